This design comes from an exercise in tuning for small area and a short achievable clock period on the open sky130 flow, not from production work.
At most, simulation tests tie the RTL to the original design; equivalence was not proved.
Order is by start time. A run may have started before the one above it ended, and the first run may already hold edits.
Some runs may be left out. An edit can pass the tests and still lose a function that they never use.
Function not checked in runs 3 to 12, 15 to 19 and 22 to 26: the RTL went through the layout flow alone.
Power and IR drop assume default switching activity.

## config.mk

```make
export PLATFORM = sky130hd
export DESIGN_NAME = arbiter_rr
export DESIGN_NICKNAME = arbiter_rr
export VERILOG_FILES = /design/flow/design.v
export SDC_FILE = /design/flow/constraint.sdc
export NUM_CORES = 4
export LEC_CHECK = 0
export CAP_MARGIN = 20
export CORE_MARGIN = 2
export CORE_UTILIZATION = 40
export SETUP_SLACK_MARGIN = 0.3
export SLEW_MARGIN = 20
```

## constraint.sdc

```tcl
create_clock -name core_clock -period 6.5 [get_ports {clk}]
set_input_delay 1.3000 -clock core_clock [delete_from_list [all_inputs] [get_ports {clk}]]
set_output_delay 1.3000 -clock core_clock [all_outputs]
set_load 0.01 [all_outputs]
```

## design.v

```verilog
module arbiter_rr #(
    parameter WIDTH = 64
)(
    input               clk,
    input               rst,
    input   [WIDTH-1:0] req,
    output  [WIDTH-1:0] grant
);
    reg     [WIDTH-1:0] onehot;
    always @(posedge clk or negedge rst) begin
        if(!rst)
            onehot <= {{(WIDTH-1){1'b0}},1'b1};
        else 
            if(|req)
                onehot <= {grant[WIDTH-2:0],grant[WIDTH-1]};
    end
    wire [2*WIDTH-1:0]  double_req = {req,req};
    wire [2*WIDTH-1:0]  double_grant = double_req & ~(double_req - onehot);
    assign grant = double_grant[WIDTH-1:0] | double_grant[2*WIDTH-1:WIDTH];
endmodule
```

## run.sh

```bash
#!/bin/bash
# synth_recipe.tcl (not shown) runs the flow's synth.tcl, then flattens the netlist and writes it again
# the make line also repeats each setting of config.mk as NAME=value (left out here)
make -C /OpenROAD-flow-scripts/flow DESIGN_CONFIG=/design/flow/config.mk WORK_HOME=/design/flow/orfs CLKGATE_MAP_FILE= SYNTH_SCRIPT=/design/flow/synth_recipe.tcl finish
```

==> impl_metrics.toml, run 1 <==
[clock_network]
clkSinkCount = 64
cts-buffers-inserted = 9
clock_latency_ns = 0.36
cts_root_buf = "clkbuf_16"
htreeDepth = 3
clk_pin_slew_ns = 0.06
holdBufCountCts = 0
clockBufferDepth = 2
cts_tree = "built"

[setup_path]
crit_required_ns = 5.20
worst-setup-path-type = "primary input to primary output"
ff2ff_path_depth = 13
worstPathMaxFanout = 7
start_kind = "primary input"
cp-end-kind = "primary output"
arrival_ns = 4.93

[detailed_routing]
vias_per_cell = 6.162
drtAntennaViolNets = 0
routed_wl_mm = 42.50
wire_per_inst_um = 23.46
route.detailed.drc = 0
dr.pass1.iters = 5
drtIter0Drc = 1049
vias = 11170

[place]
placed_area_sq_um = 11550
io_buffers = 129
gp_congestion = 1.028
placedCellCount = 1773
hpwl_mm = 34.95

[worst_hold_path]
hold_path.class = "register to register"
hold_path_depth = 1

[sta]
hold_viol = 0
rsz0062_at_grt = "yes"
setup_viol = 0
final_max_slew_viol_count = 0
tightest_slew_ns = 0.9124
max_freq_mhz = 160.6
skew_ns = 0.009818
relSlewSlack_pct = 38.40
period_needed_ns = 6.226
min_period_over_period_pct = 95.78

[synthesis]
syn_inst = 1232
syn_avg_cell_area_sq_um = 7.096
ys_ff_latch = 64
ys.warnings.count = 1
syn_area_sq_um = 8742
synth_edf_count = 0
synth_flop_cell = "dfrtp_1"
synth_fp_nets = 1362
synth_cell_types = 79
synth_seq_area_share_pct = 18.33
async_flop_share_pct = 100.0

[power]
irDropWorstVdd_v = 0.0002035
combPwrFrac_pct = 77.5
p_int_uw = 2692
netSwitchingFraction_pct = 49.30
seqPwrFrac_pct = 12.5
fin_total_pwr_uw = 5309
clkPwrFrac_pct = 10.0
p_sw_uw = 2617
powerDensity_nw_per_um2 = 421.7
p_leak_uw = 0.005582

[grt]
grt_antenna_before_repair = 1
grt_max_degree = 65
grt_pass1_wl_mm = 63.76
grtUsageTotal_pct = 35.69
grt_pass1_vias = 10830
grt.overflow.total = 0

[die]
fp-row-count = 54
die_h_um = 151.8
die_w_um = 151.8
fp.coreArea_sq_um = 21620
die-area_sq_um = 23050
num_io_pins = 130
start_util_pct = 40.43

[final_layout]
nets = 1656
fillCellCount = 2155
largest_reg_flops = 64
top_regs = "onehot (64)"
syn_to_final_growth_pct = 44.00
drive_gt1_share_pct = 21.42
regMostFlops = "onehot"
design_area_sq_um = 12590
instances_no_fill = 1812

[status]
status = "complete, no violations"

[run]
drv_cap = 0
-- area by class of cell --
type	count	area (sq um)	share of cell area, %
Antenna cell	1	2.502	0.01988
Clock buffer	12	246.5	1.958
Clock inverter	4	53.80	0.4274
Inverter	98	367.9	2.922
Multi-Input combinational cell	1024	7132	56.65
Sequential cell	64	1603	12.73
Tap cell	280	350.3	2.783
Timing Repair Buffer	329	2833	22.50
-- worst max-delay path, stage by stage --
cell and delay (ns):
clkdlybuf4s50_1 0.42, buf_4 0.17, or4_1 0.61, or3_4 0.39
nor2_2 0.18, nand3_1 0.16, or2_1 0.30, nor4_4 0.23
a211oi_1 0.15, a221oi_2 0.29, buf_4 0.18, clkdlybuf4s50_1 0.53
-- power by group through the flow --
stage	clock (uW)	sequential (uW)	combinational, uW
2_1_floorplan	0	641	2200
3_3_place_gp	0	662	3780
3_5_place_dp	0	669	3780
4_1_cts	538	662	3900
5_1_grt	547	681	4410
6_report	533	662	4110
-- logic make-up after synthesis --
| kind of cell | share of synthesized area, % |
|---|---|
| and+or+nand+nor | 28.88 |
| AOI/OAI and AO/OA | 32.45 |
| buffers and inverters | 6.269 |
| adders and majority gates | 9.246 |
| DFF | 18.33 |
| xor gates and xnor gates | 4.709 |
| muxes | 0.1145 |
-- cells in the final DEF, fill, tap and decap left out, types with 44 or more instances in the layout --
| master | synthesis | layout |
|---|---|---|
| clkdlybuf4s50_1 | 0 | 94 |
| dfrtp_1 | 63 | 63 |
| nor2_1 | 84 | 80 |
| a21o_1 | 70 | 70 |
| buf_4 | 0 | 195 |
| inv_1 | 98 | 98 |
| nand2_1 | 117 | 115 |
| nor3_1 | 49 | 45 |
| ha_1 | 63 | 44 |
| a21oi_1 | 120 | 110 |
| o21ai_0 | 68 | 49 |
-- routing by layer --
layer | up-vias | GRT usage (%) | part of all wire (%)
met5 | - | 0 | 0
met3 | 111 | 5.990 | 8.2
met2 | 496 | 57.06 | 45
met4 | 0 | 16.69 | 4.5
met1 | 5378 | 47.12 | 42
li1 | 5181 | - | -
-- synth_stat cells, drive strengths merged (4+ instances only) --
master | count | area [sq um]
xor2 | 16 | 140.1
a311oi | 4 | 41.29
o311a | 4 | 40.04
o211ai | 11 | 82.58
nor4 | 26 | 168.9
clkbuf | 45 | 168.9
a22o | 11 | 96.34
o31a | 4 | 35.03
nor3 | 51 | 265.3
inv | 98 | 367.9
nand3b | 8 | 60.06
a31oi | 16 | 100.1
ha | 63 | 788.3
nor2b | 5 | 31.28
and3 | 17 | 106.4
a21boi | 9 | 67.57
nand3 | 36 | 180.2
o21a | 25 | 188.9
a21oi | 120 | 600.6
nand4 | 43 | 269.0
or4 | 14 | 108.9
or2 | 11 | 68.82
a211oi | 13 | 112.6
o21ai | 85 | 425.4
nand2 | 117 | 439.2
nand2b | 14 | 87.58
or3 | 19 | 123.9
a221oi | 7 | 67.56
a21o | 70 | 525.5
xnor2 | 31 | 271.5
and2 | 13 | 81.33
o21bai | 14 | 105.1
nor3b | 5 | 42.54
o31ai | 6 | 45.04
or4b | 5 | 50.05
dfrtp | 63 | 1577
nor2 | 84 | 315.3
-- final timing paths --
path | from | end | slack [ns]
worst min register to register | onehot[6]$_DFFE_PN0P_ | onehot[6]$_DFFE_PN0P_ | 0.48
max in group asynchronous | rst | onehot[19]$_DFFE_PN0P_ | 4.75
worst max-delay path | req[6] | grant[59] | 0.27
worst max register to register | onehot[26]$_DFFE_PN0P_ | onehot[0]$_DFFE_PN1P_ | 3.11
worst min-delay path | onehot[6]$_DFFE_PN0P_ | onehot[6]$_DFFE_PN0P_ | 0.48
min in group asynchronous | rst | onehot[50]$_DFFE_PN0P_ | 1.15
-- metrics by stage --
| step | setup WS, ns | hold WS [ns] | utilization (%) | TNS [ns] |
|---|---|---|---|---|
| 5_1_grt | 0.1961 | 0.4861 | 58.21 | 0 |
| 3_3_place_gp | -0.2041 | 0.4610 | 53.44 | -1.043 |
| 6_report | 0.2744 | 0.4756 | 58.22 | 0 |
| 3_5_place_dp | -0.2095 | 0.4654 | 53.44 | -1.221 |
| 4_1_cts | 0.1520 | 0.4793 | 56.45 | 0 |
| 2_1_floorplan | 1.184 | 0.4493 | - | 0 |
-- timing repair --
item	CTS	global route
pin swaps	18	18
setup buffers	15	7
gates resized for setup	78	88
endpoints found under the setup margin	48	58
==> run 2: changes to the inputs <==
==> design.v (replaced) <==
module arbiter_rr #(
    parameter WIDTH = 64
)(
    input               clk,
    input               rst,
    input   [WIDTH-1:0] req,
    output  [WIDTH-1:0] grant
);
    reg  [5:0]  ptr;
    wire [63:0] mask = {64{1'b1}} << ptr;    
    wire [63:0] mreq = req & mask;
    reg [63:0] lm, lu;      
    reg [7:0]  am, au;      
    reg [7:0]  gm, gu;      
    integer g, l;
    always @* begin
        for (g = 0; g < 8; g = g + 1) begin
            lm[8*g] = 1'b0; lu[8*g] = 1'b0;
            for (l = 1; l < 8; l = l + 1) begin
                lm[8*g+l] = lm[8*g+l-1] | mreq[8*g+l-1];
                lu[8*g+l] = lu[8*g+l-1] | req[8*g+l-1];
            end
            am[g] = lm[8*g+7] | mreq[8*g+7];
            au[g] = lu[8*g+7] | req[8*g+7];
        end
        gm[0] = 1'b0; gu[0] = 1'b0;
        for (g = 1; g < 8; g = g + 1) begin
            gm[g] = gm[g-1] | am[g-1];
            gu[g] = gu[g-1] | au[g-1];
        end
    end
    wire any_m = gm[7] | am[7];
    genvar i;
    generate for (i = 0; i < 64; i = i + 1) begin : b
        assign grant[i] = mreq[i] & ~(gm[i/8] | lm[i]) | req[i] & ~(any_m | gu[i/8] | lu[i]);
    end endgenerate
    reg [5:0] nxt;
    integer k;
    always @* begin
        nxt = 6'd0;
        for (k = 0; k < 64; k = k + 1)
            if (grant[k]) nxt = nxt | (k + 1);
    end
    always @(posedge clk or negedge rst) begin
        if (!rst)
            ptr <= 6'd0;
        else if (|req)
            ptr <= nxt;
    end
endmodule
==> impl_metrics.toml, run 2 <==
[status]
status = "complete, no violations"

[grt]
grt_max_degree = 20
busiest_layer = "met2"
globalRouteMet1Util_pct = 52.22
grt_antenna_before_repair = 0
met2_usage_pct = 65.64
grtUsageTotal_pct = 40.68
use_met3_pct = 7.866
grt_pass1_wl_mm = 32.26
grt_pass1_vias = 5602
grt.overflow.total = 0

[detailed_routing]
wire_per_inst_um = 25.12
dr.pass1.iters = 9
route.detailed.drc = 0
routed_wl_mm = 21.88
drtAntennaViolNets = 0
vias = 6174
vias_per_cell = 7.088
drtIter0Drc = 876

[final_layout]
drive_gt1_share_pct = 13.48
largest_reg_flops = 6
nets = 810
layout_common_cells = "clkdlybuf4s50_1 (129), nor2_1 (60), nand2_1 (52)"
antenna_cells = 0
fillCellCount = 912
regMostFlops = "ptr"
syn_to_final_growth_pct = 43.92
final_common_cell = "clkdlybuf4s50_1"
instances_no_fill = 871
top_regs = "ptr (6)"

[sta]
relSlewSlack_pct = 34.70
hold_viol = 0
period_needed_ns = 6.144
skew_ns = 0.01037
min_period_over_period_pct = 94.52
final_max_slew_viol_count = 0
tightest_slew_ns = 0.9548
rsz0062_at_grt = "yes"
max_freq_mhz = 162.8
setup_viol = 0
setup-tns-final_ns = 0

[setup_path]
worstPathMaxFanout = 14
crit_required_ns = 5.20
worst-setup-path-type = "primary input to primary output"
arrival_ns = 4.84
cp_common_cell = "clkdlybuf4s50_1"
slowest_delay_ns = 0.58
worst_path_max_delay_cell = "or4_4"
crit_path_cell_trace = "clkdlybuf4s50_1 -> nand2b_1 -> o221a_2 -> or4_4 -> o31ai_4 -> buf_4 -> nand3_4 -> nor4_1 -> o21a_1 -> clkdlybuf4s50_1"
timing.critical_path.buf_inv = 3
start_kind = "primary input"
cp_top_family = "buffers and inverters"
cp-end-kind = "primary output"

[place]
gp_congestion = 1.011
io_buffers = 129
hpwl_mm = 17.50
placedCellCount = 868

[clock_network]
clockBufferDepth = 2
clock_latency_ns = 0.24
clkSinkCount = 6
holdBufCountCts = 0
ctsResizeCount = 0
htreeDepth = 1
cts_root_buf = "clkbuf_8"
clk_pin_slew_ns = 0.04
postCtsSetupBuffers = 0
cts_tree = "built"
cts-buffers-inserted = 3

[die]
die_h_um = 102.1
fp-row-count = 35
fp.coreArea_sq_um = 9284
die-area_sq_um = 10420
die_w_um = 102.1
start_util_pct = 41.46
num_io_pins = 130

[power]
irDropWorstVdd_v = 0.00009715
p_leak_uw = 0.002076
powerDensity_nw_per_um2 = 189.0

[run]
drv_cap = 0

[synthesis]
syn_avg_cell_area_sq_um = 6.436
synth_fp_nets = 664
synth_edf_count = 0
synthTopCellsByCount = "nor2_1 (60), nand2_1 (52), nand3_1 (34)"
synth_top_area_share_pct = 5.852
synth_seq_area_share_pct = 3.901
ys.warnings.count = 1
synth_most_common_cell = "nor2_1"
ys_ff_latch = 6
async_flop_share_pct = 100.0
synth_flop_cell = "dfrtp_1"
synth.area.top_cells = "nor2_1 (5.9%), nand2_1 (5.1%), nor4_1 (4.6%)"
syn_inst = 598
syn_area_sq_um = 3849
yosys.area.top_type = "nor2_1"
synth_cell_types = 83

[worst_hold_path]
hold_path.class = "register to register"
run 2: routing by layer:
layer / part of all wire, % / vias up
li1: - / 2669
met1: 36 / 2832
met2: 44 / 543
met3: 13 / 130
met4: 6.4 / 0
met5: 0 / -
run 2: worst paths after layout:
| path | start | end | slack [ns] | cells past startpoint |
|---|---|---|---|---|
| min in group asynchronous | rst | ptr[2]$_DFFE_PN0P_ | 1.30 | 1 |
| setup / recovery | req[7] | grant[34] | 0.36 | 10 |
| hold reg to reg | ptr[5]$_DFFE_PN0P_ | ptr[5]$_DFFE_PN0P_ | 0.81 | 1 |
| hold / removal | ptr[5]$_DFFE_PN0P_ | ptr[5]$_DFFE_PN0P_ | 0.81 | 1 |
| setup reg to reg | ptr[0]$_DFFE_PN0P_ | ptr[4]$_DFFE_PN0P_ | 1.44 | 12 |
| max in group asynchronous | rst | ptr[1]$_DFFE_PN0P_ | 4.97 | 1 |
run 2: area by class of cell:
cell class | instances | area, sq um | area share [%]
Inverter | 25 | 93.84 | 1.694
Tap cell | 129 | 161.4 | 2.914
Multi-Input combinational cell | 534 | 3463 | 62.53
Clock buffer | 3 | 41.29 | 0.7454
Sequential cell | 6 | 150.1 | 2.711
Timing Repair Buffer | 174 | 1629 | 29.41
run 2: where the power goes:
| part | switching [uW] | leakage (uW) | internal [uW] |
|---|---|---|---|
| registers | 63.1 | 0.0000776 | 52.0 |
| clock network | 19.7 | 0.0000216 | 40.1 |
| logic | 560 | 0.00198 | 312 |
| total | 642 | 0.00208 | 404 |
run 2: logic make-up after synthesis:
| group | synth area share, % |
|---|---|
| buffers and inverters | 7.152 |
| and+or+nand+nor | 53.48 |
| AOI/OAI and AO/OA | 35.47 |
| DFF | 3.901 |
run 2: stage by stage:
step	hold WS, ns	worst slack (ns)	total power (uW)	util (%)	cell area (sq um)
4_1_cts	0.7628	0.3434	983.3	59.23	5499
3_5_place_dp	0.7513	0.3496	922.1	58.79	5458
3_3_place_gp	0.7625	0.3755	918.7	58.79	5458
2_1_floorplan	0.8326	1.510	574.6	-	3849
5_1_grt	0.7929	0.2939	1076	59.66	5539
6_report	0.8058	0.3562	1047	59.66	5539
==> run 3: changes to the inputs <==
==> design.v (replaced) <==
module arb_a21o (input a1, a2, b1, output y);
    assign y = a1 & a2 | b1;
endmodule
module arb_a221oi (input a1, a2, b1, b2, c1, output y);
    assign y = ~(a1 & a2 | b1 & b2 | c1);
endmodule
module arb_a222oi (input a1, a2, b1, b2, c1, c2, output y);
    assign y = ~(a1 & a2 | b1 & b2 | c1 & c2);
endmodule
module arb_a22oi (input a1, a2, b1, b2, output y);
    assign y = ~(a1 & a2 | b1 & b2);
endmodule
module arb_a31oi (input a1, a2, a3, b1, output y);
    assign y = ~(a1 & a2 & a3 | b1);
endmodule
module arb_a32o (input a1, a2, a3, b1, b2, output y);
    assign y = a1 & a2 & a3 | b1 & b2;
endmodule
module arb_and2 (input a, b, output y);
    assign y = a & b;
endmodule
module arb_and3 (input a, b, c, output y);
    assign y = a & b & c;
endmodule
module arb_inv (input a, output y);
    assign y = ~a;
endmodule
module arb_nand2 (input a, b, output y);
    assign y = ~(a & b);
endmodule
module arb_nand4 (input a, b, c, d, output y);
    assign y = ~(a & b & c & d);
endmodule
module arb_nor2 (input a, b, output y);
    assign y = ~(a | b);
endmodule
module arb_nor2b (input a, bn, output y);
    assign y = ~a & bn;
endmodule
module arb_nor3 (input a, b, c, output y);
    assign y = ~(a | b | c);
endmodule
module arb_nor3b (input a, b, cn, output y);
    assign y = ~a & ~b & cn;
endmodule
module arb_nor4 (input a, b, c, d, output y);
    assign y = ~(a | b | c | d);
endmodule
module arb_nor4b (input a, b, c, dn, output y);
    assign y = ~a & ~b & ~c & dn;
endmodule
module arb_o21a (input a1, a2, b1, output y);
    assign y = (a1 | a2) & b1;
endmodule
module arb_or2 (input a, b, output y);
    assign y = a | b;
endmodule
module arb_or3 (input a, b, c, output y);
    assign y = a | b | c;
endmodule
module arb_or4 (input a, b, c, d, output y);
    assign y = a | b | c | d;
endmodule
module arbiter_rr #(
    parameter WIDTH = 64
)(
    input               clk,
    input               rst,
    input   [WIDTH-1:0] req,
    output  [WIDTH-1:0] grant
);
    reg  [5:0] k;
    wire [5:0] kn;
    wire a0;
    wire a1;
    wire a2;
    wire a3;
    wire a4;
    wire a5;
    wire a6;
    wire a7;
    wire ag1;
    wire ag2;
    wire ag3;
    wire ag4;
    wire ag5;
    wire ag6;
    wire ag7;
    wire anyg;
    wire cw1;
    wire cw1_a;
    wire cw1_b;
    wire cw2;
    wire cw2_a;
    wire cw2_b;
    wire cw3;
    wire cw3_a;
    wire cw3_b;
    wire cw4;
    wire cw4_a;
    wire cw4_b;
    wire cw5;
    wire cw5_a;
    wire cw5_b;
    wire cw6;
    wire cw6_a;
    wire cw6_b;
    wire cw7;
    wire cw7_a;
    wire cw7_b;
    wire eq0;
    wire eq1;
    wire eq2;
    wire eq3;
    wire eq4;
    wire eq5;
    wire eq6;
    wire eq7;
    wire g14;
    wire g57;
    wire h14;
    wire hap;
    wire le1;
    wire le2;
    wire le3;
    wire le5;
    wire le6;
    wire le7;
    wire na03;
    wire na47;
    wire nar;
    wire nkr0;
    wire nkr1;
    wire nkr2;
    wire nrw1;
    wire nrw2;
    wire nrw3;
    wire nrw4;
    wire nrw5;
    wire nrw6;
    wire nrw7;
    wire ntl1;
    wire ntl2;
    wire ntl3;
    wire ntl5;
    wire ntl6;
    wire ntl7;
    wire nz0;
    wire nz1;
    wire nz2;
    wire nz3;
    wire nz4;
    wire nz5;
    wire nz6;
    wire nz7;
    wire pa2;
    wire pa3;
    wire pa4;
    wire pa5;
    wire pa6;
    wire pa7;
    wire pg2;
    wire pg3;
    wire pg4;
    wire pg5;
    wire pg6;
    wire pg7;
    wire px1_1;
    wire px1_2;
    wire px1_3;
    wire px2_1;
    wire px2_2;
    wire px2_3;
    wire px3_1;
    wire px3_2;
    wire px3_3;
    wire px4_1;
    wire px4_2;
    wire px4_3;
    wire px5_1;
    wire px5_2;
    wire px5_3;
    wire px6_1;
    wire px6_2;
    wire px6_3;
    wire px7_1;
    wire px7_2;
    wire px7_3;
    wire r0_n47;
    wire r0_nl1;
    wire r0_nl2;
    wire r0_nl3;
    wire r0_nl4;
    wire r0_nl5;
    wire r0_nl6;
    wire r0_nl7;
    wire r0_o4;
    wire r1_n47;
    wire r1_nl1;
    wire r1_nl2;
    wire r1_nl3;
    wire r1_nl4;
    wire r1_nl5;
    wire r1_nl6;
    wire r1_nl7;
    wire r1_o4;
    wire r2_n47;
    wire r2_nl1;
    wire r2_nl2;
    wire r2_nl3;
    wire r2_nl4;
    wire r2_nl5;
    wire r2_nl6;
    wire r2_nl7;
    wire r2_o4;
    wire r3_n47;
    wire r3_nl1;
    wire r3_nl2;
    wire r3_nl3;
    wire r3_nl4;
    wire r3_nl5;
    wire r3_nl6;
    wire r3_nl7;
    wire r3_o4;
    wire r4_n47;
    wire r4_nl1;
    wire r4_nl2;
    wire r4_nl3;
    wire r4_nl4;
    wire r4_nl5;
    wire r4_nl6;
    wire r4_nl7;
    wire r4_o4;
    wire r5_n47;
    wire r5_nl1;
    wire r5_nl2;
    wire r5_nl3;
    wire r5_nl4;
    wire r5_nl5;
    wire r5_nl6;
    wire r5_nl7;
    wire r5_o4;
    wire r6_n47;
    wire r6_nl1;
    wire r6_nl2;
    wire r6_nl3;
    wire r6_nl4;
    wire r6_nl5;
    wire r6_nl6;
    wire r6_nl7;
    wire r6_o4;
    wire r7_n47;
    wire r7_nl1;
    wire r7_nl2;
    wire r7_nl3;
    wire r7_nl4;
    wire r7_nl5;
    wire r7_nl6;
    wire r7_nl7;
    wire r7_o4;
    wire rh1;
    wire rh2;
    wire rh3;
    wire rh4;
    wire rh5;
    wire rh6;
    wire rh7;
    wire sp2;
    wire sp3;
    wire sp4;
    wire sp5;
    wire sp6;
    wire sp7;
    wire wc0;
    wire wc1;
    wire wc2;
    wire wr0;
    wire wr1;
    wire wr2;
    arb_inv u1 (.a(k[3]), .y(nkr0));
    arb_inv u2 (.a(k[4]), .y(nkr1));
    arb_inv u3 (.a(k[5]), .y(nkr2));
    arb_nor3 u4 (.a(k[5]), .b(k[4]), .c(k[3]), .y(eq0));
    arb_nor3 u5 (.a(k[5]), .b(k[4]), .c(nkr0), .y(eq1));
    arb_nor3 u6 (.a(k[5]), .b(nkr1), .c(k[3]), .y(eq2));
    arb_nor3 u7 (.a(k[5]), .b(nkr1), .c(nkr0), .y(eq3));
    arb_nor3 u8 (.a(nkr2), .b(k[4]), .c(k[3]), .y(eq4));
    arb_nor3 u9 (.a(nkr2), .b(k[4]), .c(nkr0), .y(eq5));
    arb_nor3 u10 (.a(nkr2), .b(nkr1), .c(k[3]), .y(eq6));
    arb_nor3 u11 (.a(nkr2), .b(nkr1), .c(nkr0), .y(eq7));
    arb_or3 u12 (.a(k[5]), .b(k[4]), .c(k[3]), .y(le1));
    arb_or2 u13 (.a(k[5]), .b(k[4]), .y(le2));
    arb_a21o u14 (.a1(k[4]), .a2(k[3]), .b1(k[5]), .y(le3));
    arb_o21a u15 (.a1(k[4]), .a2(k[3]), .b1(k[5]), .y(le5));
    arb_and2 u16 (.a(k[5]), .b(k[4]), .y(le6));
    arb_and3 u17 (.a(k[5]), .b(k[4]), .c(k[3]), .y(le7));
    arb_or3 u18 (.a(k[2]), .b(k[1]), .c(k[0]), .y(ntl1));
    arb_or2 u19 (.a(k[2]), .b(k[1]), .y(ntl2));
    arb_a21o u20 (.a1(k[1]), .a2(k[0]), .b1(k[2]), .y(ntl3));
    arb_o21a u21 (.a1(k[1]), .a2(k[0]), .b1(k[2]), .y(ntl5));
    arb_and2 u22 (.a(k[2]), .b(k[1]), .y(ntl6));
    arb_and3 u23 (.a(k[2]), .b(k[1]), .c(k[0]), .y(ntl7));
    arb_inv u24 (.a(req[0]), .y(r0_nl1));
    arb_nor2 u25 (.a(req[0]), .b(req[1]), .y(r0_nl2));
    arb_nor3 u26 (.a(req[0]), .b(req[1]), .c(req[2]), .y(r0_nl3));
    arb_nor4 u27 (.a(req[0]), .b(req[1]), .c(req[2]), .d(req[3]), .y(r0_nl4));
    arb_inv u28 (.a(r0_nl4), .y(r0_o4));
    arb_nor2 u29 (.a(r0_o4), .b(req[4]), .y(r0_nl5));
    arb_nor3 u30 (.a(r0_o4), .b(req[4]), .c(req[5]), .y(r0_nl6));
    arb_nor4 u31 (.a(r0_o4), .b(req[4]), .c(req[5]), .d(req[6]), .y(r0_nl7));
    arb_nor4 u32 (.a(req[4]), .b(req[5]), .c(req[6]), .d(req[7]), .y(r0_n47));
    arb_nand2 u33 (.a(r0_nl4), .b(r0_n47), .y(a0));
    arb_inv u34 (.a(req[8]), .y(r1_nl1));
    arb_nor2 u35 (.a(req[8]), .b(req[9]), .y(r1_nl2));
    arb_nor3 u36 (.a(req[8]), .b(req[9]), .c(req[10]), .y(r1_nl3));
    arb_nor4 u37 (.a(req[8]), .b(req[9]), .c(req[10]), .d(req[11]), .y(r1_nl4));
    arb_inv u38 (.a(r1_nl4), .y(r1_o4));
    arb_nor2 u39 (.a(r1_o4), .b(req[12]), .y(r1_nl5));
    arb_nor3 u40 (.a(r1_o4), .b(req[12]), .c(req[13]), .y(r1_nl6));
    arb_nor4 u41 (.a(r1_o4), .b(req[12]), .c(req[13]), .d(req[14]), .y(r1_nl7));
    arb_nor4 u42 (.a(req[12]), .b(req[13]), .c(req[14]), .d(req[15]), .y(r1_n47));
    arb_nand2 u43 (.a(r1_nl4), .b(r1_n47), .y(a1));
    arb_inv u44 (.a(req[16]), .y(r2_nl1));
    arb_nor2 u45 (.a(req[16]), .b(req[17]), .y(r2_nl2));
    arb_nor3 u46 (.a(req[16]), .b(req[17]), .c(req[18]), .y(r2_nl3));
    arb_nor4 u47 (.a(req[16]), .b(req[17]), .c(req[18]), .d(req[19]), .y(r2_nl4));
    arb_inv u48 (.a(r2_nl4), .y(r2_o4));
    arb_nor2 u49 (.a(r2_o4), .b(req[20]), .y(r2_nl5));
    arb_nor3 u50 (.a(r2_o4), .b(req[20]), .c(req[21]), .y(r2_nl6));
    arb_nor4 u51 (.a(r2_o4), .b(req[20]), .c(req[21]), .d(req[22]), .y(r2_nl7));
    arb_nor4 u52 (.a(req[20]), .b(req[21]), .c(req[22]), .d(req[23]), .y(r2_n47));
    arb_nand2 u53 (.a(r2_nl4), .b(r2_n47), .y(a2));
    arb_inv u54 (.a(req[24]), .y(r3_nl1));
    arb_nor2 u55 (.a(req[24]), .b(req[25]), .y(r3_nl2));
    arb_nor3 u56 (.a(req[24]), .b(req[25]), .c(req[26]), .y(r3_nl3));
    arb_nor4 u57 (.a(req[24]), .b(req[25]), .c(req[26]), .d(req[27]), .y(r3_nl4));
    arb_inv u58 (.a(r3_nl4), .y(r3_o4));
    arb_nor2 u59 (.a(r3_o4), .b(req[28]), .y(r3_nl5));
    arb_nor3 u60 (.a(r3_o4), .b(req[28]), .c(req[29]), .y(r3_nl6));
    arb_nor4 u61 (.a(r3_o4), .b(req[28]), .c(req[29]), .d(req[30]), .y(r3_nl7));
    arb_nor4 u62 (.a(req[28]), .b(req[29]), .c(req[30]), .d(req[31]), .y(r3_n47));
    arb_nand2 u63 (.a(r3_nl4), .b(r3_n47), .y(a3));
    arb_inv u64 (.a(req[32]), .y(r4_nl1));
    arb_nor2 u65 (.a(req[32]), .b(req[33]), .y(r4_nl2));
    arb_nor3 u66 (.a(req[32]), .b(req[33]), .c(req[34]), .y(r4_nl3));
    arb_nor4 u67 (.a(req[32]), .b(req[33]), .c(req[34]), .d(req[35]), .y(r4_nl4));
    arb_inv u68 (.a(r4_nl4), .y(r4_o4));
    arb_nor2 u69 (.a(r4_o4), .b(req[36]), .y(r4_nl5));
    arb_nor3 u70 (.a(r4_o4), .b(req[36]), .c(req[37]), .y(r4_nl6));
    arb_nor4 u71 (.a(r4_o4), .b(req[36]), .c(req[37]), .d(req[38]), .y(r4_nl7));
    arb_nor4 u72 (.a(req[36]), .b(req[37]), .c(req[38]), .d(req[39]), .y(r4_n47));
    arb_nand2 u73 (.a(r4_nl4), .b(r4_n47), .y(a4));
    arb_inv u74 (.a(req[40]), .y(r5_nl1));
    arb_nor2 u75 (.a(req[40]), .b(req[41]), .y(r5_nl2));
    arb_nor3 u76 (.a(req[40]), .b(req[41]), .c(req[42]), .y(r5_nl3));
    arb_nor4 u77 (.a(req[40]), .b(req[41]), .c(req[42]), .d(req[43]), .y(r5_nl4));
    arb_inv u78 (.a(r5_nl4), .y(r5_o4));
    arb_nor2 u79 (.a(r5_o4), .b(req[44]), .y(r5_nl5));
    arb_nor3 u80 (.a(r5_o4), .b(req[44]), .c(req[45]), .y(r5_nl6));
    arb_nor4 u81 (.a(r5_o4), .b(req[44]), .c(req[45]), .d(req[46]), .y(r5_nl7));
    arb_nor4 u82 (.a(req[44]), .b(req[45]), .c(req[46]), .d(req[47]), .y(r5_n47));
    arb_nand2 u83 (.a(r5_nl4), .b(r5_n47), .y(a5));
    arb_inv u84 (.a(req[48]), .y(r6_nl1));
    arb_nor2 u85 (.a(req[48]), .b(req[49]), .y(r6_nl2));
    arb_nor3 u86 (.a(req[48]), .b(req[49]), .c(req[50]), .y(r6_nl3));
    arb_nor4 u87 (.a(req[48]), .b(req[49]), .c(req[50]), .d(req[51]), .y(r6_nl4));
    arb_inv u88 (.a(r6_nl4), .y(r6_o4));
    arb_nor2 u89 (.a(r6_o4), .b(req[52]), .y(r6_nl5));
    arb_nor3 u90 (.a(r6_o4), .b(req[52]), .c(req[53]), .y(r6_nl6));
    arb_nor4 u91 (.a(r6_o4), .b(req[52]), .c(req[53]), .d(req[54]), .y(r6_nl7));
    arb_nor4 u92 (.a(req[52]), .b(req[53]), .c(req[54]), .d(req[55]), .y(r6_n47));
    arb_nand2 u93 (.a(r6_nl4), .b(r6_n47), .y(a6));
    arb_inv u94 (.a(req[56]), .y(r7_nl1));
    arb_nor2 u95 (.a(req[56]), .b(req[57]), .y(r7_nl2));
    arb_nor3 u96 (.a(req[56]), .b(req[57]), .c(req[58]), .y(r7_nl3));
    arb_nor4 u97 (.a(req[56]), .b(req[57]), .c(req[58]), .d(req[59]), .y(r7_nl4));
    arb_inv u98 (.a(r7_nl4), .y(r7_o4));
    arb_nor2 u99 (.a(r7_o4), .b(req[60]), .y(r7_nl5));
    arb_nor3 u100 (.a(r7_o4), .b(req[60]), .c(req[61]), .y(r7_nl6));
    arb_nor4 u101 (.a(r7_o4), .b(req[60]), .c(req[61]), .d(req[62]), .y(r7_nl7));
    arb_nor4 u102 (.a(req[60]), .b(req[61]), .c(req[62]), .d(req[63]), .y(r7_n47));
    arb_nand2 u103 (.a(r7_nl4), .b(r7_n47), .y(a7));
    arb_a222oi u104 (.a1(eq0), .a2(req[1]), .b1(eq1), .b2(req[9]), .c1(eq2), .c2(req[17]), .y(px1_1));
    arb_a222oi u105 (.a1(eq3), .a2(req[25]), .b1(eq4), .b2(req[33]), .c1(eq5), .c2(req[41]), .y(px1_2));
    arb_a22oi u106 (.a1(eq6), .a2(req[49]), .b1(eq7), .b2(req[57]), .y(px1_3));
    arb_a31oi u107 (.a1(px1_1), .a2(px1_2), .a3(px1_3), .b1(ntl1), .y(rh1));
    arb_a222oi u108 (.a1(eq0), .a2(req[2]), .b1(eq1), .b2(req[10]), .c1(eq2), .c2(req[18]), .y(px2_1));
    arb_a222oi u109 (.a1(eq3), .a2(req[26]), .b1(eq4), .b2(req[34]), .c1(eq5), .c2(req[42]), .y(px2_2));
    arb_a22oi u110 (.a1(eq6), .a2(req[50]), .b1(eq7), .b2(req[58]), .y(px2_3));
    arb_a31oi u111 (.a1(px2_1), .a2(px2_2), .a3(px2_3), .b1(ntl2), .y(rh2));
    arb_a222oi u112 (.a1(eq0), .a2(req[3]), .b1(eq1), .b2(req[11]), .c1(eq2), .c2(req[19]), .y(px3_1));
    arb_a222oi u113 (.a1(eq3), .a2(req[27]), .b1(eq4), .b2(req[35]), .c1(eq5), .c2(req[43]), .y(px3_2));
    arb_a22oi u114 (.a1(eq6), .a2(req[51]), .b1(eq7), .b2(req[59]), .y(px3_3));
    arb_a31oi u115 (.a1(px3_1), .a2(px3_2), .a3(px3_3), .b1(ntl3), .y(rh3));
    arb_a222oi u116 (.a1(eq0), .a2(req[4]), .b1(eq1), .b2(req[12]), .c1(eq2), .c2(req[20]), .y(px4_1));
    arb_a222oi u117 (.a1(eq3), .a2(req[28]), .b1(eq4), .b2(req[36]), .c1(eq5), .c2(req[44]), .y(px4_2));
    arb_a22oi u118 (.a1(eq6), .a2(req[52]), .b1(eq7), .b2(req[60]), .y(px4_3));
    arb_a31oi u119 (.a1(px4_1), .a2(px4_2), .a3(px4_3), .b1(k[2]), .y(rh4));
    arb_a222oi u120 (.a1(eq0), .a2(req[5]), .b1(eq1), .b2(req[13]), .c1(eq2), .c2(req[21]), .y(px5_1));
    arb_a222oi u121 (.a1(eq3), .a2(req[29]), .b1(eq4), .b2(req[37]), .c1(eq5), .c2(req[45]), .y(px5_2));
    arb_a22oi u122 (.a1(eq6), .a2(req[53]), .b1(eq7), .b2(req[61]), .y(px5_3));
    arb_a31oi u123 (.a1(px5_1), .a2(px5_2), .a3(px5_3), .b1(ntl5), .y(rh5));
    arb_a222oi u124 (.a1(eq0), .a2(req[6]), .b1(eq1), .b2(req[14]), .c1(eq2), .c2(req[22]), .y(px6_1));
    arb_a222oi u125 (.a1(eq3), .a2(req[30]), .b1(eq4), .b2(req[38]), .c1(eq5), .c2(req[46]), .y(px6_2));
    arb_a22oi u126 (.a1(eq6), .a2(req[54]), .b1(eq7), .b2(req[62]), .y(px6_3));
    arb_a31oi u127 (.a1(px6_1), .a2(px6_2), .a3(px6_3), .b1(ntl6), .y(rh6));
    arb_a222oi u128 (.a1(eq0), .a2(req[7]), .b1(eq1), .b2(req[15]), .c1(eq2), .c2(req[23]), .y(px7_1));
    arb_a222oi u129 (.a1(eq3), .a2(req[31]), .b1(eq4), .b2(req[39]), .c1(eq5), .c2(req[47]), .y(px7_2));
    arb_a22oi u130 (.a1(eq6), .a2(req[55]), .b1(eq7), .b2(req[63]), .y(px7_3));
    arb_a31oi u131 (.a1(px7_1), .a2(px7_2), .a3(px7_3), .b1(ntl7), .y(rh7));
    arb_nor2b u132 (.a(rh1), .bn(rh2), .y(sp2));
    arb_nor3b u133 (.a(rh1), .b(rh2), .cn(rh3), .y(sp3));
    arb_nor4b u134 (.a(rh1), .b(rh2), .c(rh3), .dn(rh4), .y(sp4));
    arb_or4 u135 (.a(rh1), .b(rh2), .c(rh3), .d(rh4), .y(h14));
    arb_nor2b u136 (.a(h14), .bn(rh5), .y(sp5));
    arb_nor3b u137 (.a(h14), .b(rh5), .cn(rh6), .y(sp6));
    arb_nor4b u138 (.a(h14), .b(rh5), .c(rh6), .dn(rh7), .y(sp7));
    arb_or4 u139 (.a(h14), .b(rh5), .c(rh6), .d(rh7), .y(hap));
    arb_nor2b u140 (.a(le1), .bn(a1), .y(ag1));
    arb_nor2b u141 (.a(le2), .bn(a2), .y(ag2));
    arb_nor2b u142 (.a(le3), .bn(a3), .y(ag3));
    arb_nor2b u143 (.a(k[5]), .bn(a4), .y(ag4));
    arb_nor2b u144 (.a(le5), .bn(a5), .y(ag5));
    arb_nor2b u145 (.a(le6), .bn(a6), .y(ag6));
    arb_nor2b u146 (.a(le7), .bn(a7), .y(ag7));
    arb_or2 u147 (.a(hap), .b(ag1), .y(pg2));
    arb_or3 u148 (.a(hap), .b(ag1), .c(ag2), .y(pg3));
    arb_or4 u149 (.a(hap), .b(ag1), .c(ag2), .d(ag3), .y(pg4));
    arb_or4 u150 (.a(ag1), .b(ag2), .c(ag3), .d(ag4), .y(g14));
    arb_or2 u151 (.a(hap), .b(g14), .y(pg5));
    arb_or3 u152 (.a(hap), .b(g14), .c(ag5), .y(pg6));
    arb_or4 u153 (.a(hap), .b(g14), .c(ag5), .d(ag6), .y(pg7));
    arb_or3 u154 (.a(ag5), .b(ag6), .c(ag7), .y(g57));
    arb_or2 u155 (.a(g14), .b(g57), .y(anyg));
    arb_or2 u156 (.a(a0), .b(a1), .y(pa2));
    arb_or3 u157 (.a(a0), .b(a1), .c(a2), .y(pa3));
    arb_or4 u158 (.a(a0), .b(a1), .c(a2), .d(a3), .y(pa4));
    arb_or2 u159 (.a(pa4), .b(a4), .y(pa5));
    arb_or3 u160 (.a(pa4), .b(a4), .c(a5), .y(pa6));
    arb_or4 u161 (.a(pa4), .b(a4), .c(a5), .d(a6), .y(pa7));
    arb_nor2 u162 (.a(hap), .b(anyg), .y(nz0));
    arb_a221oi u163 (.a1(le1), .a2(anyg), .b1(le1), .b2(a0), .c1(hap), .y(nz1));
    arb_a221oi u164 (.a1(le2), .a2(anyg), .b1(le2), .b2(pa2), .c1(pg2), .y(nz2));
    arb_a221oi u165 (.a1(le3), .a2(anyg), .b1(le3), .b2(pa3), .c1(pg3), .y(nz3));
    arb_a221oi u166 (.a1(k[5]), .a2(anyg), .b1(k[5]), .b2(pa4), .c1(pg4), .y(nz4));
    arb_a221oi u167 (.a1(le5), .a2(anyg), .b1(le5), .b2(pa5), .c1(pg5), .y(nz5));
    arb_a221oi u168 (.a1(le6), .a2(anyg), .b1(le6), .b2(pa6), .c1(pg6), .y(nz6));
    arb_a221oi u169 (.a1(le7), .a2(anyg), .b1(le7), .b2(pa7), .c1(pg7), .y(nz7));
    arb_and2 u170 (.a(req[0]), .b(nz0), .y(grant[0]));
    arb_a32o u171 (.a1(req[1]), .a2(r0_nl1), .a3(nz0), .b1(eq0), .b2(rh1), .y(grant[1]));
    arb_a32o u172 (.a1(req[2]), .a2(r0_nl2), .a3(nz0), .b1(eq0), .b2(sp2), .y(grant[2]));
    arb_a32o u173 (.a1(req[3]), .a2(r0_nl3), .a3(nz0), .b1(eq0), .b2(sp3), .y(grant[3]));
    arb_a32o u174 (.a1(req[4]), .a2(r0_nl4), .a3(nz0), .b1(eq0), .b2(sp4), .y(grant[4]));
    arb_a32o u175 (.a1(req[5]), .a2(r0_nl5), .a3(nz0), .b1(eq0), .b2(sp5), .y(grant[5]));
    arb_a32o u176 (.a1(req[6]), .a2(r0_nl6), .a3(nz0), .b1(eq0), .b2(sp6), .y(grant[6]));
    arb_a32o u177 (.a1(req[7]), .a2(r0_nl7), .a3(nz0), .b1(eq0), .b2(sp7), .y(grant[7]));
    arb_and2 u178 (.a(req[8]), .b(nz1), .y(grant[8]));
    arb_a32o u179 (.a1(req[9]), .a2(r1_nl1), .a3(nz1), .b1(eq1), .b2(rh1), .y(grant[9]));
    arb_a32o u180 (.a1(req[10]), .a2(r1_nl2), .a3(nz1), .b1(eq1), .b2(sp2), .y(grant[10]));
    arb_a32o u181 (.a1(req[11]), .a2(r1_nl3), .a3(nz1), .b1(eq1), .b2(sp3), .y(grant[11]));
    arb_a32o u182 (.a1(req[12]), .a2(r1_nl4), .a3(nz1), .b1(eq1), .b2(sp4), .y(grant[12]));
    arb_a32o u183 (.a1(req[13]), .a2(r1_nl5), .a3(nz1), .b1(eq1), .b2(sp5), .y(grant[13]));
    arb_a32o u184 (.a1(req[14]), .a2(r1_nl6), .a3(nz1), .b1(eq1), .b2(sp6), .y(grant[14]));
    arb_a32o u185 (.a1(req[15]), .a2(r1_nl7), .a3(nz1), .b1(eq1), .b2(sp7), .y(grant[15]));
    arb_and2 u186 (.a(req[16]), .b(nz2), .y(grant[16]));
    arb_a32o u187 (.a1(req[17]), .a2(r2_nl1), .a3(nz2), .b1(eq2), .b2(rh1), .y(grant[17]));
    arb_a32o u188 (.a1(req[18]), .a2(r2_nl2), .a3(nz2), .b1(eq2), .b2(sp2), .y(grant[18]));
    arb_a32o u189 (.a1(req[19]), .a2(r2_nl3), .a3(nz2), .b1(eq2), .b2(sp3), .y(grant[19]));
    arb_a32o u190 (.a1(req[20]), .a2(r2_nl4), .a3(nz2), .b1(eq2), .b2(sp4), .y(grant[20]));
    arb_a32o u191 (.a1(req[21]), .a2(r2_nl5), .a3(nz2), .b1(eq2), .b2(sp5), .y(grant[21]));
    arb_a32o u192 (.a1(req[22]), .a2(r2_nl6), .a3(nz2), .b1(eq2), .b2(sp6), .y(grant[22]));
    arb_a32o u193 (.a1(req[23]), .a2(r2_nl7), .a3(nz2), .b1(eq2), .b2(sp7), .y(grant[23]));
    arb_and2 u194 (.a(req[24]), .b(nz3), .y(grant[24]));
    arb_a32o u195 (.a1(req[25]), .a2(r3_nl1), .a3(nz3), .b1(eq3), .b2(rh1), .y(grant[25]));
    arb_a32o u196 (.a1(req[26]), .a2(r3_nl2), .a3(nz3), .b1(eq3), .b2(sp2), .y(grant[26]));
    arb_a32o u197 (.a1(req[27]), .a2(r3_nl3), .a3(nz3), .b1(eq3), .b2(sp3), .y(grant[27]));
    arb_a32o u198 (.a1(req[28]), .a2(r3_nl4), .a3(nz3), .b1(eq3), .b2(sp4), .y(grant[28]));
    arb_a32o u199 (.a1(req[29]), .a2(r3_nl5), .a3(nz3), .b1(eq3), .b2(sp5), .y(grant[29]));
    arb_a32o u200 (.a1(req[30]), .a2(r3_nl6), .a3(nz3), .b1(eq3), .b2(sp6), .y(grant[30]));
    arb_a32o u201 (.a1(req[31]), .a2(r3_nl7), .a3(nz3), .b1(eq3), .b2(sp7), .y(grant[31]));
    arb_and2 u202 (.a(req[32]), .b(nz4), .y(grant[32]));
    arb_a32o u203 (.a1(req[33]), .a2(r4_nl1), .a3(nz4), .b1(eq4), .b2(rh1), .y(grant[33]));
    arb_a32o u204 (.a1(req[34]), .a2(r4_nl2), .a3(nz4), .b1(eq4), .b2(sp2), .y(grant[34]));
    arb_a32o u205 (.a1(req[35]), .a2(r4_nl3), .a3(nz4), .b1(eq4), .b2(sp3), .y(grant[35]));
    arb_a32o u206 (.a1(req[36]), .a2(r4_nl4), .a3(nz4), .b1(eq4), .b2(sp4), .y(grant[36]));
    arb_a32o u207 (.a1(req[37]), .a2(r4_nl5), .a3(nz4), .b1(eq4), .b2(sp5), .y(grant[37]));
    arb_a32o u208 (.a1(req[38]), .a2(r4_nl6), .a3(nz4), .b1(eq4), .b2(sp6), .y(grant[38]));
    arb_a32o u209 (.a1(req[39]), .a2(r4_nl7), .a3(nz4), .b1(eq4), .b2(sp7), .y(grant[39]));
    arb_and2 u210 (.a(req[40]), .b(nz5), .y(grant[40]));
    arb_a32o u211 (.a1(req[41]), .a2(r5_nl1), .a3(nz5), .b1(eq5), .b2(rh1), .y(grant[41]));
    arb_a32o u212 (.a1(req[42]), .a2(r5_nl2), .a3(nz5), .b1(eq5), .b2(sp2), .y(grant[42]));
    arb_a32o u213 (.a1(req[43]), .a2(r5_nl3), .a3(nz5), .b1(eq5), .b2(sp3), .y(grant[43]));
    arb_a32o u214 (.a1(req[44]), .a2(r5_nl4), .a3(nz5), .b1(eq5), .b2(sp4), .y(grant[44]));
    arb_a32o u215 (.a1(req[45]), .a2(r5_nl5), .a3(nz5), .b1(eq5), .b2(sp5), .y(grant[45]));
    arb_a32o u216 (.a1(req[46]), .a2(r5_nl6), .a3(nz5), .b1(eq5), .b2(sp6), .y(grant[46]));
    arb_a32o u217 (.a1(req[47]), .a2(r5_nl7), .a3(nz5), .b1(eq5), .b2(sp7), .y(grant[47]));
    arb_and2 u218 (.a(req[48]), .b(nz6), .y(grant[48]));
    arb_a32o u219 (.a1(req[49]), .a2(r6_nl1), .a3(nz6), .b1(eq6), .b2(rh1), .y(grant[49]));
    arb_a32o u220 (.a1(req[50]), .a2(r6_nl2), .a3(nz6), .b1(eq6), .b2(sp2), .y(grant[50]));
    arb_a32o u221 (.a1(req[51]), .a2(r6_nl3), .a3(nz6), .b1(eq6), .b2(sp3), .y(grant[51]));
    arb_a32o u222 (.a1(req[52]), .a2(r6_nl4), .a3(nz6), .b1(eq6), .b2(sp4), .y(grant[52]));
    arb_a32o u223 (.a1(req[53]), .a2(r6_nl5), .a3(nz6), .b1(eq6), .b2(sp5), .y(grant[53]));
    arb_a32o u224 (.a1(req[54]), .a2(r6_nl6), .a3(nz6), .b1(eq6), .b2(sp6), .y(grant[54]));
    arb_a32o u225 (.a1(req[55]), .a2(r6_nl7), .a3(nz6), .b1(eq6), .b2(sp7), .y(grant[55]));
    arb_and2 u226 (.a(req[56]), .b(nz7), .y(grant[56]));
    arb_a32o u227 (.a1(req[57]), .a2(r7_nl1), .a3(nz7), .b1(eq7), .b2(rh1), .y(grant[57]));
    arb_a32o u228 (.a1(req[58]), .a2(r7_nl2), .a3(nz7), .b1(eq7), .b2(sp2), .y(grant[58]));
    arb_a32o u229 (.a1(req[59]), .a2(r7_nl3), .a3(nz7), .b1(eq7), .b2(sp3), .y(grant[59]));
    arb_a32o u230 (.a1(req[60]), .a2(r7_nl4), .a3(nz7), .b1(eq7), .b2(sp4), .y(grant[60]));
    arb_a32o u231 (.a1(req[61]), .a2(r7_nl5), .a3(nz7), .b1(eq7), .b2(sp5), .y(grant[61]));
    arb_a32o u232 (.a1(req[62]), .a2(r7_nl6), .a3(nz7), .b1(eq7), .b2(sp6), .y(grant[62]));
    arb_a32o u233 (.a1(req[63]), .a2(r7_nl7), .a3(nz7), .b1(eq7), .b2(sp7), .y(grant[63]));
    arb_a22oi u234 (.a1(a1), .a2(nz1), .b1(eq1), .b2(hap), .y(nrw1));
    arb_a22oi u235 (.a1(a2), .a2(nz2), .b1(eq2), .b2(hap), .y(nrw2));
    arb_a22oi u236 (.a1(a3), .a2(nz3), .b1(eq3), .b2(hap), .y(nrw3));
    arb_a22oi u237 (.a1(a4), .a2(nz4), .b1(eq4), .b2(hap), .y(nrw4));
    arb_a22oi u238 (.a1(a5), .a2(nz5), .b1(eq5), .b2(hap), .y(nrw5));
    arb_a22oi u239 (.a1(a6), .a2(nz6), .b1(eq6), .b2(hap), .y(nrw6));
    arb_a22oi u240 (.a1(a7), .a2(nz7), .b1(eq7), .b2(hap), .y(nrw7));
    arb_nand4 u241 (.a(nrw1), .b(nrw3), .c(nrw5), .d(nrw7), .y(wr0));
    arb_nand4 u242 (.a(nrw2), .b(nrw3), .c(nrw6), .d(nrw7), .y(wr1));
    arb_nand4 u243 (.a(nrw4), .b(nrw5), .c(nrw6), .d(nrw7), .y(wr2));
    arb_nor4 u244 (.a(grant[1]), .b(grant[9]), .c(grant[17]), .d(grant[25]), .y(cw1_a));
    arb_nor4 u245 (.a(grant[33]), .b(grant[41]), .c(grant[49]), .d(grant[57]), .y(cw1_b));
    arb_nand2 u246 (.a(cw1_a), .b(cw1_b), .y(cw1));
    arb_nor4 u247 (.a(grant[2]), .b(grant[10]), .c(grant[18]), .d(grant[26]), .y(cw2_a));
    arb_nor4 u248 (.a(grant[34]), .b(grant[42]), .c(grant[50]), .d(grant[58]), .y(cw2_b));
    arb_nand2 u249 (.a(cw2_a), .b(cw2_b), .y(cw2));
    arb_nor4 u250 (.a(grant[3]), .b(grant[11]), .c(grant[19]), .d(grant[27]), .y(cw3_a));
    arb_nor4 u251 (.a(grant[35]), .b(grant[43]), .c(grant[51]), .d(grant[59]), .y(cw3_b));
    arb_nand2 u252 (.a(cw3_a), .b(cw3_b), .y(cw3));
    arb_nor4 u253 (.a(grant[4]), .b(grant[12]), .c(grant[20]), .d(grant[28]), .y(cw4_a));
    arb_nor4 u254 (.a(grant[36]), .b(grant[44]), .c(grant[52]), .d(grant[60]), .y(cw4_b));
    arb_nand2 u255 (.a(cw4_a), .b(cw4_b), .y(cw4));
    arb_nor4 u256 (.a(grant[5]), .b(grant[13]), .c(grant[21]), .d(grant[29]), .y(cw5_a));
    arb_nor4 u257 (.a(grant[37]), .b(grant[45]), .c(grant[53]), .d(grant[61]), .y(cw5_b));
    arb_nand2 u258 (.a(cw5_a), .b(cw5_b), .y(cw5));
    arb_nor4 u259 (.a(grant[6]), .b(grant[14]), .c(grant[22]), .d(grant[30]), .y(cw6_a));
    arb_nor4 u260 (.a(grant[38]), .b(grant[46]), .c(grant[54]), .d(grant[62]), .y(cw6_b));
    arb_nand2 u261 (.a(cw6_a), .b(cw6_b), .y(cw6));
    arb_nor4 u262 (.a(grant[7]), .b(grant[15]), .c(grant[23]), .d(grant[31]), .y(cw7_a));
    arb_nor4 u263 (.a(grant[39]), .b(grant[47]), .c(grant[55]), .d(grant[63]), .y(cw7_b));
    arb_nand2 u264 (.a(cw7_a), .b(cw7_b), .y(cw7));
    arb_or4 u265 (.a(cw1), .b(cw3), .c(cw5), .d(cw7), .y(wc0));
    arb_or4 u266 (.a(cw2), .b(cw3), .c(cw6), .d(cw7), .y(wc1));
    arb_or4 u267 (.a(cw4), .b(cw5), .c(cw6), .d(cw7), .y(wc2));
    arb_nor4 u268 (.a(a0), .b(a1), .c(a2), .d(a3), .y(na03));
    arb_nor4 u269 (.a(a4), .b(a5), .c(a6), .d(a7), .y(na47));
    arb_and2 u270 (.a(na03), .b(na47), .y(nar));
    arb_a21o u271 (.a1(nar), .a2(k[0]), .b1(wc0), .y(kn[0]));
    arb_a21o u272 (.a1(nar), .a2(k[3]), .b1(wr0), .y(kn[3]));
    arb_a21o u273 (.a1(nar), .a2(k[1]), .b1(wc1), .y(kn[1]));
    arb_a21o u274 (.a1(nar), .a2(k[4]), .b1(wr1), .y(kn[4]));
    arb_a21o u275 (.a1(nar), .a2(k[2]), .b1(wc2), .y(kn[2]));
    arb_a21o u276 (.a1(nar), .a2(k[5]), .b1(wr2), .y(kn[5]));
    always @(posedge clk or negedge rst) begin
        if (!rst)
            k <= 6'd63;
        else
            k <= kn;
    end
endmodule
--- a/config.mk
+++ b/config.mk
@@ -11,2 +11,4 @@
 export SETUP_SLACK_MARGIN = 0.3
 export SLEW_MARGIN = 20
+export SYNTH_HIERARCHICAL = 1
+export SYNTH_MINIMUM_KEEP_SIZE = 0
==> impl_metrics.toml, run 3 <==
[status]
status = "complete, no violations"

[sta]
hold_viol = 0
relSlewSlack_pct = 32.73
fin_ws_ns = 0.2384
skew_ns = 0.002925
final_max_slew_viol_count = 0
rsz0062_at_grt = "yes"
max_freq_mhz = 159.7
period_needed_ns = 6.262
setup_viol = 0
tightest_slew_ns = 1.004
min_period_over_period_pct = 96.33

[detailed_routing]
vias_per_cell = 6.678
drtAntennaViolNets = 0
vias = 3967
dr.pass1.iters = 8
route.detailed.drc = 0
routed_wl_mm = 13.30
drtIter0Drc = 437
wire_per_inst_um = 22.39

[synthesis]
ys_ff_latch = 6
syn_inst = 282
ys.warnings.count = 7
yosys.area.top_type = "a32o_1"
syn_avg_cell_area_sq_um = 9.331
synth_most_common_cell = "a32o_1"
synth_seq_area_share_pct = 5.991
synthTopCellsByCount = "a32o_1 (56), nor4_2 (40), nor3_2 (24)"
synth_top_area_share_pct = 21.30
syn_area_sq_um = 2631
synth.area.top_cells = "a32o_1 (21%), nor4_2 (19%), nor3_2 (9.1%)"
synth_cell_types = 22
synth_edf_count = 0
synth_flop_cell = "dfstp_2"
synth_fp_nets = 348
async_flop_share_pct = 100.0

[final_layout]
regMostFlops = "k"
multiInputGateArea_sq_um = 2449
syn_to_final_growth_pct = 86.21
largest_reg_flops = 6
final_common_cell = "buf_4"
drive_gt1_share_pct = 44.68
top_regs = "k (6)"
layout_common_cells = "buf_4 (99), clkdlybuf4s50_1 (62), a32o_1 (50)"
fillCellCount = 465
antenna_cells = 0
nets = 585
post-route-util_pct = 77.16
instances_no_fill = 594
seqCellArea_sq_um = 157.7

[setup_path]
arrival_ns = 4.96
crit_path_cell_trace = "clkdlybuf4s50_1 -> a222oi_1 -> a31oi_1 -> or4_4 -> or4_4 -> buf_6 -> or3_4 -> a221oi_4 -> buf_4 -> buf_4 -> buf_4 -> buf_4 -> a32o_2 -> clkbuf_2"
ff2ff_path_depth = 20
cp_common_cell = "buf_4"
worst_path_max_delay_cell = "or4_4"
cp-end-kind = "primary output"
crit_required_ns = 5.20
start_kind = "primary input"
worst-setup-path-type = "primary input to primary output"
timing.critical_path.buf_inv = 7
r2r_setup_slack_ns = 1.43
r2r-start = "k[5]$_DFF_PN1_"
rr_endpoint = "k[1]$_DFF_PN1_"
slowest_delay_ns = 0.54
cp_top_family = "simple AND/OR/NAND/NOR gates"
worstPathMaxFanout = 5

[die]
fp-row-count = 29
num_io_pins = 130
die-area_sq_um = 7243
die_h_um = 85.11
start_util_pct = 41.44
die_w_um = 85.11
fp.coreArea_sq_um = 6350

[power]
irDropWorstVdd_v = 0.0001978
p_leak_uw = 0.002394
powerDensity_nw_per_um2 = 234.1
fin_total_pwr_uw = 1147

[clock_network]
clock_latency_ns = 0.22
clockBufferDepth = 2
cts_tree = "built"
holdBufCountCts = 0
clk_pin_slew_ns = 0.03
htreeDepth = 1
cts-buffers-inserted = 3
cts_root_buf = "clkbuf_8"
clkSinkCount = 6

[grt]
grt_antenna_before_repair = 0
grt.overflow.total = 0
grt_pass1_vias = 3899
grt_max_degree = 16
grtUsageTotal_pct = 33.97
grt_pass1_wl_mm = 19.67

[worst_hold_path]
hold_path.class = "register to register"
hold_path_depth = 1
hp-start = "k[0]$_DFF_PN1_"
hold_path_end = "k[0]$_DFF_PN1_"

[place]
hpwl_mm = 10.13
placedCellCount = 556
io_buffers = 129
post-place-ws_ns = -0.06052
gp_congestion = 0.9359

[run]
drv_cap = 0
==> run 3: changes by cell type after synthesis, sizes merged, moves of 10 or more <==
cell    delta
o21a      -10
a222oi    +14
clkbuf    -10
nand3     -36
a32o      +51
a22oi     +12
o21ai     -34
nor2      -47
o31ai     -11
a21oi     -20
buf       -23
nand4     -14
nand2     -39
==> run 3: routing by layer <==
metal,vias up,GRT usage [%],share of wire (%)
li1,1755,-,-
met1,1869,40.24,36
met2,292,62.50,50
met3,51,3.502,9.5
met4,0,12.84,4.2
met5,-,0,0
==> run 3: logic make-up after synthesis <==
family | after synthesis | synth area share (%)
AOI/OAI and AO/OA | 108 | 41.80
and+or+nand+nor | 149 | 49.50
DFF | 6 | 5.991
buffers and inverters | 19 | 2.710
==> run 3: repair_timing <==
item	CTS	global route
setup endpoints to repair	55	57
pin swaps	2	17
setup buffers	15	16
cloned	2	2
gates resized for setup	37	76
endpoints found under the hold margin	0	0
==> run 3: per-module statistics from Yosys (local to each module, per instance), excerpt <==
module	cells inside	area, sq um	flops+latches
arb_a32o	1	10.01	0
arb_nor2	1	3.754	0
arb_nand2	1	3.754	0
arb_a221oi	1	15.01	0
arb_or4	1	7.507	0
arb_nand4	1	6.256	0
==> run 3: how the worst max path moves through the flow <==
stage / start / to / cells past startpoint
finish: req[9] / grant[51] / 14
detailed placement: req[1] / grant[37] / 10
global route: req[9] / grant[51] / 14
global placement: req[2] / grant[37] / 10
CTS: req[1] / grant[39] / 10
floorplan: req[1] / grant[57] / 7
==> run 3: area by class of cell <==
class / count / area share, %
timing repair buffer: 232 / 42.54
sequential: 6 / 3.218
clock buffer: 3 / 0.8427
inverter: 19 / 1.456
tap: 77 / 1.966
multi-input combinational: 257 / 49.97
==> run 3: stage by stage <==
step | TNS (ns) | hold WS [ns] | cell area, sq um
2_1_floorplan | 0 | 0.5101 | 2631
3_3_place_gp | 0 | 0.5297 | 4529
3_5_place_dp | -0.6583 | 0.5311 | 4529
4_1_cts | 0 | 0.5369 | 4671
5_1_grt | 0 | 0.5471 | 4900
6_report | 0 | 0.5356 | 4900
==> run 3: worst reg2reg max path, delay by kind of cell (launching register included) <==
family | cells | cell delay [ns]
flip-flops | 1 | 0.75
buffers and inverters | 8 | 1.30
AO/OA/AOI/OAI | 5 | 0.91
AND/OR/NAND/NOR | 7 | 2.05
==> run 3: where the power goes <==
part	switching (uW)	internal (uW)
logic	517	462
registers	40.8	71.9
clock network	15.9	39.8
==> run 4: changes to the inputs <==
==> flow/run.sh (new file) <==
#!/bin/bash
# The standard layout, with two changes: the port buffers are the smallest
# buffer (buf_1) instead of the default, and after floorplan every logic
# cell is set to its smallest drive strength (flow/downsize.tcl).
set -euo pipefail
here=$(pwd)
export BUFFER_PORTS_ARGS="-buffer_cell sky130_fd_sc_hd__buf_1"
export POST_FLOORPLAN_TCL="$here/flow/downsize.tcl"
bash standard.sh > "$here/flow_standard.log" 2>&1
==> flow/downsize.tcl (new file) <==
# Hook run after floorplan: set every logic cell to its smallest drive
# strength. Synthesis maps each gate on its own and picks stronger cells
# than the loads need; the later repair steps upsize what timing needs.
set db [ord::get_db]
set n 0
foreach inst [[ord::get_db_block] getInsts] {
  set name [[$inst getMaster] getName]
  if {[regexp {^(sky130_fd_sc_hd__[a-z0-9]+)_([0-9]+)$} $name -> base size] && $size > 1} {
    set small [$db findMaster ${base}_1]
    if {$small ne "NULL"} {
      $inst swapMaster $small
      incr n
    }
  }
}
puts "downsize: $n cells set to drive strength 1"
==> standard.sh (new file) <==
#!/bin/bash
# synth_recipe.tcl (not shown) runs the flow's synth.tcl, then flattens the netlist and writes it again
# the make line also repeats each setting of config.mk as NAME=value (left out here)
make -C /OpenROAD-flow-scripts/flow DESIGN_CONFIG=/design/flow/config.mk WORK_HOME=/design/flow/orfs CLKGATE_MAP_FILE= SYNTH_SCRIPT=/design/flow/synth_recipe.tcl "${@:-finish}"
removed: run.sh
==> impl_metrics.toml, run 4 <==
[status]
status = "complete, no violations"

[detailed_routing]
dr_wl_met3_mm = 1.208
vias = 3543
drtIter0Drc = 448
route.detailed.drc = 0
drtAntennaViolNets = 0
highest_layer = "met4"
wl_met1_mm = 4.366
wl_met2_mm = 4.501
wire_per_inst_um = 19.94
dr.pass1.iters = 7
routed_wl_mm = 10.23
vias_per_cell = 6.906

[synthesis]
synth_top_area_share_pct = 21.30
syn_inst = 282
yosys.area.top_type = "a32o_1"
synth_edf_count = 0
synth_cell_types = 22
synth_seq_area_share_pct = 5.991
synth_most_common_cell = "a32o_1"
ys.warnings.count = 7
syn_area_sq_um = 2631
ys_ff_latch = 6
async_flop_share_pct = 100.0
synth.area.top_cells = "a32o_1 (21%), nor4_2 (19%), nor3_2 (9.1%)"
synth_flop_cell = "dfstp_2"
synthTopCellsByCount = "a32o_1 (56), nor4_2 (40), nor3_2 (24)"
synth_fp_nets = 348
syn_avg_cell_area_sq_um = 9.331

[setup_path]
cp-end-kind = "primary output"
start_kind = "primary input"
worst-setup-path-type = "primary input to primary output"
worst_path_max_delay_cell = "or4_4"
arrival_ns = 4.65
r2r_setup_slack_ns = 1.70
slowest_delay_ns = 0.65
critPathLaunch = "req[2]"
crit_required_ns = 5.20
crit_path_cell_trace = "buf_1 -> a222oi_1 -> a31oi_1 -> or4_1 -> or4_4 -> or4_1 -> a221oi_1 -> buf_4 -> a32o_1 -> buf_1"
worstPathMaxFanout = 15
r2r-start = "k[4]$_DFF_PN1_"

[clock_network]
cts_root_buf = "clkbuf_8"
clockBufferDepth = 2
clock_latency_ns = 0.22
cts_tree = "built"
holdBufCountCts = 0
clkSinkCount = 6
postCtsSetupBuffers = 0
cts-buffers-inserted = 3
ctsResizeCount = 0
clk_pin_slew_ns = 0.03
htreeDepth = 1

[final_layout]
layout_common_cells = "buf_1 (129), a32o_1 (56), nor4_1 (40)"
nets = 504
regMostFlops = "k"
largest_reg_flops = 6
syn_to_final_growth_pct = 8.226
antenna_cells = 0
top_regs = "k (6)"
final_common_cell = "buf_1"
drive_gt1_share_pct = 5.963
design_area_sq_um = 2848

[die]
num_io_pins = 130
fp.coreArea_sq_um = 6350
start_util_pct = 41.44
die-area_sq_um = 7243
die_h_um = 85.11
fp-row-count = 29
die_w_um = 85.11

[sta]
tightest_slew_ns = 1.090
skew_ns = 0.0002480
final_max_slew_viol_count = 0
hold_viol = 0
relSlewSlack_pct = 27.16
setup_viol = 0
max_freq_mhz = 168.1
rsz0062_at_grt = "no"
min_period_over_period_pct = 91.52
period_needed_ns = 5.949
setup-tns-final_ns = 0

[worst_hold_path]
hp-start = "k[0]$_DFF_PN1_"
hold_path.class = "register to register"

[grt]
grt_pass1_vias = 2914
grt_antenna_before_repair = 0
grtUsageTotal_pct = 25.63
grt_pass1_wl_mm = 15.19
grt_max_degree = 16
grt.overflow.total = 0

[run]
drv_cap = 0

[place]
placed_area_sq_um = 2803
hpwl_mm = 8.138
gp_congestion = 0.9931
io_buffers = 129

[power]
p_leak_uw = 0.0008988
irDropWorstVdd_v = 0.0001308
powerDensity_nw_per_um2 = 300.7
==> run 4: cell counts after synthesis <==
No cell type changed its count.
==> run 4: layout make-up <==
| cell class | instances | area [sq um] |
|---|---|---|
| Multi-Input combinational cell | 257 | 1832 |
| Timing Repair Buffer | 151 | 649.4 |
| Tap cell | 77 | 96.34 |
| Clock buffer | 3 | 41.29 |
| Inverter | 19 | 71.32 |
| Sequential cell | 6 | 157.7 |
| Fill cell | 674 | 3502 |
==> run 4: final timing paths <==
check                                 end  cells past startpoint
min                        k[0]$_DFF_PN1_                      1
max reg2reg                k[2]$_DFF_PN1_                     14
min in group asynchronous  k[4]$_DFF_PN1_                      1
min reg2reg                k[0]$_DFF_PN1_                      1
max in group asynchronous  k[3]$_DFF_PN1_                      1
max                             grant[35]                     10
==> run 4: cell families (layout without fill, tap and decap cells) <==
| logic type | after synthesis | after routing | synth area share [%] |
|---|---|---|---|
| compound gates | 108 | 108 | 41.80 |
| buf+inv | 19 | 173 | 2.710 |
| flops | 6 | 6 | 5.991 |
| simple gates | 149 | 149 | 49.50 |
==> run 4: modules after synthesis (local to each module, per instance), a selection <==
module | times used | area (sq um) | flops+latches
arb_a32o | 56 | 10.01 | 0
arb_nor2 | 17 | 3.754 | 0
arb_a21o | 8 | 7.507 | 0
arb_nor4b | 2 | 15.01 | 0
arb_a221oi | 7 | 15.01 | 0
arb_nor3 | 24 | 10.01 | 0
arb_or3 | 7 | 6.256 | 0
arb_nand4 | 3 | 6.256 | 0
arb_nand2 | 15 | 3.754 | 0
arbiter_rr | 1 | 157.7 | 6
arb_nor3b | 2 | 12.51 | 0
arb_a222oi | 14 | 10.01 | 0
arb_inv | 19 | 3.754 | 0
arb_nor4 | 40 | 12.51 | 0
arb_or4 | 10 | 7.507 | 0
arb_a22oi | 14 | 12.51 | 0
==> run 4: through the flow <==
| stage | std cells | power, uW | hold WS (ns) | worst slack (ns) | utilization [%] |
|---|---|---|---|---|---|
| detailed placement | 510 | 767.9 | 0.5920 | 0.4205 | 44.14 |
| global route | 513 | 905.2 | 0.6084 | 0.3890 | 44.85 |
| floorplan | 282 | 607.7 | 0.5101 | 0.4734 | - |
| CTS | 513 | 824.8 | 0.5968 | 0.4061 | 44.79 |
| global placement | 510 | 762.0 | 0.5825 | 0.4994 | 44.14 |
| finish | 513 | 856.3 | 0.5990 | 0.5515 | 44.85 |
==> run 4: routing by layer <==
metal / global-route usage, % / vias up
li1: - / 1594
met1: 38.17 / 1650
met2: 39.63 / 281
met3: 3.405 / 18
met4: 4.618 / 0
met5: 0 / -
==> run 4: critical path, delay by kind of cell <==
family          cells  cell delay, ns
simple gates        3            1.81
compound gates      4            1.01
buf+inv             3            0.51
==> run 4: power by group <==
part           internal [uW]  total, uW  leakage, uW  switching [uW]
logic                    265        703     0.000816             438
registers               66.5       99.7    0.0000615            33.2
clock network           39.6       53.2    0.0000216            13.7
total                    371        856     0.000899             485
==> run 5: changes to the inputs <==
==> design.v (replaced) <==
module arb_a21o (input a1, a2, b1, output y);
    assign y = a1 & a2 | b1;
endmodule
module arb_a21oi (input a1, a2, b1, output y);
    assign y = ~(a1 & a2 | b1);
endmodule
module arb_a22oi (input a1, a2, b1, b2, output y);
    assign y = ~(a1 & a2 | b1 & b2);
endmodule
module arb_a32o (input a1, a2, a3, b1, b2, output y);
    assign y = a1 & a2 & a3 | b1 & b2;
endmodule
module arb_a41oi (input a1, a2, a3, a4, b1, output y);
    assign y = ~(a1 & a2 & a3 & a4 | b1);
endmodule
module arb_and2 (input a, b, output y);
    assign y = a & b;
endmodule
module arb_and3 (input a, b, c, output y);
    assign y = a & b & c;
endmodule
module arb_and3b (input an, b, c, output y);
    assign y = ~an & b & c;
endmodule
module arb_and4 (input a, b, c, d, output y);
    assign y = a & b & c & d;
endmodule
module arb_and4b (input an, b, c, d, output y);
    assign y = ~an & b & c & d;
endmodule
module arb_inv (input a, output y);
    assign y = ~a;
endmodule
module arb_nand2 (input a, b, output y);
    assign y = ~(a & b);
endmodule
module arb_nand2b (input an, b, output y);
    assign y = ~(~an & b);
endmodule
module arb_nand3 (input a, b, c, output y);
    assign y = ~(a & b & c);
endmodule
module arb_nand4 (input a, b, c, d, output y);
    assign y = ~(a & b & c & d);
endmodule
module arb_nand4b (input an, b, c, d, output y);
    assign y = ~(~an & b & c & d);
endmodule
module arb_nor2 (input a, b, output y);
    assign y = ~(a | b);
endmodule
module arb_nor2b (input a, bn, output y);
    assign y = ~a & bn;
endmodule
module arb_nor3 (input a, b, c, output y);
    assign y = ~(a | b | c);
endmodule
module arb_nor4 (input a, b, c, d, output y);
    assign y = ~(a | b | c | d);
endmodule
module arb_o21a (input a1, a2, b1, output y);
    assign y = (a1 | a2) & b1;
endmodule
module arb_o21ai (input a1, a2, b1, output y);
    assign y = ~((a1 | a2) & b1);
endmodule
module arb_or2 (input a, b, output y);
    assign y = a | b;
endmodule
module arb_or3 (input a, b, c, output y);
    assign y = a | b | c;
endmodule
module arbiter_rr #(
    parameter WIDTH = 64
)(
    input               clk,
    input               rst,
    input   [WIDTH-1:0] req,
    output  [WIDTH-1:0] grant
);
    reg  [5:0] k;
    wire [5:0] kn;
    wire a0;
    wire a1;
    wire a2;
    wire a3;
    wire a4;
    wire a5;
    wire a6;
    wire a7;
    wire cw1_a;
    wire cw1_b;
    wire cw2_a;
    wire cw2_b;
    wire cw3_a;
    wire cw3_b;
    wire cw4_a;
    wire cw4_b;
    wire cw5_a;
    wire cw5_b;
    wire cw6_a;
    wire cw6_b;
    wire cw7_a;
    wire cw7_b;
    wire eq0;
    wire eq1;
    wire eq2;
    wire eq3;
    wire eq4;
    wire eq5;
    wire eq6;
    wire eq7;
    wire gt2;
    wire gt3;
    wire gt5;
    wire gt6;
    wire gt7;
    wire hap;
    wire kk2;
    wire kk3;
    wire kk4;
    wire kk5;
    wire kk6;
    wire kk7;
    wire m12;
    wire m34;
    wire m56;
    wire na03;
    wire na47;
    wire nag1;
    wire nag2;
    wire nag3;
    wire nag4;
    wire nag5;
    wire nag6;
    wire nag7;
    wire nanyg;
    wire nanyg_n;
    wire nar;
    wire nkr0;
    wire nkr1;
    wire nkr2;
    wire npa1;
    wire npa2;
    wire npa3;
    wire npa4;
    wire npa5;
    wire npa6;
    wire npa7;
    wire npg3;
    wire npg4;
    wire npg5;
    wire npg6;
    wire npg7;
    wire nrw1;
    wire nrw2;
    wire nrw3;
    wire nrw4;
    wire nrw5;
    wire nrw6;
    wire nrw7;
    wire ntl1;
    wire ntl2;
    wire ntl3;
    wire ntl5;
    wire ntl6;
    wire ntl7;
    wire nu1;
    wire nu2;
    wire nu3;
    wire nu4;
    wire nu5;
    wire nu6;
    wire nu7;
    wire nz0;
    wire nz1;
    wire nz2;
    wire nz3;
    wire nz4;
    wire nz5;
    wire nz6;
    wire nz7;
    wire pa4;
    wire px1_0;
    wire px1_1;
    wire px1_2;
    wire px1_3;
    wire px2_0;
    wire px2_1;
    wire px2_2;
    wire px2_3;
    wire px3_0;
    wire px3_1;
    wire px3_2;
    wire px3_3;
    wire px4_0;
    wire px4_1;
    wire px4_2;
    wire px4_3;
    wire px5_0;
    wire px5_1;
    wire px5_2;
    wire px5_3;
    wire px6_0;
    wire px6_1;
    wire px6_2;
    wire px6_3;
    wire px7_0;
    wire px7_1;
    wire px7_2;
    wire px7_3;
    wire r0_n23;
    wire r0_n45;
    wire r0_n67;
    wire r0_nl1;
    wire r0_nl2;
    wire r0_nl3;
    wire r0_nl4;
    wire r0_nl5;
    wire r0_nl6;
    wire r0_nl7;
    wire r0_o4;
    wire r1_n23;
    wire r1_n45;
    wire r1_n67;
    wire r1_nl1;
    wire r1_nl2;
    wire r1_nl3;
    wire r1_nl4;
    wire r1_nl5;
    wire r1_nl6;
    wire r1_nl7;
    wire r1_o4;
    wire r2_n23;
    wire r2_n45;
    wire r2_n67;
    wire r2_nl1;
    wire r2_nl2;
    wire r2_nl3;
    wire r2_nl4;
    wire r2_nl5;
    wire r2_nl6;
    wire r2_nl7;
    wire r2_o4;
    wire r3_n23;
    wire r3_n45;
    wire r3_n67;
    wire r3_nl1;
    wire r3_nl2;
    wire r3_nl3;
    wire r3_nl4;
    wire r3_nl5;
    wire r3_nl6;
    wire r3_nl7;
    wire r3_o4;
    wire r4_n23;
    wire r4_n45;
    wire r4_n67;
    wire r4_nl1;
    wire r4_nl2;
    wire r4_nl3;
    wire r4_nl4;
    wire r4_nl5;
    wire r4_nl6;
    wire r4_nl7;
    wire r4_o4;
    wire r5_n23;
    wire r5_n45;
    wire r5_n67;
    wire r5_nl1;
    wire r5_nl2;
    wire r5_nl3;
    wire r5_nl4;
    wire r5_nl5;
    wire r5_nl6;
    wire r5_nl7;
    wire r5_o4;
    wire r6_n23;
    wire r6_n45;
    wire r6_n67;
    wire r6_nl1;
    wire r6_nl2;
    wire r6_nl3;
    wire r6_nl4;
    wire r6_nl5;
    wire r6_nl6;
    wire r6_nl7;
    wire r6_o4;
    wire r7_n23;
    wire r7_n45;
    wire r7_n67;
    wire r7_nl1;
    wire r7_nl2;
    wire r7_nl3;
    wire r7_nl4;
    wire r7_nl5;
    wire r7_nl6;
    wire r7_nl7;
    wire r7_o4;
    wire rh1;
    wire rh2;
    wire rh3;
    wire rh4;
    wire rh5;
    wire rh6;
    wire rh7;
    wire s12;
    wire s123;
    wire s1234;
    wire s34;
    wire s45;
    wire s456;
    wire s567;
    wire sp2;
    wire sp3;
    wire sp4;
    wire sp5;
    wire sp6;
    wire sp7;
    wire t23;
    wire wc0;
    wire wc0_a;
    wire wc0_b;
    wire wc1;
    wire wc1_a;
    wire wc1_b;
    wire wc2;
    wire wc2_a;
    wire wc2_b;
    wire wr0;
    wire wr1;
    wire wr2;
    arb_inv u1 (.a(k[3]), .y(nkr0));
    arb_inv u2 (.a(k[4]), .y(nkr1));
    arb_inv u3 (.a(k[5]), .y(nkr2));
    arb_nor3 u4 (.a(k[5]), .b(k[4]), .c(k[3]), .y(eq0));
    arb_nor3 u5 (.a(k[5]), .b(k[4]), .c(nkr0), .y(eq1));
    arb_nor3 u6 (.a(k[5]), .b(nkr1), .c(k[3]), .y(eq2));
    arb_nor3 u7 (.a(k[5]), .b(nkr1), .c(nkr0), .y(eq3));
    arb_nor3 u8 (.a(nkr2), .b(k[4]), .c(k[3]), .y(eq4));
    arb_nor3 u9 (.a(nkr2), .b(k[4]), .c(nkr0), .y(eq5));
    arb_nor3 u10 (.a(nkr2), .b(nkr1), .c(k[3]), .y(eq6));
    arb_nor3 u11 (.a(nkr2), .b(nkr1), .c(nkr0), .y(eq7));
    arb_nor2 u12 (.a(k[5]), .b(k[4]), .y(gt2));
    arb_a21oi u13 (.a1(k[4]), .a2(k[3]), .b1(k[5]), .y(gt3));
    arb_o21ai u14 (.a1(k[4]), .a2(k[3]), .b1(k[5]), .y(gt5));
    arb_nand2 u15 (.a(k[5]), .b(k[4]), .y(gt6));
    arb_nand3 u16 (.a(k[5]), .b(k[4]), .c(k[3]), .y(gt7));
    arb_or3 u17 (.a(k[2]), .b(k[1]), .c(k[0]), .y(ntl1));
    arb_or2 u18 (.a(k[2]), .b(k[1]), .y(ntl2));
    arb_a21o u19 (.a1(k[1]), .a2(k[0]), .b1(k[2]), .y(ntl3));
    arb_o21a u20 (.a1(k[1]), .a2(k[0]), .b1(k[2]), .y(ntl5));
    arb_and2 u21 (.a(k[2]), .b(k[1]), .y(ntl6));
    arb_and3 u22 (.a(k[2]), .b(k[1]), .c(k[0]), .y(ntl7));
    arb_inv u23 (.a(req[0]), .y(r0_nl1));
    arb_nor2 u24 (.a(req[0]), .b(req[1]), .y(r0_nl2));
    arb_nor3 u25 (.a(req[0]), .b(req[1]), .c(req[2]), .y(r0_nl3));
    arb_nor2 u26 (.a(req[2]), .b(req[3]), .y(r0_n23));
    arb_nand2 u27 (.a(r0_nl2), .b(r0_n23), .y(r0_o4));
    arb_inv u28 (.a(r0_o4), .y(r0_nl4));
    arb_nor2 u29 (.a(r0_o4), .b(req[4]), .y(r0_nl5));
    arb_nor3 u30 (.a(r0_o4), .b(req[4]), .c(req[5]), .y(r0_nl6));
    arb_nor4 u31 (.a(r0_o4), .b(req[4]), .c(req[5]), .d(req[6]), .y(r0_nl7));
    arb_nor2 u32 (.a(req[4]), .b(req[5]), .y(r0_n45));
    arb_nor2 u33 (.a(req[6]), .b(req[7]), .y(r0_n67));
    arb_nand4 u34 (.a(r0_nl2), .b(r0_n23), .c(r0_n45), .d(r0_n67), .y(a0));
    arb_inv u35 (.a(req[8]), .y(r1_nl1));
    arb_nor2 u36 (.a(req[8]), .b(req[9]), .y(r1_nl2));
    arb_nor3 u37 (.a(req[8]), .b(req[9]), .c(req[10]), .y(r1_nl3));
    arb_nor2 u38 (.a(req[10]), .b(req[11]), .y(r1_n23));
    arb_nand2 u39 (.a(r1_nl2), .b(r1_n23), .y(r1_o4));
    arb_inv u40 (.a(r1_o4), .y(r1_nl4));
    arb_nor2 u41 (.a(r1_o4), .b(req[12]), .y(r1_nl5));
    arb_nor3 u42 (.a(r1_o4), .b(req[12]), .c(req[13]), .y(r1_nl6));
    arb_nor4 u43 (.a(r1_o4), .b(req[12]), .c(req[13]), .d(req[14]), .y(r1_nl7));
    arb_nor2 u44 (.a(req[12]), .b(req[13]), .y(r1_n45));
    arb_nor2 u45 (.a(req[14]), .b(req[15]), .y(r1_n67));
    arb_nand4 u46 (.a(r1_nl2), .b(r1_n23), .c(r1_n45), .d(r1_n67), .y(a1));
    arb_inv u47 (.a(req[16]), .y(r2_nl1));
    arb_nor2 u48 (.a(req[16]), .b(req[17]), .y(r2_nl2));
    arb_nor3 u49 (.a(req[16]), .b(req[17]), .c(req[18]), .y(r2_nl3));
    arb_nor2 u50 (.a(req[18]), .b(req[19]), .y(r2_n23));
    arb_nand2 u51 (.a(r2_nl2), .b(r2_n23), .y(r2_o4));
    arb_inv u52 (.a(r2_o4), .y(r2_nl4));
    arb_nor2 u53 (.a(r2_o4), .b(req[20]), .y(r2_nl5));
    arb_nor3 u54 (.a(r2_o4), .b(req[20]), .c(req[21]), .y(r2_nl6));
    arb_nor4 u55 (.a(r2_o4), .b(req[20]), .c(req[21]), .d(req[22]), .y(r2_nl7));
    arb_nor2 u56 (.a(req[20]), .b(req[21]), .y(r2_n45));
    arb_nor2 u57 (.a(req[22]), .b(req[23]), .y(r2_n67));
    arb_nand4 u58 (.a(r2_nl2), .b(r2_n23), .c(r2_n45), .d(r2_n67), .y(a2));
    arb_inv u59 (.a(req[24]), .y(r3_nl1));
    arb_nor2 u60 (.a(req[24]), .b(req[25]), .y(r3_nl2));
    arb_nor3 u61 (.a(req[24]), .b(req[25]), .c(req[26]), .y(r3_nl3));
    arb_nor2 u62 (.a(req[26]), .b(req[27]), .y(r3_n23));
    arb_nand2 u63 (.a(r3_nl2), .b(r3_n23), .y(r3_o4));
    arb_inv u64 (.a(r3_o4), .y(r3_nl4));
    arb_nor2 u65 (.a(r3_o4), .b(req[28]), .y(r3_nl5));
    arb_nor3 u66 (.a(r3_o4), .b(req[28]), .c(req[29]), .y(r3_nl6));
    arb_nor4 u67 (.a(r3_o4), .b(req[28]), .c(req[29]), .d(req[30]), .y(r3_nl7));
    arb_nor2 u68 (.a(req[28]), .b(req[29]), .y(r3_n45));
    arb_nor2 u69 (.a(req[30]), .b(req[31]), .y(r3_n67));
    arb_nand4 u70 (.a(r3_nl2), .b(r3_n23), .c(r3_n45), .d(r3_n67), .y(a3));
    arb_inv u71 (.a(req[32]), .y(r4_nl1));
    arb_nor2 u72 (.a(req[32]), .b(req[33]), .y(r4_nl2));
    arb_nor3 u73 (.a(req[32]), .b(req[33]), .c(req[34]), .y(r4_nl3));
    arb_nor2 u74 (.a(req[34]), .b(req[35]), .y(r4_n23));
    arb_nand2 u75 (.a(r4_nl2), .b(r4_n23), .y(r4_o4));
    arb_inv u76 (.a(r4_o4), .y(r4_nl4));
    arb_nor2 u77 (.a(r4_o4), .b(req[36]), .y(r4_nl5));
    arb_nor3 u78 (.a(r4_o4), .b(req[36]), .c(req[37]), .y(r4_nl6));
    arb_nor4 u79 (.a(r4_o4), .b(req[36]), .c(req[37]), .d(req[38]), .y(r4_nl7));
    arb_nor2 u80 (.a(req[36]), .b(req[37]), .y(r4_n45));
    arb_nor2 u81 (.a(req[38]), .b(req[39]), .y(r4_n67));
    arb_nand4 u82 (.a(r4_nl2), .b(r4_n23), .c(r4_n45), .d(r4_n67), .y(a4));
    arb_inv u83 (.a(req[40]), .y(r5_nl1));
    arb_nor2 u84 (.a(req[40]), .b(req[41]), .y(r5_nl2));
    arb_nor3 u85 (.a(req[40]), .b(req[41]), .c(req[42]), .y(r5_nl3));
    arb_nor2 u86 (.a(req[42]), .b(req[43]), .y(r5_n23));
    arb_nand2 u87 (.a(r5_nl2), .b(r5_n23), .y(r5_o4));
    arb_inv u88 (.a(r5_o4), .y(r5_nl4));
    arb_nor2 u89 (.a(r5_o4), .b(req[44]), .y(r5_nl5));
    arb_nor3 u90 (.a(r5_o4), .b(req[44]), .c(req[45]), .y(r5_nl6));
    arb_nor4 u91 (.a(r5_o4), .b(req[44]), .c(req[45]), .d(req[46]), .y(r5_nl7));
    arb_nor2 u92 (.a(req[44]), .b(req[45]), .y(r5_n45));
    arb_nor2 u93 (.a(req[46]), .b(req[47]), .y(r5_n67));
    arb_nand4 u94 (.a(r5_nl2), .b(r5_n23), .c(r5_n45), .d(r5_n67), .y(a5));
    arb_inv u95 (.a(req[48]), .y(r6_nl1));
    arb_nor2 u96 (.a(req[48]), .b(req[49]), .y(r6_nl2));
    arb_nor3 u97 (.a(req[48]), .b(req[49]), .c(req[50]), .y(r6_nl3));
    arb_nor2 u98 (.a(req[50]), .b(req[51]), .y(r6_n23));
    arb_nand2 u99 (.a(r6_nl2), .b(r6_n23), .y(r6_o4));
    arb_inv u100 (.a(r6_o4), .y(r6_nl4));
    arb_nor2 u101 (.a(r6_o4), .b(req[52]), .y(r6_nl5));
    arb_nor3 u102 (.a(r6_o4), .b(req[52]), .c(req[53]), .y(r6_nl6));
    arb_nor4 u103 (.a(r6_o4), .b(req[52]), .c(req[53]), .d(req[54]), .y(r6_nl7));
    arb_nor2 u104 (.a(req[52]), .b(req[53]), .y(r6_n45));
    arb_nor2 u105 (.a(req[54]), .b(req[55]), .y(r6_n67));
    arb_nand4 u106 (.a(r6_nl2), .b(r6_n23), .c(r6_n45), .d(r6_n67), .y(a6));
    arb_inv u107 (.a(req[56]), .y(r7_nl1));
    arb_nor2 u108 (.a(req[56]), .b(req[57]), .y(r7_nl2));
    arb_nor3 u109 (.a(req[56]), .b(req[57]), .c(req[58]), .y(r7_nl3));
    arb_nor2 u110 (.a(req[58]), .b(req[59]), .y(r7_n23));
    arb_nand2 u111 (.a(r7_nl2), .b(r7_n23), .y(r7_o4));
    arb_inv u112 (.a(r7_o4), .y(r7_nl4));
    arb_nor2 u113 (.a(r7_o4), .b(req[60]), .y(r7_nl5));
    arb_nor3 u114 (.a(r7_o4), .b(req[60]), .c(req[61]), .y(r7_nl6));
    arb_nor4 u115 (.a(r7_o4), .b(req[60]), .c(req[61]), .d(req[62]), .y(r7_nl7));
    arb_nor2 u116 (.a(req[60]), .b(req[61]), .y(r7_n45));
    arb_nor2 u117 (.a(req[62]), .b(req[63]), .y(r7_n67));
    arb_nand4 u118 (.a(r7_nl2), .b(r7_n23), .c(r7_n45), .d(r7_n67), .y(a7));
    arb_a22oi u119 (.a1(eq0), .a2(req[1]), .b1(eq1), .b2(req[9]), .y(px1_0));
    arb_a22oi u120 (.a1(eq2), .a2(req[17]), .b1(eq3), .b2(req[25]), .y(px1_1));
    arb_a22oi u121 (.a1(eq4), .a2(req[33]), .b1(eq5), .b2(req[41]), .y(px1_2));
    arb_a22oi u122 (.a1(eq6), .a2(req[49]), .b1(eq7), .b2(req[57]), .y(px1_3));
    arb_a41oi u123 (.a1(px1_0), .a2(px1_1), .a3(px1_2), .a4(px1_3), .b1(ntl1), .y(rh1));
    arb_a22oi u124 (.a1(eq0), .a2(req[2]), .b1(eq1), .b2(req[10]), .y(px2_0));
    arb_a22oi u125 (.a1(eq2), .a2(req[18]), .b1(eq3), .b2(req[26]), .y(px2_1));
    arb_a22oi u126 (.a1(eq4), .a2(req[34]), .b1(eq5), .b2(req[42]), .y(px2_2));
    arb_a22oi u127 (.a1(eq6), .a2(req[50]), .b1(eq7), .b2(req[58]), .y(px2_3));
    arb_a41oi u128 (.a1(px2_0), .a2(px2_1), .a3(px2_2), .a4(px2_3), .b1(ntl2), .y(rh2));
    arb_a22oi u129 (.a1(eq0), .a2(req[3]), .b1(eq1), .b2(req[11]), .y(px3_0));
    arb_a22oi u130 (.a1(eq2), .a2(req[19]), .b1(eq3), .b2(req[27]), .y(px3_1));
    arb_a22oi u131 (.a1(eq4), .a2(req[35]), .b1(eq5), .b2(req[43]), .y(px3_2));
    arb_a22oi u132 (.a1(eq6), .a2(req[51]), .b1(eq7), .b2(req[59]), .y(px3_3));
    arb_a41oi u133 (.a1(px3_0), .a2(px3_1), .a3(px3_2), .a4(px3_3), .b1(ntl3), .y(rh3));
    arb_a22oi u134 (.a1(eq0), .a2(req[4]), .b1(eq1), .b2(req[12]), .y(px4_0));
    arb_a22oi u135 (.a1(eq2), .a2(req[20]), .b1(eq3), .b2(req[28]), .y(px4_1));
    arb_a22oi u136 (.a1(eq4), .a2(req[36]), .b1(eq5), .b2(req[44]), .y(px4_2));
    arb_a22oi u137 (.a1(eq6), .a2(req[52]), .b1(eq7), .b2(req[60]), .y(px4_3));
    arb_a41oi u138 (.a1(px4_0), .a2(px4_1), .a3(px4_2), .a4(px4_3), .b1(k[2]), .y(rh4));
    arb_a22oi u139 (.a1(eq0), .a2(req[5]), .b1(eq1), .b2(req[13]), .y(px5_0));
    arb_a22oi u140 (.a1(eq2), .a2(req[21]), .b1(eq3), .b2(req[29]), .y(px5_1));
    arb_a22oi u141 (.a1(eq4), .a2(req[37]), .b1(eq5), .b2(req[45]), .y(px5_2));
    arb_a22oi u142 (.a1(eq6), .a2(req[53]), .b1(eq7), .b2(req[61]), .y(px5_3));
    arb_a41oi u143 (.a1(px5_0), .a2(px5_1), .a3(px5_2), .a4(px5_3), .b1(ntl5), .y(rh5));
    arb_a22oi u144 (.a1(eq0), .a2(req[6]), .b1(eq1), .b2(req[14]), .y(px6_0));
    arb_a22oi u145 (.a1(eq2), .a2(req[22]), .b1(eq3), .b2(req[30]), .y(px6_1));
    arb_a22oi u146 (.a1(eq4), .a2(req[38]), .b1(eq5), .b2(req[46]), .y(px6_2));
    arb_a22oi u147 (.a1(eq6), .a2(req[54]), .b1(eq7), .b2(req[62]), .y(px6_3));
    arb_a41oi u148 (.a1(px6_0), .a2(px6_1), .a3(px6_2), .a4(px6_3), .b1(ntl6), .y(rh6));
    arb_a22oi u149 (.a1(eq0), .a2(req[7]), .b1(eq1), .b2(req[15]), .y(px7_0));
    arb_a22oi u150 (.a1(eq2), .a2(req[23]), .b1(eq3), .b2(req[31]), .y(px7_1));
    arb_a22oi u151 (.a1(eq4), .a2(req[39]), .b1(eq5), .b2(req[47]), .y(px7_2));
    arb_a22oi u152 (.a1(eq6), .a2(req[55]), .b1(eq7), .b2(req[63]), .y(px7_3));
    arb_a41oi u153 (.a1(px7_0), .a2(px7_1), .a3(px7_2), .a4(px7_3), .b1(ntl7), .y(rh7));
    arb_nor2 u154 (.a(rh1), .b(rh2), .y(m12));
    arb_nor2 u155 (.a(rh3), .b(rh4), .y(m34));
    arb_nor2 u156 (.a(rh5), .b(rh6), .y(m56));
    arb_nor2b u157 (.a(rh1), .bn(rh2), .y(sp2));
    arb_and2 u158 (.a(rh3), .b(m12), .y(sp3));
    arb_and3b u159 (.an(rh3), .b(rh4), .c(m12), .y(sp4));
    arb_and3 u160 (.a(rh5), .b(m12), .c(m34), .y(sp5));
    arb_and4b u161 (.an(rh5), .b(rh6), .c(m12), .d(m34), .y(sp6));
    arb_and4 u162 (.a(rh7), .b(m12), .c(m34), .d(m56), .y(sp7));
    arb_nand4b u163 (.an(rh7), .b(m12), .c(m34), .d(m56), .y(hap));
    arb_nand2 u164 (.a(a1), .b(eq0), .y(nag1));
    arb_nand2 u165 (.a(a2), .b(gt2), .y(nag2));
    arb_nand2 u166 (.a(a3), .b(gt3), .y(nag3));
    arb_nand2 u167 (.a(a4), .b(nkr2), .y(nag4));
    arb_nand2 u168 (.a(a5), .b(gt5), .y(nag5));
    arb_nand2 u169 (.a(a6), .b(gt6), .y(nag6));
    arb_nand2 u170 (.a(a7), .b(gt7), .y(nag7));
    arb_nand2 u171 (.a(nag1), .b(nag2), .y(s12));
    arb_nand3 u172 (.a(nag1), .b(nag2), .c(nag3), .y(s123));
    arb_nand2 u173 (.a(nag3), .b(nag4), .y(s34));
    arb_nand2 u174 (.a(nag4), .b(nag5), .y(s45));
    arb_nand3 u175 (.a(nag4), .b(nag5), .c(nag6), .y(s456));
    arb_nand4 u176 (.a(nag1), .b(nag2), .c(nag3), .d(nag4), .y(s1234));
    arb_nand3 u177 (.a(nag5), .b(nag6), .c(nag7), .y(s567));
    arb_inv u178 (.a(s12), .y(npg3));
    arb_inv u179 (.a(s123), .y(npg4));
    arb_nor2 u180 (.a(s12), .b(s34), .y(npg5));
    arb_nor2 u181 (.a(s123), .b(s45), .y(npg6));
    arb_nor2 u182 (.a(s123), .b(s456), .y(npg7));
    arb_nor2 u183 (.a(s1234), .b(s567), .y(nanyg));
    arb_inv u184 (.a(a0), .y(npa1));
    arb_nor2 u185 (.a(a0), .b(a1), .y(npa2));
    arb_nor3 u186 (.a(a0), .b(a1), .c(a2), .y(npa3));
    arb_nor2 u187 (.a(a2), .b(a3), .y(t23));
    arb_nand2 u188 (.a(npa2), .b(t23), .y(pa4));
    arb_inv u189 (.a(pa4), .y(npa4));
    arb_nor2 u190 (.a(pa4), .b(a4), .y(npa5));
    arb_nor3 u191 (.a(pa4), .b(a4), .c(a5), .y(npa6));
    arb_nor4 u192 (.a(pa4), .b(a4), .c(a5), .d(a6), .y(npa7));
    arb_nor2 u193 (.a(hap), .b(nanyg_n), .y(nz0));
    arb_inv u194 (.a(nanyg), .y(nanyg_n));
    arb_a21oi u195 (.a1(nanyg), .a2(npa1), .b1(eq0), .y(nu1));
    arb_nor2 u196 (.a(hap), .b(nu1), .y(nz1));
    arb_a21oi u197 (.a1(nanyg), .a2(npa2), .b1(gt2), .y(nu2));
    arb_nand2b u198 (.an(nu2), .b(nag1), .y(kk2));
    arb_nor2 u199 (.a(hap), .b(kk2), .y(nz2));
    arb_a21oi u200 (.a1(nanyg), .a2(npa3), .b1(gt3), .y(nu3));
    arb_nand2b u201 (.an(nu3), .b(npg3), .y(kk3));
    arb_nor2 u202 (.a(hap), .b(kk3), .y(nz3));
    arb_a21oi u203 (.a1(nanyg), .a2(npa4), .b1(nkr2), .y(nu4));
    arb_nand2b u204 (.an(nu4), .b(npg4), .y(kk4));
    arb_nor2 u205 (.a(hap), .b(kk4), .y(nz4));
    arb_a21oi u206 (.a1(nanyg), .a2(npa5), .b1(gt5), .y(nu5));
    arb_nand2b u207 (.an(nu5), .b(npg5), .y(kk5));
    arb_nor2 u208 (.a(hap), .b(kk5), .y(nz5));
    arb_a21oi u209 (.a1(nanyg), .a2(npa6), .b1(gt6), .y(nu6));
    arb_nand2b u210 (.an(nu6), .b(npg6), .y(kk6));
    arb_nor2 u211 (.a(hap), .b(kk6), .y(nz6));
    arb_a21oi u212 (.a1(nanyg), .a2(npa7), .b1(gt7), .y(nu7));
    arb_nand2b u213 (.an(nu7), .b(npg7), .y(kk7));
    arb_nor2 u214 (.a(hap), .b(kk7), .y(nz7));
    arb_and2 u215 (.a(req[0]), .b(nz0), .y(grant[0]));
    arb_a32o u216 (.a1(req[1]), .a2(r0_nl1), .a3(nz0), .b1(eq0), .b2(rh1), .y(grant[1]));
    arb_a32o u217 (.a1(req[2]), .a2(r0_nl2), .a3(nz0), .b1(eq0), .b2(sp2), .y(grant[2]));
    arb_a32o u218 (.a1(req[3]), .a2(r0_nl3), .a3(nz0), .b1(eq0), .b2(sp3), .y(grant[3]));
    arb_a32o u219 (.a1(req[4]), .a2(r0_nl4), .a3(nz0), .b1(eq0), .b2(sp4), .y(grant[4]));
    arb_a32o u220 (.a1(req[5]), .a2(r0_nl5), .a3(nz0), .b1(eq0), .b2(sp5), .y(grant[5]));
    arb_a32o u221 (.a1(req[6]), .a2(r0_nl6), .a3(nz0), .b1(eq0), .b2(sp6), .y(grant[6]));
    arb_a32o u222 (.a1(req[7]), .a2(r0_nl7), .a3(nz0), .b1(eq0), .b2(sp7), .y(grant[7]));
    arb_and2 u223 (.a(req[8]), .b(nz1), .y(grant[8]));
    arb_a32o u224 (.a1(req[9]), .a2(r1_nl1), .a3(nz1), .b1(eq1), .b2(rh1), .y(grant[9]));
    arb_a32o u225 (.a1(req[10]), .a2(r1_nl2), .a3(nz1), .b1(eq1), .b2(sp2), .y(grant[10]));
    arb_a32o u226 (.a1(req[11]), .a2(r1_nl3), .a3(nz1), .b1(eq1), .b2(sp3), .y(grant[11]));
    arb_a32o u227 (.a1(req[12]), .a2(r1_nl4), .a3(nz1), .b1(eq1), .b2(sp4), .y(grant[12]));
    arb_a32o u228 (.a1(req[13]), .a2(r1_nl5), .a3(nz1), .b1(eq1), .b2(sp5), .y(grant[13]));
    arb_a32o u229 (.a1(req[14]), .a2(r1_nl6), .a3(nz1), .b1(eq1), .b2(sp6), .y(grant[14]));
    arb_a32o u230 (.a1(req[15]), .a2(r1_nl7), .a3(nz1), .b1(eq1), .b2(sp7), .y(grant[15]));
    arb_and2 u231 (.a(req[16]), .b(nz2), .y(grant[16]));
    arb_a32o u232 (.a1(req[17]), .a2(r2_nl1), .a3(nz2), .b1(eq2), .b2(rh1), .y(grant[17]));
    arb_a32o u233 (.a1(req[18]), .a2(r2_nl2), .a3(nz2), .b1(eq2), .b2(sp2), .y(grant[18]));
    arb_a32o u234 (.a1(req[19]), .a2(r2_nl3), .a3(nz2), .b1(eq2), .b2(sp3), .y(grant[19]));
    arb_a32o u235 (.a1(req[20]), .a2(r2_nl4), .a3(nz2), .b1(eq2), .b2(sp4), .y(grant[20]));
    arb_a32o u236 (.a1(req[21]), .a2(r2_nl5), .a3(nz2), .b1(eq2), .b2(sp5), .y(grant[21]));
    arb_a32o u237 (.a1(req[22]), .a2(r2_nl6), .a3(nz2), .b1(eq2), .b2(sp6), .y(grant[22]));
    arb_a32o u238 (.a1(req[23]), .a2(r2_nl7), .a3(nz2), .b1(eq2), .b2(sp7), .y(grant[23]));
    arb_and2 u239 (.a(req[24]), .b(nz3), .y(grant[24]));
    arb_a32o u240 (.a1(req[25]), .a2(r3_nl1), .a3(nz3), .b1(eq3), .b2(rh1), .y(grant[25]));
    arb_a32o u241 (.a1(req[26]), .a2(r3_nl2), .a3(nz3), .b1(eq3), .b2(sp2), .y(grant[26]));
    arb_a32o u242 (.a1(req[27]), .a2(r3_nl3), .a3(nz3), .b1(eq3), .b2(sp3), .y(grant[27]));
    arb_a32o u243 (.a1(req[28]), .a2(r3_nl4), .a3(nz3), .b1(eq3), .b2(sp4), .y(grant[28]));
    arb_a32o u244 (.a1(req[29]), .a2(r3_nl5), .a3(nz3), .b1(eq3), .b2(sp5), .y(grant[29]));
    arb_a32o u245 (.a1(req[30]), .a2(r3_nl6), .a3(nz3), .b1(eq3), .b2(sp6), .y(grant[30]));
    arb_a32o u246 (.a1(req[31]), .a2(r3_nl7), .a3(nz3), .b1(eq3), .b2(sp7), .y(grant[31]));
    arb_and2 u247 (.a(req[32]), .b(nz4), .y(grant[32]));
    arb_a32o u248 (.a1(req[33]), .a2(r4_nl1), .a3(nz4), .b1(eq4), .b2(rh1), .y(grant[33]));
    arb_a32o u249 (.a1(req[34]), .a2(r4_nl2), .a3(nz4), .b1(eq4), .b2(sp2), .y(grant[34]));
    arb_a32o u250 (.a1(req[35]), .a2(r4_nl3), .a3(nz4), .b1(eq4), .b2(sp3), .y(grant[35]));
    arb_a32o u251 (.a1(req[36]), .a2(r4_nl4), .a3(nz4), .b1(eq4), .b2(sp4), .y(grant[36]));
    arb_a32o u252 (.a1(req[37]), .a2(r4_nl5), .a3(nz4), .b1(eq4), .b2(sp5), .y(grant[37]));
    arb_a32o u253 (.a1(req[38]), .a2(r4_nl6), .a3(nz4), .b1(eq4), .b2(sp6), .y(grant[38]));
    arb_a32o u254 (.a1(req[39]), .a2(r4_nl7), .a3(nz4), .b1(eq4), .b2(sp7), .y(grant[39]));
    arb_and2 u255 (.a(req[40]), .b(nz5), .y(grant[40]));
    arb_a32o u256 (.a1(req[41]), .a2(r5_nl1), .a3(nz5), .b1(eq5), .b2(rh1), .y(grant[41]));
    arb_a32o u257 (.a1(req[42]), .a2(r5_nl2), .a3(nz5), .b1(eq5), .b2(sp2), .y(grant[42]));
    arb_a32o u258 (.a1(req[43]), .a2(r5_nl3), .a3(nz5), .b1(eq5), .b2(sp3), .y(grant[43]));
    arb_a32o u259 (.a1(req[44]), .a2(r5_nl4), .a3(nz5), .b1(eq5), .b2(sp4), .y(grant[44]));
    arb_a32o u260 (.a1(req[45]), .a2(r5_nl5), .a3(nz5), .b1(eq5), .b2(sp5), .y(grant[45]));
    arb_a32o u261 (.a1(req[46]), .a2(r5_nl6), .a3(nz5), .b1(eq5), .b2(sp6), .y(grant[46]));
    arb_a32o u262 (.a1(req[47]), .a2(r5_nl7), .a3(nz5), .b1(eq5), .b2(sp7), .y(grant[47]));
    arb_and2 u263 (.a(req[48]), .b(nz6), .y(grant[48]));
    arb_a32o u264 (.a1(req[49]), .a2(r6_nl1), .a3(nz6), .b1(eq6), .b2(rh1), .y(grant[49]));
    arb_a32o u265 (.a1(req[50]), .a2(r6_nl2), .a3(nz6), .b1(eq6), .b2(sp2), .y(grant[50]));
    arb_a32o u266 (.a1(req[51]), .a2(r6_nl3), .a3(nz6), .b1(eq6), .b2(sp3), .y(grant[51]));
    arb_a32o u267 (.a1(req[52]), .a2(r6_nl4), .a3(nz6), .b1(eq6), .b2(sp4), .y(grant[52]));
    arb_a32o u268 (.a1(req[53]), .a2(r6_nl5), .a3(nz6), .b1(eq6), .b2(sp5), .y(grant[53]));
    arb_a32o u269 (.a1(req[54]), .a2(r6_nl6), .a3(nz6), .b1(eq6), .b2(sp6), .y(grant[54]));
    arb_a32o u270 (.a1(req[55]), .a2(r6_nl7), .a3(nz6), .b1(eq6), .b2(sp7), .y(grant[55]));
    arb_and2 u271 (.a(req[56]), .b(nz7), .y(grant[56]));
    arb_a32o u272 (.a1(req[57]), .a2(r7_nl1), .a3(nz7), .b1(eq7), .b2(rh1), .y(grant[57]));
    arb_a32o u273 (.a1(req[58]), .a2(r7_nl2), .a3(nz7), .b1(eq7), .b2(sp2), .y(grant[58]));
    arb_a32o u274 (.a1(req[59]), .a2(r7_nl3), .a3(nz7), .b1(eq7), .b2(sp3), .y(grant[59]));
    arb_a32o u275 (.a1(req[60]), .a2(r7_nl4), .a3(nz7), .b1(eq7), .b2(sp4), .y(grant[60]));
    arb_a32o u276 (.a1(req[61]), .a2(r7_nl5), .a3(nz7), .b1(eq7), .b2(sp5), .y(grant[61]));
    arb_a32o u277 (.a1(req[62]), .a2(r7_nl6), .a3(nz7), .b1(eq7), .b2(sp6), .y(grant[62]));
    arb_a32o u278 (.a1(req[63]), .a2(r7_nl7), .a3(nz7), .b1(eq7), .b2(sp7), .y(grant[63]));
    arb_a22oi u279 (.a1(a1), .a2(nz1), .b1(eq1), .b2(hap), .y(nrw1));
    arb_a22oi u280 (.a1(a2), .a2(nz2), .b1(eq2), .b2(hap), .y(nrw2));
    arb_a22oi u281 (.a1(a3), .a2(nz3), .b1(eq3), .b2(hap), .y(nrw3));
    arb_a22oi u282 (.a1(a4), .a2(nz4), .b1(eq4), .b2(hap), .y(nrw4));
    arb_a22oi u283 (.a1(a5), .a2(nz5), .b1(eq5), .b2(hap), .y(nrw5));
    arb_a22oi u284 (.a1(a6), .a2(nz6), .b1(eq6), .b2(hap), .y(nrw6));
    arb_a22oi u285 (.a1(a7), .a2(nz7), .b1(eq7), .b2(hap), .y(nrw7));
    arb_nand4 u286 (.a(nrw1), .b(nrw3), .c(nrw5), .d(nrw7), .y(wr0));
    arb_nand4 u287 (.a(nrw2), .b(nrw3), .c(nrw6), .d(nrw7), .y(wr1));
    arb_nand4 u288 (.a(nrw4), .b(nrw5), .c(nrw6), .d(nrw7), .y(wr2));
    arb_nor4 u289 (.a(grant[1]), .b(grant[9]), .c(grant[17]), .d(grant[25]), .y(cw1_a));
    arb_nor4 u290 (.a(grant[33]), .b(grant[41]), .c(grant[49]), .d(grant[57]), .y(cw1_b));
    arb_nor4 u291 (.a(grant[2]), .b(grant[10]), .c(grant[18]), .d(grant[26]), .y(cw2_a));
    arb_nor4 u292 (.a(grant[34]), .b(grant[42]), .c(grant[50]), .d(grant[58]), .y(cw2_b));
    arb_nor4 u293 (.a(grant[3]), .b(grant[11]), .c(grant[19]), .d(grant[27]), .y(cw3_a));
    arb_nor4 u294 (.a(grant[35]), .b(grant[43]), .c(grant[51]), .d(grant[59]), .y(cw3_b));
    arb_nor4 u295 (.a(grant[4]), .b(grant[12]), .c(grant[20]), .d(grant[28]), .y(cw4_a));
    arb_nor4 u296 (.a(grant[36]), .b(grant[44]), .c(grant[52]), .d(grant[60]), .y(cw4_b));
    arb_nor4 u297 (.a(grant[5]), .b(grant[13]), .c(grant[21]), .d(grant[29]), .y(cw5_a));
    arb_nor4 u298 (.a(grant[37]), .b(grant[45]), .c(grant[53]), .d(grant[61]), .y(cw5_b));
    arb_nor4 u299 (.a(grant[6]), .b(grant[14]), .c(grant[22]), .d(grant[30]), .y(cw6_a));
    arb_nor4 u300 (.a(grant[38]), .b(grant[46]), .c(grant[54]), .d(grant[62]), .y(cw6_b));
    arb_nor4 u301 (.a(grant[7]), .b(grant[15]), .c(grant[23]), .d(grant[31]), .y(cw7_a));
    arb_nor4 u302 (.a(grant[39]), .b(grant[47]), .c(grant[55]), .d(grant[63]), .y(cw7_b));
    arb_nand4 u303 (.a(cw1_a), .b(cw1_b), .c(cw3_a), .d(cw3_b), .y(wc0_a));
    arb_nand4 u304 (.a(cw5_a), .b(cw5_b), .c(cw7_a), .d(cw7_b), .y(wc0_b));
    arb_or2 u305 (.a(wc0_a), .b(wc0_b), .y(wc0));
    arb_nand4 u306 (.a(cw2_a), .b(cw2_b), .c(cw3_a), .d(cw3_b), .y(wc1_a));
    arb_nand4 u307 (.a(cw6_a), .b(cw6_b), .c(cw7_a), .d(cw7_b), .y(wc1_b));
    arb_or2 u308 (.a(wc1_a), .b(wc1_b), .y(wc1));
    arb_nand4 u309 (.a(cw4_a), .b(cw4_b), .c(cw5_a), .d(cw5_b), .y(wc2_a));
    arb_nand4 u310 (.a(cw6_a), .b(cw6_b), .c(cw7_a), .d(cw7_b), .y(wc2_b));
    arb_or2 u311 (.a(wc2_a), .b(wc2_b), .y(wc2));
    arb_nor4 u312 (.a(a0), .b(a1), .c(a2), .d(a3), .y(na03));
    arb_nor4 u313 (.a(a4), .b(a5), .c(a6), .d(a7), .y(na47));
    arb_and2 u314 (.a(na03), .b(na47), .y(nar));
    arb_a21o u315 (.a1(nar), .a2(k[0]), .b1(wc0), .y(kn[0]));
    arb_a21o u316 (.a1(nar), .a2(k[3]), .b1(wr0), .y(kn[3]));
    arb_a21o u317 (.a1(nar), .a2(k[1]), .b1(wc1), .y(kn[1]));
    arb_a21o u318 (.a1(nar), .a2(k[4]), .b1(wr1), .y(kn[4]));
    arb_a21o u319 (.a1(nar), .a2(k[2]), .b1(wc2), .y(kn[2]));
    arb_a21o u320 (.a1(nar), .a2(k[5]), .b1(wr2), .y(kn[5]));
    always @(posedge clk or negedge rst) begin
        if (!rst)
            k <= 6'd63;
        else
            k <= kn;
    end
endmodule
==> impl_metrics.toml, run 5 <==
[status]
status = "complete, no violations"

[final_layout]
largest_reg_flops = 6
regMostFlops = "k"
final_common_cell = "buf_1"
antenna_cells = 0
drive_gt1_share_pct = 2.570
nets = 535
layout_common_cells = "buf_1 (129), nor2_1 (59), a32o_1 (56)"
top_regs = "k (6)"
syn_to_final_growth_pct = 5.102
post-route-util_pct = 44.15

[die]
fp.coreArea_sq_um = 6422
die_h_um = 86.12
start_util_pct = 42.00
num_io_pins = 130
die_w_um = 86.12
fp-row-count = 29
die-area_sq_um = 7417

[power]
p_sw_uw = 532.8
seqPwrFrac_pct = 11.7
p_int_uw = 367.6
irDropWorstVdd_v = 0.0001151
combPwrFrac_pct = 82.3
clkPwrFrac_pct = 6.0
netSwitchingFraction_pct = 59.17
p_leak_uw = 0.001001
powerDensity_nw_per_um2 = 317.6

[grt]
grtUsageTotal_pct = 27.90
grt_max_degree = 17
grt_antenna_before_repair = 0
busiest_layer = "met2"
met2_usage_pct = 46.23
grt_pass1_vias = 3346
use_met3_pct = 6.064
grt.overflow.total = 0
globalRouteMet1Util_pct = 36.89
grt_pass1_wl_mm = 16.70

[setup_path]
cp_top_family = "simple AND/OR/NAND/NOR gates"
worst-setup-path-type = "primary input to primary output"
start_kind = "primary input"
arrival_ns = 4.17
crit_required_ns = 5.20
cp_common_cell = "nor2_1"
worstPathMaxFanout = 9
slowest_delay_ns = 0.61
crit_path_cell_trace = "buf_1 -> nor2_1 -> nand4_1 -> nand2_1 -> nand4_1 -> nor2_1 -> a21oi_1 -> nand2b_1 -> nor2_1 -> a32o_1 -> buf_1"
timing.critical_path.buf_inv = 2
worst_path_max_delay_cell = "nor2_1"
cp-end-kind = "primary output"

[clock_network]
clockBufferDepth = 2
clk_pin_slew_ns = 0.03
htreeDepth = 1
cts_root_buf = "clkbuf_8"
clkSinkCount = 6
cts_tree = "built"
clock_latency_ns = 0.22
cts-buffers-inserted = 3
ctsResizeCount = 0
postCtsSetupBuffers = 0
holdBufCountCts = 0

[synthesis]
synth_fp_nets = 392
synthTopCellsByCount = "nor2_1 (59), a32o_1 (56), a22oi_2 (35)"
syn_inst = 326
synth_top_area_share_pct = 20.78
synth_most_common_cell = "nor2_1"
yosys.area.top_type = "a32o_1"
ys_ff_latch = 6
synth_seq_area_share_pct = 5.844
synth_cell_types = 25
synth_flop_cell = "dfstp_2"
async_flop_share_pct = 100.0
synth.area.top_cells = "a32o_1 (21%), a22oi_2 (16%), nor4_2 (12%)"
ys.warnings.count = 7
synth_edf_count = 0
syn_area_sq_um = 2698
syn_avg_cell_area_sq_um = 8.275

[detailed_routing]
routed_wl_mm = 11.06
vias = 3681
drtIter0Drc = 320
dr.pass1.iters = 7
wire_per_inst_um = 20.33
vias_per_cell = 6.767
drtAntennaViolNets = 0
route.detailed.drc = 0

[sta]
max_freq_mhz = 182.9
final_max_slew_viol_count = 0
tightest_slew_ns = 0.8127
min_period_over_period_pct = 84.10
rsz0062_at_grt = "no"
setup_viol = 0
hold_viol = 0
setup-tns-final_ns = 0
relSlewSlack_pct = 45.32
period_needed_ns = 5.466
skew_ns = 0.003363

[place]
io_buffers = 129
hpwl_mm = 8.752
gp_congestion = 0.9271

[worst_hold_path]
hold_path.class = "register to register"

[run]
drv_cap = 0
## run 5: cell count changes after synthesis, moves of 10 or more
cell      change
a222oi_1     -14
or4_1        -10
a22oi_2      +21
nand4_1      +15
nor4_2       -15
nor2_1       +42
## run 5: worst paths after layout
path	from	end	slack [ns]	cells past startpoint
worst max-delay path	req[33]	grant[39]	1.03	11
worst min-delay path	k[0]$_DFF_PN1_	k[0]$_DFF_PN1_	0.61	1
worst max register to register	k[5]$_DFF_PN1_	k[0]$_DFF_PN1_	1.96	13
worst min register to register	k[0]$_DFF_PN1_	k[0]$_DFF_PN1_	0.61	1
max in group asynchronous	rst	k[0]$_DFF_PN1_	5.29	1
min in group asynchronous	rst	k[4]$_DFF_PN1_	1.19	1
## run 5: power groups by stage
stage | clock network [uW] | registers [uW] | logic (uW)
2_1_floorplan | 0 | 105 | 575
3_3_place_gp | 0 | 104 | 709
3_5_place_dp | 0 | 105 | 711
4_1_cts | 55.6 | 104 | 713
5_1_grt | 60.0 | 110 | 788
6_report | 53.9 | 105 | 741
## run 5: layout make-up
cell class / instances / area [sq um]
clock buffers: 3 / 41.29
fillers: 729 / 3587
inverters: 24 / 90.09
multi-input cells: 296 / 1898
flip-flops and latches: 6 / 157.7
well taps: 77 / 96.34
repair buffers: 138 / 551.8
## run 5: Yosys stat by module (local to each module, per instance), excerpt
| module | area [sq um] | times used |
|---|---|---|
| arb_a22oi | 12.51 | 35 |
| arb_o21ai | 5.005 | 1 |
| arb_nand4 | 6.256 | 18 |
| arb_nor3 | 10.01 | 26 |
| arb_nor2b | 13.76 | 1 |
| arb_and3b | 8.758 | 1 |
| arb_nand3 | 5.005 | 4 |
| arb_a21o | 7.507 | 7 |
| arb_nand4b | 8.758 | 1 |
| arb_and2 | 6.256 | 11 |
| arbiter_rr | 157.7 | 1 |
| arb_a32o | 10.01 | 56 |
| arb_and4b | 10.01 | 1 |
| arb_inv | 3.754 | 24 |
## run 5: per-stage QoR
step	std cells	cell area, sq um	worst slack (ns)	total power, uW	hold slack (ns)
floorplan	326	2698	1.765	679.6	0.5101
CTS	544	2835	1.198	873.5	0.6086
global placement	541	2794	1.203	813.7	0.5864
finish	544	2835	1.034	900.4	0.6072
detailed placement	541	2794	1.212	815.2	0.6023
global route	544	2835	0.8146	958.0	0.6281
## run 5: metal layers
metal	up-vias	part of all wire, %	wire [um]
met1	1724	41	4518
met5	-	0	0
met3	20	13	1467
li1	1647	-	-
met4	0	1.2	133
met2	290	45	4940
## run 5: kinds of logic (layout without fill, tap and decap cells)
kind of cell	Yosys count	in the layout	synth area share, %
buf+inv	24	165	3.340
simple gates	181	181	44.57
flops	6	6	5.844
compound gates	115	115	46.24
==> run 6: changes to the inputs <==
--- a/config.mk
+++ b/config.mk
@@ -9,5 +9,5 @@
 export CORE_MARGIN = 2
 export CORE_UTILIZATION = 40
-export SETUP_SLACK_MARGIN = 0.3
+export SETUP_SLACK_MARGIN = 2.0
 export SLEW_MARGIN = 20
 export SYNTH_HIERARCHICAL = 1
==> impl_metrics.toml, run 6 <==
[status]
status = "complete, no violations"

[setup_path]
crit_required_ns = 5.20
ff2ff_path_depth = 15
r2r-start = "k[5]$_DFF_PN1_"
slowest_delay_ns = 0.25
r2r_setup_slack_ns = 2.42
arrival_ns = 3.27
worst_path_max_delay_cell = "nor2_4"
crit_path_cell_trace = "clkbuf_4 -> nor2_4 -> nand4_1 -> nand2_1 -> nand4_1 -> nor2_4 -> a21oi_1 -> nand2b_4 -> nor2_4 -> a32o_2 -> clkbuf_2"
start_kind = "primary input"
cp-end-kind = "primary output"
timing.critical_path.buf_inv = 2
rr_endpoint = "k[0]$_DFF_PN1_"
worst-setup-path-type = "primary input to primary output"
cp_common_cell = "nor2_4"
cp_top_family = "simple AND/OR/NAND/NOR gates"
worstPathMaxFanout = 7

[final_layout]
layout_common_cells = "buf_1 (57), buf_4 (52), a32o_2 (42)"
regMostFlops = "k"
syn_to_final_growth_pct = 39.66
largest_reg_flops = 6
top_regs = "k (6)"
drive_gt1_share_pct = 43.02
nets = 584
final_common_cell = "buf_1"
design_area_sq_um = 3767
antenna_cells = 0

[die]
die_h_um = 86.12
start_util_pct = 42.00
die-area_sq_um = 7417
num_io_pins = 130
fp-row-count = 29
fp.coreArea_sq_um = 6422
die_w_um = 86.12

[synthesis]
synth_fp_nets = 392
synth_most_common_cell = "nor2_1"
synth_xor_area_share_pct = 0
synth_top_family_by_area = "compound AO/OA/AOI/OAI gates"
syn_avg_cell_area_sq_um = 8.275
muxShareOfSynthArea_pct = 0
synthSimpleGateAreaFrac_pct = 44.57
synth_cell_types = 25
synthTopCellsByCount = "nor2_1 (59), a32o_1 (56), a22oi_2 (35)"
ys_ff_latch = 6
synth_flop_cell = "dfstp_2"
synth-compound-area-share_pct = 46.24
synthAdderAreaFrac_pct = 0
synth_top_area_share_pct = 20.78
yosys.area.top_type = "a32o_1"
async_flop_share_pct = 100.0
syn_inst = 326
synth_edf_count = 0
ys.warnings.count = 7
syn_area_sq_um = 2698
synth_seq_area_share_pct = 5.844
synth.area.top_cells = "a32o_1 (21%), a22oi_2 (16%), nor4_2 (12%)"

[sta]
final_max_slew_viol_count = 0
rsz0062_at_grt = "yes"
hold_viol = 0
skew_ns = 0.001278
tightest_slew_ns = 0.8245
max_freq_mhz = 218.9
setup_viol = 0
setup-tns-final_ns = 0
period_needed_ns = 4.568
min_period_over_period_pct = 70.27
relSlewSlack_pct = 44.92

[clock_network]
htreeDepth = 1
clock_latency_ns = 0.22
clkSinkCount = 6
cts-buffers-inserted = 3
clk_pin_slew_ns = 0.03
cts_tree = "built"
cts_root_buf = "clkbuf_8"
holdBufCountCts = 0
clockBufferDepth = 2

[run]
drv_cap = 0

[place]
placed_area_sq_um = 2794
io_buffers = 129
gp_congestion = 0.9761
hpwl_mm = 8.734

[detailed_routing]
vias_per_cell = 6.752
dr.pass1.iters = 5
vias = 4004
wire_per_inst_um = 21.60
route.detailed.drc = 0
routed_wl_mm = 12.81
drtIter0Drc = 414
drtAntennaViolNets = 0

[power]
p_leak_uw = 0.001775
powerDensity_nw_per_um2 = 305.8
irDropWorstVdd_v = 0.0001968

[grt]
grtUsageTotal_pct = 28.70
grt_pass1_vias = 3303
grt_max_degree = 17
grt_pass1_wl_mm = 17.21
grt_antenna_before_repair = 0
grt.overflow.total = 0

[worst_hold_path]
hp-start = "k[5]$_DFF_PN1_"
hold_path_depth = 1
hold_path_end = "k[5]$_DFF_PN1_"
hold_path.class = "register to register"
[run 6: cell counts after synthesis]
Identical to the previous run, type by type.
[run 6: how the worst max path moves through the flow]
| stage | startpoint | to | cells after the start |
|---|---|---|---|
| finish | req[28] | grant[27] | 11 |
| CTS | req[9] | grant[60] | 11 |
| detailed placement | req[33] | grant[23] | 11 |
| global route | req[17] | grant[18] | 7 |
| floorplan | req[33] | grant[17] | 6 |
| global placement | req[33] | grant[39] | 11 |
[run 6: power breakdown]
part	switching [uW]	leakage [uW]	total (uW)	internal (uW)
logic	610	0.00169	991	382
registers	37.1	0.0000612	107	69.7
clock network	14.2	0.0000216	53.9	39.6
total	661	0.00177	1150	491
[run 6: cells by family (layout without fill, tap and decap cells)]
logic type,after synthesis,in the layout
compound gates,115,115
simple gates,181,188
flops,6,6
buf+inv,24,207
[run 6: metrics by stage]
step                      cells  utilization, %  setup slack [ns]  hold WS (ns)  power [uW]
after global routing        593           58.66             1.860        0.6087        1202
after detailed placement    541           43.50             1.190        0.5989       817.0
final                       593           58.66             1.932        0.5832        1152
after CTS                   558           46.95             1.901        0.6034       930.1
after global placement      541           43.50             1.187        0.5912       811.6
after floorplan             326               -             1.894        0.5101       698.6
[run 6: worst register-to-register path, delay by kind of cell (launching register included)]
family	cells	cell delay, ns
and+or+nand+nor	7	1.61
AOI/OAI and AO/OA	4	0.96
buffers and inverters	4	0.83
DFF	1	0.62
[run 6: layer usage]
metal  GRT usage [%]  up-vias  part of all wire, %
li1                -     1753                    -
met1           39.87     1848                   39
met2           47.22      352                   46
met3           4.524       51                   13
met4           5.051        0                  2.6
met5               0        -                    0
[run 6: timing repair]
action | CTS | global route
setup endpoints to repair | 64 | 64
cloned | 2 | 5
buffers inserted | 12 | 30
pin swaps | 14 | 67
gates resized for setup | 23 | 240
[run 6: layout make-up]
type                            instances  area, sq um
Inverter                               24        90.09
Timing Repair Buffer                  180         1104
Sequential cell                         6        157.7
Clock buffer                            3        41.29
Fill cell                             632         2655
Multi-Input combinational cell        303         2278
Tap cell                               77        96.34
[run 6: Yosys stat by module (local to each module, per instance), excerpt]
module      area, sq um  times used
arb_o21a          7.507           1
arb_a41oi         16.27           7
arb_and4b         10.01           1
arb_nor2b         13.76           1
arb_or3           6.256           1
arb_and3          6.256           2
arb_nand2b        6.256           6
arb_o21ai         5.005           1
arb_a22oi         12.51          35
arb_nor3          10.01          26
==> run 7: changes to the inputs <==
==> flow/run.sh (replaced) <==
#!/bin/bash
# The standard layout, with three changes: the port buffers are the
# smallest buffer (buf_1) instead of the default; after floorplan every
# logic cell is set to its smallest drive strength (flow/downsize.tcl);
# after placement the cells on the critical paths are sized up again
# (flow/size.tcl).
set -euo pipefail
here=$(pwd)
export BUFFER_PORTS_ARGS="-buffer_cell sky130_fd_sc_hd__buf_1"
export POST_FLOORPLAN_TCL="$here/flow/downsize.tcl"
export POST_RESIZE_TCL="$here/flow/size.tcl"
bash standard.sh > "$here/flow_standard.log" 2>&1
==> flow/downsize.tcl (replaced) <==
# Hook run after floorplan: set every logic cell to its smallest drive
# strength where that is smaller. Synthesis maps each gate on its own and
# picks stronger cells than the loads need; flow/size.tcl then upsizes
# the cells that timing needs, once the cells are placed.
set db [ord::get_db]
set n 0
foreach inst [[ord::get_db_block] getInsts] {
  set master [$inst getMaster]
  set name [$master getName]
  if {[regexp {^(sky130_fd_sc_hd__[a-z0-9]+)_([0-9]+)$} $name -> base size] && $size > 1} {
    set small [$db findMaster ${base}_1]
    if {$small ne "NULL"
        && [$small getWidth] * [$small getHeight] < [$master getWidth] * [$master getHeight]} {
      $inst swapMaster $small
      incr n
    }
  }
}
puts "downsize: $n cells set to drive strength 1"
==> flow/size.tcl (new file) <==
# Hook run after placement and its design repair: size cells up (no new
# buffers) on the paths that limit the clock period.
log_cmd repair_timing -setup -setup_margin 1.5 -sequence "sizeup,swap" -skip_last_gasp -verbose
--- a/config.mk
+++ b/config.mk
@@ -9,5 +9,5 @@
 export CORE_MARGIN = 2
 export CORE_UTILIZATION = 40
-export SETUP_SLACK_MARGIN = 2.0
+export SETUP_SLACK_MARGIN = 0.3
 export SLEW_MARGIN = 20
 export SYNTH_HIERARCHICAL = 1
==> impl_metrics.toml, run 7 <==
[sta]
rsz0062_at_grt = "no"
period_needed_ns = 5.297
final_max_slew_viol_count = 0
tightest_slew_ns = 0.8597
skew_ns = 0.002221
relSlewSlack_pct = 42.38
min_period_over_period_pct = 81.49
max_freq_mhz = 188.8
fin_ws_ns = 1.203
hold_viol = 0
setup_viol = 0
setup-tns-final_ns = 0

[final_layout]
layout_common_cells = "buf_1 (129), a32o_1 (56), nor2_1 (50)"
regMostFlops = "k"
antenna_cells = 0
syn_to_final_growth_pct = 6.957
post-route-util_pct = 44.93
final_common_cell = "buf_1"
drive_gt1_share_pct = 6.638
top_regs = "k (6)"
design_area_sq_um = 2885
largest_reg_flops = 6
nets = 535

[setup_path]
worstPathMaxFanout = 15
crit_required_ns = 5.20
cp-end-kind = "primary output"
start_kind = "primary input"
arrival_ns = 4.00
worst-setup-path-type = "primary input to primary output"

[grt]
grt_antenna_before_repair = 0
met2_usage_pct = 43.20
grt_max_degree = 17
use_met3_pct = 4.812
busiest_layer = "met2"
grt_pass1_wl_mm = 16.22
grtUsageTotal_pct = 27.30
globalRouteMet1Util_pct = 38.62
grt.overflow.total = 0
grt_pass1_vias = 3104

[synthesis]
syn_inst = 326
syn_area_sq_um = 2698
ys.warnings.count = 7
synth_most_common_cell = "nor2_1"
synth.area.top_cells = "a32o_1 (21%), a22oi_2 (16%), nor4_2 (12%)"
synth_cell_types = 25
async_flop_share_pct = 100.0
ys_ff_latch = 6
synth_top_area_share_pct = 20.78
synth_edf_count = 0
syn_avg_cell_area_sq_um = 8.275
synth_seq_area_share_pct = 5.844
synth_flop_cell = "dfstp_2"
synthTopCellsByCount = "nor2_1 (59), a32o_1 (56), a22oi_2 (35)"
synth_fp_nets = 392
yosys.area.top_type = "a32o_1"

[die]
die-area_sq_um = 7417
fp-row-count = 29
start_util_pct = 42.00
num_io_pins = 130
die_h_um = 86.12
fp.coreArea_sq_um = 6422
die_w_um = 86.12

[place]
post-place-ws_ns = 1.356
gp_congestion = 0.9637
io_buffers = 129
hpwl_mm = 8.663
placed_area_sq_um = 2844

[clock_network]
clockBufferDepth = 2
ctsResizeCount = 0
cts_tree = "built"
clk_pin_slew_ns = 0.03
holdBufCountCts = 0
clkSinkCount = 6
clock_latency_ns = 0.22
cts_root_buf = "clkbuf_8"
postCtsSetupBuffers = 0
htreeDepth = 1
cts-buffers-inserted = 3

[power]
p_leak_uw = 0.001003
irDropWorstVdd_v = 0.0001598
powerDensity_nw_per_um2 = 320.2
fin_total_pwr_uw = 924.0

[detailed_routing]
vias_per_cell = 6.678
route.detailed.drc = 0
drtIter0Drc = 313
vias = 3633
drtAntennaViolNets = 0
wire_per_inst_um = 19.90
dr.pass1.iters = 5
routed_wl_mm = 10.83

[run]
drv_cap = 0

[worst_hold_path]
hold_path.class = "register to register"

[status]
status = "complete, no violations"
[run 7: cell counts after synthesis]
Identical to the previous run, type by type.
[run 7: critical path, stage by stage]
cell and delay (ns):
buf_1 0.12, a22oi_1 0.29, a41oi_1 0.20, nor2_2 0.23, nand4b_1 0.71, nor2_2 0.66
a32o_1 0.31, buf_1 0.17
[run 7: final timing paths]
path	startpoint	endpoint	slack [ns]	depth (start not counted)
min reg2reg	k[0]$_DFF_PN1_	k[0]$_DFF_PN1_	0.56	1
min in group asynchronous	rst	k[1]$_DFF_PN1_	1.22	1
max	req[50]	grant[60]	1.20	8
max in group asynchronous	rst	k[5]$_DFF_PN1_	5.26	1
max reg2reg	k[5]$_DFF_PN1_	k[0]$_DFF_PN1_	1.97	13
min	k[0]$_DFF_PN1_	k[0]$_DFF_PN1_	0.56	1
[run 7: cell type report]
class / instances / area, sq um
clock buffers: 3 / 41.29
fillers: 705 / 3537
inverters: 24 / 90.09
multi-input cells: 296 / 1948
flip-flops and latches: 6 / 157.7
well taps: 77 / 96.34
repair buffers: 138 / 551.8
[run 7: routing by layer]
layer / part of all wire (%) / wire (um)
met5: 0 / 0
met4: 1.1 / 120
met3: 13 / 1357
met2: 44 / 4761
met1: 42 / 4586
[run 7: Yosys stat by module, one instance, submodules excluded, a selection]
module,area [sq um],cells inside
arb_nand2b,6.256,1
arb_and4,8.758,1
arb_nand3,5.005,1
arb_nand2,3.754,1
arb_and4b,10.01,1
arb_nand4,6.256,1
arb_o21a,7.507,1
arb_and2,6.256,1
arbiter_rr,157.7,6
arb_a22oi,12.51,1
arb_a21oi,8.758,1
arb_nand4b,8.758,1
[run 7: cells by family (layout without fill, tap and decap cells)]
logic type | after synthesis | count (layout) | synth area share [%]
flops | 6 | 6 | 5.844
simple gates | 181 | 181 | 44.57
buf+inv | 24 | 165 | 3.340
compound gates | 115 | 115 | 46.24
[run 7: per-stage QoR]
stage | instances | hold WS (ns)
after floorplan | 326 | 0.5101
after global placement | 541 | 0.5552
after detailed placement | 541 | 0.5526
after CTS | 544 | 0.5568
after global routing | 544 | 0.5683
final | 544 | 0.5597
[run 7: power breakdown]
part           switching [uW]  leakage (uW)  total [uW]  internal (uW)
Combinational             491      0.000919         757            266
Clock                    14.3     0.0000216        53.9           39.6
Sequential               39.1     0.0000627         113           73.8
Total                     545       0.00100         924            380
==> run 8: changes to the inputs <==
==> flow/size.tcl (replaced) <==
# Hook run after placement and its design repair: size cells up (no new
# buffers) on the paths that limit the clock period.
log_cmd repair_timing -setup -setup_margin 2.5 -sequence "sizeup,swap" -skip_last_gasp -verbose
==> impl_metrics.toml, run 8 <==
[final_layout]
largest_reg_flops = 6
multiInputGateArea_sq_um = 1996
fillCellCount = 701
final_common_cell = "buf_1"
syn_to_final_growth_pct = 10.67
regMostFlops = "k"
top_regs = "k (6)"
layout_common_cells = "buf_1 (120), a32o_1 (52), nor2_1 (49)"
antenna_cells = 0
nets = 535
post-route-util_pct = 46.48
seqCellArea_sq_um = 157.7
instances_no_fill = 544
drive_gt1_share_pct = 11.35

[clock_network]
clock_latency_ns = 0.22
htreeDepth = 1
ctsResizeCount = 0
cts_tree = "built"
cts-buffers-inserted = 3
postCtsSetupBuffers = 0
clkSinkCount = 6
clockBufferDepth = 2
holdBufCountCts = 0
clk_pin_slew_ns = 0.03
cts_root_buf = "clkbuf_8"

[die]
fp-row-count = 29
fp.coreArea_sq_um = 6422
die_h_um = 86.12
start_util_pct = 42.00
num_io_pins = 130
die-area_sq_um = 7417
die_w_um = 86.12

[place]
post-place-ws_ns = 1.387
io_buffers = 129
gp_congestion = 0.9637
placedCellCount = 541
hpwl_mm = 8.707

[synthesis]
synth_fp_nets = 392
ys_ff_latch = 6
ys.warnings.count = 7
async_flop_share_pct = 100.0
synthTopCellsByCount = "nor2_1 (59), a32o_1 (56), a22oi_2 (35)"
synth_most_common_cell = "nor2_1"
synth_edf_count = 0
synth_top_area_share_pct = 20.78
syn_area_sq_um = 2698
synth_flop_cell = "dfstp_2"
syn_avg_cell_area_sq_um = 8.275
synth_seq_area_share_pct = 5.844
yosys.area.top_type = "a32o_1"
syn_inst = 326
synth_cell_types = 25
synth.area.top_cells = "a32o_1 (21%), a22oi_2 (16%), nor4_2 (12%)"

[sta]
tightest_slew_ns = 0.8958
setup-tns-final_ns = 0
relSlewSlack_pct = 39.96
skew_ns = 0.001208
hold_viol = 0
min_period_over_period_pct = 80.37
fin_ws_ns = 1.276
period_needed_ns = 5.224
final_max_slew_viol_count = 0
max_freq_mhz = 191.4
setup_viol = 0
rsz0062_at_grt = "no"

[detailed_routing]
drtAntennaViolNets = 0
route.detailed.drc = 0
vias_per_cell = 6.765
dr.pass1.iters = 6
vias = 3680
routed_wl_mm = 10.81
drtIter0Drc = 415
wire_per_inst_um = 19.87

[setup_path]
worst_path_max_delay_cell = "nand4b_1"
cp-end-kind = "primary output"
cp_top_family = "simple AND/OR/NAND/NOR gates"
crit_path_cell_trace = "buf_1 -> a22oi_1 -> a41oi_1 -> nor2_2 -> nand4b_1 -> nor2_2 -> a32o_1 -> buf_1"
worst-setup-path-type = "primary input to primary output"
crit_required_ns = 5.20
start_kind = "primary input"
slowest_delay_ns = 0.72
timing.critical_path.buf_inv = 2
worstPathMaxFanout = 15
arrival_ns = 3.92

[worst_hold_path]
hold_path.class = "register to register"

[grt]
grt_max_degree = 17
grtUsageTotal_pct = 27.39
grt_pass1_vias = 3164
grt_pass1_wl_mm = 16.46
grt.overflow.total = 0
grt_antenna_before_repair = 0

[run]
drv_cap = 0

[status]
status = "complete, no violations"

[power]
p_leak_uw = 0.001075
irDropWorstVdd_v = 0.0001664
powerDensity_nw_per_um2 = 318.1
-- run 8: cell counts after synthesis --
Identical to the previous run, type by type.
-- run 8: where the power goes --
group	leakage [uW]	switching, uW	internal, uW	total [uW]
combinational	0.000990	500	282	783
clock	0.0000216	14.1	39.6	53.7
sequential	0.0000627	39.5	73.8	113
total	0.00107	554	396	950
-- run 8: area by class of cell --
type	count	share of cell area [%]
tap	77	3.227
timing repair buffer	138	20.24
clock buffer	3	1.383
multi-input combinational	296	66.85
sequential	6	5.281
inverter	24	3.018
-- run 8: metrics by stage --
step                hold slack, ns  power (uW)  area, sq um
CTS                         0.5596       928.1         2985
finish                      0.5632       949.6         2985
global route                0.5679        1012         2985
floorplan                   0.5101       679.6         2698
global placement            0.5552       819.1         2794
detailed placement          0.5547       870.5         2944
-- run 8: final timing paths --
kind	from	to	slack (ns)	depth (start not counted)
max in group asynchronous	rst	k[5]$_DFF_PN1_	5.28	1
min reg2reg	k[1]$_DFF_PN1_	k[1]$_DFF_PN1_	0.56	1
min in group asynchronous	rst	k[1]$_DFF_PN1_	1.19	1
max	req[52]	grant[60]	1.28	8
max reg2reg	k[5]$_DFF_PN1_	k[0]$_DFF_PN1_	2.01	13
min	k[1]$_DFF_PN1_	k[1]$_DFF_PN1_	0.56	1
-- run 8: cell families (layout without fill, tap and decap cells) --
logic type | after synthesis | in the layout | share of synthesized area [%]
flops | 6 | 6 | 5.844
compound gates | 115 | 115 | 46.24
simple gates | 181 | 181 | 44.57
buf+inv | 24 | 165 | 3.340
-- run 8: per-layer routing --
| layer | global-route usage [%] | wire (um) | vias up | share of wire [%] |
|---|---|---|---|---|
| li1 | - | - | 1659 | - |
| met1 | 40.02 | 4531 | 1690 | 42 |
| met2 | 43.41 | 4802 | 306 | 44 |
| met3 | 2.695 | 1289 | 25 | 12 |
| met4 | 5.628 | 184 | 0 | 1.7 |
| met5 | 0 | 0 | - | 0 |
-- run 8: per-module statistics from Yosys (local to each module, per instance), excerpt --
module,cells,flops+latches
arb_a32o,1,0
arb_nor2,1,0
arb_nand3,1,0
arb_nand2b,1,0
arb_and4,1,0
arb_a41oi,1,0
arb_nand2,1,0
arb_nor2b,1,0
arb_or2,1,0
arb_and2,1,0
arb_o21a,1,0
## Run 9: large edit since run 8, in outline
design.v: 659 -> 645 lines; modules unchanged: 22
  arb_a222oi: new, 3 lines
  arb_a31oi: new, 3 lines
  arbiter_rr: edited, 587 -> 573 lines, shown in part
  removed: arb_a41oi, arb_nand2b
==> module arb_a222oi as of run 9 <==
module arb_a222oi (input a1, a2, b1, b2, c1, c2, output y);
    assign y = ~(a1 & a2 | b1 & b2 | c1 & c2);
endmodule
==> module arb_a31oi as of run 9 <==
module arb_a31oi (input a1, a2, a3, b1, output y);
    assign y = ~(a1 & a2 & a3 | b1);
endmodule
==> module arbiter_rr, changes in run 9, first 85 of 627 lines <==
@@ -45,10 +45,10 @@
     wire gt7;
     wire hap;
-    wire kk2;
-    wire kk3;
-    wire kk4;
-    wire kk5;
-    wire kk6;
-    wire kk7;
+    wire le1;
+    wire le2;
+    wire le3;
+    wire le5;
+    wire le6;
+    wire le7;
     wire m12;
     wire m34;
@@ -64,6 +64,13 @@
     wire nag7;
     wire nanyg;
-    wire nanyg_n;
     wire nar;
+    wire nhap;
+    wire nk1;
+    wire nk2;
+    wire nk3;
+    wire nk4;
+    wire nk5;
+    wire nk6;
+    wire nk7;
     wire nkr0;
     wire nkr1;
@@ -94,11 +101,4 @@
     wire ntl6;
     wire ntl7;
-    wire nu1;
-    wire nu2;
-    wire nu3;
-    wire nu4;
-    wire nu5;
-    wire nu6;
-    wire nu7;
     wire nz0;
     wire nz1;
@@ -113,29 +113,22 @@
     wire px1_1;
     wire px1_2;
-    wire px1_3;
     wire px2_0;
     wire px2_1;
     wire px2_2;
-    wire px2_3;
     wire px3_0;
     wire px3_1;
     wire px3_2;
-    wire px3_3;
     wire px4_0;
     wire px4_1;
     wire px4_2;
-    wire px4_3;
     wire px5_0;
     wire px5_1;
     wire px5_2;
-    wire px5_3;
     wire px6_0;
     wire px6_1;
     wire px6_2;
-    wire px6_3;
     wire px7_0;
     wire px7_1;
     wire px7_2;
-    wire px7_3;
     wire r0_n23;
     wire r0_n45;
@@ -275,151 +268,151 @@
     arb_nand2 u15 (.a(k[5]), .b(k[4]), .y(gt6));
     arb_nand3 u16 (.a(k[5]), .b(k[4]), .c(k[3]), .y(gt7));
-    arb_or3 u17 (.a(k[2]), .b(k[1]), .c(k[0]), .y(ntl1));
-    arb_or2 u18 (.a(k[2]), .b(k[1]), .y(ntl2));
-    arb_a21o u19 (.a1(k[1]), .a2(k[0]), .b1(k[2]), .y(ntl3));
-    arb_o21a u20 (.a1(k[1]), .a2(k[0]), .b1(k[2]), .y(ntl5));
-    arb_and2 u21 (.a(k[2]), .b(k[1]), .y(ntl6));
-    arb_and3 u22 (.a(k[2]), .b(k[1]), .c(k[0]), .y(ntl7));
-    arb_inv u23 (.a(req[0]), .y(r0_nl1));
-    arb_nor2 u24 (.a(req[0]), .b(req[1]), .y(r0_nl2));
==> flow/size.tcl (replaced) <==
# Hook run after placement and its design repair: give the drivers of the
# high-fanout nets on the request-to-grant paths a stronger cell.
set db [ord::get_db]
set block [ord::get_db_block]
proc size_driver {net_name size} {
  set net [$::block findNet $net_name]
  if {$net eq "NULL"} { puts "size: no net $net_name"; return }
  foreach iterm [$net getITerms] {
    if {[$iterm isOutputSignal]} {
      set inst [$iterm getInst]
      set name [[$inst getMaster] getName]
      regexp {^(sky130_fd_sc_hd__[a-z0-9]+)_[0-9]+$} $name -> base
      set big [$::db findMaster ${base}_$size]
      if {$big ne "NULL"} {
        $inst swapMaster $big
        puts "size: $net_name driver [$inst getName] $name -> ${base}_$size"
      }
    }
  }
}
foreach g {0 1 2 3 4 5 6 7} { size_driver nz$g 4 }
size_driver nhap 4
size_driver nanyg 4
--- a/config.mk
+++ b/config.mk
@@ -11,4 +11,2 @@
 export SETUP_SLACK_MARGIN = 0.3
 export SLEW_MARGIN = 20
-export SYNTH_HIERARCHICAL = 1
-export SYNTH_MINIMUM_KEEP_SIZE = 0
==> impl_metrics.toml, run 9 <==
[synthesis]
synth_most_common_cell = "buf_4"
syn_inst = 477
yosys.area.top_type = "buf_4"
synthTopCellsByCount = "buf_4 (70), o21ai_0 (42), nor2_1 (40)"
synth_cell_types = 77
synth.area.top_cells = "buf_4 (16%), o21ai_0 (6.4%), nand3_1 (4.9%)"
synth_seq_area_share_pct = 4.811
synth_fp_nets = 543
syn_area_sq_um = 3277
synth_edf_count = 0
ys.warnings.count = 1
synth_top_area_share_pct = 16.04
synth_flop_cell = "dfstp_2"
syn_avg_cell_area_sq_um = 6.870
ys_ff_latch = 6
async_flop_share_pct = 100.0

[die]
die_h_um = 94.51
fp-row-count = 33
num_io_pins = 130
die_w_um = 94.51
start_util_pct = 40.49

[place]
io_buffers = 129
gp_congestion = 0.9893

[status]
status = "stopped before the end"
haltStage = "placement repair"
firstError = "Error: resize.tcl, 39 can't read \"::block\": no such variable"
[run 9: stage by stage]
step              worst slack (ns)  std cells
floorplan                    1.727        477
global placement            0.7206        642
[run 9: power groups by stage]
stage	Clock, uW	Sequential [uW]	Combinational, uW
global placement	0	203	1020
floorplan	0	92.5	875
[run 9: worst min path at each step]
stage	to	slack, ns	cells after the start
3_3_place_gp	k[5]$_DFF_PN1_	0.98	2
2_1_floorplan	k[1]$_DFF_PN1_	0.80	3
[run 9: kinds of logic after synthesis]
family          synth area share, %
compound gates                26.84
buf+inv                       19.66
flops                         4.811
mux                           5.651
simple gates                  43.03
==> run 10: changes to the inputs <==
--- a/flow/size.tcl
+++ b/flow/size.tcl
@@ -22,2 +22,3 @@
 size_driver nhap 4
 size_driver nanyg 4
+foreach g {0 1 2 3 4 5 6 7} { size_driver a$g 2 }
--- a/config.mk
+++ b/config.mk
@@ -9,4 +9,7 @@
 export CORE_MARGIN = 2
 export CORE_UTILIZATION = 40
+export CTS_BUF_LIST = sky130_fd_sc_hd__clkbuf_2
 export SETUP_SLACK_MARGIN = 0.3
 export SLEW_MARGIN = 20
+export SYNTH_HIERARCHICAL = 1
+export SYNTH_MINIMUM_KEEP_SIZE = 0
==> impl_metrics.toml, run 10 <==
[die]
fp-row-count = 28
die_h_um = 83.59
die_w_um = 83.59
start_util_pct = 42.05
num_io_pins = 130

[synthesis]
yosys.area.top_type = "a32o_1"
synth_flop_cell = "dfstp_2"
ys_ff_latch = 6
ys.warnings.count = 7
synth_seq_area_share_pct = 6.222
syn_area_sq_um = 2534
synthAdderAreaFrac_pct = 0
synth_top_family_by_area = "simple AND/OR/NAND/NOR gates"
synth.area.top_cells = "a32o_1 (24%), nor4_2 (12%), nor3_2 (10%)"
synthSimpleGateAreaFrac_pct = 47.90
synth_cell_types = 25
synthTopCellsByCount = "a32o_1 (62), nor2_1 (51), nor3_2 (26)"
synth_fp_nets = 384
synth_edf_count = 0
synth_top_area_share_pct = 24.49
muxShareOfSynthArea_pct = 0
synth_xor_area_share_pct = 0
async_flop_share_pct = 100.0
synth-compound-area-share_pct = 42.47
syn_avg_cell_area_sq_um = 7.968
syn_inst = 318
synth_most_common_cell = "a32o_1"

[status]
haltStage = "placement repair"
firstError = "Error: resize.tcl, 39 can't read \"::block\": no such variable"
status = "stopped before the end"

[place]
gp_congestion = 0.9668
io_buffers = 129
[run 10: power groups by stage]
| stage | clock network [uW] | registers [uW] | logic (uW) |
|---|---|---|---|
| after floorplan | 0 | 110 | 525 |
| after global placement | 0 | 119 | 711 |
[run 10: kinds of logic after synthesis]
kind of cell	count (synthesis)
buffers and inverters	23
AO/OA/AOI/OAI	110
AND/OR/NAND/NOR	179
flip-flops	6
[run 10: worst min-delay path by stage]
stage | from | end | slack, ns | depth (start not counted)
after global placement | k[0]$_DFF_PN1_ | k[0]$_DFF_PN1_ | 0.54 | 1
after floorplan | k[0]$_DFF_PN1_ | k[0]$_DFF_PN1_ | 0.51 | 1
[run 10: per-module statistics from Yosys (local to each module, per instance), a selection]
module	flops+latches	cells inside	times used	area, sq um
arb_a21o	0	1	9	7.507
arb_a21oi	0	1	1	8.758
arb_a222oi	0	1	14	10.01
arb_a22oi	0	1	14	12.51
arb_a31oi	0	1	7	6.256
arb_and4	0	1	1	8.758
arb_and4b	0	1	2	10.01
arb_nand2	0	1	20	3.754
arb_nand4b	0	1	1	8.758
arb_nor2b	0	1	1	13.76
arb_nor3	0	1	26	10.01
arb_nor4	0	1	25	12.51
arb_or3	0	1	1	6.256
[run 10: stage by stage]
step                    total power (uW)  setup slack, ns
after global placement             830.4            1.500
after floorplan                    634.9            1.820
==> run 11: changes to the inputs <==
--- a/flow/size.tcl
+++ b/flow/size.tcl
@@ -1,6 +1,6 @@
 # Hook run after placement and its design repair: give the drivers of the
 # high-fanout nets on the request-to-grant paths a stronger cell.
-set db [ord::get_db]
-set block [ord::get_db_block]
+set ::db [ord::get_db]
+set ::block [ord::get_db_block]
 proc size_driver {net_name size} {
   set net [$::block findNet $net_name]
@@ -22,3 +22,2 @@
 size_driver nhap 4
 size_driver nanyg 4
-foreach g {0 1 2 3 4 5 6 7} { size_driver a$g 2 }
--- a/config.mk
+++ b/config.mk
@@ -9,7 +9,4 @@
 export CORE_MARGIN = 2
 export CORE_UTILIZATION = 40
-export CTS_BUF_LIST = sky130_fd_sc_hd__clkbuf_2
 export SETUP_SLACK_MARGIN = 0.3
 export SLEW_MARGIN = 20
-export SYNTH_HIERARCHICAL = 1
-export SYNTH_MINIMUM_KEEP_SIZE = 0
==> impl_metrics.toml, run 11 <==
[sta]
setup-tns-final_ns = 0
hold_viol = 0
setup_viol = 0
final_max_slew_viol_count = 0
skew_ns = 0.003348
max_freq_mhz = 168.1
period_needed_ns = 5.949
tightest_slew_ns = 0.9882
min_period_over_period_pct = 91.53
relSlewSlack_pct = 33.52
rsz0062_at_grt = "no"

[synthesis]
synth_edf_count = 0
synth_flop_cell = "dfstp_2"
synth_fp_nets = 543
syn_avg_cell_area_sq_um = 6.870
yosys.area.top_type = "buf_4"
syn_area_sq_um = 3277
synthTopCellsByCount = "buf_4 (70), o21ai_0 (42), nor2_1 (40)"
synth_top_area_share_pct = 16.04
synth_seq_area_share_pct = 4.811
synth_most_common_cell = "buf_4"
syn_inst = 477
async_flop_share_pct = 100.0
ys_ff_latch = 6
synth_cell_types = 77
ys.warnings.count = 1
synth.area.top_cells = "buf_4 (16%), o21ai_0 (6.4%), nand3_1 (4.9%)"

[clock_network]
htreeDepth = 1
clock_latency_ns = 0.22
holdBufCountCts = 0
ctsResizeCount = 0
cts_tree = "built"
clockBufferDepth = 2
clkSinkCount = 6
clk_pin_slew_ns = 0.04
postCtsSetupBuffers = 0
cts-buffers-inserted = 3
cts_root_buf = "clkbuf_8"

[grt]
grt_antenna_before_repair = 0
grt.overflow.total = 0
grtUsageTotal_pct = 34.31
grt_max_degree = 41
grt_pass1_wl_mm = 23.06
grt_pass1_vias = 3997

[detailed_routing]
vias_per_cell = 6.561
wire_per_inst_um = 24.42
dr.pass1.iters = 5
drtIter0Drc = 407
drtAntennaViolNets = 0
routed_wl_mm = 15.75
route.detailed.drc = 0
vias = 4232

[setup_path]
ff2ff_path_depth = 12
worst_path_max_delay_cell = "nor4_1"
start_kind = "primary input"
arrival_ns = 4.65
slowest_delay_ns = 0.86
timing.critical_path.buf_inv = 4
cp-end-kind = "primary output"
crit_required_ns = 5.20
worstSetupPathDepth = 11
worstPathMaxFanout = 7
worst-setup-path-type = "primary input to primary output"
cp_top_family = "simple AND/OR/NAND/NOR gates"
crit_path_cell_trace = "buf_1 -> nor4_1 -> nand3b_1 -> a2111oi_1 -> buf_4 -> nand2_1 -> o41a_1 -> nor4b_1 -> buf_4 -> a32o_1 -> buf_1"

[power]
combPwrFrac_pct = 79.9
netSwitchingFraction_pct = 64.10
seqPwrFrac_pct = 15.8
powerDensity_nw_per_um2 = 398.0
p_sw_uw = 840.1
irDropWorstVdd_v = 0.0001711
p_int_uw = 470.5
clkPwrFrac_pct = 4.3
p_leak_uw = 0.001024

[die]
fp.coreArea_sq_um = 8093
die_h_um = 94.51
die-area_sq_um = 8932
start_util_pct = 40.49
num_io_pins = 130
die_w_um = 94.51
fp-row-count = 33

[status]
status = "complete, no violations"

[final_layout]
final_common_cell = "buf_1"
instances_no_fill = 645
top_regs = "k (6)"
syn_to_final_growth_pct = 0.4964
layout_common_cells = "buf_1 (129), o21ai_0 (42), nor2_1 (40)"
regMostFlops = "k"
largest_reg_flops = 6
design_area_sq_um = 3293
fillCellCount = 963
antenna_cells = 0
nets = 608
drive_gt1_share_pct = 7.593

[place]
io_buffers = 129
placed_area_sq_um = 3252
placedCellCount = 642
hpwl_mm = 12.68
gp_congestion = 0.9893

[worst_hold_path]
hold_path.class = "register to register"
hold_path_depth = 2

[run]
drv_cap = 0
==> run 11: cell count changes after synthesis, sizes merged, moves of 14 or more <==
cell / before / now
nand3b: 0 / 20
a21oi: 1 / 17
buf: 0 / 79
a32o: 62 / 8
nand2: 20 / 34
inv: 23 / 7
o21ai: 1 / 46
nand3: 4 / 32
mux2i: 0 / 14
==> run 11: cell families (layout without fill, tap and decap cells) <==
family	count (synthesis)	after routing	share of synthesized area, %
and+or+nand+nor	233	233	43.03
AOI/OAI and AO/OA	125	125	26.84
buffers and inverters	95	158	19.66
muxes	18	18	5.651
DFF	6	6	4.811
==> run 11: area by class of cell <==
cell class / instances / area (sq um) / area share, %
clock buffers: 3 / 41.29 / 1.254
flip-flops and latches: 6 / 157.7 / 4.787
well taps: 105 / 131.4 / 3.989
inverters: 8 / 30.03 / 0.9119
repair buffers: 147 / 619.3 / 18.81
multi-input cells: 376 / 2313 / 70.25
==> run 11: path summary, 6_finish.rpt <==
kind	to	startpoint	slack (ns)
max in group asynchronous	k[0]$_DFF_PN1_	rst	5.25
worst max register to register	k[2]$_DFF_PN1_	k[5]$_DFF_PN1_	1.99
worst min-delay path	k[5]$_DFF_PN1_	k[5]$_DFF_PN1_	0.99
worst min register to register	k[5]$_DFF_PN1_	k[5]$_DFF_PN1_	0.99
worst max-delay path	grant[28]	req[32]	0.55
min in group asynchronous	k[5]$_DFF_PN1_	rst	1.22
==> run 11: power by group through the flow <==
stage / combinational, uW / sequential, uW / clock, uW
floorplan: 875 / 92.5 / 0
global route: 1110 / 212 / 62.4
global placement: 1020 / 203 / 0
finish: 1050 / 208 / 56.4
detailed placement: 1010 / 200 / 0
CTS: 1010 / 200 / 58.7
==> run 11: stage by stage <==
stage | hold WS (ns) | util [%] | power (uW) | setup slack, ns
finish | 0.9864 | 40.69 | 1311 | 0.5508
detailed placement | 0.9486 | 40.18 | 1208 | 0.6366
CTS | 0.9642 | 40.69 | 1269 | 0.6310
global route | 1.038 | 40.69 | 1381 | 0.3681
floorplan | 0.7967 | - | 967.2 | 1.727
global placement | 0.9759 | 40.18 | 1225 | 0.7206
==> run 11: tightest hold or removal path: cells and delay by family (launching register included) <==
kind / cells / cell delay (ns)
flops: 1 / 0.65
compound gates: 1 / 0.20
simple gates: 1 / 0.11
==> run 11: metal layers <==
layer  track usage (%)  wire length, um
met1             46.24             6452
met2             54.23             6905
met3             7.183             1861
met4             11.84              532
met5                 0                0
==> run 12: changes to the inputs <==
--- a/flow/size.tcl
+++ b/flow/size.tcl
@@ -22,2 +22,3 @@
 size_driver nhap 4
 size_driver nanyg 4
+foreach g {0 1 2 3 4 5 6 7} { size_driver a$g 2 }
--- a/config.mk
+++ b/config.mk
@@ -9,4 +9,7 @@
 export CORE_MARGIN = 2
 export CORE_UTILIZATION = 40
+export CTS_BUF_LIST = sky130_fd_sc_hd__clkbuf_2
 export SETUP_SLACK_MARGIN = 0.3
 export SLEW_MARGIN = 20
+export SYNTH_HIERARCHICAL = 1
+export SYNTH_MINIMUM_KEEP_SIZE = 0
==> impl_metrics.toml, run 12 <==
[grt]
grt.overflow.total = 0
grt_antenna_before_repair = 0
busiest_layer = "met2"
grtUsageTotal_pct = 28.11
use_met3_pct = 4.352
grt_pass1_wl_mm = 16.44
globalRouteMet1Util_pct = 39.51
met2_usage_pct = 45.24
grt_max_degree = 18
grt_pass1_vias = 3273

[sta]
relSlewSlack_pct = 47.50
min_period_over_period_pct = 74.63
skew_ns = 0.001272
tightest_slew_ns = 0.7803
setup-tns-final_ns = 0
max_freq_mhz = 206.1
period_needed_ns = 4.851
setup_viol = 0
final_max_slew_viol_count = 0
hold_viol = 0
rsz0062_at_grt = "no"

[synthesis]
synth.area.top_cells = "a32o_1 (24%), nor4_2 (12%), nor3_2 (10%)"
ys.warnings.count = 7
yosys.area.top_type = "a32o_1"
synth_flop_cell = "dfstp_2"
syn_avg_cell_area_sq_um = 7.968
async_flop_share_pct = 100.0
synth_fp_nets = 384
ys_ff_latch = 6
syn_area_sq_um = 2534
synth_edf_count = 0
syn_inst = 318
synth_most_common_cell = "a32o_1"
synthTopCellsByCount = "a32o_1 (62), nor2_1 (51), nor3_2 (26)"
synth_seq_area_share_pct = 6.222
synth_top_area_share_pct = 24.49
synth_cell_types = 25

[final_layout]
drive_gt1_share_pct = 7.843
regMostFlops = "k"
top_regs = "k (6)"
layout_common_cells = "buf_1 (129), a32o_1 (62), nor2_1 (50)"
largest_reg_flops = 6
syn_to_final_growth_pct = 14.77
nets = 527
antenna_cells = 0
final_common_cell = "buf_1"

[power]
p_leak_uw = 0.001107
fin_total_pwr_uw = 903.8
irDropWorstVdd_v = 0.0001708
powerDensity_nw_per_um2 = 310.8

[clock_network]
htreeDepth = 1
ctsResizeCount = 0
cts-buffers-inserted = 3
cts_root_buf = "clkbuf_2"
clock_latency_ns = 0.21
postCtsSetupBuffers = 0
cts_tree = "built"
clkSinkCount = 6
clockBufferDepth = 2
holdBufCountCts = 0
clk_pin_slew_ns = 0.05

[die]
fp-row-count = 28
num_io_pins = 130
start_util_pct = 42.05
die-area_sq_um = 6986
fp.coreArea_sq_um = 6026
die_h_um = 83.59
die_w_um = 83.59

[detailed_routing]
routed_wl_mm = 10.45
vias = 3630
dr.pass1.iters = 6
vias_per_cell = 6.798
wire_per_inst_um = 19.57
route.detailed.drc = 0
drtIter0Drc = 459
drtAntennaViolNets = 0

[run]
drv_cap = 0

[setup_path]
arrival_ns = 3.55
worst-setup-path-type = "primary input to primary output"
start_kind = "primary input"
cp-end-kind = "primary output"
crit_required_ns = 5.20
worstPathMaxFanout = 9

[place]
hpwl_mm = 8.528
io_buffers = 129
gp_congestion = 0.9668

[worst_hold_path]
hold_path.class = "register to register"

[status]
status = "complete, no violations"
-- run 12: changes by cell type after synthesis, moves of 14 or more --
cell | previous run | this run
buf_4 | 70 | 0
a32o_1 | 7 | 62
o21ai_0 | 42 | 0
nand3_1 | 32 | 4
nor3_2 | 2 | 26
nand3b_1 | 19 | 0
nor4_2 | 6 | 25
inv_1 | 7 | 23
a21oi_1 | 15 | 0
a22oi_2 | 0 | 14
mux2i_1 | 14 | 0
-- run 12: kinds of logic (layout without fill, tap and decap cells) --
family	after synthesis	after routing	share of synthesized area (%)
compound gates	110	110	42.47
simple gates	179	179	47.90
buf+inv	23	164	3.407
flops	6	6	6.222
-- run 12: path summary, 6_finish.rpt --
kind | cells after the start | from | to | slack [ns]
worst max-delay path | 8 | req[2] | grant[47] | 1.65
worst min-delay path | 1 | k[0]$_DFF_PN1_ | k[0]$_DFF_PN1_ | 0.54
worst max register to register | 13 | k[5]$_DFF_PN1_ | k[0]$_DFF_PN1_ | 2.47
worst min register to register | 1 | k[0]$_DFF_PN1_ | k[0]$_DFF_PN1_ | 0.54
max in group asynchronous | 1 | rst | k[3]$_DFF_PN1_ | 5.27
min in group asynchronous | 1 | rst | k[0]$_DFF_PN1_ | 1.21
-- run 12: metal layers --
layer  wire length [um]  up-vias
met3               1238       21
li1                   -     1655
met2               4512      273
met1               4491     1681
met5                  0        -
met4                206        0
-- run 12: power breakdown --
part	internal (uW)	switching [uW]	total, uW
clock	12.5	12.2	24.7
combinational	281	478	759
sequential	73.7	46.2	120
total	367	537	904
-- run 12: layout make-up --
cell class	count	area, sq um
clock buffer	3	15.01
fill	672	3118
sequential	6	157.7
timing repair buffer	138	551.8
tap	75	93.84
multi-input combinational	289	2003
inverter	23	86.33
-- run 12: stage by stage --
step,hold WS (ns),instance area [sq um],utilization [%],setup slack [ns],instances
2_1_floorplan,0.5101,2534,-,1.820,318
3_5_place_dp,0.5349,2893,48.01,1.773,531
4_1_cts,0.5433,2908,48.26,1.758,534
6_report,0.5407,2908,48.26,1.649,534
3_3_place_gp,0.5390,2811,46.66,1.500,531
5_1_grt,0.5541,2908,48.26,1.598,534
-- run 12: modules after synthesis, one instance, submodules excluded, excerpt --
module / flip-flops and latches / cell area, sq um / cells / times used
arb_nor2b: 0 / 13.76 / 1 / 1
arb_a22oi: 0 / 12.51 / 1 / 14
arb_and4b: 0 / 10.01 / 1 / 2
arb_nand4b: 0 / 8.758 / 1 / 1
arb_and3b: 0 / 8.758 / 1 / 1
arb_a21oi: 0 / 8.758 / 1 / 1
arb_o21a: 0 / 7.507 / 1 / 2
arb_and2: 0 / 6.256 / 1 / 20
arb_a31oi: 0 / 6.256 / 1 / 7
arb_or3: 0 / 6.256 / 1 / 1
arb_or2: 0 / 6.256 / 1 / 5
arb_and3: 0 / 6.256 / 1 / 3
arb_nand3: 0 / 5.005 / 1 / 4
arb_o21ai: 0 / 5.005 / 1 / 1
arb_nand2: 0 / 3.754 / 1 / 20
-- run 12: worst max-delay path, stage by stage --
cell      delay, ns
buf_1          0.11
a222oi_1       0.58
a31oi_1        0.19
nor2_1         0.35
and4b_4        0.37
and2_4         0.24
a32o_1         0.24
buf_1          0.17
## Run 13: large edit since run 12, in outline
design.v: 645 -> 662 lines; modules unchanged: 22
  arb_a41oi: new, 3 lines
  arbiter_rr: edited, 573 -> 593 lines, shown in part
  removed: arb_a222oi, arb_a31oi
==> module arb_a41oi as of run 13 <==
module arb_a41oi (input a1, a2, a3, a4, b1, output y);
    assign y = ~(a1 & a2 & a3 & a4 | b1);
endmodule
==> module arbiter_rr, changes in run 13, first 51 of 431 lines <==
@@ -44,4 +44,7 @@
     wire gt6;
     wire gt7;
+    wire h12;
+    wire h34;
+    wire h56;
     wire hap;
     wire le1;
@@ -113,22 +116,29 @@
     wire px1_1;
     wire px1_2;
+    wire px1_3;
     wire px2_0;
     wire px2_1;
     wire px2_2;
+    wire px2_3;
     wire px3_0;
     wire px3_1;
     wire px3_2;
+    wire px3_3;
     wire px4_0;
     wire px4_1;
     wire px4_2;
+    wire px4_3;
     wire px5_0;
     wire px5_1;
     wire px5_2;
+    wire px5_3;
     wire px6_0;
     wire px6_1;
     wire px6_2;
+    wire px6_3;
     wire px7_0;
     wire px7_1;
     wire px7_2;
+    wire px7_3;
     wire r0_n23;
     wire r0_n45;
@@ -376,193 +386,203 @@
     arb_nor2 u123 (.a(req[62]), .b(req[63]), .y(r7_n67));
     arb_nand4 u124 (.a(r7_nl2), .b(r7_n23), .c(r7_n45), .d(r7_n67), .y(a7));
-    arb_a222oi u125 (.a1(eq0), .a2(req[1]), .b1(eq1), .b2(req[9]), .c1(eq2), .c2(req[17]), .y(px1_0));
-    arb_a222oi u126 (.a1(eq3), .a2(req[25]), .b1(eq4), .b2(req[33]), .c1(eq5), .c2(req[41]), .y(px1_1));
-    arb_a22oi u127 (.a1(eq6), .a2(req[49]), .b1(eq7), .b2(req[57]), .y(px1_2));
-    arb_a31oi u128 (.a1(px1_0), .a2(px1_1), .a3(px1_2), .b1(ntl1), .y(rh1));
-    arb_a222oi u129 (.a1(eq0), .a2(req[2]), .b1(eq1), .b2(req[10]), .c1(eq2), .c2(req[18]), .y(px2_0));
-    arb_a222oi u130 (.a1(eq3), .a2(req[26]), .b1(eq4), .b2(req[34]), .c1(eq5), .c2(req[42]), .y(px2_1));
-    arb_a22oi u131 (.a1(eq6), .a2(req[50]), .b1(eq7), .b2(req[58]), .y(px2_2));
-    arb_a31oi u132 (.a1(px2_0), .a2(px2_1), .a3(px2_2), .b1(ntl2), .y(rh2));
-    arb_a222oi u133 (.a1(eq0), .a2(req[3]), .b1(eq1), .b2(req[11]), .c1(eq2), .c2(req[19]), .y(px3_0));
-    arb_a222oi u134 (.a1(eq3), .a2(req[27]), .b1(eq4), .b2(req[35]), .c1(eq5), .c2(req[43]), .y(px3_1));
--- a/flow/size.tcl
+++ b/flow/size.tcl
@@ -19,6 +19,11 @@
   }
 }
-foreach g {0 1 2 3 4 5 6 7} { size_driver nz$g 4 }
+foreach g {0 1 2 3 4 5 6 7} {
+  size_driver nz$g 4
+  size_driver a$g 2
+}
 size_driver nhap 4
 size_driver nanyg 4
-foreach g {0 1 2 3 4 5 6 7} { size_driver a$g 2 }
+size_driver rh1 2
+foreach n {h12 h34 h56} { size_driver $n 2 }
+log_cmd repair_timing -setup -setup_margin 2.5 -sequence "sizeup,swap" -skip_last_gasp -verbose
==> impl_metrics.toml, run 13 <==
[status]
status = "complete, no violations"

[synthesis]
async_flop_share_pct = 100.0
synth_edf_count = 0
synth_most_common_cell = "a32o_1"
synthTopCellsByCount = "a32o_1 (62), nor2_1 (54), a22oi_2 (35)"
synth_fp_nets = 394
synth_seq_area_share_pct = 5.759
syn_area_sq_um = 2738
synth.area.top_cells = "a32o_1 (23%), a22oi_2 (16%), nor4_2 (11%)"
syn_inst = 328
ys_ff_latch = 6
yosys.area.top_type = "a32o_1"
synth_cell_types = 24
ys.warnings.count = 7
syn_avg_cell_area_sq_um = 8.346
synth_top_area_share_pct = 22.67
synth_flop_cell = "dfstp_2"

[setup_path]
r2r_setup_slack_ns = 2.43
crit_path_cell_trace = "clkbuf_2 -> nor2_4 -> nand4_4 -> nand2_2 -> nand4_1 -> nor2_4 -> a32o_1 -> and2_4 -> a32o_1 -> clkbuf_2"
worstSetupPathDepth = 10
cp_top_family = "simple AND/OR/NAND/NOR gates"
r2r-start = "k[5]$_DFF_PN1_"
arrival_ns = 3.07
crit_required_ns = 5.20
slowest_delay_ns = 0.26
rr_endpoint = "k[0]$_DFF_PN1_"
worstPathMaxFanout = 9
ff2ff_path_depth = 12
cp-end-kind = "primary output"
worst_path_max_delay_cell = "nor2_4"
worst-setup-path-type = "primary input to primary output"
start_kind = "primary input"
timing.critical_path.buf_inv = 2

[sta]
setup-tns-final_ns = 0
hold_viol = 0
final_max_slew_viol_count = 0
setup_viol = 0
period_needed_ns = 4.374
fin_ws_ns = 2.126
tightest_slew_ns = 0.6858
rsz0062_at_grt = "no"
min_period_over_period_pct = 67.29
skew_ns = 0.0004284
relSlewSlack_pct = 53.86
max_freq_mhz = 228.6

[worst_hold_path]
hold_path.class = "register to register"
hold_path_end = "k[0]$_DFF_PN1_"
hold_path_depth = 1
hp-start = "k[0]$_DFF_PN1_"

[detailed_routing]
wire_per_inst_um = 21.60
vias_per_cell = 6.852
dr.pass1.iters = 6
drtIter0Drc = 310
drtAntennaViolNets = 0
vias = 3762
route.detailed.drc = 0
routed_wl_mm = 11.86

[clock_network]
postCtsSetupBuffers = 0
clock_latency_ns = 0.22
cts-buffers-inserted = 3
ctsResizeCount = 0
cts_tree = "built"
htreeDepth = 1
holdBufCountCts = 0
clk_pin_slew_ns = 0.06
cts_root_buf = "clkbuf_2"
clockBufferDepth = 2
clkSinkCount = 6

[final_layout]
final_common_cell = "buf_6"
nets = 537
layout_common_cells = "buf_6 (42), a32o_2 (38), buf_1 (37)"
top_regs = "k (6)"
largest_reg_flops = 6
drive_gt1_share_pct = 50.32
regMostFlops = "k"
instances_no_fill = 549
syn_to_final_growth_pct = 39.94
antenna_cells = 0

[die]
num_io_pins = 130
fp-row-count = 30
die-area_sq_um = 7522
fp.coreArea_sq_um = 6719
die_h_um = 86.73
die_w_um = 86.73
start_util_pct = 40.74

[grt]
grt_pass1_vias = 3559
grt_pass1_wl_mm = 18.34
grtUsageTotal_pct = 30.23
grt.overflow.total = 0
grt_antenna_before_repair = 0
grt_max_degree = 18

[place]
post-place-ws_ns = 2.210
placedCellCount = 546
io_buffers = 129
gp_congestion = 0.9528
hpwl_mm = 9.533

[power]
p_leak_uw = 0.001773
powerDensity_nw_per_um2 = 274.4
p_sw_uw = 608.2
combPwrFrac_pct = 86.0
irDropWorstVdd_v = 0.0001220
netSwitchingFraction_pct = 57.84
p_int_uw = 443.2
clkPwrFrac_pct = 2.5
seqPwrFrac_pct = 11.5

[run]
drv_cap = 0
run 13: cell count changes after synthesis:
| cell | previous run | this run |
|---|---|---|
| a31oi_1 | 7 | 0 |
| nor2_1 | 51 | 54 |
| a222oi_1 | 14 | 0 |
| a22oi_2 | 14 | 35 |
| a41oi_2 | 0 | 7 |
run 13: logic make-up after synthesis:
group | share of synthesized area, %
AO/OA/AOI/OAI | 46.34
buffers and inverters | 3.153
flip-flops | 5.759
AND/OR/NAND/NOR | 44.74
run 13: per-stage QoR:
step	power [uW]	hold slack, ns	util [%]	area (sq um)
global route	1108	0.5528	57.02	3831
finish	1051	0.5463	57.02	3831
global placement	843.7	0.5412	42.63	2864
detailed placement	991.6	0.5407	56.80	3816
CTS	1023	0.5487	57.02	3831
floorplan	696.4	0.5101	-	2738
run 13: layer usage:
metal	part of all wire [%]	vias to the layer above	track usage (%)
li1	-	1684	-
met1	41	1777	40.35
met2	46	285	51.75
met3	11	16	4.381
met4	1.8	0	6.108
met5	0	-	0
run 13: how the worst max path moves through the flow:
stage                   startpoint        end  slack [ns]
floorplan           k[5]$_DFF_PN1_  grant[10]        2.10
global placement           req[33]  grant[55]        1.53
detailed placement         req[16]  grant[59]        2.21
CTS                 k[5]$_DFF_PN1_  grant[55]        2.16
global route        k[5]$_DFF_PN1_   grant[3]        1.92
finish                     req[16]  grant[59]        2.13
run 13: worst reg2reg max path, stage by stage (launching register included):
cell and delay [ns]:
dfstp_2 0.70, inv_1 0.21, nor3_1 0.24, buf_4 0.26, a22oi_1 0.14, a41oi_1 0.33, and4b_4 0.30, and2_4 0.22
a32o_1 0.29, nor4_1 0.62, nand4_1 0.25, or2_1 0.29, a21o_1 0.16
run 13: final cells by class:
cell class | instances | area, sq um
Timing Repair Buffer | 138 | 949.7
Fill cell | 624 | 2888
Multi-Input combinational cell | 299 | 2522
Sequential cell | 6 | 157.7
Inverter | 23 | 86.33
Clock buffer | 3 | 15.01
Tap cell | 80 | 100.1
run 13: power groups by stage:
stage	combinational, uW	sequential (uW)	clock [uW]
floorplan	586	110	0
global placement	726	118	0
detailed placement	872	120	0
CTS	876	119	27.1
global route	954	124	29.9
finish	905	121	26.1
run 13: Yosys stat by module, one instance, submodules excluded, a selection:
module	copies in the design	area [sq um]	flops+latches
arb_nand4b	1	8.758	0
arb_a41oi	7	16.27	0
arb_a21o	9	7.507	0
arb_nand3	4	5.005	0
arb_and4b	2	10.01	0
arb_a22oi	35	12.51	0
arb_and3	3	6.256	0
arb_a32o	62	10.01	0
arb_or2	5	6.256	0
==> run 14: changes to the inputs <==
--- a/flow/size.tcl
+++ b/flow/size.tcl
@@ -27,3 +27,2 @@
 size_driver rh1 2
 foreach n {h12 h34 h56} { size_driver $n 2 }
-log_cmd repair_timing -setup -setup_margin 2.5 -sequence "sizeup,swap" -skip_last_gasp -verbose
==> impl_metrics.toml, run 14 <==
[detailed_routing]
routed_wl_mm = 11.06
vias_per_cell = 6.778
dr.pass1.iters = 7
drtIter0Drc = 339
wire_per_inst_um = 20.14
vias = 3721
route.detailed.drc = 0
drtAntennaViolNets = 0

[grt]
grt_antenna_before_repair = 0
grt_max_degree = 18
grt_pass1_vias = 3334
grtUsageTotal_pct = 28.63
grt.overflow.total = 0
grt_pass1_wl_mm = 17.26

[setup_path]
worst-setup-path-type = "primary input to primary output"
ff2ff_path_depth = 14
start_kind = "primary input"
worst_path_max_delay_cell = "nor4_1"
worstPathMaxFanout = 9
r2r_setup_slack_ns = 2.41
slowest_delay_ns = 0.34
crit_required_ns = 5.20
crit_path_cell_trace = "buf_1 -> nor2_1 -> nand4_2 -> nor2_1 -> nand2_1 -> nor4_1 -> a32o_1 -> and2_4 -> a32o_1 -> buf_1"
cp-end-kind = "primary output"
arrival_ns = 3.37

[run]
drv_cap = 0

[synthesis]
syn_avg_cell_area_sq_um = 8.346
synth_flop_cell = "dfstp_2"
synth_seq_area_share_pct = 5.759
synth.area.top_cells = "a32o_1 (23%), a22oi_2 (16%), nor4_2 (11%)"
synth_edf_count = 0
yosys.area.top_type = "a32o_1"
syn_area_sq_um = 2738
syn_inst = 328
synth_fp_nets = 394
synth_top_area_share_pct = 22.67
synth_cell_types = 24
ys.warnings.count = 7
ys_ff_latch = 6
async_flop_share_pct = 100.0
synthTopCellsByCount = "a32o_1 (62), nor2_1 (54), a22oi_2 (35)"
synth_most_common_cell = "a32o_1"

[place]
io_buffers = 129
placed_area_sq_um = 2960
gp_congestion = 0.9528
hpwl_mm = 8.970

[final_layout]
antenna_cells = 0
layout_common_cells = "buf_1 (129), a32o_1 (62), nor2_1 (50)"
nets = 537
final_common_cell = "buf_1"
top_regs = "k (6)"
drive_gt1_share_pct = 8.529
fillCellCount = 741
design_area_sq_um = 2975
syn_to_final_growth_pct = 8.684
regMostFlops = "k"
largest_reg_flops = 6

[die]
die_w_um = 86.73
start_util_pct = 40.74
fp.coreArea_sq_um = 6719
fp-row-count = 30
die_h_um = 86.73
die-area_sq_um = 7522
num_io_pins = 130

[sta]
relSlewSlack_pct = 49.25
final_max_slew_viol_count = 0
period_needed_ns = 4.670
setup_viol = 0
max_freq_mhz = 214.2
setup-tns-final_ns = 0
min_period_over_period_pct = 71.84
hold_viol = 0
rsz0062_at_grt = "no"
tightest_slew_ns = 0.7597
skew_ns = 0.001423

[clock_network]
htreeDepth = 1
ctsResizeCount = 0
clock_latency_ns = 0.21
clk_pin_slew_ns = 0.06
postCtsSetupBuffers = 0
cts_root_buf = "clkbuf_2"
cts_tree = "built"
clkSinkCount = 6
clockBufferDepth = 2
cts-buffers-inserted = 3
holdBufCountCts = 0

[power]
powerDensity_nw_per_um2 = 314.4
p_leak_uw = 0.001111
irDropWorstVdd_v = 0.0001028

[worst_hold_path]
hold_path.class = "register to register"
hold_path_depth = 1

[status]
status = "complete, no violations"
[run 14: per-module statistics from Yosys (local to each module, per instance), a selection]
| module | times used | flops+latches | area [sq um] |
|---|---|---|---|
| arb_a21oi | 1 | 0 | 8.758 |
| arb_a22oi | 35 | 0 | 12.51 |
| arb_and3 | 3 | 0 | 6.256 |
| arb_and3b | 1 | 0 | 8.758 |
| arb_and4 | 1 | 0 | 8.758 |
| arb_and4b | 2 | 0 | 10.01 |
| arb_nand4 | 18 | 0 | 6.256 |
| arb_nor2b | 1 | 0 | 13.76 |
[run 14: through the flow]
stage | power, uW | utilization, % | std cells | hold WS [ns] | setup slack, ns
4_1_cts | 912.7 | 44.28 | 549 | 0.5437 | 1.862
3_5_place_dp | 883.2 | 44.06 | 546 | 0.5350 | 1.873
2_1_floorplan | 696.4 | - | 328 | 0.5101 | 2.101
3_3_place_gp | 843.7 | 42.63 | 546 | 0.5412 | 1.532
5_1_grt | 999.8 | 44.28 | 549 | 0.5534 | 1.702
6_report | 935.4 | 44.28 | 549 | 0.5401 | 1.830
[run 14: path summary, 6_finish.rpt]
check | startpoint | to
min | k[0]$_DFF_PN1_ | k[0]$_DFF_PN1_
min reg2reg | k[0]$_DFF_PN1_ | k[0]$_DFF_PN1_
max reg2reg | k[5]$_DFF_PN1_ | k[1]$_DFF_PN1_
max in group asynchronous | rst | k[3]$_DFF_PN1_
max | req[1] | grant[63]
min in group asynchronous | rst | k[2]$_DFF_PN1_
[run 14: final cells by class]
class                   instances  area (sq um)  share of cell area (%)
repair buffers                138         551.8                   18.55
inverters                      23         86.33                   2.902
clock buffers                   3         15.01                  0.5046
well taps                      80         100.1                   3.364
flip-flops and latches          6         157.7                   5.299
multi-input cells             299          2064                   69.39
[run 14: logic make-up (layout without fill, tap and decap cells)]
group / count (synthesis) / after routing / synth area share [%]
DFF: 6 / 6 / 5.759
AOI/OAI and AO/OA: 117 / 117 / 46.34
buffers and inverters: 23 / 164 / 3.153
and+or+nand+nor: 182 / 182 / 44.74
[run 14: worst max-delay path: cells and delay by family]
family	cells	cell delay, ns
simple gates	6	1.33
buf+inv	2	0.29
compound gates	2	0.45
[run 14: power by group]
group,switching (uW),internal [uW]
Combinational,504,288
Clock,12.4,12.5
Sequential,45.3,73.7
Total,561,374
[run 14: per-layer routing]
layer / track usage (%) / part of all wire [%] / vias up / wire length [um]
met2: 46.43 / 44 / 263 / 4902
met3: 4.286 / 10 / 29 / 1138
met4: 6.818 / 2.5 / 0 / 274
met1: 39.83 / 43 / 1754 / 4744
met5: 0 / 0 / - / 0
li1: - / - / 1675 / -
## Run 15: large edit since run 14, in outline
design.v: 662 -> 665 lines; modules unchanged: 21
  arb_nand2b: new, 3 lines
  arbiter_rr: edited, 593 -> 599 lines, shown in part
  removed: arb_or2, arb_or3
==> module arb_nand2b as of run 15 <==
module arb_nand2b (input an, b, output y);
    assign y = ~(~an & b);
endmodule
==> module arbiter_rr, changes in run 15, first 83 of 729 lines <==
@@ -7,6 +7,6 @@
     output  [WIDTH-1:0] grant
 );
-    reg  [5:0] k;
-    wire [5:0] kn;
+    reg  [5:0] nk;
+    wire [5:0] nkn;
     wire a0;
     wire a1;
@@ -17,4 +17,5 @@
     wire a6;
     wire a7;
+    wire anyr;
     wire cw1_a;
     wire cw1_b;
@@ -48,4 +49,8 @@
     wire h56;
     wire hap;
+    wire kc2;
+    wire kr0;
+    wire kr1;
+    wire kr2;
     wire le1;
     wire le2;
@@ -67,5 +72,4 @@
     wire nag7;
     wire nanyg;
-    wire nar;
     wire nhap;
     wire nk1;
@@ -76,7 +80,4 @@
     wire nk6;
     wire nk7;
-    wire nkr0;
-    wire nkr1;
-    wire nkr2;
     wire npa1;
     wire npa2;
@@ -104,4 +105,10 @@
     wire ntl6;
     wire ntl7;
+    wire nwc0;
+    wire nwc1;
+    wire nwc2;
+    wire nwr0;
+    wire nwr1;
+    wire nwr2;
     wire nz0;
     wire nz1;
@@ -113,4 +120,5 @@
     wire nz7;
     wire pa4;
+    wire pa46;
     wire px1_0;
     wire px1_1;
@@ -250,344 +258,342 @@
     wire sp7;
     wire t23;
-    wire wc0;
+    wire t45;
     wire wc0_a;
     wire wc0_b;
-    wire wc1;
     wire wc1_a;
     wire wc1_b;
-    wire wc2;
     wire wc2_a;
     wire wc2_b;
-    wire wr0;
-    wire wr1;
-    wire wr2;
-    arb_inv u1 (.a(k[3]), .y(nkr0));
-    arb_inv u2 (.a(k[4]), .y(nkr1));
-    arb_inv u3 (.a(k[5]), .y(nkr2));
-    arb_nor3 u4 (.a(k[5]), .b(k[4]), .c(k[3]), .y(eq0));
-    arb_nor3 u5 (.a(k[5]), .b(k[4]), .c(nkr0), .y(eq1));
-    arb_nor3 u6 (.a(k[5]), .b(nkr1), .c(k[3]), .y(eq2));
-    arb_nor3 u7 (.a(k[5]), .b(nkr1), .c(nkr0), .y(eq3));
-    arb_nor3 u8 (.a(nkr2), .b(k[4]), .c(k[3]), .y(eq4));
-    arb_nor3 u9 (.a(nkr2), .b(k[4]), .c(nkr0), .y(eq5));
-    arb_nor3 u10 (.a(nkr2), .b(nkr1), .c(k[3]), .y(eq6));
-    arb_nor3 u11 (.a(nkr2), .b(nkr1), .c(nkr0), .y(eq7));
-    arb_nor2 u12 (.a(k[5]), .b(k[4]), .y(gt2));
==> impl_metrics.toml, run 15 <==
[synthesis]
synth_edf_count = 0
syn_avg_cell_area_sq_um = 8.248
synth_flop_cell = "dfrtp_1"
yosys.area.top_type = "a32o_1"
ys_ff_latch = 6
syn_inst = 331
ys.warnings.count = 7
syn_area_sq_um = 2730
synthTopCellsByCount = "a32o_1 (62), nor2_1 (61), a22oi_2 (35)"
synth_fp_nets = 397
synth.area.top_cells = "a32o_1 (23%), a22oi_2 (16%), nor4_2 (11%)"
async_flop_share_pct = 100.0
synth_most_common_cell = "a32o_1"
synth_top_area_share_pct = 22.73
synth_seq_area_share_pct = 5.500
synth_cell_types = 23

[sta]
tightest_slew_ns = 0.7964
hold_viol = 0
hold_ws_ns = 0.6543
setup_viol = 0
period_needed_ns = 4.765
setup-tns-final_ns = 0
relSlewSlack_pct = 46.42
min_period_over_period_pct = 73.31
rsz0062_at_grt = "no"
fin_ws_ns = 1.735
final_max_slew_viol_count = 0
skew_ns = 0.0002582
max_freq_mhz = 209.8

[setup_path]
crit_required_ns = 5.20
worst-setup-path-type = "primary input to primary output"
r2r_setup_slack_ns = 2.29
slowest_delay_ns = 0.49
cp-end-kind = "primary output"
cp_top_family = "compound AO/OA/AOI/OAI gates"
worstPathMaxFanout = 11
timing.critical_path.buf_inv = 2
cp_common_cell = "buf_1"
crit_path_cell_trace = "buf_1 -> a22oi_1 -> a41oi_2 -> nor2_1 -> and4b_1 -> a32o_1 -> buf_1"
start_kind = "primary input"
arrival_ns = 3.47
worst_path_max_delay_cell = "and4b_1"

[power]
p_int_uw = 347.9
seqPwrFrac_pct = 11.1
combPwrFrac_pct = 86.0
netSwitchingFraction_pct = 62.43
p_leak_uw = 0.001047
clkPwrFrac_pct = 2.8
irDropWorstVdd_v = 0.0001728
p_sw_uw = 578.2
powerDensity_nw_per_um2 = 314.3

[worst_hold_path]
hold_path.class = "register to register"

[die]
fp-row-count = 30
die_h_um = 86.62
fp.coreArea_sq_um = 6681
die-area_sq_um = 7502
start_util_pct = 40.86
num_io_pins = 130
die_w_um = 86.62

[detailed_routing]
drtAntennaViolNets = 0
route.detailed.drc = 0
wire_per_inst_um = 20.27
drtIter0Drc = 357
vias = 3728
dr.pass1.iters = 6
vias_per_cell = 6.766
routed_wl_mm = 11.17

[grt]
grtUsageTotal_pct = 28.53
grt.overflow.total = 0
grt_pass1_wl_mm = 17.26
grt_antenna_before_repair = 0
grt_max_degree = 17
grt_pass1_vias = 3340

[final_layout]
antenna_cells = 0
seqCellArea_sq_um = 150.1
top_regs = "nk (6)"
drive_gt1_share_pct = 7.006
syn_to_final_growth_pct = 7.929
instances_no_fill = 551
final_common_cell = "buf_1"
post-route-util_pct = 44.10
layout_common_cells = "buf_1 (129), a32o_1 (62), nor2_1 (57)"
largest_reg_flops = 6
nets = 539
regMostFlops = "nk"
fillCellCount = 751
multiInputGateArea_sq_um = 2047

[clock_network]
cts_tree = "built"
clock_latency_ns = 0.22
clk_pin_slew_ns = 0.06
htreeDepth = 1
cts-buffers-inserted = 3
postCtsSetupBuffers = 0
clkSinkCount = 6
cts_root_buf = "clkbuf_2"
holdBufCountCts = 0
clockBufferDepth = 2
ctsResizeCount = 0

[place]
post-place-ws_ns = 1.854
placedCellCount = 548
io_buffers = 129
gp_congestion = 0.9470
hpwl_mm = 9.025

[status]
status = "complete, no violations"

[run]
drv_cap = 0
[run 15: logic make-up after synthesis]
logic type,synth area share [%]
AOI/OAI and AO/OA,46.38
and+or+nand+nor,44.82
buffers and inverters,3.300
DFF,5.499
[run 15: per-stage QoR]
step | area (sq um) | total power, uW
floorplan | 2730 | 693.8
global placement | 2835 | 833.5
detailed placement | 2932 | 873.5
CTS | 2947 | 903.8
global route | 2947 | 995.3
finish | 2947 | 926.1
[run 15: power groups by stage]
stage	registers, uW	logic, uW	clock network (uW)
final	103	797	26.1
after global routing	109	856	30.9
after CTS	102	774	28.6
after detailed placement	103	771	0
after global placement	101	733	0
after floorplan	98.6	595	0
[run 15: worst paths after layout]
check	endpoint	depth (start not counted)	from
worst max register to register	nk[1]$_DFF_PN0_	12	nk[5]$_DFF_PN0_
min in group asynchronous	nk[0]$_DFF_PN0_	1	rst
worst max-delay path	grant[6]	7	req[1]
worst min-delay path	nk[0]$_DFF_PN0_	1	nk[0]$_DFF_PN0_
worst min register to register	nk[0]$_DFF_PN0_	1	nk[0]$_DFF_PN0_
max in group asynchronous	nk[3]$_DFF_PN0_	1	rst
[run 15: area by class of cell]
| type | count | area share, % |
|---|---|---|
| multi-input cells | 301 | 69.47 |
| repair buffers | 137 | 18.47 |
| well taps | 80 | 3.397 |
| flip-flops and latches | 6 | 5.096 |
| clock buffers | 3 | 0.5096 |
| inverters | 24 | 3.057 |
[run 15: layer usage]
layer	vias to the layer above	track usage [%]	wire length [um]
li1	1684	-	-
met1	1736	40.69	4661
met2	292	46.78	5068
met3	16	3.619	1314
met4	0	4.261	123
met5	-	0	0
[run 15: modules after synthesis (local to each module, per instance), excerpt]
module,flip-flops and latches,copies in the design
arb_nand3,0,5
arb_o21a,0,6
arb_and2,0,17
arb_nor3,0,27
arb_a22oi,0,35
arb_a32o,0,62
arb_nand4b,0,1
arb_nand4,0,15
arb_and4,0,4
arb_inv,0,24
arb_and3b,0,1
==> run 16: changes to the inputs <==
--- a/config.mk
+++ b/config.mk
@@ -8,5 +8,5 @@
 export CAP_MARGIN = 20
 export CORE_MARGIN = 2
-export CORE_UTILIZATION = 40
+export CORE_UTILIZATION = 70
 export CTS_BUF_LIST = sky130_fd_sc_hd__clkbuf_2
 export SETUP_SLACK_MARGIN = 0.3
==> impl_metrics.toml, run 16 <==
[synthesis]
ys_ff_latch = 6
synth_seq_area_share_pct = 5.500
synth_top_area_share_pct = 22.73
yosys.area.top_type = "a32o_1"
synth_cell_types = 23
synth_flop_cell = "dfrtp_1"
syn_avg_cell_area_sq_um = 8.248
async_flop_share_pct = 100.0
synth_fp_nets = 397
syn_inst = 331
synth_edf_count = 0
ys.warnings.count = 7
synthTopCellsByCount = "a32o_1 (62), nor2_1 (61), a22oi_2 (35)"
synth.area.top_cells = "a32o_1 (23%), a22oi_2 (16%), nor4_2 (11%)"
synth_most_common_cell = "a32o_1"
syn_area_sq_um = 2730

[setup_path]
arrival_ns = 3.43
start_kind = "primary input"
critPathLaunch = "req[17]"
crit_required_ns = 5.20
cp_common_cell = "buf_1"
ff2ff_path_depth = 12
r2r-start = "nk[5]$_DFF_PN0_"
worst-setup-path-type = "primary input to primary output"
crit_path_cell_trace = "buf_1 -> a22oi_1 -> a41oi_2 -> nor2_1 -> and4_1 -> a32o_1 -> buf_1"
cp-end-kind = "primary output"
worstPathMaxFanout = 11
crit_path_end = "grant[47]"
rr_endpoint = "nk[0]$_DFF_PN0_"
slowest_delay_ns = 0.49
r2r_setup_slack_ns = 2.32
worst_path_max_delay_cell = "and4_1"

[detailed_routing]
drtAntennaViolNets = 0
dr.pass1.iters = 8
routed_wl_mm = 9.985
dr_wl_met3_mm = 1.698
vias_per_cell = 7.478
highest_layer = "met4"
drtIter0Drc = 845
vias = 3881
route.detailed.drc = 0
wl_met2_mm = 4.318
wire_per_inst_um = 19.24
wl_met1_mm = 3.614

[clock_network]
cts_root_buf = "clkbuf_2"
cts_tree = "built"
clockBufferDepth = 2
clkSinkCount = 6
cts-buffers-inserted = 3
htreeDepth = 1
ctsResizeCount = 0
holdBufCountCts = 0
clk_pin_slew_ns = 0.05
clock_latency_ns = 0.23
postCtsSetupBuffers = 0

[sta]
setup-tns-final_ns = 0
hold_viol = 0
max_freq_mhz = 211.6
final_max_slew_viol_count = 0
relSlewSlack_pct = 51.13
min_period_over_period_pct = 72.72
skew_ns = 0.005756
tightest_slew_ns = 0.7263
setup_viol = 0
period_needed_ns = 4.727
rsz0062_at_grt = "no"

[final_layout]
top_regs = "nk (6)"
drive_gt1_share_pct = 7.006
antenna_cells = 0
syn_to_final_growth_pct = 6.462
fillCellCount = 310
regMostFlops = "nk"
final_common_cell = "buf_1"
nets = 539
layout_common_cells = "buf_1 (129), a32o_1 (62), nor2_1 (57)"
largest_reg_flops = 6

[power]
p_leak_uw = 0.001047
powerDensity_nw_per_um2 = 317.0
irDropWorstVdd_v = 0.0002641
fin_total_pwr_uw = 921.3

[die]
die-area_sq_um = 4416
fp-row-count = 22
start_util_pct = 73.47
die_h_um = 66.45
die_w_um = 66.45
fp.coreArea_sq_um = 3716
num_io_pins = 130

[grt]
grt_pass1_vias = 3045
grtUsageTotal_pct = 42.12
grt_antenna_before_repair = 0
grt.overflow.total = 0
grt_max_degree = 17
grt_pass1_wl_mm = 14.61

[status]
status = "complete, no violations"

[place]
io_buffers = 129
hpwl_mm = 7.761
gp_congestion = 1.034

[run]
drv_cap = 0

[worst_hold_path]
hold_path.class = "register to register"
## run 16: cell counts after synthesis
Identical to the previous run, type by type.
## run 16: per-module statistics from Yosys, one instance, submodules excluded, a selection
module | flops+latches | cells | times used
arb_inv | 0 | 1 | 24
arb_nor2 | 0 | 1 | 61
arb_nor3 | 0 | 1 | 27
arb_and3b | 0 | 1 | 1
arb_nor2b | 0 | 1 | 2
arb_nand4 | 0 | 1 | 15
arb_o21ai | 0 | 1 | 3
arb_a21oi | 0 | 1 | 3
arb_nand2 | 0 | 1 | 23
arb_nor4 | 0 | 1 | 24
arb_a22oi | 0 | 1 | 35
arb_and4b | 0 | 1 | 2
arb_nand4b | 0 | 1 | 1
arb_and2 | 0 | 1 | 17
## run 16: area by class of cell
| type | instances | area (sq um) | share of cell area [%] |
|---|---|---|---|
| well taps | 48 | 60.06 | 2.066 |
| clock buffers | 3 | 15.01 | 0.5166 |
| multi-input cells | 301 | 2047 | 70.43 |
| inverters | 24 | 90.09 | 3.099 |
| repair buffers | 137 | 544.3 | 18.73 |
| flip-flops and latches | 6 | 150.1 | 5.166 |
## run 16: kinds of logic after synthesis
kind of cell           synth area share, %
AND/OR/NAND/NOR                      44.82
flip-flops                           5.499
AO/OA/AOI/OAI                        46.38
buffers and inverters                3.300
## run 16: through the flow
stage	hold WS, ns	cell area [sq um]	util (%)	setup WS (ns)	cells
6_report	0.6163	2907	78.22	1.773	519
5_1_grt	0.6415	2907	78.22	1.686	519
4_1_cts	0.6173	2907	78.22	1.910	519
3_5_place_dp	0.6047	2892	77.81	1.921	516
3_3_place_gp	0.6009	2795	75.22	1.667	516
2_1_floorplan	0.5634	2730	-	2.117	331
## run 16: report_power, final
group	switching (uW)	internal, uW
logic	517	277
clock network	13.8	12.5
registers	42.3	58.4
## run 16: critical path: cells and delay by family
family,cells,cell delay (ns)
compound gates,3,0.98
simple gates,2,0.86
buf+inv,2,0.29
## run 16: layer usage
layer  track usage, %  up-vias
li1                 -     1689
met1            55.13     1695
met2            69.13      429
met3            8.953       68
met4            12.50        0
met5                0        -
## run 16: worst min path at each step
stage,start,end,slack [ns],depth (start not counted)
after floorplan,nk[0]$_DFF_PN0_,nk[0]$_DFF_PN0_,0.56,1
after global placement,nk[0]$_DFF_PN0_,nk[0]$_DFF_PN0_,0.60,1
after detailed placement,nk[0]$_DFF_PN0_,nk[0]$_DFF_PN0_,0.60,1
after CTS,nk[0]$_DFF_PN0_,nk[0]$_DFF_PN0_,0.62,1
after global routing,nk[0]$_DFF_PN0_,nk[0]$_DFF_PN0_,0.64,1
final,nk[0]$_DFF_PN0_,nk[0]$_DFF_PN0_,0.62,1
==> run 17: too many edits to list; what changed since run 16 <==
design.v: 665 -> 684 lines; modules unchanged: 22
  arb_and2b: new, 3 lines
  arbiter_rr: edited, 599 -> 615 lines, shown in part
==> module arb_and2b as of run 17 <==
module arb_and2b (input an, b, output y);
    assign y = ~an & b;
endmodule
==> module arbiter_rr, changes in run 17, first 41 of 668 lines <==
@@ -40,4 +40,12 @@
     wire eq6;
     wire eq7;
+    wire eqm0;
+    wire eqm1;
+    wire eqm2;
+    wire eqm3;
+    wire eqm4;
+    wire eqm5;
+    wire eqm6;
+    wire eqm7;
     wire gt2;
     wire gt3;
@@ -270,325 +278,333 @@
     arb_inv u4 (.a(nk[2]), .y(kc2));
     arb_nor3 u5 (.a(kr2), .b(kr1), .c(kr0), .y(eq0));
-    arb_nor3 u6 (.a(kr2), .b(kr1), .c(nk[3]), .y(eq1));
-    arb_nor3 u7 (.a(kr2), .b(nk[4]), .c(kr0), .y(eq2));
-    arb_nor3 u8 (.a(kr2), .b(nk[4]), .c(nk[3]), .y(eq3));
-    arb_nor3 u9 (.a(nk[5]), .b(kr1), .c(kr0), .y(eq4));
-    arb_nor3 u10 (.a(nk[5]), .b(kr1), .c(nk[3]), .y(eq5));
-    arb_nor3 u11 (.a(nk[5]), .b(nk[4]), .c(kr0), .y(eq6));
-    arb_nor3 u12 (.a(nk[5]), .b(nk[4]), .c(nk[3]), .y(eq7));
-    arb_nor2 u13 (.a(kr2), .b(kr1), .y(gt2));
-    arb_a21oi u14 (.a1(kr1), .a2(kr0), .b1(kr2), .y(gt3));
-    arb_o21ai u15 (.a1(kr1), .a2(kr0), .b1(kr2), .y(gt5));
-    arb_nand2 u16 (.a(kr2), .b(kr1), .y(gt6));
-    arb_nand3 u17 (.a(kr2), .b(kr1), .c(kr0), .y(gt7));
-    arb_nand3 u18 (.a(nk[5]), .b(nk[4]), .c(nk[3]), .y(le1));
-    arb_nand2 u19 (.a(nk[5]), .b(nk[4]), .y(le2));
-    arb_o21ai u20 (.a1(nk[4]), .a2(nk[3]), .b1(nk[5]), .y(le3));
-    arb_a21oi u21 (.a1(nk[4]), .a2(nk[3]), .b1(nk[5]), .y(le5));
-    arb_nor2 u22 (.a(nk[5]), .b(nk[4]), .y(le6));
-    arb_nor3 u23 (.a(nk[5]), .b(nk[4]), .c(nk[3]), .y(le7));
-    arb_nand3 u24 (.a(nk[2]), .b(nk[1]), .c(nk[0]), .y(ntl1));
-    arb_nand2 u25 (.a(nk[2]), .b(nk[1]), .y(ntl2));
-    arb_o21ai u26 (.a1(nk[1]), .a2(nk[0]), .b1(nk[2]), .y(ntl3));
-    arb_a21oi u27 (.a1(nk[1]), .a2(nk[0]), .b1(nk[2]), .y(ntl5));
-    arb_nor2 u28 (.a(nk[2]), .b(nk[1]), .y(ntl6));
-    arb_nor3 u29 (.a(nk[2]), .b(nk[1]), .c(nk[0]), .y(ntl7));
-    arb_inv u30 (.a(req[0]), .y(r0_nl1));
--- a/flow/size.tcl
+++ b/flow/size.tcl
@@ -27,2 +27,4 @@
 size_driver rh1 2
 foreach n {h12 h34 h56} { size_driver $n 2 }
+foreach n {sp2 sp3 sp4 sp5 sp6 sp7} { size_driver $n 4 }
+foreach n {m12 m34 m56} { size_driver $n 2 }
--- a/config.mk
+++ b/config.mk
@@ -8,5 +8,5 @@
 export CAP_MARGIN = 20
 export CORE_MARGIN = 2
-export CORE_UTILIZATION = 70
+export CORE_UTILIZATION = 40
 export CTS_BUF_LIST = sky130_fd_sc_hd__clkbuf_2
 export SETUP_SLACK_MARGIN = 0.3
==> impl_metrics.toml, run 17 <==
[final_layout]
regMostFlops = "nk"
layout_common_cells = "buf_1 (129), a32o_1 (62), nor2_1 (54)"
syn_to_final_growth_pct = 6.545
final_common_cell = "buf_1"
largest_reg_flops = 6
drive_gt1_share_pct = 7.611
fillCellCount = 768
top_regs = "nk (6)"
antenna_cells = 0
nets = 541

[detailed_routing]
vias_per_cell = 6.779
highest_layer = "met4"
dr_wl_met3_mm = 1.382
vias = 3857
drtIter0Drc = 331
wire_per_inst_um = 19.82
routed_wl_mm = 11.28
route.detailed.drc = 0
wl_met1_mm = 4.601
drtAntennaViolNets = 0
wl_met2_mm = 5.055
dr.pass1.iters = 7

[die]
start_util_pct = 41.36
die_h_um = 87.82
fp-row-count = 30
die-area_sq_um = 7712
die_w_um = 87.82
num_io_pins = 130
fp.coreArea_sq_um = 6794

[power]
p_leak_uw = 0.001023
powerDensity_nw_per_um2 = 325.2
fin_total_pwr_uw = 973.8
irDropWorstVdd_v = 0.0002468

[sta]
min_period_over_period_pct = 76.71
setup_viol = 0
tightest_slew_ns = 1.119
setup-tns-final_ns = 0
period_needed_ns = 4.986
max_freq_mhz = 200.5
hold_viol = 0
final_max_slew_viol_count = 0
rsz0062_at_grt = "no"
relSlewSlack_pct = 24.81
skew_ns = 0.003411

[clock_network]
clkSinkCount = 6
cts_tree = "built"
clock_latency_ns = 0.21
holdBufCountCts = 0
clk_pin_slew_ns = 0.05
postCtsSetupBuffers = 0
htreeDepth = 1
cts-buffers-inserted = 3
cts_root_buf = "clkbuf_2"
ctsResizeCount = 0
clockBufferDepth = 2

[run]
drv_cap = 0

[setup_path]
worst-setup-path-type = "register to primary output"
r2r-start = "nk[5]$_DFF_PN0_"
worstPathMaxFanout = 17
start_kind = "register"
cp-end-kind = "primary output"
arrival_ns = 3.69
critPathLaunch = "nk[5]$_DFF_PN0_"
crit_required_ns = 5.20

[synthesis]
synthTopCellsByCount = "a32o_1 (62), nor2_1 (61), a22oi_2 (35), nor3_2 (35)"
synth.area.top_cells = "a32o_1 (22%), a22oi_2 (16%), nor3_2 (12%)"
ys.warnings.count = 7
syn_area_sq_um = 2810
syn_avg_cell_area_sq_um = 8.290
syn_inst = 339
async_flop_share_pct = 100.0
synth_flop_cell = "dfrtp_1"
ys_ff_latch = 6
yosys.area.top_type = "a32o_1"
synth_most_common_cell = "a32o_1"
synth_seq_area_share_pct = 5.343
synth_top_area_share_pct = 22.08
synth_edf_count = 0
synth_cell_types = 23
synth_fp_nets = 405

[grt]
grt_pass1_wl_mm = 16.75
grtUsageTotal_pct = 27.34
grt.overflow.total = 0
grt_pass1_vias = 3235
grt_max_degree = 18
grt_antenna_before_repair = 0

[worst_hold_path]
hp-start = "nk[0]$_DFF_PN0_"
hold_path.class = "register to register"

[place]
hpwl_mm = 9.310
gp_congestion = 0.9994
io_buffers = 129

[status]
status = "complete, no violations"
[run 17: Yosys stat by module, one instance, submodules excluded, a selection]
module      cells inside  flip-flops and latches  area (sq um)  copies in the design
arbiter_rr             6                       6         150.1                     1
arb_a41oi              1                       0         16.27                     7
arb_nor2b              1                       0         13.76                     1
arb_and2b              1                       0         13.76                     1
arb_a22oi              1                       0         12.51                    35
arb_nor3               1                       0         10.01                    35
arb_and4b              1                       0         10.01                     2
arb_and3b              1                       0         8.758                     1
arb_nand4b             1                       0         8.758                     1
arb_o21a               1                       0         7.507                     6
arb_and3               1                       0         6.256                     1
arb_o21ai              1                       0         5.005                     3
arb_nor2               1                       0         3.754                    61
[run 17: final cells by class]
type,count,area (sq um),share of cell area [%]
Tap cell,96,120.1,4.012
Sequential cell,6,150.1,5.015
Multi-Input combinational cell,309,2120,70.79
Timing Repair Buffer,131,499.2,16.67
Clock buffer,3,15.01,0.5015
Inverter,24,90.09,3.009
[run 17: routing by layer]
layer / global-route usage [%] / vias up
li1: - / 1704
met1: 38.74 / 1791
met2: 43.73 / 334
met4: 6.154 / 0
met5: 0 / -
met3: 4.053 / 28
[run 17: worst max-delay path: stages (launching register included)]
cell and delay (ns):
dfrtp_1 0.64, inv_1 0.31, nor3_1 0.75, a22oi_1 0.22, a41oi_2 0.61, nor2_2 0.04, and4b_4 0.26, and2_4 0.21
a32o_1 0.30, buf_1 0.14
[run 17: cells by family (layout without fill, tap and decap cells)]
kind of cell,Yosys count,count (layout),synth area share (%)
flip-flops,6,6,5.343
AND/OR/NAND/NOR,192,192,46.39
buffers and inverters,24,158,3.206
AO/OA/AOI/OAI,117,117,45.06
[run 17: path summary, 6_finish.rpt]
path / cells after the start / endpoint / slack (ns)
hold reg to reg: 1 / nk[0]$_DFF_PN0_ / 0.64
max in group asynchronous: 1 / nk[4]$_DFF_PN0_ / 5.32
min in group asynchronous: 1 / nk[1]$_DFF_PN0_ / 0.95
setup / recovery: 9 / grant[15] / 1.51
hold / removal: 1 / nk[0]$_DFF_PN0_ / 0.64
setup reg to reg: 12 / nk[1]$_DFF_PN0_ / 1.75
[run 17: through the flow]
step	setup slack, ns	instances	utilization [%]	hold WS [ns]	instance area (sq um)
finish	1.514	569	44.07	0.6382	2994
global route	1.218	569	44.07	0.6704	2994
CTS	1.589	569	44.07	0.6359	2994
detailed placement	1.854	566	43.85	0.6225	2979
global placement	1.431	566	41.95	0.6416	2850
floorplan	2.147	339	-	0.5634	2810
[run 17: power breakdown]
| part | switching [uW] | internal [uW] | total (uW) | leakage [uW] |
|---|---|---|---|---|
| sequential | 51.8 | 58.2 | 110 | 0.0000635 |
| clock | 11.5 | 12.5 | 24.0 | 0.0000125 |
| combinational | 548 | 292 | 840 | 0.000947 |
| total | 611 | 362 | 974 | 0.00102 |
==> run 18: too many edits to list; what changed since run 17 <==
design.v: 684 -> 692 lines; modules unchanged: 23
  arbiter_rr: edited, 615 -> 623 lines, shown in part
==> module arbiter_rr, changes in run 18, first 38 of 678 lines <==
@@ -100,4 +100,8 @@
     wire npg6;
     wire npg7;
+    wire nq0;
+    wire nq1;
+    wire nq2;
+    wire nq3;
     wire nrw1;
     wire nrw2;
@@ -277,334 +281,338 @@
     arb_inv u3 (.a(nk[5]), .y(kr2));
     arb_inv u4 (.a(nk[2]), .y(kc2));
-    arb_nor3 u5 (.a(kr2), .b(kr1), .c(kr0), .y(eq0));
-    arb_nor3 u6 (.a(kr2), .b(kr1), .c(kr0), .y(eqm0));
-    arb_nor3 u7 (.a(kr2), .b(kr1), .c(nk[3]), .y(eq1));
-    arb_nor3 u8 (.a(kr2), .b(kr1), .c(nk[3]), .y(eqm1));
-    arb_nor3 u9 (.a(kr2), .b(nk[4]), .c(kr0), .y(eq2));
-    arb_nor3 u10 (.a(kr2), .b(nk[4]), .c(kr0), .y(eqm2));
-    arb_nor3 u11 (.a(kr2), .b(nk[4]), .c(nk[3]), .y(eq3));
-    arb_nor3 u12 (.a(kr2), .b(nk[4]), .c(nk[3]), .y(eqm3));
-    arb_nor3 u13 (.a(nk[5]), .b(kr1), .c(kr0), .y(eq4));
-    arb_nor3 u14 (.a(nk[5]), .b(kr1), .c(kr0), .y(eqm4));
-    arb_nor3 u15 (.a(nk[5]), .b(kr1), .c(nk[3]), .y(eq5));
-    arb_nor3 u16 (.a(nk[5]), .b(kr1), .c(nk[3]), .y(eqm5));
-    arb_nor3 u17 (.a(nk[5]), .b(nk[4]), .c(kr0), .y(eq6));
-    arb_nor3 u18 (.a(nk[5]), .b(nk[4]), .c(kr0), .y(eqm6));
-    arb_nor3 u19 (.a(nk[5]), .b(nk[4]), .c(nk[3]), .y(eq7));
-    arb_nor3 u20 (.a(nk[5]), .b(nk[4]), .c(nk[3]), .y(eqm7));
-    arb_nor2 u21 (.a(kr2), .b(kr1), .y(gt2));
-    arb_a21oi u22 (.a1(kr1), .a2(kr0), .b1(kr2), .y(gt3));
-    arb_o21ai u23 (.a1(kr1), .a2(kr0), .b1(kr2), .y(gt5));
-    arb_nand2 u24 (.a(kr2), .b(kr1), .y(gt6));
-    arb_nand3 u25 (.a(kr2), .b(kr1), .c(kr0), .y(gt7));
-    arb_nand3 u26 (.a(nk[5]), .b(nk[4]), .c(nk[3]), .y(le1));
-    arb_nand2 u27 (.a(nk[5]), .b(nk[4]), .y(le2));
-    arb_o21ai u28 (.a1(nk[4]), .a2(nk[3]), .b1(nk[5]), .y(le3));
-    arb_a21oi u29 (.a1(nk[4]), .a2(nk[3]), .b1(nk[5]), .y(le5));
-    arb_nor2 u30 (.a(nk[5]), .b(nk[4]), .y(le6));
--- a/flow/size.tcl
+++ b/flow/size.tcl
@@ -29,2 +29,3 @@
 foreach n {sp2 sp3 sp4 sp5 sp6 sp7} { size_driver $n 4 }
 foreach n {m12 m34 m56} { size_driver $n 2 }
+foreach g {0 1 2 3 4 5 6 7} { size_driver eqm$g 2 }
==> impl_metrics.toml, run 18 <==
[final_layout]
regMostFlops = "nk"
antenna_cells = 0
largest_reg_flops = 6
syn_to_final_growth_pct = 9.137
design_area_sq_um = 2974
instances_no_fill = 555
fillCellCount = 735
final_common_cell = "buf_1"
top_regs = "nk (6)"
drive_gt1_share_pct = 8.842
layout_common_cells = "buf_1 (129), nor2_1 (62), a32o_1 (62)"
post-route-util_pct = 44.51
nets = 543

[synthesis]
synthTopCellsByCount = "nor2_1 (77), a32o_1 (62), a22oi_2 (35)"
synth_cell_types = 23
synth-compound-area-share_pct = 46.46
syn_area_sq_um = 2725
synth_edf_count = 0
synthSimpleGateAreaFrac_pct = 44.72
synthAdderAreaFrac_pct = 0
synth_fp_nets = 409
synth_top_family_by_area = "compound AO/OA/AOI/OAI gates"
synth.area.top_cells = "a32o_1 (23%), a22oi_2 (16%), nor4_2 (11%)"
synth_top_area_share_pct = 22.77
ys_ff_latch = 6
ys.warnings.count = 7
syn_inst = 343
syn_avg_cell_area_sq_um = 7.945
synth_xor_area_share_pct = 0
synth_seq_area_share_pct = 5.510
muxShareOfSynthArea_pct = 0
yosys.area.top_type = "a32o_1"
async_flop_share_pct = 100.0
synth_flop_cell = "dfrtp_1"
synth_most_common_cell = "nor2_1"

[clock_network]
cts_tree = "built"
postCtsSetupBuffers = 0
cts_root_buf = "clkbuf_2"
cts-buffers-inserted = 3
clkSinkCount = 6
clock_latency_ns = 0.22
holdBufCountCts = 0
clockBufferDepth = 2
htreeDepth = 1
clk_pin_slew_ns = 0.06
ctsResizeCount = 0

[place]
io_buffers = 129
gp_congestion = 1.031
placedCellCount = 552
hpwl_mm = 9.250
placed_area_sq_um = 2959

[grt]
grt_antenna_before_repair = 0
grt_pass1_wl_mm = 17.11
grtUsageTotal_pct = 28.22
grt_max_degree = 18
grt.overflow.total = 0
grt_pass1_vias = 3228

[sta]
skew_ns = 0.003021
max_freq_mhz = 207.6
setup_viol = 0
tightest_slew_ns = 0.7728
period_needed_ns = 4.818
hold_viol = 0
min_period_over_period_pct = 74.12
setup-tns-final_ns = 0
relSlewSlack_pct = 48.48
hold_ws_ns = 0.6278
final_max_slew_viol_count = 0
rsz0062_at_grt = "no"

[setup_path]
worstPathMaxFanout = 17
cp-end-kind = "primary output"
cp_common_cell = "nor2_2"
worst_path_max_delay_cell = "dfrtp_1"
crit_path_cell_trace = "inv_1 -> nor2_2 -> a22oi_1 -> a41oi_2 -> nor2_2 -> and4b_4 -> and2_4 -> a32o_1 -> buf_1"
cp_top_family = "compound AO/OA/AOI/OAI gates"
slowest_delay_ns = 0.72
timing.critical_path.buf_inv = 2
worst-setup-path-type = "register to primary output"
start_kind = "register"
crit_required_ns = 5.20
arrival_ns = 3.52

[power]
irDropWorstVdd_v = 0.0001404
p_leak_uw = 0.001039
powerDensity_nw_per_um2 = 384.9

[die]
fp-row-count = 30
die_h_um = 86.54
num_io_pins = 130
die_w_um = 86.54
start_util_pct = 40.79
die-area_sq_um = 7489
fp.coreArea_sq_um = 6681

[run]
drv_cap = 0

[detailed_routing]
drtIter0Drc = 383
drtAntennaViolNets = 0
vias = 3761
wire_per_inst_um = 20.34
dr.pass1.iters = 5
route.detailed.drc = 0
routed_wl_mm = 11.29
vias_per_cell = 6.777

[worst_hold_path]
hold_path.class = "register to register"

[status]
status = "complete, no violations"
[run 18: cell count changes after synthesis, sizes merged]
cell	before	now
nor2	61	77
nor3	35	19
nand2	23	27
[run 18: metal layers]
metal  GRT usage (%)  wire length (um)  up-vias
met5               0                 0        -
met3           4.190              1394       30
met2           45.80              5008      315
met4           5.966               227        0
li1                -                 -     1686
met1           39.63              4656     1730
[run 18: kinds of logic (layout without fill, tap and decap cells)]
group,after synthesis,after routing
AOI/OAI and AO/OA,117,117
buffers and inverters,24,156
DFF,6,6
and+or+nand+nor,196,196
[run 18: area by class of cell]
type	count	area, sq um	area share (%)
Sequential cell	6	150.1	5.048
Tap cell	80	100.1	3.366
Clock buffer	3	15.01	0.5048
Inverter	24	90.09	3.029
Timing Repair Buffer	129	484.2	16.28
Multi-Input combinational cell	313	2135	71.77
[run 18: path summary, 6_finish.rpt]
check,depth (start not counted),slack (ns),from,endpoint
hold reg to reg,1,0.63,nk[0]$_DFF_PN0_,nk[0]$_DFF_PN0_
hold / removal,1,0.63,nk[0]$_DFF_PN0_,nk[0]$_DFF_PN0_
max in group asynchronous,1,5.31,rst,nk[5]$_DFF_PN0_
setup reg to reg,12,2.10,nk[5]$_DFF_PN0_,nk[2]$_DFF_PN0_
min in group asynchronous,1,0.94,rst,nk[3]$_DFF_PN0_
setup / recovery,9,1.68,nk[5]$_DFF_PN0_,grant[34]
[run 18: per-stage QoR]
stage	setup WS [ns]	power (uW)
floorplan	2.234	812.4
global placement	1.475	970.0
detailed placement	1.871	1074
CTS	1.771	1105
global route	1.521	1211
finish	1.682	1145
[run 18: Yosys stat by module (local to each module, per instance), a selection]
module	flops+latches	cells inside	copies in the design
arb_a21o	0	1	1
arb_a22oi	0	1	35
arb_a32o	0	1	62
arb_and2	0	1	17
arb_and2b	0	1	1
arb_and3	0	1	1
arb_and4b	0	1	2
arb_inv	0	1	24
arb_nand2b	0	1	1
arb_nor2b	0	1	1
arb_nor3	0	1	19
arb_nor4	0	1	24
arb_o21a	0	1	6
arb_o21ai	0	1	3
arbiter_rr	6	6	1
[run 18: worst reg2reg max path: stages (launching register included)]
cell and delay (ns):
dfrtp_1 0.72, inv_1 0.39, nor2_2 0.37, a22oi_1 0.17, a41oi_2 0.67, nor2_2 0.06, and4b_4 0.28, and2_4 0.21
a32o_1 0.30, nor4_1 0.58, nand4_1 0.16, nor2_1 0.27, o21a_1 0.17
[run 18: where the power goes]
group	leakage, uW	switching [uW]	internal [uW]	total (uW)
logic	0.000963	658	351	1010
clock network	0.0000125	13.5	12.5	26.0
registers	0.0000637	49.1	61.0	110
total	0.00104	720	425	1140
==> run 19: changes to the inputs <==
--- a/config.mk
+++ b/config.mk
@@ -8,5 +8,5 @@
 export CAP_MARGIN = 20
 export CORE_MARGIN = 2
-export CORE_UTILIZATION = 40
+export CORE_UTILIZATION = 55
 export CTS_BUF_LIST = sky130_fd_sc_hd__clkbuf_2
 export SETUP_SLACK_MARGIN = 0.3
==> impl_metrics.toml, run 19 <==
[status]
status = "complete, no violations"

[clock_network]
clk_pin_slew_ns = 0.05
htreeDepth = 1
postCtsSetupBuffers = 0
cts_root_buf = "clkbuf_2"
clkSinkCount = 6
cts_tree = "built"
ctsResizeCount = 0
holdBufCountCts = 0
cts-buffers-inserted = 3
clockBufferDepth = 2
clock_latency_ns = 0.22

[grt]
met2_usage_pct = 63.52
busiest_layer = "met2"
grt_antenna_before_repair = 0
globalRouteMet1Util_pct = 51.30
grt_max_degree = 18
grtUsageTotal_pct = 37.73
grt_pass1_wl_mm = 16.35
grt_pass1_vias = 3228
use_met3_pct = 3.659
grt.overflow.total = 0

[run]
drv_cap = 0

[die]
start_util_pct = 57.32
num_io_pins = 130
die_w_um = 74.39
fp-row-count = 25
die_h_um = 74.39
die-area_sq_um = 5534
fp.coreArea_sq_um = 4755

[sta]
hold_viol = 0
setup_viol = 0
relSlewSlack_pct = 55.10
final_max_slew_viol_count = 0
tightest_slew_ns = 0.6710
skew_ns = 0.01266
max_freq_mhz = 216.3
min_period_over_period_pct = 71.13
period_needed_ns = 4.623
setup-tns-final_ns = 0
rsz0062_at_grt = "no"

[synthesis]
yosys.area.top_type = "a32o_1"
synth_fp_nets = 409
synthSimpleGateAreaFrac_pct = 44.72
synth_top_area_share_pct = 22.77
ys.warnings.count = 7
muxShareOfSynthArea_pct = 0
syn_avg_cell_area_sq_um = 7.945
synth_top_family_by_area = "compound AO/OA/AOI/OAI gates"
synth_cell_types = 23
synth_xor_area_share_pct = 0
synth.area.top_cells = "a32o_1 (23%), a22oi_2 (16%), nor4_2 (11%)"
synthTopCellsByCount = "nor2_1 (77), a32o_1 (62), a22oi_2 (35)"
synth_seq_area_share_pct = 5.510
async_flop_share_pct = 100.0
synth_most_common_cell = "nor2_1"
syn_inst = 343
ys_ff_latch = 6
synthAdderAreaFrac_pct = 0
synth-compound-area-share_pct = 46.46
syn_area_sq_um = 2725
synth_edf_count = 0
synth_flop_cell = "dfrtp_1"

[setup_path]
worstPathMaxFanout = 17
cp_common_cell = "a32o_1"
worst_path_max_delay_cell = "dfrtp_1"
slowest_delay_ns = 0.72
worst-setup-path-type = "register to primary output"
crit_path_cell_trace = "inv_1 -> nor2_1 -> nand2_1 -> nand4_1 -> nor2_4 -> a32o_1 -> and2_4 -> a32o_1 -> buf_1"
cp-end-kind = "primary output"
start_kind = "register"
arrival_ns = 3.32
crit_required_ns = 5.20

[detailed_routing]
route.detailed.drc = 0
vias_per_cell = 7.006
dr.pass1.iters = 5
vias = 3804
routed_wl_mm = 10.72
drtAntennaViolNets = 0
drtIter0Drc = 490
wire_per_inst_um = 19.74

[final_layout]
regMostFlops = "nk"
syn_to_final_growth_pct = 8.815
layout_common_cells = "buf_1 (129), nor2_1 (62), a32o_1 (62)"
top_regs = "nk (6)"
seqCellArea_sq_um = 150.1
largest_reg_flops = 6
fillCellCount = 476
post-route-util_pct = 62.37
multiInputGateArea_sq_um = 2135
final_common_cell = "buf_1"
antenna_cells = 0
nets = 544
drive_gt1_share_pct = 9.034

[place]
io_buffers = 129
hpwl_mm = 8.754
gp_congestion = 1.039

[power]
p_leak_uw = 0.001044
irDropWorstVdd_v = 0.0003521
powerDensity_nw_per_um2 = 387.7

[worst_hold_path]
hold_path.class = "register to register"
[run 19: cell type report]
class / instances / share of cell area, %
Multi-Input combinational cell: 313 / 71.98
Tap cell: 67 / 2.827
Sequential cell: 6 / 5.063
Clock buffer: 3 / 0.5063
Inverter: 24 / 3.038
Timing Repair Buffer: 130 / 16.58
[run 19: Yosys stat by module, one instance, submodules excluded, a selection]
module,flip-flops and latches,cells
arb_a22oi,0,1
arb_a32o,0,1
arb_a41oi,0,1
arb_and2b,0,1
arb_and3,0,1
arb_and4,0,1
arb_and4b,0,1
arb_nor2,0,1
[run 19: routing by layer]
layer | vias to the layer above | wire (um)
met5 | - | 0
met4 | 0 | 313
met3 | 30 | 1397
met2 | 358 | 4818
met1 | 1720 | 4191
li1 | 1696 | -
[run 19: kinds of logic (layout without fill, tap and decap cells)]
kind of cell           after synthesis  in the layout
AND/OR/NAND/NOR                    196            196
flip-flops                           6              6
buffers and inverters               24            157
AO/OA/AOI/OAI                      117            117
[run 19: path summary, 6_finish.rpt]
check | startpoint | endpoint | slack, ns | cells after the start
min | nk[0]$_DFF_PN0_ | nk[0]$_DFF_PN0_ | 0.64 | 1
min reg2reg | nk[0]$_DFF_PN0_ | nk[0]$_DFF_PN0_ | 0.64 | 1
max in group asynchronous | rst | nk[1]$_DFF_PN0_ | 5.28 | 1
min in group asynchronous | rst | nk[3]$_DFF_PN0_ | 0.95 | 1
max | nk[5]$_DFF_PN0_ | grant[23] | 1.88 | 9
max reg2reg | nk[5]$_DFF_PN0_ | nk[2]$_DFF_PN0_ | 2.29 | 12
[run 19: critical path: cells and delay by family, from the launching register on]
| family | cells | cell delay [ns] |
|---|---|---|
| buffers and inverters | 2 | 0.54 |
| AND/OR/NAND/NOR | 5 | 1.32 |
| AO/OA/AOI/OAI | 2 | 0.52 |
| flip-flops | 1 | 0.72 |
[run 19: through the flow]
step	worst slack, ns	area [sq um]	hold slack [ns]	std cells	power [uW]
after floorplan	2.234	2725	0.5634	343	812.4
after global placement	1.590	2801	0.6117	540	983.0
after detailed placement	1.962	2950	0.6145	540	1081
after CTS	1.959	2965	0.6280	543	1111
after global routing	1.670	2965	0.6861	543	1224
final	1.877	2965	0.6388	543	1150
[run 19: power breakdown]
group | leakage [uW] | internal [uW] | total, uW | switching [uW]
registers | 0.0000637 | 60.8 | 112 | 51.6
logic | 0.000968 | 355 | 1010 | 657
clock network | 0.0000125 | 12.5 | 25.5 | 13.0
==> run 20: changes to the inputs <==
--- a/design.v
+++ b/design.v
@@ -332,4 +332,5 @@
     wire s456;
     wire s567;
+    wire sp1;
     wire sp2;
     wire sp3;
@@ -518,170 +519,171 @@
     arb_a22oi u171 (.a1(eqm6), .a2(req[55]), .b1(eqm7), .b2(req[63]), .y(px7_3));
     arb_a41oi u172 (.a1(px7_0), .a2(px7_1), .a3(px7_2), .a4(px7_3), .b1(ntl7), .y(rh7));
-    arb_nor2 u173 (.a(rh1), .b(rh2), .y(m12));
-    arb_nor2 u174 (.a(rh3), .b(rh4), .y(m34));
-    arb_nor2 u175 (.a(rh5), .b(rh6), .y(m56));
-    arb_and2b u176 (.an(rh1), .b(rh2), .y(sp2));
-    arb_and2 u177 (.a(rh3), .b(m12), .y(sp3));
-    arb_and3b u178 (.an(rh3), .b(rh4), .c(m12), .y(sp4));
-    arb_and3 u179 (.a(rh5), .b(m12), .c(m34), .y(sp5));
-    arb_and4b u180 (.an(rh5), .b(rh6), .c(m12), .d(m34), .y(sp6));
-    arb_and4 u181 (.a(rh7), .b(m12), .c(m34), .d(m56), .y(sp7));
-    arb_nand4b u182 (.an(rh7), .b(m12), .c(m34), .d(m56), .y(hap));
-    arb_nor2 u183 (.a(rh1), .b(rh2), .y(h12));
-    arb_nor2 u184 (.a(rh3), .b(rh4), .y(h34));
-    arb_nor2 u185 (.a(rh5), .b(rh6), .y(h56));
-    arb_and4b u186 (.an(rh7), .b(h12), .c(h34), .d(h56), .y(nhap));
-    arb_nand2 u187 (.a(a1), .b(eq0), .y(nag1));
-    arb_nand2 u188 (.a(a2), .b(gt2), .y(nag2));
-    arb_nand2 u189 (.a(a3), .b(gt3), .y(nag3));
-    arb_nand2 u190 (.a(a4), .b(nk[5]), .y(nag4));
-    arb_nand2 u191 (.a(a5), .b(gt5), .y(nag5));
-    arb_nand2 u192 (.a(a6), .b(gt6), .y(nag6));
-    arb_nand2 u193 (.a(a7), .b(gt7), .y(nag7));
-    arb_nand2 u194 (.a(nag1), .b(nag2), .y(s12));
-    arb_nand3 u195 (.a(nag1), .b(nag2), .c(nag3), .y(s123));
-    arb_nand2 u196 (.a(nag3), .b(nag4), .y(s34));
-    arb_nand2 u197 (.a(nag4), .b(nag5), .y(s45));
-    arb_nand3 u198 (.a(nag4), .b(nag5), .c(nag6), .y(s456));
-    arb_nand4 u199 (.a(nag1), .b(nag2), .c(nag3), .d(nag4), .y(s1234));
-    arb_nand3 u200 (.a(nag5), .b(nag6), .c(nag7), .y(s567));
-    arb_inv u201 (.a(s12), .y(npg3));
-    arb_inv u202 (.a(s123), .y(npg4));
-    arb_nor2 u203 (.a(s12), .b(s34), .y(npg5));
-    arb_nor2 u204 (.a(s123), .b(s45), .y(npg6));
-    arb_nor2 u205 (.a(s123), .b(s456), .y(npg7));
-    arb_nor2 u206 (.a(s1234), .b(s567), .y(nanyg));
-    arb_inv u207 (.a(a0), .y(npa1));
-    arb_nor2 u208 (.a(a0), .b(a1), .y(npa2));
-    arb_nor3 u209 (.a(a0), .b(a1), .c(a2), .y(npa3));
-    arb_nor2 u210 (.a(a2), .b(a3), .y(t23));
-    arb_nand2 u211 (.a(npa2), .b(t23), .y(pa4));
-    arb_inv u212 (.a(pa4), .y(npa4));
-    arb_nor2 u213 (.a(pa4), .b(a4), .y(npa5));
-    arb_nor2 u214 (.a(a4), .b(a5), .y(t45));
-    arb_nor2b u215 (.a(pa4), .bn(t45), .y(npa6));
-    arb_nand2b u216 (.an(a6), .b(t45), .y(pa46));
-    arb_nor2 u217 (.a(pa4), .b(pa46), .y(npa7));
-    arb_a21o u218 (.a1(nanyg), .a2(npa1), .b1(eq0), .y(nk1));
-    arb_a32o u219 (.a1(le2), .a2(nanyg), .a3(npa2), .b1(gt2), .b2(nag1), .y(nk2));
-    arb_a32o u220 (.a1(le3), .a2(nanyg), .a3(npa3), .b1(gt3), .b2(npg3), .y(nk3));
-    arb_a32o u221 (.a1(kr2), .a2(nanyg), .a3(npa4), .b1(nk[5]), .b2(npg4), .y(nk4));
-    arb_a32o u222 (.a1(le5), .a2(nanyg), .a3(npa5), .b1(gt5), .b2(npg5), .y(nk5));
-    arb_a32o u223 (.a1(le6), .a2(nanyg), .a3(npa6), .b1(gt6), .b2(npg6), .y(nk6));
-    arb_a32o u224 (.a1(le7), .a2(nanyg), .a3(npa7), .b1(gt7), .b2(npg7), .y(nk7));
-    arb_and2 u225 (.a(nhap), .b(nanyg), .y(nz0));
-    arb_and2 u226 (.a(nhap), .b(nk1), .y(nz1));
-    arb_and2 u227 (.a(nhap), .b(nk2), .y(nz2));
-    arb_and2 u228 (.a(nhap), .b(nk3), .y(nz3));
-    arb_and2 u229 (.a(nhap), .b(nk4), .y(nz4));
-    arb_and2 u230 (.a(nhap), .b(nk5), .y(nz5));
-    arb_and2 u231 (.a(nhap), .b(nk6), .y(nz6));
-    arb_and2 u232 (.a(nhap), .b(nk7), .y(nz7));
-    arb_and2 u233 (.a(req[0]), .b(nz0), .y(grant[0]));
-    arb_a32o u234 (.a1(req[1]), .a2(r0_nl1), .a3(nz0), .b1(eq0), .b2(rh1), .y(grant[1]));
-    arb_a32o u235 (.a1(req[2]), .a2(r0_nl2), .a3(nz0), .b1(eq0), .b2(sp2), .y(grant[2]));
-    arb_a32o u236 (.a1(req[3]), .a2(r0_nl3), .a3(nz0), .b1(eq0), .b2(sp3), .y(grant[3]));
-    arb_a32o u237 (.a1(req[4]), .a2(r0_nl4), .a3(nz0), .b1(eq0), .b2(sp4), .y(grant[4]));
-    arb_a32o u238 (.a1(req[5]), .a2(r0_nl5), .a3(nz0), .b1(eq0), .b2(sp5), .y(grant[5]));
-    arb_a32o u239 (.a1(req[6]), .a2(r0_nl6), .a3(nz0), .b1(eq0), .b2(sp6), .y(grant[6]));
-    arb_a32o u240 (.a1(req[7]), .a2(r0_nl7), .a3(nz0), .b1(eq0), .b2(sp7), .y(grant[7]));
-    arb_and2 u241 (.a(req[8]), .b(nz1), .y(grant[8]));
-    arb_a32o u242 (.a1(req[9]), .a2(r1_nl1), .a3(nz1), .b1(eq1), .b2(rh1), .y(grant[9]));
-    arb_a32o u243 (.a1(req[10]), .a2(r1_nl2), .a3(nz1), .b1(eq1), .b2(sp2), .y(grant[10]));
-    arb_a32o u244 (.a1(req[11]), .a2(r1_nl3), .a3(nz1), .b1(eq1), .b2(sp3), .y(grant[11]));
-    arb_a32o u245 (.a1(req[12]), .a2(r1_nl4), .a3(nz1), .b1(eq1), .b2(sp4), .y(grant[12]));
-    arb_a32o u246 (.a1(req[13]), .a2(r1_nl5), .a3(nz1), .b1(eq1), .b2(sp5), .y(grant[13]));
-    arb_a32o u247 (.a1(req[14]), .a2(r1_nl6), .a3(nz1), .b1(eq1), .b2(sp6), .y(grant[14]));
-    arb_a32o u248 (.a1(req[15]), .a2(r1_nl7), .a3(nz1), .b1(eq1), .b2(sp7), .y(grant[15]));
-    arb_and2 u249 (.a(req[16]), .b(nz2), .y(grant[16]));
-    arb_a32o u250 (.a1(req[17]), .a2(r2_nl1), .a3(nz2), .b1(eq2), .b2(rh1), .y(grant[17]));
-    arb_a32o u251 (.a1(req[18]), .a2(r2_nl2), .a3(nz2), .b1(eq2), .b2(sp2), .y(grant[18]));
-    arb_a32o u252 (.a1(req[19]), .a2(r2_nl3), .a3(nz2), .b1(eq2), .b2(sp3), .y(grant[19]));
-    arb_a32o u253 (.a1(req[20]), .a2(r2_nl4), .a3(nz2), .b1(eq2), .b2(sp4), .y(grant[20]));
-    arb_a32o u254 (.a1(req[21]), .a2(r2_nl5), .a3(nz2), .b1(eq2), .b2(sp5), .y(grant[21]));
-    arb_a32o u255 (.a1(req[22]), .a2(r2_nl6), .a3(nz2), .b1(eq2), .b2(sp6), .y(grant[22]));
-    arb_a32o u256 (.a1(req[23]), .a2(r2_nl7), .a3(nz2), .b1(eq2), .b2(sp7), .y(grant[23]));
-    arb_and2 u257 (.a(req[24]), .b(nz3), .y(grant[24]));
-    arb_a32o u258 (.a1(req[25]), .a2(r3_nl1), .a3(nz3), .b1(eq3), .b2(rh1), .y(grant[25]));
-    arb_a32o u259 (.a1(req[26]), .a2(r3_nl2), .a3(nz3), .b1(eq3), .b2(sp2), .y(grant[26]));
-    arb_a32o u260 (.a1(req[27]), .a2(r3_nl3), .a3(nz3), .b1(eq3), .b2(sp3), .y(grant[27]));
-    arb_a32o u261 (.a1(req[28]), .a2(r3_nl4), .a3(nz3), .b1(eq3), .b2(sp4), .y(grant[28]));
-    arb_a32o u262 (.a1(req[29]), .a2(r3_nl5), .a3(nz3), .b1(eq3), .b2(sp5), .y(grant[29]));
-    arb_a32o u263 (.a1(req[30]), .a2(r3_nl6), .a3(nz3), .b1(eq3), .b2(sp6), .y(grant[30]));
-    arb_a32o u264 (.a1(req[31]), .a2(r3_nl7), .a3(nz3), .b1(eq3), .b2(sp7), .y(grant[31]));
-    arb_and2 u265 (.a(req[32]), .b(nz4), .y(grant[32]));
-    arb_a32o u266 (.a1(req[33]), .a2(r4_nl1), .a3(nz4), .b1(eq4), .b2(rh1), .y(grant[33]));
-    arb_a32o u267 (.a1(req[34]), .a2(r4_nl2), .a3(nz4), .b1(eq4), .b2(sp2), .y(grant[34]));
-    arb_a32o u268 (.a1(req[35]), .a2(r4_nl3), .a3(nz4), .b1(eq4), .b2(sp3), .y(grant[35]));
-    arb_a32o u269 (.a1(req[36]), .a2(r4_nl4), .a3(nz4), .b1(eq4), .b2(sp4), .y(grant[36]));
-    arb_a32o u270 (.a1(req[37]), .a2(r4_nl5), .a3(nz4), .b1(eq4), .b2(sp5), .y(grant[37]));
-    arb_a32o u271 (.a1(req[38]), .a2(r4_nl6), .a3(nz4), .b1(eq4), .b2(sp6), .y(grant[38]));
-    arb_a32o u272 (.a1(req[39]), .a2(r4_nl7), .a3(nz4), .b1(eq4), .b2(sp7), .y(grant[39]));
-    arb_and2 u273 (.a(req[40]), .b(nz5), .y(grant[40]));
-    arb_a32o u274 (.a1(req[41]), .a2(r5_nl1), .a3(nz5), .b1(eq5), .b2(rh1), .y(grant[41]));
-    arb_a32o u275 (.a1(req[42]), .a2(r5_nl2), .a3(nz5), .b1(eq5), .b2(sp2), .y(grant[42]));
-    arb_a32o u276 (.a1(req[43]), .a2(r5_nl3), .a3(nz5), .b1(eq5), .b2(sp3), .y(grant[43]));
-    arb_a32o u277 (.a1(req[44]), .a2(r5_nl4), .a3(nz5), .b1(eq5), .b2(sp4), .y(grant[44]));
-    arb_a32o u278 (.a1(req[45]), .a2(r5_nl5), .a3(nz5), .b1(eq5), .b2(sp5), .y(grant[45]));
-    arb_a32o u279 (.a1(req[46]), .a2(r5_nl6), .a3(nz5), .b1(eq5), .b2(sp6), .y(grant[46]));
-    arb_a32o u280 (.a1(req[47]), .a2(r5_nl7), .a3(nz5), .b1(eq5), .b2(sp7), .y(grant[47]));
-    arb_and2 u281 (.a(req[48]), .b(nz6), .y(grant[48]));
-    arb_a32o u282 (.a1(req[49]), .a2(r6_nl1), .a3(nz6), .b1(eq6), .b2(rh1), .y(grant[49]));
-    arb_a32o u283 (.a1(req[50]), .a2(r6_nl2), .a3(nz6), .b1(eq6), .b2(sp2), .y(grant[50]));
-    arb_a32o u284 (.a1(req[51]), .a2(r6_nl3), .a3(nz6), .b1(eq6), .b2(sp3), .y(grant[51]));
-    arb_a32o u285 (.a1(req[52]), .a2(r6_nl4), .a3(nz6), .b1(eq6), .b2(sp4), .y(grant[52]));
-    arb_a32o u286 (.a1(req[53]), .a2(r6_nl5), .a3(nz6), .b1(eq6), .b2(sp5), .y(grant[53]));
-    arb_a32o u287 (.a1(req[54]), .a2(r6_nl6), .a3(nz6), .b1(eq6), .b2(sp6), .y(grant[54]));
-    arb_a32o u288 (.a1(req[55]), .a2(r6_nl7), .a3(nz6), .b1(eq6), .b2(sp7), .y(grant[55]));
-    arb_and2 u289 (.a(req[56]), .b(nz7), .y(grant[56]));
-    arb_a32o u290 (.a1(req[57]), .a2(r7_nl1), .a3(nz7), .b1(eq7), .b2(rh1), .y(grant[57]));
-    arb_a32o u291 (.a1(req[58]), .a2(r7_nl2), .a3(nz7), .b1(eq7), .b2(sp2), .y(grant[58]));
-    arb_a32o u292 (.a1(req[59]), .a2(r7_nl3), .a3(nz7), .b1(eq7), .b2(sp3), .y(grant[59]));
-    arb_a32o u293 (.a1(req[60]), .a2(r7_nl4), .a3(nz7), .b1(eq7), .b2(sp4), .y(grant[60]));
-    arb_a32o u294 (.a1(req[61]), .a2(r7_nl5), .a3(nz7), .b1(eq7), .b2(sp5), .y(grant[61]));
-    arb_a32o u295 (.a1(req[62]), .a2(r7_nl6), .a3(nz7), .b1(eq7), .b2(sp6), .y(grant[62]));
-    arb_a32o u296 (.a1(req[63]), .a2(r7_nl7), .a3(nz7), .b1(eq7), .b2(sp7), .y(grant[63]));
-    arb_a22oi u297 (.a1(a1), .a2(nz1), .b1(eq1), .b2(hap), .y(nrw1));
-    arb_a22oi u298 (.a1(a2), .a2(nz2), .b1(eq2), .b2(hap), .y(nrw2));
-    arb_a22oi u299 (.a1(a3), .a2(nz3), .b1(eq3), .b2(hap), .y(nrw3));
-    arb_a22oi u300 (.a1(a4), .a2(nz4), .b1(eq4), .b2(hap), .y(nrw4));
-    arb_a22oi u301 (.a1(a5), .a2(nz5), .b1(eq5), .b2(hap), .y(nrw5));
-    arb_a22oi u302 (.a1(a6), .a2(nz6), .b1(eq6), .b2(hap), .y(nrw6));
-    arb_a22oi u303 (.a1(a7), .a2(nz7), .b1(eq7), .b2(hap), .y(nrw7));
-    arb_and4 u304 (.a(nrw1), .b(nrw3), .c(nrw5), .d(nrw7), .y(nwr0));
-    arb_and4 u305 (.a(nrw2), .b(nrw3), .c(nrw6), .d(nrw7), .y(nwr1));
-    arb_and4 u306 (.a(nrw4), .b(nrw5), .c(nrw6), .d(nrw7), .y(nwr2));
-    arb_nor4 u307 (.a(grant[1]), .b(grant[9]), .c(grant[17]), .d(grant[25]), .y(cw1_a));
-    arb_nor4 u308 (.a(grant[33]), .b(grant[41]), .c(grant[49]), .d(grant[57]), .y(cw1_b));
-    arb_nor4 u309 (.a(grant[2]), .b(grant[10]), .c(grant[18]), .d(grant[26]), .y(cw2_a));
-    arb_nor4 u310 (.a(grant[34]), .b(grant[42]), .c(grant[50]), .d(grant[58]), .y(cw2_b));
-    arb_nor4 u311 (.a(grant[3]), .b(grant[11]), .c(grant[19]), .d(grant[27]), .y(cw3_a));
-    arb_nor4 u312 (.a(grant[35]), .b(grant[43]), .c(grant[51]), .d(grant[59]), .y(cw3_b));
-    arb_nor4 u313 (.a(grant[4]), .b(grant[12]), .c(grant[20]), .d(grant[28]), .y(cw4_a));
-    arb_nor4 u314 (.a(grant[36]), .b(grant[44]), .c(grant[52]), .d(grant[60]), .y(cw4_b));
-    arb_nor4 u315 (.a(grant[5]), .b(grant[13]), .c(grant[21]), .d(grant[29]), .y(cw5_a));
-    arb_nor4 u316 (.a(grant[37]), .b(grant[45]), .c(grant[53]), .d(grant[61]), .y(cw5_b));
-    arb_nor4 u317 (.a(grant[6]), .b(grant[14]), .c(grant[22]), .d(grant[30]), .y(cw6_a));
-    arb_nor4 u318 (.a(grant[38]), .b(grant[46]), .c(grant[54]), .d(grant[62]), .y(cw6_b));
-    arb_nor4 u319 (.a(grant[7]), .b(grant[15]), .c(grant[23]), .d(grant[31]), .y(cw7_a));
-    arb_nor4 u320 (.a(grant[39]), .b(grant[47]), .c(grant[55]), .d(grant[63]), .y(cw7_b));
-    arb_nand4 u321 (.a(cw1_a), .b(cw1_b), .c(cw3_a), .d(cw3_b), .y(wc0_a));
-    arb_nand4 u322 (.a(cw5_a), .b(cw5_b), .c(cw7_a), .d(cw7_b), .y(wc0_b));
-    arb_nor2 u323 (.a(wc0_a), .b(wc0_b), .y(nwc0));
-    arb_nand4 u324 (.a(cw2_a), .b(cw2_b), .c(cw3_a), .d(cw3_b), .y(wc1_a));
-    arb_nand4 u325 (.a(cw6_a), .b(cw6_b), .c(cw7_a), .d(cw7_b), .y(wc1_b));
-    arb_nor2 u326 (.a(wc1_a), .b(wc1_b), .y(nwc1));
-    arb_nand4 u327 (.a(cw4_a), .b(cw4_b), .c(cw5_a), .d(cw5_b), .y(wc2_a));
-    arb_nand4 u328 (.a(cw6_a), .b(cw6_b), .c(cw7_a), .d(cw7_b), .y(wc2_b));
-    arb_nor2 u329 (.a(wc2_a), .b(wc2_b), .y(nwc2));
-    arb_nor4 u330 (.a(a0), .b(a1), .c(a2), .d(a3), .y(na03));
-    arb_nor4 u331 (.a(a4), .b(a5), .c(a6), .d(a7), .y(na47));
-    arb_nand2 u332 (.a(na03), .b(na47), .y(anyr));
-    arb_o21a u333 (.a1(anyr), .a2(nk[0]), .b1(nwc0), .y(nkn[0]));
-    arb_o21a u334 (.a1(anyr), .a2(nk[3]), .b1(nwr0), .y(nkn[3]));
-    arb_o21a u335 (.a1(anyr), .a2(nk[1]), .b1(nwc1), .y(nkn[1]));
-    arb_o21a u336 (.a1(anyr), .a2(nk[4]), .b1(nwr1), .y(nkn[4]));
-    arb_o21a u337 (.a1(anyr), .a2(nk[2]), .b1(nwc2), .y(nkn[2]));
-    arb_o21a u338 (.a1(anyr), .a2(nk[5]), .b1(nwr2), .y(nkn[5]));
+    arb_a41oi u173 (.a1(px1_0), .a2(px1_1), .a3(px1_2), .a4(px1_3), .b1(ntl1), .y(sp1));
+    arb_nor2 u174 (.a(rh1), .b(rh2), .y(m12));
+    arb_nor2 u175 (.a(rh3), .b(rh4), .y(m34));
+    arb_nor2 u176 (.a(rh5), .b(rh6), .y(m56));
+    arb_and2b u177 (.an(rh1), .b(rh2), .y(sp2));
+    arb_and2 u178 (.a(rh3), .b(m12), .y(sp3));
+    arb_and3b u179 (.an(rh3), .b(rh4), .c(m12), .y(sp4));
+    arb_and3 u180 (.a(rh5), .b(m12), .c(m34), .y(sp5));
+    arb_and4b u181 (.an(rh5), .b(rh6), .c(m12), .d(m34), .y(sp6));
+    arb_and4 u182 (.a(rh7), .b(m12), .c(m34), .d(m56), .y(sp7));
+    arb_nand4b u183 (.an(rh7), .b(m12), .c(m34), .d(m56), .y(hap));
+    arb_nor2 u184 (.a(rh1), .b(rh2), .y(h12));
+    arb_nor2 u185 (.a(rh3), .b(rh4), .y(h34));
+    arb_nor2 u186 (.a(rh5), .b(rh6), .y(h56));
+    arb_and4b u187 (.an(rh7), .b(h12), .c(h34), .d(h56), .y(nhap));
+    arb_nand2 u188 (.a(a1), .b(eq0), .y(nag1));
+    arb_nand2 u189 (.a(a2), .b(gt2), .y(nag2));
+    arb_nand2 u190 (.a(a3), .b(gt3), .y(nag3));
+    arb_nand2 u191 (.a(a4), .b(nk[5]), .y(nag4));
+    arb_nand2 u192 (.a(a5), .b(gt5), .y(nag5));
+    arb_nand2 u193 (.a(a6), .b(gt6), .y(nag6));
+    arb_nand2 u194 (.a(a7), .b(gt7), .y(nag7));
+    arb_nand2 u195 (.a(nag1), .b(nag2), .y(s12));
+    arb_nand3 u196 (.a(nag1), .b(nag2), .c(nag3), .y(s123));
+    arb_nand2 u197 (.a(nag3), .b(nag4), .y(s34));
+    arb_nand2 u198 (.a(nag4), .b(nag5), .y(s45));
+    arb_nand3 u199 (.a(nag4), .b(nag5), .c(nag6), .y(s456));
+    arb_nand4 u200 (.a(nag1), .b(nag2), .c(nag3), .d(nag4), .y(s1234));
+    arb_nand3 u201 (.a(nag5), .b(nag6), .c(nag7), .y(s567));
+    arb_inv u202 (.a(s12), .y(npg3));
+    arb_inv u203 (.a(s123), .y(npg4));
+    arb_nor2 u204 (.a(s12), .b(s34), .y(npg5));
+    arb_nor2 u205 (.a(s123), .b(s45), .y(npg6));
+    arb_nor2 u206 (.a(s123), .b(s456), .y(npg7));
+    arb_nor2 u207 (.a(s1234), .b(s567), .y(nanyg));
+    arb_inv u208 (.a(a0), .y(npa1));
+    arb_nor2 u209 (.a(a0), .b(a1), .y(npa2));
+    arb_nor3 u210 (.a(a0), .b(a1), .c(a2), .y(npa3));
+    arb_nor2 u211 (.a(a2), .b(a3), .y(t23));
+    arb_nand2 u212 (.a(npa2), .b(t23), .y(pa4));
+    arb_inv u213 (.a(pa4), .y(npa4));
+    arb_nor2 u214 (.a(pa4), .b(a4), .y(npa5));
+    arb_nor2 u215 (.a(a4), .b(a5), .y(t45));
+    arb_nor2b u216 (.a(pa4), .bn(t45), .y(npa6));
+    arb_nand2b u217 (.an(a6), .b(t45), .y(pa46));
+    arb_nor2 u218 (.a(pa4), .b(pa46), .y(npa7));
+    arb_a21o u219 (.a1(nanyg), .a2(npa1), .b1(eq0), .y(nk1));
+    arb_a32o u220 (.a1(le2), .a2(nanyg), .a3(npa2), .b1(gt2), .b2(nag1), .y(nk2));
+    arb_a32o u221 (.a1(le3), .a2(nanyg), .a3(npa3), .b1(gt3), .b2(npg3), .y(nk3));
+    arb_a32o u222 (.a1(kr2), .a2(nanyg), .a3(npa4), .b1(nk[5]), .b2(npg4), .y(nk4));
+    arb_a32o u223 (.a1(le5), .a2(nanyg), .a3(npa5), .b1(gt5), .b2(npg5), .y(nk5));
+    arb_a32o u224 (.a1(le6), .a2(nanyg), .a3(npa6), .b1(gt6), .b2(npg6), .y(nk6));
+    arb_a32o u225 (.a1(le7), .a2(nanyg), .a3(npa7), .b1(gt7), .b2(npg7), .y(nk7));
+    arb_and2 u226 (.a(nhap), .b(nanyg), .y(nz0));
+    arb_and2 u227 (.a(nhap), .b(nk1), .y(nz1));
+    arb_and2 u228 (.a(nhap), .b(nk2), .y(nz2));
+    arb_and2 u229 (.a(nhap), .b(nk3), .y(nz3));
+    arb_and2 u230 (.a(nhap), .b(nk4), .y(nz4));
+    arb_and2 u231 (.a(nhap), .b(nk5), .y(nz5));
+    arb_and2 u232 (.a(nhap), .b(nk6), .y(nz6));
+    arb_and2 u233 (.a(nhap), .b(nk7), .y(nz7));
+    arb_and2 u234 (.a(req[0]), .b(nz0), .y(grant[0]));
+    arb_a32o u235 (.a1(req[1]), .a2(r0_nl1), .a3(nz0), .b1(eq0), .b2(sp1), .y(grant[1]));
+    arb_a32o u236 (.a1(req[2]), .a2(r0_nl2), .a3(nz0), .b1(eq0), .b2(sp2), .y(grant[2]));
+    arb_a32o u237 (.a1(req[3]), .a2(r0_nl3), .a3(nz0), .b1(eq0), .b2(sp3), .y(grant[3]));
+    arb_a32o u238 (.a1(req[4]), .a2(r0_nl4), .a3(nz0), .b1(eq0), .b2(sp4), .y(grant[4]));
+    arb_a32o u239 (.a1(req[5]), .a2(r0_nl5), .a3(nz0), .b1(eq0), .b2(sp5), .y(grant[5]));
+    arb_a32o u240 (.a1(req[6]), .a2(r0_nl6), .a3(nz0), .b1(eq0), .b2(sp6), .y(grant[6]));
+    arb_a32o u241 (.a1(req[7]), .a2(r0_nl7), .a3(nz0), .b1(eq0), .b2(sp7), .y(grant[7]));
+    arb_and2 u242 (.a(req[8]), .b(nz1), .y(grant[8]));
+    arb_a32o u243 (.a1(req[9]), .a2(r1_nl1), .a3(nz1), .b1(eq1), .b2(sp1), .y(grant[9]));
+    arb_a32o u244 (.a1(req[10]), .a2(r1_nl2), .a3(nz1), .b1(eq1), .b2(sp2), .y(grant[10]));
+    arb_a32o u245 (.a1(req[11]), .a2(r1_nl3), .a3(nz1), .b1(eq1), .b2(sp3), .y(grant[11]));
+    arb_a32o u246 (.a1(req[12]), .a2(r1_nl4), .a3(nz1), .b1(eq1), .b2(sp4), .y(grant[12]));
+    arb_a32o u247 (.a1(req[13]), .a2(r1_nl5), .a3(nz1), .b1(eq1), .b2(sp5), .y(grant[13]));
+    arb_a32o u248 (.a1(req[14]), .a2(r1_nl6), .a3(nz1), .b1(eq1), .b2(sp6), .y(grant[14]));
+    arb_a32o u249 (.a1(req[15]), .a2(r1_nl7), .a3(nz1), .b1(eq1), .b2(sp7), .y(grant[15]));
+    arb_and2 u250 (.a(req[16]), .b(nz2), .y(grant[16]));
+    arb_a32o u251 (.a1(req[17]), .a2(r2_nl1), .a3(nz2), .b1(eq2), .b2(sp1), .y(grant[17]));
+    arb_a32o u252 (.a1(req[18]), .a2(r2_nl2), .a3(nz2), .b1(eq2), .b2(sp2), .y(grant[18]));
+    arb_a32o u253 (.a1(req[19]), .a2(r2_nl3), .a3(nz2), .b1(eq2), .b2(sp3), .y(grant[19]));
+    arb_a32o u254 (.a1(req[20]), .a2(r2_nl4), .a3(nz2), .b1(eq2), .b2(sp4), .y(grant[20]));
+    arb_a32o u255 (.a1(req[21]), .a2(r2_nl5), .a3(nz2), .b1(eq2), .b2(sp5), .y(grant[21]));
+    arb_a32o u256 (.a1(req[22]), .a2(r2_nl6), .a3(nz2), .b1(eq2), .b2(sp6), .y(grant[22]));
+    arb_a32o u257 (.a1(req[23]), .a2(r2_nl7), .a3(nz2), .b1(eq2), .b2(sp7), .y(grant[23]));
+    arb_and2 u258 (.a(req[24]), .b(nz3), .y(grant[24]));
+    arb_a32o u259 (.a1(req[25]), .a2(r3_nl1), .a3(nz3), .b1(eq3), .b2(sp1), .y(grant[25]));
+    arb_a32o u260 (.a1(req[26]), .a2(r3_nl2), .a3(nz3), .b1(eq3), .b2(sp2), .y(grant[26]));
+    arb_a32o u261 (.a1(req[27]), .a2(r3_nl3), .a3(nz3), .b1(eq3), .b2(sp3), .y(grant[27]));
+    arb_a32o u262 (.a1(req[28]), .a2(r3_nl4), .a3(nz3), .b1(eq3), .b2(sp4), .y(grant[28]));
+    arb_a32o u263 (.a1(req[29]), .a2(r3_nl5), .a3(nz3), .b1(eq3), .b2(sp5), .y(grant[29]));
+    arb_a32o u264 (.a1(req[30]), .a2(r3_nl6), .a3(nz3), .b1(eq3), .b2(sp6), .y(grant[30]));
+    arb_a32o u265 (.a1(req[31]), .a2(r3_nl7), .a3(nz3), .b1(eq3), .b2(sp7), .y(grant[31]));
+    arb_and2 u266 (.a(req[32]), .b(nz4), .y(grant[32]));
+    arb_a32o u267 (.a1(req[33]), .a2(r4_nl1), .a3(nz4), .b1(eq4), .b2(sp1), .y(grant[33]));
+    arb_a32o u268 (.a1(req[34]), .a2(r4_nl2), .a3(nz4), .b1(eq4), .b2(sp2), .y(grant[34]));
+    arb_a32o u269 (.a1(req[35]), .a2(r4_nl3), .a3(nz4), .b1(eq4), .b2(sp3), .y(grant[35]));
+    arb_a32o u270 (.a1(req[36]), .a2(r4_nl4), .a3(nz4), .b1(eq4), .b2(sp4), .y(grant[36]));
+    arb_a32o u271 (.a1(req[37]), .a2(r4_nl5), .a3(nz4), .b1(eq4), .b2(sp5), .y(grant[37]));
+    arb_a32o u272 (.a1(req[38]), .a2(r4_nl6), .a3(nz4), .b1(eq4), .b2(sp6), .y(grant[38]));
+    arb_a32o u273 (.a1(req[39]), .a2(r4_nl7), .a3(nz4), .b1(eq4), .b2(sp7), .y(grant[39]));
+    arb_and2 u274 (.a(req[40]), .b(nz5), .y(grant[40]));
+    arb_a32o u275 (.a1(req[41]), .a2(r5_nl1), .a3(nz5), .b1(eq5), .b2(sp1), .y(grant[41]));
+    arb_a32o u276 (.a1(req[42]), .a2(r5_nl2), .a3(nz5), .b1(eq5), .b2(sp2), .y(grant[42]));
+    arb_a32o u277 (.a1(req[43]), .a2(r5_nl3), .a3(nz5), .b1(eq5), .b2(sp3), .y(grant[43]));
+    arb_a32o u278 (.a1(req[44]), .a2(r5_nl4), .a3(nz5), .b1(eq5), .b2(sp4), .y(grant[44]));
+    arb_a32o u279 (.a1(req[45]), .a2(r5_nl5), .a3(nz5), .b1(eq5), .b2(sp5), .y(grant[45]));
+    arb_a32o u280 (.a1(req[46]), .a2(r5_nl6), .a3(nz5), .b1(eq5), .b2(sp6), .y(grant[46]));
+    arb_a32o u281 (.a1(req[47]), .a2(r5_nl7), .a3(nz5), .b1(eq5), .b2(sp7), .y(grant[47]));
+    arb_and2 u282 (.a(req[48]), .b(nz6), .y(grant[48]));
+    arb_a32o u283 (.a1(req[49]), .a2(r6_nl1), .a3(nz6), .b1(eq6), .b2(sp1), .y(grant[49]));
+    arb_a32o u284 (.a1(req[50]), .a2(r6_nl2), .a3(nz6), .b1(eq6), .b2(sp2), .y(grant[50]));
+    arb_a32o u285 (.a1(req[51]), .a2(r6_nl3), .a3(nz6), .b1(eq6), .b2(sp3), .y(grant[51]));
+    arb_a32o u286 (.a1(req[52]), .a2(r6_nl4), .a3(nz6), .b1(eq6), .b2(sp4), .y(grant[52]));
+    arb_a32o u287 (.a1(req[53]), .a2(r6_nl5), .a3(nz6), .b1(eq6), .b2(sp5), .y(grant[53]));
+    arb_a32o u288 (.a1(req[54]), .a2(r6_nl6), .a3(nz6), .b1(eq6), .b2(sp6), .y(grant[54]));
+    arb_a32o u289 (.a1(req[55]), .a2(r6_nl7), .a3(nz6), .b1(eq6), .b2(sp7), .y(grant[55]));
+    arb_and2 u290 (.a(req[56]), .b(nz7), .y(grant[56]));
+    arb_a32o u291 (.a1(req[57]), .a2(r7_nl1), .a3(nz7), .b1(eq7), .b2(sp1), .y(grant[57]));
+    arb_a32o u292 (.a1(req[58]), .a2(r7_nl2), .a3(nz7), .b1(eq7), .b2(sp2), .y(grant[58]));
+    arb_a32o u293 (.a1(req[59]), .a2(r7_nl3), .a3(nz7), .b1(eq7), .b2(sp3), .y(grant[59]));
+    arb_a32o u294 (.a1(req[60]), .a2(r7_nl4), .a3(nz7), .b1(eq7), .b2(sp4), .y(grant[60]));
+    arb_a32o u295 (.a1(req[61]), .a2(r7_nl5), .a3(nz7), .b1(eq7), .b2(sp5), .y(grant[61]));
+    arb_a32o u296 (.a1(req[62]), .a2(r7_nl6), .a3(nz7), .b1(eq7), .b2(sp6), .y(grant[62]));
+    arb_a32o u297 (.a1(req[63]), .a2(r7_nl7), .a3(nz7), .b1(eq7), .b2(sp7), .y(grant[63]));
+    arb_a22oi u298 (.a1(a1), .a2(nz1), .b1(eq1), .b2(hap), .y(nrw1));
+    arb_a22oi u299 (.a1(a2), .a2(nz2), .b1(eq2), .b2(hap), .y(nrw2));
+    arb_a22oi u300 (.a1(a3), .a2(nz3), .b1(eq3), .b2(hap), .y(nrw3));
+    arb_a22oi u301 (.a1(a4), .a2(nz4), .b1(eq4), .b2(hap), .y(nrw4));
+    arb_a22oi u302 (.a1(a5), .a2(nz5), .b1(eq5), .b2(hap), .y(nrw5));
+    arb_a22oi u303 (.a1(a6), .a2(nz6), .b1(eq6), .b2(hap), .y(nrw6));
+    arb_a22oi u304 (.a1(a7), .a2(nz7), .b1(eq7), .b2(hap), .y(nrw7));
+    arb_and4 u305 (.a(nrw1), .b(nrw3), .c(nrw5), .d(nrw7), .y(nwr0));
+    arb_and4 u306 (.a(nrw2), .b(nrw3), .c(nrw6), .d(nrw7), .y(nwr1));
+    arb_and4 u307 (.a(nrw4), .b(nrw5), .c(nrw6), .d(nrw7), .y(nwr2));
+    arb_nor4 u308 (.a(grant[1]), .b(grant[9]), .c(grant[17]), .d(grant[25]), .y(cw1_a));
+    arb_nor4 u309 (.a(grant[33]), .b(grant[41]), .c(grant[49]), .d(grant[57]), .y(cw1_b));
+    arb_nor4 u310 (.a(grant[2]), .b(grant[10]), .c(grant[18]), .d(grant[26]), .y(cw2_a));
+    arb_nor4 u311 (.a(grant[34]), .b(grant[42]), .c(grant[50]), .d(grant[58]), .y(cw2_b));
+    arb_nor4 u312 (.a(grant[3]), .b(grant[11]), .c(grant[19]), .d(grant[27]), .y(cw3_a));
+    arb_nor4 u313 (.a(grant[35]), .b(grant[43]), .c(grant[51]), .d(grant[59]), .y(cw3_b));
+    arb_nor4 u314 (.a(grant[4]), .b(grant[12]), .c(grant[20]), .d(grant[28]), .y(cw4_a));
+    arb_nor4 u315 (.a(grant[36]), .b(grant[44]), .c(grant[52]), .d(grant[60]), .y(cw4_b));
+    arb_nor4 u316 (.a(grant[5]), .b(grant[13]), .c(grant[21]), .d(grant[29]), .y(cw5_a));
+    arb_nor4 u317 (.a(grant[37]), .b(grant[45]), .c(grant[53]), .d(grant[61]), .y(cw5_b));
+    arb_nor4 u318 (.a(grant[6]), .b(grant[14]), .c(grant[22]), .d(grant[30]), .y(cw6_a));
+    arb_nor4 u319 (.a(grant[38]), .b(grant[46]), .c(grant[54]), .d(grant[62]), .y(cw6_b));
+    arb_nor4 u320 (.a(grant[7]), .b(grant[15]), .c(grant[23]), .d(grant[31]), .y(cw7_a));
+    arb_nor4 u321 (.a(grant[39]), .b(grant[47]), .c(grant[55]), .d(grant[63]), .y(cw7_b));
+    arb_nand4 u322 (.a(cw1_a), .b(cw1_b), .c(cw3_a), .d(cw3_b), .y(wc0_a));
+    arb_nand4 u323 (.a(cw5_a), .b(cw5_b), .c(cw7_a), .d(cw7_b), .y(wc0_b));
+    arb_nor2 u324 (.a(wc0_a), .b(wc0_b), .y(nwc0));
+    arb_nand4 u325 (.a(cw2_a), .b(cw2_b), .c(cw3_a), .d(cw3_b), .y(wc1_a));
+    arb_nand4 u326 (.a(cw6_a), .b(cw6_b), .c(cw7_a), .d(cw7_b), .y(wc1_b));
+    arb_nor2 u327 (.a(wc1_a), .b(wc1_b), .y(nwc1));
+    arb_nand4 u328 (.a(cw4_a), .b(cw4_b), .c(cw5_a), .d(cw5_b), .y(wc2_a));
+    arb_nand4 u329 (.a(cw6_a), .b(cw6_b), .c(cw7_a), .d(cw7_b), .y(wc2_b));
+    arb_nor2 u330 (.a(wc2_a), .b(wc2_b), .y(nwc2));
+    arb_nor4 u331 (.a(a0), .b(a1), .c(a2), .d(a3), .y(na03));
+    arb_nor4 u332 (.a(a4), .b(a5), .c(a6), .d(a7), .y(na47));
+    arb_nand2 u333 (.a(na03), .b(na47), .y(anyr));
+    arb_o21a u334 (.a1(anyr), .a2(nk[0]), .b1(nwc0), .y(nkn[0]));
+    arb_o21a u335 (.a1(anyr), .a2(nk[3]), .b1(nwr0), .y(nkn[3]));
+    arb_o21a u336 (.a1(anyr), .a2(nk[1]), .b1(nwc1), .y(nkn[1]));
+    arb_o21a u337 (.a1(anyr), .a2(nk[4]), .b1(nwr1), .y(nkn[4]));
+    arb_o21a u338 (.a1(anyr), .a2(nk[2]), .b1(nwc2), .y(nkn[2]));
+    arb_o21a u339 (.a1(anyr), .a2(nk[5]), .b1(nwr2), .y(nkn[5]));
     always @(posedge clk or negedge rst) begin
         if (!rst)
--- a/flow/size.tcl
+++ b/flow/size.tcl
@@ -25,7 +25,17 @@
 size_driver nhap 4
 size_driver nanyg 4
-size_driver rh1 2
+size_driver sp1 2
 foreach n {h12 h34 h56} { size_driver $n 2 }
 foreach n {sp2 sp3 sp4 sp5 sp6 sp7} { size_driver $n 4 }
 foreach n {m12 m34 m56} { size_driver $n 2 }
 foreach g {0 1 2 3 4 5 6 7} { size_driver eqm$g 2 }
+foreach n {kr0 kr1 kr2} { size_driver $n 4 }
+# the flip-flops of the pointer row bits drive the row decode
+foreach inst [$::block getInsts] {
+  if {[regexp {^nk\\?\[[345]\\?\]\$_DFF} [$inst getName]]} {
+    set name [[$inst getMaster] getName]
+    regexp {^(sky130_fd_sc_hd__[a-z0-9]+)_[0-9]+$} $name -> base
+    $inst swapMaster [$::db findMaster ${base}_4]
+    puts "size: [$inst getName] $name -> ${base}_4"
+  }
+}
--- a/config.mk
+++ b/config.mk
@@ -8,5 +8,5 @@
 export CAP_MARGIN = 20
 export CORE_MARGIN = 2
-export CORE_UTILIZATION = 55
+export CORE_UTILIZATION = 40
 export CTS_BUF_LIST = sky130_fd_sc_hd__clkbuf_2
 export SETUP_SLACK_MARGIN = 0.3
==> impl_metrics.toml, run 20 <==
[status]
status = "complete, no violations"

[sta]
final_max_slew_viol_count = 0
rsz0062_at_grt = "no"
tightest_slew_ns = 0.7022
max_freq_mhz = 216.1
hold_ws_ns = 0.6200
relSlewSlack_pct = 53.01
setup-tns-final_ns = 0
min_period_over_period_pct = 71.19
hold_viol = 0
setup_viol = 0
skew_ns = 0.008198
period_needed_ns = 4.627

[final_layout]
regMostFlops = "nk"
fillCellCount = 743
final_common_cell = "buf_1"
layout_common_cells = "buf_1 (129), nor2_1 (62), a32o_1 (62)"
syn_to_final_growth_pct = 9.676
nets = 544
antenna_cells = 0
largest_reg_flops = 6
post-route-util_pct = 44.75
drive_gt1_share_pct = 10.27
top_regs = "nk (6)"

[synthesis]
synth_flop_cell = "dfrtp_1"
synth_seq_area_share_pct = 5.477
syn_inst = 344
ys.warnings.count = 7
yosys.area.top_type = "a32o_1"
ys_ff_latch = 6
synth_top_area_share_pct = 22.64
synthTopCellsByCount = "nor2_1 (77), a32o_1 (62), a22oi_2 (35)"
syn_avg_cell_area_sq_um = 7.969
async_flop_share_pct = 100.0
synth_cell_types = 23
synth_edf_count = 0
synth_most_common_cell = "nor2_1"
synth.area.top_cells = "a32o_1 (23%), a22oi_2 (16%), nor4_2 (11%)"
syn_area_sq_um = 2741
synth_fp_nets = 410

[die]
fp-row-count = 30
fp.coreArea_sq_um = 6719
die_w_um = 86.79
die_h_um = 86.79
die-area_sq_um = 7532
start_util_pct = 40.80
num_io_pins = 130

[detailed_routing]
drtIter0Drc = 315
route.detailed.drc = 0
drtAntennaViolNets = 0
dr.pass1.iters = 6
vias_per_cell = 6.860
wire_per_inst_um = 20.78
vias = 3821
routed_wl_mm = 11.58

[clock_network]
cts_tree = "built"
ctsResizeCount = 0
cts_root_buf = "clkbuf_2"
cts-buffers-inserted = 3
clk_pin_slew_ns = 0.06
clockBufferDepth = 2
clock_latency_ns = 0.23
clkSinkCount = 6
holdBufCountCts = 0
htreeDepth = 1
postCtsSetupBuffers = 0

[grt]
grt.overflow.total = 0
grt_antenna_before_repair = 0
grt_pass1_wl_mm = 17.36
grt_pass1_vias = 3296
grtUsageTotal_pct = 28.84
grt_max_degree = 18

[power]
irDropWorstVdd_v = 0.0001333
powerDensity_nw_per_um2 = 386.9
p_leak_uw = 0.001037

[setup_path]
crit_required_ns = 5.20
worstPathMaxFanout = 9
arrival_ns = 3.33
start_kind = "primary input"
worst-setup-path-type = "primary input to primary output"
cp-end-kind = "primary output"

[run]
drv_cap = 0

[place]
gp_congestion = 0.9985
io_buffers = 129
hpwl_mm = 9.393

[worst_hold_path]
hold_path.class = "register to register"
-- run 20: changes by cell type after synthesis --
| cell | previous run | this run |
|---|---|---|
| a41oi_2 | 7 | 8 |
-- run 20: final timing paths --
path / start / endpoint / slack (ns) / cells past startpoint
worst max-delay path: req[33] / grant[46] / 1.87 / 10
worst min-delay path: nk[0]$_DFF_PN0_ / nk[0]$_DFF_PN0_ / 0.62 / 1
worst max register to register: nk[3]$_DFF_PN0_ / nk[2]$_DFF_PN0_ / 2.57 / 13
worst min register to register: nk[0]$_DFF_PN0_ / nk[0]$_DFF_PN0_ / 0.62 / 1
max in group asynchronous: rst / nk[5]$_DFF_PN0_ / 5.28 / 1
min in group asynchronous: rst / nk[2]$_DFF_PN0_ / 0.93 / 1
-- run 20: cell type report --
type,count,area (sq um),area share [%]
flip-flops and latches,6,161.4,5.368
multi-input cells,314,2143,71.29
clock buffers,4,20.02,0.6658
inverters,24,97.59,3.246
well taps,80,100.1,3.329
repair buffers,129,484.2,16.10
-- run 20: cells by family (layout without fill, tap and decap cells) --
group                  count (synthesis)  after routing  synth area share (%)
DFF                                    6              6                 5.477
and+or+nand+nor                      196            196                 44.45
AOI/OAI and AO/OA                    118            118                 46.78
buffers and inverters                 24            157                 3.286
-- run 20: critical path: stages --
cell and delay (ns):
buf_1 0.14, nor2_1 0.26, nand4_2 0.23, nand2_1 0.19, nand4_1 0.16, nor2_4 0.22
a32o_1 0.20, and2_4 0.22, a32o_1 0.23, buf_1 0.17
-- run 20: report_power, final --
part | leakage, uW | switching (uW) | internal [uW]
Combinational | 0.000957 | 656 | 355
Sequential | 0.0000629 | 53.5 | 67.2
Clock | 0.0000166 | 15.2 | 16.3
Total | 0.00104 | 725 | 439
-- run 20: per-stage QoR --
| stage | cells | instance area [sq um] | worst slack [ns] | power, uW |
|---|---|---|---|---|
| finish | 557 | 3007 | 1.873 | 1163 |
| global route | 557 | 3007 | 1.779 | 1227 |
| CTS | 557 | 3007 | 1.968 | 1136 |
| floorplan | 344 | 2741 | 2.234 | 818.3 |
| global placement | 553 | 2819 | 1.519 | 987.5 |
| detailed placement | 553 | 2987 | 1.981 | 1099 |
-- run 20: routing by layer --
layer | track usage (%) | up-vias | routed length [um]
met5 | 0 | - | 0
met3 | 5.429 | 33 | 1551
met2 | 45.52 | 322 | 4990
met1 | 40.27 | 1769 | 4695
met4 | 7.102 | 0 | 339
li1 | - | 1697 | -
-- run 20: modules after synthesis (local to each module, per instance), a selection --
module | flip-flops and latches | times used | cell area [sq um]
arb_nand3 | 0 | 5 | 5.005
arb_a21o | 0 | 1 | 7.507
arb_a22oi | 0 | 35 | 12.51
arb_a32o | 0 | 62 | 10.01
arb_nand2b | 0 | 1 | 6.256
arb_a41oi | 0 | 8 | 16.27
arb_o21ai | 0 | 3 | 5.005
arb_nand4b | 0 | 1 | 8.758
arb_a21oi | 0 | 3 | 8.758
arb_and4b | 0 | 2 | 10.01
arb_and2 | 0 | 17 | 6.256
arb_and4 | 0 | 4 | 8.758
==> run 21: changes to the inputs <==
--- a/config.mk
+++ b/config.mk
@@ -8,5 +8,5 @@
 export CAP_MARGIN = 20
 export CORE_MARGIN = 2
-export CORE_UTILIZATION = 40
+export CORE_UTILIZATION = 60
 export CTS_BUF_LIST = sky130_fd_sc_hd__clkbuf_2
 export SETUP_SLACK_MARGIN = 0.3
==> impl_metrics.toml, run 21 <==
[run]
drv_cap = 0

[setup_path]
arrival_ns = 3.34
cp-end-kind = "primary output"
r2r_setup_slack_ns = 2.56
worst-setup-path-type = "primary input to primary output"
r2r-start = "nk[3]$_DFF_PN0_"
start_kind = "primary input"
crit_required_ns = 5.20
rr_endpoint = "nk[2]$_DFF_PN0_"
worstPathMaxFanout = 9
ff2ff_path_depth = 13

[place]
gp_congestion = 1.056
hpwl_mm = 8.802
placed_area_sq_um = 2952
placedCellCount = 525
io_buffers = 129

[clock_network]
ctsResizeCount = 0
clock_latency_ns = 0.27
htreeDepth = 1
cts-buffers-inserted = 3
holdBufCountCts = 0
cts_root_buf = "clkbuf_2"
clkSinkCount = 6
postCtsSetupBuffers = 0
clockBufferDepth = 2
clk_pin_slew_ns = 0.05
cts_tree = "built"

[worst_hold_path]
hold_path_end = "nk[0]$_DFF_PN0_"
hold_path.class = "register to register"
hold_path_depth = 1
hp-start = "nk[0]$_DFF_PN0_"

[detailed_routing]
route.detailed.drc = 0
vias_per_cell = 7.418
drtIter0Drc = 604
wire_per_inst_um = 20.88
dr.pass1.iters = 6
drtAntennaViolNets = 0
routed_wl_mm = 11.05
vias = 3924

[final_layout]
design_area_sq_um = 2972
drive_gt1_share_pct = 10.27
regMostFlops = "nk"
layout_common_cells = "buf_1 (129), nor2_1 (62), a32o_1 (62)"
largest_reg_flops = 6
nets = 544
top_regs = "nk (6)"
final_common_cell = "buf_1"
antenna_cells = 0
syn_to_final_growth_pct = 8.398
instances_no_fill = 529

[power]
p_leak_uw = 0.001037
irDropWorstVdd_v = 0.0003369
powerDensity_nw_per_um2 = 398.6

[sta]
setup-tns-final_ns = 0
hold_viol = 0
final_max_slew_viol_count = 0
max_freq_mhz = 215.6
tightest_slew_ns = 0.7306
relSlewSlack_pct = 50.84
hold_ws_ns = 0.6456
setup_viol = 0
skew_ns = 0.03076
rsz0062_at_grt = "no"
min_period_over_period_pct = 71.37
period_needed_ns = 4.639

[synthesis]
synth.area.top_cells = "a32o_1 (23%), a22oi_2 (16%), nor4_2 (11%)"
synth_most_common_cell = "nor2_1"
async_flop_share_pct = 100.0
synthTopCellsByCount = "nor2_1 (77), a32o_1 (62), a22oi_2 (35)"
synth_top_area_share_pct = 22.64
syn_inst = 344
ys_ff_latch = 6
syn_avg_cell_area_sq_um = 7.969
synth_fp_nets = 410
synth_flop_cell = "dfrtp_1"
ys.warnings.count = 7
syn_area_sq_um = 2741
synth_seq_area_share_pct = 5.477
synth_edf_count = 0
yosys.area.top_type = "a32o_1"
synth_cell_types = 23

[die]
die_w_um = 71.60
die_h_um = 71.60
die-area_sq_um = 5126
fp.coreArea_sq_um = 4384
fp-row-count = 24
start_util_pct = 62.53
num_io_pins = 130

[grt]
grt_pass1_vias = 3463
grt_pass1_wl_mm = 16.84
grtUsageTotal_pct = 41.31
grt.overflow.total = 0
grt_max_degree = 18
grt_antenna_before_repair = 0

[status]
status = "complete, no violations"
[run 21: cell counts after synthesis]
No cell type changed its count.
[run 21: metal layers]
metal | vias to the layer above | track usage, % | routed length [um]
li1 | 1698 | - | -
met4 | 0 | 20.96 | 567
met3 | 64 | 8.158 | 1618
met5 | - | 0 | 0
met2 | 385 | 66.46 | 4821
met1 | 1777 | 52.41 | 4041
[run 21: power by group]
group / internal [uW] / leakage (uW) / switching, uW
sequential: 67.1 / 0.0000629 / 55.4
combinational: 356 / 0.000957 / 672
clock: 16.2 / 0.0000166 / 18.2
[run 21: worst max-delay path by stage]
stage / endpoint / slack [ns] / depth (start not counted) / startpoint
detailed placement: grant[51] / 1.95 / 10 / req[33]
floorplan: grant[33] / 2.23 / 8 / req[9]
global route: grant[51] / 1.76 / 10 / req[33]
finish: grant[42] / 1.86 / 10 / req[33]
global placement: grant[23] / 1.46 / 10 / req[33]
CTS: grant[51] / 1.94 / 10 / req[33]
[run 21: through the flow]
stage               worst slack (ns)  total power, uW  utilization, %
detailed placement             1.952             1097           67.32
floorplan                      2.234            818.3               -
global route                   1.755             1248           67.78
finish                         1.861             1185           67.78
global placement               1.457            980.5           63.50
CTS                            1.941             1134           67.78
[run 21: logic make-up after synthesis]
kind of cell / Yosys count / synth area share, %
compound gates: 118 / 46.78
flops: 6 / 5.477
simple gates: 196 / 44.45
buf+inv: 24 / 3.286
[run 21: final cells by class]
class | instances | area [sq um]
clock buffer | 4 | 20.02
fill | 435 | 1413
inverter | 24 | 97.59
multi-input combinational | 314 | 2143
sequential | 6 | 161.4
tap | 52 | 65.06
timing repair buffer | 129 | 484.2
[run 21: per-module statistics from Yosys, one instance, submodules excluded, excerpt]
module	cells inside	area (sq um)
arb_a32o	1	10.01
arb_nand4	1	6.256
arb_and3	1	6.256
arb_nor4	1	12.51
arb_nand3	1	5.005
arb_a21o	1	7.507
arb_nand2	1	3.754
[run 21: critical path, cell delays in order]
cell and delay (ns):
buf_1 0.13, nor2_1 0.25, nand4_2 0.24, nand2_1 0.21, nand4_1 0.17, nor2_4 0.22, a32o_1 0.21, and2_4 0.21
a32o_1 0.24, buf_1 0.17
==> run 22: changes to the inputs <==
--- a/design.v
+++ b/design.v
@@ -1,5 +1,2 @@
-module arb_a21o (input a1, a2, b1, output y);
-    assign y = a1 & a2 | b1;
-endmodule
 module arb_a21oi (input a1, a2, b1, output y);
     assign y = ~(a1 & a2 | b1);
@@ -8,4 +5,7 @@
     assign y = ~(a1 & a2 | b1 & b2);
 endmodule
+module arb_a31o (input a1, a2, a3, b1, output y);
+    assign y = a1 & a2 & a3 | b1;
+endmodule
 module arb_a32o (input a1, a2, a3, b1, b2, output y);
     assign y = a1 & a2 & a3 | b1 & b2;
@@ -122,8 +122,16 @@
     wire gt6;
     wire gt7;
+    wire gth1;
+    wire gth2;
+    wire gth3;
+    wire gth4;
+    wire gth5;
+    wire gth6;
+    wire gth7;
     wire h12;
     wire h34;
     wire h56;
     wire hap;
+    wire haph;
     wire kc2;
     wire kr0;
@@ -149,12 +157,6 @@
     wire nag7;
     wire nanyg;
+    wire nanygh;
     wire nhap;
-    wire nk1;
-    wire nk2;
-    wire nk3;
-    wire nk4;
-    wire nk5;
-    wire nk6;
-    wire nk7;
     wire npa1;
     wire npa2;
@@ -565,125 +567,127 @@
     arb_nand2b u217 (.an(a6), .b(t45), .y(pa46));
     arb_nor2 u218 (.a(pa4), .b(pa46), .y(npa7));
-    arb_a21o u219 (.a1(nanyg), .a2(npa1), .b1(eq0), .y(nk1));
-    arb_a32o u220 (.a1(le2), .a2(nanyg), .a3(npa2), .b1(gt2), .b2(nag1), .y(nk2));
-    arb_a32o u221 (.a1(le3), .a2(nanyg), .a3(npa3), .b1(gt3), .b2(npg3), .y(nk3));
-    arb_a32o u222 (.a1(kr2), .a2(nanyg), .a3(npa4), .b1(nk[5]), .b2(npg4), .y(nk4));
-    arb_a32o u223 (.a1(le5), .a2(nanyg), .a3(npa5), .b1(gt5), .b2(npg5), .y(nk5));
-    arb_a32o u224 (.a1(le6), .a2(nanyg), .a3(npa6), .b1(gt6), .b2(npg6), .y(nk6));
-    arb_a32o u225 (.a1(le7), .a2(nanyg), .a3(npa7), .b1(gt7), .b2(npg7), .y(nk7));
-    arb_and2 u226 (.a(nhap), .b(nanyg), .y(nz0));
-    arb_and2 u227 (.a(nhap), .b(nk1), .y(nz1));
-    arb_and2 u228 (.a(nhap), .b(nk2), .y(nz2));
-    arb_and2 u229 (.a(nhap), .b(nk3), .y(nz3));
-    arb_and2 u230 (.a(nhap), .b(nk4), .y(nz4));
-    arb_and2 u231 (.a(nhap), .b(nk5), .y(nz5));
-    arb_and2 u232 (.a(nhap), .b(nk6), .y(nz6));
-    arb_and2 u233 (.a(nhap), .b(nk7), .y(nz7));
-    arb_and2 u234 (.a(req[0]), .b(nz0), .y(grant[0]));
-    arb_a32o u235 (.a1(req[1]), .a2(r0_nl1), .a3(nz0), .b1(eq0), .b2(sp1), .y(grant[1]));
-    arb_a32o u236 (.a1(req[2]), .a2(r0_nl2), .a3(nz0), .b1(eq0), .b2(sp2), .y(grant[2]));
-    arb_a32o u237 (.a1(req[3]), .a2(r0_nl3), .a3(nz0), .b1(eq0), .b2(sp3), .y(grant[3]));
-    arb_a32o u238 (.a1(req[4]), .a2(r0_nl4), .a3(nz0), .b1(eq0), .b2(sp4), .y(grant[4]));
-    arb_a32o u239 (.a1(req[5]), .a2(r0_nl5), .a3(nz0), .b1(eq0), .b2(sp5), .y(grant[5]));
-    arb_a32o u240 (.a1(req[6]), .a2(r0_nl6), .a3(nz0), .b1(eq0), .b2(sp6), .y(grant[6]));
-    arb_a32o u241 (.a1(req[7]), .a2(r0_nl7), .a3(nz0), .b1(eq0), .b2(sp7), .y(grant[7]));
-    arb_and2 u242 (.a(req[8]), .b(nz1), .y(grant[8]));
-    arb_a32o u243 (.a1(req[9]), .a2(r1_nl1), .a3(nz1), .b1(eq1), .b2(sp1), .y(grant[9]));
-    arb_a32o u244 (.a1(req[10]), .a2(r1_nl2), .a3(nz1), .b1(eq1), .b2(sp2), .y(grant[10]));
-    arb_a32o u245 (.a1(req[11]), .a2(r1_nl3), .a3(nz1), .b1(eq1), .b2(sp3), .y(grant[11]));
-    arb_a32o u246 (.a1(req[12]), .a2(r1_nl4), .a3(nz1), .b1(eq1), .b2(sp4), .y(grant[12]));
-    arb_a32o u247 (.a1(req[13]), .a2(r1_nl5), .a3(nz1), .b1(eq1), .b2(sp5), .y(grant[13]));
-    arb_a32o u248 (.a1(req[14]), .a2(r1_nl6), .a3(nz1), .b1(eq1), .b2(sp6), .y(grant[14]));
-    arb_a32o u249 (.a1(req[15]), .a2(r1_nl7), .a3(nz1), .b1(eq1), .b2(sp7), .y(grant[15]));
-    arb_and2 u250 (.a(req[16]), .b(nz2), .y(grant[16]));
-    arb_a32o u251 (.a1(req[17]), .a2(r2_nl1), .a3(nz2), .b1(eq2), .b2(sp1), .y(grant[17]));
-    arb_a32o u252 (.a1(req[18]), .a2(r2_nl2), .a3(nz2), .b1(eq2), .b2(sp2), .y(grant[18]));
-    arb_a32o u253 (.a1(req[19]), .a2(r2_nl3), .a3(nz2), .b1(eq2), .b2(sp3), .y(grant[19]));
-    arb_a32o u254 (.a1(req[20]), .a2(r2_nl4), .a3(nz2), .b1(eq2), .b2(sp4), .y(grant[20]));
-    arb_a32o u255 (.a1(req[21]), .a2(r2_nl5), .a3(nz2), .b1(eq2), .b2(sp5), .y(grant[21]));
-    arb_a32o u256 (.a1(req[22]), .a2(r2_nl6), .a3(nz2), .b1(eq2), .b2(sp6), .y(grant[22]));
-    arb_a32o u257 (.a1(req[23]), .a2(r2_nl7), .a3(nz2), .b1(eq2), .b2(sp7), .y(grant[23]));
-    arb_and2 u258 (.a(req[24]), .b(nz3), .y(grant[24]));
-    arb_a32o u259 (.a1(req[25]), .a2(r3_nl1), .a3(nz3), .b1(eq3), .b2(sp1), .y(grant[25]));
-    arb_a32o u260 (.a1(req[26]), .a2(r3_nl2), .a3(nz3), .b1(eq3), .b2(sp2), .y(grant[26]));
-    arb_a32o u261 (.a1(req[27]), .a2(r3_nl3), .a3(nz3), .b1(eq3), .b2(sp3), .y(grant[27]));
-    arb_a32o u262 (.a1(req[28]), .a2(r3_nl4), .a3(nz3), .b1(eq3), .b2(sp4), .y(grant[28]));
-    arb_a32o u263 (.a1(req[29]), .a2(r3_nl5), .a3(nz3), .b1(eq3), .b2(sp5), .y(grant[29]));
-    arb_a32o u264 (.a1(req[30]), .a2(r3_nl6), .a3(nz3), .b1(eq3), .b2(sp6), .y(grant[30]));
-    arb_a32o u265 (.a1(req[31]), .a2(r3_nl7), .a3(nz3), .b1(eq3), .b2(sp7), .y(grant[31]));
-    arb_and2 u266 (.a(req[32]), .b(nz4), .y(grant[32]));
-    arb_a32o u267 (.a1(req[33]), .a2(r4_nl1), .a3(nz4), .b1(eq4), .b2(sp1), .y(grant[33]));
-    arb_a32o u268 (.a1(req[34]), .a2(r4_nl2), .a3(nz4), .b1(eq4), .b2(sp2), .y(grant[34]));
-    arb_a32o u269 (.a1(req[35]), .a2(r4_nl3), .a3(nz4), .b1(eq4), .b2(sp3), .y(grant[35]));
-    arb_a32o u270 (.a1(req[36]), .a2(r4_nl4), .a3(nz4), .b1(eq4), .b2(sp4), .y(grant[36]));
-    arb_a32o u271 (.a1(req[37]), .a2(r4_nl5), .a3(nz4), .b1(eq4), .b2(sp5), .y(grant[37]));
-    arb_a32o u272 (.a1(req[38]), .a2(r4_nl6), .a3(nz4), .b1(eq4), .b2(sp6), .y(grant[38]));
-    arb_a32o u273 (.a1(req[39]), .a2(r4_nl7), .a3(nz4), .b1(eq4), .b2(sp7), .y(grant[39]));
-    arb_and2 u274 (.a(req[40]), .b(nz5), .y(grant[40]));
-    arb_a32o u275 (.a1(req[41]), .a2(r5_nl1), .a3(nz5), .b1(eq5), .b2(sp1), .y(grant[41]));
-    arb_a32o u276 (.a1(req[42]), .a2(r5_nl2), .a3(nz5), .b1(eq5), .b2(sp2), .y(grant[42]));
-    arb_a32o u277 (.a1(req[43]), .a2(r5_nl3), .a3(nz5), .b1(eq5), .b2(sp3), .y(grant[43]));
-    arb_a32o u278 (.a1(req[44]), .a2(r5_nl4), .a3(nz5), .b1(eq5), .b2(sp4), .y(grant[44]));
-    arb_a32o u279 (.a1(req[45]), .a2(r5_nl5), .a3(nz5), .b1(eq5), .b2(sp5), .y(grant[45]));
-    arb_a32o u280 (.a1(req[46]), .a2(r5_nl6), .a3(nz5), .b1(eq5), .b2(sp6), .y(grant[46]));
-    arb_a32o u281 (.a1(req[47]), .a2(r5_nl7), .a3(nz5), .b1(eq5), .b2(sp7), .y(grant[47]));
-    arb_and2 u282 (.a(req[48]), .b(nz6), .y(grant[48]));
-    arb_a32o u283 (.a1(req[49]), .a2(r6_nl1), .a3(nz6), .b1(eq6), .b2(sp1), .y(grant[49]));
-    arb_a32o u284 (.a1(req[50]), .a2(r6_nl2), .a3(nz6), .b1(eq6), .b2(sp2), .y(grant[50]));
-    arb_a32o u285 (.a1(req[51]), .a2(r6_nl3), .a3(nz6), .b1(eq6), .b2(sp3), .y(grant[51]));
-    arb_a32o u286 (.a1(req[52]), .a2(r6_nl4), .a3(nz6), .b1(eq6), .b2(sp4), .y(grant[52]));
-    arb_a32o u287 (.a1(req[53]), .a2(r6_nl5), .a3(nz6), .b1(eq6), .b2(sp5), .y(grant[53]));
-    arb_a32o u288 (.a1(req[54]), .a2(r6_nl6), .a3(nz6), .b1(eq6), .b2(sp6), .y(grant[54]));
-    arb_a32o u289 (.a1(req[55]), .a2(r6_nl7), .a3(nz6), .b1(eq6), .b2(sp7), .y(grant[55]));
-    arb_and2 u290 (.a(req[56]), .b(nz7), .y(grant[56]));
-    arb_a32o u291 (.a1(req[57]), .a2(r7_nl1), .a3(nz7), .b1(eq7), .b2(sp1), .y(grant[57]));
-    arb_a32o u292 (.a1(req[58]), .a2(r7_nl2), .a3(nz7), .b1(eq7), .b2(sp2), .y(grant[58]));
-    arb_a32o u293 (.a1(req[59]), .a2(r7_nl3), .a3(nz7), .b1(eq7), .b2(sp3), .y(grant[59]));
-    arb_a32o u294 (.a1(req[60]), .a2(r7_nl4), .a3(nz7), .b1(eq7), .b2(sp4), .y(grant[60]));
-    arb_a32o u295 (.a1(req[61]), .a2(r7_nl5), .a3(nz7), .b1(eq7), .b2(sp5), .y(grant[61]));
-    arb_a32o u296 (.a1(req[62]), .a2(r7_nl6), .a3(nz7), .b1(eq7), .b2(sp6), .y(grant[62]));
-    arb_a32o u297 (.a1(req[63]), .a2(r7_nl7), .a3(nz7), .b1(eq7), .b2(sp7), .y(grant[63]));
-    arb_a22oi u298 (.a1(a1), .a2(nz1), .b1(eq1), .b2(hap), .y(nrw1));
-    arb_a22oi u299 (.a1(a2), .a2(nz2), .b1(eq2), .b2(hap), .y(nrw2));
-    arb_a22oi u300 (.a1(a3), .a2(nz3), .b1(eq3), .b2(hap), .y(nrw3));
-    arb_a22oi u301 (.a1(a4), .a2(nz4), .b1(eq4), .b2(hap), .y(nrw4));
-    arb_a22oi u302 (.a1(a5), .a2(nz5), .b1(eq5), .b2(hap), .y(nrw5));
-    arb_a22oi u303 (.a1(a6), .a2(nz6), .b1(eq6), .b2(hap), .y(nrw6));
-    arb_a22oi u304 (.a1(a7), .a2(nz7), .b1(eq7), .b2(hap), .y(nrw7));
-    arb_and4 u305 (.a(nrw1), .b(nrw3), .c(nrw5), .d(nrw7), .y(nwr0));
-    arb_and4 u306 (.a(nrw2), .b(nrw3), .c(nrw6), .d(nrw7), .y(nwr1));
-    arb_and4 u307 (.a(nrw4), .b(nrw5), .c(nrw6), .d(nrw7), .y(nwr2));
-    arb_nor4 u308 (.a(grant[1]), .b(grant[9]), .c(grant[17]), .d(grant[25]), .y(cw1_a));
-    arb_nor4 u309 (.a(grant[33]), .b(grant[41]), .c(grant[49]), .d(grant[57]), .y(cw1_b));
-    arb_nor4 u310 (.a(grant[2]), .b(grant[10]), .c(grant[18]), .d(grant[26]), .y(cw2_a));
-    arb_nor4 u311 (.a(grant[34]), .b(grant[42]), .c(grant[50]), .d(grant[58]), .y(cw2_b));
-    arb_nor4 u312 (.a(grant[3]), .b(grant[11]), .c(grant[19]), .d(grant[27]), .y(cw3_a));
-    arb_nor4 u313 (.a(grant[35]), .b(grant[43]), .c(grant[51]), .d(grant[59]), .y(cw3_b));
-    arb_nor4 u314 (.a(grant[4]), .b(grant[12]), .c(grant[20]), .d(grant[28]), .y(cw4_a));
-    arb_nor4 u315 (.a(grant[36]), .b(grant[44]), .c(grant[52]), .d(grant[60]), .y(cw4_b));
-    arb_nor4 u316 (.a(grant[5]), .b(grant[13]), .c(grant[21]), .d(grant[29]), .y(cw5_a));
-    arb_nor4 u317 (.a(grant[37]), .b(grant[45]), .c(grant[53]), .d(grant[61]), .y(cw5_b));
-    arb_nor4 u318 (.a(grant[6]), .b(grant[14]), .c(grant[22]), .d(grant[30]), .y(cw6_a));
-    arb_nor4 u319 (.a(grant[38]), .b(grant[46]), .c(grant[54]), .d(grant[62]), .y(cw6_b));
-    arb_nor4 u320 (.a(grant[7]), .b(grant[15]), .c(grant[23]), .d(grant[31]), .y(cw7_a));
-    arb_nor4 u321 (.a(grant[39]), .b(grant[47]), .c(grant[55]), .d(grant[63]), .y(cw7_b));
-    arb_nand4 u322 (.a(cw1_a), .b(cw1_b), .c(cw3_a), .d(cw3_b), .y(wc0_a));
-    arb_nand4 u323 (.a(cw5_a), .b(cw5_b), .c(cw7_a), .d(cw7_b), .y(wc0_b));
-    arb_nor2 u324 (.a(wc0_a), .b(wc0_b), .y(nwc0));
-    arb_nand4 u325 (.a(cw2_a), .b(cw2_b), .c(cw3_a), .d(cw3_b), .y(wc1_a));
-    arb_nand4 u326 (.a(cw6_a), .b(cw6_b), .c(cw7_a), .d(cw7_b), .y(wc1_b));
-    arb_nor2 u327 (.a(wc1_a), .b(wc1_b), .y(nwc1));
-    arb_nand4 u328 (.a(cw4_a), .b(cw4_b), .c(cw5_a), .d(cw5_b), .y(wc2_a));
-    arb_nand4 u329 (.a(cw6_a), .b(cw6_b), .c(cw7_a), .d(cw7_b), .y(wc2_b));
-    arb_nor2 u330 (.a(wc2_a), .b(wc2_b), .y(nwc2));
-    arb_nor4 u331 (.a(a0), .b(a1), .c(a2), .d(a3), .y(na03));
-    arb_nor4 u332 (.a(a4), .b(a5), .c(a6), .d(a7), .y(na47));
-    arb_nand2 u333 (.a(na03), .b(na47), .y(anyr));
-    arb_o21a u334 (.a1(anyr), .a2(nk[0]), .b1(nwc0), .y(nkn[0]));
-    arb_o21a u335 (.a1(anyr), .a2(nk[3]), .b1(nwr0), .y(nkn[3]));
-    arb_o21a u336 (.a1(anyr), .a2(nk[1]), .b1(nwc1), .y(nkn[1]));
-    arb_o21a u337 (.a1(anyr), .a2(nk[4]), .b1(nwr1), .y(nkn[4]));
-    arb_o21a u338 (.a1(anyr), .a2(nk[2]), .b1(nwc2), .y(nkn[2]));
-    arb_o21a u339 (.a1(anyr), .a2(nk[5]), .b1(nwr2), .y(nkn[5]));
+    arb_nand4b u219 (.an(rh7), .b(h12), .c(h34), .d(h56), .y(haph));
+    arb_nor3 u220 (.a(s1234), .b(s567), .c(haph), .y(nanygh));
+    arb_and2 u221 (.a(eq0), .b(nhap), .y(gth1));
+    arb_and2 u222 (.a(gt2), .b(nhap), .y(gth2));
+    arb_and2 u223 (.a(gt3), .b(nhap), .y(gth3));
+    arb_and2 u224 (.a(nk[5]), .b(nhap), .y(gth4));
+    arb_and2 u225 (.a(gt5), .b(nhap), .y(gth5));
+    arb_and2 u226 (.a(gt6), .b(nhap), .y(gth6));
+    arb_and2 u227 (.a(gt7), .b(nhap), .y(gth7));
+    arb_and2 u228 (.a(nhap), .b(nanyg), .y(nz0));
+    arb_a31o u229 (.a1(le1), .a2(nanygh), .a3(npa1), .b1(gth1), .y(nz1));
+    arb_a32o u230 (.a1(le2), .a2(nanygh), .a3(npa2), .b1(gth2), .b2(nag1), .y(nz2));
+    arb_a32o u231 (.a1(le3), .a2(nanygh), .a3(npa3), .b1(gth3), .b2(npg3), .y(nz3));
+    arb_a32o u232 (.a1(kr2), .a2(nanygh), .a3(npa4), .b1(gth4), .b2(npg4), .y(nz4));
+    arb_a32o u233 (.a1(le5), .a2(nanygh), .a3(npa5), .b1(gth5), .b2(npg5), .y(nz5));
+    arb_a32o u234 (.a1(le6), .a2(nanygh), .a3(npa6), .b1(gth6), .b2(npg6), .y(nz6));
+    arb_a32o u235 (.a1(le7), .a2(nanygh), .a3(npa7), .b1(gth7), .b2(npg7), .y(nz7));
+    arb_and2 u236 (.a(req[0]), .b(nz0), .y(grant[0]));
+    arb_a32o u237 (.a1(req[1]), .a2(r0_nl1), .a3(nz0), .b1(eq0), .b2(sp1), .y(grant[1]));
+    arb_a32o u238 (.a1(req[2]), .a2(r0_nl2), .a3(nz0), .b1(eq0), .b2(sp2), .y(grant[2]));
+    arb_a32o u239 (.a1(req[3]), .a2(r0_nl3), .a3(nz0), .b1(eq0), .b2(sp3), .y(grant[3]));
+    arb_a32o u240 (.a1(req[4]), .a2(r0_nl4), .a3(nz0), .b1(eq0), .b2(sp4), .y(grant[4]));
+    arb_a32o u241 (.a1(req[5]), .a2(r0_nl5), .a3(nz0), .b1(eq0), .b2(sp5), .y(grant[5]));
+    arb_a32o u242 (.a1(req[6]), .a2(r0_nl6), .a3(nz0), .b1(eq0), .b2(sp6), .y(grant[6]));
+    arb_a32o u243 (.a1(req[7]), .a2(r0_nl7), .a3(nz0), .b1(eq0), .b2(sp7), .y(grant[7]));
+    arb_and2 u244 (.a(req[8]), .b(nz1), .y(grant[8]));
+    arb_a32o u245 (.a1(req[9]), .a2(r1_nl1), .a3(nz1), .b1(eq1), .b2(sp1), .y(grant[9]));
+    arb_a32o u246 (.a1(req[10]), .a2(r1_nl2), .a3(nz1), .b1(eq1), .b2(sp2), .y(grant[10]));
+    arb_a32o u247 (.a1(req[11]), .a2(r1_nl3), .a3(nz1), .b1(eq1), .b2(sp3), .y(grant[11]));
+    arb_a32o u248 (.a1(req[12]), .a2(r1_nl4), .a3(nz1), .b1(eq1), .b2(sp4), .y(grant[12]));
+    arb_a32o u249 (.a1(req[13]), .a2(r1_nl5), .a3(nz1), .b1(eq1), .b2(sp5), .y(grant[13]));
+    arb_a32o u250 (.a1(req[14]), .a2(r1_nl6), .a3(nz1), .b1(eq1), .b2(sp6), .y(grant[14]));
+    arb_a32o u251 (.a1(req[15]), .a2(r1_nl7), .a3(nz1), .b1(eq1), .b2(sp7), .y(grant[15]));
+    arb_and2 u252 (.a(req[16]), .b(nz2), .y(grant[16]));
+    arb_a32o u253 (.a1(req[17]), .a2(r2_nl1), .a3(nz2), .b1(eq2), .b2(sp1), .y(grant[17]));
+    arb_a32o u254 (.a1(req[18]), .a2(r2_nl2), .a3(nz2), .b1(eq2), .b2(sp2), .y(grant[18]));
+    arb_a32o u255 (.a1(req[19]), .a2(r2_nl3), .a3(nz2), .b1(eq2), .b2(sp3), .y(grant[19]));
+    arb_a32o u256 (.a1(req[20]), .a2(r2_nl4), .a3(nz2), .b1(eq2), .b2(sp4), .y(grant[20]));
+    arb_a32o u257 (.a1(req[21]), .a2(r2_nl5), .a3(nz2), .b1(eq2), .b2(sp5), .y(grant[21]));
+    arb_a32o u258 (.a1(req[22]), .a2(r2_nl6), .a3(nz2), .b1(eq2), .b2(sp6), .y(grant[22]));
+    arb_a32o u259 (.a1(req[23]), .a2(r2_nl7), .a3(nz2), .b1(eq2), .b2(sp7), .y(grant[23]));
+    arb_and2 u260 (.a(req[24]), .b(nz3), .y(grant[24]));
+    arb_a32o u261 (.a1(req[25]), .a2(r3_nl1), .a3(nz3), .b1(eq3), .b2(sp1), .y(grant[25]));
+    arb_a32o u262 (.a1(req[26]), .a2(r3_nl2), .a3(nz3), .b1(eq3), .b2(sp2), .y(grant[26]));
+    arb_a32o u263 (.a1(req[27]), .a2(r3_nl3), .a3(nz3), .b1(eq3), .b2(sp3), .y(grant[27]));
+    arb_a32o u264 (.a1(req[28]), .a2(r3_nl4), .a3(nz3), .b1(eq3), .b2(sp4), .y(grant[28]));
+    arb_a32o u265 (.a1(req[29]), .a2(r3_nl5), .a3(nz3), .b1(eq3), .b2(sp5), .y(grant[29]));
+    arb_a32o u266 (.a1(req[30]), .a2(r3_nl6), .a3(nz3), .b1(eq3), .b2(sp6), .y(grant[30]));
+    arb_a32o u267 (.a1(req[31]), .a2(r3_nl7), .a3(nz3), .b1(eq3), .b2(sp7), .y(grant[31]));
+    arb_and2 u268 (.a(req[32]), .b(nz4), .y(grant[32]));
+    arb_a32o u269 (.a1(req[33]), .a2(r4_nl1), .a3(nz4), .b1(eq4), .b2(sp1), .y(grant[33]));
+    arb_a32o u270 (.a1(req[34]), .a2(r4_nl2), .a3(nz4), .b1(eq4), .b2(sp2), .y(grant[34]));
+    arb_a32o u271 (.a1(req[35]), .a2(r4_nl3), .a3(nz4), .b1(eq4), .b2(sp3), .y(grant[35]));
+    arb_a32o u272 (.a1(req[36]), .a2(r4_nl4), .a3(nz4), .b1(eq4), .b2(sp4), .y(grant[36]));
+    arb_a32o u273 (.a1(req[37]), .a2(r4_nl5), .a3(nz4), .b1(eq4), .b2(sp5), .y(grant[37]));
+    arb_a32o u274 (.a1(req[38]), .a2(r4_nl6), .a3(nz4), .b1(eq4), .b2(sp6), .y(grant[38]));
+    arb_a32o u275 (.a1(req[39]), .a2(r4_nl7), .a3(nz4), .b1(eq4), .b2(sp7), .y(grant[39]));
+    arb_and2 u276 (.a(req[40]), .b(nz5), .y(grant[40]));
+    arb_a32o u277 (.a1(req[41]), .a2(r5_nl1), .a3(nz5), .b1(eq5), .b2(sp1), .y(grant[41]));
+    arb_a32o u278 (.a1(req[42]), .a2(r5_nl2), .a3(nz5), .b1(eq5), .b2(sp2), .y(grant[42]));
+    arb_a32o u279 (.a1(req[43]), .a2(r5_nl3), .a3(nz5), .b1(eq5), .b2(sp3), .y(grant[43]));
+    arb_a32o u280 (.a1(req[44]), .a2(r5_nl4), .a3(nz5), .b1(eq5), .b2(sp4), .y(grant[44]));
+    arb_a32o u281 (.a1(req[45]), .a2(r5_nl5), .a3(nz5), .b1(eq5), .b2(sp5), .y(grant[45]));
+    arb_a32o u282 (.a1(req[46]), .a2(r5_nl6), .a3(nz5), .b1(eq5), .b2(sp6), .y(grant[46]));
+    arb_a32o u283 (.a1(req[47]), .a2(r5_nl7), .a3(nz5), .b1(eq5), .b2(sp7), .y(grant[47]));
+    arb_and2 u284 (.a(req[48]), .b(nz6), .y(grant[48]));
+    arb_a32o u285 (.a1(req[49]), .a2(r6_nl1), .a3(nz6), .b1(eq6), .b2(sp1), .y(grant[49]));
+    arb_a32o u286 (.a1(req[50]), .a2(r6_nl2), .a3(nz6), .b1(eq6), .b2(sp2), .y(grant[50]));
+    arb_a32o u287 (.a1(req[51]), .a2(r6_nl3), .a3(nz6), .b1(eq6), .b2(sp3), .y(grant[51]));
+    arb_a32o u288 (.a1(req[52]), .a2(r6_nl4), .a3(nz6), .b1(eq6), .b2(sp4), .y(grant[52]));
+    arb_a32o u289 (.a1(req[53]), .a2(r6_nl5), .a3(nz6), .b1(eq6), .b2(sp5), .y(grant[53]));
+    arb_a32o u290 (.a1(req[54]), .a2(r6_nl6), .a3(nz6), .b1(eq6), .b2(sp6), .y(grant[54]));
+    arb_a32o u291 (.a1(req[55]), .a2(r6_nl7), .a3(nz6), .b1(eq6), .b2(sp7), .y(grant[55]));
+    arb_and2 u292 (.a(req[56]), .b(nz7), .y(grant[56]));
+    arb_a32o u293 (.a1(req[57]), .a2(r7_nl1), .a3(nz7), .b1(eq7), .b2(sp1), .y(grant[57]));
+    arb_a32o u294 (.a1(req[58]), .a2(r7_nl2), .a3(nz7), .b1(eq7), .b2(sp2), .y(grant[58]));
+    arb_a32o u295 (.a1(req[59]), .a2(r7_nl3), .a3(nz7), .b1(eq7), .b2(sp3), .y(grant[59]));
+    arb_a32o u296 (.a1(req[60]), .a2(r7_nl4), .a3(nz7), .b1(eq7), .b2(sp4), .y(grant[60]));
+    arb_a32o u297 (.a1(req[61]), .a2(r7_nl5), .a3(nz7), .b1(eq7), .b2(sp5), .y(grant[61]));
+    arb_a32o u298 (.a1(req[62]), .a2(r7_nl6), .a3(nz7), .b1(eq7), .b2(sp6), .y(grant[62]));
+    arb_a32o u299 (.a1(req[63]), .a2(r7_nl7), .a3(nz7), .b1(eq7), .b2(sp7), .y(grant[63]));
+    arb_a22oi u300 (.a1(a1), .a2(nz1), .b1(eq1), .b2(hap), .y(nrw1));
+    arb_a22oi u301 (.a1(a2), .a2(nz2), .b1(eq2), .b2(hap), .y(nrw2));
+    arb_a22oi u302 (.a1(a3), .a2(nz3), .b1(eq3), .b2(hap), .y(nrw3));
+    arb_a22oi u303 (.a1(a4), .a2(nz4), .b1(eq4), .b2(hap), .y(nrw4));
+    arb_a22oi u304 (.a1(a5), .a2(nz5), .b1(eq5), .b2(hap), .y(nrw5));
+    arb_a22oi u305 (.a1(a6), .a2(nz6), .b1(eq6), .b2(hap), .y(nrw6));
+    arb_a22oi u306 (.a1(a7), .a2(nz7), .b1(eq7), .b2(hap), .y(nrw7));
+    arb_and4 u307 (.a(nrw1), .b(nrw3), .c(nrw5), .d(nrw7), .y(nwr0));
+    arb_and4 u308 (.a(nrw2), .b(nrw3), .c(nrw6), .d(nrw7), .y(nwr1));
+    arb_and4 u309 (.a(nrw4), .b(nrw5), .c(nrw6), .d(nrw7), .y(nwr2));
+    arb_nor4 u310 (.a(grant[1]), .b(grant[9]), .c(grant[17]), .d(grant[25]), .y(cw1_a));
+    arb_nor4 u311 (.a(grant[33]), .b(grant[41]), .c(grant[49]), .d(grant[57]), .y(cw1_b));
+    arb_nor4 u312 (.a(grant[2]), .b(grant[10]), .c(grant[18]), .d(grant[26]), .y(cw2_a));
+    arb_nor4 u313 (.a(grant[34]), .b(grant[42]), .c(grant[50]), .d(grant[58]), .y(cw2_b));
+    arb_nor4 u314 (.a(grant[3]), .b(grant[11]), .c(grant[19]), .d(grant[27]), .y(cw3_a));
+    arb_nor4 u315 (.a(grant[35]), .b(grant[43]), .c(grant[51]), .d(grant[59]), .y(cw3_b));
+    arb_nor4 u316 (.a(grant[4]), .b(grant[12]), .c(grant[20]), .d(grant[28]), .y(cw4_a));
+    arb_nor4 u317 (.a(grant[36]), .b(grant[44]), .c(grant[52]), .d(grant[60]), .y(cw4_b));
+    arb_nor4 u318 (.a(grant[5]), .b(grant[13]), .c(grant[21]), .d(grant[29]), .y(cw5_a));
+    arb_nor4 u319 (.a(grant[37]), .b(grant[45]), .c(grant[53]), .d(grant[61]), .y(cw5_b));
+    arb_nor4 u320 (.a(grant[6]), .b(grant[14]), .c(grant[22]), .d(grant[30]), .y(cw6_a));
+    arb_nor4 u321 (.a(grant[38]), .b(grant[46]), .c(grant[54]), .d(grant[62]), .y(cw6_b));
+    arb_nor4 u322 (.a(grant[7]), .b(grant[15]), .c(grant[23]), .d(grant[31]), .y(cw7_a));
+    arb_nor4 u323 (.a(grant[39]), .b(grant[47]), .c(grant[55]), .d(grant[63]), .y(cw7_b));
+    arb_nand4 u324 (.a(cw1_a), .b(cw1_b), .c(cw3_a), .d(cw3_b), .y(wc0_a));
+    arb_nand4 u325 (.a(cw5_a), .b(cw5_b), .c(cw7_a), .d(cw7_b), .y(wc0_b));
+    arb_nor2 u326 (.a(wc0_a), .b(wc0_b), .y(nwc0));
+    arb_nand4 u327 (.a(cw2_a), .b(cw2_b), .c(cw3_a), .d(cw3_b), .y(wc1_a));
+    arb_nand4 u328 (.a(cw6_a), .b(cw6_b), .c(cw7_a), .d(cw7_b), .y(wc1_b));
+    arb_nor2 u329 (.a(wc1_a), .b(wc1_b), .y(nwc1));
+    arb_nand4 u330 (.a(cw4_a), .b(cw4_b), .c(cw5_a), .d(cw5_b), .y(wc2_a));
+    arb_nand4 u331 (.a(cw6_a), .b(cw6_b), .c(cw7_a), .d(cw7_b), .y(wc2_b));
+    arb_nor2 u332 (.a(wc2_a), .b(wc2_b), .y(nwc2));
+    arb_nor4 u333 (.a(a0), .b(a1), .c(a2), .d(a3), .y(na03));
+    arb_nor4 u334 (.a(a4), .b(a5), .c(a6), .d(a7), .y(na47));
+    arb_nand2 u335 (.a(na03), .b(na47), .y(anyr));
+    arb_o21a u336 (.a1(anyr), .a2(nk[0]), .b1(nwc0), .y(nkn[0]));
+    arb_o21a u337 (.a1(anyr), .a2(nk[3]), .b1(nwr0), .y(nkn[3]));
+    arb_o21a u338 (.a1(anyr), .a2(nk[1]), .b1(nwc1), .y(nkn[1]));
+    arb_o21a u339 (.a1(anyr), .a2(nk[4]), .b1(nwr1), .y(nkn[4]));
+    arb_o21a u340 (.a1(anyr), .a2(nk[2]), .b1(nwc2), .y(nkn[2]));
+    arb_o21a u341 (.a1(anyr), .a2(nk[5]), .b1(nwr2), .y(nkn[5]));
     always @(posedge clk or negedge rst) begin
         if (!rst)
--- a/flow/size.tcl
+++ b/flow/size.tcl
@@ -19,10 +19,9 @@
   }
 }
-foreach g {0 1 2 3 4 5 6 7} {
-  size_driver nz$g 4
-  size_driver a$g 2
-}
+size_driver nz0 4
+foreach g {1 2 3 4 5 6 7} { size_driver nz$g 2 }
+foreach g {0 1 2 3 4 5 6 7} { size_driver a$g 2 }
 size_driver nhap 4
-size_driver nanyg 4
+size_driver nanygh 2
 size_driver sp1 2
 foreach n {h12 h34 h56} { size_driver $n 2 }
--- a/config.mk
+++ b/config.mk
@@ -8,5 +8,5 @@
 export CAP_MARGIN = 20
 export CORE_MARGIN = 2
-export CORE_UTILIZATION = 60
+export CORE_UTILIZATION = 40
 export CTS_BUF_LIST = sky130_fd_sc_hd__clkbuf_2
 export SETUP_SLACK_MARGIN = 0.3
==> impl_metrics.toml, run 22 <==
[detailed_routing]
drtAntennaViolNets = 0
vias = 3802
wire_per_inst_um = 19.72
routed_wl_mm = 11.04
vias_per_cell = 6.789
drtIter0Drc = 434
route.detailed.drc = 0
dr.pass1.iters = 5

[power]
combPwrFrac_pct = 86.8
p_leak_uw = 0.001065
netSwitchingFraction_pct = 61.96
powerDensity_nw_per_um2 = 390.5
clkPwrFrac_pct = 2.5
p_int_uw = 447.8
p_sw_uw = 729.2
irDropWorstVdd_v = 0.0003733
fin_total_pwr_uw = 1177
seqPwrFrac_pct = 10.7

[setup_path]
slowest_delay_ns = 0.44
r2r-start = "nk[4]$_DFF_PN0_"
cp_top_family = "compound AO/OA/AOI/OAI gates"
timing.critical_path.buf_inv = 2
crit_path_cell_trace = "buf_1 -> a22oi_1 -> a41oi_1 -> nor2_2 -> nand4b_1 -> nor3_2 -> a32o_2 -> a32o_1 -> buf_1"
r2r_setup_slack_ns = 2.39
rr_endpoint = "nk[0]$_DFF_PN0_"
start_kind = "primary input"
crit_required_ns = 5.20
cp-end-kind = "primary output"
ff2ff_path_depth = 14
worst-setup-path-type = "primary input to primary output"
arrival_ns = 3.70
worst_path_max_delay_cell = "a32o_2"
cp_common_cell = "buf_1"
worstPathMaxFanout = 9

[grt]
grtUsageTotal_pct = 27.13
grt_max_degree = 19
grt.overflow.total = 0
busiest_layer = "met2"
grt_antenna_before_repair = 0
use_met3_pct = 1.706
globalRouteMet1Util_pct = 35.95
met2_usage_pct = 43.86
grt_pass1_wl_mm = 16.44
grt_pass1_vias = 3470

[die]
die_h_um = 87.16
die_w_um = 87.16
num_io_pins = 130
fp.coreArea_sq_um = 6756
start_util_pct = 40.94
die-area_sq_um = 7597
fp-row-count = 30

[synthesis]
synth_top_family_by_area = "compound AO/OA/AOI/OAI gates"
synth_edf_count = 0
muxShareOfSynthArea_pct = 0
syn_inst = 347
synth_cell_types = 23
synthAdderAreaFrac_pct = 0
syn_area_sq_um = 2766
synth_fp_nets = 413
synthSimpleGateAreaFrac_pct = 44.91
syn_avg_cell_area_sq_um = 7.972
async_flop_share_pct = 100.0
ys.warnings.count = 7
synth_most_common_cell = "nor2_1"
synth-compound-area-share_pct = 46.40
synthTopCellsByCount = "nor2_1 (77), a32o_1 (62), a22oi_2 (35)"
synth_seq_area_share_pct = 5.427
synth_top_area_share_pct = 22.43
yosys.area.top_type = "a32o_1"
synth_xor_area_share_pct = 0
ys_ff_latch = 6
synth_flop_cell = "dfrtp_1"
synth.area.top_cells = "a32o_1 (22%), a22oi_2 (16%), nor4_2 (11%)"

[clock_network]
clockBufferDepth = 2
clkSinkCount = 6
cts_tree = "built"
holdBufCountCts = 0
postCtsSetupBuffers = 0
htreeDepth = 1
cts-buffers-inserted = 3
ctsResizeCount = 0
clock_latency_ns = 0.22
cts_root_buf = "clkbuf_2"
clk_pin_slew_ns = 0.06

[final_layout]
instances_no_fill = 560
antenna_cells = 0
layout_common_cells = "buf_1 (129), nor2_1 (63), a32o_1 (56)"
post-route-util_pct = 44.61
drive_gt1_share_pct = 10.21
regMostFlops = "nk"
top_regs = "nk (6)"
final_common_cell = "buf_1"
syn_to_final_growth_pct = 8.955
nets = 547
largest_reg_flops = 6

[sta]
min_period_over_period_pct = 76.88
setup_viol = 0
max_freq_mhz = 200.1
period_needed_ns = 4.997
rsz0062_at_grt = "no"
final_max_slew_viol_count = 0
hold_ws_ns = 0.6377
tightest_slew_ns = 0.7405
skew_ns = 0.009777
hold_viol = 0
setup-tns-final_ns = 0
relSlewSlack_pct = 50.45

[worst_hold_path]
hold_path_depth = 1
hp-start = "nk[0]$_DFF_PN0_"
hold_path_end = "nk[0]$_DFF_PN0_"
hold_path.class = "register to register"

[run]
drv_cap = 0

[status]
status = "complete, no violations"

[place]
gp_congestion = 0.9268
io_buffers = 129
hpwl_mm = 8.971
placedCellCount = 556
[run 22: changes by cell type in the layout (fill, tap and decap cells not counted), sizes merged]
cell    previous run  this run
nor3              19        20
a31o               0         1
a21o               1         0
nand4b             1         2
nand3              5         6
[run 22: power groups by stage]
stage / Combinational, uW / Sequential, uW / Clock (uW)
3_3_place_gp: 894 / 110 / 0
5_1_grt: 1090 / 129 / 33.1
6_report: 1020 / 126 / 30.0
2_1_floorplan: 746 / 99.9 / 0
3_5_place_dp: 983 / 123 / 0
4_1_cts: 986 / 123 / 31.6
[run 22: how the worst max path moves through the flow]
stage,start,endpoint,slack (ns),cells past startpoint
6_report,req[33],grant[53],1.50,9
5_1_grt,req[49],grant[22],1.43,9
4_1_cts,req[33],grant[22],1.61,9
3_5_place_dp,req[33],grant[22],1.63,9
3_3_place_gp,req[25],grant[22],1.43,9
2_1_floorplan,req[9],grant[17],2.24,7
[run 22: per-module statistics from Yosys (local to each module, per instance), excerpt]
module	cells	cell area (sq um)	flops+latches	copies in the design
arb_and4	1	8.758	0	4
arb_nor4	1	12.51	0	24
arb_nand2	1	3.754	0	27
arbiter_rr	6	150.1	6	1
arb_and3b	1	8.758	0	1
arb_a32o	1	10.01	0	62
arb_a41oi	1	16.27	0	8
arb_a31o	1	8.758	0	1
arb_nand4	1	6.256	0	15
arb_nor2	1	3.754	0	77
arb_o21ai	1	5.005	0	3
[run 22: cell type report]
cell class / instances / area (sq um)
multi-input combinational: 317 / 2151
timing repair buffer: 129 / 484.2
inverter: 24 / 97.59
clock buffer: 4 / 20.02
tap: 80 / 100.1
sequential: 6 / 161.4
fill: 742 / 3742
[run 22: cells by family (layout without fill, tap and decap cells)]
| kind of cell | after synthesis | in the layout |
|---|---|---|
| simple gates | 199 | 199 |
| flops | 6 | 6 |
| compound gates | 118 | 118 |
| buf+inv | 24 | 157 |
[run 22: routing by layer]
metal | vias to the layer above | routed length, um
met5 | - | 0
li1 | 1709 | -
met1 | 1756 | 4259
met3 | 51 | 1126
met4 | 0 | 564
met2 | 286 | 5092
[run 22: per-stage QoR]
stage | setup slack, ns | area, sq um
global route | 1.431 | 3014
global placement | 1.430 | 2839
detailed placement | 1.629 | 2994
CTS | 1.608 | 3014
floorplan | 2.243 | 2766
finish | 1.503 | 3014
==> run 23: changes to the inputs <==
--- a/config.mk
+++ b/config.mk
@@ -8,5 +8,5 @@
 export CAP_MARGIN = 20
 export CORE_MARGIN = 2
-export CORE_UTILIZATION = 40
+export CORE_UTILIZATION = 50
 export CTS_BUF_LIST = sky130_fd_sc_hd__clkbuf_2
 export SETUP_SLACK_MARGIN = 0.3
==> impl_metrics.toml, run 23 <==
[synthesis]
async_flop_share_pct = 100.0
synthAdderAreaFrac_pct = 0
synth.area.top_cells = "a32o_1 (22%), a22oi_2 (16%), nor4_2 (11%)"
synth_xor_area_share_pct = 0
synth_flop_cell = "dfrtp_1"
synth_cell_types = 23
synthSimpleGateAreaFrac_pct = 44.91
synth_most_common_cell = "nor2_1"
synth_seq_area_share_pct = 5.427
ys.warnings.count = 7
syn_area_sq_um = 2766
yosys.area.top_type = "a32o_1"
synth_edf_count = 0
synth_top_family_by_area = "compound AO/OA/AOI/OAI gates"
ys_ff_latch = 6
synth_top_area_share_pct = 22.43
synth_fp_nets = 413
synth-compound-area-share_pct = 46.40
syn_avg_cell_area_sq_um = 7.972
syn_inst = 347
synthTopCellsByCount = "nor2_1 (77), a32o_1 (62), a22oi_2 (35)"
muxShareOfSynthArea_pct = 0

[grt]
grt_pass1_wl_mm = 16.95
grt_pass1_vias = 3478
grt_max_degree = 19
grt_antenna_before_repair = 1
grtUsageTotal_pct = 33.87
grt.overflow.total = 0

[setup_path]
cp-end-kind = "primary output"
worst-setup-path-type = "primary input to primary output"
r2r_setup_slack_ns = 2.34
ff2ff_path_depth = 14
critPathLaunch = "req[49]"
worstPathMaxFanout = 9
r2r-start = "nk[4]$_DFF_PN0_"
crit_required_ns = 5.20
arrival_ns = 3.68
start_kind = "primary input"
rr_endpoint = "nk[2]$_DFF_PN0_"

[power]
seqPwrFrac_pct = 10.5
clkPwrFrac_pct = 2.5
p_leak_uw = 0.001065
p_sw_uw = 731.7
netSwitchingFraction_pct = 62.00
irDropWorstVdd_v = 0.0003390
powerDensity_nw_per_um2 = 392.9
combPwrFrac_pct = 87.0
p_int_uw = 448.5

[final_layout]
top_regs = "nk (6)"
nets = 547
syn_to_final_growth_pct = 8.593
seqCellArea_sq_um = 161.4
antenna_cells = 0
instances_no_fill = 552
layout_common_cells = "buf_1 (129), nor2_1 (63), a32o_1 (56)"
largest_reg_flops = 6
drive_gt1_share_pct = 10.21
fillCellCount = 610
multiInputGateArea_sq_um = 2151
final_common_cell = "buf_1"
regMostFlops = "nk"

[run]
drv_cap = 0

[detailed_routing]
dr.pass1.iters = 5
routed_wl_mm = 10.89
drtAntennaViolNets = 0
vias = 3773
drtIter0Drc = 365
wire_per_inst_um = 19.73
vias_per_cell = 6.835
route.detailed.drc = 0

[place]
placedCellCount = 548
hpwl_mm = 9.027
io_buffers = 129
gp_congestion = 1.068

[clock_network]
ctsResizeCount = 0
htreeDepth = 1
clk_pin_slew_ns = 0.05
cts_root_buf = "clkbuf_2"
clkSinkCount = 6
cts-buffers-inserted = 3
postCtsSetupBuffers = 0
holdBufCountCts = 0
clock_latency_ns = 0.22
clockBufferDepth = 2
cts_tree = "built"

[sta]
hold_viol = 0
tightest_slew_ns = 0.8010
relSlewSlack_pct = 46.11
max_freq_mhz = 201.0
skew_ns = 0.01176
rsz0062_at_grt = "no"
min_period_over_period_pct = 76.55
setup_viol = 0
final_max_slew_viol_count = 0
period_needed_ns = 4.975
setup-tns-final_ns = 0

[die]
fp-row-count = 27
die-area_sq_um = 6143
die_w_um = 78.38
die_h_um = 78.38
start_util_pct = 50.86
fp.coreArea_sq_um = 5439
num_io_pins = 130

[worst_hold_path]
hold_path_depth = 1
hold_path_end = "nk[0]$_DFF_PN0_"
hold_path.class = "register to register"
hp-start = "nk[0]$_DFF_PN0_"

[status]
status = "complete, no violations"
==> run 23: how the worst max path moves through the flow <==
stage                           end  slack (ns)
after global routing      grant[39]        1.36
after CTS                 grant[59]        1.58
after detailed placement  grant[59]        1.60
after global placement    grant[39]        1.32
after floorplan           grant[17]        2.24
final                     grant[59]        1.52
==> run 23: area by class of cell <==
| type | count | share of cell area [%] |
|---|---|---|
| sequential | 6 | 5.373 |
| tap | 72 | 2.999 |
| inverter | 24 | 3.249 |
| timing repair buffer | 129 | 16.12 |
| clock buffer | 4 | 0.6664 |
| multi-input combinational | 317 | 71.60 |
==> run 23: stage by stage <==
stage	setup WS [ns]	cell area (sq um)	power (uW)	hold WS [ns]	utilization [%]
final	1.525	3004	1180	0.6478	55.23
after global routing	1.361	3004	1261	0.6603	55.23
after CTS	1.581	3004	1142	0.6476	55.23
after detailed placement	1.596	2984	1109	0.6354	54.87
after global placement	1.325	2829	1011	0.6274	52.01
after floorplan	2.243	2766	845.8	0.5634	-
==> run 23: cells by family after synthesis <==
| family | Yosys count |
|---|---|
| simple gates | 199 |
| compound gates | 118 |
| buf+inv | 24 |
| flops | 6 |
==> run 23: power groups by stage <==
| stage | sequential [uW] | clock (uW) | combinational (uW) |
|---|---|---|---|
| 2_1_floorplan | 99.9 | 0 | 746 |
| 5_1_grt | 128 | 33.5 | 1100 |
| 6_report | 124 | 29.1 | 1030 |
| 3_3_place_gp | 110 | 0 | 901 |
| 3_5_place_dp | 123 | 0 | 985 |
| 4_1_cts | 123 | 30.2 | 989 |
==> run 23: worst max-delay path: stages <==
cell	delay (ns)
buf_1	0.12
a22oi_1	0.32
a41oi_1	0.31
nor2_2	0.20
nand4b_1	0.16
nor3_2	0.41
a32o_2	0.41
a32o_1	0.26
buf_1	0.17
==> run 23: per-module statistics from Yosys, one instance, submodules excluded, a selection <==
module	area, sq um	flops+latches	cells inside
arb_a21oi	8.758	0	1
arb_a31o	8.758	0	1
arb_a32o	10.01	0	1
arb_and3	6.256	0	1
arb_and3b	8.758	0	1
arb_and4	8.758	0	1
arb_inv	3.754	0	1
arb_nand2b	6.256	0	1
arb_nand3	5.005	0	1
arb_nand4	6.256	0	1
arb_nand4b	8.758	0	1
arb_nor2	3.754	0	1
arb_nor2b	13.76	0	1
arb_nor3	10.01	0	1
arb_o21ai	5.005	0	1
arbiter_rr	150.1	6	6
==> run 23: metal layers <==
layer / vias up / wire length [um] / GRT usage, %
met3: 29 / 1146 / 4.253
met1: 1745 / 4569 / 45.18
met2: 280 / 4914 / 56.81
li1: 1719 / - / -
met5: - / 0 / 0
met4: 0 / 259 / 10.53
==> run 24: changes to the inputs <==
--- a/design.v
+++ b/design.v
@@ -2,10 +2,10 @@
     assign y = ~(a1 & a2 | b1);
 endmodule
+module arb_a221oi (input a1, a2, b1, b2, c1, output y);
+    assign y = ~(a1 & a2 | b1 & b2 | c1);
+endmodule
 module arb_a22oi (input a1, a2, b1, b2, output y);
     assign y = ~(a1 & a2 | b1 & b2);
 endmodule
-module arb_a31o (input a1, a2, a3, b1, output y);
-    assign y = a1 & a2 & a3 | b1;
-endmodule
 module arb_a32o (input a1, a2, a3, b1, b2, output y);
     assign y = a1 & a2 & a3 | b1 & b2;
@@ -44,4 +44,7 @@
     assign y = ~(a & b & c);
 endmodule
+module arb_nand3b (input an, b, c, output y);
+    assign y = ~(~an & b & c);
+endmodule
 module arb_nand4 (input a, b, c, d, output y);
     assign y = ~(a & b & c & d);
@@ -53,7 +56,4 @@
     assign y = ~(a | b);
 endmodule
-module arb_nor2b (input a, bn, output y);
-    assign y = ~a & bn;
-endmodule
 module arb_nor3 (input a, b, c, output y);
     assign y = ~(a | b | c);
@@ -68,4 +68,7 @@
     assign y = ~((a1 | a2) & b1);
 endmodule
+module arb_or2 (input a, b, output y);
+    assign y = a | b;
+endmodule
 module arbiter_rr #(
     parameter WIDTH = 64
@@ -86,4 +89,5 @@
     wire a6;
     wire a7;
+    wire anyg;
     wire anyr;
     wire cw1_a;
@@ -122,16 +126,8 @@
     wire gt6;
     wire gt7;
-    wire gth1;
-    wire gth2;
-    wire gth3;
-    wire gth4;
-    wire gth5;
-    wire gth6;
-    wire gth7;
     wire h12;
     wire h34;
     wire h56;
     wire hap;
-    wire haph;
     wire kc2;
     wire kr0;
@@ -152,23 +148,15 @@
     wire nag2;
     wire nag3;
-    wire nag4;
     wire nag5;
-    wire nag6;
     wire nag7;
     wire nanyg;
-    wire nanygh;
     wire nhap;
-    wire npa1;
-    wire npa2;
-    wire npa3;
-    wire npa4;
-    wire npa5;
-    wire npa6;
-    wire npa7;
-    wire npg3;
-    wire npg4;
-    wire npg5;
-    wire npg6;
-    wire npg7;
+    wire nk1;
+    wire nk2;
+    wire nk3;
+    wire nk4;
+    wire nk5;
+    wire nk6;
+    wire nk7;
     wire nq0;
     wire nq1;
@@ -202,6 +190,16 @@
     wire nz6;
     wire nz7;
+    wire pa2;
+    wire pa3;
     wire pa4;
-    wire pa46;
+    wire pa5;
+    wire pa6;
+    wire pa7;
+    wire pg2;
+    wire pg3;
+    wire pg4;
+    wire pg5;
+    wire pg6;
+    wire pg7;
     wire px1_0;
     wire px1_1;
@@ -327,11 +325,4 @@
     wire rh6;
     wire rh7;
-    wire s12;
-    wire s123;
-    wire s1234;
-    wire s34;
-    wire s45;
-    wire s456;
-    wire s567;
     wire sp1;
     wire sp2;
@@ -341,6 +332,10 @@
     wire sp6;
     wire sp7;
+    wire t01;
     wire t23;
     wire t45;
+    wire w12;
+    wire w34;
+    wire w56;
     wire wc0_a;
     wire wc0_b;
@@ -539,155 +534,147 @@
     arb_nand2 u189 (.a(a2), .b(gt2), .y(nag2));
     arb_nand2 u190 (.a(a3), .b(gt3), .y(nag3));
-    arb_nand2 u191 (.a(a4), .b(nk[5]), .y(nag4));
-    arb_nand2 u192 (.a(a5), .b(gt5), .y(nag5));
-    arb_nand2 u193 (.a(a6), .b(gt6), .y(nag6));
-    arb_nand2 u194 (.a(a7), .b(gt7), .y(nag7));
-    arb_nand2 u195 (.a(nag1), .b(nag2), .y(s12));
-    arb_nand3 u196 (.a(nag1), .b(nag2), .c(nag3), .y(s123));
-    arb_nand2 u197 (.a(nag3), .b(nag4), .y(s34));
-    arb_nand2 u198 (.a(nag4), .b(nag5), .y(s45));
-    arb_nand3 u199 (.a(nag4), .b(nag5), .c(nag6), .y(s456));
-    arb_nand4 u200 (.a(nag1), .b(nag2), .c(nag3), .d(nag4), .y(s1234));
-    arb_nand3 u201 (.a(nag5), .b(nag6), .c(nag7), .y(s567));
-    arb_inv u202 (.a(s12), .y(npg3));
-    arb_inv u203 (.a(s123), .y(npg4));
-    arb_nor2 u204 (.a(s12), .b(s34), .y(npg5));
-    arb_nor2 u205 (.a(s123), .b(s45), .y(npg6));
-    arb_nor2 u206 (.a(s123), .b(s456), .y(npg7));
-    arb_nor2 u207 (.a(s1234), .b(s567), .y(nanyg));
-    arb_inv u208 (.a(a0), .y(npa1));
-    arb_nor2 u209 (.a(a0), .b(a1), .y(npa2));
-    arb_nor3 u210 (.a(a0), .b(a1), .c(a2), .y(npa3));
-    arb_nor2 u211 (.a(a2), .b(a3), .y(t23));
-    arb_nand2 u212 (.a(npa2), .b(t23), .y(pa4));
-    arb_inv u213 (.a(pa4), .y(npa4));
-    arb_nor2 u214 (.a(pa4), .b(a4), .y(npa5));
-    arb_nor2 u215 (.a(a4), .b(a5), .y(t45));
-    arb_nor2b u216 (.a(pa4), .bn(t45), .y(npa6));
-    arb_nand2b u217 (.an(a6), .b(t45), .y(pa46));
-    arb_nor2 u218 (.a(pa4), .b(pa46), .y(npa7));
-    arb_nand4b u219 (.an(rh7), .b(h12), .c(h34), .d(h56), .y(haph));
-    arb_nor3 u220 (.a(s1234), .b(s567), .c(haph), .y(nanygh));
-    arb_and2 u221 (.a(eq0), .b(nhap), .y(gth1));
-    arb_and2 u222 (.a(gt2), .b(nhap), .y(gth2));
-    arb_and2 u223 (.a(gt3), .b(nhap), .y(gth3));
-    arb_and2 u224 (.a(nk[5]), .b(nhap), .y(gth4));
-    arb_and2 u225 (.a(gt5), .b(nhap), .y(gth5));
-    arb_and2 u226 (.a(gt6), .b(nhap), .y(gth6));
-    arb_and2 u227 (.a(gt7), .b(nhap), .y(gth7));
-    arb_and2 u228 (.a(nhap), .b(nanyg), .y(nz0));
-    arb_a31o u229 (.a1(le1), .a2(nanygh), .a3(npa1), .b1(gth1), .y(nz1));
-    arb_a32o u230 (.a1(le2), .a2(nanygh), .a3(npa2), .b1(gth2), .b2(nag1), .y(nz2));
-    arb_a32o u231 (.a1(le3), .a2(nanygh), .a3(npa3), .b1(gth3), .b2(npg3), .y(nz3));
-    arb_a32o u232 (.a1(kr2), .a2(nanygh), .a3(npa4), .b1(gth4), .b2(npg4), .y(nz4));
-    arb_a32o u233 (.a1(le5), .a2(nanygh), .a3(npa5), .b1(gth5), .b2(npg5), .y(nz5));
-    arb_a32o u234 (.a1(le6), .a2(nanygh), .a3(npa6), .b1(gth6), .b2(npg6), .y(nz6));
-    arb_a32o u235 (.a1(le7), .a2(nanygh), .a3(npa7), .b1(gth7), .b2(npg7), .y(nz7));
-    arb_and2 u236 (.a(req[0]), .b(nz0), .y(grant[0]));
-    arb_a32o u237 (.a1(req[1]), .a2(r0_nl1), .a3(nz0), .b1(eq0), .b2(sp1), .y(grant[1]));
-    arb_a32o u238 (.a1(req[2]), .a2(r0_nl2), .a3(nz0), .b1(eq0), .b2(sp2), .y(grant[2]));
-    arb_a32o u239 (.a1(req[3]), .a2(r0_nl3), .a3(nz0), .b1(eq0), .b2(sp3), .y(grant[3]));
-    arb_a32o u240 (.a1(req[4]), .a2(r0_nl4), .a3(nz0), .b1(eq0), .b2(sp4), .y(grant[4]));
-    arb_a32o u241 (.a1(req[5]), .a2(r0_nl5), .a3(nz0), .b1(eq0), .b2(sp5), .y(grant[5]));
-    arb_a32o u242 (.a1(req[6]), .a2(r0_nl6), .a3(nz0), .b1(eq0), .b2(sp6), .y(grant[6]));
-    arb_a32o u243 (.a1(req[7]), .a2(r0_nl7), .a3(nz0), .b1(eq0), .b2(sp7), .y(grant[7]));
-    arb_and2 u244 (.a(req[8]), .b(nz1), .y(grant[8]));
-    arb_a32o u245 (.a1(req[9]), .a2(r1_nl1), .a3(nz1), .b1(eq1), .b2(sp1), .y(grant[9]));
-    arb_a32o u246 (.a1(req[10]), .a2(r1_nl2), .a3(nz1), .b1(eq1), .b2(sp2), .y(grant[10]));
-    arb_a32o u247 (.a1(req[11]), .a2(r1_nl3), .a3(nz1), .b1(eq1), .b2(sp3), .y(grant[11]));
-    arb_a32o u248 (.a1(req[12]), .a2(r1_nl4), .a3(nz1), .b1(eq1), .b2(sp4), .y(grant[12]));
-    arb_a32o u249 (.a1(req[13]), .a2(r1_nl5), .a3(nz1), .b1(eq1), .b2(sp5), .y(grant[13]));
-    arb_a32o u250 (.a1(req[14]), .a2(r1_nl6), .a3(nz1), .b1(eq1), .b2(sp6), .y(grant[14]));
-    arb_a32o u251 (.a1(req[15]), .a2(r1_nl7), .a3(nz1), .b1(eq1), .b2(sp7), .y(grant[15]));
-    arb_and2 u252 (.a(req[16]), .b(nz2), .y(grant[16]));
-    arb_a32o u253 (.a1(req[17]), .a2(r2_nl1), .a3(nz2), .b1(eq2), .b2(sp1), .y(grant[17]));
-    arb_a32o u254 (.a1(req[18]), .a2(r2_nl2), .a3(nz2), .b1(eq2), .b2(sp2), .y(grant[18]));
-    arb_a32o u255 (.a1(req[19]), .a2(r2_nl3), .a3(nz2), .b1(eq2), .b2(sp3), .y(grant[19]));
-    arb_a32o u256 (.a1(req[20]), .a2(r2_nl4), .a3(nz2), .b1(eq2), .b2(sp4), .y(grant[20]));
-    arb_a32o u257 (.a1(req[21]), .a2(r2_nl5), .a3(nz2), .b1(eq2), .b2(sp5), .y(grant[21]));
-    arb_a32o u258 (.a1(req[22]), .a2(r2_nl6), .a3(nz2), .b1(eq2), .b2(sp6), .y(grant[22]));
-    arb_a32o u259 (.a1(req[23]), .a2(r2_nl7), .a3(nz2), .b1(eq2), .b2(sp7), .y(grant[23]));
-    arb_and2 u260 (.a(req[24]), .b(nz3), .y(grant[24]));
-    arb_a32o u261 (.a1(req[25]), .a2(r3_nl1), .a3(nz3), .b1(eq3), .b2(sp1), .y(grant[25]));
-    arb_a32o u262 (.a1(req[26]), .a2(r3_nl2), .a3(nz3), .b1(eq3), .b2(sp2), .y(grant[26]));
-    arb_a32o u263 (.a1(req[27]), .a2(r3_nl3), .a3(nz3), .b1(eq3), .b2(sp3), .y(grant[27]));
-    arb_a32o u264 (.a1(req[28]), .a2(r3_nl4), .a3(nz3), .b1(eq3), .b2(sp4), .y(grant[28]));
-    arb_a32o u265 (.a1(req[29]), .a2(r3_nl5), .a3(nz3), .b1(eq3), .b2(sp5), .y(grant[29]));
-    arb_a32o u266 (.a1(req[30]), .a2(r3_nl6), .a3(nz3), .b1(eq3), .b2(sp6), .y(grant[30]));
-    arb_a32o u267 (.a1(req[31]), .a2(r3_nl7), .a3(nz3), .b1(eq3), .b2(sp7), .y(grant[31]));
-    arb_and2 u268 (.a(req[32]), .b(nz4), .y(grant[32]));
-    arb_a32o u269 (.a1(req[33]), .a2(r4_nl1), .a3(nz4), .b1(eq4), .b2(sp1), .y(grant[33]));
-    arb_a32o u270 (.a1(req[34]), .a2(r4_nl2), .a3(nz4), .b1(eq4), .b2(sp2), .y(grant[34]));
-    arb_a32o u271 (.a1(req[35]), .a2(r4_nl3), .a3(nz4), .b1(eq4), .b2(sp3), .y(grant[35]));
-    arb_a32o u272 (.a1(req[36]), .a2(r4_nl4), .a3(nz4), .b1(eq4), .b2(sp4), .y(grant[36]));
-    arb_a32o u273 (.a1(req[37]), .a2(r4_nl5), .a3(nz4), .b1(eq4), .b2(sp5), .y(grant[37]));
-    arb_a32o u274 (.a1(req[38]), .a2(r4_nl6), .a3(nz4), .b1(eq4), .b2(sp6), .y(grant[38]));
-    arb_a32o u275 (.a1(req[39]), .a2(r4_nl7), .a3(nz4), .b1(eq4), .b2(sp7), .y(grant[39]));
-    arb_and2 u276 (.a(req[40]), .b(nz5), .y(grant[40]));
-    arb_a32o u277 (.a1(req[41]), .a2(r5_nl1), .a3(nz5), .b1(eq5), .b2(sp1), .y(grant[41]));
-    arb_a32o u278 (.a1(req[42]), .a2(r5_nl2), .a3(nz5), .b1(eq5), .b2(sp2), .y(grant[42]));
-    arb_a32o u279 (.a1(req[43]), .a2(r5_nl3), .a3(nz5), .b1(eq5), .b2(sp3), .y(grant[43]));
-    arb_a32o u280 (.a1(req[44]), .a2(r5_nl4), .a3(nz5), .b1(eq5), .b2(sp4), .y(grant[44]));
-    arb_a32o u281 (.a1(req[45]), .a2(r5_nl5), .a3(nz5), .b1(eq5), .b2(sp5), .y(grant[45]));
-    arb_a32o u282 (.a1(req[46]), .a2(r5_nl6), .a3(nz5), .b1(eq5), .b2(sp6), .y(grant[46]));
-    arb_a32o u283 (.a1(req[47]), .a2(r5_nl7), .a3(nz5), .b1(eq5), .b2(sp7), .y(grant[47]));
-    arb_and2 u284 (.a(req[48]), .b(nz6), .y(grant[48]));
-    arb_a32o u285 (.a1(req[49]), .a2(r6_nl1), .a3(nz6), .b1(eq6), .b2(sp1), .y(grant[49]));
-    arb_a32o u286 (.a1(req[50]), .a2(r6_nl2), .a3(nz6), .b1(eq6), .b2(sp2), .y(grant[50]));
-    arb_a32o u287 (.a1(req[51]), .a2(r6_nl3), .a3(nz6), .b1(eq6), .b2(sp3), .y(grant[51]));
-    arb_a32o u288 (.a1(req[52]), .a2(r6_nl4), .a3(nz6), .b1(eq6), .b2(sp4), .y(grant[52]));
-    arb_a32o u289 (.a1(req[53]), .a2(r6_nl5), .a3(nz6), .b1(eq6), .b2(sp5), .y(grant[53]));
-    arb_a32o u290 (.a1(req[54]), .a2(r6_nl6), .a3(nz6), .b1(eq6), .b2(sp6), .y(grant[54]));
-    arb_a32o u291 (.a1(req[55]), .a2(r6_nl7), .a3(nz6), .b1(eq6), .b2(sp7), .y(grant[55]));
-    arb_and2 u292 (.a(req[56]), .b(nz7), .y(grant[56]));
-    arb_a32o u293 (.a1(req[57]), .a2(r7_nl1), .a3(nz7), .b1(eq7), .b2(sp1), .y(grant[57]));
-    arb_a32o u294 (.a1(req[58]), .a2(r7_nl2), .a3(nz7), .b1(eq7), .b2(sp2), .y(grant[58]));
-    arb_a32o u295 (.a1(req[59]), .a2(r7_nl3), .a3(nz7), .b1(eq7), .b2(sp3), .y(grant[59]));
-    arb_a32o u296 (.a1(req[60]), .a2(r7_nl4), .a3(nz7), .b1(eq7), .b2(sp4), .y(grant[60]));
-    arb_a32o u297 (.a1(req[61]), .a2(r7_nl5), .a3(nz7), .b1(eq7), .b2(sp5), .y(grant[61]));
-    arb_a32o u298 (.a1(req[62]), .a2(r7_nl6), .a3(nz7), .b1(eq7), .b2(sp6), .y(grant[62]));
-    arb_a32o u299 (.a1(req[63]), .a2(r7_nl7), .a3(nz7), .b1(eq7), .b2(sp7), .y(grant[63]));
-    arb_a22oi u300 (.a1(a1), .a2(nz1), .b1(eq1), .b2(hap), .y(nrw1));
-    arb_a22oi u301 (.a1(a2), .a2(nz2), .b1(eq2), .b2(hap), .y(nrw2));
-    arb_a22oi u302 (.a1(a3), .a2(nz3), .b1(eq3), .b2(hap), .y(nrw3));
-    arb_a22oi u303 (.a1(a4), .a2(nz4), .b1(eq4), .b2(hap), .y(nrw4));
-    arb_a22oi u304 (.a1(a5), .a2(nz5), .b1(eq5), .b2(hap), .y(nrw5));
-    arb_a22oi u305 (.a1(a6), .a2(nz6), .b1(eq6), .b2(hap), .y(nrw6));
-    arb_a22oi u306 (.a1(a7), .a2(nz7), .b1(eq7), .b2(hap), .y(nrw7));
-    arb_and4 u307 (.a(nrw1), .b(nrw3), .c(nrw5), .d(nrw7), .y(nwr0));
-    arb_and4 u308 (.a(nrw2), .b(nrw3), .c(nrw6), .d(nrw7), .y(nwr1));
-    arb_and4 u309 (.a(nrw4), .b(nrw5), .c(nrw6), .d(nrw7), .y(nwr2));
-    arb_nor4 u310 (.a(grant[1]), .b(grant[9]), .c(grant[17]), .d(grant[25]), .y(cw1_a));
-    arb_nor4 u311 (.a(grant[33]), .b(grant[41]), .c(grant[49]), .d(grant[57]), .y(cw1_b));
-    arb_nor4 u312 (.a(grant[2]), .b(grant[10]), .c(grant[18]), .d(grant[26]), .y(cw2_a));
-    arb_nor4 u313 (.a(grant[34]), .b(grant[42]), .c(grant[50]), .d(grant[58]), .y(cw2_b));
-    arb_nor4 u314 (.a(grant[3]), .b(grant[11]), .c(grant[19]), .d(grant[27]), .y(cw3_a));
-    arb_nor4 u315 (.a(grant[35]), .b(grant[43]), .c(grant[51]), .d(grant[59]), .y(cw3_b));
-    arb_nor4 u316 (.a(grant[4]), .b(grant[12]), .c(grant[20]), .d(grant[28]), .y(cw4_a));
-    arb_nor4 u317 (.a(grant[36]), .b(grant[44]), .c(grant[52]), .d(grant[60]), .y(cw4_b));
-    arb_nor4 u318 (.a(grant[5]), .b(grant[13]), .c(grant[21]), .d(grant[29]), .y(cw5_a));
-    arb_nor4 u319 (.a(grant[37]), .b(grant[45]), .c(grant[53]), .d(grant[61]), .y(cw5_b));
-    arb_nor4 u320 (.a(grant[6]), .b(grant[14]), .c(grant[22]), .d(grant[30]), .y(cw6_a));
-    arb_nor4 u321 (.a(grant[38]), .b(grant[46]), .c(grant[54]), .d(grant[62]), .y(cw6_b));
-    arb_nor4 u322 (.a(grant[7]), .b(grant[15]), .c(grant[23]), .d(grant[31]), .y(cw7_a));
-    arb_nor4 u323 (.a(grant[39]), .b(grant[47]), .c(grant[55]), .d(grant[63]), .y(cw7_b));
-    arb_nand4 u324 (.a(cw1_a), .b(cw1_b), .c(cw3_a), .d(cw3_b), .y(wc0_a));
-    arb_nand4 u325 (.a(cw5_a), .b(cw5_b), .c(cw7_a), .d(cw7_b), .y(wc0_b));
-    arb_nor2 u326 (.a(wc0_a), .b(wc0_b), .y(nwc0));
-    arb_nand4 u327 (.a(cw2_a), .b(cw2_b), .c(cw3_a), .d(cw3_b), .y(wc1_a));
-    arb_nand4 u328 (.a(cw6_a), .b(cw6_b), .c(cw7_a), .d(cw7_b), .y(wc1_b));
-    arb_nor2 u329 (.a(wc1_a), .b(wc1_b), .y(nwc1));
-    arb_nand4 u330 (.a(cw4_a), .b(cw4_b), .c(cw5_a), .d(cw5_b), .y(wc2_a));
-    arb_nand4 u331 (.a(cw6_a), .b(cw6_b), .c(cw7_a), .d(cw7_b), .y(wc2_b));
-    arb_nor2 u332 (.a(wc2_a), .b(wc2_b), .y(nwc2));
-    arb_nor4 u333 (.a(a0), .b(a1), .c(a2), .d(a3), .y(na03));
-    arb_nor4 u334 (.a(a4), .b(a5), .c(a6), .d(a7), .y(na47));
-    arb_nand2 u335 (.a(na03), .b(na47), .y(anyr));
-    arb_o21a u336 (.a1(anyr), .a2(nk[0]), .b1(nwc0), .y(nkn[0]));
-    arb_o21a u337 (.a1(anyr), .a2(nk[3]), .b1(nwr0), .y(nkn[3]));
-    arb_o21a u338 (.a1(anyr), .a2(nk[1]), .b1(nwc1), .y(nkn[1]));
-    arb_o21a u339 (.a1(anyr), .a2(nk[4]), .b1(nwr1), .y(nkn[4]));
-    arb_o21a u340 (.a1(anyr), .a2(nk[2]), .b1(nwc2), .y(nkn[2]));
-    arb_o21a u341 (.a1(anyr), .a2(nk[5]), .b1(nwr2), .y(nkn[5]));
+    arb_nand2 u191 (.a(a5), .b(gt5), .y(nag5));
+    arb_nand2 u192 (.a(a7), .b(gt7), .y(nag7));
+    arb_a22oi u193 (.a1(a1), .a2(eq0), .b1(a2), .b2(gt2), .y(w12));
+    arb_a22oi u194 (.a1(a3), .a2(gt3), .b1(a4), .b2(nk[5]), .y(w34));
+    arb_a22oi u195 (.a1(a5), .a2(gt5), .b1(a6), .b2(gt6), .y(w56));
+    arb_and2 u196 (.a(a1), .b(eq0), .y(pg2));
+    arb_nand2 u197 (.a(nag1), .b(nag2), .y(pg3));
+    arb_nand3 u198 (.a(nag1), .b(nag2), .c(nag3), .y(pg4));
+    arb_nand2 u199 (.a(w12), .b(w34), .y(pg5));
+    arb_nand3 u200 (.a(w12), .b(w34), .c(nag5), .y(pg6));
+    arb_nand3 u201 (.a(w12), .b(w34), .c(w56), .y(pg7));
+    arb_nand4 u202 (.a(w12), .b(w34), .c(w56), .d(nag7), .y(anyg));
+    arb_and4 u203 (.a(w12), .b(w34), .c(w56), .d(nag7), .y(nanyg));
+    arb_nor2 u204 (.a(a0), .b(a1), .y(t01));
+    arb_nor2 u205 (.a(a2), .b(a3), .y(t23));
+    arb_nor2 u206 (.a(a4), .b(a5), .y(t45));
+    arb_or2 u207 (.a(a0), .b(a1), .y(pa2));
+    arb_nand2b u208 (.an(a2), .b(t01), .y(pa3));
+    arb_nand2 u209 (.a(t01), .b(t23), .y(pa4));
+    arb_nand3b u210 (.an(a4), .b(t01), .c(t23), .y(pa5));
+    arb_nand3 u211 (.a(t01), .b(t23), .c(t45), .y(pa6));
+    arb_nand4b u212 (.an(a6), .b(t01), .c(t23), .d(t45), .y(pa7));
+    arb_a22oi u213 (.a1(le1), .a2(anyg), .b1(le1), .b2(a0), .y(nk1));
+    arb_a221oi u214 (.a1(le2), .a2(anyg), .b1(le2), .b2(pa2), .c1(pg2), .y(nk2));
+    arb_a221oi u215 (.a1(le3), .a2(anyg), .b1(le3), .b2(pa3), .c1(pg3), .y(nk3));
+    arb_a221oi u216 (.a1(kr2), .a2(anyg), .b1(kr2), .b2(pa4), .c1(pg4), .y(nk4));
+    arb_a221oi u217 (.a1(le5), .a2(anyg), .b1(le5), .b2(pa5), .c1(pg5), .y(nk5));
+    arb_a221oi u218 (.a1(le6), .a2(anyg), .b1(le6), .b2(pa6), .c1(pg6), .y(nk6));
+    arb_a221oi u219 (.a1(le7), .a2(anyg), .b1(le7), .b2(pa7), .c1(pg7), .y(nk7));
+    arb_and2 u220 (.a(nhap), .b(nanyg), .y(nz0));
+    arb_and2 u221 (.a(nhap), .b(nk1), .y(nz1));
+    arb_and2 u222 (.a(nhap), .b(nk2), .y(nz2));
+    arb_and2 u223 (.a(nhap), .b(nk3), .y(nz3));
+    arb_and2 u224 (.a(nhap), .b(nk4), .y(nz4));
+    arb_and2 u225 (.a(nhap), .b(nk5), .y(nz5));
+    arb_and2 u226 (.a(nhap), .b(nk6), .y(nz6));
+    arb_and2 u227 (.a(nhap), .b(nk7), .y(nz7));
+    arb_and2 u228 (.a(req[0]), .b(nz0), .y(grant[0]));
+    arb_a32o u229 (.a1(req[1]), .a2(r0_nl1), .a3(nz0), .b1(eq0), .b2(sp1), .y(grant[1]));
+    arb_a32o u230 (.a1(req[2]), .a2(r0_nl2), .a3(nz0), .b1(eq0), .b2(sp2), .y(grant[2]));
+    arb_a32o u231 (.a1(req[3]), .a2(r0_nl3), .a3(nz0), .b1(eq0), .b2(sp3), .y(grant[3]));
+    arb_a32o u232 (.a1(req[4]), .a2(r0_nl4), .a3(nz0), .b1(eq0), .b2(sp4), .y(grant[4]));
+    arb_a32o u233 (.a1(req[5]), .a2(r0_nl5), .a3(nz0), .b1(eq0), .b2(sp5), .y(grant[5]));
+    arb_a32o u234 (.a1(req[6]), .a2(r0_nl6), .a3(nz0), .b1(eq0), .b2(sp6), .y(grant[6]));
+    arb_a32o u235 (.a1(req[7]), .a2(r0_nl7), .a3(nz0), .b1(eq0), .b2(sp7), .y(grant[7]));
+    arb_and2 u236 (.a(req[8]), .b(nz1), .y(grant[8]));
+    arb_a32o u237 (.a1(req[9]), .a2(r1_nl1), .a3(nz1), .b1(eq1), .b2(sp1), .y(grant[9]));
+    arb_a32o u238 (.a1(req[10]), .a2(r1_nl2), .a3(nz1), .b1(eq1), .b2(sp2), .y(grant[10]));
+    arb_a32o u239 (.a1(req[11]), .a2(r1_nl3), .a3(nz1), .b1(eq1), .b2(sp3), .y(grant[11]));
+    arb_a32o u240 (.a1(req[12]), .a2(r1_nl4), .a3(nz1), .b1(eq1), .b2(sp4), .y(grant[12]));
+    arb_a32o u241 (.a1(req[13]), .a2(r1_nl5), .a3(nz1), .b1(eq1), .b2(sp5), .y(grant[13]));
+    arb_a32o u242 (.a1(req[14]), .a2(r1_nl6), .a3(nz1), .b1(eq1), .b2(sp6), .y(grant[14]));
+    arb_a32o u243 (.a1(req[15]), .a2(r1_nl7), .a3(nz1), .b1(eq1), .b2(sp7), .y(grant[15]));
+    arb_and2 u244 (.a(req[16]), .b(nz2), .y(grant[16]));
+    arb_a32o u245 (.a1(req[17]), .a2(r2_nl1), .a3(nz2), .b1(eq2), .b2(sp1), .y(grant[17]));
+    arb_a32o u246 (.a1(req[18]), .a2(r2_nl2), .a3(nz2), .b1(eq2), .b2(sp2), .y(grant[18]));
+    arb_a32o u247 (.a1(req[19]), .a2(r2_nl3), .a3(nz2), .b1(eq2), .b2(sp3), .y(grant[19]));
+    arb_a32o u248 (.a1(req[20]), .a2(r2_nl4), .a3(nz2), .b1(eq2), .b2(sp4), .y(grant[20]));
+    arb_a32o u249 (.a1(req[21]), .a2(r2_nl5), .a3(nz2), .b1(eq2), .b2(sp5), .y(grant[21]));
+    arb_a32o u250 (.a1(req[22]), .a2(r2_nl6), .a3(nz2), .b1(eq2), .b2(sp6), .y(grant[22]));
+    arb_a32o u251 (.a1(req[23]), .a2(r2_nl7), .a3(nz2), .b1(eq2), .b2(sp7), .y(grant[23]));
+    arb_and2 u252 (.a(req[24]), .b(nz3), .y(grant[24]));
+    arb_a32o u253 (.a1(req[25]), .a2(r3_nl1), .a3(nz3), .b1(eq3), .b2(sp1), .y(grant[25]));
+    arb_a32o u254 (.a1(req[26]), .a2(r3_nl2), .a3(nz3), .b1(eq3), .b2(sp2), .y(grant[26]));
+    arb_a32o u255 (.a1(req[27]), .a2(r3_nl3), .a3(nz3), .b1(eq3), .b2(sp3), .y(grant[27]));
+    arb_a32o u256 (.a1(req[28]), .a2(r3_nl4), .a3(nz3), .b1(eq3), .b2(sp4), .y(grant[28]));
+    arb_a32o u257 (.a1(req[29]), .a2(r3_nl5), .a3(nz3), .b1(eq3), .b2(sp5), .y(grant[29]));
+    arb_a32o u258 (.a1(req[30]), .a2(r3_nl6), .a3(nz3), .b1(eq3), .b2(sp6), .y(grant[30]));
+    arb_a32o u259 (.a1(req[31]), .a2(r3_nl7), .a3(nz3), .b1(eq3), .b2(sp7), .y(grant[31]));
+    arb_and2 u260 (.a(req[32]), .b(nz4), .y(grant[32]));
+    arb_a32o u261 (.a1(req[33]), .a2(r4_nl1), .a3(nz4), .b1(eq4), .b2(sp1), .y(grant[33]));
+    arb_a32o u262 (.a1(req[34]), .a2(r4_nl2), .a3(nz4), .b1(eq4), .b2(sp2), .y(grant[34]));
+    arb_a32o u263 (.a1(req[35]), .a2(r4_nl3), .a3(nz4), .b1(eq4), .b2(sp3), .y(grant[35]));
+    arb_a32o u264 (.a1(req[36]), .a2(r4_nl4), .a3(nz4), .b1(eq4), .b2(sp4), .y(grant[36]));
+    arb_a32o u265 (.a1(req[37]), .a2(r4_nl5), .a3(nz4), .b1(eq4), .b2(sp5), .y(grant[37]));
+    arb_a32o u266 (.a1(req[38]), .a2(r4_nl6), .a3(nz4), .b1(eq4), .b2(sp6), .y(grant[38]));
+    arb_a32o u267 (.a1(req[39]), .a2(r4_nl7), .a3(nz4), .b1(eq4), .b2(sp7), .y(grant[39]));
+    arb_and2 u268 (.a(req[40]), .b(nz5), .y(grant[40]));
+    arb_a32o u269 (.a1(req[41]), .a2(r5_nl1), .a3(nz5), .b1(eq5), .b2(sp1), .y(grant[41]));
+    arb_a32o u270 (.a1(req[42]), .a2(r5_nl2), .a3(nz5), .b1(eq5), .b2(sp2), .y(grant[42]));
+    arb_a32o u271 (.a1(req[43]), .a2(r5_nl3), .a3(nz5), .b1(eq5), .b2(sp3), .y(grant[43]));
+    arb_a32o u272 (.a1(req[44]), .a2(r5_nl4), .a3(nz5), .b1(eq5), .b2(sp4), .y(grant[44]));
+    arb_a32o u273 (.a1(req[45]), .a2(r5_nl5), .a3(nz5), .b1(eq5), .b2(sp5), .y(grant[45]));
+    arb_a32o u274 (.a1(req[46]), .a2(r5_nl6), .a3(nz5), .b1(eq5), .b2(sp6), .y(grant[46]));
+    arb_a32o u275 (.a1(req[47]), .a2(r5_nl7), .a3(nz5), .b1(eq5), .b2(sp7), .y(grant[47]));
+    arb_and2 u276 (.a(req[48]), .b(nz6), .y(grant[48]));
+    arb_a32o u277 (.a1(req[49]), .a2(r6_nl1), .a3(nz6), .b1(eq6), .b2(sp1), .y(grant[49]));
+    arb_a32o u278 (.a1(req[50]), .a2(r6_nl2), .a3(nz6), .b1(eq6), .b2(sp2), .y(grant[50]));
+    arb_a32o u279 (.a1(req[51]), .a2(r6_nl3), .a3(nz6), .b1(eq6), .b2(sp3), .y(grant[51]));
+    arb_a32o u280 (.a1(req[52]), .a2(r6_nl4), .a3(nz6), .b1(eq6), .b2(sp4), .y(grant[52]));
+    arb_a32o u281 (.a1(req[53]), .a2(r6_nl5), .a3(nz6), .b1(eq6), .b2(sp5), .y(grant[53]));
+    arb_a32o u282 (.a1(req[54]), .a2(r6_nl6), .a3(nz6), .b1(eq6), .b2(sp6), .y(grant[54]));
+    arb_a32o u283 (.a1(req[55]), .a2(r6_nl7), .a3(nz6), .b1(eq6), .b2(sp7), .y(grant[55]));
+    arb_and2 u284 (.a(req[56]), .b(nz7), .y(grant[56]));
+    arb_a32o u285 (.a1(req[57]), .a2(r7_nl1), .a3(nz7), .b1(eq7), .b2(sp1), .y(grant[57]));
+    arb_a32o u286 (.a1(req[58]), .a2(r7_nl2), .a3(nz7), .b1(eq7), .b2(sp2), .y(grant[58]));
+    arb_a32o u287 (.a1(req[59]), .a2(r7_nl3), .a3(nz7), .b1(eq7), .b2(sp3), .y(grant[59]));
+    arb_a32o u288 (.a1(req[60]), .a2(r7_nl4), .a3(nz7), .b1(eq7), .b2(sp4), .y(grant[60]));
+    arb_a32o u289 (.a1(req[61]), .a2(r7_nl5), .a3(nz7), .b1(eq7), .b2(sp5), .y(grant[61]));
+    arb_a32o u290 (.a1(req[62]), .a2(r7_nl6), .a3(nz7), .b1(eq7), .b2(sp6), .y(grant[62]));
+    arb_a32o u291 (.a1(req[63]), .a2(r7_nl7), .a3(nz7), .b1(eq7), .b2(sp7), .y(grant[63]));
+    arb_a22oi u292 (.a1(a1), .a2(nz1), .b1(eq1), .b2(hap), .y(nrw1));
+    arb_a22oi u293 (.a1(a2), .a2(nz2), .b1(eq2), .b2(hap), .y(nrw2));
+    arb_a22oi u294 (.a1(a3), .a2(nz3), .b1(eq3), .b2(hap), .y(nrw3));
+    arb_a22oi u295 (.a1(a4), .a2(nz4), .b1(eq4), .b2(hap), .y(nrw4));
+    arb_a22oi u296 (.a1(a5), .a2(nz5), .b1(eq5), .b2(hap), .y(nrw5));
+    arb_a22oi u297 (.a1(a6), .a2(nz6), .b1(eq6), .b2(hap), .y(nrw6));
+    arb_a22oi u298 (.a1(a7), .a2(nz7), .b1(eq7), .b2(hap), .y(nrw7));
+    arb_and4 u299 (.a(nrw1), .b(nrw3), .c(nrw5), .d(nrw7), .y(nwr0));
+    arb_and4 u300 (.a(nrw2), .b(nrw3), .c(nrw6), .d(nrw7), .y(nwr1));
+    arb_and4 u301 (.a(nrw4), .b(nrw5), .c(nrw6), .d(nrw7), .y(nwr2));
+    arb_nor4 u302 (.a(grant[1]), .b(grant[9]), .c(grant[17]), .d(grant[25]), .y(cw1_a));
+    arb_nor4 u303 (.a(grant[33]), .b(grant[41]), .c(grant[49]), .d(grant[57]), .y(cw1_b));
+    arb_nor4 u304 (.a(grant[2]), .b(grant[10]), .c(grant[18]), .d(grant[26]), .y(cw2_a));
+    arb_nor4 u305 (.a(grant[34]), .b(grant[42]), .c(grant[50]), .d(grant[58]), .y(cw2_b));
+    arb_nor4 u306 (.a(grant[3]), .b(grant[11]), .c(grant[19]), .d(grant[27]), .y(cw3_a));
+    arb_nor4 u307 (.a(grant[35]), .b(grant[43]), .c(grant[51]), .d(grant[59]), .y(cw3_b));
+    arb_nor4 u308 (.a(grant[4]), .b(grant[12]), .c(grant[20]), .d(grant[28]), .y(cw4_a));
+    arb_nor4 u309 (.a(grant[36]), .b(grant[44]), .c(grant[52]), .d(grant[60]), .y(cw4_b));
+    arb_nor4 u310 (.a(grant[5]), .b(grant[13]), .c(grant[21]), .d(grant[29]), .y(cw5_a));
+    arb_nor4 u311 (.a(grant[37]), .b(grant[45]), .c(grant[53]), .d(grant[61]), .y(cw5_b));
+    arb_nor4 u312 (.a(grant[6]), .b(grant[14]), .c(grant[22]), .d(grant[30]), .y(cw6_a));
+    arb_nor4 u313 (.a(grant[38]), .b(grant[46]), .c(grant[54]), .d(grant[62]), .y(cw6_b));
+    arb_nor4 u314 (.a(grant[7]), .b(grant[15]), .c(grant[23]), .d(grant[31]), .y(cw7_a));
+    arb_nor4 u315 (.a(grant[39]), .b(grant[47]), .c(grant[55]), .d(grant[63]), .y(cw7_b));
+    arb_nand4 u316 (.a(cw1_a), .b(cw1_b), .c(cw3_a), .d(cw3_b), .y(wc0_a));
+    arb_nand4 u317 (.a(cw5_a), .b(cw5_b), .c(cw7_a), .d(cw7_b), .y(wc0_b));
+    arb_nor2 u318 (.a(wc0_a), .b(wc0_b), .y(nwc0));
+    arb_nand4 u319 (.a(cw2_a), .b(cw2_b), .c(cw3_a), .d(cw3_b), .y(wc1_a));
+    arb_nand4 u320 (.a(cw6_a), .b(cw6_b), .c(cw7_a), .d(cw7_b), .y(wc1_b));
+    arb_nor2 u321 (.a(wc1_a), .b(wc1_b), .y(nwc1));
+    arb_nand4 u322 (.a(cw4_a), .b(cw4_b), .c(cw5_a), .d(cw5_b), .y(wc2_a));
+    arb_nand4 u323 (.a(cw6_a), .b(cw6_b), .c(cw7_a), .d(cw7_b), .y(wc2_b));
+    arb_nor2 u324 (.a(wc2_a), .b(wc2_b), .y(nwc2));
+    arb_nor4 u325 (.a(a0), .b(a1), .c(a2), .d(a3), .y(na03));
+    arb_nor4 u326 (.a(a4), .b(a5), .c(a6), .d(a7), .y(na47));
+    arb_nand2 u327 (.a(na03), .b(na47), .y(anyr));
+    arb_o21a u328 (.a1(anyr), .a2(nk[0]), .b1(nwc0), .y(nkn[0]));
+    arb_o21a u329 (.a1(anyr), .a2(nk[3]), .b1(nwr0), .y(nkn[3]));
+    arb_o21a u330 (.a1(anyr), .a2(nk[1]), .b1(nwc1), .y(nkn[1]));
+    arb_o21a u331 (.a1(anyr), .a2(nk[4]), .b1(nwr1), .y(nkn[4]));
+    arb_o21a u332 (.a1(anyr), .a2(nk[2]), .b1(nwc2), .y(nkn[2]));
+    arb_o21a u333 (.a1(anyr), .a2(nk[5]), .b1(nwr2), .y(nkn[5]));
     always @(posedge clk or negedge rst) begin
         if (!rst)
--- a/flow/size.tcl
+++ b/flow/size.tcl
@@ -19,9 +19,10 @@
   }
 }
-size_driver nz0 4
-foreach g {1 2 3 4 5 6 7} { size_driver nz$g 2 }
-foreach g {0 1 2 3 4 5 6 7} { size_driver a$g 2 }
+foreach g {0 1 2 3 4 5 6 7} {
+  size_driver nz$g 4
+  size_driver a$g 2
+}
 size_driver nhap 4
-size_driver nanygh 2
+size_driver anyg 2
 size_driver sp1 2
 foreach n {h12 h34 h56} { size_driver $n 2 }
--- a/config.mk
+++ b/config.mk
@@ -8,5 +8,5 @@
 export CAP_MARGIN = 20
 export CORE_MARGIN = 2
-export CORE_UTILIZATION = 50
+export CORE_UTILIZATION = 40
 export CTS_BUF_LIST = sky130_fd_sc_hd__clkbuf_2
 export SETUP_SLACK_MARGIN = 0.3
==> impl_metrics.toml, run 24 <==
[status]
status = "complete, no violations"

[synthesis]
synth.area.top_cells = "a32o_1 (20%), a22oi_2 (17%), nor4_2 (11%)"
synth_cell_types = 25
synthTopCellsByCount = "nor2_1 (71), a32o_1 (56), a22oi_2 (39)"
synthSimpleGateAreaFrac_pct = 43.34
synth_edf_count = 0
syn_avg_cell_area_sq_um = 8.227
ys_ff_latch = 6
synthAdderAreaFrac_pct = 0
synth_most_common_cell = "nor2_1"
async_flop_share_pct = 100.0
synth_fp_nets = 405
syn_area_sq_um = 2789
synth_flop_cell = "dfrtp_1"
ys.warnings.count = 7
yosys.area.top_type = "a32o_1"
synth_top_area_share_pct = 20.10
synth_xor_area_share_pct = 0
muxShareOfSynthArea_pct = 0
synth-compound-area-share_pct = 48.59
syn_inst = 339
synth_top_family_by_area = "compound AO/OA/AOI/OAI gates"
synth_seq_area_share_pct = 5.384

[sta]
relSlewSlack_pct = 42.72
min_period_over_period_pct = 76.88
max_freq_mhz = 200.1
final_max_slew_viol_count = 0
rsz0062_at_grt = "no"
period_needed_ns = 4.997
hold_viol = 0
skew_ns = 0.01751
tightest_slew_ns = 0.8514
hold_ws_ns = 0.6243
setup-tns-final_ns = 0
setup_viol = 0
fin_ws_ns = 1.503

[run]
drv_cap = 0

[grt]
use_met3_pct = 4.455
grt_pass1_wl_mm = 16.98
grt_pass1_vias = 3403
grt_max_degree = 18
grt.overflow.total = 0
busiest_layer = "met2"
grtUsageTotal_pct = 27.42
met2_usage_pct = 44.21
globalRouteMet1Util_pct = 38.97
grt_antenna_before_repair = 0

[worst_hold_path]
hold_path.class = "register to register"
hold_path_end = "nk[0]$_DFF_PN0_"
hp-start = "nk[0]$_DFF_PN0_"
hold_path_depth = 1

[clock_network]
ctsResizeCount = 0
clockBufferDepth = 2
postCtsSetupBuffers = 0
clkSinkCount = 6
cts_tree = "built"
cts_root_buf = "clkbuf_2"
htreeDepth = 1
clk_pin_slew_ns = 0.08
clock_latency_ns = 0.24
holdBufCountCts = 0
cts-buffers-inserted = 3

[die]
die_w_um = 87.50
start_util_pct = 41.28
die_h_um = 87.50
num_io_pins = 130
die-area_sq_um = 7656
fp-row-count = 30
fp.coreArea_sq_um = 6756

[setup_path]
rr_endpoint = "nk[2]$_DFF_PN0_"
arrival_ns = 3.70
worst-setup-path-type = "primary input to primary output"
ff2ff_path_depth = 13
start_kind = "primary input"
cp-end-kind = "primary output"
worstPathMaxFanout = 9
critPathLaunch = "req[9]"
r2r-start = "nk[4]$_DFF_PN0_"
crit_required_ns = 5.20
r2r_setup_slack_ns = 2.57

[detailed_routing]
routed_wl_mm = 11.13
vias_per_cell = 6.850
wire_per_inst_um = 20.16
route.detailed.drc = 0
drtIter0Drc = 344
drtAntennaViolNets = 0
vias = 3781
dr.pass1.iters = 6

[power]
p_leak_uw = 0.001003
powerDensity_nw_per_um2 = 334.6
fin_total_pwr_uw = 1007
irDropWorstVdd_v = 0.0002059

[final_layout]
final_common_cell = "buf_1"
nets = 539
top_regs = "nk (6)"
antenna_cells = 0
regMostFlops = "nk"
syn_to_final_growth_pct = 7.851
layout_common_cells = "buf_1 (129), nor2_1 (57), a32o_1 (56)"
largest_reg_flops = 6
drive_gt1_share_pct = 10.38

[place]
io_buffers = 129
hpwl_mm = 9.198
post-place-ws_ns = 1.561
gp_congestion = 0.9987
## run 24: worst max-delay path by stage
stage | endpoint | depth (start not counted)
floorplan | grant[33] | 7
global placement | grant[46] | 9
detailed placement | grant[31] | 9
CTS | grant[47] | 9
global route | grant[47] | 9
finish | grant[47] | 9
## run 24: metrics by stage
| stage | cells | utilization (%) | area [sq um] |
|---|---|---|---|
| 2_1_floorplan | 339 | - | 2789 |
| 3_3_place_gp | 548 | 41.76 | 2821 |
| 3_5_place_dp | 548 | 44.22 | 2988 |
| 4_1_cts | 552 | 44.52 | 3008 |
| 5_1_grt | 552 | 44.52 | 3008 |
| 6_report | 552 | 44.52 | 3008 |
## run 24: metal layers
metal	part of all wire, %	vias up	wire length [um]
met1	43	1740	4764
met5	0	-	0
met4	1.5	0	163
li1	-	1700	-
met3	12	18	1311
met2	44	323	4889
## run 24: cell families after synthesis
group / Yosys count
and+or+nand+nor: 192
AOI/OAI and AO/OA: 121
DFF: 6
buffers and inverters: 20
## run 24: power breakdown
part           switching (uW)  internal [uW]  leakage (uW)
logic                     556            306      0.000925
clock network            15.7           16.3     0.0000166
registers                49.0           63.6     0.0000621
## run 24: final cells by class
class / instances / area (sq um)
flip-flops and latches: 6 / 161.4
repair buffers: 129 / 484.2
clock buffers: 4 / 20.02
fillers: 770 / 3749
inverters: 20 / 82.58
well taps: 80 / 100.1
multi-input cells: 313 / 2160
## run 24: worst max-delay path: stages
cell,delay [ns]
buf_1,0.12
nor2_1,0.28
nand4_2,0.24
a22oi_1,0.45
nand4_2,0.29
a221oi_1,0.34
and2_4,0.27
a32o_1,0.24
buf_1,0.17
## run 24: Yosys stat by module (local to each module, per instance), a selection
module      cell area, sq um  flops+latches  cells  copies in the design
arb_and3b              8.758              0      1                     1
arb_nand3              5.005              0      1                     7
arb_and2b              13.76              0      1                     1
arb_nand2b             6.256              0      1                     1
arb_or2                6.256              0      1                     1
arbiter_rr             150.1              6      6                     1
arb_o21a               7.507              0      1                     6
==> run 25: changes to the inputs <==
--- a/config.mk
+++ b/config.mk
@@ -8,5 +8,5 @@
 export CAP_MARGIN = 20
 export CORE_MARGIN = 2
-export CORE_UTILIZATION = 40
+export CORE_UTILIZATION = 50
 export CTS_BUF_LIST = sky130_fd_sc_hd__clkbuf_2
 export SETUP_SLACK_MARGIN = 0.3
==> impl_metrics.toml, run 25 <==
[synthesis]
syn_inst = 339
synth_seq_area_share_pct = 5.384
async_flop_share_pct = 100.0
syn_area_sq_um = 2789
synth.area.top_cells = "a32o_1 (20%), a22oi_2 (17%), nor4_2 (11%)"
synth_edf_count = 0
ys_ff_latch = 6
ys.warnings.count = 7
synth_cell_types = 25
synth_most_common_cell = "nor2_1"
synth_flop_cell = "dfrtp_1"
yosys.area.top_type = "a32o_1"
synthTopCellsByCount = "nor2_1 (71), a32o_1 (56), a22oi_2 (39)"
synth_top_area_share_pct = 20.10
syn_avg_cell_area_sq_um = 8.227
synth_fp_nets = 405

[sta]
fin_ws_ns = 1.484
hold_viol = 0
max_freq_mhz = 199.4
skew_ns = 0.02056
period_needed_ns = 5.016
final_max_slew_viol_count = 0
relSlewSlack_pct = 36.53
tightest_slew_ns = 0.9434
min_period_over_period_pct = 77.17
setup-tns-final_ns = 0
rsz0062_at_grt = "no"
setup_viol = 0

[final_layout]
regMostFlops = "nk"
antenna_cells = 0
drive_gt1_share_pct = 10.38
final_common_cell = "buf_1"
top_regs = "nk (6)"
largest_reg_flops = 6
layout_common_cells = "buf_1 (129), nor2_1 (57), a32o_1 (56)"
fillCellCount = 574
nets = 539
multiInputGateArea_sq_um = 2160
syn_to_final_growth_pct = 7.492
seqCellArea_sq_um = 161.4

[setup_path]
start_kind = "primary input"
arrival_ns = 3.72
cp_top_family = "compound AO/OA/AOI/OAI gates"
crit_required_ns = 5.20
slowest_delay_ns = 0.45
worstPathMaxFanout = 9
worst-setup-path-type = "primary input to primary output"
timing.critical_path.buf_inv = 2
cp-end-kind = "primary output"
worst_path_max_delay_cell = "a22oi_1"
crit_path_cell_trace = "buf_1 -> nor2_1 -> nand4_2 -> a22oi_1 -> nand4_2 -> a221oi_1 -> and2_4 -> a32o_1 -> buf_1"

[die]
die-area_sq_um = 6191
die_h_um = 78.69
num_io_pins = 130
fp.coreArea_sq_um = 5439
start_util_pct = 51.28
fp-row-count = 27
die_w_um = 78.69

[run]
drv_cap = 0

[power]
p_leak_uw = 0.001003
irDropWorstVdd_v = 0.0002201
powerDensity_nw_per_um2 = 335.1

[clock_network]
clkSinkCount = 6
clk_pin_slew_ns = 0.05
ctsResizeCount = 0
clock_latency_ns = 0.23
postCtsSetupBuffers = 0
cts_tree = "built"
cts_root_buf = "clkbuf_2"
htreeDepth = 1
clockBufferDepth = 2
cts-buffers-inserted = 3
holdBufCountCts = 0

[detailed_routing]
dr.pass1.iters = 7
wire_per_inst_um = 20.10
vias = 3750
routed_wl_mm = 10.94
drtIter0Drc = 385
drtAntennaViolNets = 0
vias_per_cell = 6.893
route.detailed.drc = 0

[status]
status = "complete, no violations"

[grt]
grt_max_degree = 18
grtUsageTotal_pct = 34.01
grt.overflow.total = 0
grt_antenna_before_repair = 0
grt_pass1_wl_mm = 17.15
grt_pass1_vias = 3377

[place]
post-place-ws_ns = 1.602
hpwl_mm = 8.871
gp_congestion = 0.9781
io_buffers = 129

[worst_hold_path]
hold_path.class = "register to register"
==> run 25: cell counts after synthesis <==
Identical to the previous run, type by type.
==> run 25: metal layers <==
| layer | wire length, um | vias to the layer above | track usage [%] | part of all wire (%) |
|---|---|---|---|---|
| li1 | - | 1706 | - | - |
| met1 | 4605 | 1755 | 46.94 | 42 |
| met2 | 4982 | 278 | 56.58 | 46 |
| met3 | 1213 | 11 | 4.483 | 11 |
| met4 | 134 | 0 | 6.667 | 1.2 |
| met5 | 0 | - | 0 | 0 |
==> run 25: worst register-to-register path, delay by kind of cell, from the launching register on <==
family	cells	cell delay [ns]
and+or+nand+nor	8	2.16
AOI/OAI and AO/OA	4	1.13
DFF	1	0.54
buffers and inverters	1	0.11
==> run 25: final cells by class <==
class | count | share of cell area (%)
Sequential cell | 6 | 5.384
Tap cell | 72 | 3.005
Clock buffer | 4 | 0.6678
Timing Repair Buffer | 129 | 16.15
Inverter | 20 | 2.755
Multi-Input combinational cell | 313 | 72.04
==> run 25: logic make-up after synthesis <==
kind of cell / Yosys count / share of synthesized area, %
buffers and inverters: 20 / 2.692
AND/OR/NAND/NOR: 192 / 43.34
AO/OA/AOI/OAI: 121 / 48.59
flip-flops: 6 / 5.383
==> run 25: per-module statistics from Yosys, one instance, submodules excluded, excerpt <==
module	cells	cell area, sq um	times used
arb_nand2	1	3.754	24
arb_a221oi	1	15.01	6
arb_a41oi	1	16.27	8
arb_nand4b	1	8.758	2
arb_o21ai	1	5.005	3
arb_nand3	1	5.005	7
arb_and3b	1	8.758	1
arb_nand4	1	6.256	15
arb_o21a	1	7.507	6
arb_and3	1	6.256	1
arb_and4b	1	10.01	2
arb_nor2	1	3.754	71
arb_and2b	1	13.76	1
arb_and4	1	8.758	5
==> run 25: path summary, 6_finish.rpt <==
kind	slack, ns	depth (start not counted)	endpoint	start
setup / recovery	1.48	9	grant[23]	req[33]
hold / removal	0.64	1	nk[0]$_DFF_PN0_	nk[0]$_DFF_PN0_
setup reg to reg	2.47	13	nk[2]$_DFF_PN0_	nk[4]$_DFF_PN0_
hold reg to reg	0.64	1	nk[0]$_DFF_PN0_	nk[0]$_DFF_PN0_
max in group asynchronous	5.30	1	nk[3]$_DFF_PN0_	rst
min in group asynchronous	0.93	1	nk[5]$_DFF_PN0_	rst
==> run 25: where the power goes <==
group / total [uW] / switching [uW] / internal, uW
combinational: 860 / 554 / 306
sequential: 114 / 50.7 / 63.6
clock: 30.5 / 14.2 / 16.3
==> run 25: through the flow <==
| stage | area, sq um | utilization (%) | cells | total power (uW) | hold WS (ns) |
|---|---|---|---|---|---|
| 2_1_floorplan | 2789 | - | 339 | 726.4 | 0.5634 |
| 3_3_place_gp | 2811 | 51.69 | 540 | 844.2 | 0.6217 |
| 3_5_place_dp | 2978 | 54.75 | 540 | 939.1 | 0.6263 |
| 4_1_cts | 2998 | 55.12 | 544 | 973.2 | 0.6375 |
| 5_1_grt | 2998 | 55.12 | 544 | 1078 | 0.6500 |
| 6_report | 2998 | 55.12 | 544 | 1005 | 0.6368 |
==> run 26: changes to the inputs <==
==> design.v: back to that of run 22 <==
--- a/flow/size.tcl
+++ b/flow/size.tcl
@@ -19,10 +19,10 @@
   }
 }
-foreach g {0 1 2 3 4 5 6 7} {
-  size_driver nz$g 4
-  size_driver a$g 2
-}
+size_driver nz0 4
+foreach g {1 2 3 4 5 6 7} { size_driver nz$g 4 }
+foreach g {0 1 2 3 4 5 6 7} { size_driver a$g 2 }
 size_driver nhap 4
-size_driver anyg 2
+size_driver nanygh 4
+size_driver haph 2
 size_driver sp1 2
 foreach n {h12 h34 h56} { size_driver $n 2 }
--- a/config.mk
+++ b/config.mk
@@ -8,5 +8,5 @@
 export CAP_MARGIN = 20
 export CORE_MARGIN = 2
-export CORE_UTILIZATION = 50
+export CORE_UTILIZATION = 40
 export CTS_BUF_LIST = sky130_fd_sc_hd__clkbuf_2
 export SETUP_SLACK_MARGIN = 0.3
==> impl_metrics.toml, run 26 <==
[status]
status = "complete, no violations"

[die]
fp.coreArea_sq_um = 6756
fp-row-count = 30
die_w_um = 87.16
die_h_um = 87.16
die-area_sq_um = 7597
start_util_pct = 40.94
num_io_pins = 130

[grt]
grt_antenna_before_repair = 0
grt.overflow.total = 0
grtUsageTotal_pct = 27.65
grt_pass1_wl_mm = 16.87
grt_max_degree = 19
grt_pass1_vias = 3510

[place]
post-place-ws_ns = 1.621
hpwl_mm = 9.029
gp_congestion = 0.9268
io_buffers = 129

[synthesis]
synth_edf_count = 0
muxShareOfSynthArea_pct = 0
synth-compound-area-share_pct = 46.40
syn_avg_cell_area_sq_um = 7.972
synth.area.top_cells = "a32o_1 (22%), a22oi_2 (16%), nor4_2 (11%)"
synth_flop_cell = "dfrtp_1"
syn_area_sq_um = 2766
synthTopCellsByCount = "nor2_1 (77), a32o_1 (62), a22oi_2 (35)"
syn_inst = 347
synth_top_area_share_pct = 22.43
synth_cell_types = 23
synth_most_common_cell = "nor2_1"
synth_fp_nets = 413
ys.warnings.count = 7
ys_ff_latch = 6
async_flop_share_pct = 100.0
synthSimpleGateAreaFrac_pct = 44.91
yosys.area.top_type = "a32o_1"
synth_seq_area_share_pct = 5.427
synthAdderAreaFrac_pct = 0
synth_xor_area_share_pct = 0
synth_top_family_by_area = "compound AO/OA/AOI/OAI gates"

[setup_path]
worst_path_max_delay_cell = "nor3_4"
start_kind = "primary input"
crit_path_cell_trace = "buf_1 -> a22oi_1 -> a41oi_1 -> nor2_2 -> nand4b_2 -> nor3_4 -> a32o_4 -> a32o_1 -> buf_1"
worstSetupPathDepth = 9
cp_common_cell = "buf_1"
arrival_ns = 3.65
worstPathMaxFanout = 9
timing.critical_path.buf_inv = 2
worst-setup-path-type = "primary input to primary output"
rr_endpoint = "nk[0]$_DFF_PN0_"
r2r_setup_slack_ns = 2.44
crit_required_ns = 5.20
crit_path_end = "grant[28]"
cp-end-kind = "primary output"
cp_top_family = "compound AO/OA/AOI/OAI gates"
ff2ff_path_depth = 14
r2r-start = "nk[4]$_DFF_PN0_"
slowest_delay_ns = 0.40
critPathLaunch = "req[33]"

[sta]
max_freq_mhz = 201.8
setup-tns-final_ns = 0
final_max_slew_viol_count = 0
tightest_slew_ns = 0.7426
setup_viol = 0
rsz0062_at_grt = "no"
fin_ws_ns = 1.545
relSlewSlack_pct = 50.31
period_needed_ns = 4.955
skew_ns = 0.01109
min_period_over_period_pct = 76.23
hold_viol = 0
hold_ws_ns = 0.6397

[detailed_routing]
highest_layer = "met4"
wl_met2_mm = 5.144
vias = 3816
wire_per_inst_um = 19.80
drtIter0Drc = 575
route.detailed.drc = 0
routed_wl_mm = 11.09
wl_met1_mm = 4.354
vias_per_cell = 6.814
dr_wl_met3_mm = 1.041
dr.pass1.iters = 6
drtAntennaViolNets = 0

[power]
p_int_uw = 458.5
seqPwrFrac_pct = 10.4
p_leak_uw = 0.001067
p_sw_uw = 750.8
netSwitchingFraction_pct = 62.08
powerDensity_nw_per_um2 = 390.7
clkPwrFrac_pct = 2.5
irDropWorstVdd_v = 0.0003898
combPwrFrac_pct = 87.1

[clock_network]
clkSinkCount = 6
postCtsSetupBuffers = 0
holdBufCountCts = 0
clk_pin_slew_ns = 0.05
cts_root_buf = "clkbuf_2"
clockBufferDepth = 2
cts-buffers-inserted = 3
ctsResizeCount = 0
cts_tree = "built"
htreeDepth = 1
clock_latency_ns = 0.22

[final_layout]
final_common_cell = "buf_1"
fillCellCount = 730
layout_common_cells = "buf_1 (129), nor2_1 (63), a32o_1 (56)"
top_regs = "nk (6)"
syn_to_final_growth_pct = 11.90
drive_gt1_share_pct = 10.42
antenna_cells = 0
regMostFlops = "nk"
largest_reg_flops = 6
nets = 547

[worst_hold_path]
hp-start = "nk[0]$_DFF_PN0_"
hold_path.class = "register to register"

[run]
drv_cap = 0
==> run 26: cell types whose count changed after synthesis, sizes merged, moves of 2 or more <==
cell | previous run | this run
a221oi | 6 | 0
a22oi | 39 | 35
inv | 20 | 24
nand2 | 24 | 27
nor3 | 18 | 20
nor2 | 71 | 77
a32o | 56 | 62
==> run 26: worst reg2reg max path, cell delays in order, from the launching register on <==
cell and delay, ns:
dfrtp_4 0.54, inv_4 0.11, nand2_1 0.15, nor2_2 0.27
a22oi_1 0.19, a41oi_1 0.52, nor2_2 0.09, and4b_4 0.26
and2_1 0.15, a32o_4 0.30, a32o_1 0.30, nor4_1 0.50
nand4_1 0.25, nor2_1 0.20, o21a_1 0.14
==> run 26: area by class of cell <==
class                      count  area [sq um]  share of cell area (%)
inverter                      24         97.59                   3.153
clock buffer                   4         20.02                  0.6467
timing repair buffer         129         484.2                   15.64
sequential                     6         161.4                   5.214
multi-input combinational    317          2232                   72.11
tap                           80         100.1                   3.234
==> run 26: how the worst min path moves through the flow <==
stage,to,depth (start not counted)
after global placement,nk[0]$_DFF_PN0_,1
after CTS,nk[0]$_DFF_PN0_,1
final,nk[0]$_DFF_PN0_,1
after floorplan,nk[0]$_DFF_PN0_,1
after detailed placement,nk[0]$_DFF_PN0_,1
after global routing,nk[0]$_DFF_PN0_,1
==> run 26: power groups by stage <==
stage / clock network, uW / logic [uW] / registers [uW]
detailed placement: 0 / 1010 / 123
floorplan: 0 / 746 / 99.9
global placement: 0 / 894 / 110
CTS: 31.5 / 1020 / 122
finish: 29.7 / 1050 / 126
global route: 33.5 / 1120 / 128
==> run 26: logic make-up (layout without fill, tap and decap cells) <==
| logic type | after synthesis | in the layout |
|---|---|---|
| DFF | 6 | 6 |
| and+or+nand+nor | 199 | 199 |
| AOI/OAI and AO/OA | 118 | 118 |
| buffers and inverters | 24 | 157 |
==> run 26: per-stage QoR <==
stage / cells / power (uW) / utilization, % / area [sq um]
global placement: 556 / 1004 / 42.02 / 2839
floorplan: 347 / 845.8 / - / 2766
CTS: 560 / 1173 / 45.81 / 3095
global route: 560 / 1282 / 45.81 / 3095
detailed placement: 556 / 1138 / 45.52 / 3075
finish: 560 / 1209 / 45.81 / 3095
==> run 26: per-layer routing <==
metal	vias up	GRT usage, %
met5	-	0
met4	0	14.13
met3	51	1.801
met2	284	45.39
met1	1767	36.37
li1	1714	-
==> run 26: per-module statistics from Yosys, one instance, submodules excluded, excerpt <==
| module | cell area, sq um | copies in the design | flops+latches |
|---|---|---|---|
| arb_a41oi | 16.27 | 8 | 0 |
| arb_and4b | 10.01 | 2 | 0 |
| arb_nor3 | 10.01 | 20 | 0 |
| arb_and3b | 8.758 | 1 | 0 |
| arb_nand2b | 6.256 | 1 | 0 |
| arb_o21ai | 5.005 | 3 | 0 |
| arb_nor2 | 3.754 | 77 | 0 |
==> run 27: changes to the inputs <==
==> design.v: back to that of run 20 <==
--- a/flow/size.tcl
+++ b/flow/size.tcl
@@ -19,10 +19,10 @@
   }
 }
-size_driver nz0 4
-foreach g {1 2 3 4 5 6 7} { size_driver nz$g 4 }
-foreach g {0 1 2 3 4 5 6 7} { size_driver a$g 2 }
+foreach g {0 1 2 3 4 5 6 7} {
+  size_driver nz$g 4
+
+}
 size_driver nhap 4
-size_driver nanygh 4
-size_driver haph 2
+size_driver nanyg 4
 size_driver sp1 2
 foreach n {h12 h34 h56} { size_driver $n 2 }
==> impl_metrics.toml, run 27 <==
[die]
die-area_sq_um = 7532
fp-row-count = 30
num_io_pins = 130
die_w_um = 86.79
start_util_pct = 40.80
fp.coreArea_sq_um = 6719
die_h_um = 86.79

[worst_hold_path]
hold_path.class = "register to register"

[synthesis]
synth_flop_cell = "dfrtp_1"
synth_cell_types = 23
synth_seq_area_share_pct = 5.477
synth.area.top_cells = "a32o_1 (23%), a22oi_2 (16%), nor4_2 (11%)"
syn_avg_cell_area_sq_um = 7.969
synth_most_common_cell = "nor2_1"
async_flop_share_pct = 100.0
yosys.area.top_type = "a32o_1"
syn_inst = 344
syn_area_sq_um = 2741
synth_top_area_share_pct = 22.64
ys_ff_latch = 6
synthTopCellsByCount = "nor2_1 (77), a32o_1 (62), a22oi_2 (35)"
synth_edf_count = 0
synth_fp_nets = 410
ys.warnings.count = 7

[sta]
setup_viol = 0
setup-tns-final_ns = 0
skew_ns = 0.004708
max_freq_mhz = 215.0
relSlewSlack_pct = 47.33
min_period_over_period_pct = 71.56
hold_viol = 0
tightest_slew_ns = 0.7871
rsz0062_at_grt = "no"
period_needed_ns = 4.651
final_max_slew_viol_count = 0

[final_layout]
syn_to_final_growth_pct = 7.850
post-route-util_pct = 44.00
regMostFlops = "nk"
layout_common_cells = "buf_1 (129), nor2_1 (62), a32o_1 (62)"
antenna_cells = 0
fillCellCount = 743
drive_gt1_share_pct = 8.595
final_common_cell = "buf_1"
nets = 544
top_regs = "nk (6)"
largest_reg_flops = 6

[clock_network]
clk_pin_slew_ns = 0.06
clkSinkCount = 6
clockBufferDepth = 2
cts_root_buf = "clkbuf_2"
holdBufCountCts = 0
postCtsSetupBuffers = 0
clock_latency_ns = 0.23
cts_tree = "built"
htreeDepth = 1
ctsResizeCount = 0
cts-buffers-inserted = 3

[setup_path]
worst_path_max_delay_cell = "nand4_1"
timing.critical_path.buf_inv = 2
worstPathMaxFanout = 9
cp-end-kind = "primary output"
slowest_delay_ns = 0.28
worst-setup-path-type = "primary input to primary output"
crit_path_cell_trace = "buf_1 -> nor2_1 -> nand4_1 -> nand2_1 -> nand4_1 -> nor2_4 -> a32o_1 -> and2_4 -> a32o_1 -> buf_1"
arrival_ns = 3.35
cp_top_family = "simple AND/OR/NAND/NOR gates"
r2r_setup_slack_ns = 2.60
crit_required_ns = 5.20
start_kind = "primary input"

[grt]
grt_antenna_before_repair = 0
grt_max_degree = 18
grtUsageTotal_pct = 29.59
grt_pass1_vias = 3361
grt.overflow.total = 0
grt_pass1_wl_mm = 17.77

[detailed_routing]
dr.pass1.iters = 5
route.detailed.drc = 0
routed_wl_mm = 11.63
vias_per_cell = 6.842
vias = 3811
wire_per_inst_um = 20.88
drtIter0Drc = 349
drtAntennaViolNets = 0

[power]
powerDensity_nw_per_um2 = 395.0
p_leak_uw = 0.0009754
irDropWorstVdd_v = 0.0001203

[place]
gp_congestion = 0.9985
hpwl_mm = 9.429
io_buffers = 129

[status]
status = "complete, no violations"

[run]
drv_cap = 0
## run 27: changes by cell type after synthesis, sizes merged
cell / delta
nor3: -1
nand4b: -1
a31o: -1
nand3: -1
a21o: +1
## run 27: cells by family (layout without fill, tap and decap cells)
family	count (synthesis)	after routing	synth area share [%]
AO/OA/AOI/OAI	118	118	46.78
AND/OR/NAND/NOR	196	196	44.45
buffers and inverters	24	157	3.286
flip-flops	6	6	5.477
## run 27: worst paths after layout
check,from,end,depth (start not counted)
min in group asynchronous,rst,nk[2]$_DFF_PN0_,1
hold reg to reg,nk[0]$_DFF_PN0_,nk[0]$_DFF_PN0_,1
max in group asynchronous,rst,nk[5]$_DFF_PN0_,1
hold / removal,nk[0]$_DFF_PN0_,nk[0]$_DFF_PN0_,1
setup / recovery,req[33],grant[36],10
setup reg to reg,nk[3]$_DFF_PN0_,nk[0]$_DFF_PN0_,13
## run 27: per-stage QoR
| step | std cells | total power [uW] | setup slack [ns] | area [sq um] | hold WS [ns] |
|---|---|---|---|---|---|
| 2_1_floorplan | 344 | 818.3 | 2.234 | 2741 | 0.5634 |
| 3_3_place_gp | 553 | 987.5 | 1.519 | 2819 | 0.6005 |
| 3_5_place_dp | 553 | 1102 | 1.904 | 2937 | 0.6032 |
| 4_1_cts | 557 | 1137 | 1.899 | 2957 | 0.6181 |
| 5_1_grt | 557 | 1237 | 1.692 | 2957 | 0.6325 |
| 6_report | 557 | 1168 | 1.849 | 2957 | 0.6154 |
## run 27: metal layers
layer	share of wire [%]	wire [um]	GRT usage (%)
met2	44	5067	46.29
met1	40	4606	40.10
met5	0	0	0
met3	14	1638	7.810
met4	2.7	316	7.813
## run 27: power by group
part	leakage, uW	internal [uW]	switching (uW)	total, uW
logic	0.000896	355	660	1010
clock network	0.0000166	16.3	15.0	31.3
registers	0.0000629	67.2	54.7	122
## run 27: area by class of cell
cell class                      instances  area [sq um]  share of cell area [%]
Multi-Input combinational cell        314          2093                   70.80
Tap cell                               80         100.1                   3.386
Inverter                               24         97.59                   3.301
Sequential cell                         6         161.4                   5.459
Timing Repair Buffer                  129         484.2                   16.38
Clock buffer                            4         20.02                  0.6771
## run 27: Yosys stat by module (local to each module, per instance), excerpt
module / times used / flops+latches / cells inside
arb_a41oi: 8 / 0 / 1
arb_and2b: 1 / 0 / 1
arb_nor3: 19 / 0 / 1
arb_and4b: 2 / 0 / 1
arb_nand4b: 1 / 0 / 1
arb_o21ai: 3 / 0 / 1
arb_nor2: 77 / 0 / 1
## run 27: worst register-to-register path, delay by kind of cell, from the launching register on
family / cells / cell delay, ns
simple gates: 8 / 2.07
compound gates: 4 / 1.16
flops: 1 / 0.53
buf+inv: 1 / 0.09
==> run 28: changes to the inputs <==
--- a/flow/size.tcl
+++ b/flow/size.tcl
@@ -29,13 +29,2 @@
 foreach n {sp2 sp3 sp4 sp5 sp6 sp7} { size_driver $n 4 }
 foreach n {m12 m34 m56} { size_driver $n 2 }
-foreach g {0 1 2 3 4 5 6 7} { size_driver eqm$g 2 }
-foreach n {kr0 kr1 kr2} { size_driver $n 4 }
-# the flip-flops of the pointer row bits drive the row decode
-foreach inst [$::block getInsts] {
-  if {[regexp {^nk\\?\[[345]\\?\]\$_DFF} [$inst getName]]} {
-    set name [[$inst getMaster] getName]
-    regexp {^(sky130_fd_sc_hd__[a-z0-9]+)_[0-9]+$} $name -> base
-    $inst swapMaster [$::db findMaster ${base}_4]
-    puts "size: [$inst getName] $name -> ${base}_4"
-  }
-}
==> impl_metrics.toml, run 28 <==
[sta]
period_needed_ns = 4.798
hold_ws_ns = 0.6227
setup_viol = 0
rsz0062_at_grt = "no"
final_max_slew_viol_count = 0
setup-tns-final_ns = 0
max_freq_mhz = 208.4
min_period_over_period_pct = 73.82
hold_viol = 0
tightest_slew_ns = 0.7102
skew_ns = 0.003796
relSlewSlack_pct = 52.48

[power]
fin_total_pwr_uw = 1144
irDropWorstVdd_v = 0.0001234
combPwrFrac_pct = 88.2
p_sw_uw = 720.9
netSwitchingFraction_pct = 63.04
p_leak_uw = 0.0009799
p_int_uw = 422.6
clkPwrFrac_pct = 2.3
powerDensity_nw_per_um2 = 392.6
seqPwrFrac_pct = 9.5

[clock_network]
cts_root_buf = "clkbuf_2"
postCtsSetupBuffers = 0
ctsResizeCount = 0
clk_pin_slew_ns = 0.07
cts_tree = "built"
clkSinkCount = 6
clock_latency_ns = 0.22
cts-buffers-inserted = 3
clockBufferDepth = 2
holdBufCountCts = 0
htreeDepth = 1

[final_layout]
design_area_sq_um = 2913
syn_to_final_growth_pct = 6.253
largest_reg_flops = 6
final_common_cell = "buf_1"
regMostFlops = "nk"
nets = 544
layout_common_cells = "buf_1 (129), nor2_1 (70), a32o_1 (62)"
top_regs = "nk (6)"
antenna_cells = 0
drive_gt1_share_pct = 5.462

[setup_path]
worstPathMaxFanout = 17
slowest_delay_ns = 0.68
cp-end-kind = "primary output"
start_kind = "register"
arrival_ns = 3.50
worst-setup-path-type = "register to primary output"
crit_path_cell_trace = "inv_1 -> nor2_1 -> a22oi_1 -> a41oi_1 -> nor2_2 -> and4b_4 -> and2_4 -> a32o_1 -> buf_1"
crit_required_ns = 5.20
worst_path_max_delay_cell = "dfrtp_1"

[place]
gp_congestion = 0.9985
hpwl_mm = 9.382
placed_area_sq_um = 2898
io_buffers = 129

[detailed_routing]
dr.pass1.iters = 6
vias = 3795
drtAntennaViolNets = 0
routed_wl_mm = 11.66
route.detailed.drc = 0
drtIter0Drc = 386
wire_per_inst_um = 20.97
vias_per_cell = 6.826

[die]
die_h_um = 86.79
die_w_um = 86.79
start_util_pct = 40.80
die-area_sq_um = 7532
fp-row-count = 30
num_io_pins = 130
fp.coreArea_sq_um = 6719

[synthesis]
synth_seq_area_share_pct = 5.477
syn_area_sq_um = 2741
syn_inst = 344
synth_cell_types = 23
synth.area.top_cells = "a32o_1 (23%), a22oi_2 (16%), nor4_2 (11%)"
ys_ff_latch = 6
synth_edf_count = 0
synth_most_common_cell = "nor2_1"
yosys.area.top_type = "a32o_1"
syn_avg_cell_area_sq_um = 7.969
async_flop_share_pct = 100.0
synth_flop_cell = "dfrtp_1"
synthTopCellsByCount = "nor2_1 (77), a32o_1 (62), a22oi_2 (35)"
synth_top_area_share_pct = 22.64
ys.warnings.count = 7
synth_fp_nets = 410

[grt]
grt_pass1_vias = 3330
grt_antenna_before_repair = 0
grt_max_degree = 18
grtUsageTotal_pct = 29.34
grt.overflow.total = 0
grt_pass1_wl_mm = 17.63

[worst_hold_path]
hold_path.class = "register to register"

[status]
status = "complete, no violations"

[run]
drv_cap = 0
==> run 28: changes by cell type in the layout (fill, tap and decap cells not counted) <==
cell / before / now
dfrtp_1: 3 / 6
nor2_2: 14 / 6
nor2_1: 62 / 70
inv_1: 21 / 24
dfrtp_4: 3 / 0
inv_4: 3 / 0
clkbuf_2: 4 / 3
==> run 28: layer usage <==
layer  up-vias  share of wire, %  GRT usage (%)
met5         -                 0              0
met4         0               2.0          7.102
met3        22                13          7.048
met2       319                44          46.29
met1      1756                41          40.10
li1       1698                 -              -
==> run 28: final cells by class <==
type                    instances  area (sq um)
well taps                      80         100.1
multi-input cells             314          2073
fillers                       724          3806
flip-flops and latches          6         150.1
clock buffers                   3         15.01
inverters                      24         90.09
repair buffers                129         484.2
==> run 28: cells by family after synthesis <==
| group | after synthesis | share of synthesized area [%] |
|---|---|---|
| simple gates | 196 | 44.45 |
| compound gates | 118 | 46.78 |
| flops | 6 | 5.477 |
| buf+inv | 24 | 3.286 |
==> run 28: path summary, 6_finish.rpt <==
| path | depth (start not counted) | start | end | slack (ns) |
|---|---|---|---|---|
| worst max-delay path | 9 | nk[5]$_DFF_PN0_ | grant[10] | 1.70 |
| worst min-delay path | 1 | nk[0]$_DFF_PN0_ | nk[0]$_DFF_PN0_ | 0.62 |
| worst max register to register | 12 | nk[5]$_DFF_PN0_ | nk[2]$_DFF_PN0_ | 2.10 |
| worst min register to register | 1 | nk[0]$_DFF_PN0_ | nk[0]$_DFF_PN0_ | 0.62 |
| max in group asynchronous | 1 | rst | nk[3]$_DFF_PN0_ | 5.30 |
| min in group asynchronous | 1 | rst | nk[5]$_DFF_PN0_ | 0.94 |
==> run 28: power groups by stage <==
stage	Sequential (uW)	Combinational (uW)	Clock, uW
CTS	107	972	27.9
floorplan	98.5	720	0
detailed placement	109	968	0
finish	108	1010	26.6
global route	111	1060	28.6
global placement	108	880	0
==> run 28: through the flow <==
stage,instances,setup WS [ns],util (%)
after floorplan,344,2.234,-
after global placement,553,1.519,41.96
after detailed placement,553,1.913,43.13
after CTS,556,1.813,43.35
after global routing,556,1.591,43.35
final,556,1.702,43.35
==> run 28: worst max-delay path: cells and delay by family (launching register included) <==
family,cells,cell delay (ns)
compound gates,3,1.08
buf+inv,2,0.48
flops,1,0.68
simple gates,4,1.02
==> run 28: per-module statistics from Yosys (local to each module, per instance), a selection <==
module      cells  times used  cell area, sq um  flip-flops and latches
arb_and2        1          17             6.256                       0
arb_and2b       1           1             13.76                       0
arb_nand2b      1           1             6.256                       0
arb_and3        1           1             6.256                       0
arb_nor4        1          24             12.51                       0
arb_and4b       1           2             10.01                       0
arb_nor2b       1           1             13.76                       0
arb_nand4b      1           1             8.758                       0
arb_nor2        1          77             3.754                       0
arb_inv         1          24             3.754                       0
arb_nand4       1          15             6.256                       0
==> run 29: changes to the inputs <==
--- a/flow/size.tcl
+++ b/flow/size.tcl
@@ -25,6 +25,14 @@
 size_driver nhap 4
 size_driver nanyg 4
-size_driver sp1 2
 foreach n {h12 h34 h56} { size_driver $n 2 }
-foreach n {sp2 sp3 sp4 sp5 sp6 sp7} { size_driver $n 4 }
-foreach n {m12 m34 m56} { size_driver $n 2 }
+foreach g {0 1 2 3 4 5 6 7} { size_driver eqm$g 2 }
+foreach n {kr0 kr1 kr2} { size_driver $n 4 }
+# the flip-flops of the pointer row bits drive the row decode
+foreach inst [$::block getInsts] {
+  if {[regexp {^nk\\?\[[345]\\?\]\$_DFF} [$inst getName]]} {
+    set name [[$inst getMaster] getName]
+    regexp {^(sky130_fd_sc_hd__[a-z0-9]+)_[0-9]+$} $name -> base
+    $inst swapMaster [$::db findMaster ${base}_4]
+    puts "size: [$inst getName] $name -> ${base}_4"
+  }
+}
==> impl_metrics.toml, run 29 <==
[status]
status = "complete, no violations"

[sta]
setup-tns-final_ns = 0
hold_ws_ns = 0.6397
skew_ns = 0.01138
period_needed_ns = 4.680
tightest_slew_ns = 0.8955
relSlewSlack_pct = 39.52
hold_viol = 0
final_max_slew_viol_count = 0
max_freq_mhz = 213.7
min_period_over_period_pct = 72.00
rsz0062_at_grt = "no"
fin_ws_ns = 1.820
setup_viol = 0

[power]
p_leak_uw = 0.0009746
netSwitchingFraction_pct = 63.54
seqPwrFrac_pct = 11.1
irDropWorstVdd_v = 0.0001168
p_int_uw = 407.6
p_sw_uw = 710.3
powerDensity_nw_per_um2 = 383.3
clkPwrFrac_pct = 2.8
combPwrFrac_pct = 86.2

[clock_network]
cts_root_buf = "clkbuf_2"
clkSinkCount = 6
clockBufferDepth = 2
cts_tree = "built"
cts-buffers-inserted = 3
holdBufCountCts = 0
postCtsSetupBuffers = 0
ctsResizeCount = 0
clock_latency_ns = 0.23
htreeDepth = 1
clk_pin_slew_ns = 0.06

[place]
io_buffers = 129
post-place-ws_ns = 1.904
gp_congestion = 0.9985
hpwl_mm = 9.336
placedCellCount = 553

[setup_path]
r2r_setup_slack_ns = 2.70
arrival_ns = 3.38
cp-end-kind = "primary output"
crit_required_ns = 5.20
worst-setup-path-type = "primary input to primary output"
worstPathMaxFanout = 9
ff2ff_path_depth = 12
start_kind = "primary input"
rr_endpoint = "nk[1]$_DFF_PN0_"
r2r-start = "nk[4]$_DFF_PN0_"

[grt]
grt.overflow.total = 0
grt_pass1_vias = 3252
grt_antenna_before_repair = 0
grt_pass1_wl_mm = 17.54
grt_max_degree = 18
grtUsageTotal_pct = 29.22

[die]
fp-row-count = 30
fp.coreArea_sq_um = 6719
start_util_pct = 40.80
die_w_um = 86.79
die-area_sq_um = 7532
num_io_pins = 130
die_h_um = 86.79

[run]
drv_cap = 0

[detailed_routing]
wire_per_inst_um = 20.79
drtAntennaViolNets = 0
vias = 3805
routed_wl_mm = 11.58
drtIter0Drc = 404
dr.pass1.iters = 6
route.detailed.drc = 0
vias_per_cell = 6.831

[synthesis]
synth_seq_area_share_pct = 5.477
ys.warnings.count = 7
synth_most_common_cell = "nor2_1"
syn_avg_cell_area_sq_um = 7.969
syn_area_sq_um = 2741
synth_fp_nets = 410
synth_cell_types = 23
synth_edf_count = 0
synth.area.top_cells = "a32o_1 (23%), a22oi_2 (16%), nor4_2 (11%)"
synth_flop_cell = "dfrtp_1"
async_flop_share_pct = 100.0
ys_ff_latch = 6
synthTopCellsByCount = "nor2_1 (77), a32o_1 (62), a22oi_2 (35)"
yosys.area.top_type = "a32o_1"
synth_top_area_share_pct = 22.64
syn_inst = 344

[worst_hold_path]
hold_path.class = "register to register"
hold_path_end = "nk[0]$_DFF_PN0_"
hold_path_depth = 1
hp-start = "nk[0]$_DFF_PN0_"

[final_layout]
syn_to_final_growth_pct = 6.390
fillCellCount = 747
largest_reg_flops = 6
top_regs = "nk (6)"
drive_gt1_share_pct = 6.499
nets = 544
regMostFlops = "nk"
layout_common_cells = "buf_1 (129), nor2_1 (65), a32o_1 (62)"
post-route-util_pct = 43.41
instances_no_fill = 557
antenna_cells = 0
final_common_cell = "buf_1"
## run 29: cell counts after synthesis
Identical to the previous run, type by type.
## run 29: worst max-delay path by stage
stage,slack [ns],start,cells after the start,endpoint
6_report,1.82,req[33],10,grant[36]
5_1_grt,1.73,req[33],10,grant[25]
4_1_cts,1.89,req[33],10,grant[36]
3_5_place_dp,1.90,req[33],10,grant[36]
3_3_place_gp,1.52,req[33],10,grant[37]
2_1_floorplan,2.23,req[9],8,grant[33]
## run 29: routing by layer
metal	GRT usage [%]	wire [um]	up-vias
met4	4.261	187	0
met1	42.42	4909	1752
met3	4.095	1385	22
li1	-	-	1697
met2	46.63	5095	334
met5	0	0	-
## run 29: final cells by class
cell class	instances	area (sq um)	area share, %
Multi-Input combinational cell	314	2053	70.40
Sequential cell	6	161.4	5.534
Timing Repair Buffer	129	484.2	16.60
Tap cell	80	100.1	3.432
Clock buffer	4	20.02	0.6864
Inverter	24	97.59	3.346
## run 29: power by group through the flow
stage                     logic (uW)  clock network, uW  registers (uW)
after floorplan                  720                  0            98.5
after global placement           880                  0             108
after detailed placement         929                  0             122
after CTS                        932               32.2             121
after global routing            1020               34.5             125
final                            963               30.9             124
## run 29: cells by family after synthesis
group,after synthesis,share of synthesized area [%]
compound gates,118,46.78
buf+inv,24,3.286
flops,6,5.477
simple gates,196,44.45
## run 29: per-module statistics from Yosys, one instance, submodules excluded, excerpt
module,cells,copies in the design
arb_and4b,1,2
arb_nand4,1,15
arb_and4,1,4
arb_a41oi,1,8
arb_o21a,1,6
arb_a22oi,1,35
## run 29: stage by stage
stage	instance area, sq um	total power (uW)
floorplan	2741	818.3
global placement	2819	987.5
detailed placement	2897	1050
CTS	2917	1085
global route	2917	1174
finish	2917	1118
## run 29: critical path, cell delays in order
cell and delay [ns]:
buf_1 0.12, nor2_1 0.22, nand4_1 0.29, nand2_1 0.23
nand4_1 0.16, nor2_4 0.22, a32o_1 0.22, and2_4 0.21
a32o_1 0.23, buf_1 0.16
==> run 30: changes to the inputs <==
--- a/design.v
+++ b/design.v
@@ -122,7 +122,4 @@
     wire gt6;
     wire gt7;
-    wire h12;
-    wire h34;
-    wire h56;
     wire hap;
     wire kc2;
@@ -530,160 +527,157 @@
     arb_and4 u182 (.a(rh7), .b(m12), .c(m34), .d(m56), .y(sp7));
     arb_nand4b u183 (.an(rh7), .b(m12), .c(m34), .d(m56), .y(hap));
-    arb_nor2 u184 (.a(rh1), .b(rh2), .y(h12));
-    arb_nor2 u185 (.a(rh3), .b(rh4), .y(h34));
-    arb_nor2 u186 (.a(rh5), .b(rh6), .y(h56));
-    arb_and4b u187 (.an(rh7), .b(h12), .c(h34), .d(h56), .y(nhap));
-    arb_nand2 u188 (.a(a1), .b(eq0), .y(nag1));
-    arb_nand2 u189 (.a(a2), .b(gt2), .y(nag2));
-    arb_nand2 u190 (.a(a3), .b(gt3), .y(nag3));
-    arb_nand2 u191 (.a(a4), .b(nk[5]), .y(nag4));
-    arb_nand2 u192 (.a(a5), .b(gt5), .y(nag5));
-    arb_nand2 u193 (.a(a6), .b(gt6), .y(nag6));
-    arb_nand2 u194 (.a(a7), .b(gt7), .y(nag7));
-    arb_nand2 u195 (.a(nag1), .b(nag2), .y(s12));
-    arb_nand3 u196 (.a(nag1), .b(nag2), .c(nag3), .y(s123));
-    arb_nand2 u197 (.a(nag3), .b(nag4), .y(s34));
-    arb_nand2 u198 (.a(nag4), .b(nag5), .y(s45));
-    arb_nand3 u199 (.a(nag4), .b(nag5), .c(nag6), .y(s456));
-    arb_nand4 u200 (.a(nag1), .b(nag2), .c(nag3), .d(nag4), .y(s1234));
-    arb_nand3 u201 (.a(nag5), .b(nag6), .c(nag7), .y(s567));
-    arb_inv u202 (.a(s12), .y(npg3));
-    arb_inv u203 (.a(s123), .y(npg4));
-    arb_nor2 u204 (.a(s12), .b(s34), .y(npg5));
-    arb_nor2 u205 (.a(s123), .b(s45), .y(npg6));
-    arb_nor2 u206 (.a(s123), .b(s456), .y(npg7));
-    arb_nor2 u207 (.a(s1234), .b(s567), .y(nanyg));
-    arb_inv u208 (.a(a0), .y(npa1));
-    arb_nor2 u209 (.a(a0), .b(a1), .y(npa2));
-    arb_nor3 u210 (.a(a0), .b(a1), .c(a2), .y(npa3));
-    arb_nor2 u211 (.a(a2), .b(a3), .y(t23));
-    arb_nand2 u212 (.a(npa2), .b(t23), .y(pa4));
-    arb_inv u213 (.a(pa4), .y(npa4));
-    arb_nor2 u214 (.a(pa4), .b(a4), .y(npa5));
-    arb_nor2 u215 (.a(a4), .b(a5), .y(t45));
-    arb_nor2b u216 (.a(pa4), .bn(t45), .y(npa6));
-    arb_nand2b u217 (.an(a6), .b(t45), .y(pa46));
-    arb_nor2 u218 (.a(pa4), .b(pa46), .y(npa7));
-    arb_a21o u219 (.a1(nanyg), .a2(npa1), .b1(eq0), .y(nk1));
-    arb_a32o u220 (.a1(le2), .a2(nanyg), .a3(npa2), .b1(gt2), .b2(nag1), .y(nk2));
-    arb_a32o u221 (.a1(le3), .a2(nanyg), .a3(npa3), .b1(gt3), .b2(npg3), .y(nk3));
-    arb_a32o u222 (.a1(kr2), .a2(nanyg), .a3(npa4), .b1(nk[5]), .b2(npg4), .y(nk4));
-    arb_a32o u223 (.a1(le5), .a2(nanyg), .a3(npa5), .b1(gt5), .b2(npg5), .y(nk5));
-    arb_a32o u224 (.a1(le6), .a2(nanyg), .a3(npa6), .b1(gt6), .b2(npg6), .y(nk6));
-    arb_a32o u225 (.a1(le7), .a2(nanyg), .a3(npa7), .b1(gt7), .b2(npg7), .y(nk7));
-    arb_and2 u226 (.a(nhap), .b(nanyg), .y(nz0));
-    arb_and2 u227 (.a(nhap), .b(nk1), .y(nz1));
-    arb_and2 u228 (.a(nhap), .b(nk2), .y(nz2));
-    arb_and2 u229 (.a(nhap), .b(nk3), .y(nz3));
-    arb_and2 u230 (.a(nhap), .b(nk4), .y(nz4));
-    arb_and2 u231 (.a(nhap), .b(nk5), .y(nz5));
-    arb_and2 u232 (.a(nhap), .b(nk6), .y(nz6));
-    arb_and2 u233 (.a(nhap), .b(nk7), .y(nz7));
-    arb_and2 u234 (.a(req[0]), .b(nz0), .y(grant[0]));
-    arb_a32o u235 (.a1(req[1]), .a2(r0_nl1), .a3(nz0), .b1(eq0), .b2(sp1), .y(grant[1]));
-    arb_a32o u236 (.a1(req[2]), .a2(r0_nl2), .a3(nz0), .b1(eq0), .b2(sp2), .y(grant[2]));
-    arb_a32o u237 (.a1(req[3]), .a2(r0_nl3), .a3(nz0), .b1(eq0), .b2(sp3), .y(grant[3]));
-    arb_a32o u238 (.a1(req[4]), .a2(r0_nl4), .a3(nz0), .b1(eq0), .b2(sp4), .y(grant[4]));
-    arb_a32o u239 (.a1(req[5]), .a2(r0_nl5), .a3(nz0), .b1(eq0), .b2(sp5), .y(grant[5]));
-    arb_a32o u240 (.a1(req[6]), .a2(r0_nl6), .a3(nz0), .b1(eq0), .b2(sp6), .y(grant[6]));
-    arb_a32o u241 (.a1(req[7]), .a2(r0_nl7), .a3(nz0), .b1(eq0), .b2(sp7), .y(grant[7]));
-    arb_and2 u242 (.a(req[8]), .b(nz1), .y(grant[8]));
-    arb_a32o u243 (.a1(req[9]), .a2(r1_nl1), .a3(nz1), .b1(eq1), .b2(sp1), .y(grant[9]));
-    arb_a32o u244 (.a1(req[10]), .a2(r1_nl2), .a3(nz1), .b1(eq1), .b2(sp2), .y(grant[10]));
-    arb_a32o u245 (.a1(req[11]), .a2(r1_nl3), .a3(nz1), .b1(eq1), .b2(sp3), .y(grant[11]));
-    arb_a32o u246 (.a1(req[12]), .a2(r1_nl4), .a3(nz1), .b1(eq1), .b2(sp4), .y(grant[12]));
-    arb_a32o u247 (.a1(req[13]), .a2(r1_nl5), .a3(nz1), .b1(eq1), .b2(sp5), .y(grant[13]));
-    arb_a32o u248 (.a1(req[14]), .a2(r1_nl6), .a3(nz1), .b1(eq1), .b2(sp6), .y(grant[14]));
-    arb_a32o u249 (.a1(req[15]), .a2(r1_nl7), .a3(nz1), .b1(eq1), .b2(sp7), .y(grant[15]));
-    arb_and2 u250 (.a(req[16]), .b(nz2), .y(grant[16]));
-    arb_a32o u251 (.a1(req[17]), .a2(r2_nl1), .a3(nz2), .b1(eq2), .b2(sp1), .y(grant[17]));
-    arb_a32o u252 (.a1(req[18]), .a2(r2_nl2), .a3(nz2), .b1(eq2), .b2(sp2), .y(grant[18]));
-    arb_a32o u253 (.a1(req[19]), .a2(r2_nl3), .a3(nz2), .b1(eq2), .b2(sp3), .y(grant[19]));
-    arb_a32o u254 (.a1(req[20]), .a2(r2_nl4), .a3(nz2), .b1(eq2), .b2(sp4), .y(grant[20]));
-    arb_a32o u255 (.a1(req[21]), .a2(r2_nl5), .a3(nz2), .b1(eq2), .b2(sp5), .y(grant[21]));
-    arb_a32o u256 (.a1(req[22]), .a2(r2_nl6), .a3(nz2), .b1(eq2), .b2(sp6), .y(grant[22]));
-    arb_a32o u257 (.a1(req[23]), .a2(r2_nl7), .a3(nz2), .b1(eq2), .b2(sp7), .y(grant[23]));
-    arb_and2 u258 (.a(req[24]), .b(nz3), .y(grant[24]));
-    arb_a32o u259 (.a1(req[25]), .a2(r3_nl1), .a3(nz3), .b1(eq3), .b2(sp1), .y(grant[25]));
-    arb_a32o u260 (.a1(req[26]), .a2(r3_nl2), .a3(nz3), .b1(eq3), .b2(sp2), .y(grant[26]));
-    arb_a32o u261 (.a1(req[27]), .a2(r3_nl3), .a3(nz3), .b1(eq3), .b2(sp3), .y(grant[27]));
-    arb_a32o u262 (.a1(req[28]), .a2(r3_nl4), .a3(nz3), .b1(eq3), .b2(sp4), .y(grant[28]));
-    arb_a32o u263 (.a1(req[29]), .a2(r3_nl5), .a3(nz3), .b1(eq3), .b2(sp5), .y(grant[29]));
-    arb_a32o u264 (.a1(req[30]), .a2(r3_nl6), .a3(nz3), .b1(eq3), .b2(sp6), .y(grant[30]));
-    arb_a32o u265 (.a1(req[31]), .a2(r3_nl7), .a3(nz3), .b1(eq3), .b2(sp7), .y(grant[31]));
-    arb_and2 u266 (.a(req[32]), .b(nz4), .y(grant[32]));
-    arb_a32o u267 (.a1(req[33]), .a2(r4_nl1), .a3(nz4), .b1(eq4), .b2(sp1), .y(grant[33]));
-    arb_a32o u268 (.a1(req[34]), .a2(r4_nl2), .a3(nz4), .b1(eq4), .b2(sp2), .y(grant[34]));
-    arb_a32o u269 (.a1(req[35]), .a2(r4_nl3), .a3(nz4), .b1(eq4), .b2(sp3), .y(grant[35]));
-    arb_a32o u270 (.a1(req[36]), .a2(r4_nl4), .a3(nz4), .b1(eq4), .b2(sp4), .y(grant[36]));
-    arb_a32o u271 (.a1(req[37]), .a2(r4_nl5), .a3(nz4), .b1(eq4), .b2(sp5), .y(grant[37]));
-    arb_a32o u272 (.a1(req[38]), .a2(r4_nl6), .a3(nz4), .b1(eq4), .b2(sp6), .y(grant[38]));
-    arb_a32o u273 (.a1(req[39]), .a2(r4_nl7), .a3(nz4), .b1(eq4), .b2(sp7), .y(grant[39]));
-    arb_and2 u274 (.a(req[40]), .b(nz5), .y(grant[40]));
-    arb_a32o u275 (.a1(req[41]), .a2(r5_nl1), .a3(nz5), .b1(eq5), .b2(sp1), .y(grant[41]));
-    arb_a32o u276 (.a1(req[42]), .a2(r5_nl2), .a3(nz5), .b1(eq5), .b2(sp2), .y(grant[42]));
-    arb_a32o u277 (.a1(req[43]), .a2(r5_nl3), .a3(nz5), .b1(eq5), .b2(sp3), .y(grant[43]));
-    arb_a32o u278 (.a1(req[44]), .a2(r5_nl4), .a3(nz5), .b1(eq5), .b2(sp4), .y(grant[44]));
-    arb_a32o u279 (.a1(req[45]), .a2(r5_nl5), .a3(nz5), .b1(eq5), .b2(sp5), .y(grant[45]));
-    arb_a32o u280 (.a1(req[46]), .a2(r5_nl6), .a3(nz5), .b1(eq5), .b2(sp6), .y(grant[46]));
-    arb_a32o u281 (.a1(req[47]), .a2(r5_nl7), .a3(nz5), .b1(eq5), .b2(sp7), .y(grant[47]));
-    arb_and2 u282 (.a(req[48]), .b(nz6), .y(grant[48]));
-    arb_a32o u283 (.a1(req[49]), .a2(r6_nl1), .a3(nz6), .b1(eq6), .b2(sp1), .y(grant[49]));
-    arb_a32o u284 (.a1(req[50]), .a2(r6_nl2), .a3(nz6), .b1(eq6), .b2(sp2), .y(grant[50]));
-    arb_a32o u285 (.a1(req[51]), .a2(r6_nl3), .a3(nz6), .b1(eq6), .b2(sp3), .y(grant[51]));
-    arb_a32o u286 (.a1(req[52]), .a2(r6_nl4), .a3(nz6), .b1(eq6), .b2(sp4), .y(grant[52]));
-    arb_a32o u287 (.a1(req[53]), .a2(r6_nl5), .a3(nz6), .b1(eq6), .b2(sp5), .y(grant[53]));
-    arb_a32o u288 (.a1(req[54]), .a2(r6_nl6), .a3(nz6), .b1(eq6), .b2(sp6), .y(grant[54]));
-    arb_a32o u289 (.a1(req[55]), .a2(r6_nl7), .a3(nz6), .b1(eq6), .b2(sp7), .y(grant[55]));
-    arb_and2 u290 (.a(req[56]), .b(nz7), .y(grant[56]));
-    arb_a32o u291 (.a1(req[57]), .a2(r7_nl1), .a3(nz7), .b1(eq7), .b2(sp1), .y(grant[57]));
-    arb_a32o u292 (.a1(req[58]), .a2(r7_nl2), .a3(nz7), .b1(eq7), .b2(sp2), .y(grant[58]));
-    arb_a32o u293 (.a1(req[59]), .a2(r7_nl3), .a3(nz7), .b1(eq7), .b2(sp3), .y(grant[59]));
-    arb_a32o u294 (.a1(req[60]), .a2(r7_nl4), .a3(nz7), .b1(eq7), .b2(sp4), .y(grant[60]));
-    arb_a32o u295 (.a1(req[61]), .a2(r7_nl5), .a3(nz7), .b1(eq7), .b2(sp5), .y(grant[61]));
-    arb_a32o u296 (.a1(req[62]), .a2(r7_nl6), .a3(nz7), .b1(eq7), .b2(sp6), .y(grant[62]));
-    arb_a32o u297 (.a1(req[63]), .a2(r7_nl7), .a3(nz7), .b1(eq7), .b2(sp7), .y(grant[63]));
-    arb_a22oi u298 (.a1(a1), .a2(nz1), .b1(eq1), .b2(hap), .y(nrw1));
-    arb_a22oi u299 (.a1(a2), .a2(nz2), .b1(eq2), .b2(hap), .y(nrw2));
-    arb_a22oi u300 (.a1(a3), .a2(nz3), .b1(eq3), .b2(hap), .y(nrw3));
-    arb_a22oi u301 (.a1(a4), .a2(nz4), .b1(eq4), .b2(hap), .y(nrw4));
-    arb_a22oi u302 (.a1(a5), .a2(nz5), .b1(eq5), .b2(hap), .y(nrw5));
-    arb_a22oi u303 (.a1(a6), .a2(nz6), .b1(eq6), .b2(hap), .y(nrw6));
-    arb_a22oi u304 (.a1(a7), .a2(nz7), .b1(eq7), .b2(hap), .y(nrw7));
-    arb_and4 u305 (.a(nrw1), .b(nrw3), .c(nrw5), .d(nrw7), .y(nwr0));
-    arb_and4 u306 (.a(nrw2), .b(nrw3), .c(nrw6), .d(nrw7), .y(nwr1));
-    arb_and4 u307 (.a(nrw4), .b(nrw5), .c(nrw6), .d(nrw7), .y(nwr2));
-    arb_nor4 u308 (.a(grant[1]), .b(grant[9]), .c(grant[17]), .d(grant[25]), .y(cw1_a));
-    arb_nor4 u309 (.a(grant[33]), .b(grant[41]), .c(grant[49]), .d(grant[57]), .y(cw1_b));
-    arb_nor4 u310 (.a(grant[2]), .b(grant[10]), .c(grant[18]), .d(grant[26]), .y(cw2_a));
-    arb_nor4 u311 (.a(grant[34]), .b(grant[42]), .c(grant[50]), .d(grant[58]), .y(cw2_b));
-    arb_nor4 u312 (.a(grant[3]), .b(grant[11]), .c(grant[19]), .d(grant[27]), .y(cw3_a));
-    arb_nor4 u313 (.a(grant[35]), .b(grant[43]), .c(grant[51]), .d(grant[59]), .y(cw3_b));
-    arb_nor4 u314 (.a(grant[4]), .b(grant[12]), .c(grant[20]), .d(grant[28]), .y(cw4_a));
-    arb_nor4 u315 (.a(grant[36]), .b(grant[44]), .c(grant[52]), .d(grant[60]), .y(cw4_b));
-    arb_nor4 u316 (.a(grant[5]), .b(grant[13]), .c(grant[21]), .d(grant[29]), .y(cw5_a));
-    arb_nor4 u317 (.a(grant[37]), .b(grant[45]), .c(grant[53]), .d(grant[61]), .y(cw5_b));
-    arb_nor4 u318 (.a(grant[6]), .b(grant[14]), .c(grant[22]), .d(grant[30]), .y(cw6_a));
-    arb_nor4 u319 (.a(grant[38]), .b(grant[46]), .c(grant[54]), .d(grant[62]), .y(cw6_b));
-    arb_nor4 u320 (.a(grant[7]), .b(grant[15]), .c(grant[23]), .d(grant[31]), .y(cw7_a));
-    arb_nor4 u321 (.a(grant[39]), .b(grant[47]), .c(grant[55]), .d(grant[63]), .y(cw7_b));
-    arb_nand4 u322 (.a(cw1_a), .b(cw1_b), .c(cw3_a), .d(cw3_b), .y(wc0_a));
-    arb_nand4 u323 (.a(cw5_a), .b(cw5_b), .c(cw7_a), .d(cw7_b), .y(wc0_b));
-    arb_nor2 u324 (.a(wc0_a), .b(wc0_b), .y(nwc0));
-    arb_nand4 u325 (.a(cw2_a), .b(cw2_b), .c(cw3_a), .d(cw3_b), .y(wc1_a));
-    arb_nand4 u326 (.a(cw6_a), .b(cw6_b), .c(cw7_a), .d(cw7_b), .y(wc1_b));
-    arb_nor2 u327 (.a(wc1_a), .b(wc1_b), .y(nwc1));
-    arb_nand4 u328 (.a(cw4_a), .b(cw4_b), .c(cw5_a), .d(cw5_b), .y(wc2_a));
-    arb_nand4 u329 (.a(cw6_a), .b(cw6_b), .c(cw7_a), .d(cw7_b), .y(wc2_b));
-    arb_nor2 u330 (.a(wc2_a), .b(wc2_b), .y(nwc2));
-    arb_nor4 u331 (.a(a0), .b(a1), .c(a2), .d(a3), .y(na03));
-    arb_nor4 u332 (.a(a4), .b(a5), .c(a6), .d(a7), .y(na47));
-    arb_nand2 u333 (.a(na03), .b(na47), .y(anyr));
-    arb_o21a u334 (.a1(anyr), .a2(nk[0]), .b1(nwc0), .y(nkn[0]));
-    arb_o21a u335 (.a1(anyr), .a2(nk[3]), .b1(nwr0), .y(nkn[3]));
-    arb_o21a u336 (.a1(anyr), .a2(nk[1]), .b1(nwc1), .y(nkn[1]));
-    arb_o21a u337 (.a1(anyr), .a2(nk[4]), .b1(nwr1), .y(nkn[4]));
-    arb_o21a u338 (.a1(anyr), .a2(nk[2]), .b1(nwc2), .y(nkn[2]));
-    arb_o21a u339 (.a1(anyr), .a2(nk[5]), .b1(nwr2), .y(nkn[5]));
+    arb_and4b u184 (.an(rh7), .b(m12), .c(m34), .d(m56), .y(nhap));
+    arb_nand2 u185 (.a(a1), .b(eq0), .y(nag1));
+    arb_nand2 u186 (.a(a2), .b(gt2), .y(nag2));
+    arb_nand2 u187 (.a(a3), .b(gt3), .y(nag3));
+    arb_nand2 u188 (.a(a4), .b(nk[5]), .y(nag4));
+    arb_nand2 u189 (.a(a5), .b(gt5), .y(nag5));
+    arb_nand2 u190 (.a(a6), .b(gt6), .y(nag6));
+    arb_nand2 u191 (.a(a7), .b(gt7), .y(nag7));
+    arb_nand2 u192 (.a(nag1), .b(nag2), .y(s12));
+    arb_nand3 u193 (.a(nag1), .b(nag2), .c(nag3), .y(s123));
+    arb_nand2 u194 (.a(nag3), .b(nag4), .y(s34));
+    arb_nand2 u195 (.a(nag4), .b(nag5), .y(s45));
+    arb_nand3 u196 (.a(nag4), .b(nag5), .c(nag6), .y(s456));
+    arb_nand4 u197 (.a(nag1), .b(nag2), .c(nag3), .d(nag4), .y(s1234));
+    arb_nand3 u198 (.a(nag5), .b(nag6), .c(nag7), .y(s567));
+    arb_inv u199 (.a(s12), .y(npg3));
+    arb_inv u200 (.a(s123), .y(npg4));
+    arb_nor2 u201 (.a(s12), .b(s34), .y(npg5));
+    arb_nor2 u202 (.a(s123), .b(s45), .y(npg6));
+    arb_nor2 u203 (.a(s123), .b(s456), .y(npg7));
+    arb_nor2 u204 (.a(s1234), .b(s567), .y(nanyg));
+    arb_inv u205 (.a(a0), .y(npa1));
+    arb_nor2 u206 (.a(a0), .b(a1), .y(npa2));
+    arb_nor3 u207 (.a(a0), .b(a1), .c(a2), .y(npa3));
+    arb_nor2 u208 (.a(a2), .b(a3), .y(t23));
+    arb_nand2 u209 (.a(npa2), .b(t23), .y(pa4));
+    arb_inv u210 (.a(pa4), .y(npa4));
+    arb_nor2 u211 (.a(pa4), .b(a4), .y(npa5));
+    arb_nor2 u212 (.a(a4), .b(a5), .y(t45));
+    arb_nor2b u213 (.a(pa4), .bn(t45), .y(npa6));
+    arb_nand2b u214 (.an(a6), .b(t45), .y(pa46));
+    arb_nor2 u215 (.a(pa4), .b(pa46), .y(npa7));
+    arb_a21o u216 (.a1(nanyg), .a2(npa1), .b1(eq0), .y(nk1));
+    arb_a32o u217 (.a1(le2), .a2(nanyg), .a3(npa2), .b1(gt2), .b2(nag1), .y(nk2));
+    arb_a32o u218 (.a1(le3), .a2(nanyg), .a3(npa3), .b1(gt3), .b2(npg3), .y(nk3));
+    arb_a32o u219 (.a1(kr2), .a2(nanyg), .a3(npa4), .b1(nk[5]), .b2(npg4), .y(nk4));
+    arb_a32o u220 (.a1(le5), .a2(nanyg), .a3(npa5), .b1(gt5), .b2(npg5), .y(nk5));
+    arb_a32o u221 (.a1(le6), .a2(nanyg), .a3(npa6), .b1(gt6), .b2(npg6), .y(nk6));
+    arb_a32o u222 (.a1(le7), .a2(nanyg), .a3(npa7), .b1(gt7), .b2(npg7), .y(nk7));
+    arb_and2 u223 (.a(nhap), .b(nanyg), .y(nz0));
+    arb_and2 u224 (.a(nhap), .b(nk1), .y(nz1));
+    arb_and2 u225 (.a(nhap), .b(nk2), .y(nz2));
+    arb_and2 u226 (.a(nhap), .b(nk3), .y(nz3));
+    arb_and2 u227 (.a(nhap), .b(nk4), .y(nz4));
+    arb_and2 u228 (.a(nhap), .b(nk5), .y(nz5));
+    arb_and2 u229 (.a(nhap), .b(nk6), .y(nz6));
+    arb_and2 u230 (.a(nhap), .b(nk7), .y(nz7));
+    arb_and2 u231 (.a(req[0]), .b(nz0), .y(grant[0]));
+    arb_a32o u232 (.a1(req[1]), .a2(r0_nl1), .a3(nz0), .b1(eq0), .b2(sp1), .y(grant[1]));
+    arb_a32o u233 (.a1(req[2]), .a2(r0_nl2), .a3(nz0), .b1(eq0), .b2(sp2), .y(grant[2]));
+    arb_a32o u234 (.a1(req[3]), .a2(r0_nl3), .a3(nz0), .b1(eq0), .b2(sp3), .y(grant[3]));
+    arb_a32o u235 (.a1(req[4]), .a2(r0_nl4), .a3(nz0), .b1(eq0), .b2(sp4), .y(grant[4]));
+    arb_a32o u236 (.a1(req[5]), .a2(r0_nl5), .a3(nz0), .b1(eq0), .b2(sp5), .y(grant[5]));
+    arb_a32o u237 (.a1(req[6]), .a2(r0_nl6), .a3(nz0), .b1(eq0), .b2(sp6), .y(grant[6]));
+    arb_a32o u238 (.a1(req[7]), .a2(r0_nl7), .a3(nz0), .b1(eq0), .b2(sp7), .y(grant[7]));
+    arb_and2 u239 (.a(req[8]), .b(nz1), .y(grant[8]));
+    arb_a32o u240 (.a1(req[9]), .a2(r1_nl1), .a3(nz1), .b1(eq1), .b2(sp1), .y(grant[9]));
+    arb_a32o u241 (.a1(req[10]), .a2(r1_nl2), .a3(nz1), .b1(eq1), .b2(sp2), .y(grant[10]));
+    arb_a32o u242 (.a1(req[11]), .a2(r1_nl3), .a3(nz1), .b1(eq1), .b2(sp3), .y(grant[11]));
+    arb_a32o u243 (.a1(req[12]), .a2(r1_nl4), .a3(nz1), .b1(eq1), .b2(sp4), .y(grant[12]));
+    arb_a32o u244 (.a1(req[13]), .a2(r1_nl5), .a3(nz1), .b1(eq1), .b2(sp5), .y(grant[13]));
+    arb_a32o u245 (.a1(req[14]), .a2(r1_nl6), .a3(nz1), .b1(eq1), .b2(sp6), .y(grant[14]));
+    arb_a32o u246 (.a1(req[15]), .a2(r1_nl7), .a3(nz1), .b1(eq1), .b2(sp7), .y(grant[15]));
+    arb_and2 u247 (.a(req[16]), .b(nz2), .y(grant[16]));
+    arb_a32o u248 (.a1(req[17]), .a2(r2_nl1), .a3(nz2), .b1(eq2), .b2(sp1), .y(grant[17]));
+    arb_a32o u249 (.a1(req[18]), .a2(r2_nl2), .a3(nz2), .b1(eq2), .b2(sp2), .y(grant[18]));
+    arb_a32o u250 (.a1(req[19]), .a2(r2_nl3), .a3(nz2), .b1(eq2), .b2(sp3), .y(grant[19]));
+    arb_a32o u251 (.a1(req[20]), .a2(r2_nl4), .a3(nz2), .b1(eq2), .b2(sp4), .y(grant[20]));
+    arb_a32o u252 (.a1(req[21]), .a2(r2_nl5), .a3(nz2), .b1(eq2), .b2(sp5), .y(grant[21]));
+    arb_a32o u253 (.a1(req[22]), .a2(r2_nl6), .a3(nz2), .b1(eq2), .b2(sp6), .y(grant[22]));
+    arb_a32o u254 (.a1(req[23]), .a2(r2_nl7), .a3(nz2), .b1(eq2), .b2(sp7), .y(grant[23]));
+    arb_and2 u255 (.a(req[24]), .b(nz3), .y(grant[24]));
+    arb_a32o u256 (.a1(req[25]), .a2(r3_nl1), .a3(nz3), .b1(eq3), .b2(sp1), .y(grant[25]));
+    arb_a32o u257 (.a1(req[26]), .a2(r3_nl2), .a3(nz3), .b1(eq3), .b2(sp2), .y(grant[26]));
+    arb_a32o u258 (.a1(req[27]), .a2(r3_nl3), .a3(nz3), .b1(eq3), .b2(sp3), .y(grant[27]));
+    arb_a32o u259 (.a1(req[28]), .a2(r3_nl4), .a3(nz3), .b1(eq3), .b2(sp4), .y(grant[28]));
+    arb_a32o u260 (.a1(req[29]), .a2(r3_nl5), .a3(nz3), .b1(eq3), .b2(sp5), .y(grant[29]));
+    arb_a32o u261 (.a1(req[30]), .a2(r3_nl6), .a3(nz3), .b1(eq3), .b2(sp6), .y(grant[30]));
+    arb_a32o u262 (.a1(req[31]), .a2(r3_nl7), .a3(nz3), .b1(eq3), .b2(sp7), .y(grant[31]));
+    arb_and2 u263 (.a(req[32]), .b(nz4), .y(grant[32]));
+    arb_a32o u264 (.a1(req[33]), .a2(r4_nl1), .a3(nz4), .b1(eq4), .b2(sp1), .y(grant[33]));
+    arb_a32o u265 (.a1(req[34]), .a2(r4_nl2), .a3(nz4), .b1(eq4), .b2(sp2), .y(grant[34]));
+    arb_a32o u266 (.a1(req[35]), .a2(r4_nl3), .a3(nz4), .b1(eq4), .b2(sp3), .y(grant[35]));
+    arb_a32o u267 (.a1(req[36]), .a2(r4_nl4), .a3(nz4), .b1(eq4), .b2(sp4), .y(grant[36]));
+    arb_a32o u268 (.a1(req[37]), .a2(r4_nl5), .a3(nz4), .b1(eq4), .b2(sp5), .y(grant[37]));
+    arb_a32o u269 (.a1(req[38]), .a2(r4_nl6), .a3(nz4), .b1(eq4), .b2(sp6), .y(grant[38]));
+    arb_a32o u270 (.a1(req[39]), .a2(r4_nl7), .a3(nz4), .b1(eq4), .b2(sp7), .y(grant[39]));
+    arb_and2 u271 (.a(req[40]), .b(nz5), .y(grant[40]));
+    arb_a32o u272 (.a1(req[41]), .a2(r5_nl1), .a3(nz5), .b1(eq5), .b2(sp1), .y(grant[41]));
+    arb_a32o u273 (.a1(req[42]), .a2(r5_nl2), .a3(nz5), .b1(eq5), .b2(sp2), .y(grant[42]));
+    arb_a32o u274 (.a1(req[43]), .a2(r5_nl3), .a3(nz5), .b1(eq5), .b2(sp3), .y(grant[43]));
+    arb_a32o u275 (.a1(req[44]), .a2(r5_nl4), .a3(nz5), .b1(eq5), .b2(sp4), .y(grant[44]));
+    arb_a32o u276 (.a1(req[45]), .a2(r5_nl5), .a3(nz5), .b1(eq5), .b2(sp5), .y(grant[45]));
+    arb_a32o u277 (.a1(req[46]), .a2(r5_nl6), .a3(nz5), .b1(eq5), .b2(sp6), .y(grant[46]));
+    arb_a32o u278 (.a1(req[47]), .a2(r5_nl7), .a3(nz5), .b1(eq5), .b2(sp7), .y(grant[47]));
+    arb_and2 u279 (.a(req[48]), .b(nz6), .y(grant[48]));
+    arb_a32o u280 (.a1(req[49]), .a2(r6_nl1), .a3(nz6), .b1(eq6), .b2(sp1), .y(grant[49]));
+    arb_a32o u281 (.a1(req[50]), .a2(r6_nl2), .a3(nz6), .b1(eq6), .b2(sp2), .y(grant[50]));
+    arb_a32o u282 (.a1(req[51]), .a2(r6_nl3), .a3(nz6), .b1(eq6), .b2(sp3), .y(grant[51]));
+    arb_a32o u283 (.a1(req[52]), .a2(r6_nl4), .a3(nz6), .b1(eq6), .b2(sp4), .y(grant[52]));
+    arb_a32o u284 (.a1(req[53]), .a2(r6_nl5), .a3(nz6), .b1(eq6), .b2(sp5), .y(grant[53]));
+    arb_a32o u285 (.a1(req[54]), .a2(r6_nl6), .a3(nz6), .b1(eq6), .b2(sp6), .y(grant[54]));
+    arb_a32o u286 (.a1(req[55]), .a2(r6_nl7), .a3(nz6), .b1(eq6), .b2(sp7), .y(grant[55]));
+    arb_and2 u287 (.a(req[56]), .b(nz7), .y(grant[56]));
+    arb_a32o u288 (.a1(req[57]), .a2(r7_nl1), .a3(nz7), .b1(eq7), .b2(sp1), .y(grant[57]));
+    arb_a32o u289 (.a1(req[58]), .a2(r7_nl2), .a3(nz7), .b1(eq7), .b2(sp2), .y(grant[58]));
+    arb_a32o u290 (.a1(req[59]), .a2(r7_nl3), .a3(nz7), .b1(eq7), .b2(sp3), .y(grant[59]));
+    arb_a32o u291 (.a1(req[60]), .a2(r7_nl4), .a3(nz7), .b1(eq7), .b2(sp4), .y(grant[60]));
+    arb_a32o u292 (.a1(req[61]), .a2(r7_nl5), .a3(nz7), .b1(eq7), .b2(sp5), .y(grant[61]));
+    arb_a32o u293 (.a1(req[62]), .a2(r7_nl6), .a3(nz7), .b1(eq7), .b2(sp6), .y(grant[62]));
+    arb_a32o u294 (.a1(req[63]), .a2(r7_nl7), .a3(nz7), .b1(eq7), .b2(sp7), .y(grant[63]));
+    arb_a22oi u295 (.a1(a1), .a2(nz1), .b1(eq1), .b2(hap), .y(nrw1));
+    arb_a22oi u296 (.a1(a2), .a2(nz2), .b1(eq2), .b2(hap), .y(nrw2));
+    arb_a22oi u297 (.a1(a3), .a2(nz3), .b1(eq3), .b2(hap), .y(nrw3));
+    arb_a22oi u298 (.a1(a4), .a2(nz4), .b1(eq4), .b2(hap), .y(nrw4));
+    arb_a22oi u299 (.a1(a5), .a2(nz5), .b1(eq5), .b2(hap), .y(nrw5));
+    arb_a22oi u300 (.a1(a6), .a2(nz6), .b1(eq6), .b2(hap), .y(nrw6));
+    arb_a22oi u301 (.a1(a7), .a2(nz7), .b1(eq7), .b2(hap), .y(nrw7));
+    arb_and4 u302 (.a(nrw1), .b(nrw3), .c(nrw5), .d(nrw7), .y(nwr0));
+    arb_and4 u303 (.a(nrw2), .b(nrw3), .c(nrw6), .d(nrw7), .y(nwr1));
+    arb_and4 u304 (.a(nrw4), .b(nrw5), .c(nrw6), .d(nrw7), .y(nwr2));
+    arb_nor4 u305 (.a(grant[1]), .b(grant[9]), .c(grant[17]), .d(grant[25]), .y(cw1_a));
+    arb_nor4 u306 (.a(grant[33]), .b(grant[41]), .c(grant[49]), .d(grant[57]), .y(cw1_b));
+    arb_nor4 u307 (.a(grant[2]), .b(grant[10]), .c(grant[18]), .d(grant[26]), .y(cw2_a));
+    arb_nor4 u308 (.a(grant[34]), .b(grant[42]), .c(grant[50]), .d(grant[58]), .y(cw2_b));
+    arb_nor4 u309 (.a(grant[3]), .b(grant[11]), .c(grant[19]), .d(grant[27]), .y(cw3_a));
+    arb_nor4 u310 (.a(grant[35]), .b(grant[43]), .c(grant[51]), .d(grant[59]), .y(cw3_b));
+    arb_nor4 u311 (.a(grant[4]), .b(grant[12]), .c(grant[20]), .d(grant[28]), .y(cw4_a));
+    arb_nor4 u312 (.a(grant[36]), .b(grant[44]), .c(grant[52]), .d(grant[60]), .y(cw4_b));
+    arb_nor4 u313 (.a(grant[5]), .b(grant[13]), .c(grant[21]), .d(grant[29]), .y(cw5_a));
+    arb_nor4 u314 (.a(grant[37]), .b(grant[45]), .c(grant[53]), .d(grant[61]), .y(cw5_b));
+    arb_nor4 u315 (.a(grant[6]), .b(grant[14]), .c(grant[22]), .d(grant[30]), .y(cw6_a));
+    arb_nor4 u316 (.a(grant[38]), .b(grant[46]), .c(grant[54]), .d(grant[62]), .y(cw6_b));
+    arb_nor4 u317 (.a(grant[7]), .b(grant[15]), .c(grant[23]), .d(grant[31]), .y(cw7_a));
+    arb_nor4 u318 (.a(grant[39]), .b(grant[47]), .c(grant[55]), .d(grant[63]), .y(cw7_b));
+    arb_nand4 u319 (.a(cw1_a), .b(cw1_b), .c(cw3_a), .d(cw3_b), .y(wc0_a));
+    arb_nand4 u320 (.a(cw5_a), .b(cw5_b), .c(cw7_a), .d(cw7_b), .y(wc0_b));
+    arb_nor2 u321 (.a(wc0_a), .b(wc0_b), .y(nwc0));
+    arb_nand4 u322 (.a(cw2_a), .b(cw2_b), .c(cw3_a), .d(cw3_b), .y(wc1_a));
+    arb_nand4 u323 (.a(cw6_a), .b(cw6_b), .c(cw7_a), .d(cw7_b), .y(wc1_b));
+    arb_nor2 u324 (.a(wc1_a), .b(wc1_b), .y(nwc1));
+    arb_nand4 u325 (.a(cw4_a), .b(cw4_b), .c(cw5_a), .d(cw5_b), .y(wc2_a));
+    arb_nand4 u326 (.a(cw6_a), .b(cw6_b), .c(cw7_a), .d(cw7_b), .y(wc2_b));
+    arb_nor2 u327 (.a(wc2_a), .b(wc2_b), .y(nwc2));
+    arb_nor4 u328 (.a(a0), .b(a1), .c(a2), .d(a3), .y(na03));
+    arb_nor4 u329 (.a(a4), .b(a5), .c(a6), .d(a7), .y(na47));
+    arb_nand2 u330 (.a(na03), .b(na47), .y(anyr));
+    arb_o21a u331 (.a1(anyr), .a2(nk[0]), .b1(nwc0), .y(nkn[0]));
+    arb_o21a u332 (.a1(anyr), .a2(nk[3]), .b1(nwr0), .y(nkn[3]));
+    arb_o21a u333 (.a1(anyr), .a2(nk[1]), .b1(nwc1), .y(nkn[1]));
+    arb_o21a u334 (.a1(anyr), .a2(nk[4]), .b1(nwr1), .y(nkn[4]));
+    arb_o21a u335 (.a1(anyr), .a2(nk[2]), .b1(nwc2), .y(nkn[2]));
+    arb_o21a u336 (.a1(anyr), .a2(nk[5]), .b1(nwr2), .y(nkn[5]));
     always @(posedge clk or negedge rst) begin
         if (!rst)
--- a/flow/size.tcl
+++ b/flow/size.tcl
@@ -25,5 +25,5 @@
 size_driver nhap 4
 size_driver nanyg 4
-foreach n {h12 h34 h56} { size_driver $n 2 }
+foreach n {m12 m34 m56} { size_driver $n 2 }
 foreach g {0 1 2 3 4 5 6 7} { size_driver eqm$g 2 }
 foreach n {kr0 kr1 kr2} { size_driver $n 4 }
==> impl_metrics.toml, run 30 <==
[detailed_routing]
wire_per_inst_um = 19.73
dr.pass1.iters = 5
vias = 3702
drtIter0Drc = 379
routed_wl_mm = 10.93
route.detailed.drc = 0
vias_per_cell = 6.682
drtAntennaViolNets = 0

[grt]
grt_max_degree = 18
grtUsageTotal_pct = 27.96
grt_pass1_wl_mm = 16.93
use_met3_pct = 5.429
grt_antenna_before_repair = 0
grt.overflow.total = 0
busiest_layer = "met2"
met2_usage_pct = 46.71
grt_pass1_vias = 3398
globalRouteMet1Util_pct = 37.25

[synthesis]
synth_cell_types = 23
synth_flop_cell = "dfrtp_1"
synth.area.top_cells = "a32o_1 (23%), a22oi_2 (16%), nor4_2 (11%)"
synthTopCellsByCount = "nor2_1 (74), a32o_1 (62), a22oi_2 (35)"
synth_top_area_share_pct = 22.73
synth_edf_count = 0
ys.warnings.count = 7
syn_inst = 341
synth_fp_nets = 407
syn_area_sq_um = 2730
ys_ff_latch = 6
synth_seq_area_share_pct = 5.500
syn_avg_cell_area_sq_um = 8.006
async_flop_share_pct = 100.0
synth_most_common_cell = "nor2_1"
yosys.area.top_type = "a32o_1"

[place]
post-place-ws_ns = 1.916
hpwl_mm = 9.015
gp_congestion = 1.018
io_buffers = 129

[clock_network]
holdBufCountCts = 0
clockBufferDepth = 2
clock_latency_ns = 0.22
clk_pin_slew_ns = 0.06
cts_tree = "built"
cts_root_buf = "clkbuf_2"
ctsResizeCount = 0
postCtsSetupBuffers = 0
htreeDepth = 1
cts-buffers-inserted = 3
clkSinkCount = 6

[power]
irDropWorstVdd_v = 0.0003027
seqPwrFrac_pct = 11.1
p_sw_uw = 688.7
p_int_uw = 403.4
p_leak_uw = 0.0009701
clkPwrFrac_pct = 2.7
powerDensity_nw_per_um2 = 375.9
netSwitchingFraction_pct = 63.06
combPwrFrac_pct = 86.2

[final_layout]
post-route-util_pct = 43.48
fillCellCount = 749
seqCellArea_sq_um = 161.4
antenna_cells = 0
final_common_cell = "buf_1"
regMostFlops = "nk"
largest_reg_flops = 6
nets = 541
top_regs = "nk (6)"
drive_gt1_share_pct = 6.540
syn_to_final_growth_pct = 6.416
layout_common_cells = "buf_1 (129), nor2_1 (62), a32o_1 (62)"
multiInputGateArea_sq_um = 2042

[setup_path]
worstPathMaxFanout = 9
worst_path_max_delay_cell = "nand4_1"
cp-end-kind = "primary output"
crit_path_cell_trace = "buf_1 -> nor2_1 -> nand4_1 -> nand2_1 -> nand4_1 -> nor2_4 -> a32o_1 -> and2_4 -> a32o_1 -> buf_1"
arrival_ns = 3.34
crit_required_ns = 5.20
worst-setup-path-type = "primary input to primary output"
start_kind = "primary input"
slowest_delay_ns = 0.27

[status]
status = "complete, no violations"

[die]
start_util_pct = 40.86
die_w_um = 86.62
fp-row-count = 30
die_h_um = 86.62
die-area_sq_um = 7502
fp.coreArea_sq_um = 6681
num_io_pins = 130

[sta]
hold_viol = 0
period_needed_ns = 4.638
min_period_over_period_pct = 71.36
fin_ws_ns = 1.862
setup-tns-final_ns = 0
final_max_slew_viol_count = 0
relSlewSlack_pct = 33.37
setup_viol = 0
skew_ns = 0.005792
rsz0062_at_grt = "no"
max_freq_mhz = 215.6
tightest_slew_ns = 0.9903

[run]
drv_cap = 0

[worst_hold_path]
hold_path.class = "register to register"
==> run 30: power by group through the flow <==
stage | combinational (uW) | clock [uW] | sequential [uW]
global placement | 870 | 0 | 107
floorplan | 710 | 0 | 98.5
finish | 941 | 29.8 | 121
CTS | 917 | 31.9 | 120
detailed placement | 913 | 0 | 121
global route | 1030 | 35.9 | 126
==> run 30: worst max-delay path: cells and delay by family <==
kind            cells  cell delay [ns]
buf+inv             2             0.28
simple gates        6             1.29
compound gates      2             0.46
==> run 30: metal layers <==
layer	vias to the layer above	wire length (um)	part of all wire [%]
li1	1686	-	-
met1	1730	4550	42
met2	264	4865	45
met3	22	1335	12
met4	0	177	1.6
met5	-	0	0
==> run 30: per-stage QoR <==
stage	std cells	hold slack, ns	instance area (sq um)	power [uW]
floorplan	341	0.5634	2730	808.8
global placement	550	0.6104	2808	977.4
detailed placement	550	0.6222	2885	1034
CTS	554	0.6364	2905	1069
global route	554	0.6584	2905	1187
finish	554	0.6323	2905	1092
==> run 30: layout make-up <==
class	count	area share, %
repair buffers	129	16.67
multi-input cells	311	70.28
flip-flops and latches	6	5.556
clock buffers	4	0.6891
well taps	80	3.445
inverters	24	3.359
==> run 30: kinds of logic after synthesis <==
group	after synthesis	synth area share, %
simple gates	193	44.23
compound gates	118	46.98
buf+inv	24	3.300
flops	6	5.499
==> run 30: Yosys stat by module (local to each module, per instance), excerpt <==
module / cells / cell area [sq um]
arb_and2b: 1 / 13.76
arb_nand3: 1 / 5.005
arb_inv: 1 / 3.754
arb_a21oi: 1 / 8.758
arb_a22oi: 1 / 12.51
arb_a41oi: 1 / 16.27
arb_nand2b: 1 / 6.256
arb_nand2: 1 / 3.754
arb_and2: 1 / 6.256
arb_and3b: 1 / 8.758
arb_nand4: 1 / 6.256
arb_o21ai: 1 / 5.005
==> run 30: path summary, 6_finish.rpt <==
| path | from | endpoint | slack (ns) | cells past startpoint |
|---|---|---|---|---|
| max reg2reg | nk[3]$_DFF_PN0_ | nk[2]$_DFF_PN0_ | 2.64 | 13 |
| min reg2reg | nk[3]$_DFF_PN0_ | nk[3]$_DFF_PN0_ | 0.63 | 1 |
| max | req[33] | grant[55] | 1.86 | 10 |
| max in group asynchronous | rst | nk[4]$_DFF_PN0_ | 5.31 | 1 |
| min | nk[3]$_DFF_PN0_ | nk[3]$_DFF_PN0_ | 0.63 | 1 |
| min in group asynchronous | rst | nk[5]$_DFF_PN0_ | 0.93 | 1 |

==> what the ideal ports hide <==
No port has a modelled driver above. Below, the same layouts with a new extraction and two added sets of constraints.
Step 1 assumes that a clkbuf_16 drives the clock port and a buf_2 every other input.
Step 2 adds t to the input delays and takes it off the output delays; t is the mean of the earliest and latest rising clock arrival at the registers after step 1. Input paths then give back, and output paths get back, about the clock's delay inside the block.
Slacks: ideal / step 1 / step 2; pairs: ideal / step 1.
run	shift t [ns]	setup slack, ns	hold slack, ns	latest minus earliest clock arrival (ns)
run 1	0.409	0.274 / 0.252 / 0.252	0.476 / 0.476 / 0.476	0.010 / 0.010
run 2	0.251	0.356 / 0.328 / 0.328	0.806 / 0.806 / 0.806	0.011 / 0.010
run 3	0.244	0.238 / 0.211 / 0.211	0.536 / 0.536 / 0.536	0.003 / 0.003
run 4	0.237	0.551 / 0.525 / 0.525	0.599 / 0.599 / 0.599	0.000 / 0.000
run 5	0.236	1.034 / 1.013 / 1.013	0.607 / 0.607 / 0.607	0.004 / 0.004
run 6	0.234	1.932 / 1.907 / 1.907	0.583 / 0.583 / 0.583	0.001 / 0.001
run 7	0.235	1.203 / 1.181 / 1.181	0.560 / 0.560 / 0.560	0.002 / 0.002
run 8	0.234	1.276 / 1.238 / 1.238	0.563 / 0.563 / 0.563	0.001 / 0.001
run 11	0.240	0.551 / 0.527 / 0.527	0.986 / 0.986 / 0.986	0.003 / 0.003
run 12	0.232	1.649 / 1.627 / 1.627	0.541 / 0.541 / 0.541	0.001 / 0.001
run 13	0.241	2.126 / 2.103 / 2.103	0.546 / 0.546 / 0.546	0.001 / 0.000
run 14	0.230	1.830 / 1.809 / 1.809	0.540 / 0.540 / 0.540	0.002 / 0.001
run 15	0.235	1.735 / 1.713 / 1.713	0.654 / 0.654 / 0.654	0.000 / 0.000
run 16	0.252	1.773 / 1.753 / 1.753	0.616 / 0.616 / 0.616	0.006 / 0.006
run 17	0.224	1.514 / 1.498 / 1.721	0.638 / 0.638 / 0.638	0.003 / 0.003
run 18	0.233	1.682 / 1.666 / 1.719	0.628 / 0.628 / 0.628	0.003 / 0.003
run 19	0.231	1.877 / 1.862 / 1.874	0.639 / 0.639 / 0.639	0.012 / 0.013
run 20	0.246	1.873 / 1.852 / 1.852	0.620 / 0.620 / 0.620	0.008 / 0.008
run 21	0.279	1.861 / 1.841 / 1.841	0.646 / 0.646 / 0.646	0.031 / 0.031
run 22	0.236	1.503 / 1.477 / 1.477	0.638 / 0.638 / 0.638	0.010 / 0.010
run 23	0.229	1.525 / 1.504 / 1.504	0.648 / 0.648 / 0.648	0.012 / 0.012
run 24	0.244	1.503 / 1.481 / 1.481	0.624 / 0.624 / 0.624	0.017 / 0.018
run 25	0.234	1.484 / 1.463 / 1.463	0.637 / 0.637 / 0.637	0.020 / 0.021
run 26	0.233	1.545 / 1.516 / 1.516	0.640 / 0.640 / 0.640	0.011 / 0.011
run 27	0.244	1.849 / 1.825 / 1.825	0.615 / 0.615 / 0.615	0.005 / 0.004
run 28	0.238	1.702 / 1.681 / 1.834	0.623 / 0.623 / 0.623	0.004 / 0.003
run 29	0.243	1.820 / 1.798 / 1.798	0.640 / 0.640 / 0.640	0.012 / 0.011
run 30	0.234	1.862 / 1.838 / 1.838	0.632 / 0.632 / 0.632	0.006 / 0.006
After both steps setup and hold are still met in every run listed. For run 8, which loses most, drivers alone change the setup slack by -0.038 ns; drivers and shift together by -0.038 ns.
